From an optimization exercise on the open Yosys and OpenROAD flow, aimed at small area; shortcuts taken in it are not production practice.
Where RTL was checked, it was by simulation tests only, not by an equivalence proof against the original.
Order is by start time. A run may have started before the one above it ended, and the first run may already hold edits.
Not every run is shown, and edits may drop behaviour that the tests do not exercise.
No functional check of the RTL was part of runs 1 to 14, 22, 27, 28, 30 and 31.
Power is estimated from default activity; no workload was simulated.

**flow/design.v**
```verilog
`timescale 1ns / 1ps
module dff_reset(
    input clk,
    input reset,
    input D,
    output reg Q
    );
always @(posedge clk or posedge reset)
begin
    if (reset)
        Q <= 1'b0;
    else
        Q <= D;
end
endmodule
`timescale 1ns / 1ps
module stage_register_n #(parameter WIDTH = 1)(
    input clk,
    input reset,
    input [WIDTH-1:0] d,
    output [WIDTH-1:0] q
    );
    genvar i;
    generate
        for (i = 0; i < WIDTH; i = i + 1) begin : dff_gen
            dff_reset dff_inst (
                .clk(clk),
                .reset(reset),
                .D(d[i]),
                .Q(q[i])
            );
        end
    endgenerate
endmodule
`timescale 1ns / 1ps
module PC(
    input clk,
    input reset,
    output [8:0] pc_out
    );
    wire [8:0] pc_current;
    wire [8:0] pc_next;
    assign pc_next = pc_current + 9'd1;
    stage_register_n #(9) pc_reg (.clk(clk), .reset(reset), .d(pc_next), .q(pc_current));
    assign pc_out = pc_current;
endmodule
`timescale 1ns / 1ps
module IF_ID(
    input clk,
    input reset,
    input [31:0] instruction_in,
    output [31:0] instruction_out
    );
    stage_register_n #(32) inst_reg (.clk(clk), .reset(reset), .d(instruction_in), .q(instruction_out));
endmodule
`timescale 1ns / 1ps
module instruction_decoder(
    input  [3:0] opcode,
    output WMemEn,
    output WRegEn,
    output MemToReg
    );
    wire op3, op2, op1, op0;
    wire not_op2, not_op0;
    wire store, nop;
    wire store_or_nop;
    assign op3 = opcode[3];
    assign op2 = opcode[2];
    assign op1 = opcode[1];
    assign op0 = opcode[0];
    not (not_op2, op2);
    not (not_op0, op0);
    and (store, op3, not_op2, op1, op0);
    and (nop, op3, op2, op1, op0);
    assign WMemEn = store;
    and (MemToReg, op3, not_op2, op1, not_op0);
    or  (store_or_nop, store, nop);
    not (WRegEn, store_or_nop);
endmodule
`timescale 1ns / 1ps
module decoder2to4(
    input [1:0] addr,
    input we,
    output [3:0] dec_out
    );
	assign dec_out[0] = we & (~addr[1]) & (~addr[0]);  
	assign dec_out[1] = we & (~addr[1]) & ( addr[0]);  
	assign dec_out[2] = we & ( addr[1]) & (~addr[0]);  
	assign dec_out[3] = we & ( addr[1]) & ( addr[0]);  
endmodule
`timescale 1ns / 1ps
module reg64_2(
    input clk,
    input we,
    input [63:0] D,
	 input reset,
    output reg [63:0] Q
    );
always @(posedge clk or posedge reset)
begin
	 if (reset)
		  Q <= 64'b0;
    else if (we)
        Q <= D;
end
endmodule
`timescale 1ns / 1ps
module mux4to1_64(
    input [63:0] in0,
    input [63:0] in1,
    input [63:0] in2,
    input [63:0] in3,
    input [1:0] sel,
    output reg [63:0] y
    );
always @(*) begin
    case(sel)
        2'b00: y = in0;
        2'b01: y = in1;
        2'b10: y = in2;
        2'b11: y = in3;
        default: y = 64'b0;
    endcase
end
endmodule
`timescale 1ns / 1ps
module regfile(
    input clk,
    input we,
	 input reset,
    input [1:0] wr_addr,
    input [63:0] wr_data,
    input [1:0] rd_addr1,
    input [1:0] rd_addr2,
    output [63:0] rd_data1,
    output [63:0] rd_data2
    );
wire [3:0] dec_out;
wire [63:0] r0_out;
wire [63:0] r1_out;
wire [63:0] r2_out;
wire [63:0] r3_out;
decoder2to4 DEC (
    .addr(wr_addr),
    .we(we),
    .dec_out(dec_out)
);
reg64_2 R0 (
    .clk(clk),
    .we(dec_out[0]),
	 .reset(reset),
    .D(wr_data),
    .Q(r0_out)
);
reg64_2 R1 (
    .clk(clk),
    .we(dec_out[1]),
	 .reset(reset),
    .D(wr_data),
    .Q(r1_out)
);
reg64_2 R2 (
    .clk(clk),
    .we(dec_out[2]),
	 .reset(reset),
    .D(wr_data),
    .Q(r2_out)
);
reg64_2 R3 (
    .clk(clk),
    .we(dec_out[3]),
	 .reset(reset),
    .D(wr_data),
    .Q(r3_out)
);
mux4to1_64 MUX1 (
    .in0(r0_out),
    .in1(r1_out),
    .in2(r2_out),
    .in3(r3_out),
    .sel(rd_addr1),
    .y(rd_data1)
);
mux4to1_64 MUX2 (
    .in0(r0_out),
    .in1(r1_out),
    .in2(r2_out),
    .in3(r3_out),
    .sel(rd_addr2),
    .y(rd_data2)
);
endmodule
`timescale 1ns / 1ps
module ID_EX(
    input clk,
    input reset,
    input  [63:0] rs_data_in,
    input  [63:0] rt_data_in,
    input  [1:0]  rd_in,
    input  [7:0]  address_in,
    input         WRegEn_in,
    input         WMemEn_in,
    input         MemToReg_in,
    input  [3:0]  ALUOp_in,
    output [63:0] rs_data_out,
    output [63:0] rt_data_out,
    output [1:0]  rd_out,
    output [7:0]  address_out,
    output        WRegEn_out,
    output        WMemEn_out,
    output        MemToReg_out,
    output [3:0]  ALUOp_out
    );
    stage_register_n #(64) rs_reg (.clk(clk), .reset(reset), .d(rs_data_in), .q(rs_data_out));
    stage_register_n #(64) rt_reg (.clk(clk), .reset(reset), .d(rt_data_in), .q(rt_data_out));
    stage_register_n #(2)  rd_reg (.clk(clk), .reset(reset), .d(rd_in), .q(rd_out));
    stage_register_n #(8)  addr_reg (.clk(clk), .reset(reset), .d(address_in), .q(address_out));
    stage_register_n #(1)  wreg_reg (.clk(clk), .reset(reset), .d(WRegEn_in), .q(WRegEn_out));
    stage_register_n #(1)  wmem_reg (.clk(clk), .reset(reset), .d(WMemEn_in), .q(WMemEn_out));
    stage_register_n #(1)  mtr_reg  (.clk(clk), .reset(reset), .d(MemToReg_in), .q(MemToReg_out));
    stage_register_n #(4)  aluop_reg(.clk(clk), .reset(reset), .d(ALUOp_in), .q(ALUOp_out));
endmodule
`timescale 1ns / 1ps
module EX_MEM(
    input clk,
    input reset,
    input  [63:0] alu_result_in,
    input  [63:0] rt_data_in,
    input  [1:0]  rd_in,
    input         WRegEn_in,
    input         WMemEn_in,
    input         MemToReg_in,
	 input  [7:0]  address_in,
	 input  [63:0] rs_data_in,
    output [63:0] rs_data_out,
    output [63:0] alu_result_out,
    output [63:0] rt_data_out,
    output [1:0]  rd_out,
    output        WRegEn_out,
    output        WMemEn_out,
    output        MemToReg_out,
	 output [7:0]  address_out
    );
    stage_register_n #(64) rs_reg  (.clk(clk), .reset(reset), .d(rs_data_in), .q(rs_data_out));
    stage_register_n #(64) alu_reg (.clk(clk), .reset(reset), .d(alu_result_in), .q(alu_result_out));
    stage_register_n #(64) rt_reg  (.clk(clk), .reset(reset), .d(rt_data_in), .q(rt_data_out));
    stage_register_n #(2)  rd_reg  (.clk(clk), .reset(reset), .d(rd_in), .q(rd_out));
    stage_register_n #(8)  addr_reg(.clk(clk), .reset(reset), .d(address_in), .q(address_out));
    stage_register_n #(1)  wreg_reg(.clk(clk), .reset(reset), .d(WRegEn_in), .q(WRegEn_out));
    stage_register_n #(1)  wmem_reg(.clk(clk), .reset(reset), .d(WMemEn_in), .q(WMemEn_out));
    stage_register_n #(1)  mtr_reg (.clk(clk), .reset(reset), .d(MemToReg_in), .q(MemToReg_out));
endmodule
`timescale 1ns / 1ps
module MEM_WB(
    input clk,
    input reset,
    input  [63:0] alu_result_in,
    input  [63:0] mem_data_in,
    input  [1:0]  rd_in,
    input         WRegEn_in,
    input         MemToReg_in,
    output [63:0] alu_result_out,
    output [63:0] mem_data_out,
    output [1:0]  rd_out,
    output        WRegEn_out,
    output        MemToReg_out
    );
    stage_register_n #(64) alu_reg (.clk(clk), .reset(reset), .d(alu_result_in), .q(alu_result_out));
    stage_register_n #(64) mem_reg (.clk(clk), .reset(reset), .d(mem_data_in), .q(mem_data_out));
    stage_register_n #(2)  rd_reg  (.clk(clk), .reset(reset), .d(rd_in), .q(rd_out));
    stage_register_n #(1)  wreg_reg(.clk(clk), .reset(reset), .d(WRegEn_in), .q(WRegEn_out));
    stage_register_n #(1)  mtr_reg (.clk(clk), .reset(reset), .d(MemToReg_in), .q(MemToReg_out));
endmodule
`timescale 1ns / 1ps
module pipeline_top(
    input clk,
    input reset,
    output [8:0]  imem_addr,
    input  [31:0] imem_rdata,
    output [7:0]  dmem_addr,
    input  [63:0] dmem_rdata,
    output [63:0] dmem_wdata,
    output        dmem_we
    );
    wire [8:0] pc_out;
    wire [31:0] instruction;
    PC pc_inst (
        .clk(clk),
        .reset(reset),
        .pc_out(pc_out)
    );
    assign imem_addr   = pc_out;
    assign instruction = imem_rdata;
    wire [31:0] instruction_ID;
    IF_ID if_id_inst (
        .clk(clk),
        .reset(reset),
        .instruction_in(instruction),
        .instruction_out(instruction_ID)
    );
    wire [3:0] opcode;
    wire [1:0] rs, rt, rd;
    wire [7:0] address;
	 assign opcode  = instruction_ID[31:28];
	 assign rs      = instruction_ID[27:26];
	 assign rt      = instruction_ID[25:24];
	 wire [1:0] rd_rtype = instruction_ID[23:22];    
	 wire [1:0] rd_load  = instruction_ID[27:26];    
	 assign rd = (opcode == 4'b1010) ? rd_load : rd_rtype;
	 assign address = instruction_ID[21:14];
    wire WMemEn_ID;
    wire WRegEn_ID;
    wire MemToReg_ID;
    instruction_decoder decoder_inst (
        .opcode(opcode),
        .WMemEn(WMemEn_ID),
        .WRegEn(WRegEn_ID),
        .MemToReg(MemToReg_ID)
    );
    wire [63:0] rs_data;
    wire [63:0] rt_data;
    wire [63:0] write_data_WB;
    wire [1:0]  rd_WB;
    wire        WRegEn_WB;
    regfile regfile_inst (
        .clk(clk),
		  .reset(reset),
		  .we(WRegEn_WB),
		  .wr_addr(rd_WB),
		  .wr_data(write_data_WB),
		  .rd_addr1(rs),
		  .rd_addr2(rt),
		  .rd_data1(rs_data),
		  .rd_data2(rt_data)
    );
    wire [63:0] rs_data_EX;
    wire [63:0] rt_data_EX;
    wire [1:0]  rd_EX;
    wire [7:0]  address_EX;
    wire        WMemEn_EX;
    wire        WRegEn_EX;
    wire        MemToReg_EX;
    ID_EX id_ex_inst (
        .clk(clk),
        .reset(reset),
        .rs_data_in(rs_data),
        .rt_data_in(rt_data),
        .rd_in(rd),
        .address_in(address),
        .WRegEn_in(WRegEn_ID),
        .WMemEn_in(WMemEn_ID),
        .MemToReg_in(MemToReg_ID),
        .ALUOp_in(4'b0),
        .rs_data_out(rs_data_EX),
        .rt_data_out(rt_data_EX),
        .rd_out(rd_EX),
        .address_out(address_EX),
        .WRegEn_out(WRegEn_EX),
        .WMemEn_out(WMemEn_EX),
        .MemToReg_out(MemToReg_EX),
        .ALUOp_out()
    );
    wire [63:0] alu_result_EX;
    assign alu_result_EX = rs_data_EX;  
    wire [63:0] alu_result_MEM;
    wire [63:0] rt_data_MEM;
    wire [1:0]  rd_MEM;
    wire        WMemEn_MEM;
    wire        WRegEn_MEM;
    wire        MemToReg_MEM;
	 wire [7:0]  address_MEM;
	 wire [63:0] rs_data_MEM;
    EX_MEM ex_mem_inst (
        .clk(clk),
        .reset(reset),
        .alu_result_in(alu_result_EX),
        .rt_data_in(rt_data_EX),
        .rd_in(rd_EX),
        .WRegEn_in(WRegEn_EX),
        .WMemEn_in(WMemEn_EX),
        .MemToReg_in(MemToReg_EX),
		  .address_in(address_EX),
		  .address_out(address_MEM),
		  .rs_data_in(rs_data_EX),
        .rs_data_out(rs_data_MEM),
        .alu_result_out(alu_result_MEM),
        .rt_data_out(rt_data_MEM),
        .rd_out(rd_MEM),
        .WRegEn_out(WRegEn_MEM),
        .WMemEn_out(WMemEn_MEM),
        .MemToReg_out(MemToReg_MEM)
    );
    wire [63:0] mem_data;
    assign dmem_addr  = address_MEM;
    assign dmem_wdata = rs_data_MEM;
    assign dmem_we    = WMemEn_MEM;
    assign mem_data   = dmem_rdata;
    wire [63:0] alu_result_WB;
    wire [63:0] mem_data_WB;
    wire        MemToReg_WB;
    MEM_WB mem_wb_inst (
        .clk(clk),
        .reset(reset),
        .alu_result_in(alu_result_MEM),
        .mem_data_in(mem_data),
        .rd_in(rd_MEM),
        .WRegEn_in(WRegEn_MEM),
        .MemToReg_in(MemToReg_MEM),
        .alu_result_out(alu_result_WB),
        .mem_data_out(mem_data_WB),
        .rd_out(rd_WB),
        .WRegEn_out(WRegEn_WB),
        .MemToReg_out(MemToReg_WB)
    );
    assign write_data_WB = (MemToReg_WB) ? mem_data_WB : alu_result_WB;
endmodule
```
**flow/run.sh**
```bash
#!/bin/bash
# synth_recipe.tcl (not shown) runs the flow's synth.tcl, then flattens the netlist and writes it again
# the make line also repeats each setting of config.mk as NAME=value (left out here)
make -C /OpenROAD-flow-scripts/flow DESIGN_CONFIG=/design/flow/config.mk WORK_HOME=/design/flow/orfs CLKGATE_MAP_FILE= SYNTH_SCRIPT=/design/flow/synth_recipe.tcl finish
```
**flow/config.mk**
```make
export PLATFORM = sky130hd
export DESIGN_NAME = pipeline_top
export DESIGN_NICKNAME = pipeline_top
export VERILOG_FILES = /design/flow/design.v
export SDC_FILE = /design/flow/constraint.sdc
export NUM_CORES = 4
export LEC_CHECK = 0
export CAP_MARGIN = 20
export CORE_MARGIN = 2
export CORE_UTILIZATION = 40
export SLEW_MARGIN = 20
```
**flow/constraint.sdc**
```tcl
create_clock -name core_clock -period 5.0 [get_ports {clk}]
set_input_delay 1.0000 -clock core_clock [delete_from_list [all_inputs] [get_ports {clk}]]
set_output_delay 1.0000 -clock core_clock [all_outputs]
set_load 0.01 [all_outputs]
```
==> results of run 1 <==
==> report_power, final <==
| group | total (mW) | switching [mW] | internal [mW] | leakage (nW) |
|---|---|---|---|---|
| Sequential | 6.45 | 0.596 | 5.86 | 6.99 |
| Combinational | 1.87 | 0.897 | 0.972 | 2.25 |
| Clock | 4.53 | 1.77 | 2.76 | 1.01 |
==> metrics by stage <==
step	instances	util (%)	hold slack [ps]
2_1_floorplan	1395	-	331.2
3_3_place_gp	2087	43.83	331.2
3_5_place_dp	2087	43.83	334.7
4_1_cts	2195	48.02	345.0
5_1_grt	2195	48.02	349.5
6_report	2195	48.02	341.6
==> kinds of logic after synthesis <==
| group | count (synthesis) |
|---|---|
| AOI/OAI and AO/OA | 256 |
| and+or+nand+nor | 274 |
| buffers and inverters | 160 |
| muxes | 130 |
| xor gates and xnor gates | 7 |
| DFF | 567 |
| adders and majority gates | 1 |
==> routing by layer <==
layer	vias to the layer above	share of wire (%)	GRT usage, %
met1	5383	46	20.96
met2	201	47	23.34
li1	4835	-	-
met5	-	0	0
met4	0	2.3	4.860
met3	64	4.3	2.656
==> state kept, by name, summed over array words and instances, names as in the netlist, 2 cells and up <==
| register | count |
|---|---|
| if_id_inst.inst_reg.dff_gen.dff_inst.Q | 16 |
| regfile_inst.R0.Q | 64 |
| id_ex_inst.rs_reg.dff_gen.dff_inst.Q | 64 |
| mem_wb_inst.rd_reg.dff_gen.dff_inst.Q | 2 |
| mem_wb_inst.alu_reg.dff_gen.dff_inst.Q | 64 |
| mem_wb_inst.mem_reg.dff_gen.dff_inst.Q | 64 |
| id_ex_inst.rd_reg.dff_gen.dff_inst.Q | 2 |
| pc_inst.pc_reg.dff_gen.dff_inst.Q | 9 |
| regfile_inst.R1.Q | 64 |
| ex_mem_inst.rs_reg.dff_gen.dff_inst.Q | 63 |
| id_ex_inst.addr_reg.dff_gen.dff_inst.Q | 8 |
| regfile_inst.R3.Q | 64 |
| ex_mem_inst.rd_reg.dff_gen.dff_inst.Q | 2 |
| regfile_inst.R2.Q | 64 |
| ex_mem_inst.addr_reg.dff_gen.dff_inst.Q | 8 |
==> layout by cell type, fill, tap and decap left out <==
cell	instances
a21oi_1	64
buf_12	6
buf_4	17
bufinv_16	7
clkbuf_1	9
clkbuf_16	61
clkbuf_8	12
clkdlybuf4s50_1	163
clkinv_2	13
clkinv_4	1
clkinvlp_4	4
dfrtp_1	564
dfrtp_4	3
ha_1	1
inv_1	1
inv_6	1
inv_8	1
mux2_2	2
mux2i_1	64
mux4_2	64
nand2_1	196
nand3_1	4
nand3_4	1
nand3b_1	2
nor2_1	67
nor3_1	3
nor3b_4	1
o21ai_0	186
o21ai_1	6
xnor2_1	2
xor2_1	5
==> layout make-up <==
type	instances	area (um^2)
fillers	4245	25440
clock inverters	26	326.6
clock buffers	82	1725
multi-input cells	668	4533
repair buffers	186	1879
flip-flops and latches	567	14200
well taps	664	830.8
inverters	2	11.26
==> final timing paths <==
kind | from | to | slack [ps] | cells past startpoint
hold / removal | ex_mem_inst.mtr_reg.dff_gen[0].dff_inst.Q$_DFF_PP0_ | mem_wb_inst.mtr_reg.dff_gen[0].dff_inst.Q$_DFF_PP0_ | 340 | 0
setup reg to reg | mem_wb_inst.mtr_reg.dff_gen[0].dff_inst.Q$_DFF_PP0_ | regfile_inst.R3.Q[22]$_DFFE_PP0P_ | 2610 | 3
min in group asynchronous | reset | ex_mem_inst.addr_reg.dff_gen[1].dff_inst.Q$_DFF_PP0_ | 830 | 2
max in group asynchronous | reset | id_ex_inst.rs_reg.dff_gen[32].dff_inst.Q$_DFF_PP0_ | 3030 | 3
hold reg to reg | ex_mem_inst.mtr_reg.dff_gen[0].dff_inst.Q$_DFF_PP0_ | mem_wb_inst.mtr_reg.dff_gen[0].dff_inst.Q$_DFF_PP0_ | 340 | 0
setup / recovery | ex_mem_inst.rs_reg.dff_gen[29].dff_inst.Q$_DFF_PP0_ | dmem_wdata[29] | 2410 | 1
==> reports/qor.txt, run 1 <==
Vias: 10,480
synth warn: 3
DRT Pass-1 Iters: 5
Clock Tree Root: clkbuf_16
minimum clock period: 2588 ps
Placed Area: 21,450 um^2
Req. time, crit path: 4000 ps
synthesized area per cell: 14.23 um^2
Port Buf Inserts: 163
clk_skew: 9.568 ps
Final TNS setup: 0 ps
cell row count: 81
ys async rst share: 100.0%
WL/cell: 16.50 um
die area: 51,410 um^2
Total Routed Length: 36,230 um
top-count cell post-synth: dfrtp_1
Core ar.: 48,950 um^2
Adder-Cell Fraction of Synth Area: 0.06305%
complex-gate fraction of the synthesized area: 6.456%
Cell variety after synth: 24
first-pass GRT wire length: 59,690 um
Ant. Diodes: 0
share of cells above drive strength 1: 12.67%
cells along the critical path: clkdlybuf4s50_1
CTS tree: done
Clock Sinks: 567
pin count of the biggest net entering global routing: 146
largest cells by area after synthesis: dfrtp_1 (71%), mux4_2 (7.3%), o21ai_0 (4.7%)
outcome: timing/DRC/antenna clean
DPL Wire Length: 20,590 um
Slew Limit Fails: 0
critical path peak fanout: 2
mapped cell area: 19,850 um^2
area share of the largest cell type after synthesis: 71.50%
fmax: 386.4 MHz
Tcrit/Tclk final: 51.75%
startpoint types: register
layout net count: 1,582
CTS clk-pin slew, worst paths: 60 ps
Finished Cell Area: 23,510 um^2
EDFF count, synth: 0
top cell family by delay on the critical path: buffers and inverters
vias in the first global route: 11,090
Starting Density: 40.54%
largest family of logic cells by synthesized area: multiplexers
initial antenna violation count: 0
Arrival @ worst endpoint: 1590 ps
post-route DRC violation count: 0
CP max stage delay: 570 ps
Num CTS Buffers: 58
Buffers & Inverters on Critical Path: 1
DP Worst Slack: 2344 ps
Die W: 226.7 um
Die Height: 226.7 um
DRT iter0 DRCs: 806
Worst-Skew Late Latency: 590 ps
post-CTS setup buffers: 0
Total Power: 12.85 mW
area grow syn2layout: 18.45%
#FFs+latches synth: 567
Worst-Margin Slew: 985.9 ps
slowest cell on the critical path: clkdlybuf4s50_1
Peak VDD IR: 0.2771 mV
Final Hold Viols: 0
Synth top cells by count: dfrtp_1 (567), nand2_1 (196), o21ai_0 (186)
cts hold-fix bufs: 0
area leader, netlist: dfrtp_1
Ports: 180
Syn Nets: 1,494
gpl congestion: 0.6709
mux contribution to synthesized area: 10.60%
max-cap viol count: 0
post-cts resize count: 0
final setup vio count: 0
Gate Count Post-Synth: 1,395
critical path class: register to primary output
grt ovf: 0
Leak Pwr: 10.25 nW
Hold WC Path Type: register to register
RSZ-0062 raised after global routing: false
vias per cell: 4.776
Final WS setup: 2412 ps
CTS H-tree depth: 2
CTS max path bufs: 3
Total GRT Usage: 14.83%
XOR/XNOR Fraction of Synth Area: 0.3089%
Post-synth top flop: dfrtp_1
simple-gate share of the synthesized area: 5.315%
Slew HR: 34.27%
power density over the cells: 546.8 nW/um^2
DRT antenna net count: 0
CP Capture Type: primary output
sequential area share after synthesis: 71.50%
==> run 2, diff against run 1 <==
==> flow/design.v (replaced) <==
`timescale 1ns / 1ps
module pipeline_top(
    input         clk,
    input         reset,
    output [8:0]  imem_addr,
    input  [31:0] imem_rdata,
    output [7:0]  dmem_addr,
    input  [63:0] dmem_rdata,
    output [63:0] dmem_wdata,
    output        dmem_we
    );
    reg [8:0] pc;
    always @(posedge clk or posedge reset)
        if (reset) pc <= 9'd0;
        else       pc <= pc + 9'd1;
    assign imem_addr = pc;
    wire [3:0] f_op    = imem_rdata[31:28];
    wire       f_load  = (f_op == 4'b1010);
    wire       f_store = (f_op == 4'b1011);
    wire       f_wreg  = ~(f_store | (f_op == 4'b1111));
    wire [1:0] f_dst   = f_load ? imem_rdata[27:26] : imem_rdata[23:22];
    reg       d_store, d_wreg;
    reg       d_load;
    reg [1:0] d_ra, d_dst;
    reg [7:0] d_addr;
    always @(posedge clk or posedge reset)
        if (reset) begin
            d_store <= 1'b0;
            d_wreg  <= 1'b0;
        end else begin
            d_store <= f_store;
            d_wreg  <= f_wreg;
        end
    always @(posedge clk) begin
        d_load <= f_load;
        d_ra   <= imem_rdata[27:26];
        d_dst  <= f_dst;
        d_addr <= imem_rdata[21:14];
    end
    reg [63:0] r0, r1, r2, r3;
    reg [3:0]  valid;
    wire [3:0] rsel;
    assign rsel[0] = valid[0] & (d_ra == 2'd0);
    assign rsel[1] = valid[1] & (d_ra == 2'd1);
    assign rsel[2] = valid[2] & (d_ra == 2'd2);
    assign rsel[3] = valid[3] & (d_ra == 2'd3);
    wire [63:0] rdata = ({64{rsel[0]}} & r0) | ({64{rsel[1]}} & r1) |
                        ({64{rsel[2]}} & r2) | ({64{rsel[3]}} & r3);
    reg        e_store, e_wreg;
    reg        e_load;
    reg [1:0]  e_dst;
    reg [7:0]  e_addr;
    reg [63:0] e_val;
    always @(posedge clk or posedge reset)
        if (reset) begin
            e_store <= 1'b0;
            e_wreg  <= 1'b0;
        end else begin
            e_store <= d_store;
            e_wreg  <= d_wreg;
        end
    always @(posedge clk) begin
        e_load <= d_load;
        e_dst  <= d_dst;
        e_addr <= d_addr;
        e_val  <= rdata;
    end
    reg        m_store, m_wreg;
    reg        m_load;
    reg [1:0]  m_dst;
    reg [7:0]  m_addr;
    reg [63:0] m_val;
    always @(posedge clk or posedge reset)
        if (reset) begin
            m_store <= 1'b0;
            m_wreg  <= 1'b0;
        end else begin
            m_store <= e_store;
            m_wreg  <= e_wreg;
        end
    always @(posedge clk) begin
        m_load <= e_load;
        m_dst  <= e_dst;
        m_addr <= e_addr;
        m_val  <= e_val;
    end
    assign dmem_we    = m_store;
    assign dmem_addr  = m_addr;
    assign dmem_wdata = m_val;
    reg        w_wreg;
    reg [1:0]  w_dst;
    reg [63:0] w_val;
    always @(posedge clk or posedge reset)
        if (reset) w_wreg <= 1'b0;
        else       w_wreg <= m_wreg;
    always @(posedge clk) begin
        w_dst <= m_dst;
        w_val <= m_load ? dmem_rdata : m_val;
    end
    wire [3:0] we;
    assign we[0] = w_wreg & (w_dst == 2'd0);
    assign we[1] = w_wreg & (w_dst == 2'd1);
    assign we[2] = w_wreg & (w_dst == 2'd2);
    assign we[3] = w_wreg & (w_dst == 2'd3);
    always @(posedge clk or posedge reset)
        if (reset) valid <= 4'b0;
        else       valid <= valid | we;
    always @(posedge clk) begin
        if (we[0]) r0 <= w_val;
        if (we[1]) r1 <= w_val;
        if (we[2]) r2 <= w_val;
        if (we[3]) r3 <= w_val;
    end
endmodule
==> reports/qor.txt, run 2 <==
outcome: timing/DRC/antenna clean
Clock Tree Root: clkbuf_16
number of placed instances, taps included: 1,476 (-29%)
DPL Wire Length: 15,610 um (-24%)
ys async rst share: 3.960% (-96 points)
mapped cell area: 15,270 um^2 (-23%)
filler instances: 3,169 (-25%)
cts hold-fix bufs: 0 (unchanged)
startpoint types: register
top-count cell post-synth: edfxtp_1
most common cell after layout, fill and taps aside: edfxtp_1
pin count of the biggest net entering global routing: 66 (-55%)
Finished Cell Area: 18,990 um^2 (-19%)
Hold Path End: m_val[55]$_DFF_P_
area leader, netlist: edfxtp_1
sequential area share after synthesis: 83.65% (+12 points)
final setup vio count: 0 (unchanged)
most frequent cells in the layout: edfxtp_1 (256), dfxtp_1 (228), clkdlybuf4s50_1 (163)
sw frac: 20.52% (-4.8 points)
Ports: 180 (unchanged)
post-cts resize count: 0 (unchanged)
GR Util met1: 20.79% (-0.16 points)
Port Buf Inserts: 163 (unchanged)
WL/cell: 18.48 um (+12%)
Slew Limit Fails: 0 (unchanged)
CTS tree: done
Vias: 7,413 (-29%)
cells along the critical path: buf_4, and3b_2, buf_4, a22oi_1, o21ai_0
Logic pwr share: 5.8% (-8.7 points)
Cell variety after synth: 31 (+29%)
minimum clock period: 2869 ps (+281.4 ps)
CP Capture Type: register
CP max stage delay: 850 ps (+280 ps)
GR met2 Demand/Resource: 22.80% (-0.54 points)
FF-to-FF path depth: 5 (+2)
fmax: 348.5 MHz (-9.8%)
grt ovf: 0 (unchanged)
CTS clk-pin slew, worst paths: 60 ps (about the same)
post-CTS setup buffers: 0 (unchanged)
clock share of power: 38.6% (+3.4 points)
share of cells above drive strength 1: 14.91% (+2.2 points)
Layout Utilization: 50.42% (+2.4 points)
RSZ-0062 raised after global routing: false
area share of the largest cell type after synthesis: 50.35% (-21 points)
RR Startpoint: d_ra[1]$_DFF_P_
Peak VDD IR: 0.2179 mV (-21%)
simple-gate share of the synthesized area: 1.180% (-4.1 points)
Leak Pwr: 6.803 nW (-34%)
Int Power: 7.037 mW (-27%)
die area: 39,750 um^2 (-23%)
gpl congestion: 0.6539 (-2.5%)
Critical Path Most Common Cell: buf_4
Placed Area: 17,480 um^2 (-19%)
Post-synth top flop: edfxtp_1
top cell family by delay on the critical path: buffers and inverters
initial antenna violation count: 0 (unchanged)
Tcrit/Tclk final: 57.38% (+5.6 points)
Finished Layout Cells: 1,564 (-29%)
synthesized area per cell: 18.37 um^2 (+29%)
DRT Pass-1 Iters: 5 (unchanged)
Worst-Margin Slew: 1091 ps (+105.2 ps)
first-pass GRT wire length: 44,110 um (-26%)
critical path class: register to register
DP Worst Slack: 2080 ps (-263.6 ps)
EDFF count, synth: 256 (+256)
Core ar.: 37,670 um^2 (-23%)
max-cap viol count: 0 (unchanged)
DRT antenna net count: 0 (unchanged)
cell row count: 71 (-12%)
largest cells by area after synthesis: edfxtp_1 (50%), dfxtp_1 (30%), mux2_2 (4.9%)
area grow syn2layout: 24.37%
Worst-Skew Late Latency: 540 ps (-50 ps)
busiest grt layer: met2
post-route DRC violation count: 0 (unchanged)
Clock Sinks: 505 (-11%)
reg-to-reg slack, setup: 2130 ps (-480 ps)
#FFs+latches synth: 505 (-11%)
Total GRT Usage: 14.66% (-0.16 points)
power density over the cells: 466.3 nW/um^2 (-15%)
met3 Use GR: 3.342% (+0.69 points)
clk_skew: 9.833 ps (+0.2651 ps)
CTS H-tree depth: 2 (unchanged)
Total Power: 8.854 mW (-31%)
Total Routed Length: 28,910 um (-20%)
XOR/XNOR Fraction of Synth Area: 0.4015% (+0.093 points)
Die Height: 199.4 um (-12%)
Starting Density: 40.54% (about the same)
HP Start: e_val[55]$_DFF_P_
mux contribution to synthesized area: 4.868% (-5.7 points)
Switching Power: 1.816 mW (-44%)
Arrival @ worst endpoint: 3310 ps (+1720 ps)
DRT iter0 DRCs: 462 (-43%)
critical path peak fanout: 38 (+36)
CTS max path bufs: 3 (unchanged)
Final TNS setup: 0 ps (unchanged)
Req. time, crit path: 5450 ps (+1450 ps)
Hold Path Cell Cnt: 0 (unchanged)
Num CTS Buffers: 49 (-16%)
Final Hold Viols: 0 (unchanged)
largest family of logic cells by synthesized area: compound AO/OA/AOI/OAI gates
Flop pwr share: 55.6% (+5.4 points)
Die W: 199.4 um (-12%)
Slew HR: 27.26% (-7.0 points)
layout net count: 1,115 (-30%)
Adder-Cell Fraction of Synth Area: 0.08195% (+0.019 points)
Buffers & Inverters on Critical Path: 2 (+1)
Synth top cells by count: edfxtp_1 (256), dfxtp_1 (229), a22oi_1 (98)
slowest cell on the critical path: and3b_2
vias per cell: 4.740 (-0.76%)
worst reg2reg endpoint: e_val[16]$_DFF_P_
complex-gate fraction of the synthesized area: 8.268% (+1.8 points)
Final WS setup: 2131 ps (-281.4 ps)
Gate Count Post-Synth: 831 (-40%)
Ant. Diodes: 0 (unchanged)
Syn Nets: 930 (-38%)
synth warn: 1 (-2)
Hold WC Path Type: register to register
final hold slack: 322.3 ps (-19.32 ps)
vias in the first global route: 7,570 (-32%)
## run 2: cell families after synthesis
| logic type | Yosys count |
|---|---|
| flip-flops | 505 |
| AO/OA/AOI/OAI | 177 |
| multiplexers | 66 |
| buffers and inverters | 44 |
| AND/OR/NAND/NOR | 31 |
| XOR/XNOR | 7 |
| adder cells (fa/ha/maj) | 1 |
## run 2: worst max path at each step
stage | to | cells past startpoint | slack [ps] | from
floorplan | r1[0]$_DFFE_PP_ | 2 | 1390 | w_dst[0]$_DFF_P_
global placement | e_val[33]$_DFF_P_ | 5 | 2110 | d_ra[1]$_DFF_P_
detailed placement | e_val[16]$_DFF_P_ | 5 | 2080 | d_ra[1]$_DFF_P_
CTS | e_val[16]$_DFF_P_ | 5 | 2060 | d_ra[1]$_DFF_P_
global route | e_val[33]$_DFF_P_ | 5 | 1890 | d_ra[1]$_DFF_P_
finish | e_val[16]$_DFF_P_ | 5 | 2130 | d_ra[1]$_DFF_P_
## run 2: final cells by class
type / count / area [um^2] / share of cell area (%)
Multi-Input combinational cell: 282 / 2308 / 12.16
Clock buffer: 75 / 1425 / 7.505
Sequential cell: 505 / 12780 / 67.28
Clock inverter: 13 / 82.58 / 0.4349
Tap cell: 511 / 639.4 / 3.367
Timing Repair Buffer: 175 / 1747 / 9.198
Inverter: 3 / 11.26 / 0.05930
## run 2: routing by layer
| metal | share of wire (%) | up-vias |
|---|---|---|
| met5 | 0 | - |
| met3 | 5.5 | 45 |
| met1 | 47 | 3645 |
| li1 | - | 3530 |
| met4 | 2.0 | 0 |
| met2 | 45 | 193 |
## run 2: power groups by stage
stage | Combinational, mW | Clock (mW) | Sequential, mW
after floorplan | 0.214 | 0 | 4.99
after global placement | 0.515 | 0 | 5.00
after detailed placement | 0.517 | 0 | 5.01
after CTS | 0.522 | 3.51 | 4.93
after global routing | 0.555 | 3.68 | 4.96
final | 0.510 | 3.42 | 4.92
## run 2: worst reg2reg max path, cell delays in order, from the launching register on
cell     delay, ps
dfxtp_1        730
buf_4          370
and3b_2        860
buf_4          520
a22oi_1        160
o21ai_0        130
==> run 3, diff against run 2 <==
--- a/flow/design.v
+++ b/flow/design.v
@@ -106,9 +106,9 @@
         if (reset) valid <= 4'b0;
         else       valid <= valid | we;
     always @(posedge clk) begin
-        if (we[0]) r0 <= w_val;
-        if (we[1]) r1 <= w_val;
-        if (we[2]) r2 <= w_val;
-        if (we[3]) r3 <= w_val;
+        r0 <= ({64{we[0]}} & w_val) | ({64{~we[0]}} & r0);
+        r1 <= ({64{we[1]}} & w_val) | ({64{~we[1]}} & r1);
+        r2 <= ({64{we[2]}} & w_val) | ({64{~we[2]}} & r2);
+        r3 <= ({64{we[3]}} & w_val) | ({64{~we[3]}} & r3);
     end
 endmodule
==> reports/qor.txt, run 3 <==
area leader, netlist: edfxtp_1
most common cell after layout, fill and taps aside: edfxtp_1
simple-gate share of the synthesized area: 1.164% (-0.016 points)
critical path peak fanout: 2 (-95%)
Starting Density: 40.61% (+0.076 points)
Req. time, crit path: 4000 ps (-1450 ps)
slowest cell on the critical path: clkdlybuf4s50_1
most frequent cells in the layout: edfxtp_1 (256), dfxtp_1 (227), clkdlybuf4s50_1 (163)
first-pass GRT wire length: 44,410 um (+0.67%)
Ant. Diodes: 0 (unchanged)
Core ar.: 37,580 um^2 (-0.24%)
Syn Nets: 930 (unchanged)
vias in the first global route: 7,700 (+1.7%)
top cell family by delay on the critical path: buffers and inverters
Final TNS setup: 0 ps (unchanged)
EDFF count, synth: 256 (unchanged)
Hold WC Path Type: register to register
Ports: 180 (unchanged)
Placed Area: 17,460 um^2 (-0.12%)
register area: 12,780 um^2 (about the same)
DPL Wire Length: 16,000 um (+2.5%)
top-count cell post-synth: edfxtp_1
cells along the critical path: clkdlybuf4s50_1
Leak Pwr: 6.861 nW (+0.86%)
post-route DRC violation count: 0 (unchanged)
area share of the largest cell type after synthesis: 50.37% (about the same)
Tcrit/Tclk final: 51.38% (-6.0 points)
Arrival @ worst endpoint: 1570 ps (-1740 ps)
Num CTS Buffers: 49 (unchanged)
outcome: timing/DRC/antenna clean
minimum clock period: 2569 ps (-300.1 ps)
cell row count: 71 (unchanged)
Post-synth top flop: edfxtp_1
Gate Count Post-Synth: 831 (unchanged)
Worst-Margin Slew: 1076 ps (-14.93 ps)
CTS max path bufs: 3 (unchanged)
share of cells above drive strength 1: 16.30% (+1.4 points)
filler instances: 3,098 (-2.2%)
complex-gate fraction of the synthesized area: 8.273% (about the same)
Vias: 7,404 (-0.12%)
fmax: 389.3 MHz (+12%)
cts hold-fix bufs: 0 (unchanged)
die area: 39,730 um^2 (about the same)
RSZ-0062 raised after global routing: false
Die W: 199.3 um (about the same)
Total GRT Usage: 15.08% (+0.41 points)
gpl congestion: 0.6566 (+0.41%)
synthesized area per cell: 18.36 um^2 (about the same)
max-cap viol count: 0 (unchanged)
number of placed instances, taps included: 1,475 (-0.068%)
mapped cell area: 15,260 um^2 (about the same)
XOR/XNOR Fraction of Synth Area: 0.4017% (about the same)
Clock Sinks: 505 (unchanged)
area grow syn2layout: 24.99%
Peak VDD IR: 0.2646 mV (+21%)
largest family of logic cells by synthesized area: compound AO/OA/AOI/OAI gates
Layout Utilization: 50.76% (+0.35 points)
synth warn: 1 (unchanged)
Synth top cells by count: edfxtp_1 (256), dfxtp_1 (229), a22oi_1 (98)
Multi-input gate area: 2306 um^2 (-0.11%)
largest cells by area after synthesis: edfxtp_1 (50%), dfxtp_1 (30%), mux2_2 (4.9%)
CP max stage delay: 570 ps (-280 ps)
Worst-Skew Late Latency: 580 ps (+40 ps)
#FFs+latches synth: 505 (unchanged)
Die Height: 199.3 um (about the same)
mux contribution to synthesized area: 4.870% (about the same)
Finished Layout Cells: 1,566 (+0.13%)
Buffers & Inverters on Critical Path: 1 (-1)
CTS tree: done
Clock Tree Root: clkbuf_16
vias per cell: 4.728 (-0.25%)
Total Routed Length: 29,450 um (+1.9%)
Adder-Cell Fraction of Synth Area: 0.08199% (about the same)
Finished Cell Area: 19,070 um^2 (+0.45%)
startpoint types: register
Port Buf Inserts: 163 (unchanged)
critical path class: register to primary output
initial antenna violation count: 0 (unchanged)
WL/cell: 18.80 um (+1.7%)
DRT Pass-1 Iters: 5 (unchanged)
Final Hold Viols: 0 (unchanged)
layout net count: 1,114 (-0.090%)
post-CTS setup buffers: 0 (unchanged)
post-cts resize count: 0 (unchanged)
DRT antenna net count: 0 (unchanged)
grt ovf: 0 (unchanged)
ys async rst share: 3.960% (unchanged)
sequential area share after synthesis: 83.69% (about the same)
clk_skew: 17.63 ps (+7.792 ps)
Slew HR: 28.25% (+1.0 points)
CTS clk-pin slew, worst paths: 60 ps (about the same)
power density over the cells: 473.6 nW/um^2 (+1.6%)
final setup vio count: 0 (unchanged)
DRT iter0 DRCs: 320 (-31%)
CP Capture Type: primary output
Cell variety after synth: 33 (+6.5%)
Slew Limit Fails: 0 (unchanged)
CTS H-tree depth: 2 (unchanged)
pin count of the biggest net entering global routing: 66 (unchanged)
[run 3: logic make-up (layout without fill, tap and decap cells)]
family | Yosys count | count (layout)
XOR/XNOR | 7 | 7
AND/OR/NAND/NOR | 31 | 31
flip-flops | 505 | 505
buffers and inverters | 44 | 268
multiplexers | 66 | 66
adder cells (fa/ha/maj) | 1 | 1
AO/OA/AOI/OAI | 177 | 177
[run 3: worst register-to-register path, stage by stage (launching register included)]
cell and delay [ps]:
dfxtp_2 860, and3b_2 770, buf_4 430, a22oi_1 160, o21ai_0 130
[run 3: worst paths after layout]
path | from | end | slack, ps | cells past startpoint
min in group asynchronous | reset | m_store$_DFF_PP0_ | 870 | 2
worst min register to register | e_load$_DFF_P_ | m_load$_DFF_P_ | 320 | 0
max in group asynchronous | reset | pc[4]$_DFF_PP0_ | 3620 | 2
worst min-delay path | e_load$_DFF_P_ | m_load$_DFF_P_ | 320 | 0
worst max register to register | d_ra[1]$_DFF_P_ | e_val[13]$_DFF_P_ | 2560 | 4
worst max-delay path | m_val[63]$_DFF_P_ | dmem_wdata[63] | 2430 | 1
[run 3: per-layer routing]
layer  GRT usage, %  part of all wire [%]  wire [um]  vias up
met3          4.135                   5.7       1672       31
li1               -                     -          -     3545
met4          3.814                   1.5        446        0
met1          20.48                    46      13460     3664
met2          24.04                    47      13870      164
met5              0                     0          0        -
[run 3: area by class of cell]
| cell class | count | area share [%] |
|---|---|---|
| Multi-Input combinational cell | 282 | 12.09 |
| Clock inverter | 24 | 1.089 |
| Inverter | 3 | 0.05904 |
| Tap cell | 511 | 3.352 |
| Clock buffer | 67 | 7.373 |
| Timing Repair Buffer | 174 | 9.052 |
| Sequential cell | 505 | 66.99 |
[run 3: metrics by stage]
step	hold WS (ps)	total power [mW]	setup WS, ps
finish	324.8	9.034	2431
global route	327.9	9.387	2346
detailed placement	312.1	5.531	2492
global placement	309.3	5.516	2481
floorplan	309.6	5.199	1383
CTS	326.0	9.156	2370
[run 3: power breakdown]
part           switching [mW]  internal (mW)  total, mW  leakage, nW
combinational           0.238          0.271      0.509         1.48
sequential              0.160           4.76       4.92         4.57
clock                    1.51           2.09       3.60        0.806
total                    1.91           7.12       9.03         6.86
==> run 4, diff against run 3 <==
--- a/flow/design.v
+++ b/flow/design.v
@@ -106,9 +106,9 @@
         if (reset) valid <= 4'b0;
         else       valid <= valid | we;
     always @(posedge clk) begin
-        r0 <= ({64{we[0]}} & w_val) | ({64{~we[0]}} & r0);
-        r1 <= ({64{we[1]}} & w_val) | ({64{~we[1]}} & r1);
-        r2 <= ({64{we[2]}} & w_val) | ({64{~we[2]}} & r2);
-        r3 <= ({64{we[3]}} & w_val) | ({64{~we[3]}} & r3);
+        if (we[0]) r0 <= w_val;
+        if (we[1]) r1 <= w_val;
+        if (we[2]) r2 <= w_val;
+        if (we[3]) r3 <= w_val;
     end
 endmodule
--- a/flow/config.mk
+++ b/flow/config.mk
@@ -5,6 +5,7 @@
 export SDC_FILE = /design/flow/constraint.sdc
 export NUM_CORES = 4
 export LEC_CHECK = 0
+export ABC_AREA = 1
 export CAP_MARGIN = 20
 export CORE_MARGIN = 2
 export CORE_UTILIZATION = 40
==> reports/qor.txt, run 4 <==
Hold Path End: m_addr[1]$_DFF_P_
die area: 43,530 um^2 (+9.6%)
Clock Sinks: 505 (unchanged)
CTS clk-pin slew, worst paths: 60 ps (about the same)
Ports: 180 (unchanged)
grt ovf: 0 (unchanged)
startpoint types: register
Total GRT Usage: 15.69% (+0.61 points)
area leader, netlist: edfxtp_1
Buffers & Inverters on Critical Path: 1 (unchanged)
CP max stage delay: 570 ps (about the same)
Finished Cell Area: 20,660 um^2 (+8.3%)
Synth top cells by count: edfxtp_1 (256), dfxtp_1 (229), inv_1 (190)
post-CTS setup buffers: 0 (unchanged)
CTS tree: done
Hold Path Cell Cnt: 0 (unchanged)
post-route DRC violation count: 0 (unchanged)
Hold WC Path Type: register to register
Req. time, crit path: 4000 ps (about the same)
Leak Pwr: 8.499 nW (+24%)
DRT Pass-1 Iters: 5 (unchanged)
reg-to-reg slack, setup: 2430 ps (-130 ps)
HP Start: e_addr[1]$_DFF_P_
clock share of power: 41.1% (+1.2 points)
Slew HR: 29.12% (+0.86 points)
top-count cell post-synth: edfxtp_1
Die W: 208.6 um (+4.7%)
Vias: 9,579 (+29%)
Flop pwr share: 52.7% (-1.8 points)
Int Power: 7.374 mW (+3.5%)
cells along the critical path: clkdlybuf4s50_1
area grow syn2layout: 23.33%
Port Buf Inserts: 163 (unchanged)
fmax: 388.1 MHz (-0.31%)
top cell family by delay on the critical path: buffers and inverters
Arrival @ worst endpoint: 1580 ps (about the same)
Gate Count Post-Synth: 1,323 (+59%)
Multi-input gate area: 3040 um^2 (+32%)
ys async rst share: 3.960% (unchanged)
Layout Utilization: 50.25% (-0.51 points)
Num CTS Buffers: 51 (+4.1%)
Tcrit/Tclk final: 51.54% (+0.16 points)
slowest cell on the critical path: clkdlybuf4s50_1
Logic pwr share: 6.2% (+0.6 points)
Total Routed Length: 33,980 um (+15%)
power density over the cells: 454.6 nW/um^2 (-4.0%)
critical path peak fanout: 5 (+3)
max-cap viol count: 0 (unchanged)
share of cells above drive strength 1: 11.69% (-4.6 points)
gpl congestion: 0.6921 (+5.4%)
cell row count: 74 (+4.2%)
sw frac: 21.48% (+0.34 points)
Peak VDD IR: 0.2718 mV (+2.7%)
EDFF count, synth: 256 (unchanged)
FF-to-FF path depth: 5 (+1)
vias in the first global route: 9,742 (+27%)
outcome: timing/DRC/antenna clean
critical path class: register to primary output
post-cts resize count: 0 (unchanged)
Clock Tree Root: clkbuf_16
Final TNS setup: 0 ps (unchanged)
register area: 12,780 um^2 (about the same)
final setup vio count: 0 (unchanged)
DRT antenna net count: 0 (unchanged)
pin count of the biggest net entering global routing: 66 (unchanged)
CTS max path bufs: 3 (unchanged)
CP Capture Type: primary output
Core ar.: 41,110 um^2 (+9.4%)
Post-synth top flop: edfxtp_1
Switching Power: 2.017 mW (+5.6%)
DRT iter0 DRCs: 610 (+91%)
Die Height: 208.6 um (+4.7%)
Slew Limit Fails: 0 (unchanged)
minimum clock period: 2577 ps (+7.890 ps)
area share of the largest cell type after synthesis: 45.90% (-4.5 points)
Starting Density: 40.74% (+0.13 points)
CTS H-tree depth: 2 (unchanged)
sequential area share after synthesis: 76.25% (-7.4 points)
Syn Nets: 1,422 (+53%)
Cell variety after synth: 21 (-36%)
Worst-Margin Slew: 1063 ps (-12.93 ps)
synth warn: 1 (unchanged)
largest cells by area after synthesis: edfxtp_1 (46%), dfxtp_1 (27%), mux2_2 (4.3%)
Final Hold Viols: 0 (unchanged)
Placed Area: 18,920 um^2 (+8.4%)
synthesized area per cell: 12.66 um^2 (-31%)
filler instances: 3,529 (+14%)
RSZ-0062 raised after global routing: false
Worst-Skew Late Latency: 580 ps (about the same)
RR Startpoint: d_ra[0]$_DFF_P_
mapped cell area: 16,750 um^2 (+9.8%)
#FFs+latches synth: 505 (unchanged)
most frequent cells in the layout: edfxtp_1 (256), dfxtp_1 (226), inv_1 (188)
most common cell after layout, fill and taps aside: edfxtp_1
initial antenna violation count: 0 (unchanged)
DPL Wire Length: 17,900 um (+12%)
vias per cell: 4.641 (-1.8%)
clk_skew: 15.43 ps (-2.193 ps)
cts hold-fix bufs: 0 (unchanged)
WL/cell: 16.46 um (-12%)
worst reg2reg endpoint: e_val[51]$_DFF_P_
first-pass GRT wire length: 53,110 um (+20%)
layout net count: 1,589 (+43%)
## run 4: power groups by stage
stage	clock network, mW	registers, mW	logic [mW]
2_1_floorplan	0	5.01	0.267
3_3_place_gp	0	5.02	0.587
3_5_place_dp	0	5.04	0.593
4_1_cts	3.96	4.95	0.598
5_1_grt	4.11	4.99	0.646
6_report	3.86	4.95	0.583
## run 4: per-layer routing
| layer | GRT usage (%) | up-vias | wire length (um) |
|---|---|---|---|
| met4 | 6.232 | 0 | 851 |
| met5 | 0 | - | 0 |
| met1 | 20.49 | 4540 | 15320 |
| met2 | 25.94 | 259 | 15990 |
| li1 | - | 4715 | - |
| met3 | 2.991 | 65 | 1809 |
## run 4: final cells by class
cell class | instances | area share, %
Sequential cell | 505 | 61.88
Multi-Input combinational cell | 567 | 14.72
Timing Repair Buffer | 175 | 8.334
Clock buffer | 62 | 6.778
Inverter | 190 | 3.452
Tap cell | 532 | 3.222
Clock inverter | 32 | 1.605
Antenna cell | 1 | 0.01211
## run 4: cell families after synthesis
kind of cell	after synthesis	synth area share, %
AO/OA/AOI/OAI	2	0.05976
XOR/XNOR	3	0.1569
adder cells (fa/ha/maj)	1	0.07469
buffers and inverters	251	5.909
flip-flops	505	76.25
multiplexers	64	4.303
AND/OR/NAND/NOR	497	13.24
## run 4: worst max-delay path by stage
stage / startpoint / to / cells past startpoint
final: pc[4]$_DFF_PP0_ / imem_addr[4] / 1
after global routing: d_ra[0]$_DFF_P_ / e_val[56]$_DFF_P_ / 5
after CTS: d_ra[0]$_DFF_P_ / e_val[45]$_DFF_P_ / 5
after detailed placement: d_ra[0]$_DFF_P_ / e_val[41]$_DFF_P_ / 5
after global placement: d_ra[0]$_DFF_P_ / e_val[35]$_DFF_P_ / 5
after floorplan: w_wreg$_DFF_PP0_ / r0[0]$_DFFE_PP_ / 2
## run 4: through the flow
stage / worst slack [ps] / instances / power, mW / hold WS, ps
5_1_grt: 2141 / 2063 / 9.749 / 327.5
6_report: 2423 / 2064 / 9.391 / 318.2
3_5_place_dp: 2368 / 1969 / 5.628 / 311.8
2_1_floorplan: 1415 / 1323 / 5.279 / 309.6
4_1_cts: 2346 / 2063 / 9.514 / 322.4
3_3_place_gp: 2390 / 1969 / 5.611 / 310.5
==> run 5, diff against run 4 <==
--- a/flow/design.v
+++ b/flow/design.v
@@ -106,9 +106,9 @@
         if (reset) valid <= 4'b0;
         else       valid <= valid | we;
     always @(posedge clk) begin
-        if (we[0]) r0 <= w_val;
-        if (we[1]) r1 <= w_val;
-        if (we[2]) r2 <= w_val;
-        if (we[3]) r3 <= w_val;
+        r0 <= ({64{we[0]}} & w_val) | ({64{~we[0]}} & r0);
+        r1 <= ({64{we[1]}} & w_val) | ({64{~we[1]}} & r1);
+        r2 <= ({64{we[2]}} & w_val) | ({64{~we[2]}} & r2);
+        r3 <= ({64{we[3]}} & w_val) | ({64{~we[3]}} & r3);
     end
 endmodule
==> reports/qor.txt, run 5 <==
outcome: timing/DRC/antenna clean
Starting Density: 40.28% (-0.46 points)
Final TNS setup: 0 ps (unchanged)
register area: 12,790 um^2 (about the same)
FF-to-FF path depth: 5 (unchanged)
CTS clk-pin slew, worst paths: 60 ps (about the same)
area share of the largest cell type after synthesis: 45.70% (-0.20 points)
CP max stage delay: 920 ps (+350 ps)
Total Power: 9.157 mW (-2.5%)
CP Capture Type: register
Vias: 9,631 (+0.54%)
Hold Path End: m_val[15]$_DFF_P_
share of cells above drive strength 1: 10.81% (-0.88 points)
synthesized area per cell: 12.72 um^2 (+0.43%)
final setup vio count: 0 (unchanged)
DPL Wire Length: 17,880 um (about the same)
area grow syn2layout: 22.14%
DRT iter0 DRCs: 544 (-11%)
Slew HR: 26.95% (-2.2 points)
Ports: 180 (unchanged)
top-count cell post-synth: edfxtp_1
Num CTS Buffers: 50 (-2.0%)
critical path peak fanout: 57 (+52)
slowest cell on the critical path: nand3_2
post-CTS setup buffers: 0 (unchanged)
Final WS setup: 2105 ps (-317.8 ps)
mux contribution to synthesized area: 4.284% (-0.019 points)
clk_skew: 9.309 ps (-6.123 ps)
EDFF count, synth: 256 (unchanged)
cells along the critical path: inv_2, nand3_2, nor2_1, nor2_1, nand2_1
critical path class: register to register
DRT Pass-1 Iters: 7 (+2)
first-pass GRT wire length: 54,490 um (+2.6%)
minimum clock period: 2895 ps (+317.8 ps)
vias in the first global route: 9,890 (+1.5%)
cell row count: 75 (+1.4%)
CTS max path bufs: 3 (unchanged)
sequential area share after synthesis: 75.92% (-0.33 points)
Finished Cell Area: 20,550 um^2 (-0.53%)
Ant. Diodes: 0 (-1)
Syn Nets: 1,422 (unchanged)
Worst-Margin Slew: 1096 ps (+32.41 ps)
Total GRT Usage: 16.11% (+0.42 points)
post-route DRC violation count: 0 (unchanged)
filler instances: 3,576 (+1.3%)
Die W: 209.1 um (+0.21%)
RR Startpoint: d_ra[1]$_DFF_P_
synth warn: 1 (unchanged)
pin count of the biggest net entering global routing: 66 (unchanged)
max-cap viol count: 0 (unchanged)
DRT antenna net count: 0 (unchanged)
Port Buf Inserts: 163 (unchanged)
Cell variety after synth: 24 (+14%)
Slew Limit Fails: 0 (unchanged)
Tcrit/Tclk final: 57.89% (+6.4 points)
Hold Path Cell Cnt: 0 (unchanged)
Gate Count Post-Synth: 1,323 (unchanged)
largest family of logic cells by synthesized area: simple AND/OR/NAND/NOR gates
Arrival @ worst endpoint: 3410 ps (+1830 ps)
Placed Area: 18,930 um^2 (about the same)
grt ovf: 0 (unchanged)
Die Height: 209.1 um (+0.21%)
CTS tree: done
vias per cell: 4.664 (+0.49%)
Multi-input gate area: 3057 um^2 (+0.53%)
Adder-Cell Fraction of Synth Area: 0.07438% (-0.00032 points)
ys async rst share: 3.960% (unchanged)
Worst-Skew Late Latency: 570 ps (about the same)
die area: 43,710 um^2 (+0.43%)
fmax: 345.5 MHz (-11%)
Leak Pwr: 8.439 nW (-0.71%)
layout net count: 1,583 (-0.38%)
Clock Tree Root: clkbuf_16
mapped cell area: 16,820 um^2 (+0.43%)
Final Hold Viols: 0 (unchanged)
worst reg2reg endpoint: e_val[60]$_DFF_P_
post-cts resize count: 0 (unchanged)
area leader, netlist: edfxtp_1
cts hold-fix bufs: 0 (unchanged)
Peak VDD IR: 0.2635 mV (-3.1%)
Synth top cells by count: edfxtp_1 (256), dfxtp_1 (229), inv_1 (189)
RSZ-0062 raised after global routing: false
gpl congestion: 0.6904 (-0.25%)
DP Worst Slack: 2024 ps (-343.8 ps)
Req. time, crit path: 5510 ps (+1510 ps)
Critical Path Most Common Cell: nor2_1
HP Start: e_val[15]$_DFF_P_
XOR/XNOR Fraction of Synth Area: 0.1562% (-0.00068 points)
initial antenna violation count: 0 (unchanged)
largest cells by area after synthesis: edfxtp_1 (46%), dfxtp_1 (27%), mux2_2 (4.3%)
Total Routed Length: 34,860 um (+2.6%)
#FFs+latches synth: 505 (unchanged)
WL/cell: 16.88 um (+2.6%)
power density over the cells: 445.7 nW/um^2 (-2.0%)
Clock Sinks: 505 (unchanged)
reg-to-reg slack, setup: 2110 ps (-320 ps)
Post-synth top flop: edfxtp_1
complex-gate fraction of the synthesized area: 0.05950% (-0.00026 points)
most frequent cells in the layout: edfxtp_1 (256), dfxtp_1 (226), inv_1 (188)
simple-gate share of the synthesized area: 13.34% (+0.099 points)
Core ar.: 41,760 um^2 (+1.6%)
most common cell after layout, fill and taps aside: edfxtp_1
Hold WC Path Type: register to register
CTS H-tree depth: 2 (unchanged)
startpoint types: register
run 5: changes by cell type in the layout (fill, tap and decap cells not counted), moves of 2 or more:
cell,delta
dfxtp_4,+2
dfxtp_2,-2
clkbuf_8,+6
clkinv_1,-5
clkinv_2,-3
buf_4,-6
inv_6,-2
clkinvlp_4,-3
clkbuf_1,+14
bufinv_16,-6
run 5: layer usage:
metal	GRT usage, %	wire (um)
met1	20.76	15570
met2	27.76	17150
met3	2.780	1539
met4	5.049	604
met5	0	0
run 5: cell families after synthesis:
| family | after synthesis |
|---|---|
| compound gates | 2 |
| xor+xnor | 3 |
| fa+ha+maj | 1 |
| buf+inv | 251 |
| flops | 505 |
| mux | 64 |
| simple gates | 497 |
run 5: worst max path at each step:
stage | startpoint | to | slack, ps | cells after the start
after floorplan | w_wreg$_DFF_PP0_ | register | 1420 | 2
after global placement | d_ra[1]$_DFF_P_ | e_val[6]$_DFF_P_ | 2110 | 5
after detailed placement | d_ra[1]$_DFF_P_ | e_val[60]$_DFF_P_ | 2020 | 5
after CTS | d_ra[1]$_DFF_P_ | e_val[60]$_DFF_P_ | 2010 | 5
after global routing | d_ra[1]$_DFF_P_ | e_val[46]$_DFF_P_ | 1870 | 5
final | d_ra[1]$_DFF_P_ | e_val[60]$_DFF_P_ | 2110 | 5
run 5: cell type report:
class	instances	area share (%)
inverter	190	3.471
sequential	505	62.23
multi-input combinational	567	14.88
clock buffer	84	7.630
timing repair buffer	170	8.257
tap	539	3.282
clock inverter	10	0.2497
run 5: stage by stage:
stage               hold slack (ps)  util, %  cells
floorplan                     309.6        -   1323
global route                  329.6    49.20   2065
finish                        324.4    49.20   2065
detailed placement            312.1    45.33   1971
CTS                           322.7    49.20   2065
global placement              310.4    45.28   1970
run 5: worst max-delay path, delay by kind of cell (launching register included):
family                 cells  cell delay, ps
buffers and inverters      1             820
flip-flops                 1             580
AND/OR/NAND/NOR            4            1400
run 5: power by group:
group	internal, mW	switching (mW)	leakage [nW]	total (mW)
sequential	4.78	0.182	4.57	4.96
clock	2.13	1.49	0.797	3.62
combinational	0.284	0.292	3.07	0.576
==> run 6, diff against run 5 <==
--- a/flow/design.v
+++ b/flow/design.v
@@ -106,9 +106,9 @@
         if (reset) valid <= 4'b0;
         else       valid <= valid | we;
     always @(posedge clk) begin
-        r0 <= ({64{we[0]}} & w_val) | ({64{~we[0]}} & r0);
-        r1 <= ({64{we[1]}} & w_val) | ({64{~we[1]}} & r1);
-        r2 <= ({64{we[2]}} & w_val) | ({64{~we[2]}} & r2);
-        r3 <= ({64{we[3]}} & w_val) | ({64{~we[3]}} & r3);
+        if (we[0]) r0 <= w_val;
+        if (we[1]) r1 <= w_val;
+        if (we[2]) r2 <= w_val;
+        if (we[3]) r3 <= w_val;
     end
 endmodule
--- a/flow/config.mk
+++ b/flow/config.mk
@@ -5,8 +5,8 @@
 export SDC_FILE = /design/flow/constraint.sdc
 export NUM_CORES = 4
 export LEC_CHECK = 0
-export ABC_AREA = 1
 export CAP_MARGIN = 20
 export CORE_MARGIN = 2
 export CORE_UTILIZATION = 40
+export CTS_BUF_LIST = sky130_fd_sc_hd__clkbuf_4
 export SLEW_MARGIN = 20
==> reports/qor.txt, run 6 <==
DPL Wire Length: 15,610 um (-13%)
vias per cell: 4.663 (about the same)
grt ovf: 0 (unchanged)
Final TNS setup: 0 ps (unchanged)
Core ar.: 37,670 um^2 (-9.8%)
Clock Sinks: 505 (unchanged)
share of cells above drive strength 1: 25.38% (+15 points)
CTS tree: done
ys async rst share: 3.960% (unchanged)
RSZ-0062 raised after global routing: false
Ports: 180 (unchanged)
slowest cell on the critical path: and3b_2
minimum clock period: 2836 ps (-59.03 ps)
Cell variety after synth: 31 (+29%)
EDFF count, synth: 256 (unchanged)
post-cts resize count: 0 (unchanged)
DRT antenna net count: 0 (unchanged)
final setup vio count: 0 (unchanged)
synthesized area per cell: 18.37 um^2 (+44%)
critical path class: register to register
first-pass GRT wire length: 45,560 um (-16%)
most frequent cells in the layout: edfxtp_1 (256), dfxtp_1 (228), clkbuf_4 (205)
area grow syn2layout: 25.17%
Total Routed Length: 29,590 um (-15%)
Starting Density: 40.54% (+0.25 points)
DRT iter0 DRCs: 417 (-23%)
startpoint types: register
synth warn: 1 (unchanged)
CP max stage delay: 850 ps (-70 ps)
Slew HR: 27.56% (+0.60 points)
Vias: 7,918 (-18%)
clk_skew: 35.07 ps (+25.76 ps)
mapped cell area: 15,270 um^2 (-9.2%)
Req. time, crit path: 5660 ps (+150 ps)
die area: 39,750 um^2 (-9.1%)
area leader, netlist: edfxtp_1
Post-synth top flop: edfxtp_1
Synth top cells by count: edfxtp_1 (256), dfxtp_1 (229), a22oi_1 (98)
Worst-Skew Late Latency: 770 ps (+200 ps)
Port Buf Inserts: 163 (unchanged)
initial antenna violation count: 1 (+1)
post-CTS setup buffers: 0 (unchanged)
Total Power: 8.803 mW (-3.9%)
Die Height: 199.4 um (-4.6%)
cells along the critical path: buf_4, and3b_2, buf_4, a22oi_1, o21ai_0
Total GRT Usage: 15.24% (-0.87 points)
cell row count: 71 (-5.3%)
Worst-Margin Slew: 1087 ps (-9.028 ps)
most common cell after layout, fill and taps aside: edfxtp_1
Finished Layout Cells: 1,698 (-18%)
Gate Count Post-Synth: 831 (-37%)
Final Hold Viols: 0 (unchanged)
Die W: 199.4 um (-4.6%)
Arrival @ worst endpoint: 3490 ps (+80 ps)
Clock Tree Root: clkbuf_4
Tcrit/Tclk final: 56.71% (-1.2 points)
Leak Pwr: 7.050 nW (-16%)
power density over the cells: 460.6 nW/um^2 (+3.3%)
WL/cell: 17.43 um (+3.2%)
filler instances: 3,247 (-9.2%)
Slew Limit Fails: 0 (unchanged)
number of placed instances, taps included: 1,476 (-25%)
CTS max path bufs: 3 (unchanged)
Peak VDD IR: 0.2034 mV (-23%)
top cell family by delay on the critical path: buffers and inverters
layout net count: 1,185 (-25%)
CTS clk-pin slew, worst paths: 70 ps (about the same)
#FFs+latches synth: 505 (unchanged)
largest cells by area after synthesis: edfxtp_1 (50%), dfxtp_1 (30%), mux2_2 (4.9%)
Hold WC Path Type: register to register
gpl congestion: 0.6539 (-5.3%)
critical path peak fanout: 38 (-33%)
max-cap viol count: 0 (unchanged)
Syn Nets: 930 (-35%)
sequential area share after synthesis: 83.65% (+7.7 points)
CP Capture Type: register
Critical Path Most Common Cell: buf_4
cts hold-fix bufs: 0 (unchanged)
post-route DRC violation count: 0 (unchanged)
fmax: 352.7 MHz (+2.1%)
Buffers & Inverters on Critical Path: 2 (+1)
area share of the largest cell type after synthesis: 50.35% (+4.7 points)
outcome: timing/DRC/antenna clean
pin count of the biggest net entering global routing: 66 (unchanged)
top-count cell post-synth: edfxtp_1
DRT Pass-1 Iters: 5 (-2)
CTS H-tree depth: 3 (+1)
vias in the first global route: 8,207 (-17%)
Num CTS Buffers: 119 (+140%)
==> run 6: worst paths after layout <==
check	from	end	slack (ps)	cells past startpoint
min reg2reg	e_val[5]$_DFF_P_	m_val[5]$_DFF_P_	320	0
max in group asynchronous	reset	pc[1]$_DFF_PP0_	3790	2
min in group asynchronous	reset	valid[3]$_DFF_PP0_	690	2
max	d_ra[1]$_DFF_P_	e_val[22]$_DFF_P_	2160	5
min	e_val[5]$_DFF_P_	m_val[5]$_DFF_P_	320	0
max reg2reg	d_ra[1]$_DFF_P_	e_val[22]$_DFF_P_	2160	5
==> run 6: report_power, final <==
group | switching [mW] | internal [mW]
clock | 1.50 | 1.88
combinational | 0.237 | 0.273
sequential | 0.162 | 4.76
total | 1.89 | 6.91
==> run 6: cell families after synthesis <==
kind of cell	Yosys count	synth area share, %
buffers and inverters	44	1.549
flip-flops	505	83.65
AND/OR/NAND/NOR	31	1.180
AO/OA/AOI/OAI	177	8.269
adder cells (fa/ha/maj)	1	0.08193
XOR/XNOR	7	0.4015
multiplexers	66	4.868
==> run 6: final cells by class <==
class	instances	area (um^2)	share of cell area (%)
Inverter	3	11.26	0.05892
Antenna cell	1	2.502	0.01309
Clock buffer	205	1539	8.052
Clock inverter	16	88.84	0.4648
Tap cell	511	639.4	3.345
Sequential cell	505	12780	66.85
Multi-Input combinational cell	282	2308	12.08
Timing Repair Buffer	175	1747	9.139
==> run 6: metrics by stage <==
stage / setup slack, ps / cell area, um^2 / util [%] / hold slack (ps)
detailed placement: 2080 / 17480 / 46.41 / 312.1
floorplan: 1392 / 15270 / - / 309.6
CTS: 2060 / 19110 / 50.73 / 304.6
finish: 2164 / 19110 / 50.74 / 318.5
global placement: 2113 / 17460 / 46.36 / 310.1
global route: 1863 / 19110 / 50.74 / 324.7
==> run 6: worst reg2reg max path: stages, from the launching register on <==
cell and delay (ps):
dfxtp_1 720, buf_4 370, and3b_2 870, buf_4 520
a22oi_1 150, o21ai_0 130
==> run 6: per-layer routing <==
layer  vias up  part of all wire (%)  global-route usage (%)
li1       3769                     -                       -
met1      3867                    46                   20.42
met2       229                    46                   23.13
met3        53                   6.1                   4.743
met4         0                   2.0                   6.200
met5         -                     0                       0
==> run 7, diff against run 6 <==
--- a/flow/config.mk
+++ b/flow/config.mk
@@ -8,5 +8,5 @@
 export CAP_MARGIN = 20
 export CORE_MARGIN = 2
 export CORE_UTILIZATION = 40
-export CTS_BUF_LIST = sky130_fd_sc_hd__clkbuf_4
+export CTS_BUF_LIST = sky130_fd_sc_hd__clkbuf_8
 export SLEW_MARGIN = 20
==> reports/qor.txt, run 7 <==
gpl congestion: 0.6539 (unchanged)
top-count cell post-synth: edfxtp_1
initial antenna violation count: 0 (-1)
DRT antenna net count: 0 (unchanged)
startpoint types: register
CTS clk-pin slew, worst paths: 60 ps (about the same)
final hold slack: 315.7 ps (-2.819 ps)
Tcrit/Tclk final: 56.81% (+0.10 points)
mapped cell area: 15,270 um^2 (unchanged)
Die Height: 199.4 um (unchanged)
first-pass GRT wire length: 44,820 um (-1.6%)
filler instances: 3,184 (-1.9%)
EDFF count, synth: 256 (unchanged)
WP depth: 5 (unchanged)
most frequent cells in the layout: edfxtp_1 (256), dfxtp_1 (228), clkdlybuf4s50_1 (163)
critical path class: register to register
power density over the cells: 467.9 nW/um^2 (+1.6%)
Total Power: 8.966 mW (+1.9%)
slowest cell on the critical path: and3b_2
CP max stage delay: 860 ps (about the same)
DRT iter0 DRCs: 470 (+13%)
Slew Limit Fails: 0 (unchanged)
register area: 12,780 um^2 (unchanged)
Buffers & Inverters on Critical Path: 2 (unchanged)
Total Routed Length: 29,450 um (-0.47%)
ys async rst share: 3.960% (unchanged)
Peak VDD IR: 0.2376 mV (+17%)
sequential area share after synthesis: 83.65% (unchanged)
DPL Wire Length: 15,610 um (unchanged)
area grow syn2layout: 25.51%
pin count of the biggest net entering global routing: 66 (unchanged)
DRT Pass-1 Iters: 5 (unchanged)
layout net count: 1,144 (-3.5%)
Vias: 7,635 (-3.6%)
Slew HR: 25.98% (-1.6 points)
Syn Nets: 930 (unchanged)
final setup vio count: 0 (unchanged)
sw frac: 21.31% (-0.21 points)
Cell variety after synth: 31 (unchanged)
vias per cell: 4.707 (+0.94%)
Finished Layout Cells: 1,622 (-4.5%)
CP Capture Type: register
post-cts resize count: 0 (unchanged)
Worst-Margin Slew: 1110 ps (+23.58 ps)
fmax: 352.0 MHz (-0.18%)
cts hold-fix bufs: 0 (unchanged)
Hold Path Cell Cnt: 0 (unchanged)
Critical Path Most Common Cell: buf_4
synthesized area per cell: 18.37 um^2 (unchanged)
max-cap viol count: 0 (unchanged)
Clock Tree Root: clkbuf_8
RSZ-0062 raised after global routing: false
Gate Count Post-Synth: 831 (unchanged)
most common cell after layout, fill and taps aside: edfxtp_1
cells along the critical path: buf_4, and3b_2, buf_4, a22oi_1, o21ai_1
clk_skew: 15.94 ps (-19.13 ps)
Worst-Skew Late Latency: 600 ps (-170 ps)
Final Hold Viols: 0 (unchanged)
CTS tree: done
CTS H-tree depth: 3 (unchanged)
share of cells above drive strength 1: 19.08% (-6.3 points)
FF-to-FF path depth: 5 (unchanged)
Total GRT Usage: 15.07% (-0.17 points)
Placed Area: 17,480 um^2 (unchanged)
area leader, netlist: edfxtp_1
WL/cell: 18.16 um (+4.2%)
Arrival @ worst endpoint: 3360 ps (-130 ps)
critical path peak fanout: 38 (unchanged)
die area: 39,750 um^2 (unchanged)
top cell family by delay on the critical path: buffers and inverters
vias in the first global route: 7,872 (-4.1%)
clock share of power: 39.4% (+1.1 points)
outcome: timing/DRC/antenna clean
Post-synth top flop: edfxtp_1
Switching Power: 1.911 mW (+0.89%)
Req. time, crit path: 5520 ps (-140 ps)
post-route DRC violation count: 0 (unchanged)
number of placed instances, taps included: 1,476 (unchanged)
Final TNS setup: 0 ps (unchanged)
area share of the largest cell type after synthesis: 50.35% (unchanged)
Logic pwr share: 5.7% (about the same)
Flop pwr share: 54.9% (-1.0 points)
grt ovf: 0 (unchanged)
Int Power: 7.056 mW (+2.1%)
largest cells by area after synthesis: edfxtp_1 (50%), dfxtp_1 (30%), mux2_2 (4.9%)
post-CTS setup buffers: 0 (unchanged)
Synth top cells by count: edfxtp_1 (256), dfxtp_1 (229), a22oi_1 (98)
cell row count: 71 (unchanged)
Port Buf Inserts: 163 (unchanged)
Clock Sinks: 505 (unchanged)
Layout Utilization: 50.88% (+0.14 points)
Multi-input gate area: 2308 um^2 (unchanged)
CTS max path bufs: 3 (unchanged)
Finished Cell Area: 19,160 um^2 (+0.27%)
Num CTS Buffers: 78 (-34%)
Leak Pwr: 7.006 nW (-0.63%)
Core ar.: 37,670 um^2 (unchanged)
Ant. Diodes: 0 (-1)
Starting Density: 40.54% (unchanged)
DP Worst Slack: 2080 ps (unchanged)
synth warn: 1 (unchanged)
Hold WC Path Type: register to register
#FFs+latches synth: 505 (unchanged)
Die W: 199.4 um (unchanged)
Final WS setup: 2159 ps (-5.050 ps)
Ports: 180 (unchanged)
minimum clock period: 2841 ps (+5.050 ps)
-- run 7: cell count changes in the layout (fill, tap and decap cells not counted), moves of 2 or more --
cell        delta
clkinv_2      +13
clkbuf_8      +97
clkbuf_4     -205
inv_1         +19
bufinv_16      +4
clkinvlp_4     +2
clkinv_1       -5
-- run 7: area by class of cell --
cell class              count  area share (%)
clock buffers              97           6.967
flip-flops and latches    505           66.67
repair buffers            175           9.115
multi-input cells         282           12.05
inverters                   3         0.05876
clock inverters            49           1.809
well taps                 511           3.336
-- run 7: routing by layer --
metal	GRT usage (%)	routed length, um	vias to the layer above
met5	0	0	-
met1	20.74	13710	3729
li1	-	-	3609
met4	5.295	688	0
met2	23.02	13220	230
met3	4.186	1825	67
-- run 7: kinds of logic (layout without fill, tap and decap cells) --
group / count (synthesis) / count (layout) / share of synthesized area, %
AND/OR/NAND/NOR: 31 / 31 / 1.180
AO/OA/AOI/OAI: 177 / 177 / 8.269
buffers and inverters: 44 / 324 / 1.549
flip-flops: 505 / 505 / 83.65
XOR/XNOR: 7 / 7 / 0.4015
multiplexers: 66 / 66 / 4.868
adder cells (fa/ha/maj): 1 / 1 / 0.08193
-- run 7: final timing paths --
check,from,endpoint,slack [ps]
max in group asynchronous,reset,w_wreg$_DFF_PP0_,3660
max reg2reg,d_ra[1]$_DFF_P_,e_val[34]$_DFF_P_,2160
min,e_val[5]$_DFF_P_,m_val[5]$_DFF_P_,320
min reg2reg,e_val[5]$_DFF_P_,m_val[5]$_DFF_P_,320
min in group asynchronous,reset,d_store$_DFF_PP0_,850
max,d_ra[1]$_DFF_P_,e_val[34]$_DFF_P_,2160
-- run 7: power groups by stage --
stage               clock, mW  sequential (mW)  combinational [mW]
detailed placement          0             5.01               0.517
global route             3.83             4.96               0.556
global placement            0             5.00               0.515
finish                   3.53             4.92               0.511
floorplan                   0             4.99               0.214
CTS                      3.65             4.93               0.522
==> run 8, diff against run 7 <==
--- a/flow/config.mk
+++ b/flow/config.mk
@@ -8,5 +8,7 @@
 export CAP_MARGIN = 20
 export CORE_MARGIN = 2
 export CORE_UTILIZATION = 40
-export CTS_BUF_LIST = sky130_fd_sc_hd__clkbuf_8
+export CTS_BUF_LIST = sky130_fd_sc_hd__clkbuf_4
+export CTS_CLUSTER_DIAMETER = 50
+export CTS_CLUSTER_SIZE = 10
 export SLEW_MARGIN = 20
==> reports/qor.txt, run 8 <==
clk_skew: 34.41 ps (+18.47 ps)
Starting Density: 40.54% (unchanged)
post-CTS setup buffers: 0 (unchanged)
Placed Area: 17,480 um^2 (unchanged)
Critical Path Most Common Cell: buf_4
clock share of power: 28.7% (-11 points)
Total Routed Length: 28,840 um (-2.1%)
pin count of the biggest net entering global routing: 66 (unchanged)
Adder-Cell Fraction of Synth Area: 0.08195% (unchanged)
cts hold-fix bufs: 0 (unchanged)
Slew HR: 33.86% (+7.9 points)
fmax: 349.8 MHz (-0.64%)
vias in the first global route: 7,610 (-3.3%)
Multi-input gate area: 2308 um^2 (unchanged)
RSZ-0062 raised after global routing: false
Clock Sinks: 505 (unchanged)
startpoint types: register
#FFs+latches synth: 505 (unchanged)
CP Capture Type: register
Final TNS setup: 0 ps (unchanged)
Hold WC Path Type: register to register
Peak VDD IR: 0.1922 mV (-19%)
power density over the cells: 416.1 nW/um^2 (-11%)
vias per cell: 4.727 (+0.42%)
top-count cell post-synth: edfxtp_1
most frequent cells in the layout: edfxtp_1 (256), dfxtp_1 (228), clkdlybuf4s50_1 (163)
CTS tree: done
Leak Pwr: 6.554 nW (-6.5%)
Slew Limit Fails: 0 (unchanged)
final setup vio count: 0 (unchanged)
Switching Power: 1.658 mW (-13%)
slowest cell on the critical path: and3b_2
Flop pwr share: 64.5% (+9.6 points)
DPL Wire Length: 15,610 um (unchanged)
register area: 12,780 um^2 (unchanged)
Req. time, crit path: 5680 ps (+160 ps)
Die Height: 199.4 um (unchanged)
share of cells above drive strength 1: 18.11% (-0.97 points)
post-route DRC violation count: 0 (unchanged)
complex-gate fraction of the synthesized area: 8.268% (unchanged)
Core ar.: 37,670 um^2 (unchanged)
Int Power: 5.956 mW (-16%)
CTS max path bufs: 3 (unchanged)
Gate Count Post-Synth: 831 (unchanged)
Total GRT Usage: 14.84% (-0.23 points)
max-cap viol count: 0 (unchanged)
CTS clk-pin slew, worst paths: 120 ps (+60 ps)
Synth top cells by count: edfxtp_1 (256), dfxtp_1 (229), a22oi_1 (98)
ys async rst share: 3.960% (unchanged)
cells along the critical path: buf_4, and3b_2, buf_4, a22oi_1, o21ai_0
Clock Tree Root: clkbuf_4
die area: 39,750 um^2 (unchanged)
sw frac: 21.77% (+0.47 points)
CP max stage delay: 860 ps (about the same)
Top Layer Used: met4
minimum clock period: 2859 ps (+18.17 ps)
DRT Pass-1 Iters: 5 (unchanged)
gpl congestion: 0.6539 (unchanged)
synthesized area per cell: 18.37 um^2 (unchanged)
Die W: 199.4 um (unchanged)
Post-synth top flop: edfxtp_1
WL/cell: 18.22 um (+0.34%)
largest cells by area after synthesis: edfxtp_1 (50%), dfxtp_1 (30%), mux2_2 (4.9%)
Cell variety after synth: 31 (unchanged)
XOR/XNOR Fraction of Synth Area: 0.4015% (unchanged)
critical path class: register to register
cell row count: 71 (unchanged)
synth warn: 1 (unchanged)
Logic pwr share: 6.7% (+1.0 points)
mux contribution to synthesized area: 4.868% (unchanged)
EDFF count, synth: 256 (unchanged)
area leader, netlist: edfxtp_1
outcome: timing/DRC/antenna clean
largest family of logic cells by synthesized area: compound AO/OA/AOI/OAI gates
critical path peak fanout: 38 (unchanged)
grt ovf: 0 (unchanged)
Worst-Margin Slew: 991.0 ps (-119.2 ps)
area share of the largest cell type after synthesis: 50.35% (unchanged)
Syn Nets: 930 (unchanged)
routed length on met3: 1911 um (+4.7%)
simple-gate share of the synthesized area: 1.180% (unchanged)
DRT antenna net count: 0 (unchanged)
first-pass GRT wire length: 44,270 um (-1.2%)
Finished Cell Area: 18,300 um^2 (-4.5%)
Worst-Skew Late Latency: 780 ps (+180 ps)
mapped cell area: 15,270 um^2 (unchanged)
Num CTS Buffers: 57 (-27%)
Total Power: 7.614 mW (-15%)
CTS H-tree depth: 2 (-1)
Tcrit/Tclk final: 57.18% (+0.36 points)
Final Hold Viols: 0 (unchanged)
initial antenna violation count: 1 (+1)
Port Buf Inserts: 163 (unchanged)
Ports: 180 (unchanged)
layout net count: 1,124 (-1.7%)
DRT iter0 DRCs: 438 (-6.8%)
met1 WL: 13,420 um (-2.1%)
area grow syn2layout: 19.86%
most common cell after layout, fill and taps aside: edfxtp_1
Routed met2 length: 13,010 um (-1.6%)
post-cts resize count: 0 (unchanged)
filler instances: 3,246 (+1.9%)
sequential area share after synthesis: 83.65% (unchanged)
Vias: 7,483 (-2.0%)
Arrival @ worst endpoint: 3540 ps (+180 ps)
[run 8: power by group through the flow]
stage | Sequential, mW | Clock [mW] | Combinational (mW)
2_1_floorplan | 4.99 | 0 | 0.214
3_3_place_gp | 5.00 | 0 | 0.515
3_5_place_dp | 5.01 | 0 | 0.517
4_1_cts | 4.92 | 2.30 | 0.521
5_1_grt | 4.96 | 2.46 | 0.558
6_report | 4.91 | 2.19 | 0.512
[run 8: cell type report]
class | instances | area share, %
Clock buffer | 98 | 4.020
Inverter | 3 | 0.06153
Clock inverter | 7 | 0.2872
Timing Repair Buffer | 176 | 9.695
Tap cell | 511 | 3.494
Multi-Input combinational cell | 282 | 12.61
Sequential cell | 505 | 69.81
Antenna cell | 1 | 0.01367
[run 8: metrics by stage]
stage	utilization [%]	worst slack, ps	instances	hold slack [ps]
detailed placement	46.41	2080	1476	312.1
global route	48.58	1879	1583	300.9
finish	48.58	2141	1583	313.4
global placement	46.36	2113	1475	310.1
CTS	48.51	2042	1581	312.2
floorplan	-	1392	831	309.6
[run 8: cell families (layout without fill, tap and decap cells)]
logic type / count (synthesis) / after routing
compound gates: 177 / 177
xor+xnor: 7 / 7
fa+ha+maj: 1 / 1
buf+inv: 44 / 284
flops: 505 / 505
mux: 66 / 66
other cells: 0 / 1
simple gates: 31 / 31
[run 8: path summary, 6_finish.rpt]
kind | startpoint | endpoint | slack, ps | cells after the start
setup / recovery | d_ra[1]$_DFF_P_ | e_val[16]$_DFF_P_ | 2140 | 5
hold reg to reg | e_val[5]$_DFF_P_ | m_val[5]$_DFF_P_ | 310 | 0
setup reg to reg | d_ra[1]$_DFF_P_ | e_val[16]$_DFF_P_ | 2140 | 5
max in group asynchronous | reset | w_wreg$_DFF_PP0_ | 3830 | 2
hold / removal | e_val[5]$_DFF_P_ | m_val[5]$_DFF_P_ | 310 | 0
min in group asynchronous | reset | valid[2]$_DFF_PP0_ | 650 | 2
[run 8: per-layer routing]
metal	global-route usage, %	vias to the layer above
met3	4.186	45
met5	0	-
li1	-	3583
met4	4.499	0
met2	22.47	207
met1	20.84	3648
[run 8: worst max-delay path: cells and delay by family, from the launching register on]
kind,cells,cell delay (ps)
AOI/OAI and AO/OA,2,280
buffers and inverters,2,850
and+or+nand+nor,1,860
DFF,1,740
==> run 9, diff against run 8 <==
--- a/flow/config.mk
+++ b/flow/config.mk
@@ -8,7 +8,6 @@
 export CAP_MARGIN = 20
 export CORE_MARGIN = 2
 export CORE_UTILIZATION = 40
-export CTS_BUF_LIST = sky130_fd_sc_hd__clkbuf_4
-export CTS_CLUSTER_DIAMETER = 50
-export CTS_CLUSTER_SIZE = 10
+export CTS_CLUSTER_DIAMETER = 60
+export CTS_CLUSTER_SIZE = 25
 export SLEW_MARGIN = 20
==> reports/qor.txt, run 9 <==
synth warn: 1 (unchanged)
Port Buf Inserts: 163 (unchanged)
minimum clock period: 2854 ps (-4.420 ps)
Ant. Diodes: 0 (-1)
startpoint types: register
DRT Pass-1 Iters: 4 (-1)
power density over the cells: 451.6 nW/um^2 (+8.5%)
Peak VDD IR: 0.3327 mV (+73%)
register area: 12,780 um^2 (unchanged)
cts hold-fix bufs: 0 (unchanged)
outcome: timing/DRC/antenna clean
ys async rst share: 3.960% (unchanged)
CP Capture Type: register
Post-synth top flop: edfxtp_1
number of placed instances, taps included: 1,476 (unchanged)
Gate Count Post-Synth: 831 (unchanged)
CTS tree: done
largest cells by area after synthesis: edfxtp_1 (50%), dfxtp_1 (30%), mux2_2 (4.9%)
cell row count: 71 (unchanged)
post-CTS setup buffers: 0 (unchanged)
area share of the largest cell type after synthesis: 50.35% (unchanged)
die area: 39,750 um^2 (unchanged)
#FFs+latches synth: 505 (unchanged)
vias in the first global route: 7,433 (-2.3%)
mapped cell area: 15,270 um^2 (unchanged)
Slew HR: 27.23% (-6.6 points)
Ports: 180 (unchanged)
gpl congestion: 0.6539 (unchanged)
synthesized area per cell: 18.37 um^2 (unchanged)
Final Hold Viols: 0 (unchanged)
critical path class: register to register
Slew Limit Fails: 0 (unchanged)
Starting Density: 40.54% (unchanged)
vias per cell: 4.791 (+1.3%)
Die W: 199.4 um (unchanged)
post-cts resize count: 0 (unchanged)
most frequent cells in the layout: edfxtp_1 (256), dfxtp_1 (228), clkdlybuf4s50_1 (163)
Clock Sinks: 505 (unchanged)
filler instances: 3,189 (-1.8%)
CTS clk-pin slew, worst paths: 90 ps (-30 ps)
Hold WC Path Type: register to register
Num CTS Buffers: 34 (-40%)
DRT antenna net count: 0 (unchanged)
Arrival @ worst endpoint: 3290 ps (-250 ps)
area leader, netlist: edfxtp_1
max-cap viol count: 0 (unchanged)
most common cell after layout, fill and taps aside: edfxtp_1
Die Height: 199.4 um (unchanged)
Total GRT Usage: 14.40% (-0.44 points)
first-pass GRT wire length: 43,460 um (-1.8%)
Syn Nets: 930 (unchanged)
critical path peak fanout: 38 (unchanged)
FF-to-FF path depth: 5 (unchanged)
layout net count: 1,100 (-2.1%)
clk_skew: 24.50 ps (-9.912 ps)
top-count cell post-synth: edfxtp_1
sequential area share after synthesis: 83.65% (unchanged)
area grow syn2layout: 22.73%
CTS H-tree depth: 2 (unchanged)
RSZ-0062 raised after global routing: false
Req. time, crit path: 5440 ps (-240 ps)
grt ovf: 0 (unchanged)
Leak Pwr: 6.675 nW (+1.8%)
post-route DRC violation count: 0 (unchanged)
initial antenna violation count: 0 (-1)
share of cells above drive strength 1: 14.62% (-3.5 points)
Worst-Skew Late Latency: 530 ps (-250 ps)
Total Power: 8.462 mW (+11%)
Clock Tree Root: clkbuf_16
reg-to-reg slack, setup: 2150 ps (about the same)
DPL Wire Length: 15,610 um (unchanged)
CTS max path bufs: 3 (unchanged)
fmax: 350.3 MHz (+0.15%)
Hold Path Cell Cnt: 0 (unchanged)
Finished Layout Cells: 1,537 (-2.9%)
Vias: 7,363 (-1.6%)
Tcrit/Tclk final: 57.09% (-0.088 points)
Cell variety after synth: 31 (unchanged)
Core ar.: 37,670 um^2 (unchanged)
WL/cell: 18.49 um (+1.5%)
Synth top cells by count: edfxtp_1 (256), dfxtp_1 (229), a22oi_1 (98)
final setup vio count: 0 (unchanged)
EDFF count, synth: 256 (unchanged)
Multi-input gate area: 2308 um^2 (unchanged)
pin count of the biggest net entering global routing: 66 (unchanged)
Final TNS setup: 0 ps (unchanged)
Worst-Margin Slew: 1092 ps (+100.5 ps)
Total Routed Length: 28,420 um (-1.5%)
DRT iter0 DRCs: 462 (+5.5%)
run 9: cell counts after synthesis:
Identical to the previous run, type by type.
run 9: routing by layer:
layer,global-route usage (%),routed length (um),up-vias,part of all wire [%]
li1,-,-,3499,-
met1,20.60,13250,3627,47
met2,22.61,13040,199,46
met3,2.700,1583,38,5.6
met4,3.978,544,0,1.9
met5,0,0,-,0
run 9: cell type report:
cell class                 count  area share, %
inverter                       3        0.06009
tap                          511          3.412
timing repair buffer         175          9.321
multi-input combinational    282          12.32
clock buffer                  44          5.415
sequential                   505          68.18
clock inverter                17          1.295
run 9: cells by family after synthesis:
logic type                 after synthesis  share of synthesized area, %
DFF                                    505                         83.65
AOI/OAI and AO/OA                      177                         8.269
muxes                                   66                         4.868
buffers and inverters                   44                         1.549
and+or+nand+nor                         31                         1.180
xor gates and xnor gates                 7                        0.4015
adders and majority gates                1                       0.08193
run 9: through the flow:
stage,util [%],area (um^2),hold WS (ps),setup WS (ps)
floorplan,-,15270,309.6,1392
global placement,46.36,17460,310.1,2113
detailed placement,46.41,17480,312.1,2080
CTS,49.75,18740,318.3,2079
global route,49.75,18740,322.0,1906
finish,49.75,18740,316.5,2146
run 9: critical path: stages, from the launching register on:
cell	delay, ps
dfxtp_1	740
buf_4	370
and3b_2	860
buf_4	510
a22oi_1	150
o21ai_0	120
run 9: where the power goes:
group | switching (mW) | internal [mW] | leakage (nW)
Sequential | 0.161 | 4.75 | 4.57
Combinational | 0.236 | 0.273 | 1.49
Clock | 1.46 | 1.58 | 0.613
run 9: final timing paths:
path	startpoint	endpoint
max	d_ra[1]$_DFF_P_	e_val[16]$_DFF_P_
min	d_addr[7]$_DFF_P_	e_addr[7]$_DFF_P_
min in group asynchronous	reset	pc[3]$_DFF_PP0_
min reg2reg	d_addr[7]$_DFF_P_	e_addr[7]$_DFF_P_
max reg2reg	d_ra[1]$_DFF_P_	e_val[16]$_DFF_P_
max in group asynchronous	reset	valid[1]$_DFF_PP0_
==> run 10, diff against run 9 <==
--- a/flow/config.mk
+++ b/flow/config.mk
@@ -8,6 +8,7 @@
 export CAP_MARGIN = 20
 export CORE_MARGIN = 2
 export CORE_UTILIZATION = 40
-export CTS_CLUSTER_DIAMETER = 60
-export CTS_CLUSTER_SIZE = 25
+export CTS_BUF_LIST = sky130_fd_sc_hd__clkbuf_8
+export CTS_CLUSTER_DIAMETER = 50
+export CTS_CLUSTER_SIZE = 18
 export SLEW_MARGIN = 20
==> reports/qor.txt, run 10 <==
outcome: timing/DRC/antenna clean
RSZ-0062 raised after global routing: false
#FFs+latches synth: 505 (unchanged)
DRT iter0 DRCs: 497 (+7.6%)
most frequent cells in the layout: edfxtp_1 (256), dfxtp_1 (228), clkdlybuf4s50_1 (163)
post-cts resize count: 0 (unchanged)
fmax: 347.0 MHz (-0.94%)
largest cells by area after synthesis: edfxtp_1 (50%), dfxtp_1 (30%), mux2_2 (4.9%)
synth warn: 1 (unchanged)
startpoint types: register
synthesized area per cell: 18.37 um^2 (unchanged)
Syn Nets: 930 (unchanged)
clk_skew: 29.50 ps (+5.003 ps)
most common cell after layout, fill and taps aside: edfxtp_1
Port Buf Inserts: 163 (unchanged)
first-pass GRT wire length: 43,630 um (+0.40%)
die area: 39,750 um^2 (unchanged)
area grow syn2layout: 20.30%
vias in the first global route: 7,511 (+1.0%)
Placed Area: 17,480 um^2 (unchanged)
final setup vio count: 0 (unchanged)
Final Hold Viols: 0 (unchanged)
Cell variety after synth: 31 (unchanged)
cells along the critical path: buf_4, and3b_2, buf_4, a22oi_1, o21ai_0
CTS clk-pin slew, worst paths: 100 ps (about the same)
Total Routed Length: 28,810 um (+1.4%)
met1 WL: 13,360 um (+0.88%)
Starting Density: 40.54% (unchanged)
Total GRT Usage: 14.51% (+0.10 points)
filler instances: 3,232 (+1.3%)
worst setup path startpoint: d_ra[1]$_DFF_P_
CTS H-tree depth: 2 (unchanged)
post-CTS setup buffers: 0 (unchanged)
initial antenna violation count: 1 (+1)
CP max stage delay: 860 ps (about the same)
Critical Path Most Common Cell: buf_4
grt ovf: 0 (unchanged)
Synth top cells by count: edfxtp_1 (256), dfxtp_1 (229), a22oi_1 (98)
Worst-Margin Slew: 1082 ps (-9.896 ps)
CTS tree: done
vias per cell: 4.791 (about the same)
Clock Tree Root: clkbuf_8
RR Startpoint: d_ra[1]$_DFF_P_
slowest cell on the critical path: and3b_2
post-route DRC violation count: 0 (unchanged)
mapped cell area: 15,270 um^2 (unchanged)
area share of the largest cell type after synthesis: 50.35% (unchanged)
worst reg2reg endpoint: e_val[16]$_DFF_P_
CTS max path bufs: 3 (unchanged)
Num CTS Buffers: 42 (+24%)
Final TNS setup: 0 ps (unchanged)
Ant. Diodes: 0 (unchanged)
Req. time, crit path: 5490 ps (+50 ps)
Worst-Skew Late Latency: 590 ps (+60 ps)
Ports: 180 (unchanged)
reg-to-reg slack, setup: 2120 ps (-30 ps)
minimum clock period: 2881 ps (+27.02 ps)
power density over the cells: 422.9 nW/um^2 (-6.3%)
Peak VDD IR: 0.2664 mV (-20%)
share of cells above drive strength 1: 15.53% (+0.91 points)
Slew Limit Fails: 0 (unchanged)
Clock Sinks: 505 (unchanged)
Die W: 199.4 um (unchanged)
Layout Utilization: 48.76% (-0.99 points)
ys async rst share: 3.960% (unchanged)
Arrival @ worst endpoint: 3370 ps (+80 ps)
WP depth: 5 (unchanged)
Top Layer Used: met4
DRT antenna net count: 0 (unchanged)
critical path peak fanout: 38 (unchanged)
layout net count: 1,108 (+0.73%)
Post-synth top flop: edfxtp_1
EDFF count, synth: 256 (unchanged)
critical path class: register to register
max-cap viol count: 0 (unchanged)
Vias: 7,445 (+1.1%)
pin count of the biggest net entering global routing: 66 (unchanged)
cell row count: 71 (unchanged)
Buffers & Inverters on Critical Path: 2 (unchanged)
routed length on met3: 1869 um (+18%)
Setup crit end: e_val[16]$_DFF_P_
Die Height: 199.4 um (unchanged)
cts hold-fix bufs: 0 (unchanged)
Hold WC Path Type: register to register
Leak Pwr: 6.531 nW (-2.2%)
Core ar.: 37,670 um^2 (unchanged)
top-count cell post-synth: edfxtp_1
Routed met2 length: 13,060 um (+0.15%)
area leader, netlist: edfxtp_1
Slew HR: 27.89% (+0.66 points)
WL/cell: 18.54 um (+0.27%)
Finished Cell Area: 18,370 um^2 (-2.0%)
FF-to-FF path depth: 5 (unchanged)
DP Worst Slack: 2080 ps (unchanged)
gpl congestion: 0.6539 (unchanged)
CP Capture Type: register
DRT Pass-1 Iters: 5 (+1)
DPL Wire Length: 15,610 um (unchanged)
Gate Count Post-Synth: 831 (unchanged)
Final WS setup: 2119 ps (-27.02 ps)
sequential area share after synthesis: 83.65% (unchanged)
top cell family by delay on the critical path: buffers and inverters
Tcrit/Tclk final: 57.63% (+0.54 points)
[run 10: worst min path at each step]
| stage | from | endpoint | slack (ps) | cells after the start |
|---|---|---|---|---|
| 2_1_floorplan | d_addr[0]$_DFF_P_ | e_addr[0]$_DFF_P_ | 310 | 0 |
| 3_3_place_gp | e_load$_DFF_P_ | m_load$_DFF_P_ | 310 | 0 |
| 3_5_place_dp | e_val[52]$_DFF_P_ | m_val[52]$_DFF_P_ | 310 | 0 |
| 4_1_cts | e_val[5]$_DFF_P_ | m_val[5]$_DFF_P_ | 320 | 0 |
| 5_1_grt | e_load$_DFF_P_ | m_load$_DFF_P_ | 330 | 0 |
| 6_report | e_load$_DFF_P_ | m_load$_DFF_P_ | 320 | 0 |
[run 10: layer usage]
layer  vias up  track usage [%]
met2       225            22.65
met1      3653            20.74
met5         -                0
li1       3520                -
met3        47            2.852
met4         0            4.088
[run 10: cell type report]
| cell class | instances | area (um^2) | share of cell area [%] |
|---|---|---|---|
| Inverter | 3 | 11.26 | 0.06131 |
| Sequential cell | 505 | 12780 | 69.56 |
| Timing Repair Buffer | 175 | 1747 | 9.510 |
| Clock buffer | 44 | 605.6 | 3.297 |
| Multi-Input combinational cell | 282 | 2308 | 12.57 |
| Clock inverter | 34 | 280.3 | 1.526 |
| Tap cell | 511 | 639.4 | 3.481 |
[run 10: through the flow]
stage	hold slack, ps	std cells	total power, mW
finish	323.3	1554	7.768
global route	330.8	1554	8.100
floorplan	309.6	831	5.199
detailed placement	312.1	1476	5.527
global placement	310.1	1475	5.517
CTS	323.5	1554	7.877
[run 10: kinds of logic (layout without fill, tap and decap cells)]
kind of cell,Yosys count,count (layout),share of synthesized area [%]
flops,505,505,83.65
xor+xnor,7,7,0.4015
fa+ha+maj,1,1,0.08193
simple gates,31,31,1.180
compound gates,177,177,8.269
buf+inv,44,256,1.549
mux,66,66,4.868
[run 10: power by group]
group	internal, mW	switching [mW]
registers	4.75	0.162
logic	0.273	0.237
clock network	0.947	1.40
==> run 11, diff against run 10 <==
==> flow/flow/run.sh (new file) <==
#!/bin/bash
# Standard ORFS layout (standard.sh), with the ports buffered by the smallest
# buffer and the clock tree built from small clock buffers.
set -euo pipefail
bash standard.sh \
  BUFFER_PORTS_ARGS="-buffer_cell sky130_fd_sc_hd__buf_1" \
  CTS_ARGS="-sink_clustering_enable -repair_clock_nets -buf_list sky130_fd_sc_hd__clkbuf_4 -sink_clustering_size 10 -sink_clustering_max_diameter 50" \
  finish > standard_flow.log 2>&1
==> flow/standard.sh (new file) <==
#!/bin/bash
# synth_recipe.tcl (not shown) runs the flow's synth.tcl, then flattens the netlist and writes it again
# the make line also repeats each setting of config.mk as NAME=value (left out here)
make -C /OpenROAD-flow-scripts/flow DESIGN_CONFIG=/design/flow/config.mk WORK_HOME=/design/flow/orfs CLKGATE_MAP_FILE= SYNTH_SCRIPT=/design/flow/synth_recipe.tcl "${@:-finish}"
--- a/flow/config.mk
+++ b/flow/config.mk
@@ -8,7 +8,4 @@
 export CAP_MARGIN = 20
 export CORE_MARGIN = 2
 export CORE_UTILIZATION = 40
-export CTS_BUF_LIST = sky130_fd_sc_hd__clkbuf_8
-export CTS_CLUSTER_DIAMETER = 50
-export CTS_CLUSTER_SIZE = 18
 export SLEW_MARGIN = 20
removed: flow/run.sh
==> reports/qor.txt, run 11 <==
ys async rst share: 3.960% (unchanged)
mapped cell area: 15,270 um^2 (unchanged)
grt ovf: 0 (unchanged)
power density over the cells: 436.7 nW/um^2 (+3.3%)
Hold WC Path Type: input pin to register
Req. time, crit path: 5700 ps (+210 ps)
cell row count: 71 (unchanged)
Arrival @ worst endpoint: 3250 ps (-120 ps)
DRT antenna net count: 0 (unchanged)
DP Worst Slack: 2445 ps (+364.5 ps)
Worst-Skew Late Latency: 810 ps (+220 ps)
Ports: 180 (unchanged)
cts hold-fix bufs: 0 (unchanged)
synth warn: 1 (unchanged)
vias per cell: 4.759 (-0.67%)
most common cell after layout, fill and taps aside: edfxtp_1
area grow syn2layout: 13.05%
Tcrit/Tclk final: 50.91% (-6.7 points)
synthesized area per cell: 18.37 um^2 (unchanged)
WL/cell: 18.29 um (-1.4%)
top-count cell post-synth: edfxtp_1
gpl congestion: 0.6636 (+1.5%)
CTS clk-pin slew, worst paths: 110 ps (about the same)
Slew HR: 26.25% (-1.6 points)
outcome: timing/DRC/antenna clean
area leader, netlist: edfxtp_1
Clock Tree Root: clkbuf_4
largest cells by area after synthesis: edfxtp_1 (50%), dfxtp_1 (30%), mux2_2 (4.9%)
Gate Count Post-Synth: 831 (unchanged)
Leak Pwr: 6.122 nW (-6.3%)
#FFs+latches synth: 505 (unchanged)
Synth top cells by count: edfxtp_1 (256), dfxtp_1 (229), a22oi_1 (98)
Slew Limit Fails: 0 (unchanged)
Peak VDD IR: 0.1905 mV (-29%)
post-route DRC violation count: 0 (unchanged)
Die Height: 199.4 um (unchanged)
Total GRT Usage: 14.78% (+0.28 points)
Die W: 199.4 um (unchanged)
initial antenna violation count: 1 (unchanged)
post-CTS setup buffers: 0 (unchanged)
vias in the first global route: 7,675 (+2.2%)
minimum clock period: 2546 ps (-335.9 ps)
Finished Cell Area: 17,260 um^2 (-6.0%)
post-cts resize count: 0 (unchanged)
Placed Area: 16,440 um^2 (-5.9%)
critical path class: register to register
Num CTS Buffers: 59 (+40%)
DRT iter0 DRCs: 363 (-27%)
layout net count: 1,126 (+1.6%)
pin count of the biggest net entering global routing: 65 (-1.5%)
Vias: 7,557 (+1.5%)
area share of the largest cell type after synthesis: 50.35% (unchanged)
DPL Wire Length: 15,650 um (+0.27%)
Final Hold Viols: 0 (unchanged)
most frequent cells in the layout: edfxtp_1 (256), dfxtp_1 (228), buf_1 (163)
EDFF count, synth: 256 (unchanged)
Layout Utilization: 45.83% (-2.9 points)
first-pass GRT wire length: 43,680 um (+0.13%)
Clock Sinks: 505 (unchanged)
critical path peak fanout: 42 (+11%)
fmax: 392.8 MHz (+13%)
Core ar.: 37,670 um^2 (unchanged)
final setup vio count: 0 (unchanged)
max-cap viol count: 0 (unchanged)
Cell variety after synth: 31 (unchanged)
Worst-Margin Slew: 1106 ps (+24.57 ps)
CTS tree: done
share of cells above drive strength 1: 18.68% (+3.1 points)
final hold slack: 295.5 ps (-27.80 ps)
Post-synth top flop: edfxtp_1
Final TNS setup: 0 ps (unchanged)
sequential area share after synthesis: 83.65% (unchanged)
Final WS setup: 2454 ps (+335.9 ps)
Syn Nets: 930 (unchanged)
CTS max path bufs: 3 (unchanged)
filler instances: 3,379 (+4.5%)
Total Power: 7.538 mW (-3.0%)
Total Routed Length: 29,040 um (+0.79%)
Finished Layout Cells: 1,588 (+2.2%)
clk_skew: 37.98 ps (+8.481 ps)
Port Buf Inserts: 163 (unchanged)
startpoint types: register
CP Capture Type: register
RSZ-0062 raised after global routing: false
number of placed instances, taps included: 1,477 (+0.068%)
die area: 39,750 um^2 (unchanged)
Starting Density: 40.54% (unchanged)
DRT Pass-1 Iters: 5 (unchanged)
CTS H-tree depth: 2 (unchanged)
[run 11: cell count changes in the layout (fill, tap and decap cells not counted), moves of 6 or more]
| cell | before | now |
|---|---|---|
| clkbuf_8 | 44 | 0 |
| clkdlybuf4s50_1 | 163 | 0 |
| clkbuf_4 | 0 | 102 |
| buf_1 | 0 | 163 |
| inv_6 | 7 | 1 |
| inv_1 | 10 | 3 |
[run 11: layer usage]
metal / vias up / routed length, um / part of all wire (%) / global-route usage [%]
li1: 3575 / - / - / -
met1: 3697 / 13550 / 47 / 20.49
met2: 221 / 13040 / 45 / 22.73
met3: 64 / 1688 / 5.8 / 3.190
met4: 0 / 761 / 2.6 / 5.981
met5: - / 0 / 0 / 0
[run 11: kinds of logic (layout without fill, tap and decap cells)]
family,Yosys count,in the layout,synth area share (%)
flip-flops,505,505,83.65
AO/OA/AOI/OAI,177,177,8.269
multiplexers,66,66,4.868
buffers and inverters,44,289,1.549
AND/OR/NAND/NOR,31,31,1.180
XOR/XNOR,7,7,0.4015
adder cells (fa/ha/maj),1,1,0.08193
other,0,1,0
[run 11: layout make-up]
cell class	count	area [um^2]	area share, %
Sequential cell	505	12780	74.01
Multi-Input combinational cell	282	2308	13.37
Clock buffer	102	765.7	4.436
Timing Repair Buffer	176	709.4	4.110
Tap cell	511	639.4	3.704
Clock inverter	8	48.80	0.2827
Inverter	3	11.26	0.06524
Antenna cell	1	2.502	0.01450
[run 11: path summary, 6_finish.rpt]
check / from / slack (ps) / depth (start not counted) / end
max in group asynchronous: reset / 4160 / 2 / valid[2]$_DFF_PP0_
worst max register to register: d_ra[1]$_DFF_P_ / 2450 / 5 / e_val[13]$_DFF_P_
worst min-delay path: imem_rdata[15] / 300 / 1 / d_addr[1]$_DFF_P_
worst max-delay path: d_ra[1]$_DFF_P_ / 2450 / 5 / e_val[13]$_DFF_P_
worst min register to register: e_val[3]$_DFF_P_ / 310 / 0 / m_val[3]$_DFF_P_
min in group asynchronous: reset / 320 / 2 / pc[0]$_DFF_PP0_
[run 11: critical path, cell delays in order (launching register included)]
cell	delay, ps
dfxtp_1	330
buf_4	370
and3b_2	1020
buf_4	460
a22oi_1	150
o21ai_0	130
[run 11: where the power goes]
| group | switching (mW) | total (mW) | internal [mW] | leakage, nW |
|---|---|---|---|---|
| clock | 1.31 | 2.23 | 0.921 | 0.497 |
| combinational | 0.240 | 0.394 | 0.154 | 1.05 |
| sequential | 0.159 | 4.91 | 4.75 | 4.57 |
| total | 1.71 | 7.54 | 5.83 | 6.12 |
==> run 12, diff against run 11 <==
==> flow/flow/run.sh (replaced) <==
#!/bin/bash
# Standard ORFS layout (standard.sh) with smaller port buffers and a tuned clock tree.
set -euo pipefail
bash standard.sh \
  BUFFER_PORTS_ARGS="-buffer_cell sky130_fd_sc_hd__buf_1" \
  CTS_ARGS="-sink_clustering_enable -repair_clock_nets -dont_use_dummy_load -buf_list sky130_fd_sc_hd__clkbuf_8 -sink_clustering_size 20 -sink_clustering_max_diameter 60"  \
  finish > standard_flow.log 2>&1
==> reports/qor.txt, run 12 <==
outcome: timing/DRC/antenna clean
Ports: 180 (unchanged)
Final TNS setup: 0 ps (unchanged)
Slew Limit Fails: 0 (unchanged)
grt ovf: 0 (unchanged)
Cell variety after synth: 31 (unchanged)
gpl congestion: 0.6636 (unchanged)
cell row count: 71 (unchanged)
FF-to-FF path depth: 5 (unchanged)
CP Capture Type: register
minimum clock period: 2549 ps (+3.660 ps)
Starting Density: 40.54% (unchanged)
Port Buf Inserts: 163 (unchanged)
Clock Tree Root: clkbuf_8
CTS H-tree depth: 2 (unchanged)
reg-to-reg slack, setup: 2450 ps (about the same)
fmax: 392.3 MHz (-0.14%)
Num CTS Buffers: 34 (-42%)
Clock Sinks: 505 (unchanged)
die area: 39,750 um^2 (unchanged)
cts hold-fix bufs: 0 (unchanged)
post-cts resize count: 0 (unchanged)
DRT antenna net count: 0 (unchanged)
Finished Cell Area: 16,910 um^2 (-2.0%)
area share of the largest cell type after synthesis: 50.35% (unchanged)
final setup vio count: 0 (unchanged)
area grow syn2layout: 10.77%
RR Startpoint: d_ra[1]$_DFF_P_
most common cell after layout, fill and taps aside: edfxtp_1
DPL Wire Length: 15,650 um (unchanged)
Leak Pwr: 5.869 nW (-4.1%)
area leader, netlist: edfxtp_1
#FFs+latches synth: 505 (unchanged)
vias per cell: 4.860 (+2.1%)
CTS tree: done
largest cells by area after synthesis: edfxtp_1 (50%), dfxtp_1 (30%), mux2_2 (4.9%)
Synth top cells by count: edfxtp_1 (256), dfxtp_1 (229), a22oi_1 (98)
sequential area share after synthesis: 83.65% (unchanged)
clk_skew: 64.32 ps (+26.34 ps)
max-cap viol count: 0 (unchanged)
Vias: 7,344 (-2.8%)
Slew HR: 27.50% (+1.3 points)
DRT iter0 DRCs: 399 (+9.9%)
first-pass GRT wire length: 42,530 um (-2.6%)
RSZ-0062 raised after global routing: false
Core ar.: 37,670 um^2 (unchanged)
Total GRT Usage: 14.30% (-0.48 points)
critical path class: register to register
synthesized area per cell: 18.37 um^2 (unchanged)
top-count cell post-synth: edfxtp_1
Placed Area: 16,440 um^2 (unchanged)
post-CTS setup buffers: 0 (unchanged)
mapped cell area: 15,270 um^2 (unchanged)
Die W: 199.4 um (unchanged)
post-route DRC violation count: 0 (unchanged)
Peak VDD IR: 0.2693 mV (+41%)
Tcrit/Tclk final: 50.98% (+0.073 points)
HP Start: e_val[17]$_DFF_P_
Hold Path Cell Cnt: 0 (-1)
filler instances: 3,373 (-0.18%)
Layout Utilization: 44.90% (-0.93 points)
Worst-Margin Slew: 1087 ps (-18.76 ps)
Worst-Skew Late Latency: 570 ps (-240 ps)
Gate Count Post-Synth: 831 (unchanged)
pin count of the biggest net entering global routing: 65 (unchanged)
Req. time, crit path: 5460 ps (-240 ps)
Hold WC Path Type: register to register
EDFF count, synth: 256 (unchanged)
Post-synth top flop: edfxtp_1
share of cells above drive strength 1: 12.70% (-6.0 points)
layout net count: 1,101 (-2.2%)
worst reg2reg endpoint: e_val[2]$_DFF_P_
ys async rst share: 3.960% (unchanged)
critical path peak fanout: 42 (unchanged)
synth warn: 1 (unchanged)
CTS max path bufs: 3 (unchanged)
Arrival @ worst endpoint: 3010 ps (-240 ps)
startpoint types: register
Final Hold Viols: 0 (unchanged)
vias in the first global route: 7,401 (-3.6%)
DRT Pass-1 Iters: 4 (-1)
CTS clk-pin slew, worst paths: 110 ps (about the same)
power density over the cells: 417.3 nW/um^2 (-4.5%)
final hold slack: 308.4 ps (+12.87 ps)
most frequent cells in the layout: edfxtp_1 (256), dfxtp_1 (228), buf_1 (163)
Syn Nets: 930 (unchanged)
Hold Path End: m_val[17]$_DFF_P_
Total Power: 7.057 mW (-6.4%)
Die Height: 199.4 um (unchanged)
initial antenna violation count: 0 (-1)
Total Routed Length: 28,160 um (-3.0%)
Ant. Diodes: 0 (-1)
WL/cell: 18.64 um (+1.9%)
[run 12: changes by cell type in the layout (fill, tap and decap cells not counted), sizes merged]
cell    delta
clkinv     -7
inv        -1
clkbuf    -68
diode      -1
[run 12: through the flow]
stage	cells	setup WS, ps
floorplan	831	1392
global placement	1477	2514
detailed placement	1477	2445
CTS	1511	2392
global route	1511	2260
finish	1511	2451
[run 12: layer usage]
| layer | wire length, um | global-route usage, % |
|---|---|---|
| met5 | 0 | 0 |
| met4 | 493 | 3.731 |
| met3 | 1461 | 2.903 |
| met2 | 12840 | 22.71 |
| met1 | 13370 | 20.16 |
[run 12: critical path, cell delays in order, from the launching register on]
cell	delay [ps]
dfxtp_1	330
buf_4	360
and3b_2	1000
buf_4	460
a22oi_1	150
o21ai_0	120
[run 12: cell families (layout without fill, tap and decap cells)]
| family | after synthesis | after routing | synth area share [%] |
|---|---|---|---|
| AOI/OAI and AO/OA | 177 | 177 | 8.269 |
| muxes | 66 | 66 | 4.868 |
| buffers and inverters | 44 | 213 | 1.549 |
| adders and majority gates | 1 | 1 | 0.08193 |
| xor gates and xnor gates | 7 | 7 | 0.4015 |
| DFF | 505 | 505 | 83.65 |
| and+or+nand+nor | 31 | 31 | 1.180 |
[run 12: worst max path at each step]
stage,endpoint,startpoint,slack [ps],cells after the start
after floorplan,r1[0]$_DFFE_PP_,w_dst[0]$_DFF_P_,1390,2
after global placement,e_val[13]$_DFF_P_,d_ra[1]$_DFF_P_,2510,5
after detailed placement,e_val[14]$_DFF_P_,d_ra[1]$_DFF_P_,2440,5
after CTS,e_val[2]$_DFF_P_,d_ra[1]$_DFF_P_,2390,5
after global routing,e_val[2]$_DFF_P_,d_ra[1]$_DFF_P_,2260,5
final,e_val[2]$_DFF_P_,d_ra[1]$_DFF_P_,2450,5
[run 12: cell type report]
class,instances,area [um^2],area share [%]
Sequential cell,505,12780,75.54
Tap cell,511,639.4,3.780
Clock buffer,34,467.9,2.767
Inverter,3,11.26,0.06658
Multi-Input combinational cell,282,2308,13.65
Timing Repair Buffer,176,709.4,4.195
[run 12: report_power, final]
group / total (mW) / internal, mW / leakage (nW) / switching [mW]
clock: 1.75 / 0.616 / 0.244 / 1.14
sequential: 4.91 / 4.75 / 4.57 / 0.159
combinational: 0.392 / 0.154 / 1.05 / 0.238
total: 7.06 / 5.52 / 5.87 / 1.53
==> run 13, diff against run 12 <==
==> flow/flow/run.sh (replaced) <==
#!/bin/bash
# Standard ORFS layout (standard.sh) with smaller port buffers and a tuned clock tree.
set -euo pipefail
bash standard.sh \
  BUFFER_PORTS_ARGS="-buffer_cell sky130_fd_sc_hd__buf_1" \
  CTS_ARGS="-sink_clustering_enable -repair_clock_nets -dont_use_dummy_load -buf_list sky130_fd_sc_hd__clkbuf_4 -sink_clustering_size 10 -sink_clustering_max_diameter 50"  \
  finish > standard_flow.log 2>&1
==> reports/qor.txt, run 13 <==
outcome: timing/DRC/antenna clean
final hold slack: 301.1 ps (-7.323 ps)
layout net count: 1,126 (+2.3%)
cell row count: 71 (unchanged)
CTS H-tree depth: 2 (unchanged)
startpoint types: register
Post-synth top flop: edfxtp_1
largest family of logic cells by synthesized area: compound AO/OA/AOI/OAI gates
critical path class: register to register
area share of the largest cell type after synthesis: 50.35% (unchanged)
Die W: 199.4 um (unchanged)
Die Height: 199.4 um (unchanged)
mapped cell area: 15,270 um^2 (unchanged)
fmax: 396.8 MHz (+1.2%)
post-CTS setup buffers: 0 (unchanged)
die area: 39,750 um^2 (unchanged)
clk_skew: 72.75 ps (+8.427 ps)
minimum clock period: 2520 ps (-29.30 ps)
Gate Count Post-Synth: 831 (unchanged)
DRT Pass-1 Iters: 5 (+1)
Hold WC Path Type: register to register
most common cell after layout, fill and taps aside: edfxtp_1
most frequent cells in the layout: edfxtp_1 (256), dfxtp_1 (228), buf_1 (163)
post-route DRC violation count: 0 (unchanged)
DRT antenna net count: 0 (unchanged)
synthesized area per cell: 18.37 um^2 (unchanged)
CTS max path bufs: 3 (unchanged)
initial antenna violation count: 1 (+1)
slowest cell on the critical path: and3b_2
WL/cell: 18.71 um (+0.38%)
Leak Pwr: 5.896 nW (+0.46%)
sequential area share after synthesis: 83.65% (unchanged)
Final WS setup: 2480 ps (+29.30 ps)
Placed Area: 16,440 um^2 (unchanged)
Final TNS setup: 0 ps (unchanged)
max-cap viol count: 0 (unchanged)
vias in the first global route: 7,638 (+3.2%)
cells along the critical path: buf_4, and3b_2, buf_4, a22oi_1, o21ai_1
XOR/XNOR Fraction of Synth Area: 0.4015% (unchanged)
Worst-Margin Slew: 1109 ps (+21.68 ps)
grt ovf: 0 (unchanged)
Final Hold Viols: 0 (unchanged)
filler instances: 3,397 (+0.71%)
critical path peak fanout: 42 (unchanged)
area grow syn2layout: 10.64%
RSZ-0062 raised after global routing: false
Num CTS Buffers: 59 (+74%)
power density over the cells: 416.5 nW/um^2 (-0.19%)
Slew HR: 26.06% (-1.4 points)
Peak VDD IR: 0.2107 mV (-22%)
mux contribution to synthesized area: 4.868% (unchanged)
DRT iter0 DRCs: 369 (-7.5%)
area leader, netlist: edfxtp_1
Adder-Cell Fraction of Synth Area: 0.08195% (unchanged)
Total Power: 7.035 mW (-0.31%)
ys async rst share: 3.960% (unchanged)
top cell family by delay on the critical path: simple AND/OR/NAND/NOR gates
simple-gate share of the synthesized area: 1.180% (unchanged)
Finished Cell Area: 16,890 um^2 (-0.12%)
Tcrit/Tclk final: 50.40% (-0.59 points)
DP Worst Slack: 2445 ps (unchanged)
largest cells by area after synthesis: edfxtp_1 (50%), dfxtp_1 (30%), mux2_2 (4.9%)
synth warn: 1 (unchanged)
CTS tree: done
Clock Tree Root: clkbuf_4
vias per cell: 4.854 (-0.12%)
top-count cell post-synth: edfxtp_1
final setup vio count: 0 (unchanged)
Req. time, crit path: 5660 ps (+200 ps)
share of cells above drive strength 1: 14.83% (+2.1 points)
Synth top cells by count: edfxtp_1 (256), dfxtp_1 (229), a22oi_1 (98)
first-pass GRT wire length: 43,490 um (+2.3%)
pin count of the biggest net entering global routing: 65 (unchanged)
gpl congestion: 0.6636 (unchanged)
Vias: 7,466 (+1.7%)
Cell variety after synth: 31 (unchanged)
#FFs+latches synth: 505 (unchanged)
Ports: 180 (unchanged)
Clock Sinks: 505 (unchanged)
Slew Limit Fails: 0 (unchanged)
Syn Nets: 930 (unchanged)
Core ar.: 37,670 um^2 (unchanged)
Port Buf Inserts: 163 (unchanged)
complex-gate fraction of the synthesized area: 8.268% (unchanged)
post-cts resize count: 0 (unchanged)
Total Routed Length: 28,770 um (+2.2%)
EDFF count, synth: 256 (unchanged)
Starting Density: 40.54% (unchanged)
Arrival @ worst endpoint: 3180 ps (+170 ps)
cts hold-fix bufs: 0 (unchanged)
Buffers & Inverters on Critical Path: 2 (unchanged)
CTS clk-pin slew, worst paths: 100 ps (about the same)
DPL Wire Length: 15,650 um (unchanged)
reg-to-reg slack, setup: 2480 ps (+30 ps)
Total GRT Usage: 14.71% (+0.41 points)
CP max stage delay: 1020 ps (+20 ps)
CP Capture Type: register
Critical Path Most Common Cell: buf_4
Worst-Skew Late Latency: 790 ps (+220 ps)
-- run 13: cell counts after synthesis --
Identical to the previous run, type by type.
-- run 13: worst register-to-register path, cell delays in order, from the launching register on --
cell and delay, ps:
dfxtp_1 320, buf_4 360, and3b_2 1020, buf_4 470, a22oi_1 150, o21ai_1 100
-- run 13: layout make-up --
cell class,count,area (um^2),area share (%)
multi-input combinational,282,2308,13.67
sequential,505,12780,75.63
antenna,2,5.005,0.02963
tap,511,639.4,3.785
clock buffer,59,442.9,2.622
timing repair buffer,176,709.4,4.200
inverter,3,11.26,0.06666
-- run 13: final timing paths --
kind	startpoint	end	depth (start not counted)
max	d_ra[1]$_DFF_P_	e_val[34]$_DFF_P_	5
min	e_val[5]$_DFF_P_	m_val[5]$_DFF_P_	0
max reg2reg	d_ra[1]$_DFF_P_	e_val[34]$_DFF_P_	5
min reg2reg	e_val[5]$_DFF_P_	m_val[5]$_DFF_P_	0
max in group asynchronous	reset	valid[2]$_DFF_PP0_	2
min in group asynchronous	reset	pc[0]$_DFF_PP0_	2
-- run 13: layer usage --
layer / vias up / track usage (%) / wire length [um]
met3: 56 / 3.291 / 1828
met1: 3650 / 20.33 / 13280
met5: - / 0 / 0
li1: 3532 / - / -
met2: 228 / 22.64 / 12980
met4: 0 / 5.844 / 680
-- run 13: through the flow --
stage	std cells	util, %
finish	1538	44.85
global route	1537	44.84
CTS	1536	44.83
detailed placement	1477	43.66
global placement	1477	43.66
floorplan	831	-
-- run 13: cells by family after synthesis --
kind of cell / count (synthesis)
flops: 505
buf+inv: 44
xor+xnor: 7
fa+ha+maj: 1
mux: 66
compound gates: 177
simple gates: 31
-- run 13: report_power, final --
| group | leakage [nW] | switching [mW] | total, mW | internal (mW) |
|---|---|---|---|---|
| Combinational | 1.05 | 0.239 | 0.393 | 0.154 |
| Sequential | 4.57 | 0.158 | 4.91 | 4.75 |
| Clock | 0.271 | 1.19 | 1.73 | 0.539 |
==> run 14, diff against run 13 <==
==> flow/flow/run.sh (replaced) <==
#!/bin/bash
# Standard ORFS layout (standard.sh) with smaller port buffers and a tuned clock tree.
set -euo pipefail
bash standard.sh \
  BUFFER_PORTS_ARGS="-buffer_cell sky130_fd_sc_hd__buf_1" \
  CTS_ARGS="-sink_clustering_enable -repair_clock_nets -dont_use_dummy_load -buf_list sky130_fd_sc_hd__clkbuf_4 -sink_clustering_size 12 -sink_clustering_max_diameter 60"  \
  finish > standard_flow.log 2>&1
==> reports/qor.txt, run 14 <==
fmax: 395.9 MHz (-0.23%)
CTS clk-pin slew, worst paths: 120 ps (+20 ps)
CP Capture Type: register
Arrival @ worst endpoint: 3120 ps (-60 ps)
outcome: timing/DRC/antenna clean
reg-to-reg slack, setup: 2470 ps (about the same)
CTS max path bufs: 3 (unchanged)
mux contribution to synthesized area: 4.868% (unchanged)
Finished Layout Cells: 1,526 (-0.78%)
vias per cell: 4.872 (+0.35%)
Slew Limit Fails: 0 (unchanged)
top-count cell post-synth: edfxtp_1
Final Hold Viols: 0 (unchanged)
#FFs+latches synth: 505 (unchanged)
Core ar.: 37,670 um^2 (unchanged)
critical path peak fanout: 42 (unchanged)
minimum clock period: 2526 ps (+5.890 ps)
Vias: 7,434 (-0.43%)
Finished Cell Area: 16,810 um^2 (-0.50%)
Num CTS Buffers: 48 (-19%)
register area: 12,780 um^2 (unchanged)
DRT iter0 DRCs: 390 (+5.7%)
DRT Pass-1 Iters: 4 (-1)
Gate Count Post-Synth: 831 (unchanged)
CTS tree: done
grt ovf: 0 (unchanged)
Final TNS setup: 0 ps (unchanged)
Hold WC Path Type: register to register
Syn Nets: 930 (unchanged)
Die Height: 199.4 um (unchanged)
post-route DRC violation count: 0 (unchanged)
final hold slack: 276.9 ps (-24.15 ps)
Total GRT Usage: 14.44% (-0.27 points)
worst reg2reg endpoint: e_val[2]$_DFF_P_
GR Util met1: 20.36% (+0.025 points)
largest cells by area after synthesis: edfxtp_1 (50%), dfxtp_1 (30%), mux2_2 (4.9%)
DRT antenna net count: 0 (unchanged)
Clock Sinks: 505 (unchanged)
synth warn: 1 (unchanged)
area grow syn2layout: 10.08%
WL/cell: 18.63 um (-0.43%)
vias in the first global route: 7,534 (-1.4%)
XOR/XNOR Fraction of Synth Area: 0.4015% (unchanged)
gpl congestion: 0.6636 (unchanged)
Starting Density: 40.54% (unchanged)
critical path class: register to register
FF-to-FF path depth: 5 (unchanged)
Total Power: 6.898 mW (-2.0%)
Clock Tree Root: clkbuf_4
post-cts resize count: 0 (unchanged)
Total Routed Length: 28,430 um (-1.2%)
Leak Pwr: 5.846 nW (-0.86%)
synthesized area per cell: 18.37 um^2 (unchanged)
ys async rst share: 3.960% (unchanged)
Slew HR: 26.99% (+0.93 points)
met3 Use GR: 2.970% (-0.32 points)
initial antenna violation count: 1 (unchanged)
GR met2 Demand/Resource: 22.69% (+0.052 points)
Port Buf Inserts: 163 (unchanged)
RR Startpoint: d_ra[1]$_DFF_P_
most common cell after layout, fill and taps aside: edfxtp_1
Ports: 180 (unchanged)
share of cells above drive strength 1: 13.91% (-0.92 points)
Tcrit/Tclk final: 50.52% (+0.12 points)
Setup crit end: e_val[2]$_DFF_P_
worst setup path startpoint: d_ra[1]$_DFF_P_
Req. time, crit path: 5590 ps (-70 ps)
startpoint types: register
Worst-Margin Slew: 1095 ps (-14.01 ps)
CTS H-tree depth: 2 (unchanged)
Multi-input gate area: 2308 um^2 (unchanged)
power density over the cells: 410.4 nW/um^2 (-1.5%)
cell row count: 71 (unchanged)
Adder-Cell Fraction of Synth Area: 0.08195% (unchanged)
Peak VDD IR: 0.1956 mV (-7.1%)
filler instances: 3,404 (+0.21%)
complex-gate fraction of the synthesized area: 8.268% (unchanged)
EDFF count, synth: 256 (unchanged)
mapped cell area: 15,270 um^2 (unchanged)
Placed Area: 16,440 um^2 (unchanged)
Post-synth top flop: edfxtp_1
layout net count: 1,115 (-0.98%)
simple-gate share of the synthesized area: 1.180% (unchanged)
Cell variety after synth: 31 (unchanged)
largest family of logic cells by synthesized area: compound AO/OA/AOI/OAI gates
post-CTS setup buffers: 0 (unchanged)
cts hold-fix bufs: 0 (unchanged)
sequential area share after synthesis: 83.65% (unchanged)
Synth top cells by count: edfxtp_1 (256), dfxtp_1 (229), a22oi_1 (98)
RSZ-0062 raised after global routing: false
die area: 39,750 um^2 (unchanged)
busiest grt layer: met2
pin count of the biggest net entering global routing: 65 (unchanged)
area leader, netlist: edfxtp_1
Die W: 199.4 um (unchanged)
Worst-Skew Late Latency: 720 ps (-70 ps)
final setup vio count: 0 (unchanged)
clk_skew: 65.49 ps (-7.262 ps)
first-pass GRT wire length: 43,120 um (-0.86%)
max-cap viol count: 0 (unchanged)
area share of the largest cell type after synthesis: 50.35% (unchanged)
DPL Wire Length: 15,650 um (unchanged)
number of placed instances, taps included: 1,477 (unchanged)
most frequent cells in the layout: edfxtp_1 (256), dfxtp_1 (228), buf_1 (163)
[run 14: report_power, final]
group / switching, mW / internal, mW
combinational: 0.239 / 0.154
clock: 1.15 / 0.444
sequential: 0.158 / 4.75
[run 14: metrics by stage]
step | setup WS (ps) | util [%]
3_3_place_gp | 2514 | 43.66
3_5_place_dp | 2445 | 43.66
2_1_floorplan | 1392 | -
6_report | 2474 | 44.62
4_1_cts | 2395 | 44.62
5_1_grt | 2274 | 44.62
[run 14: final cells by class]
type,instances,area share [%]
clock buffer,48,2.144
inverter,3,0.06700
antenna,1,0.01489
multi-input combinational,282,13.73
timing repair buffer,176,4.221
sequential,505,76.01
tap,511,3.804
[run 14: worst min-delay path by stage]
stage | depth (start not counted) | to | slack, ps | start
CTS | 0 | m_val[3]$_DFF_P_ | 260 | e_val[3]$_DFF_P_
global route | 0 | m_val[3]$_DFF_P_ | 270 | e_val[3]$_DFF_P_
detailed placement | 0 | m_addr[5]$_DFF_P_ | 310 | e_addr[5]$_DFF_P_
global placement | 0 | e_addr[0]$_DFF_P_ | 310 | d_addr[0]$_DFF_P_
floorplan | 0 | e_addr[0]$_DFF_P_ | 310 | d_addr[0]$_DFF_P_
finish | 0 | m_val[3]$_DFF_P_ | 280 | e_val[3]$_DFF_P_
[run 14: logic make-up after synthesis]
| family | Yosys count |
|---|---|
| buffers and inverters | 44 |
| adder cells (fa/ha/maj) | 1 |
| AND/OR/NAND/NOR | 31 |
| XOR/XNOR | 7 |
| flip-flops | 505 |
| AO/OA/AOI/OAI | 177 |
| multiplexers | 66 |
[run 14: critical path: stages (launching register included)]
cell and delay [ps]:
dfxtp_1 330, buf_4 360, and3b_2 1010, buf_4 460, a22oi_1 150, o21ai_0 120
[run 14: layer usage]
metal  wire length, um  share of wire (%)
met1             13590                 48
met2             12830                 45
met3              1491                5.2
met4               515                1.8
met5                 0                  0
==> run 15, diff against run 14 <==
--- a/flow/design.v
+++ b/flow/design.v
@@ -18,21 +18,20 @@
     wire       f_load  = (f_op == 4'b1010);
     wire       f_store = (f_op == 4'b1011);
     wire       f_wreg  = ~(f_store | (f_op == 4'b1111));
+    wire       f_mem   = f_load | f_store;
     wire [1:0] f_dst   = f_load ? imem_rdata[27:26] : imem_rdata[23:22];
-    reg       d_store, d_wreg;
-    reg       d_load;
+    reg       d_mem, d_wreg;
     reg [1:0] d_ra, d_dst;
     reg [7:0] d_addr;
     always @(posedge clk or posedge reset)
         if (reset) begin
-            d_store <= 1'b0;
-            d_wreg  <= 1'b0;
+            d_mem  <= 1'b0;
+            d_wreg <= 1'b0;
         end else begin
-            d_store <= f_store;
-            d_wreg  <= f_wreg;
+            d_mem  <= f_mem;
+            d_wreg <= f_wreg;
         end
     always @(posedge clk) begin
-        d_load <= f_load;
         d_ra   <= imem_rdata[27:26];
         d_dst  <= f_dst;
         d_addr <= imem_rdata[21:14];
@@ -46,45 +45,42 @@
     assign rsel[3] = valid[3] & (d_ra == 2'd3);
     wire [63:0] rdata = ({64{rsel[0]}} & r0) | ({64{rsel[1]}} & r1) |
                         ({64{rsel[2]}} & r2) | ({64{rsel[3]}} & r3);
-    reg        e_store, e_wreg;
-    reg        e_load;
+    reg        e_mem, e_wreg;
     reg [1:0]  e_dst;
     reg [7:0]  e_addr;
     reg [63:0] e_val;
     always @(posedge clk or posedge reset)
         if (reset) begin
-            e_store <= 1'b0;
-            e_wreg  <= 1'b0;
+            e_mem  <= 1'b0;
+            e_wreg <= 1'b0;
         end else begin
-            e_store <= d_store;
-            e_wreg  <= d_wreg;
+            e_mem  <= d_mem;
+            e_wreg <= d_wreg;
         end
     always @(posedge clk) begin
-        e_load <= d_load;
         e_dst  <= d_dst;
         e_addr <= d_addr;
         e_val  <= rdata;
     end
-    reg        m_store, m_wreg;
-    reg        m_load;
+    reg        m_mem, m_wreg;
     reg [1:0]  m_dst;
     reg [7:0]  m_addr;
     reg [63:0] m_val;
     always @(posedge clk or posedge reset)
         if (reset) begin
-            m_store <= 1'b0;
-            m_wreg  <= 1'b0;
+            m_mem  <= 1'b0;
+            m_wreg <= 1'b0;
         end else begin
-            m_store <= e_store;
-            m_wreg  <= e_wreg;
+            m_mem  <= e_mem;
+            m_wreg <= e_wreg;
         end
     always @(posedge clk) begin
-        m_load <= e_load;
         m_dst  <= e_dst;
         m_addr <= e_addr;
         m_val  <= e_val;
     end
-    assign dmem_we    = m_store;
+    wire   m_load     = m_mem & m_wreg;
+    assign dmem_we    = m_mem & ~m_wreg;
     assign dmem_addr  = m_addr;
     assign dmem_wdata = m_val;
     reg        w_wreg;
==> flow/run.sh (new file) <==
#!/bin/bash
# synth_recipe.tcl (not shown) runs the flow's synth.tcl, then flattens the netlist and writes it again
# the make line also repeats each setting of config.mk as NAME=value (left out here)
make -C /OpenROAD-flow-scripts/flow DESIGN_CONFIG=/design/flow/config.mk WORK_HOME=/design/flow/orfs CLKGATE_MAP_FILE= SYNTH_SCRIPT=/design/flow/synth_recipe.tcl finish
--- a/flow/config.mk
+++ b/flow/config.mk
@@ -8,4 +8,7 @@
 export CAP_MARGIN = 20
 export CORE_MARGIN = 2
 export CORE_UTILIZATION = 40
+export CTS_BUF_LIST = sky130_fd_sc_hd__clkbuf_8
+export CTS_CLUSTER_DIAMETER = 50
+export CTS_CLUSTER_SIZE = 18
 export SLEW_MARGIN = 20
removed: flow/flow/run.sh
removed: flow/standard.sh
==> reports/qor.txt, run 15 <==
CTS tree: done
Routed met2 length: 14,070 um (+9.7%)
Leak Pwr: 6.608 nW (+13%)
outcome: timing/DRC/antenna clean
Starting Density: 40.66% (+0.13 points)
largest cells by area after synthesis: edfxtp_1 (50%), dfxtp_1 (30%), a22oi_1 (5.8%)
Synth top cells by count: edfxtp_1 (256), dfxtp_1 (226), a22oi_1 (118)
clk_skew: 20.78 ps (-44.71 ps)
post-CTS setup buffers: 0 (unchanged)
#FFs+latches synth: 502 (-0.59%)
max-cap viol count: 0 (unchanged)
minimum clock period: 2787 ps (+261.6 ps)
Syn Nets: 943 (+1.4%)
EDFF count, synth: 256 (unchanged)
Peak VDD IR: 0.2121 mV (+8.4%)
Arrival @ worst endpoint: 1790 ps (-1330 ps)
CP Capture Type: primary output
Worst-Skew Late Latency: 630 ps (-90 ps)
sequential area share after synthesis: 83.00% (-0.65 points)
Clock Tree Root: clkbuf_8
filler instances: 3,211 (-5.7%)
Total Routed Length: 29,890 um (+5.2%)
Core ar.: 37,670 um^2 (unchanged)
Gate Count Post-Synth: 844 (+1.6%)
vias in the first global route: 7,765 (+3.1%)
top-count cell post-synth: edfxtp_1
DRT Pass-1 Iters: 4 (unchanged)
Post-synth top flop: edfxtp_1
CTS clk-pin slew, worst paths: 100 ps (-20 ps)
CTS max path bufs: 3 (unchanged)
Tcrit/Tclk final: 55.75% (+5.2 points)
critical path class: register to primary output
DRT iter0 DRCs: 381 (-2.3%)
ys async rst share: 3.984% (+0.024 points)
first-pass GRT wire length: 44,940 um (+4.2%)
share of cells above drive strength 1: 15.50% (+1.6 points)
Multi-input gate area: 2344 um^2 (+1.5%)
Worst-Margin Slew: 1012 ps (-83.46 ps)
WL/cell: 19.05 um (+2.3%)
Port Buf Inserts: 163 (unchanged)
cell row count: 71 (unchanged)
pin count of the biggest net entering global routing: 65 (unchanged)
Clock Sinks: 502 (-0.59%)
synth warn: 1 (unchanged)
area leader, netlist: edfxtp_1
Slew Limit Fails: 0 (unchanged)
Ports: 180 (unchanged)
fmax: 358.7 MHz (-9.4%)
die area: 39,870 um^2 (+0.30%)
Final TNS setup: 0 ps (unchanged)
final setup vio count: 0 (unchanged)
mapped cell area: 15,320 um^2 (+0.31%)
CTS H-tree depth: 2 (unchanged)
DPL Wire Length: 15,880 um (+1.5%)
Die Height: 199.7 um (+0.15%)
Hold WC Path Type: register to register
Req. time, crit path: 4000 ps (-1590 ps)
Vias: 7,550 (+1.6%)
grt ovf: 0 (unchanged)
routed length on met3: 1526 um (+2.3%)
most frequent cells in the layout: edfxtp_1 (256), dfxtp_1 (225), clkdlybuf4s50_1 (163)
gpl congestion: 0.6640 (about the same)
register area: 12,710 um^2 (-0.49%)
Ant. Diodes: 0 (-1)
Total GRT Usage: 15.26% (+0.82 points)
Final WS setup: 2213 ps (-261.6 ps)
post-cts resize count: 0 (unchanged)
post-route DRC violation count: 0 (unchanged)
area grow syn2layout: 20.55%
Slew HR: 32.56% (+5.6 points)
critical path peak fanout: 3 (-93%)
met1 WL: 13,750 um (+1.2%)
area share of the largest cell type after synthesis: 50.19% (-0.16 points)
initial antenna violation count: 0 (-1)
DP Worst Slack: 2504 ps (+59.90 ps)
synthesized area per cell: 18.15 um^2 (-1.2%)
layout net count: 1,122 (+0.63%)
most common cell after layout, fill and taps aside: edfxtp_1
power density over the cells: 434.1 nW/um^2 (+5.8%)
Cell variety after synth: 31 (unchanged)
RSZ-0062 raised after global routing: false
Top Layer Used: met4
Die W: 199.7 um (+0.15%)
cts hold-fix bufs: 0 (unchanged)
Num CTS Buffers: 43 (-10%)
vias per cell: 4.812 (-1.2%)
DRT antenna net count: 0 (unchanged)
Final Hold Viols: 0 (unchanged)
startpoint types: register
## run 15: cell types whose count changed after synthesis, moves of 3 or more
| cell | change |
|---|---|
| a221o_1 | -15 |
| a22o_1 | -15 |
| a22oi_1 | +20 |
| a32oi_1 | +8 |
| buf_2 | -9 |
| buf_6 | +11 |
| dfxtp_1 | -3 |
| nand2_1 | +13 |
| o21ai_0 | -31 |
| o21ai_1 | +31 |
## run 15: critical path, stage by stage (launching register included)
cell             delay [ps]
dfrtp_1                 430
nor2b_1                 150
clkdlybuf4s50_1         590
## run 15: layer usage
| metal | global-route usage [%] | vias up |
|---|---|---|
| met4 | 4.362 | 0 |
| met3 | 3.612 | 42 |
| met5 | 0 | - |
| li1 | - | 3555 |
| met1 | 20.47 | 3778 |
| met2 | 24.81 | 175 |
## run 15: report_power, final
part	switching, mW	leakage [nW]	total [mW]	internal, mW
registers	0.161	4.55	4.91	4.75
logic	0.255	1.54	0.537	0.282
clock network	1.41	0.526	2.57	1.16
## run 15: cells by family (layout without fill, tap and decap cells)
family | Yosys count | after routing | share of synthesized area, %
compound gates | 177 | 177 | 8.006
simple gates | 47 | 47 | 1.642
mux | 66 | 66 | 4.853
fa+ha+maj | 1 | 1 | 0.08168
flops | 502 | 502 | 83.00
xor+xnor | 7 | 7 | 0.4003
buf+inv | 44 | 258 | 2.018
## run 15: final cells by class
cell class / instances / area share [%]
timing repair buffer: 176 / 9.582
tap: 511 / 3.463
multi-input combinational: 298 / 12.69
sequential: 502 / 68.86
clock buffer: 45 / 3.354
inverter: 2 / 0.04066
clock inverter: 35 / 2.013
## run 15: metrics by stage
step	cells	util (%)	hold WS, ps	total power [mW]	instance area (um^2)
after global placement	1486	46.22	309.5	5.532	17410
after floorplan	844	-	309.6	5.217	15320
final	1569	49.02	327.3	8.016	18460
after CTS	1567	48.89	329.8	8.127	18420
after global routing	1569	49.02	329.4	8.347	18460
after detailed placement	1487	46.26	312.1	5.546	17430
## run 15: final timing paths
| check | cells past startpoint | from | slack [ps] | end |
|---|---|---|---|---|
| worst max-delay path | 2 | m_wreg$_DFF_PP0_ | 2210 | dmem_we |
| worst min-delay path | 0 | e_dst[1]$_DFF_P_ | 330 | m_dst[1]$_DFF_P_ |
| worst max register to register | 3 | d_ra[1]$_DFF_P_ | 2600 | e_val[53]$_DFF_P_ |
| worst min register to register | 0 | e_dst[1]$_DFF_P_ | 330 | m_dst[1]$_DFF_P_ |
| max in group asynchronous | 2 | reset | 3680 | pc[4]$_DFF_PP0_ |
| min in group asynchronous | 2 | reset | 820 | m_mem$_DFF_PP0_ |
==> run 16, diff against run 15 <==
==> flow/flow/run.sh (new file) <==
#!/bin/bash
# Standard ORFS layout (standard.sh) with smaller port buffers and a tuned clock tree.
set -euo pipefail
bash standard.sh \
  BUFFER_PORTS_ARGS="-buffer_cell sky130_fd_sc_hd__buf_1" \
  CTS_ARGS="-sink_clustering_enable -repair_clock_nets -dont_use_dummy_load -buf_list sky130_fd_sc_hd__clkbuf_4 -sink_clustering_size 10 -sink_clustering_max_diameter 50"  \
  finish > standard_flow.log 2>&1
==> flow/standard.sh (new file) <==
#!/bin/bash
# synth_recipe.tcl (not shown) runs the flow's synth.tcl, then flattens the netlist and writes it again
# the make line also repeats each setting of config.mk as NAME=value (left out here)
make -C /OpenROAD-flow-scripts/flow DESIGN_CONFIG=/design/flow/config.mk WORK_HOME=/design/flow/orfs CLKGATE_MAP_FILE= SYNTH_SCRIPT=/design/flow/synth_recipe.tcl "${@:-finish}"
--- a/flow/config.mk
+++ b/flow/config.mk
@@ -8,7 +8,4 @@
 export CAP_MARGIN = 20
 export CORE_MARGIN = 2
 export CORE_UTILIZATION = 40
-export CTS_BUF_LIST = sky130_fd_sc_hd__clkbuf_8
-export CTS_CLUSTER_DIAMETER = 50
-export CTS_CLUSTER_SIZE = 18
 export SLEW_MARGIN = 20
removed: flow/run.sh
==> reports/qor.txt, run 16 <==
mapped cell area: 15,320 um^2 (unchanged)
DRT Pass-1 Iters: 5 (+1)
Peak VDD IR: 0.2707 mV (+28%)
#FFs+latches synth: 502 (unchanged)
Slew HR: 33.25% (+0.70 points)
Synth top cells by count: edfxtp_1 (256), dfxtp_1 (226), a22oi_1 (118)
Hold Path End: m_val[28]$_DFF_P_
vias in the first global route: 7,593 (-2.2%)
gpl congestion: 0.6812 (+2.6%)
initial antenna violation count: 1 (+1)
FF-to-FF path depth: 5 (+2)
Starting Density: 40.66% (unchanged)
startpoint types: register
top-count cell post-synth: edfxtp_1
CTS max path bufs: 3 (unchanged)
DRT iter0 DRCs: 289 (-24%)
Logic pwr share: 5.8% (-0.9 points)
CTS clk-pin slew, worst paths: 100 ps (about the same)
first-pass GRT wire length: 43,780 um (-2.6%)
area grow syn2layout: 10.01%
die area: 39,870 um^2 (unchanged)
Slew Limit Fails: 0 (unchanged)
area leader, netlist: edfxtp_1
Clock Tree Root: clkbuf_4
share of cells above drive strength 1: 14.45% (-1.0 points)
Ports: 180 (unchanged)
critical path peak fanout: 3 (unchanged)
sw frac: 22.53% (-0.25 points)
DRT antenna net count: 0 (unchanged)
Post-synth top flop: edfxtp_1
CP Capture Type: primary output
Port Buf Inserts: 163 (unchanged)
HP Start: e_val[28]$_DFF_P_
Vias: 7,542 (-0.11%)
cts hold-fix bufs: 0 (unchanged)
pin count of the biggest net entering global routing: 65 (unchanged)
Switching Power: 1.579 mW (-14%)
most common cell after layout, fill and taps aside: edfxtp_1
Worst-Margin Slew: 1001 ps (-10.45 ps)
Num CTS Buffers: 57 (+33%)
Leak Pwr: 5.886 nW (-11%)
Int Power: 5.430 mW (-12%)
Worst-Skew Late Latency: 770 ps (+140 ps)
DP Worst Slack: 2570 ps (+65.26 ps)
Final WS setup: 2512 ps (+299.2 ps)
CTS tree: done
most frequent cells in the layout: edfxtp_1 (256), dfxtp_1 (225), buf_1 (163)
Syn Nets: 943 (unchanged)
fmax: 401.9 MHz (+12%)
WL/cell: 18.98 um (-0.37%)
Flop pwr share: 70.0% (+8.7 points)
max-cap viol count: 0 (unchanged)
CTS H-tree depth: 2 (unchanged)
power density over the cells: 416.0 nW/um^2 (-4.2%)
minimum clock period: 2488 ps (-299.2 ps)
outcome: timing/DRC/antenna clean
Arrival @ worst endpoint: 1490 ps (-300 ps)
Die W: 199.7 um (unchanged)
sequential area share after synthesis: 83.00% (unchanged)
worst reg2reg endpoint: e_val[12]$_DFF_P_
Hold WC Path Type: register to register
Final TNS setup: 0 ps (unchanged)
ys async rst share: 3.984% (unchanged)
Tcrit/Tclk final: 49.76% (-6.0 points)
clock share of power: 24.1% (-8.0 points)
Gate Count Post-Synth: 844 (unchanged)
clk_skew: 51.35 ps (+30.57 ps)
Clock Sinks: 502 (unchanged)
critical path class: register to primary output
reg-to-reg slack, setup: 2600 ps (about the same)
post-route DRC violation count: 0 (unchanged)
grt ovf: 0 (unchanged)
Die Height: 199.7 um (unchanged)
post-CTS setup buffers: 0 (unchanged)
DPL Wire Length: 14,820 um (-6.7%)
cell row count: 71 (unchanged)
Req. time, crit path: 4000 ps (about the same)
synthesized area per cell: 18.15 um^2 (unchanged)
RR Startpoint: d_ra[1]$_DFF_P_
area share of the largest cell type after synthesis: 50.19% (unchanged)
Core ar.: 37,670 um^2 (unchanged)
final setup vio count: 0 (unchanged)
vias per cell: 4.885 (+1.5%)
Final Hold Viols: 0 (unchanged)
synth warn: 1 (unchanged)
worst setup path startpoint: m_wreg$_DFF_PP0_
Hold Path Cell Cnt: 0 (unchanged)
Total GRT Usage: 14.88% (-0.38 points)
largest cells by area after synthesis: edfxtp_1 (50%), dfxtp_1 (30%), a22oi_1 (5.8%)
EDFF count, synth: 256 (unchanged)
layout net count: 1,132 (+0.89%)
Total Routed Length: 29,310 um (-2.0%)
Cell variety after synth: 31 (unchanged)
post-cts resize count: 0 (unchanged)
RSZ-0062 raised after global routing: false
[run 16: how the worst max path moves through the flow]
stage               slack, ps                 to  cells past startpoint
finish                   2510            dmem_we                      2
detailed placement       2570  e_val[12]$_DFF_P_                      5
floorplan                1400    r2[0]$_DFFE_PP_                      2
global route             2330            dmem_we                      2
global placement         2570  e_val[12]$_DFF_P_                      5
CTS                      2370            dmem_we                      2
[run 16: layout make-up]
type | instances | area [um^2]
Timing Repair Buffer | 172 | 711.9
Antenna cell | 2 | 5.005
Sequential cell | 502 | 12710
Clock buffer | 57 | 427.9
Tap cell | 511 | 639.4
Multi-Input combinational cell | 298 | 2344
Fill cell | 3357 | 20820
Inverter | 2 | 7.507
[run 16: logic make-up after synthesis]
kind of cell	synth area share, %
DFF	83.00
AOI/OAI and AO/OA	8.006
muxes	4.853
and+or+nand+nor	1.642
buffers and inverters	2.018
xor gates and xnor gates	0.4003
adders and majority gates	0.08168
[run 16: worst max-delay path: stages, from the launching register on]
cell and delay [ps]:
dfrtp_1 430, nor2b_1 120, buf_1 190
[run 16: routing by layer]
layer	global-route usage (%)	vias up	routed length, um
met3	3.359	52	1485
li1	-	3563	-
met5	0	-	0
met1	19.80	3741	13360
met2	23.79	186	13780
met4	5.761	0	675
[run 16: through the flow]
| step | power, mW | hold slack [ps] | instance area [um^2] | util [%] | cells |
|---|---|---|---|---|---|
| global placement | 5.409 | 310.1 | 16390 | 43.51 | 1484 |
| detailed placement | 5.422 | 312.1 | 16390 | 43.51 | 1484 |
| global route | 7.340 | 225.1 | 16850 | 44.73 | 1544 |
| CTS | 7.134 | 195.3 | 16820 | 44.65 | 1541 |
| finish | 7.009 | 325.7 | 16850 | 44.73 | 1544 |
| floorplan | 5.217 | 309.6 | 15320 | - | 844 |
[run 16: power by group through the flow]
stage	sequential, mW	combinational (mW)	clock (mW)
2_1_floorplan	4.98	0.232	0
3_3_place_gp	4.99	0.420	0
3_5_place_dp	5.00	0.419	0
4_1_cts	4.91	0.422	1.80
5_1_grt	4.95	0.456	1.93
6_report	4.91	0.410	1.69
==> run 17, diff against run 16 <==
==> flow/flow/run.sh (replaced) <==
#!/bin/bash
# Standard ORFS layout (standard.sh) with smaller port buffers and a tuned clock tree.
set -euo pipefail
bash standard.sh \
  BUFFER_PORTS_ARGS="-buffer_cell sky130_fd_sc_hd__buf_1" \
  CTS_ARGS="-sink_clustering_enable -repair_clock_nets -dont_use_dummy_load -buf_list sky130_fd_sc_hd__clkbuf_16 -sink_clustering_size 40 -sink_clustering_max_diameter 50"  \
  finish > standard_flow.log 2>&1
--- a/flow/config.mk
+++ b/flow/config.mk
@@ -7,5 +7,5 @@
 export LEC_CHECK = 0
 export CAP_MARGIN = 20
 export CORE_MARGIN = 2
-export CORE_UTILIZATION = 40
+export CORE_UTILIZATION = 60
 export SLEW_MARGIN = 20
==> reports/qor.txt, run 17 <==
outcome: timing/DRC/antenna clean
Post-synth top flop: edfxtp_1
Final Hold Viols: 0 (unchanged)
synthesized area per cell: 18.15 um^2 (unchanged)
FF-to-FF path depth: 4 (-1)
Arrival @ worst endpoint: 2990 ps (+1500 ps)
Req. time, crit path: 5420 ps (+1420 ps)
Num CTS Buffers: 37 (-35%)
vias in the first global route: 7,853 (+3.4%)
DPL Wire Length: 15,060 um (+1.6%)
EDFF count, synth: 256 (unchanged)
top-count cell post-synth: edfxtp_1
Starting Density: 61.00% (+20 points)
Hold Path Cell Cnt: 0 (unchanged)
Slew Limit Fails: 0 (unchanged)
clk_skew: 28.90 ps (-22.45 ps)
DP Worst Slack: 2422 ps (-147.9 ps)
Port Buf Inserts: 163 (unchanged)
#FFs+latches synth: 502 (unchanged)
CP max stage delay: 930 ps (+500 ps)
initial antenna violation count: 0 (-1)
post-route DRC violation count: 0 (unchanged)
DRT iter0 DRCs: 496 (+72%)
vias per cell: 5.622 (+15%)
startpoint types: register
CTS tree: done
Layout Utilization: 67.94% (+23 points)
slowest cell on the critical path: and3_2
critical path peak fanout: 35 (+32)
worst reg2reg endpoint: e_val[30]$_DFF_P_
share of cells above drive strength 1: 12.60% (-1.9 points)
power density over the cells: 459.7 nW/um^2 (+11%)
Hold WC Path Type: register to register
Ports: 180 (unchanged)
cells along the critical path: and3_2, buf_4, a22oi_1, o21ai_1
DRT antenna net count: 0 (unchanged)
ys async rst share: 3.984% (unchanged)
die area: 26,820 um^2 (-33%)
Vias: 7,522 (-0.27%)
first-pass GRT wire length: 42,820 um (-2.2%)
grt ovf: 0 (unchanged)
CP Capture Type: register
Cell variety after synth: 31 (unchanged)
Gate Count Post-Synth: 844 (unchanged)
area share of the largest cell type after synthesis: 50.19% (unchanged)
max-cap viol count: 0 (unchanged)
Ant. Diodes: 0 (-2)
Clock Tree Root: clkbuf_16
RSZ-0062 raised after global routing: false
most frequent cells in the layout: edfxtp_1 (256), dfxtp_1 (225), buf_1 (163)
Die Height: 163.8 um (-18%)
sequential area share after synthesis: 83.00% (unchanged)
minimum clock period: 2570 ps (+81.34 ps)
HP Start: e_val[33]$_DFF_P_
critical path class: register to register
Syn Nets: 943 (unchanged)
largest cells by area after synthesis: edfxtp_1 (50%), dfxtp_1 (30%), a22oi_1 (5.8%)
Final WS setup: 2430 ps (-81.34 ps)
RR Startpoint: d_ra[0]$_DFF_P_
Hold Path End: m_val[33]$_DFF_P_
CTS clk-pin slew, worst paths: 90 ps (about the same)
synth warn: 1 (unchanged)
Total Routed Length: 28,260 um (-3.6%)
most common cell after layout, fill and taps aside: edfxtp_1
Finished Cell Area: 17,060 um^2 (+1.2%)
DRT Pass-1 Iters: 5 (unchanged)
post-CTS setup buffers: 0 (unchanged)
final hold slack: 303.3 ps (-22.43 ps)
Worst-Margin Slew: 1091 ps (+90.07 ps)
Total GRT Usage: 21.13% (+6.3 points)
CTS max path bufs: 3 (unchanged)
layout net count: 1,109 (-2.0%)
Synth top cells by count: edfxtp_1 (256), dfxtp_1 (226), a22oi_1 (118)
Die W: 163.8 um (-18%)
WL/cell: 21.12 um (+11%)
Final TNS setup: 0 ps (unchanged)
CTS H-tree depth: 2 (unchanged)
Slew HR: 27.25% (-6.0 points)
fmax: 389.2 MHz (-3.2%)
mapped cell area: 15,320 um^2 (unchanged)
Peak VDD IR: 0.3948 mV (+46%)
Clock Sinks: 502 (unchanged)
area grow syn2layout: 11.38%
Tcrit/Tclk final: 51.39% (+1.6 points)
pin count of the biggest net entering global routing: 66 (+1.5%)
post-cts resize count: 0 (unchanged)
Leak Pwr: 6.055 nW (+2.9%)
area leader, netlist: edfxtp_1
cell row count: 58 (-18%)
cts hold-fix bufs: 0 (unchanged)
Placed Area: 16,130 um^2 (-1.6%)
final setup vio count: 0 (unchanged)
Worst-Skew Late Latency: 520 ps (-250 ps)
reg-to-reg slack, setup: 2430 ps (-170 ps)
Core ar.: 25,110 um^2 (-33%)
gpl congestion: 0.7333 (+7.6%)
-- run 17: changes by cell type in the layout (fill, tap and decap cells not counted), sizes merged --
cell and change:
buf -3, diode -2, clkbuf -20
-- run 17: cells by family (layout without fill, tap and decap cells) --
family | after synthesis | in the layout | share of synthesized area, %
fa+ha+maj | 1 | 1 | 0.08168
xor+xnor | 7 | 7 | 0.4003
flops | 502 | 502 | 83.00
mux | 66 | 66 | 4.853
simple gates | 47 | 47 | 1.642
buf+inv | 44 | 208 | 2.018
compound gates | 177 | 177 | 8.006
-- run 17: layout make-up --
| cell class | instances | area, um^2 |
|---|---|---|
| multi-input combinational | 298 | 2342 |
| clock buffer | 37 | 925.9 |
| sequential | 502 | 12710 |
| tap | 330 | 412.9 |
| fill | 1766 | 8050 |
| timing repair buffer | 169 | 656.9 |
| inverter | 2 | 7.507 |
-- run 17: worst max-delay path by stage --
stage	depth (start not counted)	to	from	slack [ps]
after floorplan	2	r2[0]$_DFFE_PP_	w_dst[1]$_DFF_P_	1400
after global placement	4	e_val[4]$_DFF_P_	d_ra[0]$_DFF_P_	2420
after detailed placement	4	e_val[17]$_DFF_P_	d_ra[0]$_DFF_P_	2420
after CTS	4	e_val[17]$_DFF_P_	d_ra[0]$_DFF_P_	2420
after global routing	4	e_val[6]$_DFF_P_	d_ra[0]$_DFF_P_	2230
final	4	e_val[30]$_DFF_P_	d_ra[0]$_DFF_P_	2430
-- run 17: metrics by stage --
step	total power [mW]	cells
2_1_floorplan	5.217	844
3_5_place_dp	5.422	1301
5_1_grt	8.123	1338
3_3_place_gp	5.386	1301
4_1_cts	7.918	1338
6_report	7.843	1338
-- run 17: per-layer routing --
layer / routed length (um) / part of all wire [%] / GRT usage (%) / up-vias
met5: 0 / 0 / 0 / -
met4: 487 / 1.7 / 5.383 / 0
met3: 1362 / 4.8 / 3.258 / 38
met2: 13940 / 49 / 35.66 / 207
met1: 12480 / 44 / 29.19 / 3777
li1: - / - / - / 3500
-- run 17: worst max-delay path: cells and delay by family (launching register included) --
family,cells,cell delay [ps]
and+or+nand+nor,1,930
DFF,1,720
AOI/OAI and AO/OA,2,280
buffers and inverters,1,530
-- run 17: power breakdown --
part | switching, mW | total (mW) | internal [mW] | leakage, nW
sequential | 0.162 | 4.92 | 4.76 | 4.55
clock | 1.20 | 2.51 | 1.31 | 0.456
combinational | 0.257 | 0.412 | 0.155 | 1.05
==> run 18, diff against run 17 <==
==> flow/flow/run.sh (replaced) <==
#!/bin/bash
# Standard ORFS layout (standard.sh) with smaller port buffers and a tuned clock tree.
set -euo pipefail
bash standard.sh \
  BUFFER_PORTS_ARGS="-buffer_cell sky130_fd_sc_hd__buf_1" \
  CTS_ARGS="-sink_clustering_enable -repair_clock_nets -dont_use_dummy_load -buf_list sky130_fd_sc_hd__clkbuf_8 -sink_clustering_size 24 -sink_clustering_max_diameter 40"  \
  finish > standard_flow.log 2>&1
--- a/flow/config.mk
+++ b/flow/config.mk
@@ -7,5 +7,5 @@
 export LEC_CHECK = 0
 export CAP_MARGIN = 20
 export CORE_MARGIN = 2
-export CORE_UTILIZATION = 60
+export CORE_UTILIZATION = 70
 export SLEW_MARGIN = 20
==> reports/qor.txt, run 18 <==
Core ar.: 21,620 um^2 (-14%)
vias per cell: 5.896 (+4.9%)
vias in the first global route: 8,041 (+2.4%)
Synth top cells by count: edfxtp_1 (256), dfxtp_1 (226), a22oi_1 (118)
die area: 23,080 um^2 (-14%)
area leader, netlist: edfxtp_1
power density over the cells: 432.1 nW/um^2 (-6.0%)
Hold WC Path Type: register to register
Cell variety after synth: 31 (unchanged)
Starting Density: 70.84% (+9.8 points)
pin count of the biggest net entering global routing: 66 (unchanged)
clk_skew: 43.00 ps (+14.10 ps)
Final TNS setup: 0 ps (unchanged)
max-cap viol count: 0 (unchanged)
Logic pwr share: 5.7% (+0.4 points)
post-CTS setup buffers: 0 (unchanged)
Total Power: 7.196 mW (-8.2%)
Flop pwr share: 68.4% (+5.7 points)
gpl congestion: 0.7238 (-1.3%)
sequential area share after synthesis: 83.00% (unchanged)
Tcrit/Tclk final: 55.54% (+4.2 points)
Gate Count Post-Synth: 844 (unchanged)
synthesized area per cell: 18.15 um^2 (unchanged)
post-route DRC violation count: 0 (unchanged)
area share of the largest cell type after synthesis: 50.19% (unchanged)
EDFF count, synth: 256 (unchanged)
CTS H-tree depth: 2 (unchanged)
startpoint types: register
most frequent cells in the layout: edfxtp_1 (256), dfxtp_1 (225), buf_1 (163)
CP max stage delay: 1030 ps (+100 ps)
first-pass GRT wire length: 42,680 um (-0.32%)
Die Height: 151.9 um (-7.2%)
ys async rst share: 3.984% (unchanged)
Num CTS Buffers: 42 (+14%)
RSZ-0062 raised after global routing: false
Ant. Diodes: 0 (unchanged)
Clock Tree Root: clkbuf_8
Final Hold Viols: 0 (unchanged)
DRT iter0 DRCs: 522 (+5.2%)
cell row count: 54 (-6.9%)
cells along the critical path: buf_4, and3_2, buf_4, a22oi_1, o21ai_1
minimum clock period: 2777 ps (+207.5 ps)
clock share of power: 26.0% (-6.0 points)
Syn Nets: 943 (unchanged)
Peak VDD IR: 0.2843 mV (-28%)
#FFs+latches synth: 502 (unchanged)
share of cells above drive strength 1: 13.12% (+0.52 points)
DPL Wire Length: 14,920 um (-0.91%)
CTS clk-pin slew, worst paths: 90 ps (about the same)
critical path class: register to register
Slew HR: 23.35% (-3.9 points)
Worst-Skew Late Latency: 570 ps (+50 ps)
Worst-Margin Slew: 1150 ps (+58.48 ps)
Routed met2 length: 13,280 um (-4.7%)
fmax: 360.1 MHz (-7.5%)
Die W: 151.9 um (-7.2%)
Post-synth top flop: edfxtp_1
Buffers & Inverters on Critical Path: 2 (+1)
Req. time, crit path: 5450 ps (+30 ps)
area grow syn2layout: 8.741%
sw frac: 21.34% (+0.64 points)
Int Power: 5.661 mW (-9.0%)
WL/cell: 21.12 um (about the same)
Switching Power: 1.535 mW (-5.4%)
DRT Pass-1 Iters: 4 (-1)
CP Capture Type: register
Total Routed Length: 27,340 um (-3.3%)
slowest cell on the critical path: and3_2
Slew Limit Fails: 0 (unchanged)
cts hold-fix bufs: 0 (unchanged)
Critical Path Most Common Cell: buf_4
filler instances: 1,273 (-28%)
grt ovf: 0 (unchanged)
Arrival @ worst endpoint: 3220 ps (+230 ps)
Ports: 180 (unchanged)
CTS max path bufs: 3 (unchanged)
routed length on met3: 1842 um (+35%)
final setup vio count: 0 (unchanged)
Top Layer Used: met4
DRT antenna net count: 0 (unchanged)
top cell family by delay on the critical path: buffers and inverters
initial antenna violation count: 0 (unchanged)
Layout Utilization: 77.03% (+9.1 points)
critical path peak fanout: 54 (+54%)
CTS tree: done
largest cells by area after synthesis: edfxtp_1 (50%), dfxtp_1 (30%), a22oi_1 (5.8%)
layout net count: 1,115 (+0.54%)
top-count cell post-synth: edfxtp_1
Total GRT Usage: 23.62% (+2.5 points)
mapped cell area: 15,320 um^2 (unchanged)
synth warn: 1 (unchanged)
outcome: timing/DRC/antenna clean
Vias: 7,630 (+1.4%)
most common cell after layout, fill and taps aside: edfxtp_1
Port Buf Inserts: 163 (unchanged)
met1 WL: 11,550 um (-7.4%)
Leak Pwr: 5.904 nW (-2.5%)
Clock Sinks: 502 (unchanged)
post-cts resize count: 0 (unchanged)
==> run 18: per-layer routing <==
layer | global-route usage, % | vias to the layer above
met5 | 0 | -
met4 | 7.833 | 0
met3 | 4.050 | 49
met2 | 38.82 | 302
met1 | 32.87 | 3778
li1 | - | 3501
==> run 18: final cells by class <==
type	count	area [um^2]	share of cell area, %
clock buffer	42	578.1	3.471
inverter	2	7.507	0.04508
multi-input combinational	298	2341	14.06
sequential	502	12710	76.34
tap	280	350.3	2.104
timing repair buffer	170	664.4	3.989
==> run 18: worst reg2reg max path, delay by kind of cell (launching register included) <==
kind            cells  cell delay, ps
compound gates      2             230
simple gates        1            1060
buf+inv             2            1060
flops               1             320
==> run 18: final timing paths <==
kind                                    from                 to  slack (ps)  cells past startpoint
hold reg to reg            e_val[22]$_DFF_P_  m_val[22]$_DFF_P_         300                      0
setup reg to reg             d_ra[1]$_DFF_P_  e_val[22]$_DFF_P_        2220                      5
setup / recovery             d_ra[1]$_DFF_P_  e_val[22]$_DFF_P_        2220                      5
min in group asynchronous              reset    pc[2]$_DFF_PP0_         550                      2
hold / removal             e_val[22]$_DFF_P_  m_val[22]$_DFF_P_         300                      0
max in group asynchronous              reset    m_mem$_DFF_PP0_        3940                      2
==> run 18: logic make-up after synthesis <==
family	share of synthesized area (%)
compound gates	8.006
xor+xnor	0.4003
fa+ha+maj	0.08168
buf+inv	2.018
flops	83.00
mux	4.853
simple gates	1.642
==> run 18: power by group through the flow <==
stage	Clock [mW]	Combinational [mW]	Sequential (mW)
finish	1.87	0.407	4.92
global route	2.06	0.445	4.95
CTS	1.91	0.414	4.92
detailed placement	0	0.410	5.01
global placement	0	0.403	4.97
floorplan	0	0.232	4.98
==> run 18: stage by stage <==
step | worst slack, ps | hold slack [ps] | cell area, um^2 | std cells
global route | 2035 | 303.1 | 16650 | 1294
CTS | 2232 | 303.4 | 16650 | 1294
global placement | 2251 | 309.7 | 16080 | 1252
finish | 2223 | 299.9 | 16650 | 1294
floorplan | 1400 | 309.6 | 15320 | 844
detailed placement | 2257 | 312.1 | 16080 | 1252
==> run 19, diff against run 18 <==
==> flow/flow/run.sh (replaced) <==
#!/bin/bash
# Standard ORFS layout (standard.sh) with smaller port buffers and a tuned clock tree.
set -euo pipefail
bash standard.sh \
  BUFFER_PORTS_ARGS="-buffer_cell sky130_fd_sc_hd__buf_1" \
  CTS_ARGS="-sink_clustering_enable -repair_clock_nets -dont_use_dummy_load -buf_list sky130_fd_sc_hd__clkbuf_4 -sink_clustering_size 12 -sink_clustering_max_diameter 40"  \
  finish > standard_flow.log 2>&1
--- a/flow/config.mk
+++ b/flow/config.mk
@@ -7,5 +7,5 @@
 export LEC_CHECK = 0
 export CAP_MARGIN = 20
 export CORE_MARGIN = 2
-export CORE_UTILIZATION = 70
+export CORE_UTILIZATION = 60
 export SLEW_MARGIN = 20
==> reports/qor.txt, run 19 <==
Arrival @ worst endpoint: 3180 ps (-40 ps)
Vias: 7,635 (+0.066%)
post-cts resize count: 0 (unchanged)
Worst-Skew Late Latency: 690 ps (+120 ps)
cell row count: 58 (+7.4%)
fmax: 387.0 MHz (+7.5%)
Finished Cell Area: 16,560 um^2 (-0.59%)
synthesized area per cell: 18.15 um^2 (unchanged)
Total GRT Usage: 21.34% (-2.3 points)
DRT antenna net count: 0 (unchanged)
pin count of the biggest net entering global routing: 66 (unchanged)
first-pass GRT wire length: 43,150 um (+1.1%)
minimum clock period: 2584 ps (-193.4 ps)
synth warn: 1 (unchanged)
Leak Pwr: 5.849 nW (-0.94%)
Core ar.: 25,110 um^2 (+16%)
Clock Tree Root: clkbuf_4
CTS tree: done
Int Power: 5.387 mW (-4.8%)
Cell variety after synth: 31 (unchanged)
Hold Path End: m_val[36]$_DFF_P_
gpl congestion: 0.7333 (+1.3%)
Tcrit/Tclk final: 51.67% (-3.9 points)
sequential area share after synthesis: 83.00% (unchanged)
Flop pwr share: 70.9% (+2.5 points)
Hold Path Cell Cnt: 0 (unchanged)
Starting Density: 61.00% (-9.8 points)
RSZ-0062 raised after global routing: false
largest cells by area after synthesis: edfxtp_1 (50%), dfxtp_1 (30%), a22oi_1 (5.8%)
Final WS setup: 2416 ps (+193.4 ps)
critical path class: register to register
reg-to-reg slack, setup: 2420 ps (+190 ps)
Slew HR: 25.30% (+1.9 points)
CTS H-tree depth: 2 (unchanged)
top-count cell post-synth: edfxtp_1
die area: 26,820 um^2 (+16%)
most frequent cells in the layout: edfxtp_1 (256), dfxtp_1 (225), buf_1 (163)
layout net count: 1,125 (+0.90%)
post-route DRC violation count: 0 (unchanged)
HP Start: e_val[36]$_DFF_P_
Die Height: 163.8 um (+7.8%)
Req. time, crit path: 5590 ps (+140 ps)
Hold WC Path Type: register to register
Switching Power: 1.538 mW (+0.18%)
max-cap viol count: 0 (unchanged)
EDFF count, synth: 256 (unchanged)
mapped cell area: 15,320 um^2 (unchanged)
FF-to-FF path depth: 4 (-1)
Clock Sinks: 502 (unchanged)
CP Capture Type: register
clk_skew: 42.71 ps (-0.2909 ps)
Gate Count Post-Synth: 844 (unchanged)
Worst-Margin Slew: 1121 ps (-29.24 ps)
grt ovf: 0 (unchanged)
Die W: 163.8 um (+7.8%)
Syn Nets: 943 (unchanged)
vias in the first global route: 7,992 (-0.61%)
DRT iter0 DRCs: 440 (-16%)
Total Power: 6.925 mW (-3.8%)
area grow syn2layout: 8.104%
area share of the largest cell type after synthesis: 50.19% (unchanged)
Port Buf Inserts: 163 (unchanged)
Logic pwr share: 6.0% (+0.3 points)
initial antenna violation count: 1 (+1)
DP Worst Slack: 2422 ps (+164.9 ps)
DPL Wire Length: 15,060 um (+0.92%)
filler instances: 1,849 (+45%)
outcome: timing/DRC/antenna clean
Total Routed Length: 28,400 um (+3.9%)
WL/cell: 20.93 um (-0.91%)
CTS max path bufs: 3 (unchanged)
vias per cell: 5.626 (-4.6%)
clock share of power: 23.1% (-2.9 points)
DRT Pass-1 Iters: 4 (unchanged)
most common cell after layout, fill and taps aside: edfxtp_1
share of cells above drive strength 1: 13.96% (+0.85 points)
RR Startpoint: d_ra[0]$_DFF_P_
Slew Limit Fails: 0 (unchanged)
Placed Area: 16,130 um^2 (+0.34%)
final setup vio count: 0 (unchanged)
cts hold-fix bufs: 0 (unchanged)
sw frac: 22.21% (+0.87 points)
Final TNS setup: 0 ps (unchanged)
Post-synth top flop: edfxtp_1
area leader, netlist: edfxtp_1
post-CTS setup buffers: 0 (unchanged)
Num CTS Buffers: 52 (+24%)
power density over the cells: 418.3 nW/um^2 (-3.2%)
Synth top cells by count: edfxtp_1 (256), dfxtp_1 (226), a22oi_1 (118)
worst reg2reg endpoint: e_val[17]$_DFF_P_
startpoint types: register
critical path peak fanout: 35 (-35%)
Peak VDD IR: 0.2451 mV (-14%)
CTS clk-pin slew, worst paths: 110 ps (+20 ps)
#FFs+latches synth: 502 (unchanged)
Final Hold Viols: 0 (unchanged)
ys async rst share: 3.984% (unchanged)
Ports: 180 (unchanged)
[run 19: cell counts after synthesis]
Identical to the previous run, type by type.
[run 19: power by group through the flow]
stage / logic [mW] / clock network, mW / registers [mW]
floorplan: 0.232 / 0 / 4.98
global placement: 0.412 / 0 / 4.97
detailed placement: 0.416 / 0 / 5.01
CTS: 0.421 / 1.66 / 4.92
global route: 0.456 / 1.82 / 4.95
finish: 0.414 / 1.60 / 4.91
[run 19: cell type report]
type	instances	area, um^2	share of cell area (%)
flip-flops and latches	502	12710	76.79
multi-input cells	298	2341	14.14
repair buffers	170	684.4	4.134
well taps	330	412.9	2.494
clock buffers	52	390.4	2.358
inverters	2	7.507	0.04534
diodes	3	7.507	0.04534
[run 19: routing by layer]
layer  wire (um)  share of wire [%]  vias to the layer above  global-route usage [%]
met5           0                  0                        -                       0
met4         557                2.0                        0                   5.821
met3        1684                5.9                       52                   4.015
met2       13800                 49                      246                   35.41
met1       12370                 44                     3787                   29.35
li1            -                  -                     3550                       -
[run 19: worst max-delay path by stage]
stage | from | endpoint | cells past startpoint
finish | d_ra[0]$_DFF_P_ | e_val[17]$_DFF_P_ | 4
global route | d_ra[0]$_DFF_P_ | e_val[17]$_DFF_P_ | 4
CTS | d_ra[0]$_DFF_P_ | e_val[17]$_DFF_P_ | 4
detailed placement | d_ra[0]$_DFF_P_ | e_val[17]$_DFF_P_ | 4
global placement | d_ra[0]$_DFF_P_ | e_val[4]$_DFF_P_ | 4
floorplan | w_dst[1]$_DFF_P_ | r2[0]$_DFFE_PP_ | 2
[run 19: cell families after synthesis]
family	after synthesis	synth area share (%)
AO/OA/AOI/OAI	177	8.006
AND/OR/NAND/NOR	47	1.642
buffers and inverters	44	2.018
adder cells (fa/ha/maj)	1	0.08168
multiplexers	66	4.853
flip-flops	502	83.00
XOR/XNOR	7	0.4003
[run 19: worst max-delay path, cell delays in order (launching register included)]
cell     delay (ps)
dfxtp_1         740
and3_2          920
buf_4           530
a22oi_1         120
o21ai_1         160
[run 19: stage by stage]
step	hold slack (ps)	util, %	cells
floorplan	309.6	-	844
global placement	309.9	64.24	1301
detailed placement	312.1	64.25	1301
CTS	307.4	65.80	1353
global route	313.2	65.94	1357
finish	315.5	65.94	1357
==> run 20, diff against run 19 <==
==> flow/flow/run.sh (replaced) <==
#!/bin/bash
# Standard ORFS layout (standard.sh) with smaller port buffers and a tuned clock tree.
set -euo pipefail
bash standard.sh \
  BUFFER_PORTS_ARGS="-buffer_cell sky130_fd_sc_hd__buf_1" \
  CTS_ARGS="-sink_clustering_enable -repair_clock_nets -dont_use_dummy_load -buf_list sky130_fd_sc_hd__clkbuf_4 -sink_clustering_size 10 -sink_clustering_max_diameter 50"  \
  finish > standard_flow.log 2>&1
==> flow/config.mk (replaced) <==
export PLATFORM = sky130hd
export DESIGN_NAME = pipeline_top
export DESIGN_NICKNAME = pipeline_top
export VERILOG_FILES = /design/flow/design.v
export SDC_FILE = /design/flow/constraint.sdc
export NUM_CORES = 4
export LEC_CHECK = 0
export CAP_MARGIN = 0
export CORE_MARGIN = 2
export CORE_UTILIZATION = 40
export SLEW_MARGIN = 0
==> reports/qor.txt, run 20 <==
minimum clock period: 2483 ps (-100.7 ps)
cells along the critical path: nor2b_1, buf_1
sw frac: 22.47% (+0.26 points)
pin count of the biggest net entering global routing: 65 (-1.5%)
slowest cell on the critical path: dfrtp_1
Total Power: 7.003 mW (+1.1%)
post-route DRC violation count: 0 (unchanged)
Clock Tree Root: clkbuf_4
Req. time, crit path: 4000 ps (-1590 ps)
mapped cell area: 15,320 um^2 (unchanged)
Core ar.: 37,670 um^2 (+50%)
Final TNS setup: 0 ps (unchanged)
Tcrit/Tclk final: 49.66% (-2.0 points)
DRT antenna net count: 0 (unchanged)
clk_skew: 53.83 ps (+11.12 ps)
worst setup path startpoint: m_wreg$_DFF_PP0_
#FFs+latches synth: 502 (unchanged)
CTS H-tree depth: 2 (unchanged)
Leak Pwr: 5.872 nW (+0.41%)
outcome: timing/DRC/antenna clean
Total GRT Usage: 14.88% (-6.5 points)
CP Capture Type: primary output
top-count cell post-synth: edfxtp_1
post-CTS setup buffers: 0 (unchanged)
HP Start: e_val[28]$_DFF_P_
post-cts resize count: 0 (unchanged)
Cell variety after synth: 31 (unchanged)
CTS tree: done
Hold WC Path Type: register to register
cts hold-fix bufs: 0 (unchanged)
Total Routed Length: 29,260 um (+3.0%)
CTS max path bufs: 3 (unchanged)
final setup vio count: 0 (unchanged)
Vias: 7,520 (-1.5%)
clock share of power: 24.1% (+1.0 points)
synthesized area per cell: 18.15 um^2 (unchanged)
Clock Sinks: 502 (unchanged)
CTS clk-pin slew, worst paths: 100 ps (about the same)
Worst-Margin Slew: 1058 ps (-62.95 ps)
Slew HR: 29.50% (+4.2 points)
critical path peak fanout: 3 (-91%)
Num CTS Buffers: 57 (+9.6%)
synth warn: 1 (unchanged)
largest cells by area after synthesis: edfxtp_1 (50%), dfxtp_1 (30%), a22oi_1 (5.8%)
vias in the first global route: 7,593 (-5.0%)
EDFF count, synth: 256 (unchanged)
gpl congestion: 0.6812 (-7.1%)
first-pass GRT wire length: 43,780 um (+1.5%)
Int Power: 5.429 mW (+0.78%)
DRT iter0 DRCs: 330 (-25%)
Final Hold Viols: 0 (unchanged)
max-cap viol count: 0 (unchanged)
most frequent cells in the layout: edfxtp_1 (256), dfxtp_1 (225), buf_1 (163)
Peak VDD IR: 0.2706 mV (+10%)
RSZ-0062 raised after global routing: false
most common cell after layout, fill and taps aside: edfxtp_1
Worst-Skew Late Latency: 770 ps (+80 ps)
vias per cell: 4.874 (-13%)
power density over the cells: 416.3 nW/um^2 (-0.47%)
Port Buf Inserts: 163 (unchanged)
Gate Count Post-Synth: 844 (unchanged)
die area: 39,870 um^2 (+49%)
area share of the largest cell type after synthesis: 50.19% (unchanged)
DRT Pass-1 Iters: 4 (unchanged)
WL/cell: 18.97 um (-9.4%)
share of cells above drive strength 1: 14.37% (+0.40 points)
Logic pwr share: 5.8% (-0.2 points)
area leader, netlist: edfxtp_1
Post-synth top flop: edfxtp_1
Buffers & Inverters on Critical Path: 1 (unchanged)
Starting Density: 40.66% (-20 points)
ys async rst share: 3.984% (unchanged)
CP max stage delay: 430 ps (-490 ps)
DPL Wire Length: 14,820 um (-1.5%)
RR Startpoint: d_ra[1]$_DFF_P_
layout net count: 1,131 (+0.53%)
area grow syn2layout: 9.827%
sequential area share after synthesis: 83.00% (unchanged)
Syn Nets: 943 (unchanged)
top cell family by delay on the critical path: flip-flops
critical path class: register to primary output
startpoint types: register
Synth top cells by count: edfxtp_1 (256), dfxtp_1 (226), a22oi_1 (118)
Arrival @ worst endpoint: 1480 ps (-1700 ps)
fmax: 402.7 MHz (+4.1%)
Switching Power: 1.574 mW (+2.3%)
Die W: 199.7 um (+22%)
Die Height: 199.7 um (+22%)
Flop pwr share: 70.1% (-0.8 points)
Slew Limit Fails: 0 (unchanged)
grt ovf: 0 (unchanged)
initial antenna violation count: 1 (unchanged)
Ports: 180 (unchanged)
cell row count: 71 (+22%)
## run 20: cell count changes in the layout (fill, tap and decap cells not counted), sizes merged
cell / before / now
buf: 170 / 171
diode: 3 / 2
clkbuf: 52 / 57
## run 20: kinds of logic (layout without fill, tap and decap cells)
group                      count (synthesis)  count (layout)  synth area share [%]
xor gates and xnor gates                   7               7                0.4003
DFF                                      502             502                 83.00
AOI/OAI and AO/OA                        177             177                 8.006
buffers and inverters                     44             230                 2.018
muxes                                     66              66                 4.853
adders and majority gates                  1               1               0.08168
and+or+nand+nor                           47              47                 1.642
other                                      0               2                     0
## run 20: worst reg2reg max path: stages (launching register included)
cell and delay, ps:
dfxtp_2 860, buf_4 530, and3b_1 310, buf_4 260
a22oi_1 160, o21ai_0 140
## run 20: final cells by class
type,count,area [um^2]
timing repair buffer,171,684.4
antenna,2,5.005
tap,511,639.4
clock buffer,57,427.9
fill,3360,20850
sequential,502,12710
inverter,2,7.507
multi-input combinational,298,2344
## run 20: metrics by stage
stage	instances	hold WS [ps]	util [%]	area, um^2	worst slack, ps
detailed placement	1484	312.1	43.51	16390	2570
global placement	1484	310.1	43.51	16390	2573
CTS	1541	195.3	44.65	16820	2372
floorplan	844	309.6	-	15320	1400
global route	1543	225.1	44.66	16820	2332
finish	1543	324.6	44.66	16820	2517
## run 20: path summary, 6_finish.rpt
kind	cells past startpoint	to	slack, ps
min reg2reg	0	m_val[28]$_DFF_P_	320
max reg2reg	5	e_val[12]$_DFF_P_	2600
max	2	dmem_we	2520
min in group asynchronous	2	e_wreg$_DFF_PP0_	350
max in group asynchronous	2	valid[0]$_DFF_PP0_	4140
min	0	m_val[28]$_DFF_P_	320
## run 20: power by group through the flow
stage          clock network, mW  logic [mW]  registers [mW]
2_1_floorplan                  0       0.232            4.98
3_3_place_gp                   0       0.420            4.99
3_5_place_dp                   0       0.419            5.00
4_1_cts                     1.80       0.422            4.91
5_1_grt                     1.93       0.455            4.95
6_report                    1.69       0.407            4.91
## run 20: metal layers
metal	GRT usage, %	vias to the layer above	wire length (um)
met5	0	-	0
met4	5.761	0	636
met3	3.359	52	1520
met2	23.79	187	13810
met1	19.80	3722	13300
li1	-	3559	-
==> run 21, diff against run 20 <==
--- a/flow/config.mk
+++ b/flow/config.mk
@@ -7,5 +7,6 @@
 export LEC_CHECK = 0
 export CAP_MARGIN = 0
 export CORE_MARGIN = 2
-export CORE_UTILIZATION = 40
+export CORE_UTILIZATION = 55
+export PLACE_DENSITY = 0.7
 export SLEW_MARGIN = 0
==> reports/qor.txt, run 21 <==
Leak Pwr: 5.869 nW (about the same)
Gate Count Post-Synth: 844 (unchanged)
Peak VDD IR: 0.2133 mV (-21%)
Clock Tree Root: clkbuf_4
Hold Path End: m_val[25]$_DFF_P_
Req. time, crit path: 5610 ps (+1610 ps)
area leader, netlist: edfxtp_1
most frequent cells in the layout: edfxtp_1 (256), dfxtp_1 (225), buf_1 (163)
cell row count: 61 (-14%)
top-count cell post-synth: edfxtp_1
Cell variety after synth: 31 (unchanged)
largest cells by area after synthesis: edfxtp_1 (50%), dfxtp_1 (30%), a22oi_1 (5.8%)
die area: 29,200 um^2 (-27%)
WL/cell: 18.52 um (-2.4%)
synthesized area per cell: 18.15 um^2 (unchanged)
Final TNS setup: 0 ps (unchanged)
Placed Area: 16,220 um^2 (-1.0%)
post-route DRC violation count: 0 (unchanged)
layout net count: 1,130 (-0.088%)
CTS clk-pin slew, worst paths: 110 ps (about the same)
Hold WC Path Type: register to register
critical path class: register to register
area share of the largest cell type after synthesis: 50.19% (unchanged)
Slew Limit Fails: 0 (unchanged)
sequential area share after synthesis: 83.00% (unchanged)
reg-to-reg slack, setup: 2480 ps (-120 ps)
vias per cell: 5.311 (+9.0%)
met1 WL: 12,080 um (-9.2%)
cts hold-fix bufs: 0 (unchanged)
critical path peak fanout: 38 (+35)
initial antenna violation count: 1 (unchanged)
CTS tree: done
#FFs+latches synth: 502 (unchanged)
Worst-Margin Slew: 1101 ps (+43.66 ps)
outcome: timing/DRC/antenna clean
share of cells above drive strength 1: 14.29% (-0.083 points)
Total GRT Usage: 17.98% (+3.1 points)
Layout Utilization: 60.24% (+16 points)
clk_skew: 51.16 ps (-2.668 ps)
synth warn: 1 (unchanged)
mapped cell area: 15,320 um^2 (unchanged)
Total Routed Length: 26,090 um (-11%)
most common cell after layout, fill and taps aside: edfxtp_1
DRT Pass-1 Iters: 5 (+1)
DPL Wire Length: 13,710 um (-7.5%)
RR Startpoint: d_ra[0]$_DFF_P_
Slew HR: 26.41% (-3.1 points)
Worst-Skew Late Latency: 680 ps (-90 ps)
grt ovf: 0 (unchanged)
Synth top cells by count: edfxtp_1 (256), dfxtp_1 (226), a22oi_1 (118)
startpoint types: register
post-cts resize count: 0 (unchanged)
Arrival @ worst endpoint: 3130 ps (+1650 ps)
Die Height: 170.9 um (-14%)
DRT antenna net count: 0 (unchanged)
Vias: 7,483 (-0.49%)
CTS max path bufs: 3 (unchanged)
RSZ-0062 raised after global routing: false
ys async rst share: 3.984% (unchanged)
Post-synth top flop: edfxtp_1
number of placed instances, taps included: 1,351 (-9.0%)
CP Capture Type: register
Top Layer Used: met4
Die W: 170.9 um (-14%)
Routed met2 length: 11,930 um (-14%)
Hold Path Cell Cnt: 0 (unchanged)
Tcrit/Tclk final: 50.42% (+0.76 points)
Num CTS Buffers: 56 (-1.8%)
CTS H-tree depth: 2 (unchanged)
Finished Cell Area: 16,640 um^2 (-1.1%)
vias in the first global route: 7,279 (-4.1%)
Starting Density: 55.43% (+15 points)
Clock Sinks: 502 (unchanged)
EDFF count, synth: 256 (unchanged)
Port Buf Inserts: 163 (unchanged)
Core ar.: 27,630 um^2 (-27%)
area grow syn2layout: 8.668%
post-CTS setup buffers: 0 (unchanged)
Ports: 180 (unchanged)
max-cap viol count: 0 (unchanged)
power density over the cells: 417.3 nW/um^2 (+0.25%)
Final Hold Viols: 0 (unchanged)
filler instances: 2,099 (-38%)
FF-to-FF path depth: 4 (-1)
DRT iter0 DRCs: 464 (+41%)
worst reg2reg endpoint: e_val[36]$_DFF_P_
HP Start: e_val[25]$_DFF_P_
pin count of the biggest net entering global routing: 66 (+1.5%)
minimum clock period: 2521 ps (+38.23 ps)
Syn Nets: 943 (unchanged)
routed length on met3: 1704 um (+12%)
Finished Layout Cells: 1,409 (-8.7%)
gpl congestion: 0.6799 (-0.19%)
fmax: 396.6 MHz (-1.5%)
final setup vio count: 0 (unchanged)
first-pass GRT wire length: 39,650 um (-9.4%)
-- run 21: cell counts after synthesis --
Identical to the previous run, type by type.
-- run 21: cell families after synthesis --
| kind of cell | synth area share (%) |
|---|---|
| flip-flops | 83.00 |
| AO/OA/AOI/OAI | 8.006 |
| multiplexers | 4.853 |
| AND/OR/NAND/NOR | 1.642 |
| buffers and inverters | 2.018 |
| XOR/XNOR | 0.4003 |
| adder cells (fa/ha/maj) | 0.08168 |
-- run 21: report_power, final --
part	switching (mW)	internal [mW]	leakage [nW]
Combinational	0.248	0.157	1.06
Clock	1.12	0.515	0.258
Sequential	0.160	4.75	4.55
Total	1.52	5.42	5.87
-- run 21: critical path, cell delays in order, from the launching register on --
cell and delay (ps):
dfxtp_1 800, and3_2 780, buf_4 570, a22oi_1 180
o21ai_1 110
-- run 21: area by class of cell --
cell class                      instances  area, um^2  share of cell area (%)
Timing Repair Buffer                  171       684.4                   4.112
Inverter                                2       7.507                 0.04511
Tap cell                              378       473.0                   2.842
Multi-Input combinational cell        298        2340                   14.06
Sequential cell                       502       12710                   76.39
Clock buffer                           56       420.4                   2.526
Antenna cell                            2       5.005                 0.03007
-- run 21: metrics by stage --
step / hold WS, ps / setup WS [ps] / total power [mW]
floorplan: 309.6 / 1400 / 5.217
global placement: 309.7 / 2522 / 5.396
detailed placement: 312.1 / 2465 / 5.412
CTS: 310.4 / 2452 / 7.019
global route: 315.8 / 2279 / 7.265
finish: 325.5 / 2479 / 6.946
-- run 21: layer usage --
metal  up-vias  global-route usage, %
li1       3556                      -
met1      3633                  26.03
met2       251                  27.92
met3        43                  4.025
met4         0                  4.679
met5         -                      0
-- run 21: worst max path at each step --
stage / from / end
detailed placement: d_ra[0]$_DFF_P_ / e_val[36]$_DFF_P_
CTS: d_ra[0]$_DFF_P_ / e_val[20]$_DFF_P_
floorplan: w_dst[1]$_DFF_P_ / r2[0]$_DFFE_PP_
global route: d_ra[0]$_DFF_P_ / e_val[33]$_DFF_P_
finish: d_ra[0]$_DFF_P_ / e_val[36]$_DFF_P_
global placement: d_ra[0]$_DFF_P_ / e_val[20]$_DFF_P_
==> run 22, diff against run 21 <==
--- a/flow/design.v
+++ b/flow/design.v
@@ -43,8 +43,8 @@
     assign rsel[1] = valid[1] & (d_ra == 2'd1);
     assign rsel[2] = valid[2] & (d_ra == 2'd2);
     assign rsel[3] = valid[3] & (d_ra == 2'd3);
-    wire [63:0] rdata = ({64{rsel[0]}} & r0) | ({64{rsel[1]}} & r1) |
-                        ({64{rsel[2]}} & r2) | ({64{rsel[3]}} & r3);
+    wire [63:0] rdata = ({64{rsel[0]}} & ~r0) | ({64{rsel[1]}} & ~r1) |
+                        ({64{rsel[2]}} & ~r2) | ({64{rsel[3]}} & ~r3);
     reg        e_mem, e_wreg;
     reg [1:0]  e_dst;
     reg [7:0]  e_addr;
@@ -85,13 +85,13 @@
     assign dmem_wdata = m_val;
     reg        w_wreg;
     reg [1:0]  w_dst;
-    reg [63:0] w_val;
+    reg [63:0] w_nval;    
     always @(posedge clk or posedge reset)
         if (reset) w_wreg <= 1'b0;
         else       w_wreg <= m_wreg;
     always @(posedge clk) begin
         w_dst <= m_dst;
-        w_val <= m_load ? dmem_rdata : m_val;
+        w_nval <= ~(m_load ? dmem_rdata : m_val);
     end
     wire [3:0] we;
     assign we[0] = w_wreg & (w_dst == 2'd0);
@@ -102,9 +102,9 @@
         if (reset) valid <= 4'b0;
         else       valid <= valid | we;
     always @(posedge clk) begin
-        if (we[0]) r0 <= w_val;
-        if (we[1]) r1 <= w_val;
-        if (we[2]) r2 <= w_val;
-        if (we[3]) r3 <= w_val;
+        if (we[0]) r0 <= w_nval;
+        if (we[1]) r1 <= w_nval;
+        if (we[2]) r2 <= w_nval;
+        if (we[3]) r3 <= w_nval;
     end
 endmodule
==> flow/config.mk (replaced) <==
export PLATFORM = sky130hd
export DESIGN_NAME = pipeline_top
export DESIGN_NICKNAME = pipeline_top
export VERILOG_FILES = /design/flow/design.v
export SDC_FILE = /design/flow/constraint.sdc
export NUM_CORES = 4
export LEC_CHECK = 0
export CAP_MARGIN = 20
export CORE_MARGIN = 2
export CORE_UTILIZATION = 40
export SLEW_MARGIN = 20
==> reports/qor.txt, run 22 <==
Total GRT Usage: 15.30% (-2.7 points)
GR met2 Demand/Resource: 23.49% (-4.4 points)
Arrival @ worst endpoint: 3460 ps (+330 ps)
Hold WC Path Type: input pin to asynchronous set/reset pin
post-route DRC violation count: 0 (unchanged)
Syn Nets: 925 (-1.9%)
Die W: 199.4 um (+17%)
clk_skew: 59.44 ps (+8.279 ps)
CTS H-tree depth: 2 (unchanged)
CTS clk-pin slew, worst paths: 100 ps (about the same)
Worst-Margin Slew: 983.7 ps (-117.5 ps)
layout net count: 1,124 (-0.53%)
Tcrit/Tclk final: 56.72% (+6.3 points)
filler instances: 3,373 (+61%)
post-cts resize count: 0 (unchanged)
DRT iter0 DRCs: 341 (-27%)
Leak Pwr: 6.067 nW (+3.4%)
RSZ-0062 raised after global routing: false
power density over the cells: 413.5 nW/um^2 (-0.92%)
gpl congestion: 0.6580 (-3.2%)
DRT Pass-1 Iters: 4 (-1)
synth warn: 1 (unchanged)
Die Height: 199.4 um (+17%)
area grow syn2layout: 10.97%
fmax: 352.6 MHz (-11%)
WL/cell: 19.28 um (+4.1%)
FF-to-FF path depth: 5 (+1)
Synth top cells by count: edfxtp_1 (256), dfxtp_1 (226), o22a_1 (108)
DP Worst Slack: 2148 ps (-317.6 ps)
area share of the largest cell type after synthesis: 50.32% (+0.12 points)
share of cells above drive strength 1: 9.971% (-4.3 points)
Slew Limit Fails: 0 (unchanged)
post-CTS setup buffers: 0 (unchanged)
EDFF count, synth: 256 (unchanged)
most common cell after layout, fill and taps aside: edfxtp_1
Final TNS setup: 0 ps (unchanged)
pin count of the biggest net entering global routing: 65 (-1.5%)
mapped cell area: 15,280 um^2 (-0.25%)
final setup vio count: 0 (unchanged)
met3 Use GR: 4.506% (+0.48 points)
vias in the first global route: 7,716 (+6.0%)
Total Power: 7.010 mW (+0.93%)
largest family of logic cells by synthesized area: compound AO/OA/AOI/OAI gates
complex-gate fraction of the synthesized area: 9.393% (+1.4 points)
critical path peak fanout: 27 (-29%)
cell row count: 71 (+16%)
Post-synth top flop: edfxtp_1
DPL Wire Length: 16,210 um (+18%)
Num CTS Buffers: 58 (+3.6%)
Clock Tree Root: clkbuf_4
DRT antenna net count: 0 (unchanged)
Slew HR: 34.22% (+7.8 points)
busiest grt layer: met2
Peak VDD IR: 0.2395 mV (+12%)
RR Startpoint: d_ra[1]$_DFF_P_
mux contribution to synthesized area: 4.340% (-0.51 points)
Req. time, crit path: 5630 ps (+20 ps)
startpoint types: register
reg-to-reg slack, setup: 2160 ps (-310 ps)
Core ar.: 37,670 um^2 (+36%)
Total Routed Length: 29,680 um (+14%)
initial antenna violation count: 2 (+1)
top-count cell post-synth: edfxtp_1
max-cap viol count: 0 (unchanged)
Gate Count Post-Synth: 826 (-2.1%)
XOR/XNOR Fraction of Synth Area: 0.4013% (+0.00098 points)
Final WS setup: 2164 ps (-314.7 ps)
most frequent cells in the layout: edfxtp_1 (256), dfxtp_1 (225), buf_1 (163)
first-pass GRT wire length: 44,940 um (+13%)
Final Hold Viols: 0 (unchanged)
Port Buf Inserts: 163 (unchanged)
CTS tree: done
minimum clock period: 2836 ps (+314.7 ps)
die area: 39,770 um^2 (+36%)
vias per cell: 4.829 (-9.1%)
Worst-Skew Late Latency: 790 ps (+110 ps)
critical path class: register to register
grt ovf: 0 (unchanged)
worst reg2reg endpoint: e_val[28]$_DFF_P_
Starting Density: 40.56% (-15 points)
CTS max path bufs: 3 (unchanged)
ys async rst share: 3.984% (unchanged)
Adder-Cell Fraction of Synth Area: 0.08189% (+0.00020 points)
Vias: 7,432 (-0.68%)
Ports: 180 (unchanged)
Clock Sinks: 502 (unchanged)
Cell variety after synth: 34 (+9.7%)
simple-gate share of the synthesized area: 1.253% (-0.39 points)
CP Capture Type: register
largest cells by area after synthesis: edfxtp_1 (50%), dfxtp_1 (30%), o22a_1 (6.2%)
area leader, netlist: edfxtp_1
outcome: timing/DRC/antenna clean
cts hold-fix bufs: 0 (unchanged)
GR Util met1: 21.13% (-4.9 points)
#FFs+latches synth: 502 (unchanged)
sequential area share after synthesis: 83.20% (+0.20 points)
synthesized area per cell: 18.50 um^2 (+1.9%)
[run 22: cell count changes in the layout (fill, tap and decap cells not counted), sizes merged, moves of 6 or more]
cell / before / now
o221ai: 0 / 15
buf: 171 / 177
a32oi: 8 / 0
mux2: 66 / 2
nand2: 19 / 6
o22a: 0 / 113
mux2i: 0 / 64
a22oi: 120 / 0
[run 22: how the worst max path moves through the flow]
| stage | startpoint | end | slack (ps) | depth (start not counted) |
|---|---|---|---|---|
| final | d_ra[1]$_DFF_P_ | e_val[28]$_DFF_P_ | 2160 | 5 |
| after global routing | d_ra[1]$_DFF_P_ | e_val[28]$_DFF_P_ | 1970 | 5 |
| after CTS | d_ra[1]$_DFF_P_ | e_val[28]$_DFF_P_ | 2080 | 5 |
| after detailed placement | d_ra[1]$_DFF_P_ | e_val[28]$_DFF_P_ | 2150 | 5 |
| after global placement | d_ra[1]$_DFF_P_ | e_val[20]$_DFF_P_ | 2210 | 5 |
| after floorplan | w_dst[0]$_DFF_P_ | r1[0]$_DFFE_PP_ | 1400 | 2 |
[run 22: cells by family (layout without fill, tap and decap cells)]
logic type      Yosys count  in the layout
mux                      66             66
buf+inv                  40            237
flops                   502            502
fa+ha+maj                 1              1
other cells               0              5
xor+xnor                  7              7
compound gates          177            177
simple gates             33             33
[run 22: cell type report]
class,count,area [um^2],share of cell area [%]
Timing Repair Buffer,177,742.0,4.376
Inverter,2,7.507,0.04428
Tap cell,511,639.4,3.771
Antenna cell,5,12.51,0.07380
Sequential cell,502,12710,74.99
Multi-Input combinational cell,284,2404,14.18
Clock buffer,58,435.4,2.568
[run 22: metrics by stage]
step	util, %	hold slack [ps]	instances	cell area (um^2)
floorplan	-	309.6	826	15280
global placement	43.77	310.1	1475	16490
detailed placement	43.77	312.1	1475	16490
CTS	44.92	173.9	1533	16920
global route	45.01	145.5	1539	16950
finish	45.01	296.5	1539	16950
[run 22: critical path: stages (launching register included)]
cell and delay (ps):
dfxtp_2 870, buf_4 420, nand3b_1 760, buf_4 390
o22a_1 170, o21ai_1 60
[run 22: layer usage]
layer	part of all wire, %	vias to the layer above
li1	-	3540
met1	47	3657
met3	6.0	55
met5	0	-
met2	45	180
met4	2.0	0
[run 22: report_power, final]
| group | switching, mW | leakage (nW) | internal (mW) | total (mW) |
|---|---|---|---|---|
| Sequential | 0.160 | 4.47 | 4.72 | 4.88 |
| Clock | 1.19 | 0.267 | 0.531 | 1.72 |
| Combinational | 0.252 | 1.33 | 0.155 | 0.407 |
| Total | 1.60 | 6.07 | 5.41 | 7.01 |
==> run 23, diff against run 22 <==
--- a/flow/design.v
+++ b/flow/design.v
@@ -43,8 +43,9 @@
     assign rsel[1] = valid[1] & (d_ra == 2'd1);
     assign rsel[2] = valid[2] & (d_ra == 2'd2);
     assign rsel[3] = valid[3] & (d_ra == 2'd3);
-    wire [63:0] rdata = ({64{rsel[0]}} & ~r0) | ({64{rsel[1]}} & ~r1) |
-                        ({64{rsel[2]}} & ~r2) | ({64{rsel[3]}} & ~r3);
+    wire [63:0] p01 = ~(({64{~rsel[0]}} | r0) & ({64{~rsel[1]}} | r1));
+    wire [63:0] p23 = ~(({64{~rsel[2]}} | r2) & ({64{~rsel[3]}} | r3));
+    wire [63:0] rdata = p01 | p23;
     reg        e_mem, e_wreg;
     reg [1:0]  e_dst;
     reg [7:0]  e_addr;
==> reports/qor.txt, run 23 <==
Hold WC Path Type: register to register
Arrival @ worst endpoint: 1620 ps (-1840 ps)
Peak VDD IR: 0.2109 mV (-12%)
Vias: 7,521 (+1.2%)
post-route DRC violation count: 0 (unchanged)
Switching Power: 1.572 mW (-1.8%)
number of placed instances, taps included: 1,483 (+0.54%)
share of cells above drive strength 1: 8.058% (-1.9 points)
DRT antenna net count: 0 (unchanged)
clock share of power: 24.4% (about the same)
CTS clk-pin slew, worst paths: 100 ps (about the same)
cell row count: 71 (unchanged)
max-cap viol count: 0 (unchanged)
Slew HR: 27.16% (-7.1 points)
Die Height: 198.4 um (-0.51%)
pin count of the biggest net entering global routing: 66 (+1.5%)
most common cell after layout, fill and taps aside: edfxtp_1
Die W: 198.4 um (-0.51%)
final setup vio count: 0 (unchanged)
Total Power: 6.971 mW (-0.55%)
Routed met2 length: 13,530 um (+1.7%)
ys async rst share: 3.984% (unchanged)
gpl congestion: 0.6983 (+6.1%)
final hold slack: 301.9 ps (+5.373 ps)
Finished Layout Cells: 1,542 (+0.19%)
Starting Density: 40.42% (-0.14 points)
Slew Limit Fails: 0 (unchanged)
critical path peak fanout: 3 (-89%)
filler instances: 3,355 (-0.53%)
top-count cell post-synth: edfxtp_1
area grow syn2layout: 10.51%
EDFF count, synth: 256 (unchanged)
mapped cell area: 15,120 um^2 (-1.0%)
#FFs+latches synth: 502 (unchanged)
Final WS setup: 2380 ps (+216.3 ps)
post-cts resize count: 0 (unchanged)
sequential area share after synthesis: 84.09% (+0.88 points)
post-CTS setup buffers: 0 (unchanged)
Finished Cell Area: 16,710 um^2 (-1.5%)
grt ovf: 0 (unchanged)
Leak Pwr: 6.398 nW (+5.5%)
Worst-Skew Late Latency: 770 ps (-20 ps)
vias per cell: 4.877 (+1.0%)
Logic pwr share: 5.8% (about the same)
Port Buf Inserts: 163 (unchanged)
area share of the largest cell type after synthesis: 50.85% (+0.53 points)
Final Hold Viols: 0 (unchanged)
Layout Utilization: 44.67% (-0.34 points)
DRT Pass-1 Iters: 5 (+1)
outcome: timing/DRC/antenna clean
CP Capture Type: primary output
area leader, netlist: edfxtp_1
Ports: 180 (unchanged)
DPL Wire Length: 14,640 um (-9.7%)
Total Routed Length: 28,530 um (-3.9%)
Top Layer Used: met4
DP Worst Slack: 2727 ps (+579.5 ps)
Tcrit/Tclk final: 52.39% (-4.3 points)
WL/cell: 18.50 um (-4.1%)
DRT iter0 DRCs: 356 (+4.4%)
Post-synth top flop: edfxtp_1
Core ar.: 37,400 um^2 (-0.71%)
fmax: 381.7 MHz (+8.3%)
register area: 12,710 um^2 (unchanged)
CTS H-tree depth: 2 (unchanged)
power density over the cells: 417.3 nW/um^2 (+0.91%)
synth warn: 1 (unchanged)
sw frac: 22.54% (-0.29 points)
Clock Tree Root: clkbuf_4
clk_skew: 77.76 ps (+18.33 ps)
cts hold-fix bufs: 0 (unchanged)
Total GRT Usage: 14.65% (-0.65 points)
met1 WL: 13,020 um (-7.1%)
Req. time, crit path: 4000 ps (-1630 ps)
synthesized area per cell: 18.02 um^2 (-2.6%)
minimum clock period: 2620 ps (-216.3 ps)
Gate Count Post-Synth: 839 (+1.6%)
Int Power: 5.400 mW (-0.18%)
critical path class: register to primary output
startpoint types: register
largest cells by area after synthesis: edfxtp_1 (51%), dfxtp_1 (30%), o22ai_1 (5.3%)
CTS max path bufs: 3 (unchanged)
Worst-Margin Slew: 1093 ps (+108.9 ps)
Syn Nets: 938 (+1.4%)
routed length on met3: 1358 um (-23%)
first-pass GRT wire length: 43,290 um (-3.7%)
Placed Area: 16,270 um^2 (-1.3%)
Multi-input gate area: 2218 um^2 (-7.7%)
Cell variety after synth: 27 (-21%)
Clock Sinks: 502 (unchanged)
die area: 39,370 um^2 (-1.0%)
Flop pwr share: 69.8% (about the same)
initial antenna violation count: 1 (-1)
RSZ-0062 raised after global routing: false
most frequent cells in the layout: edfxtp_1 (256), dfxtp_1 (225), buf_1 (163)
CTS tree: done
Final TNS setup: 0 ps (unchanged)
vias in the first global route: 7,694 (-0.29%)
layout net count: 1,131 (+0.62%)
Num CTS Buffers: 58 (unchanged)
Synth top cells by count: edfxtp_1 (256), dfxtp_1 (226), o22ai_1 (128)
==> run 23: changes by cell type after synthesis, moves of 5 or more <==
cell | previous run | this run
a21o_1 | 0 | 64
buf_6 | 1 | 7
o21ai_0 | 22 | 0
o21ai_1 | 27 | 0
o221ai_1 | 5 | 0
o221ai_2 | 10 | 0
o22a_1 | 108 | 0
o22a_2 | 5 | 0
o22ai_1 | 0 | 128
==> run 23: layout make-up <==
class | count | share of cell area [%]
Antenna cell | 1 | 0.01498
Tap cell | 511 | 3.827
Inverter | 3 | 0.06740
Sequential cell | 502 | 76.09
Clock buffer | 58 | 2.606
Multi-Input combinational cell | 294 | 13.28
Timing Repair Buffer | 173 | 4.111
==> run 23: cells by family (layout without fill, tap and decap cells) <==
| logic type | Yosys count | after routing | synth area share [%] |
|---|---|---|---|
| buffers and inverters | 43 | 234 | 1.556 |
| muxes | 66 | 66 | 4.386 |
| AOI/OAI and AO/OA | 192 | 192 | 8.475 |
| other | 0 | 1 | 0 |
| xor gates and xnor gates | 7 | 7 | 0.4055 |
| adders and majority gates | 1 | 1 | 0.08275 |
| DFF | 502 | 502 | 84.09 |
| and+or+nand+nor | 28 | 28 | 1.010 |
==> run 23: final timing paths <==
kind | from | endpoint | cells after the start | slack [ps]
worst min register to register | e_val[24]$_DFF_P_ | m_val[24]$_DFF_P_ | 0 | 300
min in group asynchronous | reset | pc[4]$_DFF_PP0_ | 2 | 320
worst max register to register | w_dst[1]$_DFF_P_ | r2[9]$_DFFE_PP_ | 3 | 2720
worst max-delay path | m_wreg$_DFF_PP0_ | dmem_we | 2 | 2380
worst min-delay path | e_val[24]$_DFF_P_ | m_val[24]$_DFF_P_ | 0 | 300
max in group asynchronous | reset | valid[1]$_DFF_PP0_ | 2 | 4160
==> run 23: per-layer routing <==
metal | global-route usage, % | up-vias
met1 | 19.48 | 3732
met4 | 5.473 | 0
li1 | - | 3570
met2 | 23.73 | 173
met3 | 3.171 | 46
met5 | 0 | -
==> run 23: critical path: stages, from the launching register on <==
cell and delay (ps):
dfrtp_1 430, nor2b_1 240, buf_1 190
==> run 23: power groups by stage <==
stage | combinational (mW) | sequential, mW | clock, mW
finish | 0.401 | 4.87 | 1.70
global route | 0.444 | 4.91 | 1.95
CTS | 0.413 | 4.87 | 1.80
detailed placement | 0.410 | 4.96 | 0
global placement | 0.409 | 4.95 | 0
floorplan | 0.220 | 4.95 | 0
==> run 24, diff against run 23 <==
==> flow/flow/run.sh (replaced) <==
#!/bin/bash
# Standard ORFS layout (standard.sh) with smaller port buffers and a tuned clock tree.
set -euo pipefail
bash standard.sh \
  BUFFER_PORTS_ARGS="-buffer_cell sky130_fd_sc_hd__buf_1" \
  CTS_ARGS="-sink_clustering_enable -repair_clock_nets -dont_use_dummy_load -buf_list sky130_fd_sc_hd__clkbuf_4 -sink_clustering_size 10 -sink_clustering_max_diameter 60"  \
  finish > standard_flow.log 2>&1
==> reports/qor.txt, run 24 <==
outcome: timing/DRC/antenna clean
post-cts resize count: 0 (unchanged)
Clock Tree Root: clkbuf_4
Peak VDD IR: 0.2109 mV (about the same)
worst reg2reg endpoint: e_val[26]$_DFF_P_
Switching Power: 1.569 mW (-0.17%)
DPL Wire Length: 14,640 um (unchanged)
largest family of logic cells by synthesized area: compound AO/OA/AOI/OAI gates
minimum clock period: 2600 ps (-19.29 ps)
area leader, netlist: edfxtp_1
Ports: 180 (unchanged)
ys async rst share: 3.984% (unchanged)
RSZ-0062 raised after global routing: false
Post-synth top flop: edfxtp_1
Die Height: 198.4 um (unchanged)
final setup vio count: 0 (unchanged)
complex-gate fraction of the synthesized area: 8.475% (unchanged)
Slew Limit Fails: 0 (unchanged)
power density over the cells: 416.8 nW/um^2 (-0.12%)
sw frac: 22.54% (about the same)
Total Routed Length: 28,460 um (-0.21%)
Num CTS Buffers: 57 (-1.7%)
Adder-Cell Fraction of Synth Area: 0.08276% (unchanged)
startpoint types: register
mux contribution to synthesized area: 4.386% (unchanged)
HP Start: e_addr[5]$_DFF_P_
DP Worst Slack: 2727 ps (unchanged)
#FFs+latches synth: 502 (unchanged)
CTS clk-pin slew, worst paths: 100 ps (about the same)
Logic pwr share: 5.7% (about the same)
Hold Path End: m_addr[5]$_DFF_P_
area share of the largest cell type after synthesis: 50.85% (unchanged)
CTS H-tree depth: 2 (unchanged)
synthesized area per cell: 18.02 um^2 (unchanged)
EDFF count, synth: 256 (unchanged)
DRT antenna net count: 0 (unchanged)
largest cells by area after synthesis: edfxtp_1 (51%), dfxtp_1 (30%), o22ai_1 (5.3%)
Syn Nets: 938 (unchanged)
Req. time, crit path: 4000 ps (about the same)
area grow syn2layout: 10.46% (about the same)
initial antenna violation count: 1 (unchanged)
clock share of power: 24.3% (about the same)
Clock Sinks: 502 (unchanged)
Starting Density: 40.42% (unchanged)
grt ovf: 0 (unchanged)
post-CTS setup buffers: 0 (unchanged)
gpl congestion: 0.6983 (unchanged)
Core ar.: 37,400 um^2 (unchanged)
Tcrit/Tclk final: 52.01% (-0.39 points)
Port Buf Inserts: 163 (unchanged)
Vias: 7,526 (+0.066%)
CTS tree: done
most common cell after layout, fill and taps aside: edfxtp_1
first-pass GRT wire length: 43,270 um (about the same)
DRT iter0 DRCs: 357 (+0.28%)
share of cells above drive strength 1: 7.969% (-0.089 points)
sequential area share after synthesis: 84.09% (unchanged)
WL/cell: 18.47 um (-0.15%)
Worst-Skew Late Latency: 770 ps (about the same)
clk_skew: 37.14 ps (-40.62 ps)
top-count cell post-synth: edfxtp_1
Total Power: 6.960 mW (-0.16%)
Final TNS setup: 0 ps (unchanged)
vias per cell: 4.884 (+0.13%)
FF-to-FF path depth: 5 (+2)
RR Startpoint: d_ra[1]$_DFF_P_
Final Hold Viols: 0 (unchanged)
Worst-Margin Slew: 1096 ps (+3.438 ps)
Int Power: 5.391 mW (-0.16%)
Gate Count Post-Synth: 839 (unchanged)
mapped cell area: 15,120 um^2 (unchanged)
layout net count: 1,130 (-0.088%)
Final WS setup: 2400 ps (+19.29 ps)
XOR/XNOR Fraction of Synth Area: 0.4055% (unchanged)
synth warn: 1 (unchanged)
cts hold-fix bufs: 0 (unchanged)
CTS max path bufs: 3 (unchanged)
Die W: 198.4 um (unchanged)
cell row count: 71 (unchanged)
Total GRT Usage: 14.64% (-0.015 points)
Arrival @ worst endpoint: 1600 ps (-20 ps)
most frequent cells in the layout: edfxtp_1 (256), dfxtp_1 (225), buf_1 (163)
simple-gate share of the synthesized area: 1.010% (unchanged)
critical path peak fanout: 3 (unchanged)
Cell variety after synth: 27 (unchanged)
critical path class: register to primary output
fmax: 384.6 MHz (+0.74%)
pin count of the biggest net entering global routing: 66 (unchanged)
Hold Path Cell Cnt: 0 (unchanged)
vias in the first global route: 7,707 (+0.17%)
Hold WC Path Type: register to register
reg-to-reg slack, setup: 2760 ps (+40 ps)
Slew HR: 26.93% (-0.23 points)
max-cap viol count: 0 (unchanged)
CP Capture Type: primary output
Leak Pwr: 6.394 nW (about the same)
Layout Utilization: 44.65% (about the same)
Synth top cells by count: edfxtp_1 (256), dfxtp_1 (226), o22ai_1 (128)
Flop pwr share: 70.0% (+0.2 points)
DRT Pass-1 Iters: 5 (unchanged)
die area: 39,370 um^2 (unchanged)
post-route DRC violation count: 0 (unchanged)
==> run 24: cell count changes in the layout (fill, tap and decap cells not counted), sizes merged <==
cell    previous run  this run
clkbuf            58        57
==> run 24: critical path, cell delays in order, from the launching register on <==
cell	delay, ps
dfrtp_1	430
nor2b_1	240
buf_1	190
==> run 24: how the worst max path moves through the flow <==
| stage | start | to | slack (ps) |
|---|---|---|---|
| 6_report | m_wreg$_DFF_PP0_ | dmem_we | 2400 |
| 2_1_floorplan | w_dst[1]$_DFF_P_ | r2[0]$_DFFE_PP_ | 1400 |
| 5_1_grt | m_mem$_DFF_PP0_ | dmem_we | 2290 |
| 3_3_place_gp | d_ra[1]$_DFF_P_ | e_val[62]$_DFF_P_ | 2760 |
| 3_5_place_dp | d_ra[1]$_DFF_P_ | e_val[5]$_DFF_P_ | 2730 |
| 4_1_cts | m_wreg$_DFF_PP0_ | dmem_we | 2250 |
==> run 24: cells by family after synthesis <==
kind of cell / Yosys count
fa+ha+maj: 1
buf+inv: 43
simple gates: 28
xor+xnor: 7
flops: 502
compound gates: 192
mux: 66
==> run 24: layout make-up <==
type / instances / area (um^2)
fillers: 3358 / 20700
flip-flops and latches: 502 / 12710
multi-input cells: 294 / 2218
repair buffers: 173 / 686.9
well taps: 511 / 639.4
clock buffers: 57 / 427.9
inverters: 3 / 11.26
diodes: 1 / 2.502
==> run 24: power by group through the flow <==
stage / Combinational (mW) / Sequential, mW / Clock, mW
final: 0.400 / 4.87 / 1.69
after global routing: 0.444 / 4.91 / 1.94
after CTS: 0.413 / 4.87 / 1.79
after detailed placement: 0.410 / 4.96 / 0
after global placement: 0.409 / 4.95 / 0
after floorplan: 0.220 / 4.95 / 0
==> run 24: metal layers <==
layer  GRT usage [%]  wire [um]  vias to the layer above
li1                -          -                     3564
met1           19.39      12920                     3739
met2           23.82      13560                      179
met3           3.154       1407                       44
met4           5.417        570                        0
met5               0          0                        -
==> run 24: through the flow <==
step / instances / hold WS, ps / instance area [um^2]
6_report: 1541 / 301.5 / 16700
5_1_grt: 1541 / 241.1 / 16700
4_1_cts: 1540 / 209.6 / 16700
3_5_place_dp: 1483 / 312.1 / 16270
3_3_place_gp: 1483 / 310.1 / 16270
2_1_floorplan: 839 / 309.6 / 15120
==> run 25, diff against run 24 <==
==> flow/flow/run.sh (replaced) <==
#!/bin/bash
# Standard ORFS layout (standard.sh) with smaller port buffers and a tuned clock tree.
set -euo pipefail
bash standard.sh \
  BUFFER_PORTS_ARGS="-buffer_cell sky130_fd_sc_hd__buf_1" \
  CTS_ARGS="-sink_clustering_enable -repair_clock_nets -dont_use_dummy_load -buf_list sky130_fd_sc_hd__clkbuf_4 -sink_clustering_size 12 -sink_clustering_max_diameter 50"  \
  finish > standard_flow.log 2>&1
==> reports/qor.txt, run 25 <==
outcome: timing/DRC/antenna clean
CTS max path bufs: 3 (unchanged)
most frequent cells in the layout: edfxtp_1 (256), dfxtp_1 (225), buf_1 (163)
Leak Pwr: 6.362 nW (-0.50%)
Die Height: 198.4 um (unchanged)
area grow syn2layout: 10.13%
post-CTS setup buffers: 0 (unchanged)
critical path peak fanout: 3 (unchanged)
final hold slack: 300.3 ps (-1.188 ps)
top cell family by delay on the critical path: flip-flops
Num CTS Buffers: 50 (-12%)
Synth top cells by count: edfxtp_1 (256), dfxtp_1 (226), o22ai_1 (128)
Port Buf Inserts: 163 (unchanged)
final setup vio count: 0 (unchanged)
GR met2 Demand/Resource: 23.87% (+0.052 points)
ys async rst share: 3.984% (unchanged)
DPL Wire Length: 14,640 um (unchanged)
EDFF count, synth: 256 (unchanged)
cts hold-fix bufs: 0 (unchanged)
WL/cell: 18.52 um (+0.26%)
Final WS setup: 2420 ps (+19.97 ps)
sequential area share after synthesis: 84.09% (unchanged)
gpl congestion: 0.6983 (unchanged)
DRT iter0 DRCs: 330 (-7.6%)
synth warn: 1 (unchanged)
pin count of the biggest net entering global routing: 66 (unchanged)
power density over the cells: 413.1 nW/um^2 (-0.87%)
layout net count: 1,123 (-0.62%)
Starting Density: 40.42% (unchanged)
synthesized area per cell: 18.02 um^2 (unchanged)
Arrival @ worst endpoint: 1580 ps (-20 ps)
fmax: 387.6 MHz (+0.77%)
busiest grt layer: met2
vias in the first global route: 7,696 (-0.14%)
Worst-Skew Late Latency: 770 ps (about the same)
Worst-Margin Slew: 1089 ps (-6.941 ps)
Post-synth top flop: edfxtp_1
area share of the largest cell type after synthesis: 50.85% (unchanged)
Hold Path Cell Cnt: 0 (unchanged)
Final TNS setup: 0 ps (unchanged)
clk_skew: 86.21 ps (+49.07 ps)
CTS clk-pin slew, worst paths: 110 ps (about the same)
vias per cell: 4.876 (-0.16%)
Vias: 7,485 (-0.54%)
Total Routed Length: 28,430 um (-0.13%)
Hold WC Path Type: register to register
grt ovf: 0 (unchanged)
CTS H-tree depth: 2 (unchanged)
Total GRT Usage: 14.58% (-0.056 points)
cells along the critical path: nor2b_1, buf_1
Cell variety after synth: 27 (unchanged)
CP max stage delay: 430 ps (about the same)
Syn Nets: 938 (unchanged)
FF-to-FF path depth: 5 (unchanged)
reg-to-reg slack, setup: 2710 ps (-50 ps)
largest cells by area after synthesis: edfxtp_1 (51%), dfxtp_1 (30%), o22ai_1 (5.3%)
Slew HR: 27.39% (+0.46 points)
mapped cell area: 15,120 um^2 (unchanged)
Peak VDD IR: 0.2249 mV (+6.6%)
Buffers & Inverters on Critical Path: 1 (unchanged)
DP Worst Slack: 2727 ps (unchanged)
Tcrit/Tclk final: 51.61% (-0.40 points)
met3 Use GR: 3.103% (-0.051 points)
minimum clock period: 2580 ps (-19.97 ps)
CTS tree: done
DRT Pass-1 Iters: 5 (unchanged)
area leader, netlist: edfxtp_1
Layout Utilization: 44.52% (-0.13 points)
Req. time, crit path: 4000 ps (about the same)
most common cell after layout, fill and taps aside: edfxtp_1
slowest cell on the critical path: dfrtp_1
post-cts resize count: 0 (unchanged)
share of cells above drive strength 1: 7.339% (-0.63 points)
top-count cell post-synth: edfxtp_1
cell row count: 71 (unchanged)
Clock Tree Root: clkbuf_4
startpoint types: register
RSZ-0062 raised after global routing: false
DRT antenna net count: 0 (unchanged)
CP Capture Type: primary output
Gate Count Post-Synth: 839 (unchanged)
max-cap viol count: 0 (unchanged)
die area: 39,370 um^2 (unchanged)
Final Hold Viols: 0 (unchanged)
Slew Limit Fails: 0 (unchanged)
#FFs+latches synth: 502 (unchanged)
Clock Sinks: 502 (unchanged)
WP depth: 2 (unchanged)
first-pass GRT wire length: 43,030 um (-0.56%)
GR Util met1: 19.28% (-0.11 points)
Die W: 198.4 um (unchanged)
critical path class: register to primary output
Ports: 180 (unchanged)
post-route DRC violation count: 0 (unchanged)
Core ar.: 37,400 um^2 (unchanged)
initial antenna violation count: 1 (unchanged)
run 25: worst paths after layout:
path / startpoint / to
min in group asynchronous: reset / pc[6]$_DFF_PP0_
max in group asynchronous: reset / valid[1]$_DFF_PP0_
max reg2reg: d_ra[1]$_DFF_P_ / e_val[9]$_DFF_P_
min: e_val[9]$_DFF_P_ / m_val[9]$_DFF_P_
min reg2reg: e_val[9]$_DFF_P_ / m_val[9]$_DFF_P_
max: m_wreg$_DFF_PP0_ / dmem_we
run 25: logic make-up (layout without fill, tap and decap cells):
logic type      Yosys count  after routing  synth area share (%)
buf+inv                  43            226                 1.556
mux                      66             66                 4.386
flops                   502            502                 84.09
xor+xnor                  7              7                0.4055
simple gates             28             28                 1.010
other cells               0              2                     0
fa+ha+maj                 1              1               0.08275
compound gates          192            192                 8.475
run 25: power by group:
group	internal [mW]	switching [mW]
clock network	0.461	1.15
registers	4.72	0.148
logic	0.147	0.253
total	5.33	1.55
run 25: area by class of cell:
cell class                 count  area, um^2
fill                        3369       20750
inverter                       3       11.26
tap                          511       639.4
sequential                   502       12710
timing repair buffer         173       686.9
antenna                        2       5.005
clock buffer                  50       375.4
multi-input combinational    294        2218
run 25: per-stage QoR:
| stage | instances | cell area [um^2] | power (mW) |
|---|---|---|---|
| after floorplan | 839 | 15120 | 5.169 |
| after global placement | 1483 | 16270 | 5.360 |
| after detailed placement | 1483 | 16270 | 5.374 |
| after CTS | 1533 | 16640 | 6.986 |
| after global routing | 1535 | 16650 | 7.199 |
| final | 1535 | 16650 | 6.878 |
run 25: routing by layer:
layer / vias up / share of wire, %
li1: 3551 / -
met5: - / 0
met4: 0 / 2.1
met2: 157 / 48
met3: 49 / 4.6
met1: 3728 / 46
==> run 26, diff against run 25 <==
==> flow/flow/run.sh (replaced) <==
#!/bin/bash
# Standard ORFS layout (standard.sh) with smaller port buffers and a tuned clock tree.
set -euo pipefail
bash standard.sh \
  BUFFER_PORTS_ARGS="-buffer_cell sky130_fd_sc_hd__buf_1" \
  CTS_ARGS="-sink_clustering_enable -repair_clock_nets -dont_use_dummy_load -buf_list sky130_fd_sc_hd__clkbuf_8 -sink_clustering_size 16 -sink_clustering_max_diameter 50"  \
  finish > standard_flow.log 2>&1
==> reports/qor.txt, run 26 <==
outcome: timing/DRC/antenna clean
ys async rst share: 3.984% (unchanged)
clk_skew: 56.16 ps (-30.05 ps)
cell row count: 71 (unchanged)
Tcrit/Tclk final: 48.64% (-3.0 points)
Ant. Diodes: 0 (-2)
complex-gate fraction of the synthesized area: 8.475% (unchanged)
DRT antenna net count: 0 (unchanged)
reg-to-reg slack, setup: 2740 ps (+30 ps)
vias in the first global route: 7,575 (-1.6%)
final setup vio count: 0 (unchanged)
Total GRT Usage: 14.59% (about the same)
Die Height: 198.4 um (unchanged)
initial antenna violation count: 0 (-1)
Hold WC Path Type: register to register
fmax: 411.2 MHz (+6.1%)
Leak Pwr: 6.448 nW (+1.4%)
Num CTS Buffers: 44 (-12%)
startpoint types: register
RSZ-0062 raised after global routing: false
Vias: 7,421 (-0.86%)
Final TNS setup: 0 ps (unchanged)
grt ovf: 0 (unchanged)
WL/cell: 18.65 um (+0.71%)
Post-synth top flop: edfxtp_1
largest cells by area after synthesis: edfxtp_1 (51%), dfxtp_1 (30%), o22ai_1 (5.3%)
DPL Wire Length: 14,640 um (unchanged)
met1 WL: 13,160 um (+1.5%)
Finished Cell Area: 16,870 um^2 (+1.4%)
CTS tree: done
minimum clock period: 2432 ps (-148.4 ps)
Req. time, crit path: 4000 ps (about the same)
DRT Pass-1 Iters: 4 (-1)
most frequent cells in the layout: edfxtp_1 (256), dfxtp_1 (225), buf_1 (163)
Die W: 198.4 um (unchanged)
critical path class: register to primary output
gpl congestion: 0.6983 (unchanged)
Total Power: 7.257 mW (+5.5%)
Slew Limit Fails: 0 (unchanged)
most common cell after layout, fill and taps aside: edfxtp_1
cts hold-fix bufs: 0 (unchanged)
mux contribution to synthesized area: 4.386% (unchanged)
Final Hold Viols: 0 (unchanged)
Arrival @ worst endpoint: 1430 ps (-150 ps)
sequential area share after synthesis: 84.09% (unchanged)
area grow syn2layout: 11.62%
critical path peak fanout: 3 (unchanged)
Top Layer Used: met4
post-cts resize count: 0 (unchanged)
Adder-Cell Fraction of Synth Area: 0.08276% (unchanged)
Clock Tree Root: clkbuf_8
largest family of logic cells by synthesized area: compound AO/OA/AOI/OAI gates
post-CTS setup buffers: 0 (unchanged)
synth warn: 1 (unchanged)
DRT iter0 DRCs: 370 (+12%)
Syn Nets: 938 (unchanged)
Placed Area: 16,270 um^2 (unchanged)
layout net count: 1,117 (-0.53%)
Clock Sinks: 502 (unchanged)
post-route DRC violation count: 0 (unchanged)
Port Buf Inserts: 163 (unchanged)
XOR/XNOR Fraction of Synth Area: 0.4055% (unchanged)
Routed met2 length: 13,340 um (-1.7%)
power density over the cells: 430.0 nW/um^2 (+4.1%)
mapped cell area: 15,120 um^2 (unchanged)
Cell variety after synth: 27 (unchanged)
share of cells above drive strength 1: 6.791% (-0.55 points)
filler instances: 3,320 (-1.5%)
area leader, netlist: edfxtp_1
area share of the largest cell type after synthesis: 50.85% (unchanged)
simple-gate share of the synthesized area: 1.010% (unchanged)
max-cap viol count: 0 (unchanged)
Total Routed Length: 28,480 um (+0.18%)
CP Capture Type: primary output
die area: 39,370 um^2 (unchanged)
pin count of the biggest net entering global routing: 66 (unchanged)
Worst-Margin Slew: 1084 ps (-4.716 ps)
top-count cell post-synth: edfxtp_1
routed length on met3: 1258 um (-2.8%)
Worst-Skew Late Latency: 600 ps (-170 ps)
Peak VDD IR: 0.2580 mV (+15%)
vias per cell: 4.860 (-0.34%)
CTS clk-pin slew, worst paths: 90 ps (-20 ps)
Starting Density: 40.42% (unchanged)
CTS H-tree depth: 2 (unchanged)
#FFs+latches synth: 502 (unchanged)
Gate Count Post-Synth: 839 (unchanged)
Synth top cells by count: edfxtp_1 (256), dfxtp_1 (226), o22ai_1 (128)
Ports: 180 (unchanged)
Slew HR: 27.71% (+0.31 points)
CTS max path bufs: 3 (unchanged)
EDFF count, synth: 256 (unchanged)
synthesized area per cell: 18.02 um^2 (unchanged)
Core ar.: 37,400 um^2 (unchanged)
first-pass GRT wire length: 43,070 um (about the same)
run 26: cell counts after synthesis:
No cell type changed its count.
run 26: per-stage QoR:
| step | worst slack (ps) | hold slack, ps | instances | util (%) |
|---|---|---|---|---|
| 2_1_floorplan | 1400 | 309.6 | 839 | - |
| 3_3_place_gp | 2759 | 310.1 | 1483 | 43.50 |
| 3_5_place_dp | 2727 | 312.1 | 1483 | 43.50 |
| 4_1_cts | 2478 | 293.3 | 1527 | 45.12 |
| 5_1_grt | 2501 | 283.0 | 1527 | 45.12 |
| 6_report | 2568 | 293.1 | 1527 | 45.12 |
run 26: report_power, final:
part           internal, mW  switching, mW
Clock                 0.787           1.20
Sequential             4.72          0.148
Combinational         0.147          0.253
Total                  5.66           1.60
run 26: area by class of cell:
class                           instances  area, um^2  share of cell area [%]
Timing Repair Buffer                  173       686.9                   4.071
Tap cell                              511       639.4                   3.789
Sequential cell                       502       12710                   75.34
Clock buffer                           44       605.6                   3.589
Multi-Input combinational cell        294        2218                   13.15
Inverter                                3       11.26                 0.06673
run 26: worst paths after layout:
path	start	end	depth (start not counted)
min in group asynchronous	reset	pc[8]$_DFF_PP0_	2
max in group asynchronous	reset	pc[0]$_DFF_PP0_	2
worst max-delay path	m_wreg$_DFF_PP0_	dmem_we	2
worst min register to register	e_val[9]$_DFF_P_	m_val[9]$_DFF_P_	0
worst max register to register	d_ra[1]$_DFF_P_	e_val[6]$_DFF_P_	5
worst min-delay path	e_val[9]$_DFF_P_	m_val[9]$_DFF_P_	0
run 26: cell families (layout without fill, tap and decap cells):
family | after synthesis | after routing
AOI/OAI and AO/OA | 192 | 192
xor gates and xnor gates | 7 | 7
adders and majority gates | 1 | 1
buffers and inverters | 43 | 220
DFF | 502 | 502
muxes | 66 | 66
and+or+nand+nor | 28 | 28
run 26: critical path: stages (launching register included):
cell     delay, ps
dfrtp_1        420
nor2b_1        230
buf_1          180
run 26: per-layer routing:
metal | up-vias | track usage (%)
met5 | - | 0
met4 | 0 | 5.583
met3 | 53 | 2.696
met2 | 153 | 23.53
met1 | 3699 | 19.73
li1 | 3516 | -
==> run 27, diff against run 26 <==
==> flow/design.v (replaced) <==
`timescale 1ns / 1ps
module pipeline_top(
    input         clk,
    input         reset,
    output [8:0]  imem_addr,
    input  [31:0] imem_rdata,
    output [7:0]  dmem_addr,
    input  [63:0] dmem_rdata,
    output [63:0] dmem_wdata,
    output        dmem_we
    );
    reg [63:0] r0, r1, r2, r3;    
    reg [3:0]  valid;             
    reg [3:0]  we;                
    reg [3:0]  hold;              
    reg [8:0] pc;
    always @(posedge clk or posedge reset)
        if (reset) pc <= 9'd0;
        else       pc <= pc + 9'd1;
    assign imem_addr = pc;
    wire [3:0] f_op    = imem_rdata[31:28];
    wire [1:0] f_ra    = imem_rdata[27:26];
    wire       f_load  = (f_op == 4'b1010);
    wire       f_store = (f_op == 4'b1011);
    wire       f_wreg  = ~(f_store | (f_op == 4'b1111));
    wire       f_mem   = f_load | f_store;
    wire [1:0] f_dst   = f_load ? f_ra : imem_rdata[23:22];
    wire [3:0] valid_next = valid | we;
    reg       d_mem, d_wreg;
    reg [3:0] d_rsel;             
    reg [1:0] d_dst;
    reg [7:0] d_addr;
    always @(posedge clk or posedge reset)
        if (reset) begin
            d_mem  <= 1'b0;
            d_wreg <= 1'b0;
        end else begin
            d_mem  <= f_mem;
            d_wreg <= f_wreg;
        end
    always @(posedge clk) begin
        d_rsel[0] <= valid_next[0] & (f_ra == 2'd0);
        d_rsel[1] <= valid_next[1] & (f_ra == 2'd1);
        d_rsel[2] <= valid_next[2] & (f_ra == 2'd2);
        d_rsel[3] <= valid_next[3] & (f_ra == 2'd3);
        d_dst  <= f_dst;
        d_addr <= imem_rdata[21:14];
    end
    wire [63:0] rdata = ({64{d_rsel[0]}} & r0) | ({64{d_rsel[1]}} & r1) |
                        ({64{d_rsel[2]}} & r2) | ({64{d_rsel[3]}} & r3);
    reg        e_mem, e_wreg;
    reg [1:0]  e_dst;
    reg [7:0]  e_addr;
    reg [63:0] e_val;
    always @(posedge clk or posedge reset)
        if (reset) begin
            e_mem  <= 1'b0;
            e_wreg <= 1'b0;
        end else begin
            e_mem  <= d_mem;
            e_wreg <= d_wreg;
        end
    always @(posedge clk) begin
        e_dst  <= d_dst;
        e_addr <= d_addr;
        e_val  <= rdata;
    end
    reg        m_mem, m_wreg;
    reg        m_load;
    reg [1:0]  m_dst;
    reg [7:0]  m_addr;
    reg [63:0] m_val;
    always @(posedge clk or posedge reset)
        if (reset) begin
            m_mem  <= 1'b0;
            m_wreg <= 1'b0;
        end else begin
            m_mem  <= e_mem;
            m_wreg <= e_wreg;
        end
    always @(posedge clk) begin
        m_load <= e_mem & e_wreg;
        m_dst  <= e_dst;
        m_addr <= e_addr;
        m_val  <= e_val;
    end
    assign dmem_we    = m_mem & ~m_wreg;
    assign dmem_addr  = m_addr;
    assign dmem_wdata = m_val;
    reg [63:0] w_val;
    wire [3:0] m_we;
    assign m_we[0] = m_wreg & (m_dst == 2'd0);
    assign m_we[1] = m_wreg & (m_dst == 2'd1);
    assign m_we[2] = m_wreg & (m_dst == 2'd2);
    assign m_we[3] = m_wreg & (m_dst == 2'd3);
    always @(posedge clk or posedge reset)
        if (reset) we <= 4'b0;
        else       we <= m_we;
    always @(posedge clk) begin
        hold  <= ~m_we;
        w_val <= m_load ? dmem_rdata : m_val;
    end
    always @(posedge clk or posedge reset)
        if (reset) valid <= 4'b0;
        else       valid <= valid_next;
    always @(posedge clk) begin
        r0 <= ({64{we[0]}} & w_val) | ({64{hold[0]}} & r0);
        r1 <= ({64{we[1]}} & w_val) | ({64{hold[1]}} & r1);
        r2 <= ({64{we[2]}} & w_val) | ({64{hold[2]}} & r2);
        r3 <= ({64{we[3]}} & w_val) | ({64{hold[3]}} & r3);
    end
endmodule
==> flow/flow/run.sh (replaced) <==
#!/bin/bash
# Standard ORFS layout (standard.sh) with smaller port buffers and a tuned clock tree.
set -euo pipefail
bash standard.sh \
  BUFFER_PORTS_ARGS="-buffer_cell sky130_fd_sc_hd__buf_1" \
  CTS_ARGS="-sink_clustering_enable -repair_clock_nets -dont_use_dummy_load -buf_list sky130_fd_sc_hd__clkbuf_4 -sink_clustering_size 10 -sink_clustering_max_diameter 50"  \
  finish > standard_flow.log 2>&1
==> reports/qor.txt, run 27 <==
synthesized area per cell: 13.44 um^2 (-25%)
ys async rst share: 4.510% (+0.53 points)
Total Routed Length: 35,380 um (+24%)
XOR/XNOR Fraction of Synth Area: 0.3940% (-0.012 points)
#FFs+latches synth: 510 (+1.6%)
cell row count: 72 (+1.4%)
startpoint types: register
DPL Wire Length: 18,740 um (+28%)
Syn Nets: 1,257 (+34%)
largest cells by area after synthesis: dfxtp_1 (63%), a22o_1 (14%), a22oi_1 (6.2%)
outcome: timing/DRC/antenna clean
Worst-Skew Late Latency: 820 ps (+220 ps)
Req. time, crit path: 4000 ps (about the same)
minimum clock period: 2541 ps (+109.2 ps)
Synth top cells by count: dfxtp_1 (487), a22o_1 (256), a22oi_1 (128)
CTS tree: done
Arrival @ worst endpoint: 1540 ps (+110 ps)
mux contribution to synthesized area: 6.224% (+1.8 points)
power density over the cells: 517.2 nW/um^2 (+20%)
simple-gate share of the synthesized area: 2.646% (+1.6 points)
top-count cell post-synth: dfxtp_1
area share of the largest cell type after synthesis: 62.66% (+12 points)
Total GRT Usage: 17.35% (+2.8 points)
Port Buf Inserts: 163 (unchanged)
critical path class: register to primary output
final setup vio count: 0 (unchanged)
Cell variety after synth: 26 (-3.7%)
Peak VDD IR: 0.2321 mV (-10%)
most frequent cells in the layout: dfxtp_1 (478), a22o_1 (256), buf_1 (163)
layout net count: 1,401 (+25%)
Tcrit/Tclk final: 50.82% (+2.2 points)
Final TNS setup: 0 ps (unchanged)
grt ovf: 0 (unchanged)
max-cap viol count: 0 (unchanged)
area leader, netlist: dfxtp_1
post-route DRC violation count: 0 (unchanged)
Clock Sinks: 510 (+1.6%)
Leak Pwr: 6.907 nW (+7.1%)
DRT Pass-1 Iters: 5 (+1)
Starting Density: 40.36% (-0.068 points)
RSZ-0062 raised after global routing: false
largest family of logic cells by synthesized area: compound AO/OA/AOI/OAI gates
Slew HR: 30.99% (+3.3 points)
fmax: 393.5 MHz (-4.3%)
DRT iter0 DRCs: 590 (+59%)
Worst-Margin Slew: 1035 ps (-49.21 ps)
register area: 10,340 um^2 (-19%)
most common cell after layout, fill and taps aside: dfxtp_1
Post-synth top flop: dfxtp_1
Num CTS Buffers: 57 (+30%)
Ports: 180 (unchanged)
post-CTS setup buffers: 0 (unchanged)
share of cells above drive strength 1: 12.00% (+5.2 points)
filler instances: 3,604 (+8.6%)
area grow syn2layout: 8.065%
synth warn: 1 (unchanged)
CTS H-tree depth: 2 (unchanged)
cts hold-fix bufs: 0 (unchanged)
die area: 40,490 um^2 (+2.9%)
Slew Limit Fails: 0 (unchanged)
initial antenna violation count: 1 (+1)
first-pass GRT wire length: 56,070 um (+30%)
gpl congestion: 0.6882 (-1.4%)
mapped cell area: 15,560 um^2 (+2.9%)
pin count of the biggest net entering global routing: 43 (-35%)
vias in the first global route: 9,884 (+30%)
Gate Count Post-Synth: 1,158 (+38%)
vias per cell: 5.349 (+10%)
Clock Tree Root: clkbuf_4
CTS max path bufs: 3 (unchanged)
Multi-input gate area: 4657 um^2 (+110%)
EDFF count, synth: 0 (-100%)
CP Capture Type: primary output
sequential area share after synthesis: 66.36% (-18 points)
Hold WC Path Type: input pin to register
Core ar.: 38,560 um^2 (+3.1%)
final hold slack: 272.6 ps (-20.44 ps)
Vias: 9,730 (+31%)
WL/cell: 19.45 um (+4.3%)
critical path peak fanout: 5 (+2)
Die Height: 201.2 um (+1.4%)
CTS clk-pin slew, worst paths: 100 ps (about the same)
complex-gate fraction of the synthesized area: 20.59% (+12 points)
Die W: 201.2 um (+1.4%)
clk_skew: 63.98 ps (+7.829 ps)
post-cts resize count: 0 (unchanged)
Final Hold Viols: 0 (unchanged)
DRT antenna net count: 0 (unchanged)
Adder-Cell Fraction of Synth Area: 0.08041% (-0.0023 points)
run 27: cell count changes after synthesis, moves of 67 or more:
cell and change:
a22o_1 +256, dfxtp_1 +261, edfxtp_1 -256, o22ai_1 -128, a22oi_1 +128, buf_2 +67
run 27: metal layers:
layer | routed length [um] | GRT usage [%] | up-vias
met5 | 0 | 0 | -
met4 | 711 | 5.042 | 0
met2 | 15090 | 25.98 | 307
met1 | 17410 | 24.91 | 4804
li1 | - | - | 4552
met3 | 2165 | 4.163 | 67
run 27: logic make-up (layout without fill, tap and decap cells):
group | Yosys count | after routing
and+or+nand+nor | 92 | 92
muxes | 66 | 66
xor gates and xnor gates | 7 | 7
AOI/OAI and AO/OA | 384 | 384
other | 0 | 1
buffers and inverters | 98 | 240
adders and majority gates | 1 | 1
DFF | 510 | 510
run 27: area by class of cell:
cell class	count	share of cell area (%)
flip-flops and latches	510	61.52
multi-input cells	550	27.70
repair buffers	176	4.219
well taps	518	3.854
clock buffers	57	2.545
inverters	7	0.1563
diodes	1	0.01488
run 27: worst max-delay path: stages, from the launching register on:
cell and delay (ps):
dfrtp_1 440, nor2b_1 150, buf_1 200
run 27: path summary, 6_finish.rpt:
| path | endpoint | depth (start not counted) | slack [ps] | startpoint |
|---|---|---|---|---|
| setup reg to reg | w_val[63]$_DFF_P_ | 2 | 2980 | m_load$_DFF_P_ |
| max in group asynchronous | we[3]$_DFF_PP0_ | 2 | 4020 | reset |
| min in group asynchronous | pc[0]$_DFF_PP0_ | 2 | 370 | reset |
| hold / removal | d_addr[4]$_DFF_P_ | 1 | 270 | imem_rdata[18] |
| hold reg to reg | m_val[8]$_DFF_P_ | 0 | 290 | e_val[8]$_DFF_P_ |
| setup / recovery | dmem_we | 2 | 2460 | m_wreg$_DFF_PP0_ |
run 27: report_power, final:
| group | internal, mW | switching (mW) | leakage (nW) | total [mW] |
|---|---|---|---|---|
| registers | 5.08 | 0.674 | 4.29 | 5.76 |
| clock network | 0.522 | 1.22 | 0.262 | 1.74 |
| logic | 0.733 | 0.463 | 2.36 | 1.20 |
run 27: stage by stage:
| step | util (%) | power (mW) | std cells | setup slack, ps | cell area (um^2) |
|---|---|---|---|---|---|
| after detailed placement | 42.49 | 7.025 | 1761 | 2926 | 16380 |
| after global routing | 43.61 | 9.201 | 1819 | 2287 | 16810 |
| final | 43.61 | 8.696 | 1819 | 2459 | 16810 |
| after floorplan | - | 6.562 | 1158 | 3343 | 15560 |
| after CTS | 43.60 | 8.806 | 1818 | 2373 | 16810 |
| after global placement | 42.49 | 6.973 | 1761 | 2931 | 16380 |
==> run 28, diff against run 27 <==
==> flow/flow/run.sh (replaced) <==
#!/bin/bash
# Standard ORFS layout (standard.sh) with smaller port buffers and a tuned clock tree.
set -euo pipefail
bash standard.sh \
  BUFFER_PORTS_ARGS="-buffer_cell sky130_fd_sc_hd__buf_1" \
  CTS_ARGS="-sink_clustering_enable -repair_clock_nets -dont_use_dummy_load -buf_list sky130_fd_sc_hd__clkbuf_4 -sink_clustering_size 10 -sink_clustering_max_diameter 50" RECOVER_POWER=100 \
  finish > standard_flow.log 2>&1
==> reports/qor.txt, run 28 <==
Adder-Cell Fraction of Synth Area: 0.08041% (unchanged)
Gate Count Post-Synth: 1,158 (unchanged)
Final WS setup: 1448 ps (-1011 ps)
largest cells by area after synthesis: dfxtp_1 (63%), a22o_1 (14%), a22oi_1 (6.2%)
power density over the cells: 519.4 nW/um^2 (+0.43%)
initial antenna violation count: 1 (unchanged)
max-cap viol count: 11 (+11)
final setup vio count: 0 (unchanged)
simple-gate share of the synthesized area: 2.646% (unchanged)
critical path class: register to register
Synth top cells by count: dfxtp_1 (487), a22o_1 (256), a22oi_1 (128)
CTS H-tree depth: 2 (unchanged)
ys async rst share: 4.510% (unchanged)
synthesized area per cell: 13.44 um^2 (unchanged)
number of placed instances, taps included: 1,761 (unchanged)
outcome: complete, but fails checks
largest family of logic cells by synthesized area: compound AO/OA/AOI/OAI gates
WL/cell: 19.36 um (-0.45%)
complex-gate fraction of the synthesized area: 20.59% (unchanged)
worst setup path startpoint: d_rsel[0]$_DFF_P_
Port Buf Inserts: 163 (unchanged)
Worst-Margin Slew: 2379 ps (+1344 ps)
die area: 40,490 um^2 (unchanged)
mux contribution to synthesized area: 6.224% (unchanged)
synth warn: 1 (unchanged)
minimum clock period: 3552 ps (+1011 ps)
Syn Nets: 1,257 (unchanged)
area grow syn2layout: 6.321%
Total Routed Length: 35,220 um (-0.45%)
#FFs+latches synth: 510 (unchanged)
Vias: 9,670 (-0.62%)
DRT iter0 DRCs: 643 (+9.0%)
share of cells above drive strength 1: 6.077% (-5.9 points)
cts hold-fix bufs: 0 (unchanged)
Ports: 180 (unchanged)
RR Startpoint: d_rsel[0]$_DFF_P_
pin count of the biggest net entering global routing: 43 (unchanged)
post-cts resize count: 0 (unchanged)
HP Start: imem_rdata[18]
cell row count: 72 (unchanged)
EDFF count, synth: 0 (unchanged)
Clock Tree Root: clkbuf_4
Req. time, crit path: 5740 ps (+1740 ps)
fmax: 281.6 MHz (-28%)
Post-synth top flop: dfxtp_1
Die Height: 201.2 um (unchanged)
top-count cell post-synth: dfxtp_1
CTS clk-pin slew, worst paths: 100 ps (about the same)
first-pass GRT wire length: 56,070 um (unchanged)
Placed Area: 16,380 um^2 (unchanged)
vias in the first global route: 9,884 (unchanged)
sequential area share after synthesis: 66.36% (unchanged)
Slew HR: -58.60% (-90 points)
Leak Pwr: 6.816 nW (-1.3%)
most frequent cells in the layout: dfxtp_1 (484), a22o_1 (256), buf_1 (163)
most common cell after layout, fill and taps aside: dfxtp_1
Cell variety after synth: 26 (unchanged)
XOR/XNOR Fraction of Synth Area: 0.3940% (unchanged)
RSZ-0062 raised after global routing: false
Finished Cell Area: 16,540 um^2 (-1.6%)
Worst-Skew Late Latency: 820 ps (about the same)
critical path peak fanout: 33 (+28)
clk_skew: 67.72 ps (+3.733 ps)
Starting Density: 40.36% (unchanged)
CTS max path bufs: 3 (unchanged)
DPL Wire Length: 18,740 um (unchanged)
Peak VDD IR: 0.2289 mV (-1.4%)
Hold WC Path Type: input pin to register
mapped cell area: 15,560 um^2 (unchanged)
DP Worst Slack: 2926 ps (unchanged)
gpl congestion: 0.6882 (unchanged)
startpoint types: register
DRT Pass-1 Iters: 7 (+2)
layout net count: 1,401 (unchanged)
Total GRT Usage: 17.35% (unchanged)
DRT antenna net count: 0 (unchanged)
post-route DRC violation count: 0 (unchanged)
Fail Reasons: max-capacitance violations, max-slew violations
Num CTS Buffers: 57 (unchanged)
vias per cell: 5.316 (-0.62%)
area share of the largest cell type after synthesis: 62.66% (unchanged)
Finished Layout Cells: 1,819 (unchanged)
Clock Sinks: 510 (unchanged)
area leader, netlist: dfxtp_1
post-CTS setup buffers: 0 (unchanged)
reg-to-reg slack, setup: 1450 ps (-1530 ps)
Arrival @ worst endpoint: 4290 ps (+2750 ps)
CP Capture Type: register
Core ar.: 38,560 um^2 (unchanged)
Tcrit/Tclk final: 71.03% (+20 points)
Slew Limit Fails: 372 (+372)
CTS tree: done
Die W: 201.2 um (unchanged)
Final TNS setup: 0 ps (unchanged)
grt ovf: 0 (unchanged)
Final Hold Viols: 0 (unchanged)
run 28: cell counts after synthesis:
No cell type changed its count.
run 28: through the flow:
step                      power (mW)  utilization [%]  hold slack (ps)
after floorplan                6.562                -            309.6
after global placement         6.973            42.49            310.1
after detailed placement       7.025            42.49            312.1
after CTS                      8.806            43.60            178.3
after global routing           9.095            42.91            185.6
final                          8.592            42.91            275.4
run 28: logic make-up after synthesis:
kind of cell | count (synthesis)
multiplexers | 66
buffers and inverters | 98
AND/OR/NAND/NOR | 92
XOR/XNOR | 7
AO/OA/AOI/OAI | 384
adder cells (fa/ha/maj) | 1
flip-flops | 510
run 28: metal layers:
layer	track usage, %	vias to the layer above	part of all wire, %
met5	0	-	0
met4	5.042	0	1.9
met3	4.163	61	6.5
met2	25.98	303	43
met1	24.91	4752	49
li1	-	4554	-
run 28: area by class of cell:
| cell class | instances | area, um^2 |
|---|---|---|
| sequential | 510 | 10330 |
| inverter | 7 | 26.28 |
| timing repair buffer | 176 | 676.9 |
| clock buffer | 57 | 427.9 |
| antenna | 1 | 2.502 |
| multi-input combinational | 550 | 4433 |
| tap | 518 | 648.1 |
| fill | 3679 | 22010 |
run 28: final timing paths:
path,cells after the start,to
worst min register to register,0,m_val[8]$_DFF_P_
worst min-delay path,1,d_addr[4]$_DFF_P_
min in group asynchronous,2,pc[0]$_DFF_PP0_
worst max register to register,3,e_val[11]$_DFF_P_
max in group asynchronous,2,pc[5]$_DFF_PP0_
worst max-delay path,3,e_val[11]$_DFF_P_
run 28: where the power goes:
part           leakage [nW]  internal (mW)  switching, mW
sequential             4.29           5.08          0.665
clock                 0.262          0.522           1.22
combinational          2.26          0.640          0.459
run 28: critical path, cell delays in order, from the launching register on:
cell and delay, ps:
dfxtp_1 1320, clkbuf_1 1650, a22oi_1 290, nand2_1 210
==> run 29, diff against run 28 <==
==> flow/design.v: back to that of run 23 <==
==> reports/qor.txt, run 29 <==
met3 Use GR: 3.171% (-0.99 points)
clk_skew: 75.16 ps (+7.439 ps)
clock share of power: 24.3% (+4.0 points)
Die W: 198.4 um (-1.4%)
Port Buf Inserts: 163 (unchanged)
most common cell after layout, fill and taps aside: edfxtp_1
busiest grt layer: met2
CP Capture Type: register
post-cts resize count: 0 (unchanged)
fmax: 282.3 MHz (+0.26%)
cts hold-fix bufs: 0 (unchanged)
Fail Reasons: max-capacitance violations, max-slew violations
CTS tree: done
Num CTS Buffers: 58 (+1.8%)
die area: 39,370 um^2 (-2.8%)
Synth top cells by count: edfxtp_1 (256), dfxtp_1 (226), o22ai_1 (128)
Arrival @ worst endpoint: 4200 ps (-90 ps)
most frequent cells in the layout: edfxtp_1 (256), dfxtp_1 (226), buf_1 (163)
area leader, netlist: edfxtp_1
Final TNS setup: 0 ps (unchanged)
Final Hold Viols: 0 (unchanged)
post-CTS setup buffers: 0 (unchanged)
Total GRT Usage: 14.65% (-2.7 points)
sequential area share after synthesis: 84.09% (+18 points)
CTS max path bufs: 3 (unchanged)
complex-gate fraction of the synthesized area: 8.475% (-12 points)
Clock Sinks: 502 (-1.6%)
share of cells above drive strength 1: 7.282% (+1.2 points)
grt ovf: 0 (unchanged)
Worst-Skew Late Latency: 770 ps (-50 ps)
Core ar.: 37,400 um^2 (-3.0%)
WL/cell: 18.53 um (-4.3%)
Clock Tree Root: clkbuf_4
startpoint types: register
Hold WC Path Type: register to register
minimum clock period: 3542 ps (-9.180 ps)
GR met2 Demand/Resource: 23.73% (-2.2 points)
post-route DRC violation count: 0 (unchanged)
Slew HR: -81.76% (-23 points)
Finished Cell Area: 16,660 um^2 (+0.70%)
Worst-Margin Slew: 2726 ps (+347.4 ps)
Ports: 180 (unchanged)
Cell variety after synth: 27 (+3.8%)
critical path class: register to register
Req. time, crit path: 5650 ps (-90 ps)
Switching Power: 1.564 mW (-33%)
Adder-Cell Fraction of Synth Area: 0.08276% (+0.0023 points)
Peak VDD IR: 0.2110 mV (-7.8%)
Syn Nets: 938 (-25%)
Main power group: registers
Logic pwr share: 5.7% (-7.1 points)
vias per cell: 4.881 (-8.2%)
Total Power: 6.967 mW (-19%)
initial antenna violation count: 1 (unchanged)
Tcrit/Tclk final: 70.85% (-0.18 points)
DPL Wire Length: 14,640 um (-22%)
outcome: complete, but fails checks
largest cells by area after synthesis: edfxtp_1 (51%), dfxtp_1 (30%), o22ai_1 (5.3%)
Total Routed Length: 28,570 um (-19%)
vias in the first global route: 7,694 (-22%)
seq pwr: 4.87 mW (-15%)
Clk power: 1.69 mW (-3%)
first-pass GRT wire length: 43,290 um (-23%)
top-count cell post-synth: edfxtp_1
largest family of logic cells by synthesized area: compound AO/OA/AOI/OAI gates
layout net count: 1,131 (-19%)
Starting Density: 40.42% (+0.068 points)
mapped cell area: 15,120 um^2 (-2.8%)
Gate Count Post-Synth: 839 (-28%)
XOR/XNOR Fraction of Synth Area: 0.4055% (+0.012 points)
Leak Pwr: 6.385 nW (-6.3%)
RSZ-0062 raised after global routing: false
gpl congestion: 0.6983 (+1.5%)
DRT iter0 DRCs: 378 (-41%)
combinational power: 0.400 mW (-64%)
pin count of the biggest net entering global routing: 66 (+53%)
Die Height: 198.4 um (-1.4%)
Post-synth top flop: edfxtp_1
final setup vio count: 0 (unchanged)
area share of the largest cell type after synthesis: 50.85% (-12 points)
CTS H-tree depth: 2 (unchanged)
ys async rst share: 3.984% (-0.53 points)
Int Power: 5.403 mW (-13%)
area grow syn2layout: 10.19%
mux contribution to synthesized area: 4.386% (-1.8 points)
simple-gate share of the synthesized area: 1.010% (-1.6 points)
synth warn: 1 (unchanged)
EDFF count, synth: 256 (+256)
DRT antenna net count: 0 (unchanged)
critical path peak fanout: 35 (+6.1%)
Flop pwr share: 69.9% (+3.0 points)
max-cap viol count: 7 (-4)
filler instances: 3,365 (-8.5%)
Placed Area: 16,270 um^2 (-0.70%)
#FFs+latches synth: 502 (-1.6%)
DRT Pass-1 Iters: 4 (-3)
synthesized area per cell: 18.02 um^2 (+34%)
power density over the cells: 418.2 nW/um^2 (-19%)
GR Util met1: 19.48% (-5.4 points)
cell row count: 71 (-1.4%)
Slew Limit Fails: 269 (-28%)
CTS clk-pin slew, worst paths: 100 ps (about the same)
Vias: 7,526 (-22%)
sw frac: 22.45% (-4.9 points)
## run 29: changes by cell type after synthesis, moves of 6 or more
cell | before | now
buf_12 | 6 | 0
a21o_1 | 0 | 64
a22o_1 | 256 | 0
nand2_1 | 67 | 5
dfxtp_1 | 487 | 226
mux2_4 | 60 | 0
clkbuf_1 | 0 | 16
o22ai_1 | 0 | 128
buf_6 | 1 | 7
edfxtp_1 | 0 | 256
a22oi_1 | 128 | 0
mux2i_1 | 0 | 64
buf_2 | 84 | 17
## run 29: path summary, 6_finish.rpt
path	from	end	slack (ps)	cells past startpoint
hold / removal	e_val[24]$_DFF_P_	m_val[24]$_DFF_P_	310	0
setup reg to reg	m_wreg$_DFF_PP0_	w_nval[42]$_DFF_P_	1460	3
min in group asynchronous	reset	pc[4]$_DFF_PP0_	320	2
max in group asynchronous	reset	valid[1]$_DFF_PP0_	4160	2
hold reg to reg	e_val[24]$_DFF_P_	m_val[24]$_DFF_P_	310	0
setup / recovery	m_wreg$_DFF_PP0_	w_nval[42]$_DFF_P_	1460	3
## run 29: metal layers
| metal | up-vias | routed length (um) |
|---|---|---|
| li1 | 3568 | - |
| met1 | 3744 | 12990 |
| met2 | 167 | 13630 |
| met3 | 47 | 1324 |
| met4 | 0 | 626 |
| met5 | - | 0 |
## run 29: final cells by class
class | count | area [um^2] | share of cell area, %
diodes | 1 | 2.502 | 0.01502
clock buffers | 58 | 435.4 | 2.614
inverters | 3 | 11.26 | 0.06760
multi-input cells | 294 | 2183 | 13.11
flip-flops and latches | 502 | 12710 | 76.31
well taps | 511 | 639.4 | 3.838
repair buffers | 173 | 674.4 | 4.048
## run 29: worst max-delay path, cell delays in order, from the launching register on
cell and delay (ps):
dfrtp_1 400, nand2_1 1610, clkbuf_2 1060, mux2i_1 340
## run 29: logic make-up (layout without fill, tap and decap cells)
| kind of cell | Yosys count | after routing |
|---|---|---|
| AND/OR/NAND/NOR | 28 | 28 |
| buffers and inverters | 43 | 234 |
| AO/OA/AOI/OAI | 192 | 192 |
| multiplexers | 66 | 66 |
| other | 0 | 1 |
| adder cells (fa/ha/maj) | 1 | 1 |
| flip-flops | 502 | 502 |
| XOR/XNOR | 7 | 7 |
## run 29: metrics by stage
stage               hold slack (ps)  std cells  util [%]  setup slack, ps
floorplan                     309.6        839         -             1400
global placement              310.1       1483     43.50             2759
detailed placement            312.1       1483     43.50             2727
CTS                           198.3       1541     44.67             2229
global route                  231.1       1542     44.54             1158
finish                        305.4       1542     44.54             1458
==> run 30, diff against run 29 <==
==> flow/design.v: back to that of run 27 <==
==> flow/flow/run.sh (replaced) <==
#!/bin/bash
# Standard ORFS layout (standard.sh) in two parts: after the floorplan, every
# cell is swapped to its smallest drive strength (flow/downsize.tcl), so that
# the later repair steps size up only where needed.  Ports are buffered by the
# smallest buffer and the clock tree is built from small clock buffers.
set -euo pipefail
ARGS=(BUFFER_PORTS_ARGS="-buffer_cell sky130_fd_sc_hd__buf_1"
      CTS_ARGS="-sink_clustering_enable -repair_clock_nets -dont_use_dummy_load -buf_list sky130_fd_sc_hd__clkbuf_4 -sink_clustering_size 10 -sink_clustering_max_diameter 50" )
bash standard.sh "${ARGS[@]}" floorplan > standard_floorplan.log 2>&1
DOWNSIZE_ODB=orfs/results/$FLOW_PLATFORM/pipeline_top/base/2_floorplan.odb \
DONT_USE_CELLS="$(make -s -C $FLOW_HOME DESIGN_CONFIG=$PWD/config.mk print-DONT_USE_CELLS 2>/dev/null | sed 's/^DONT_USE_CELLS = //')" \
  openroad -no_init -exit flow/downsize.tcl > downsize.log 2>&1
bash standard.sh "${ARGS[@]}" finish > standard_finish.log 2>&1
==> flow/flow/downsize.tcl (new file) <==
# Swap every standard cell of the synthesized netlist to the smallest drive
# strength of the same cell, before placement; the flow's own repair steps
# then size up or buffer only where slew, capacitance or timing need it.
set odb $::env(DOWNSIZE_ODB)
read_db $odb
set db [ord::get_db]
set block [ord::get_db_block]
set masters {}
foreach lib [$db getLibs] {
  foreach m [$lib getMasters] {
    dict set masters [$m getName] $m
  }
}
set dont_use [split $::env(DONT_USE_CELLS)]
set n 0
foreach inst [$block getInsts] {
  set m [$inst getMaster]
  set name [$m getName]
  if {![regexp {^(sky130_fd_sc_hd__[a-z0-9]+)_([0-9]+)$} $name -> base drv]} { continue }
  if {[string match *tap* $base] || [string match *fill* $base] || [string match *decap* $base]} { continue }
  set best $m
  set best_area [expr {[$m getWidth] * [$m getHeight]}]
  dict for {cand cm} $masters {
    if {![regexp "^${base}_\[0-9\]+\$" $cand]} { continue }
    if {[lsearch -exact $dont_use $cand] >= 0} { continue }
    set a [expr {[$cm getWidth] * [$cm getHeight]}]
    if {$a < $best_area} { set best $cm; set best_area $a }
  }
  if {$best ne $m} {
    $inst swapMaster $best
    incr n
  }
}
puts "downsize: swapped $n instances"
write_db $odb
==> reports/qor.txt, run 30 <==
filler instances: 3,687 (+9.6%)
Clock Sinks: 510 (+1.6%)
max-cap viol count: 0 (-7)
cts hold-fix bufs: 0 (unchanged)
CTS tree: done
Die W: 201.2 um (+1.4%)
outcome: timing/DRC/antenna clean
post-route DRC violation count: 0 (unchanged)
final setup vio count: 0 (unchanged)
DRT antenna net count: 0 (unchanged)
EDFF count, synth: 0 (-100%)
minimum clock period: 2496 ps (-1046 ps)
Tcrit/Tclk final: 49.93% (-21 points)
Final Hold Viols: 0 (unchanged)
power density over the cells: 518.5 nW/um^2 (+24%)
Core ar.: 38,560 um^2 (+3.1%)
Die Height: 201.2 um (+1.4%)
Hold WC Path Type: input pin to register
Arrival @ worst endpoint: 1500 ps (-2700 ps)
Total GRT Usage: 17.32% (+2.7 points)
Post-synth top flop: dfxtp_1
largest cells by area after synthesis: dfxtp_1 (63%), a22o_1 (14%), a22oi_1 (6.2%)
gpl congestion: 0.6809 (-2.5%)
ys async rst share: 4.510% (+0.53 points)
most common cell after layout, fill and taps aside: dfxtp_1
RSZ-0062 raised after global routing: false
Hold Path Cell Cnt: 1 (+1)
Leak Pwr: 6.844 nW (+7.2%)
initial antenna violation count: 1 (unchanged)
DP Worst Slack: 3102 ps (+375.0 ps)
Slew HR: 26.71% (+110 points)
share of cells above drive strength 1: 7.302% (+0.021 points)
Total Power: 8.604 mW (+23%)
vias per cell: 5.354 (+9.7%)
top-count cell post-synth: dfxtp_1
cell row count: 72 (+1.4%)
Worst-Skew Late Latency: 810 ps (+40 ps)
post-CTS setup buffers: 0 (unchanged)
first-pass GRT wire length: 56,080 um (+30%)
Req. time, crit path: 4000 ps (-1650 ps)
startpoint types: register
Finished Cell Area: 16,590 um^2 (-0.40%)
Gate Count Post-Synth: 1,158 (+38%)
FF-to-FF path depth: 3 (unchanged)
Num CTS Buffers: 58 (unchanged)
Peak VDD IR: 0.2795 mV (+32%)
Placed Area: 16,150 um^2 (-0.74%)
#FFs+latches synth: 510 (+1.6%)
Total Routed Length: 35,230 um (+23%)
DPL Wire Length: 18,830 um (+29%)
Worst-Margin Slew: 1099 ps (-1627 ps)
fmax: 400.6 MHz (+42%)
die area: 40,490 um^2 (+2.9%)
Vias: 9,745 (+29%)
sequential area share after synthesis: 66.36% (-18 points)
synthesized area per cell: 13.44 um^2 (-25%)
CTS clk-pin slew, worst paths: 100 ps (about the same)
clk_skew: 54.13 ps (-21.03 ps)
Ports: 180 (unchanged)
critical path class: register to primary output
post-cts resize count: 0 (unchanged)
Final TNS setup: 0 ps (unchanged)
pin count of the biggest net entering global routing: 44 (-33%)
Slew Limit Fails: 0 (-100%)
Synth top cells by count: dfxtp_1 (487), a22o_1 (256), a22oi_1 (128)
mapped cell area: 15,560 um^2 (+2.9%)
Starting Density: 40.36% (-0.068 points)
layout net count: 1,402 (+24%)
CP Capture Type: primary output
vias in the first global route: 9,931 (+29%)
CTS max path bufs: 3 (unchanged)
final hold slack: 311.9 ps (+6.509 ps)
WL/cell: 19.36 um (+4.5%)
DRT iter0 DRCs: 608 (+61%)
synth warn: 1 (unchanged)
most frequent cells in the layout: dfxtp_1 (478), a22o_1 (256), buf_1 (163)
Syn Nets: 1,257 (+34%)
grt ovf: 0 (unchanged)
Port Buf Inserts: 163 (unchanged)
area leader, netlist: dfxtp_1
Cell variety after synth: 26 (-3.7%)
area share of the largest cell type after synthesis: 62.66% (+12 points)
DRT Pass-1 Iters: 5 (+1)
Clock Tree Root: clkbuf_4
CTS H-tree depth: 2 (unchanged)
critical path peak fanout: 5 (-86%)
area grow syn2layout: 6.634%
Final WS setup: 2504 ps (+1046 ps)
run 30: cell types whose count changed in the layout (fill, tap and decap cells not counted), moves of 7 or more:
cell | before | now
edfxtp_1 | 256 | 0
a21o_1 | 64 | 0
dfxtp_1 | 226 | 478
a22o_1 | 0 | 256
mux2i_1 | 64 | 0
mux2_1 | 0 | 60
buf_4 | 6 | 13
nand2_1 | 4 | 67
o22ai_1 | 128 | 0
a22oi_1 | 0 | 128
run 30: worst paths after layout:
check | startpoint | to | slack (ps)
setup / recovery | m_wreg$_DFF_PP0_ | dmem_we | 2500
hold / removal | imem_rdata[16] | d_addr[2]$_DFF_P_ | 310
setup reg to reg | d_rsel[1]$_DFF_P_ | e_val[25]$_DFF_P_ | 3110
hold reg to reg | d_addr[7]$_DFF_P_ | e_addr[7]$_DFF_P_ | 320
max in group asynchronous | reset | we[1]$_DFF_PP0_ | 4040
min in group asynchronous | reset | valid[3]$_DFF_PP0_ | 330
run 30: power breakdown:
group / leakage, nW / internal [mW] / switching (mW)
sequential: 4.29 / 5.08 / 0.676
clock: 0.267 / 0.530 / 1.23
combinational: 2.29 / 0.636 / 0.447
total: 6.84 / 6.25 / 2.35
run 30: critical path, stage by stage (launching register included):
cell and delay [ps]:
dfrtp_1 430, nor2b_1 120, buf_1 190
run 30: cells by family (layout without fill, tap and decap cells):
family / count (synthesis) / after routing / synth area share, %
flops: 510 / 510 / 66.36
compound gates: 384 / 384 / 20.59
buf+inv: 98 / 241 / 3.715
simple gates: 92 / 92 / 2.646
mux: 66 / 66 / 6.224
xor+xnor: 7 / 7 / 0.3940
fa+ha+maj: 1 / 1 / 0.08040
other cells: 0 / 1 / 0
run 30: per-stage QoR:
step | utilization, % | cells
2_1_floorplan | - | 1158
3_5_place_dp | 41.88 | 1761
5_1_grt | 43.03 | 1820
3_3_place_gp | 41.88 | 1761
4_1_cts | 43.01 | 1819
6_report | 43.03 | 1820
run 30: layer usage:
layer	vias up	share of wire, %	GRT usage (%)
met5	-	0	0
met4	0	2.1	6.224
met3	58	6.5	3.531
met2	321	43	25.56
met1	4809	49	25.10
li1	4557	-	-
run 30: layout make-up:
| cell class | count | area (um^2) | share of cell area (%) |
|---|---|---|---|
| diodes | 1 | 2.502 | 0.01508 |
| repair buffers | 176 | 709.4 | 4.276 |
| flip-flops and latches | 510 | 10350 | 62.37 |
| clock buffers | 58 | 435.4 | 2.624 |
| well taps | 518 | 648.1 | 3.906 |
| multi-input cells | 550 | 4422 | 26.65 |
| inverters | 7 | 26.28 | 0.1584 |
==> run 31, diff against run 30 <==
--- a/flow/design.v
+++ b/flow/design.v
@@ -46,8 +46,9 @@
         d_dst  <= f_dst;
         d_addr <= imem_rdata[21:14];
     end
-    wire [63:0] rdata = ({64{d_rsel[0]}} & r0) | ({64{d_rsel[1]}} & r1) |
-                        ({64{d_rsel[2]}} & r2) | ({64{d_rsel[3]}} & r3);
+    wire [63:0] p01 = ~(({64{~d_rsel[0]}} | r0) & ({64{~d_rsel[1]}} | r1));
+    wire [63:0] p23 = ~(({64{~d_rsel[2]}} | r2) & ({64{~d_rsel[3]}} | r3));
+    wire [63:0] rdata = p01 | p23;
     reg        e_mem, e_wreg;
     reg [1:0]  e_dst;
     reg [7:0]  e_addr;
@@ -87,7 +88,7 @@
     assign dmem_we    = m_mem & ~m_wreg;
     assign dmem_addr  = m_addr;
     assign dmem_wdata = m_val;
-    reg [63:0] w_val;
+    reg [63:0] w_nval;    
     wire [3:0] m_we;
     assign m_we[0] = m_wreg & (m_dst == 2'd0);
     assign m_we[1] = m_wreg & (m_dst == 2'd1);
@@ -98,15 +99,15 @@
         else       we <= m_we;
     always @(posedge clk) begin
         hold  <= ~m_we;
-        w_val <= m_load ? dmem_rdata : m_val;
+        w_nval <= ~(m_load ? dmem_rdata : m_val);
     end
     always @(posedge clk or posedge reset)
         if (reset) valid <= 4'b0;
         else       valid <= valid_next;
     always @(posedge clk) begin
-        r0 <= ({64{we[0]}} & w_val) | ({64{hold[0]}} & r0);
-        r1 <= ({64{we[1]}} & w_val) | ({64{hold[1]}} & r1);
-        r2 <= ({64{we[2]}} & w_val) | ({64{hold[2]}} & r2);
-        r3 <= ({64{we[3]}} & w_val) | ({64{hold[3]}} & r3);
+        r0 <= ({64{we[0]}} & w_nval) | ({64{hold[0]}} & r0);
+        r1 <= ({64{we[1]}} & w_nval) | ({64{hold[1]}} & r1);
+        r2 <= ({64{we[2]}} & w_nval) | ({64{hold[2]}} & r2);
+        r3 <= ({64{we[3]}} & w_nval) | ({64{hold[3]}} & r3);
     end
 endmodule
==> reports/qor.txt, run 31 <==
outcome: timing/DRC/antenna clean
initial antenna violation count: 1 (unchanged)
Final Hold Viols: 0 (unchanged)
Hold WC Path Type: input pin to register
clk_skew: 100.9 ps (+46.79 ps)
gpl congestion: 0.7029 (+3.2%)
Finished Cell Area: 16,840 um^2 (+1.5%)
synthesized area per cell: 13.34 um^2 (-0.75%)
number of placed instances, taps included: 1,834 (+4.1%)
DRT Pass-1 Iters: 4 (-1)
Arrival @ worst endpoint: 1520 ps (+20 ps)
Clock Sinks: 510 (unchanged)
CP max stage delay: 430 ps (about the same)
Die W: 205.8 um (+2.3%)
post-CTS setup buffers: 0 (unchanged)
post-route DRC violation count: 0 (unchanged)
most common cell after layout, fill and taps aside: dfxtp_1
#FFs+latches synth: 510 (unchanged)
sequential area share after synthesis: 63.36% (-3.0 points)
final setup vio count: 0 (unchanged)
Slew HR: 41.26% (+15 points)
max-cap viol count: 0 (unchanged)
power density over the cells: 512.1 nW/um^2 (-1.2%)
Slew Limit Fails: 0 (unchanged)
slowest cell on the critical path: dfrtp_1
Vias: 9,839 (+0.96%)
Tcrit/Tclk final: 50.38% (+0.45 points)
Ports: 180 (unchanged)
Core ar.: 40,010 um^2 (+3.8%)
most frequent cells in the layout: dfxtp_1 (480), a22o_1 (256), buf_1 (163)
Port Buf Inserts: 163 (unchanged)
Gate Count Post-Synth: 1,222 (+5.5%)
critical path class: register to primary output
Worst-Skew Late Latency: 830 ps (+20 ps)
EDFF count, synth: 0 (unchanged)
top cell family by delay on the critical path: flip-flops
Peak VDD IR: 0.2245 mV (-20%)
top-count cell post-synth: dfxtp_1
cell row count: 73 (+1.4%)
startpoint types: register
critical path peak fanout: 5 (unchanged)
complex-gate fraction of the synthesized area: 24.25% (+3.7 points)
die area: 42,370 um^2 (+4.6%)
CTS clk-pin slew, worst paths: 100 ps (about the same)
share of cells above drive strength 1: 6.657% (-0.65 points)
minimum clock period: 2519 ps (+22.74 ps)
Num CTS Buffers: 58 (unchanged)
area leader, netlist: dfxtp_1
CTS H-tree depth: 2 (unchanged)
vias in the first global route: 10,040 (+1.1%)
largest cells by area after synthesis: dfxtp_1 (60%), a22o_1 (14%), o221ai_2 (5.4%)
ys async rst share: 4.510% (unchanged)
Placed Area: 16,400 um^2 (+1.6%)
layout net count: 1,468 (+4.7%)
Die Height: 205.8 um (+2.3%)
first-pass GRT wire length: 56,810 um (+1.3%)
area grow syn2layout: 3.340%
Buffers & Inverters on Critical Path: 1 (unchanged)
Finished Layout Cells: 1,893 (+4.0%)
Starting Density: 40.74% (+0.38 points)
Adder-Cell Fraction of Synth Area: 0.07678% (-0.0036 points)
RSZ-0062 raised after global routing: false
WL/cell: 19.15 um (-1.1%)
DRT antenna net count: 0 (unchanged)
pin count of the biggest net entering global routing: 43 (-2.3%)
mux contribution to synthesized area: 4.069% (-2.2 points)
Post-synth top flop: dfxtp_1
mapped cell area: 16,300 um^2 (+4.7%)
CTS max path bufs: 3 (unchanged)
CP Capture Type: primary output
DRT iter0 DRCs: 572 (-5.9%)
Synth top cells by count: dfxtp_1 (487), a22o_1 (256), inv_1 (135)
Leak Pwr: 7.171 nW (+4.8%)
Clock Tree Root: clkbuf_4
Syn Nets: 1,321 (+5.1%)
Total Routed Length: 36,240 um (+2.9%)
Cell variety after synth: 31 (+19%)
XOR/XNOR Fraction of Synth Area: 0.3762% (-0.018 points)
cts hold-fix bufs: 0 (unchanged)
area share of the largest cell type after synthesis: 59.82% (-2.8 points)
vias per cell: 5.198 (-2.9%)
simple-gate share of the synthesized area: 1.052% (-1.6 points)
post-cts resize count: 0 (unchanged)
Final TNS setup: 0 ps (unchanged)
synth warn: 1 (unchanged)
cells along the critical path: nor2b_1, buf_1
grt ovf: 0 (unchanged)
Worst-Margin Slew: 880.2 ps (-219.2 ps)
largest family of logic cells by synthesized area: compound AO/OA/AOI/OAI gates
Req. time, crit path: 4000 ps (about the same)
Total GRT Usage: 17.16% (-0.16 points)
DPL Wire Length: 19,670 um (+4.5%)
CTS tree: done
fmax: 397.0 MHz (-0.90%)
-- run 31: path summary, 6_finish.rpt --
check | start | to | slack (ps) | cells after the start
setup reg to reg | d_rsel[1]$_DFF_P_ | e_val[56]$_DFF_P_ | 3070 | 3
min in group asynchronous | reset | valid[3]$_DFF_PP0_ | 320 | 2
hold / removal | imem_rdata[14] | d_addr[0]$_DFF_P_ | 260 | 1
max in group asynchronous | reset | we[3]$_DFF_PP0_ | 4030 | 2
setup / recovery | m_wreg$_DFF_PP0_ | dmem_we | 2480 | 2
hold reg to reg | e_val[54]$_DFF_P_ | m_val[54]$_DFF_P_ | 330 | 0
-- run 31: logic make-up after synthesis --
group / count (synthesis)
flip-flops: 510
AND/OR/NAND/NOR: 28
AO/OA/AOI/OAI: 384
buffers and inverters: 226
multiplexers: 66
XOR/XNOR: 7
adder cells (fa/ha/maj): 1
-- run 31: metrics by stage --
stage	worst slack (ps)	hold slack [ps]	power [mW]	utilization, %
after floorplan	3343	309.6	6.683	-
after global placement	3075	309.7	6.890	41.00
after detailed placement	3084	312.1	6.938	41.00
after CTS	2359	151.5	8.721	42.09
after global routing	2336	186.3	9.128	42.10
final	2481	256.9	8.625	42.10
-- run 31: per-layer routing --
metal  vias to the layer above  track usage [%]  wire length, um
li1                       4698                -                -
met3                        59            3.627             1879
met5                         -                0                0
met2                       263            26.83            16360
met1                      4819            23.59            17180
met4                         0            5.765              827
-- run 31: power breakdown --
group / total (mW) / switching (mW) / internal, mW
Sequential: 5.69 / 0.628 / 5.06
Combinational: 1.17 / 0.524 / 0.650
Clock: 1.76 / 1.23 / 0.530
-- run 31: layout make-up --
| cell class | count | area, um^2 |
|---|---|---|
| Antenna cell | 1 | 2.502 |
| Clock buffer | 58 | 435.4 |
| Fill cell | 3753 | 23160 |
| Inverter | 137 | 514.2 |
| Multi-Input combinational cell | 486 | 4182 |
| Sequential cell | 510 | 10340 |
| Tap cell | 525 | 656.9 |
| Timing Repair Buffer | 176 | 709.4 |
==> run 32, diff against run 31 <==
==> flow/design.v: back to that of run 23 <==
==> reports/qor.txt, run 32 <==
critical path class: register to primary output
XOR/XNOR Fraction of Synth Area: 0.4055% (+0.029 points)
Port Buf Inserts: 163 (unchanged)
outcome: timing/DRC/antenna clean
#FFs+latches synth: 502 (-1.6%)
fmax: 403.7 MHz (+1.7%)
WL/cell: 18.48 um (-3.4%)
Final WS setup: 2523 ps (+41.91 ps)
die area: 39,370 um^2 (-7.1%)
Worst-Skew Late Latency: 790 ps (-40 ps)
Total Power: 6.952 mW (-19%)
Total Routed Length: 28,520 um (-21%)
RR Startpoint: d_ra[1]$_DFF_P_
Gate Count Post-Synth: 839 (-31%)
number of placed instances, taps included: 1,485 (-19%)
FF-to-FF path depth: 5 (+2)
CTS tree: done
critical path peak fanout: 3 (-2)
Die W: 198.4 um (-3.6%)
largest family of logic cells by synthesized area: compound AO/OA/AOI/OAI gates
Placed Area: 16,280 um^2 (-0.73%)
Final Hold Viols: 0 (unchanged)
Leak Pwr: 6.393 nW (-11%)
Post-synth top flop: edfxtp_1
Vias: 7,484 (-24%)
ys async rst share: 3.984% (-0.53 points)
Syn Nets: 938 (-29%)
mux contribution to synthesized area: 4.386% (+0.32 points)
synth warn: 1 (unchanged)
mapped cell area: 15,120 um^2 (-7.2%)
Synth top cells by count: edfxtp_1 (256), dfxtp_1 (226), o22ai_1 (128)
Die Height: 198.4 um (-3.6%)
DRT iter0 DRCs: 315 (-45%)
layout net count: 1,131 (-23%)
EDFF count, synth: 256 (+256)
Finished Layout Cells: 1,543 (-18%)
post-CTS setup buffers: 0 (unchanged)
Num CTS Buffers: 56 (-3.4%)
largest cells by area after synthesis: edfxtp_1 (51%), dfxtp_1 (30%), o22ai_1 (5.3%)
sequential area share after synthesis: 84.09% (+21 points)
minimum clock period: 2477 ps (-41.91 ps)
Slew HR: 30.70% (-11 points)
power density over the cells: 416.1 nW/um^2 (-19%)
DP Worst Slack: 2762 ps (-322.7 ps)
Tcrit/Tclk final: 49.54% (-0.84 points)
final setup vio count: 0 (unchanged)
area grow syn2layout: 10.52%
most frequent cells in the layout: edfxtp_1 (256), dfxtp_1 (225), buf_1 (163)
Adder-Cell Fraction of Synth Area: 0.08276% (+0.0060 points)
clk_skew: 56.05 ps (-44.87 ps)
Hold WC Path Type: input pin to register
first-pass GRT wire length: 43,090 um (-24%)
synthesized area per cell: 18.02 um^2 (+35%)
area leader, netlist: edfxtp_1
CTS clk-pin slew, worst paths: 100 ps (about the same)
cell row count: 71 (-2.7%)
post-cts resize count: 0 (unchanged)
Core ar.: 37,400 um^2 (-6.5%)
filler instances: 3,340 (-11%)
top-count cell post-synth: edfxtp_1
Starting Density: 40.42% (-0.31 points)
DPL Wire Length: 14,450 um (-27%)
final hold slack: 295.4 ps (+38.41 ps)
max-cap viol count: 0 (unchanged)
cts hold-fix bufs: 0 (unchanged)
startpoint types: register
area share of the largest cell type after synthesis: 50.85% (-9.0 points)
RSZ-0062 raised after global routing: false
gpl congestion: 0.7235 (+2.9%)
post-route DRC violation count: 0 (unchanged)
CP Capture Type: primary output
Cell variety after synth: 27 (-13%)
Total GRT Usage: 14.57% (-2.6 points)
Setup crit end: dmem_we
vias in the first global route: 7,603 (-24%)
Finished Cell Area: 16,710 um^2 (-0.79%)
Layout Utilization: 44.68% (+2.6 points)
initial antenna violation count: 1 (unchanged)
Ports: 180 (unchanged)
most common cell after layout, fill and taps aside: edfxtp_1
DRT Pass-1 Iters: 4 (unchanged)
Worst-Margin Slew: 1037 ps (+156.9 ps)
CTS max path bufs: 3 (unchanged)
grt ovf: 0 (unchanged)
Slew Limit Fails: 0 (unchanged)
DRT antenna net count: 0 (unchanged)
worst setup path startpoint: m_wreg$_DFF_PP0_
Peak VDD IR: 0.2197 mV (-2.1%)
Arrival @ worst endpoint: 1480 ps (-40 ps)
worst reg2reg endpoint: e_val[59]$_DFF_P_
share of cells above drive strength 1: 8.058% (+1.4 points)
CTS H-tree depth: 2 (unchanged)
vias per cell: 4.850 (-6.7%)
complex-gate fraction of the synthesized area: 8.475% (-16 points)
reg-to-reg slack, setup: 2810 ps (-260 ps)
Clock Tree Root: clkbuf_4
Req. time, crit path: 4000 ps (about the same)
pin count of the biggest net entering global routing: 66 (+53%)
Clock Sinks: 502 (-1.6%)
simple-gate share of the synthesized area: 1.010% (-0.042 points)
Final TNS setup: 0 ps (unchanged)
run 32: area by class of cell:
class | count | area (um^2) | area share (%)
Sequential cell | 502 | 12710 | 76.09
Multi-Input combinational cell | 294 | 2205 | 13.19
Timing Repair Buffer | 175 | 714.4 | 4.276
Tap cell | 511 | 639.4 | 3.827
Clock buffer | 56 | 420.4 | 2.516
Inverter | 3 | 11.26 | 0.06740
Antenna cell | 2 | 5.005 | 0.02995
run 32: worst max-delay path, stage by stage, from the launching register on:
cell     delay, ps
dfrtp_1        430
nor2b_1        120
buf_1          180
run 32: kinds of logic after synthesis:
group                      count (synthesis)
adders and majority gates                  1
DFF                                      502
buffers and inverters                     43
xor gates and xnor gates                   7
AOI/OAI and AO/OA                        192
muxes                                     66
and+or+nand+nor                           28
run 32: worst min path at each step:
stage	end	depth (start not counted)	start	slack, ps
floorplan	e_addr[0]$_DFF_P_	0	d_addr[0]$_DFF_P_	310
global placement	m_val[57]$_DFF_P_	0	e_val[57]$_DFF_P_	310
detailed placement	m_val[20]$_DFF_P_	0	e_val[20]$_DFF_P_	310
CTS	d_addr[7]$_DFF_P_	1	imem_rdata[21]	180
global route	d_addr[0]$_DFF_P_	1	imem_rdata[14]	200
finish	d_addr[7]$_DFF_P_	1	imem_rdata[21]	300
run 32: report_power, final:
group / internal, mW / leakage, nW / switching [mW] / total [mW]
Sequential: 4.72 / 4.47 / 0.149 / 4.87
Combinational: 0.148 / 1.67 / 0.255 / 0.403
Clock: 0.513 / 0.258 / 1.16 / 1.68
Total: 5.38 / 6.39 / 1.57 / 6.95
run 32: per-layer routing:
metal	vias to the layer above	track usage, %	share of wire (%)
li1	3566	-	-
met1	3714	18.98	46
met2	152	24.11	48
met3	52	3.001	4.0
met4	0	5.583	2.2
met5	-	0	0
==> run 33, diff against run 32 <==
==> flow/design.v (replaced) <==
`timescale 1ns / 1ps
module pipeline_top(
    input         clk,
    input         reset,
    output [8:0]  imem_addr,
    input  [31:0] imem_rdata,
    output [7:0]  dmem_addr,
    input  [63:0] dmem_rdata,
    output [63:0] dmem_wdata,
    output        dmem_we
    );
    reg [63:0] r0, r1, r2, r3;    
    reg [3:0]  valid;             
    reg [3:0]  we;                
    reg [3:0]  hold;              
    reg [8:0] pc;
    always @(posedge clk or posedge reset)
        if (reset) pc <= 9'd0;
        else       pc <= pc + 9'd1;
    assign imem_addr = pc;
    wire [3:0] f_op    = imem_rdata[31:28];
    wire [1:0] f_ra    = imem_rdata[27:26];
    wire       f_load  = (f_op == 4'b1010);
    wire       f_store = (f_op == 4'b1011);
    wire       f_wreg  = ~(f_store | (f_op == 4'b1111));
    wire       f_mem   = f_load | f_store;
    wire [1:0] f_dst   = f_load ? f_ra : imem_rdata[23:22];
    wire [3:0] valid_next = valid | we;
    reg       d_mem, d_wreg;
    reg [3:0] d_nrsel;            
    reg [1:0] d_dst;
    reg [7:0] d_addr;
    always @(posedge clk or posedge reset)
        if (reset) begin
            d_mem  <= 1'b0;
            d_wreg <= 1'b0;
        end else begin
            d_mem  <= f_mem;
            d_wreg <= f_wreg;
        end
    always @(posedge clk) begin
        d_nrsel[0] <= ~(valid_next[0] & (f_ra == 2'd0));
        d_nrsel[1] <= ~(valid_next[1] & (f_ra == 2'd1));
        d_nrsel[2] <= ~(valid_next[2] & (f_ra == 2'd2));
        d_nrsel[3] <= ~(valid_next[3] & (f_ra == 2'd3));
        d_dst  <= f_dst;
        d_addr <= imem_rdata[21:14];
    end
    wire [63:0] p01 = ~(({64{d_nrsel[0]}} | r0) & ({64{d_nrsel[1]}} | r1));
    wire [63:0] p23 = ~(({64{d_nrsel[2]}} | r2) & ({64{d_nrsel[3]}} | r3));
    wire [63:0] rdata = p01 | p23;
    reg        e_mem, e_wreg;
    reg [1:0]  e_dst;
    reg [7:0]  e_addr;
    reg [63:0] e_val;
    always @(posedge clk or posedge reset)
        if (reset) begin
            e_mem  <= 1'b0;
            e_wreg <= 1'b0;
        end else begin
            e_mem  <= d_mem;
            e_wreg <= d_wreg;
        end
    always @(posedge clk) begin
        e_dst  <= d_dst;
        e_addr <= d_addr;
        e_val  <= rdata;
    end
    reg        m_mem, m_wreg;
    reg        m_load;
    reg [1:0]  m_dst;
    reg [7:0]  m_addr;
    reg [63:0] m_val;
    always @(posedge clk or posedge reset)
        if (reset) begin
            m_mem  <= 1'b0;
            m_wreg <= 1'b0;
        end else begin
            m_mem  <= e_mem;
            m_wreg <= e_wreg;
        end
    always @(posedge clk) begin
        m_load <= e_mem & e_wreg;
        m_dst  <= e_dst;
        m_addr <= e_addr;
        m_val  <= e_val;
    end
    assign dmem_we    = m_mem & ~m_wreg;
    assign dmem_addr  = m_addr;
    assign dmem_wdata = m_val;
    reg [63:0] w_nval;    
    wire [3:0] m_we;
    assign m_we[0] = m_wreg & (m_dst == 2'd0);
    assign m_we[1] = m_wreg & (m_dst == 2'd1);
    assign m_we[2] = m_wreg & (m_dst == 2'd2);
    assign m_we[3] = m_wreg & (m_dst == 2'd3);
    always @(posedge clk or posedge reset)
        if (reset) we <= 4'b0;
        else       we <= m_we;
    always @(posedge clk) begin
        hold  <= ~m_we;
        w_nval <= ~(m_load ? dmem_rdata : m_val);
    end
    always @(posedge clk or posedge reset)
        if (reset) valid <= 4'b0;
        else       valid <= valid_next;
    always @(posedge clk) begin
        r0 <= ({64{we[0]}} & w_nval) | ({64{hold[0]}} & r0);
        r1 <= ({64{we[1]}} & w_nval) | ({64{hold[1]}} & r1);
        r2 <= ({64{we[2]}} & w_nval) | ({64{hold[2]}} & r2);
        r3 <= ({64{we[3]}} & w_nval) | ({64{hold[3]}} & r3);
    end
endmodule
==> flow/flow/run.sh (replaced) <==
#!/bin/bash
# Standard ORFS layout (standard.sh) with smaller port buffers and a tuned clock tree.
set -euo pipefail
bash standard.sh \
  BUFFER_PORTS_ARGS="-buffer_cell sky130_fd_sc_hd__buf_1" \
  CTS_ARGS="-sink_clustering_enable -repair_clock_nets -dont_use_dummy_load -buf_list sky130_fd_sc_hd__clkbuf_4 -sink_clustering_size 10 -sink_clustering_max_diameter 50"  \
  finish > standard_flow.log 2>&1
removed: flow/flow/downsize.tcl
==> reports/qor.txt, run 33 <==
outcome: timing/DRC/antenna clean
Placed Area: 15,990 um^2 (-1.8%)
CTS H-tree depth: 2 (unchanged)
ys async rst share: 4.510% (+0.53 points)
CTS tree: done
share of cells above drive strength 1: 7.103% (-0.96 points)
minimum clock period: 2523 ps (+45.37 ps)
Req. time, crit path: 4000 ps (about the same)
Tcrit/Tclk final: 50.45% (+0.91 points)
number of placed instances, taps included: 1,691 (+14%)
worst setup path startpoint: m_wreg$_DFF_PP0_
Cell variety after synth: 28 (+3.7%)
post-route DRC violation count: 0 (unchanged)
Syn Nets: 1,194 (+27%)
CP max stage delay: 420 ps (about the same)
Clock Tree Root: clkbuf_4
Arrival @ worst endpoint: 1520 ps (+40 ps)
Multi-input gate area: 4273 um^2 (+94%)
gpl congestion: 0.6842 (-5.4%)
post-cts resize count: 0 (unchanged)
Vias: 9,429 (+26%)
Worst-Margin Slew: 984.9 ps (-52.22 ps)
RR Startpoint: d_nrsel[2]$_DFF_P_
pin count of the biggest net entering global routing: 41 (-38%)
DP Worst Slack: 3030 ps (+268.5 ps)
DRT antenna net count: 0 (unchanged)
Ports: 180 (unchanged)
Port Buf Inserts: 163 (unchanged)
Total GRT Usage: 17.84% (+3.3 points)
CTS max path bufs: 3 (unchanged)
Core ar.: 37,670 um^2 (+0.71%)
slowest cell on the critical path: dfrtp_1
sw frac: 27.11% (+4.5 points)
Flop pwr share: 66.7% (-3.4 points)
fmax: 396.4 MHz (-1.8%)
CTS clk-pin slew, worst paths: 110 ps (about the same)
Synth top cells by count: dfxtp_1 (487), a22o_1 (256), mux2i_1 (64), o221ai_1 (64), o22a_1 (64)
Slew Limit Fails: 0 (unchanged)
initial antenna violation count: 1 (unchanged)
EDFF count, synth: 0 (-100%)
first-pass GRT wire length: 54,970 um (+28%)
most common cell after layout, fill and taps aside: dfxtp_1
Clock Sinks: 510 (+1.6%)
die area: 39,860 um^2 (+1.3%)
Final WS setup: 2477 ps (-45.37 ps)
#FFs+latches synth: 510 (+1.6%)
register area: 10,340 um^2 (-19%)
startpoint types: register
final setup vio count: 0 (unchanged)
Post-synth top flop: dfxtp_1
Total Routed Length: 35,410 um (+24%)
Int Power: 6.242 mW (+16%)
cts hold-fix bufs: 0 (unchanged)
critical path peak fanout: 5 (+2)
RSZ-0062 raised after global routing: false
Finished Cell Area: 16,440 um^2 (-1.6%)
max-cap viol count: 0 (unchanged)
sequential area share after synthesis: 67.42% (-17 points)
cell row count: 71 (unchanged)
Num CTS Buffers: 59 (+5.4%)
DPL Wire Length: 18,690 um (+29%)
HP Start: e_val[36]$_DFF_P_
post-CTS setup buffers: 0 (unchanged)
DRT Pass-1 Iters: 5 (+1)
Finished Layout Cells: 1,751 (+13%)
layout net count: 1,340 (+18%)
most frequent cells in the layout: dfxtp_1 (478), a22o_1 (256), buf_1 (163)
cells along the critical path: nor2b_1, buf_1
Starting Density: 40.66% (+0.23 points)
DRT iter0 DRCs: 543 (+72%)
synth warn: 1 (unchanged)
grt ovf: 0 (unchanged)
largest cells by area after synthesis: dfxtp_1 (64%), a22o_1 (15%), mux2i_1 (4.2%)
filler instances: 3,499 (+4.8%)
Slew HR: 34.34% (+3.6 points)
Die Height: 199.7 um (+0.63%)
Worst-Skew Late Latency: 800 ps (about the same)
mapped cell area: 15,310 um^2 (+1.3%)
Peak VDD IR: 0.1996 mV (-9.2%)
clock share of power: 20.7% (-3.4 points)
CP Capture Type: primary output
area leader, netlist: dfxtp_1
area grow syn2layout: 7.337%
Hold WC Path Type: register to register
Final TNS setup: 0 ps (unchanged)
Gate Count Post-Synth: 1,095 (+31%)
WL/cell: 20.22 um (+9.4%)
clk_skew: 36.17 ps (-19.88 ps)
vias per cell: 5.385 (+11%)
Logic pwr share: 12.6% (+6.8 points)
Die W: 199.7 um (+0.63%)
synthesized area per cell: 13.98 um^2 (-22%)
Final Hold Viols: 0 (unchanged)
area share of the largest cell type after synthesis: 63.67% (+13 points)
critical path class: register to primary output
top-count cell post-synth: dfxtp_1
vias in the first global route: 9,645 (+27%)
power density over the cells: 521.0 nW/um^2 (+25%)
Switching Power: 2.322 mW (+48%)
Leak Pwr: 6.622 nW (+3.6%)
==> run 33: cell types whose count changed after synthesis, moves of 128 or more <==
cell	change
a22o_1	+256
dfxtp_1	+261
edfxtp_1	-256
o22ai_1	-128
==> run 33: final cells by class <==
cell class	instances	area share (%)
inverters	7	0.1599
multi-input cells	487	26.00
clock buffers	59	2.695
diodes	1	0.01522
well taps	511	3.890
repair buffers	176	4.316
flip-flops and latches	510	62.93
==> run 33: kinds of logic (layout without fill, tap and decap cells) <==
family	after synthesis	after routing	share of synthesized area (%)
flip-flops	510	510	67.42
XOR/XNOR	7	7	0.4004
AO/OA/AOI/OAI	384	384	21.96
buffers and inverters	98	242	4.674
adder cells (fa/ha/maj)	1	1	0.08169
multiplexers	66	66	4.330
other	0	1	0
AND/OR/NAND/NOR	29	29	1.128
==> run 33: layer usage <==
metal	share of wire, %	vias up	global-route usage (%)
met5	0	-	0
li1	-	4455	-
met4	2.0	0	5.898
met3	6.3	56	4.118
met2	44	290	26.90
met1	48	4628	25.20
==> run 33: worst max-delay path: cells and delay by family (launching register included) <==
kind                   cells  cell delay [ps]
flip-flops                 1              420
AND/OR/NAND/NOR            1              120
buffers and inverters      1              210
==> run 33: power by group through the flow <==
stage	clock network (mW)	logic (mW)	registers, mW
2_1_floorplan	0	0.830	5.61
3_3_place_gp	0	1.06	5.75
3_5_place_dp	0	1.09	5.78
4_1_cts	1.87	1.10	5.70
5_1_grt	2.02	1.20	5.82
6_report	1.77	1.08	5.71
==> run 33: path summary, 6_finish.rpt <==
check	depth (start not counted)	slack (ps)	end
min in group asynchronous	2	370	pc[7]$_DFF_PP0_
max in group asynchronous	2	4000	we[2]$_DFF_PP0_
setup / recovery	2	2480	dmem_we
hold / removal	0	280	m_val[36]$_DFF_P_
hold reg to reg	0	280	m_val[36]$_DFF_P_
setup reg to reg	3	2980	e_val[8]$_DFF_P_
==> run 33: through the flow <==
stage	power [mW]	util (%)	hold slack (ps)
floorplan	6.438	-	309.6
global placement	6.816	42.46	310.1
detailed placement	6.861	42.46	312.1
CTS	8.666	43.63	189.3
global route	9.046	43.64	211.1
finish	8.564	43.64	284.2
==> run 34, diff against run 33 <==
==> flow/flow/run.sh (replaced) <==
#!/bin/bash
# Standard ORFS layout (standard.sh) in two parts: after the floorplan, every
# cell is swapped to its smallest drive strength (flow/downsize.tcl), so that
# the later repair steps size up only where needed.  Ports are buffered by the
# smallest buffer and the clock tree is built from small clock buffers.
set -euo pipefail
ARGS=(BUFFER_PORTS_ARGS="-buffer_cell sky130_fd_sc_hd__buf_1"
      CTS_ARGS="-sink_clustering_enable -repair_clock_nets -dont_use_dummy_load -buf_list sky130_fd_sc_hd__clkbuf_4 -sink_clustering_size 10 -sink_clustering_max_diameter 50" )
bash standard.sh "${ARGS[@]}" floorplan > standard_floorplan.log 2>&1
DOWNSIZE_ODB=orfs/results/$FLOW_PLATFORM/pipeline_top/base/2_floorplan.odb \
DONT_USE_CELLS="$(make -s -C $FLOW_HOME DESIGN_CONFIG=$PWD/config.mk print-DONT_USE_CELLS 2>/dev/null | sed 's/^DONT_USE_CELLS = //')" \
  openroad -no_init -exit flow/downsize.tcl > downsize.log 2>&1
bash standard.sh "${ARGS[@]}" finish > standard_finish.log 2>&1
==> flow/flow/downsize.tcl (new file) <==
# Swap every standard cell of the synthesized netlist to the smallest drive
# strength of the same cell, before placement; the flow's own repair steps
# then size up or buffer only where slew, capacitance or timing need it.
set odb $::env(DOWNSIZE_ODB)
read_db $odb
set db [ord::get_db]
set block [ord::get_db_block]
set masters {}
foreach lib [$db getLibs] {
  foreach m [$lib getMasters] {
    dict set masters [$m getName] $m
  }
}
set dont_use [split $::env(DONT_USE_CELLS)]
set n 0
foreach inst [$block getInsts] {
  set m [$inst getMaster]
  set name [$m getName]
  if {![regexp {^(sky130_fd_sc_hd__[a-z0-9]+)_([0-9]+)$} $name -> base drv]} { continue }
  if {[string match *tap* $base] || [string match *fill* $base] || [string match *decap* $base]} { continue }
  set best $m
  set best_area [expr {[$m getWidth] * [$m getHeight]}]
  dict for {cand cm} $masters {
    if {![regexp "^${base}_\[0-9\]+\$" $cand]} { continue }
    if {[lsearch -exact $dont_use $cand] >= 0} { continue }
    set a [expr {[$cm getWidth] * [$cm getHeight]}]
    if {$a < $best_area} { set best $cm; set best_area $a }
  }
  if {$best ne $m} {
    $inst swapMaster $best
    incr n
  }
}
puts "downsize: swapped $n instances"
write_db $odb
==> reports/qor.txt, run 34 <==
Syn Nets: 1,194 (unchanged)
busiest grt layer: met2
RSZ-0062 raised after global routing: false
WL/cell: 19.92 um (-1.5%)
Slew Limit Fails: 0 (unchanged)
post-cts resize count: 0 (unchanged)
Vias: 9,436 (+0.074%)
vias in the first global route: 9,821 (+1.8%)
DPL Wire Length: 18,430 um (-1.4%)
CP Capture Type: primary output
Final WS setup: 2424 ps (-52.99 ps)
layout net count: 1,339 (-0.075%)
pin count of the biggest net entering global routing: 56 (+37%)
Req. time, crit path: 4000 ps (about the same)
Worst-Skew Late Latency: 810 ps (about the same)
sequential area share after synthesis: 67.42% (unchanged)
ys async rst share: 4.510% (unchanged)
fmax: 388.3 MHz (-2.1%)
synth warn: 1 (unchanged)
Hold WC Path Type: input pin to register
Peak VDD IR: 0.2371 mV (+19%)
share of cells above drive strength 1: 6.785% (-0.32 points)
cts hold-fix bufs: 0 (unchanged)
Leak Pwr: 6.616 nW (about the same)
die area: 39,860 um^2 (unchanged)
#FFs+latches synth: 510 (unchanged)
Port Buf Inserts: 163 (unchanged)
DRT antenna net count: 0 (unchanged)
mapped cell area: 15,310 um^2 (unchanged)
Tcrit/Tclk final: 51.51% (+1.1 points)
final hold slack: 283.1 ps (-1.168 ps)
Ports: 180 (unchanged)
CTS tree: done
critical path class: register to primary output
cells along the critical path: nor2b_1, buf_1
Worst-Margin Slew: 1141 ps (+156.2 ps)
synthesized area per cell: 13.98 um^2 (unchanged)
GR Util met1: 25.20% (about the same)
met3 Use GR: 3.527% (-0.59 points)
max-cap viol count: 0 (unchanged)
final setup vio count: 0 (unchanged)
Slew HR: 23.93% (-10 points)
largest cells by area after synthesis: dfxtp_1 (64%), a22o_1 (15%), mux2i_1 (4.2%)
Adder-Cell Fraction of Synth Area: 0.08171% (unchanged)
Die W: 199.7 um (unchanged)
Gate Count Post-Synth: 1,095 (unchanged)
grt ovf: 0 (unchanged)
Finished Cell Area: 16,410 um^2 (-0.14%)
DP Worst Slack: 3027 ps (-2.690 ps)
EDFF count, synth: 0 (unchanged)
GR met2 Demand/Resource: 26.56% (-0.35 points)
simple-gate share of the synthesized area: 1.128% (unchanged)
Post-synth top flop: dfxtp_1
DRT Pass-1 Iters: 4 (-1)
CTS clk-pin slew, worst paths: 100 ps (about the same)
Buffers & Inverters on Critical Path: 1 (unchanged)
CP max stage delay: 420 ps (about the same)
minimum clock period: 2576 ps (+52.99 ps)
Num CTS Buffers: 58 (-1.7%)
CTS max path bufs: 3 (unchanged)
mux contribution to synthesized area: 4.330% (unchanged)
startpoint types: register
post-route DRC violation count: 0 (unchanged)
XOR/XNOR Fraction of Synth Area: 0.4004% (unchanged)
top-count cell post-synth: dfxtp_1
most common cell after layout, fill and taps aside: dfxtp_1
DRT iter0 DRCs: 561 (+3.3%)
Total Power: 8.546 mW (-0.22%)
Clock Tree Root: clkbuf_4
Cell variety after synth: 28 (unchanged)
slowest cell on the critical path: dfrtp_1
complex-gate fraction of the synthesized area: 21.96% (unchanged)
most frequent cells in the layout: dfxtp_1 (478), a22o_1 (256), buf_1 (163)
power density over the cells: 520.6 nW/um^2 (about the same)
initial antenna violation count: 1 (unchanged)
first-pass GRT wire length: 54,990 um (about the same)
Clock Sinks: 510 (unchanged)
vias per cell: 5.392 (+0.13%)
post-CTS setup buffers: 0 (unchanged)
Die Height: 199.7 um (unchanged)
Total GRT Usage: 17.82% (-0.027 points)
area leader, netlist: dfxtp_1
CTS H-tree depth: 2 (unchanged)
top cell family by delay on the critical path: flip-flops
Final TNS setup: 0 ps (unchanged)
Total Routed Length: 34,860 um (-1.5%)
Core ar.: 37,670 um^2 (unchanged)
critical path peak fanout: 5 (unchanged)
area grow syn2layout: 7.190%
clk_skew: 43.51 ps (+7.333 ps)
largest family of logic cells by synthesized area: compound AO/OA/AOI/OAI gates
Starting Density: 40.66% (unchanged)
Arrival @ worst endpoint: 1580 ps (+60 ps)
area share of the largest cell type after synthesis: 63.67% (unchanged)
cell row count: 71 (unchanged)
Synth top cells by count: dfxtp_1 (487), a22o_1 (256), mux2i_1 (64), o221ai_1 (64), o22a_1 (64)
outcome: timing/DRC/antenna clean
Final Hold Viols: 0 (unchanged)
gpl congestion: 0.6967 (+1.8%)
Placed Area: 15,980 um^2 (about the same)
-- run 34: where the power goes --
group	internal [mW]	switching, mW
logic	0.642	0.433
registers	5.06	0.657
clock network	0.530	1.22
total	6.23	2.31
-- run 34: logic make-up (layout without fill, tap and decap cells) --
| family | after synthesis | count (layout) |
|---|---|---|
| buf+inv | 98 | 241 |
| flops | 510 | 510 |
| xor+xnor | 7 | 7 |
| compound gates | 384 | 384 |
| mux | 66 | 66 |
| other cells | 0 | 1 |
| fa+ha+maj | 1 | 1 |
| simple gates | 29 | 29 |
-- run 34: cell type report --
type                       count  area (um^2)
antenna                        1        2.502
sequential                   510        10340
tap                          511        639.4
multi-input combinational    487         4258
clock buffer                  58        435.4
timing repair buffer         176        709.4
inverter                       7        26.28
fill                        3503        21250
-- run 34: metrics by stage --
step / utilization [%] / instances
2_1_floorplan: - / 1095
3_3_place_gp: 42.42 / 1691
3_5_place_dp: 42.42 / 1691
4_1_cts: 43.57 / 1749
5_1_grt: 43.58 / 1750
6_report: 43.58 / 1750
-- run 34: layer usage --
layer  share of wire, %  wire (um)  up-vias
met1                 48      16810     4653
met3                5.5       1926       70
met4                2.7        935        0
met2                 44      15190      270
li1                   -          -     4443
met5                  0          0        -
-- run 34: worst paths after layout --
path / startpoint / end / slack [ps] / cells past startpoint
min reg2reg: e_val[56]$_DFF_P_ / m_val[56]$_DFF_P_ / 330 / 0
min in group asynchronous: reset / e_wreg$_DFF_PP0_ / 340 / 2
min: imem_rdata[20] / d_addr[6]$_DFF_P_ / 280 / 1
max: m_wreg$_DFF_PP0_ / dmem_we / 2420 / 2
max in group asynchronous: reset / we[1]$_DFF_PP0_ / 4050 / 2
max reg2reg: d_nrsel[2]$_DFF_P_ / e_val[56]$_DFF_P_ / 2970 / 3
==> run 35, diff against run 34 <==
==> flow/flow/run.sh (replaced) <==
#!/bin/bash
# Standard ORFS layout (standard.sh) in two parts: after the floorplan, every
# cell is swapped to its smallest drive strength (flow/downsize.tcl), so that
# the later repair steps size up only where needed.  Ports are buffered by the
# smallest buffer and the clock tree is built from small clock buffers.
set -euo pipefail
ARGS=(BUFFER_PORTS_ARGS="-buffer_cell sky130_fd_sc_hd__buf_1"
      CTS_ARGS="-sink_clustering_enable -repair_clock_nets -dont_use_dummy_load -buf_list sky130_fd_sc_hd__clkbuf_8 -sink_clustering_size 20 -sink_clustering_max_diameter 50" )
bash standard.sh "${ARGS[@]}" floorplan > standard_floorplan.log 2>&1
DOWNSIZE_ODB=orfs/results/$FLOW_PLATFORM/pipeline_top/base/2_floorplan.odb \
  openroad -no_init -exit flow/downsize.tcl > downsize.log 2>&1
bash standard.sh "${ARGS[@]}" finish > standard_finish.log 2>&1
--- a/flow/flow/downsize.tcl
+++ b/flow/flow/downsize.tcl
@@ -11,7 +11,6 @@
     dict set masters [$m getName] $m
   }
 }
-set dont_use [split $::env(DONT_USE_CELLS)]
 set n 0
 foreach inst [$block getInsts] {
   set m [$inst getMaster]
@@ -22,7 +21,7 @@
   set best_area [expr {[$m getWidth] * [$m getHeight]}]
   dict for {cand cm} $masters {
     if {![regexp "^${base}_\[0-9\]+\$" $cand]} { continue }
-    if {[lsearch -exact $dont_use $cand] >= 0} { continue }
+    if {[string match *lpflow* $cand] || [string match *probe* $cand]} { continue }
     set a [expr {[$cm getWidth] * [$cm getHeight]}]
     if {$a < $best_area} { set best $cm; set best_area $a }
   }
==> reports/qor.txt, run 35 <==
final setup vio count: 0 (unchanged)
Peak VDD IR: 0.2359 mV (-0.54%)
Die Height: 199.7 um (unchanged)
Final Hold Viols: 0 (unchanged)
worst setup path startpoint: m_wreg$_DFF_PP0_
Multi-input gate area: 4258 um^2 (unchanged)
final hold slack: 271.8 ps (-11.30 ps)
filler instances: 3,489 (-0.40%)
Port Buf Inserts: 163 (unchanged)
area grow syn2layout: 8.016%
Cell variety after synth: 28 (unchanged)
minimum clock period: 2399 ps (-176.4 ps)
area leader, netlist: dfxtp_1
RSZ-0062 raised after global routing: false
RR Startpoint: d_nrsel[3]$_DFF_P_
Total Power: 8.740 mW (+2.3%)
initial antenna violation count: 0 (-1)
outcome: timing/DRC/antenna clean
Hold WC Path Type: register to register
cts hold-fix bufs: 0 (unchanged)
DRT antenna net count: 0 (unchanged)
Worst-Margin Slew: 1155 ps (+13.66 ps)
Setup crit end: dmem_we
Total GRT Usage: 17.58% (-0.23 points)
Ports: 180 (unchanged)
pin count of the biggest net entering global routing: 56 (unchanged)
number of placed instances, taps included: 1,691 (unchanged)
#FFs+latches synth: 510 (unchanged)
top-count cell post-synth: dfxtp_1
synthesized area per cell: 13.98 um^2 (unchanged)
fmax: 416.8 MHz (+7.4%)
Worst-Skew Late Latency: 610 ps (-200 ps)
post-CTS setup buffers: 0 (unchanged)
Final TNS setup: 0 ps (unchanged)
largest cells by area after synthesis: dfxtp_1 (64%), a22o_1 (15%), mux2i_1 (4.2%)
Core ar.: 37,670 um^2 (unchanged)
Syn Nets: 1,194 (unchanged)
DPL Wire Length: 18,430 um (unchanged)
Ant. Diodes: 0 (-1)
CTS H-tree depth: 2 (unchanged)
Req. time, crit path: 4000 ps (about the same)
FF-to-FF path depth: 3 (unchanged)
vias in the first global route: 9,590 (-2.4%)
mapped cell area: 15,310 um^2 (unchanged)
EDFF count, synth: 0 (unchanged)
CTS tree: done
Clock Sinks: 510 (unchanged)
Synth top cells by count: dfxtp_1 (487), a22o_1 (256), mux2i_1 (64), o221ai_1 (64), o22a_1 (64)
Vias: 9,325 (-1.2%)
post-route DRC violation count: 0 (unchanged)
area share of the largest cell type after synthesis: 63.67% (unchanged)
ys async rst share: 4.510% (unchanged)
synth warn: 1 (unchanged)
Post-synth top flop: dfxtp_1
cell row count: 71 (unchanged)
Tcrit/Tclk final: 47.98% (-3.5 points)
reg-to-reg slack, setup: 2970 ps (about the same)
Slew Limit Fails: 0 (unchanged)
DRT iter0 DRCs: 571 (+1.8%)
CP Capture Type: primary output
power density over the cells: 528.4 nW/um^2 (+1.5%)
critical path peak fanout: 5 (unchanged)
Total Routed Length: 34,600 um (-0.76%)
Leak Pwr: 6.644 nW (+0.42%)
Clock Tree Root: clkbuf_8
Num CTS Buffers: 41 (-29%)
vias per cell: 5.384 (-0.15%)
post-cts resize count: 0 (unchanged)
Slew HR: 23.01% (-0.91 points)
clk_skew: 62.50 ps (+18.99 ps)
gpl congestion: 0.6967 (unchanged)
Gate Count Post-Synth: 1,095 (unchanged)
max-cap viol count: 0 (unchanged)
Starting Density: 40.66% (unchanged)
first-pass GRT wire length: 54,420 um (-1.0%)
most frequent cells in the layout: dfxtp_1 (478), a22o_1 (256), buf_1 (163)
CTS max path bufs: 3 (unchanged)
most common cell after layout, fill and taps aside: dfxtp_1
startpoint types: register
Finished Layout Cells: 1,732 (-1.0%)
register area: 10,340 um^2 (unchanged)
Arrival @ worst endpoint: 1400 ps (-180 ps)
die area: 39,860 um^2 (unchanged)
critical path class: register to primary output
grt ovf: 0 (unchanged)
Die W: 199.7 um (unchanged)
WL/cell: 19.97 um (+0.27%)
layout net count: 1,322 (-1.3%)
CTS clk-pin slew, worst paths: 120 ps (+20 ps)
worst reg2reg endpoint: e_val[56]$_DFF_P_
Layout Utilization: 43.91% (+0.34 points)
share of cells above drive strength 1: 5.487% (-1.3 points)
DRT Pass-1 Iters: 5 (+1)
sequential area share after synthesis: 67.42% (unchanged)
## run 35: cell counts after synthesis
Identical to the previous run, type by type.
## run 35: logic make-up (layout without fill, tap and decap cells)
group	after synthesis	count (layout)	share of synthesized area, %
buffers and inverters	98	224	4.674
AO/OA/AOI/OAI	384	384	21.96
multiplexers	66	66	4.330
XOR/XNOR	7	7	0.4004
AND/OR/NAND/NOR	29	29	1.128
flip-flops	510	510	67.42
adder cells (fa/ha/maj)	1	1	0.08169
## run 35: how the worst min path moves through the flow
stage / to / start / depth (start not counted) / slack (ps)
6_report: m_val[2]$_DFF_P_ / e_val[2]$_DFF_P_ / 0 / 270
5_1_grt: m_val[2]$_DFF_P_ / e_val[2]$_DFF_P_ / 0 / 280
4_1_cts: m_val[2]$_DFF_P_ / e_val[2]$_DFF_P_ / 0 / 270
3_5_place_dp: m_val[12]$_DFF_P_ / e_val[12]$_DFF_P_ / 0 / 310
3_3_place_gp: m_addr[3]$_DFF_P_ / e_addr[3]$_DFF_P_ / 0 / 310
2_1_floorplan: e_addr[0]$_DFF_P_ / d_addr[0]$_DFF_P_ / 0 / 310
## run 35: per-stage QoR
stage	instance area (um^2)	worst slack (ps)
detailed placement	15980	3027
finish	16540	2601
CTS	16540	2523
floorplan	15310	3354
global route	16540	2498
global placement	15980	3049
## run 35: layer usage
| layer | GRT usage [%] | up-vias | share of wire (%) |
|---|---|---|---|
| met5 | 0 | - | 0 |
| met4 | 6.447 | 0 | 2.5 |
| met3 | 3.072 | 61 | 5.5 |
| met2 | 26.27 | 267 | 43 |
| met1 | 25.40 | 4618 | 49 |
| li1 | - | 4379 | - |
## run 35: area by class of cell
class | instances | share of cell area [%]
Multi-Input combinational cell | 487 | 25.74
Sequential cell | 510 | 62.53
Clock buffer | 41 | 3.411
Tap cell | 511 | 3.865
Timing Repair Buffer | 176 | 4.289
Inverter | 7 | 0.1588
## run 35: where the power goes
group / leakage, nW / total, mW / internal (mW) / switching, mW
registers: 4.36 / 5.72 / 5.06 / 0.657
logic: 1.99 / 1.07 / 0.642 / 0.432
clock network: 0.295 / 1.95 / 0.737 / 1.21
## run 35: worst max-delay path, cell delays in order (launching register included)
cell     delay [ps]
dfrtp_1         430
nor2b_1         130
buf_1           230
==> run 36, diff against run 35 <==
--- a/flow/flow/run.sh
+++ b/flow/flow/run.sh
@@ -5,7 +5,7 @@
 # smallest buffer and the clock tree is built from small clock buffers.
 set -euo pipefail
 ARGS=(BUFFER_PORTS_ARGS="-buffer_cell sky130_fd_sc_hd__buf_1"
-      CTS_ARGS="-sink_clustering_enable -repair_clock_nets -dont_use_dummy_load -buf_list sky130_fd_sc_hd__clkbuf_8 -sink_clustering_size 20 -sink_clustering_max_diameter 50" )
+      CTS_ARGS="-sink_clustering_enable -repair_clock_nets -dont_use_dummy_load -buf_list sky130_fd_sc_hd__clkbuf_4 -sink_clustering_size 11 -sink_clustering_max_diameter 45" )
 bash standard.sh "${ARGS[@]}" floorplan > standard_floorplan.log 2>&1
 DOWNSIZE_ODB=orfs/results/$FLOW_PLATFORM/pipeline_top/base/2_floorplan.odb \
   openroad -no_init -exit flow/downsize.tcl > downsize.log 2>&1
==> reports/qor.txt, run 36 <==
Layout Utilization: 43.55% (-0.37 points)
Clock Sinks: 510 (unchanged)
Final TNS setup: 0 ps (unchanged)
clock share of power: 20.1% (-2.2 points)
Req. time, crit path: 4000 ps (about the same)
Synth top cells by count: dfxtp_1 (487), a22o_1 (256), mux2i_1 (64), o221ai_1 (64), o22a_1 (64)
CP Capture Type: primary output
share of cells above drive strength 1: 6.559% (+1.1 points)
DRT antenna net count: 0 (unchanged)
sw frac: 27.02% (+0.71 points)
most frequent cells in the layout: dfxtp_1 (478), a22o_1 (256), buf_1 (163)
Final Hold Viols: 0 (unchanged)
XOR/XNOR Fraction of Synth Area: 0.4004% (unchanged)
ys async rst share: 4.510% (unchanged)
critical path class: register to primary output
Arrival @ worst endpoint: 1580 ps (+180 ps)
DRT iter0 DRCs: 513 (-10%)
largest cells by area after synthesis: dfxtp_1 (64%), a22o_1 (15%), mux2i_1 (4.2%)
CTS tree: done
RSZ-0062 raised after global routing: false
simple-gate share of the synthesized area: 1.128% (unchanged)
grt ovf: 0 (unchanged)
Slew Limit Fails: 0 (unchanged)
mapped cell area: 15,310 um^2 (unchanged)
top cell family by delay on the critical path: flip-flops
Core ar.: 37,670 um^2 (unchanged)
Starting Density: 40.66% (unchanged)
CTS clk-pin slew, worst paths: 110 ps (about the same)
Multi-input gate area: 4258 um^2 (unchanged)
Buffers & Inverters on Critical Path: 1 (unchanged)
post-route DRC violation count: 0 (unchanged)
minimum clock period: 2584 ps (+184.6 ps)
power density over the cells: 518.5 nW/um^2 (-1.9%)
cells along the critical path: nor2b_1, buf_1
register area: 10,340 um^2 (unchanged)
Slew HR: 23.90% (+0.88 points)
clk_skew: 41.63 ps (-20.87 ps)
filler instances: 3,509 (+0.57%)
Switching Power: 2.298 mW (about the same)
FF-to-FF path depth: 3 (unchanged)
layout net count: 1,336 (+1.1%)
Finished Layout Cells: 1,751 (+1.1%)
Cell variety after synth: 28 (unchanged)
Hold WC Path Type: input pin to register
synthesized area per cell: 13.98 um^2 (unchanged)
complex-gate fraction of the synthesized area: 21.96% (unchanged)
Setup crit end: dmem_we
post-CTS setup buffers: 0 (unchanged)
CP max stage delay: 430 ps (about the same)
Worst-Margin Slew: 1142 ps (-13.23 ps)
worst reg2reg endpoint: e_val[56]$_DFF_P_
Worst-Skew Late Latency: 800 ps (+190 ps)
WP depth: 2 (unchanged)
Total Power: 8.505 mW (-2.7%)
area grow syn2layout: 7.109%
final setup vio count: 0 (unchanged)
EDFF count, synth: 0 (unchanged)
WL/cell: 19.88 um (-0.49%)
outcome: timing/DRC/antenna clean
final hold slack: 282.5 ps (+10.71 ps)
post-cts resize count: 0 (unchanged)
top-count cell post-synth: dfxtp_1
Flop pwr share: 67.2% (+1.8 points)
fmax: 387.0 MHz (-7.1%)
Int Power: 6.207 mW (-3.6%)
Syn Nets: 1,194 (unchanged)
Tcrit/Tclk final: 51.68% (+3.7 points)
Logic pwr share: 12.6% (+0.3 points)
first-pass GRT wire length: 54,840 um (+0.77%)
DRT Pass-1 Iters: 4 (-1)
sequential area share after synthesis: 67.42% (unchanged)
Final WS setup: 2416 ps (-184.6 ps)
vias in the first global route: 9,738 (+1.5%)
area leader, netlist: dfxtp_1
RR Startpoint: d_nrsel[2]$_DFF_P_
startpoint types: register
critical path peak fanout: 5 (unchanged)
Vias: 9,397 (+0.77%)
Port Buf Inserts: 163 (unchanged)
max-cap viol count: 0 (unchanged)
Clock Tree Root: clkbuf_4
Ports: 180 (unchanged)
cts hold-fix bufs: 0 (unchanged)
Gate Count Post-Synth: 1,095 (unchanged)
slowest cell on the critical path: dfrtp_1
synth warn: 1 (unchanged)
reg-to-reg slack, setup: 2980 ps (about the same)
Die Height: 199.7 um (unchanged)
mux contribution to synthesized area: 4.330% (unchanged)
Adder-Cell Fraction of Synth Area: 0.08171% (unchanged)
#FFs+latches synth: 510 (unchanged)
gpl congestion: 0.6967 (unchanged)
cell row count: 71 (unchanged)
CTS max path bufs: 3 (unchanged)
most common cell after layout, fill and taps aside: dfxtp_1
Finished Cell Area: 16,400 um^2 (-0.84%)
DP Worst Slack: 3027 ps (unchanged)
CTS H-tree depth: 2 (unchanged)
Die W: 199.7 um (unchanged)
area share of the largest cell type after synthesis: 63.67% (unchanged)
pin count of the biggest net entering global routing: 56 (unchanged)
Post-synth top flop: dfxtp_1
Leak Pwr: 6.603 nW (-0.63%)
Total GRT Usage: 17.76% (+0.18 points)
die area: 39,860 um^2 (unchanged)
Total Routed Length: 34,800 um (+0.60%)
vias per cell: 5.367 (-0.32%)
Placed Area: 15,980 um^2 (unchanged)
number of placed instances, taps included: 1,691 (unchanged)
DPL Wire Length: 18,430 um (unchanged)
worst setup path startpoint: m_wreg$_DFF_PP0_
Num CTS Buffers: 55 (+34%)
largest family of logic cells by synthesized area: compound AO/OA/AOI/OAI gates
Peak VDD IR: 0.2716 mV (+15%)
initial antenna violation count: 2 (+2)
==> run 36: cell counts after synthesis <==
No cell type changed its count.
==> run 36: power by group through the flow <==
| stage | combinational (mW) | clock, mW | sequential (mW) |
|---|---|---|---|
| after floorplan | 0.830 | 0 | 5.61 |
| after global placement | 1.06 | 0 | 5.76 |
| after detailed placement | 1.08 | 0 | 5.78 |
| after CTS | 1.09 | 1.80 | 5.71 |
| after global routing | 1.20 | 1.97 | 5.84 |
| final | 1.07 | 1.71 | 5.72 |
==> run 36: worst register-to-register path, stage by stage (launching register included) <==
cell and delay [ps]:
dfxtp_2 920, buf_4 570, o22a_1 220, o221ai_1 110
==> run 36: cell type report <==
type	instances	share of cell area, %
Inverter	7	0.1602
Multi-Input combinational cell	487	25.96
Antenna cell	5	0.07628
Clock buffer	55	2.517
Timing Repair Buffer	176	4.325
Sequential cell	510	63.06
Tap cell	511	3.898
==> run 36: how the worst min path moves through the flow <==
| stage | start | to | slack (ps) | cells after the start |
|---|---|---|---|---|
| 6_report | imem_rdata[21] | d_addr[7]$_DFF_P_ | 280 | 1 |
| 5_1_grt | imem_rdata[17] | d_addr[3]$_DFF_P_ | 170 | 1 |
| 4_1_cts | imem_rdata[21] | d_addr[7]$_DFF_P_ | 180 | 1 |
| 3_3_place_gp | e_addr[3]$_DFF_P_ | m_addr[3]$_DFF_P_ | 310 | 0 |
| 3_5_place_dp | e_val[12]$_DFF_P_ | m_val[12]$_DFF_P_ | 310 | 0 |
| 2_1_floorplan | d_addr[0]$_DFF_P_ | e_addr[0]$_DFF_P_ | 310 | 0 |
==> run 36: logic make-up after synthesis <==
kind of cell / after synthesis
adders and majority gates: 1
and+or+nand+nor: 29
DFF: 510
AOI/OAI and AO/OA: 384
xor gates and xnor gates: 7
muxes: 66
buffers and inverters: 98
==> run 36: routing by layer <==
metal	global-route usage [%]	up-vias	share of wire, %	routed length, um
met3	4.051	58	5.3	1856
met5	0	-	0	0
met2	26.62	258	43	15090
met4	5.706	0	2.1	721
met1	25.30	4639	49	17130
li1	-	4442	-	-
==> run 37, diff against run 36 <==
--- a/flow/design.v
+++ b/flow/design.v
@@ -67,7 +67,6 @@
         e_val  <= rdata;
     end
     reg        m_mem, m_wreg;
-    reg        m_load;
     reg [1:0]  m_dst;
     reg [7:0]  m_addr;
     reg [63:0] m_val;
@@ -80,11 +79,11 @@
             m_wreg <= e_wreg;
         end
     always @(posedge clk) begin
-        m_load <= e_mem & e_wreg;
         m_dst  <= e_dst;
         m_addr <= e_addr;
         m_val  <= e_val;
     end
+    wire   m_load     = m_mem & m_wreg;
     assign dmem_we    = m_mem & ~m_wreg;
     assign dmem_addr  = m_addr;
     assign dmem_wdata = m_val;
--- a/flow/flow/run.sh
+++ b/flow/flow/run.sh
@@ -5,7 +5,7 @@
 # smallest buffer and the clock tree is built from small clock buffers.
 set -euo pipefail
 ARGS=(BUFFER_PORTS_ARGS="-buffer_cell sky130_fd_sc_hd__buf_1"
-      CTS_ARGS="-sink_clustering_enable -repair_clock_nets -dont_use_dummy_load -buf_list sky130_fd_sc_hd__clkbuf_4 -sink_clustering_size 11 -sink_clustering_max_diameter 45" )
+      CTS_ARGS="-sink_clustering_enable -repair_clock_nets -dont_use_dummy_load -buf_list sky130_fd_sc_hd__clkbuf_4 -sink_clustering_size 10 -sink_clustering_max_diameter 50" )
 bash standard.sh "${ARGS[@]}" floorplan > standard_floorplan.log 2>&1
 DOWNSIZE_ODB=orfs/results/$FLOW_PLATFORM/pipeline_top/base/2_floorplan.odb \
   openroad -no_init -exit flow/downsize.tcl > downsize.log 2>&1
==> reports/qor.txt, run 37 <==
critical path peak fanout: 6 (+1)
Int Power: 6.220 mW (+0.20%)
Switching Power: 2.320 mW (+0.97%)
Worst-Margin Slew: 960.0 ps (-181.6 ps)
post-cts resize count: 0 (unchanged)
Arrival @ worst endpoint: 1550 ps (-30 ps)
first-pass GRT wire length: 54,710 um (-0.24%)
critical path class: register to primary output
Synth top cells by count: dfxtp_1 (486), a22o_1 (256), buf_2 (68)
Vias: 9,405 (+0.085%)
DRT iter0 DRCs: 551 (+7.4%)
cell row count: 71 (unchanged)
Final Hold Viols: 0 (unchanged)
sw frac: 27.17% (+0.15 points)
DRT Pass-1 Iters: 4 (unchanged)
area grow syn2layout: 8.341%
worst setup path startpoint: m_wreg$_DFF_PP0_
#FFs+latches synth: 509 (-0.20%)
sequential area share after synthesis: 68.08% (+0.66 points)
pin count of the biggest net entering global routing: 56 (unchanged)
Placed Area: 15,960 um^2 (-0.12%)
Die Height: 198.5 um (-0.57%)
grt ovf: 0 (unchanged)
area share of the largest cell type after synthesis: 64.28% (+0.62 points)
filler instances: 3,455 (-1.5%)
outcome: timing/DRC/antenna clean
Final TNS setup: 0 ps (unchanged)
Logic pwr share: 12.8% (+0.2 points)
DRT antenna net count: 0 (unchanged)
register area: 10,320 um^2 (-0.23%)
post-CTS setup buffers: 0 (unchanged)
share of cells above drive strength 1: 6.796% (+0.24 points)
Gate Count Post-Synth: 1,094 (-0.091%)
Cell variety after synth: 28 (unchanged)
Final WS setup: 2448 ps (+31.85 ps)
Finished Cell Area: 16,400 um^2 (about the same)
ys async rst share: 4.519% (+0.0089 points)
Syn Nets: 1,193 (-0.084%)
Worst-Skew Late Latency: 820 ps (+20 ps)
max-cap viol count: 0 (unchanged)
RSZ-0062 raised after global routing: false
Leak Pwr: 7.030 nW (+6.5%)
final setup vio count: 0 (unchanged)
most common cell after layout, fill and taps aside: dfxtp_1
CTS tree: done
layout net count: 1,337 (+0.075%)
Num CTS Buffers: 57 (+3.6%)
mapped cell area: 15,140 um^2 (-1.2%)
most frequent cells in the layout: dfxtp_1 (478), a22o_1 (256), buf_1 (163)
CTS H-tree depth: 2 (unchanged)
Clock Sinks: 509 (-0.20%)
Total GRT Usage: 17.89% (+0.13 points)
CTS max path bufs: 3 (unchanged)
startpoint types: register
WL/cell: 20.05 um (+0.88%)
die area: 39,410 um^2 (-1.1%)
Req. time, crit path: 4000 ps (about the same)
Clock Tree Root: clkbuf_4
Slew HR: 36.00% (+12 points)
Ports: 180 (unchanged)
top-count cell post-synth: dfxtp_1
clock share of power: 20.5% (+0.4 points)
Die W: 198.5 um (-0.57%)
cts hold-fix bufs: 0 (unchanged)
RR Startpoint: d_nrsel[3]$_DFF_P_
synthesized area per cell: 13.84 um^2 (-1.1%)
initial antenna violation count: 2 (unchanged)
fmax: 391.9 MHz (+1.2%)
largest cells by area after synthesis: dfxtp_1 (64%), a22o_1 (15%), mux2i_1 (4.2%)
EDFF count, synth: 0 (unchanged)
minimum clock period: 2552 ps (-31.85 ps)
Peak VDD IR: 0.2247 mV (-17%)
Post-synth top flop: dfxtp_1
Slew Limit Fails: 0 (unchanged)
vias in the first global route: 9,518 (-2.3%)
CP Capture Type: primary output
Total Routed Length: 35,130 um (+0.94%)
gpl congestion: 0.6947 (-0.29%)
Flop pwr share: 66.7% (-0.5 points)
power density over the cells: 520.8 nW/um^2 (+0.44%)
HP Start: imem_rdata[17]
Hold WC Path Type: input pin to register
post-route DRC violation count: 0 (unchanged)
Port Buf Inserts: 163 (unchanged)
clk_skew: 60.98 ps (+19.36 ps)
DP Worst Slack: 2981 ps (-46.74 ps)
Multi-input gate area: 4263 um^2 (+0.12%)
Starting Density: 40.37% (-0.28 points)
area leader, netlist: dfxtp_1
CTS clk-pin slew, worst paths: 100 ps (about the same)
DPL Wire Length: 18,290 um (-0.79%)
Tcrit/Tclk final: 51.04% (-0.64 points)
Core ar.: 37,490 um^2 (-0.47%)
vias per cell: 5.368 (about the same)
synth warn: 1 (unchanged)
==> run 37: changes by cell type in the layout (fill, tap and decap cells not counted) <==
cell and change:
and2_1 -1, clkbuf_4 +2, inv_2 +1, inv_1 -1, dfxtp_4 -1, nand2_4 +1
==> run 37: path summary, 6_finish.rpt <==
kind | slack, ps | to | cells past startpoint
worst max register to register | 2970 | e_val[10]$_DFF_P_ | 3
worst max-delay path | 2450 | dmem_we | 2
worst min register to register | 300 | m_val[60]$_DFF_P_ | 0
max in group asynchronous | 4030 | we[0]$_DFF_PP0_ | 2
min in group asynchronous | 360 | valid[2]$_DFF_PP0_ | 2
worst min-delay path | 280 | d_addr[3]$_DFF_P_ | 1
==> run 37: cells by family (layout without fill, tap and decap cells) <==
group           count (synthesis)  after routing  synth area share [%]
flops                         509            509                 68.08
compound gates                384            384                 22.22
buf+inv                        98            240                 3.662
mux                            66             66                 4.381
simple gates                   29             29                 1.166
xor+xnor                        7              7                0.4051
fa+ha+maj                       1              1               0.08265
other cells                     0              5                     0
==> run 37: power by group through the flow <==
stage / sequential, mW / combinational, mW / clock, mW
2_1_floorplan: 5.60 / 0.814 / 0
3_3_place_gp: 5.74 / 1.07 / 0
3_5_place_dp: 5.76 / 1.10 / 0
4_1_cts: 5.69 / 1.10 / 1.83
5_1_grt: 5.82 / 1.21 / 1.98
6_report: 5.70 / 1.09 / 1.75
==> run 37: metrics by stage <==
stage          hold WS (ps)  cells  total power [mW]  utilization [%]
4_1_cts               189.3   1747             8.624            43.71
5_1_grt               170.5   1749             9.007            43.72
2_1_floorplan         309.6   1094             6.414                -
3_3_place_gp          309.8   1690             6.813            42.57
3_5_place_dp          312.1   1690             6.858            42.57
6_report              278.1   1752             8.540            43.74
==> run 37: routing by layer <==
layer / up-vias / track usage, % / share of wire [%]
li1: 4435 / - / -
met1: 4632 / 25.56 / 49
met2: 281 / 26.93 / 44
met3: 57 / 4.222 / 5.8
met4: 0 / 5.224 / 1.9
met5: - / 0 / 0
==> run 37: critical path, stage by stage, from the launching register on <==
cell	delay, ps
dfrtp_1	460
nor2b_1	140
buf_1	190
==> run 37: cell type report <==
| class | instances | share of cell area [%] |
|---|---|---|
| timing repair buffer | 176 | 4.326 |
| sequential | 509 | 62.93 |
| tap | 511 | 3.899 |
| multi-input combinational | 487 | 26.00 |
| clock buffer | 57 | 2.609 |
| antenna | 5 | 0.07630 |
| inverter | 7 | 0.1602 |
==> run 38, diff against run 37 <==
--- a/flow/flow/run.sh
+++ b/flow/flow/run.sh
@@ -5,7 +5,7 @@
 # smallest buffer and the clock tree is built from small clock buffers.
 set -euo pipefail
 ARGS=(BUFFER_PORTS_ARGS="-buffer_cell sky130_fd_sc_hd__buf_1"
-      CTS_ARGS="-sink_clustering_enable -repair_clock_nets -dont_use_dummy_load -buf_list sky130_fd_sc_hd__clkbuf_4 -sink_clustering_size 10 -sink_clustering_max_diameter 50" )
+      CTS_ARGS="-sink_clustering_enable -repair_clock_nets -dont_use_dummy_load -buf_list sky130_fd_sc_hd__clkbuf_4 -sink_clustering_size 12 -sink_clustering_max_diameter 40" )
 bash standard.sh "${ARGS[@]}" floorplan > standard_floorplan.log 2>&1
 DOWNSIZE_ODB=orfs/results/$FLOW_PLATFORM/pipeline_top/base/2_floorplan.odb \
   openroad -no_init -exit flow/downsize.tcl > downsize.log 2>&1
--- a/flow/config.mk
+++ b/flow/config.mk
@@ -7,5 +7,5 @@
 export LEC_CHECK = 0
 export CAP_MARGIN = 20
 export CORE_MARGIN = 2
-export CORE_UTILIZATION = 40
+export CORE_UTILIZATION = 60
 export SLEW_MARGIN = 20
==> reports/qor.txt, run 38 <==
pin count of the biggest net entering global routing: 54 (-3.6%)
Slew Limit Fails: 0 (unchanged)
startpoint types: register
register area: 10,320 um^2 (unchanged)
Final WS setup: 2497 ps (+48.51 ps)
Total Routed Length: 32,510 um (-7.4%)
Cell variety after synth: 28 (unchanged)
reg-to-reg slack, setup: 2940 ps (-30 ps)
Final TNS setup: 0 ps (unchanged)
met1 WL: 15,530 um (-9.4%)
clk_skew: 46.75 ps (-14.23 ps)
Port Buf Inserts: 163 (unchanged)
area grow syn2layout: 6.547%
DP Worst Slack: 2926 ps (-54.50 ps)
final setup vio count: 0 (unchanged)
Leak Pwr: 7.007 nW (-0.33%)
cts hold-fix bufs: 0 (unchanged)
area share of the largest cell type after synthesis: 64.28% (unchanged)
layout net count: 1,332 (-0.37%)
area leader, netlist: dfxtp_1
most frequent cells in the layout: dfxtp_1 (478), a22o_1 (256), buf_1 (163)
Clock Tree Root: clkbuf_4
critical path peak fanout: 6 (unchanged)
Starting Density: 60.63% (+20 points)
Placed Area: 15,730 um^2 (-1.4%)
Die W: 162.8 um (-18%)
DRT iter0 DRCs: 803 (+46%)
CTS tree: done
CTS H-tree depth: 2 (unchanged)
#FFs+latches synth: 509 (unchanged)
Num CTS Buffers: 52 (-8.8%)
CTS max path bufs: 3 (unchanged)
DRT antenna net count: 0 (unchanged)
first-pass GRT wire length: 51,750 um (-5.4%)
power density over the cells: 521.2 nW/um^2 (about the same)
Peak VDD IR: 0.3106 mV (+38%)
mapped cell area: 15,140 um^2 (unchanged)
top-count cell post-synth: dfxtp_1
sequential area share after synthesis: 68.08% (unchanged)
Die Height: 162.8 um (-18%)
CTS clk-pin slew, worst paths: 110 ps (about the same)
grt ovf: 0 (unchanged)
cell row count: 58 (-18%)
Total Power: 8.405 mW (-1.6%)
gpl congestion: 0.7025 (+1.1%)
post-cts resize count: 0 (unchanged)
vias per cell: 6.072 (+13%)
Arrival @ worst endpoint: 1500 ps (-50 ps)
Hold WC Path Type: register to register
Multi-input gate area: 4263 um^2 (unchanged)
most common cell after layout, fill and taps aside: dfxtp_1
Worst-Skew Late Latency: 700 ps (-120 ps)
final hold slack: 315.8 ps (+37.66 ps)
HP Start: e_val[38]$_DFF_P_
CP Capture Type: primary output
routed length on met3: 1931 um (-4.7%)
Tcrit/Tclk final: 50.07% (-0.97 points)
Syn Nets: 1,193 (unchanged)
post-CTS setup buffers: 0 (unchanged)
EDFF count, synth: 0 (unchanged)
largest cells by area after synthesis: dfxtp_1 (64%), a22o_1 (15%), mux2i_1 (4.2%)
outcome: timing/DRC/antenna clean
DRT Pass-1 Iters: 5 (+1)
synth warn: 1 (unchanged)
fmax: 399.4 MHz (+1.9%)
Req. time, crit path: 4000 ps (about the same)
post-route DRC violation count: 0 (unchanged)
Top Layer Used: met4
Slew HR: 42.27% (+6.3 points)
minimum clock period: 2503 ps (-48.51 ps)
max-cap viol count: 0 (unchanged)
initial antenna violation count: 2 (unchanged)
critical path class: register to primary output
Synth top cells by count: dfxtp_1 (486), a22o_1 (256), buf_2 (68)
Gate Count Post-Synth: 1,094 (unchanged)
Core ar.: 24,960 um^2 (-33%)
share of cells above drive strength 1: 6.418% (-0.38 points)
Post-synth top flop: dfxtp_1
DPL Wire Length: 17,150 um (-6.2%)
Ports: 180 (unchanged)
ys async rst share: 4.519% (unchanged)
Worst-Margin Slew: 865.0 ps (-94.98 ps)
Final Hold Viols: 0 (unchanged)
Vias: 9,490 (+0.90%)
vias in the first global route: 9,542 (+0.25%)
Total GRT Usage: 24.63% (+6.7 points)
WL/cell: 20.80 um (+3.7%)
Clock Sinks: 509 (unchanged)
die area: 26,510 um^2 (-33%)
synthesized area per cell: 13.84 um^2 (unchanged)
RSZ-0062 raised after global routing: false
RR Startpoint: m_wreg$_DFF_PP0_
Routed met2 length: 14,430 um (-5.6%)
worst setup path startpoint: m_wreg$_DFF_PP0_
Finished Cell Area: 16,130 um^2 (-1.7%)
filler instances: 1,938 (-44%)
-- run 38: cell counts after synthesis --
Identical to the previous run, type by type.
-- run 38: per-stage QoR --
step,utilization (%),instances
global route,64.60,1563
floorplan,-,1094
CTS,64.58,1561
global placement,63.02,1509
detailed placement,63.02,1509
finish,64.60,1563
-- run 38: path summary, 6_finish.rpt --
kind / cells past startpoint / to
worst max-delay path: 2 / dmem_we
worst min-delay path: 0 / m_val[38]$_DFF_P_
worst max register to register: 3 / w_nval[63]$_DFF_P_
worst min register to register: 0 / m_val[38]$_DFF_P_
max in group asynchronous: 2 / we[1]$_DFF_PP0_
min in group asynchronous: 2 / we[2]$_DFF_PP0_
-- run 38: where the power goes --
group          internal [mW]  leakage [nW]  switching, mW  total (mW)
logic                  0.645          2.41          0.448        1.09
registers               5.05          4.35          0.623        5.68
clock network          0.479         0.239           1.16        1.64
total                   6.18          7.01           2.23        8.40
-- run 38: layer usage --
metal	up-vias	global-route usage, %
met5	-	0
met3	64	4.125
li1	4426	-
met1	4689	35.79
met2	311	37.90
met4	0	7.683
-- run 38: layout make-up --
| cell class | instances | share of cell area (%) |
|---|---|---|
| diodes | 2 | 0.03103 |
| multi-input cells | 487 | 26.43 |
| flip-flops and latches | 509 | 63.99 |
| repair buffers | 176 | 4.399 |
| clock buffers | 52 | 2.421 |
| well taps | 330 | 2.560 |
| inverters | 7 | 0.1629 |
-- run 38: logic make-up after synthesis --
kind of cell / after synthesis / share of synthesized area, %
xor+xnor: 7 / 0.4051
compound gates: 384 / 22.22
mux: 66 / 4.381
flops: 509 / 68.08
fa+ha+maj: 1 / 0.08265
simple gates: 29 / 1.166
buf+inv: 98 / 3.662
-- run 38: critical path, stage by stage (launching register included) --
cell     delay, ps
dfrtp_1        480
nor2b_1        160
buf_1          180
==> run 39, diff against run 38 <==
--- a/flow/flow/run.sh
+++ b/flow/flow/run.sh
@@ -5,7 +5,7 @@
 # smallest buffer and the clock tree is built from small clock buffers.
 set -euo pipefail
 ARGS=(BUFFER_PORTS_ARGS="-buffer_cell sky130_fd_sc_hd__buf_1"
-      CTS_ARGS="-sink_clustering_enable -repair_clock_nets -dont_use_dummy_load -buf_list sky130_fd_sc_hd__clkbuf_4 -sink_clustering_size 12 -sink_clustering_max_diameter 40" )
+      CTS_ARGS="-sink_clustering_enable -repair_clock_nets -dont_use_dummy_load -buf_list sky130_fd_sc_hd__clkbuf_4 -sink_clustering_size 10 -sink_clustering_max_diameter 40" )
 bash standard.sh "${ARGS[@]}" floorplan > standard_floorplan.log 2>&1
 DOWNSIZE_ODB=orfs/results/$FLOW_PLATFORM/pipeline_top/base/2_floorplan.odb \
   openroad -no_init -exit flow/downsize.tcl > downsize.log 2>&1
==> reports/qor.txt, run 39 <==
HP Start: d_addr[4]$_DFF_P_
Slew Limit Fails: 0 (unchanged)
cts hold-fix bufs: 0 (unchanged)
pin count of the biggest net entering global routing: 54 (unchanged)
Arrival @ worst endpoint: 1510 ps (about the same)
final setup vio count: 0 (unchanged)
Finished Layout Cells: 1,569 (+0.38%)
#FFs+latches synth: 509 (unchanged)
fmax: 398.9 MHz (-0.14%)
post-route DRC violation count: 0 (unchanged)
Clock Sinks: 509 (unchanged)
Flop pwr share: 66.9% (-0.6 points)
XOR/XNOR Fraction of Synth Area: 0.4051% (unchanged)
Die Height: 162.8 um (unchanged)
Worst-Margin Slew: 863.9 ps (-1.122 ps)
CTS max path bufs: 3 (unchanged)
most common cell after layout, fill and taps aside: dfxtp_1
mapped cell area: 15,140 um^2 (unchanged)
Tcrit/Tclk final: 50.14% (+0.072 points)
ys async rst share: 4.519% (unchanged)
area share of the largest cell type after synthesis: 64.28% (unchanged)
outcome: timing/DRC/antenna clean
cell row count: 58 (unchanged)
complex-gate fraction of the synthesized area: 22.22% (unchanged)
Cell variety after synth: 28 (unchanged)
Switching Power: 2.255 mW (+1.2%)
power density over the cells: 524.7 nW/um^2 (+0.67%)
grt ovf: 0 (unchanged)
post-CTS setup buffers: 0 (unchanged)
RSZ-0062 raised after global routing: false
worst setup path startpoint: m_wreg$_DFF_PP0_
CP max stage delay: 470 ps (about the same)
vias per cell: 6.069 (about the same)
Clock Tree Root: clkbuf_4
Starting Density: 60.63% (unchanged)
DRT Pass-1 Iters: 5 (unchanged)
Leak Pwr: 7.035 nW (+0.39%)
area grow syn2layout: 6.845%
sequential area share after synthesis: 68.08% (unchanged)
Req. time, crit path: 4000 ps (about the same)
Synth top cells by count: dfxtp_1 (486), a22o_1 (256), buf_2 (68)
Syn Nets: 1,193 (unchanged)
cells along the critical path: nor2b_1, buf_1
largest family of logic cells by synthesized area: compound AO/OA/AOI/OAI gates
post-cts resize count: 0 (unchanged)
clock share of power: 20.2% (+0.7 points)
max-cap viol count: 0 (unchanged)
largest cells by area after synthesis: dfxtp_1 (64%), a22o_1 (15%), mux2i_1 (4.2%)
WL/cell: 20.74 um (-0.32%)
DRT antenna net count: 0 (unchanged)
Int Power: 6.230 mW (+0.87%)
critical path class: register to primary output
DRT iter0 DRCs: 648 (-19%)
minimum clock period: 2507 ps (+3.620 ps)
Vias: 9,523 (+0.35%)
vias in the first global route: 9,583 (+0.43%)
Die W: 162.8 um (unchanged)
CTS tree: done
area leader, netlist: dfxtp_1
Final Hold Viols: 0 (unchanged)
RR Startpoint: m_wreg$_DFF_PP0_
initial antenna violation count: 2 (unchanged)
CTS H-tree depth: 2 (unchanged)
mux contribution to synthesized area: 4.381% (unchanged)
critical path peak fanout: 6 (unchanged)
top cell family by delay on the critical path: flip-flops
clk_skew: 47.58 ps (+0.8253 ps)
slowest cell on the critical path: dfrtp_1
Total Routed Length: 32,530 um (about the same)
Logic pwr share: 12.9% (about the same)
DPL Wire Length: 17,150 um (unchanged)
Ports: 180 (unchanged)
first-pass GRT wire length: 51,920 um (+0.33%)
simple-gate share of the synthesized area: 1.166% (unchanged)
startpoint types: register
Final TNS setup: 0 ps (unchanged)
Post-synth top flop: dfxtp_1
number of placed instances, taps included: 1,509 (unchanged)
CTS clk-pin slew, worst paths: 100 ps (about the same)
Core ar.: 24,960 um^2 (unchanged)
synthesized area per cell: 13.84 um^2 (unchanged)
Port Buf Inserts: 163 (unchanged)
layout net count: 1,338 (+0.45%)
Buffers & Inverters on Critical Path: 1 (unchanged)
share of cells above drive strength 1: 6.871% (+0.45 points)
Peak VDD IR: 0.3050 mV (-1.8%)
sw frac: 26.58% (+0.059 points)
Gate Count Post-Synth: 1,094 (unchanged)
top-count cell post-synth: dfxtp_1
Adder-Cell Fraction of Synth Area: 0.08267% (unchanged)
EDFF count, synth: 0 (unchanged)
Slew HR: 42.34% (+0.075 points)
Worst-Skew Late Latency: 690 ps (about the same)
die area: 26,510 um^2 (unchanged)
Total GRT Usage: 24.69% (+0.059 points)
synth warn: 1 (unchanged)
CP Capture Type: primary output
Hold WC Path Type: register to register
Num CTS Buffers: 58 (+12%)
most frequent cells in the layout: dfxtp_1 (478), a22o_1 (256), buf_1 (163)
Layout Utilization: 64.78% (+0.18 points)
gpl congestion: 0.7025 (unchanged)
-- run 39: cell counts after synthesis --
No cell type changed its count.
-- run 39: per-stage QoR --
step	cell area (um^2)	setup WS, ps	power (mW)	hold slack (ps)
final	16170	2493	8.485	280.0
after global routing	16170	2387	8.932	285.7
after floorplan	15140	3313	6.414	309.6
after CTS	16170	2440	8.541	286.7
after detailed placement	15730	2926	6.832	312.1
after global placement	15730	2988	6.788	310.1
-- run 39: per-layer routing --
layer	part of all wire (%)	vias up	wire length [um]	track usage [%]
li1	-	4437	-	-
met1	48	4697	15470	36.02
met2	44	335	14410	37.85
met3	6.3	54	2058	4.176
met4	1.8	0	597	7.603
met5	0	-	0	0
-- run 39: worst reg2reg max path: stages, from the launching register on --
cell and delay, ps:
dfrtp_1 470, nand2_4 660, buf_4 580, mux2i_1 260
-- run 39: path summary, 6_finish.rpt --
kind | to | slack (ps) | depth (start not counted)
min | e_addr[4]$_DFF_P_ | 280 | 0
max | dmem_we | 2490 | 2
max in group asynchronous | we[1]$_DFF_PP0_ | 3970 | 2
min in group asynchronous | d_mem$_DFF_PP0_ | 440 | 2
min reg2reg | e_addr[4]$_DFF_P_ | 280 | 0
max reg2reg | w_nval[32]$_DFF_P_ | 2960 | 3
-- run 39: kinds of logic after synthesis --
family	after synthesis
mux	66
buf+inv	98
fa+ha+maj	1
simple gates	29
xor+xnor	7
compound gates	384
flops	509
-- run 39: cell type report --
type / count / area (um^2)
sequential: 509 / 10320
fill: 1953 / 8792
multi-input combinational: 487 / 4263
timing repair buffer: 176 / 709.4
clock buffer: 58 / 435.4
tap: 330 / 412.9
inverter: 7 / 26.28
antenna: 2 / 5.005
-- run 39: power by group through the flow --
stage | registers [mW] | clock network (mW) | logic [mW]
5_1_grt | 5.79 | 1.93 | 1.21
2_1_floorplan | 5.60 | 0 | 0.814
6_report | 5.68 | 1.71 | 1.09
3_3_place_gp | 5.72 | 0 | 1.07
3_5_place_dp | 5.74 | 0 | 1.09
4_1_cts | 5.66 | 1.77 | 1.10
==> run 40, diff against run 39 <==
--- a/flow/flow/run.sh
+++ b/flow/flow/run.sh
@@ -5,7 +5,7 @@
 # smallest buffer and the clock tree is built from small clock buffers.
 set -euo pipefail
 ARGS=(BUFFER_PORTS_ARGS="-buffer_cell sky130_fd_sc_hd__buf_1"
-      CTS_ARGS="-sink_clustering_enable -repair_clock_nets -dont_use_dummy_load -buf_list sky130_fd_sc_hd__clkbuf_4 -sink_clustering_size 10 -sink_clustering_max_diameter 40" )
+      CTS_ARGS="-sink_clustering_enable -repair_clock_nets -dont_use_dummy_load -buf_list sky130_fd_sc_hd__clkbuf_4 -sink_clustering_size 11 -sink_clustering_max_diameter 40" )
 bash standard.sh "${ARGS[@]}" floorplan > standard_floorplan.log 2>&1
 DOWNSIZE_ODB=orfs/results/$FLOW_PLATFORM/pipeline_top/base/2_floorplan.odb \
   openroad -no_init -exit flow/downsize.tcl > downsize.log 2>&1
--- a/flow/config.mk
+++ b/flow/config.mk
@@ -7,5 +7,6 @@
 export LEC_CHECK = 0
 export CAP_MARGIN = 20
 export CORE_MARGIN = 2
-export CORE_UTILIZATION = 60
+export CORE_UTILIZATION = 50
+export PLACE_DENSITY = 0.7
 export SLEW_MARGIN = 20
==> reports/qor.txt, run 40 <==
Clock Sinks: 509 (unchanged)
Buffers & Inverters on Critical Path: 1 (unchanged)
grt ovf: 0 (unchanged)
Ports: 180 (unchanged)
mapped cell area: 15,140 um^2 (unchanged)
vias in the first global route: 9,567 (-0.17%)
WL/cell: 20.23 um (-2.4%)
Cell variety after synth: 28 (unchanged)
Post-synth top flop: dfxtp_1
power density over the cells: 521.7 nW/um^2 (-0.56%)
CTS clk-pin slew, worst paths: 110 ps (about the same)
die area: 31,680 um^2 (+19%)
Int Power: 6.203 mW (-0.43%)
largest cells by area after synthesis: dfxtp_1 (64%), a22o_1 (15%), mux2i_1 (4.2%)
area grow syn2layout: 7.175%
layout net count: 1,335 (-0.22%)
Starting Density: 50.93% (-9.7 points)
Total Routed Length: 32,870 um (+1.0%)
Req. time, crit path: 4000 ps (about the same)
Flop pwr share: 67.4% (+0.5 points)
top cell family by delay on the critical path: flip-flops
pin count of the biggest net entering global routing: 51 (-5.6%)
Die W: 178.0 um (+9.3%)
DPL Wire Length: 17,970 um (+4.8%)
Leak Pwr: 7.021 nW (-0.20%)
Core ar.: 29,720 um^2 (+19%)
fmax: 404.9 MHz (+1.5%)
Tcrit/Tclk final: 49.40% (-0.74 points)
DRT antenna net count: 0 (unchanged)
Peak VDD IR: 0.1970 mV (-35%)
sequential area share after synthesis: 68.08% (unchanged)
CP Capture Type: primary output
Gate Count Post-Synth: 1,094 (unchanged)
slowest cell on the critical path: dfrtp_1
RSZ-0062 raised after global routing: false
DRT iter0 DRCs: 854 (+32%)
Slew Limit Fails: 0 (unchanged)
most frequent cells in the layout: dfxtp_1 (478), a22o_1 (256), buf_1 (163)
Synth top cells by count: dfxtp_1 (486), a22o_1 (256), buf_2 (68)
Worst-Margin Slew: 866.1 ps (+2.157 ps)
Num CTS Buffers: 55 (-5.2%)
CTS max path bufs: 3 (unchanged)
#FFs+latches synth: 509 (unchanged)
post-cts resize count: 0 (unchanged)
gpl congestion: 0.7059 (+0.48%)
Hold WC Path Type: register to register
clock share of power: 19.8% (-0.4 points)
EDFF count, synth: 0 (unchanged)
initial antenna violation count: 1 (-1)
synthesized area per cell: 13.84 um^2 (unchanged)
cell row count: 63 (+8.6%)
post-CTS setup buffers: 0 (unchanged)
post-route DRC violation count: 0 (unchanged)
Logic pwr share: 12.9% (about the same)
CTS H-tree depth: 2 (unchanged)
most common cell after layout, fill and taps aside: dfxtp_1
area leader, netlist: dfxtp_1
filler instances: 2,477 (+27%)
Placed Area: 15,810 um^2 (+0.48%)
cts hold-fix bufs: 0 (unchanged)
clk_skew: 77.27 ps (+29.69 ps)
CTS tree: done
sw frac: 26.71% (+0.13 points)
ys async rst share: 4.519% (unchanged)
final setup vio count: 0 (unchanged)
CP max stage delay: 460 ps (about the same)
Switching Power: 2.261 mW (+0.25%)
startpoint types: register
area share of the largest cell type after synthesis: 64.28% (unchanged)
outcome: timing/DRC/antenna clean
Final TNS setup: 0 ps (unchanged)
Final Hold Viols: 0 (unchanged)
Finished Cell Area: 16,220 um^2 (+0.31%)
Vias: 9,462 (-0.64%)
cells along the critical path: nor2b_1, buf_1
critical path class: register to primary output
Syn Nets: 1,193 (unchanged)
Clock Tree Root: clkbuf_4
max-cap viol count: 0 (unchanged)
synth warn: 1 (unchanged)
Total GRT Usage: 20.57% (-4.1 points)
minimum clock period: 2470 ps (-37.16 ps)
vias per cell: 5.823 (-4.1%)
Slew HR: 42.20% (-0.14 points)
share of cells above drive strength 1: 6.645% (-0.23 points)
Die Height: 178.0 um (+9.3%)
Worst-Skew Late Latency: 740 ps (+50 ps)
Port Buf Inserts: 163 (unchanged)
first-pass GRT wire length: 51,860 um (-0.12%)
DRT Pass-1 Iters: 5 (unchanged)
top-count cell post-synth: dfxtp_1
critical path peak fanout: 6 (unchanged)
Arrival @ worst endpoint: 1470 ps (-40 ps)
run 40: power groups by stage:
stage                     combinational, mW  sequential (mW)  clock [mW]
after global placement                 1.06             5.73           0
final                                  1.09             5.70        1.67
after CTS                              1.10             5.69        1.74
after global routing                   1.20             5.82        1.89
after floorplan                       0.814             5.60           0
after detailed placement               1.09             5.76           0
run 40: path summary, 6_finish.rpt:
check	end	slack (ps)	cells past startpoint	from
setup / recovery	dmem_we	2530	2	m_wreg$_DFF_PP0_
setup reg to reg	w_nval[54]$_DFF_P_	2980	3	m_wreg$_DFF_PP0_
min in group asynchronous	we[1]$_DFF_PP0_	410	2	reset
hold reg to reg	m_val[60]$_DFF_P_	260	0	e_val[60]$_DFF_P_
max in group asynchronous	we[0]$_DFF_PP0_	3940	2	reset
hold / removal	m_val[60]$_DFF_P_	260	0	e_val[60]$_DFF_P_
run 40: metal layers:
layer	part of all wire, %	global-route usage (%)
met1	48	29.58
met2	44	31.57
met3	5.8	3.708
met4	2.0	6.387
met5	0	0
run 40: through the flow:
stage	worst slack (ps)	hold slack (ps)	util (%)	total power [mW]	cells
3_5_place_dp	3006	312.1	53.19	6.849	1569
5_1_grt	2365	267.6	54.59	8.904	1625
6_report	2530	263.3	54.59	8.464	1625
2_1_floorplan	3313	309.6	-	6.414	1094
4_1_cts	2447	262.7	54.58	8.527	1624
3_3_place_gp	3035	309.7	53.19	6.789	1569
run 40: cell families after synthesis:
group / Yosys count / synth area share, %
DFF: 509 / 68.08
AOI/OAI and AO/OA: 384 / 22.22
buffers and inverters: 98 / 3.662
muxes: 66 / 4.381
and+or+nand+nor: 29 / 1.166
xor gates and xnor gates: 7 / 0.4051
adders and majority gates: 1 / 0.08265
run 40: cell type report:
type | count | area (um^2) | area share [%]
diodes | 1 | 2.502 | 0.01543
clock buffers | 55 | 412.9 | 2.545
repair buffers | 176 | 709.4 | 4.373
inverters | 7 | 26.28 | 0.1620
well taps | 390 | 488.0 | 3.008
multi-input cells | 487 | 4263 | 26.28
flip-flops and latches | 509 | 10320 | 63.62
==> run 41, diff against run 40 <==
--- a/flow/design.v
+++ b/flow/design.v
@@ -10,7 +10,6 @@
     output        dmem_we
     );
     reg [63:0] r0, r1, r2, r3;    
-    reg [3:0]  valid;             
     reg [3:0]  we;                
     reg [3:0]  hold;              
     reg [8:0] pc;
@@ -25,7 +24,6 @@
     wire       f_wreg  = ~(f_store | (f_op == 4'b1111));
     wire       f_mem   = f_load | f_store;
     wire [1:0] f_dst   = f_load ? f_ra : imem_rdata[23:22];
-    wire [3:0] valid_next = valid | we;
     reg       d_mem, d_wreg;
     reg [3:0] d_nrsel;            
     reg [1:0] d_dst;
@@ -39,10 +37,10 @@
             d_wreg <= f_wreg;
         end
     always @(posedge clk) begin
-        d_nrsel[0] <= ~(valid_next[0] & (f_ra == 2'd0));
-        d_nrsel[1] <= ~(valid_next[1] & (f_ra == 2'd1));
-        d_nrsel[2] <= ~(valid_next[2] & (f_ra == 2'd2));
-        d_nrsel[3] <= ~(valid_next[3] & (f_ra == 2'd3));
+        d_nrsel[0] <= (f_ra != 2'd0);
+        d_nrsel[1] <= (f_ra != 2'd1);
+        d_nrsel[2] <= (f_ra != 2'd2);
+        d_nrsel[3] <= (f_ra != 2'd3);
         d_dst  <= f_dst;
         d_addr <= imem_rdata[21:14];
     end
@@ -94,19 +92,19 @@
     assign m_we[2] = m_wreg & (m_dst == 2'd2);
     assign m_we[3] = m_wreg & (m_dst == 2'd3);
     always @(posedge clk or posedge reset)
-        if (reset) we <= 4'b0;
-        else       we <= m_we;
+        if (reset) begin
+            we   <= 4'b1111;
+            hold <= 4'b1111;
+        end else begin
+            we   <= m_we;
+            hold <= ~m_we;
+        end
+    always @(posedge clk)
+        w_nval <= ~(m_load ? dmem_rdata : m_val);
     always @(posedge clk) begin
-        hold  <= ~m_we;
-        w_nval <= ~(m_load ? dmem_rdata : m_val);
-    end
-    always @(posedge clk or posedge reset)
-        if (reset) valid <= 4'b0;
-        else       valid <= valid_next;
-    always @(posedge clk) begin
-        r0 <= ({64{we[0]}} & w_nval) | ({64{hold[0]}} & r0);
-        r1 <= ({64{we[1]}} & w_nval) | ({64{hold[1]}} & r1);
-        r2 <= ({64{we[2]}} & w_nval) | ({64{hold[2]}} & r2);
-        r3 <= ({64{we[3]}} & w_nval) | ({64{hold[3]}} & r3);
+        r0 <= ({64{we[0]}} | r0) & ({64{hold[0]}} | w_nval);
+        r1 <= ({64{we[1]}} | r1) & ({64{hold[1]}} | w_nval);
+        r2 <= ({64{we[2]}} | r2) & ({64{hold[2]}} | w_nval);
+        r3 <= ({64{we[3]}} | r3) & ({64{hold[3]}} | w_nval);
     end
 endmodule
--- a/flow/flow/run.sh
+++ b/flow/flow/run.sh
@@ -5,7 +5,7 @@
 # smallest buffer and the clock tree is built from small clock buffers.
 set -euo pipefail
 ARGS=(BUFFER_PORTS_ARGS="-buffer_cell sky130_fd_sc_hd__buf_1"
-      CTS_ARGS="-sink_clustering_enable -repair_clock_nets -dont_use_dummy_load -buf_list sky130_fd_sc_hd__clkbuf_4 -sink_clustering_size 11 -sink_clustering_max_diameter 40" )
+      CTS_ARGS="-sink_clustering_enable -repair_clock_nets -dont_use_dummy_load -buf_list sky130_fd_sc_hd__clkbuf_4 -sink_clustering_size 10 -sink_clustering_max_diameter 50" )
 bash standard.sh "${ARGS[@]}" floorplan > standard_floorplan.log 2>&1
 DOWNSIZE_ODB=orfs/results/$FLOW_PLATFORM/pipeline_top/base/2_floorplan.odb \
   openroad -no_init -exit flow/downsize.tcl > downsize.log 2>&1
--- a/flow/config.mk
+++ b/flow/config.mk
@@ -7,6 +7,5 @@
 export LEC_CHECK = 0
 export CAP_MARGIN = 20
 export CORE_MARGIN = 2
-export CORE_UTILIZATION = 50
-export PLACE_DENSITY = 0.7
+export CORE_UTILIZATION = 40
 export SLEW_MARGIN = 20
==> reports/qor.txt, run 41 <==
most frequent cells in the layout: dfxtp_1 (478), o22a_1 (320), buf_1 (163)
Syn Nets: 1,184 (-0.75%)
slowest cell on the critical path: dfrtp_1
Die Height: 197.9 um (+11%)
post-cts resize count: 0 (unchanged)
Cell variety after synth: 28 (unchanged)
Multi-input gate area: 4233 um^2 (-0.70%)
die area: 39,180 um^2 (+24%)
Num CTS Buffers: 57 (+3.6%)
layout net count: 1,328 (-0.52%)
CTS clk-pin slew, worst paths: 100 ps (about the same)
first-pass GRT wire length: 53,340 um (+2.8%)
Vias: 9,358 (-1.1%)
CTS tree: done
CP max stage delay: 460 ps (about the same)
Core ar.: 37,310 um^2 (+26%)
Peak VDD IR: 0.2169 mV (+10%)
cells along the critical path: nor2b_1, buf_1
cell row count: 71 (+13%)
CP Capture Type: primary output
Worst-Margin Slew: 839.4 ps (-26.65 ps)
power density over the cells: 524.2 nW/um^2 (+0.47%)
#FFs+latches synth: 505 (-0.79%)
top-count cell post-synth: dfxtp_1
critical path peak fanout: 6 (unchanged)
most common cell after layout, fill and taps aside: dfxtp_1
area grow syn2layout: 7.883%
Total Routed Length: 33,910 um (+3.1%)
DRT iter0 DRCs: 350 (-59%)
grt ovf: 0 (unchanged)
outcome: timing/DRC/antenna clean
post-route DRC violation count: 0 (unchanged)
Worst-Skew Late Latency: 830 ps (+90 ps)
ys async rst share: 4.554% (+0.036 points)
synth warn: 1 (unchanged)
Die W: 197.9 um (+11%)
DRT Pass-1 Iters: 4 (-1)
Final WS setup: 2373 ps (-156.9 ps)
pin count of the biggest net entering global routing: 56 (+9.8%)
max-cap viol count: 0 (unchanged)
area share of the largest cell type after synthesis: 64.13% (-0.15 points)
Clock Sinks: 505 (-0.79%)
Port Buf Inserts: 163 (unchanged)
reg-to-reg slack, setup: 2890 ps (-90 ps)
CTS max path bufs: 3 (unchanged)
vias per cell: 5.498 (-5.6%)
final setup vio count: 0 (unchanged)
DPL Wire Length: 18,490 um (+2.9%)
startpoint types: register
DP Worst Slack: 2906 ps (-100.4 ps)
Leak Pwr: 6.210 nW (-12%)
sequential area share after synthesis: 68.02% (about the same)
DRT antenna net count: 0 (unchanged)
clk_skew: 107.5 ps (+30.25 ps)
Post-synth top flop: dfxtp_1
Arrival @ worst endpoint: 1630 ps (+160 ps)
area leader, netlist: dfxtp_1
Total Power: 8.509 mW (+0.53%)
Tcrit/Tclk final: 52.54% (+3.1 points)
fmax: 380.7 MHz (-6.0%)
vias in the first global route: 9,638 (+0.74%)
Hold WC Path Type: input pin to register
Final Hold Viols: 0 (unchanged)
WL/cell: 19.92 um (-1.5%)
largest cells by area after synthesis: dfxtp_1 (64%), o22a_1 (19%), mux2i_1 (4.3%)
Total GRT Usage: 17.47% (-3.1 points)
filler instances: 3,503 (+41%)
Slew HR: 43.98% (+1.8 points)
Synth top cells by count: dfxtp_1 (482), o22a_1 (320), buf_2 (72)
EDFF count, synth: 0 (unchanged)
Gate Count Post-Synth: 1,085 (-0.82%)
critical path class: register to primary output
Slew Limit Fails: 0 (unchanged)
post-CTS setup buffers: 0 (unchanged)
Req. time, crit path: 4000 ps (about the same)
initial antenna violation count: 1 (unchanged)
final hold slack: 254.6 ps (-8.697 ps)
synthesized area per cell: 13.87 um^2 (+0.23%)
mapped cell area: 15,050 um^2 (-0.60%)
RSZ-0062 raised after global routing: false
Ports: 180 (unchanged)
cts hold-fix bufs: 0 (unchanged)
register area: 10,240 um^2 (-0.78%)
CTS H-tree depth: 2 (unchanged)
share of cells above drive strength 1: 6.846% (+0.20 points)
Clock Tree Root: clkbuf_4
Final TNS setup: 0 ps (unchanged)
Starting Density: 40.33% (-11 points)
gpl congestion: 0.6838 (-3.1%)
minimum clock period: 2627 ps (+156.9 ps)
==> run 41: cell types whose count changed after synthesis, moves of 2 or more <==
cell	previous run	this run
nand2b_1	0	2
dfstp_2	0	8
clkbuf_1	16	12
o22a_1	64	320
or2_1	5	2
dfxtp_1	486	482
a22o_1	256	0
dfrtp_1	23	15
nand3b_1	3	1
buf_2	68	72
==> run 41: kinds of logic after synthesis <==
logic type                 synth area share, %
AOI/OAI and AO/OA                        22.35
adders and majority gates              0.08315
muxes                                    4.407
buffers and inverters                    3.717
and+or+nand+nor                          1.006
xor gates and xnor gates                0.4075
DFF                                      68.02
==> run 41: stage by stage <==
stage | cell area [um^2] | std cells | utilization (%)
2_1_floorplan | 15050 | 1085 | -
3_3_place_gp | 15800 | 1644 | 42.35
3_5_place_dp | 15800 | 1644 | 42.35
4_1_cts | 16230 | 1701 | 43.50
5_1_grt | 16230 | 1702 | 43.50
6_report | 16230 | 1702 | 43.50
==> run 41: area by class of cell <==
class / instances / share of cell area (%)
Antenna cell: 1 / 0.01542
Inverter: 7 / 0.1619
Multi-Input combinational cell: 482 / 26.08
Clock buffer: 57 / 2.636
Tap cell: 474 / 3.654
Sequential cell: 505 / 63.08
Timing Repair Buffer: 176 / 4.371
==> run 41: worst paths after layout <==
kind | start | endpoint | cells after the start
min | imem_rdata[21] | d_addr[7]$_DFF_P_ | 1
min in group asynchronous | reset | d_wreg$_DFF_PP0_ | 2
max reg2reg | m_wreg$_DFF_PP0_ | w_nval[55]$_DFF_P_ | 3
max in group asynchronous | reset | e_mem$_DFF_PP0_ | 2
min reg2reg | e_val[60]$_DFF_P_ | m_val[60]$_DFF_P_ | 0
max | m_wreg$_DFF_PP0_ | dmem_we | 2
==> run 41: per-layer routing <==
layer	track usage (%)	part of all wire, %
met5	0	0
met3	3.560	5.1
met4	6.906	2.6
met1	23.66	48
met2	27.41	44
==> run 41: where the power goes <==
| group | switching (mW) | internal (mW) |
|---|---|---|
| Clock | 1.20 | 0.521 |
| Combinational | 0.449 | 0.660 |
| Sequential | 0.633 | 5.04 |
| Total | 2.28 | 6.23 |
==> run 41: critical path, delay by kind of cell, from the launching register on <==
family | cells | cell delay, ps
buffers and inverters | 1 | 200
DFF | 1 | 460
and+or+nand+nor | 1 | 140
==> run 42, diff against run 41 <==
--- a/flow/flow/run.sh
+++ b/flow/flow/run.sh
@@ -5,7 +5,7 @@
 # smallest buffer and the clock tree is built from small clock buffers.
 set -euo pipefail
 ARGS=(BUFFER_PORTS_ARGS="-buffer_cell sky130_fd_sc_hd__buf_1"
-      CTS_ARGS="-sink_clustering_enable -repair_clock_nets -dont_use_dummy_load -buf_list sky130_fd_sc_hd__clkbuf_4 -sink_clustering_size 10 -sink_clustering_max_diameter 50" )
+      CTS_ARGS="-sink_clustering_enable -repair_clock_nets -dont_use_dummy_load -buf_list {sky130_fd_sc_hd__clkbuf_4 sky130_fd_sc_hd__clkbuf_8} -sink_clustering_size 10 -sink_clustering_max_diameter 50" )
 bash standard.sh "${ARGS[@]}" floorplan > standard_floorplan.log 2>&1
 DOWNSIZE_ODB=orfs/results/$FLOW_PLATFORM/pipeline_top/base/2_floorplan.odb \
   openroad -no_init -exit flow/downsize.tcl > downsize.log 2>&1
==> reports/qor.txt, run 42 <==
Buffers & Inverters on Critical Path: 1 (unchanged)
Total Routed Length: 34,120 um (+0.63%)
area grow syn2layout: 10.24%
most common cell after layout, fill and taps aside: dfxtp_1
Die W: 197.9 um (unchanged)
Clock Sinks: 505 (unchanged)
minimum clock period: 2438 ps (-189.3 ps)
outcome: timing/DRC/antenna clean
top cell family by delay on the critical path: flip-flops
Tcrit/Tclk final: 48.75% (-3.8 points)
vias in the first global route: 9,697 (+0.61%)
power density over the cells: 547.1 nW/um^2 (+4.4%)
die area: 39,180 um^2 (unchanged)
Ant. Diodes: 0 (-1)
DRT iter0 DRCs: 302 (-14%)
DP Worst Slack: 2906 ps (unchanged)
Cell variety after synth: 28 (unchanged)
gpl congestion: 0.6838 (unchanged)
cells along the critical path: nor2b_1, buf_1
final hold slack: 322.2 ps (+67.51 ps)
Worst-Skew Late Latency: 650 ps (-180 ps)
max-cap viol count: 0 (unchanged)
Final WS setup: 2562 ps (+189.3 ps)
CP max stage delay: 450 ps (about the same)
top-count cell post-synth: dfxtp_1
ys async rst share: 4.554% (unchanged)
Syn Nets: 1,184 (unchanged)
Port Buf Inserts: 163 (unchanged)
most frequent cells in the layout: dfxtp_1 (478), o22a_1 (320), buf_1 (163)
Layout Utilization: 44.45% (+0.95 points)
Total Power: 9.075 mW (+6.7%)
CP Capture Type: primary output
CTS max path bufs: 3 (unchanged)
simple-gate share of the synthesized area: 1.006% (unchanged)
complex-gate fraction of the synthesized area: 22.35% (unchanged)
mapped cell area: 15,050 um^2 (unchanged)
WL/cell: 20.06 um (+0.68%)
XOR/XNOR Fraction of Synth Area: 0.4075% (unchanged)
filler instances: 3,457 (-1.3%)
CTS tree: done
Slew HR: 44.08% (+0.11 points)
Finished Cell Area: 16,590 um^2 (+2.2%)
Post-synth top flop: dfxtp_1
register area: 10,240 um^2 (unchanged)
critical path peak fanout: 6 (unchanged)
CTS H-tree depth: 2 (unchanged)
Ports: 180 (unchanged)
Starting Density: 40.33% (unchanged)
synthesized area per cell: 13.87 um^2 (unchanged)
startpoint types: register
final setup vio count: 0 (unchanged)
Worst-Margin Slew: 837.8 ps (-1.576 ps)
largest family of logic cells by synthesized area: compound AO/OA/AOI/OAI gates
Vias: 9,327 (-0.33%)
Final TNS setup: 0 ps (unchanged)
cts hold-fix bufs: 0 (unchanged)
number of placed instances, taps included: 1,644 (unchanged)
Arrival @ worst endpoint: 1440 ps (-190 ps)
clock share of power: 25.1% (+4.9 points)
Gate Count Post-Synth: 1,085 (unchanged)
slowest cell on the critical path: dfrtp_1
#FFs+latches synth: 505 (unchanged)
DRT Pass-1 Iters: 4 (unchanged)
post-cts resize count: 0 (unchanged)
Die Height: 197.9 um (unchanged)
Slew Limit Fails: 0 (unchanged)
Flop pwr share: 62.7% (-4.0 points)
area leader, netlist: dfxtp_1
layout net count: 1,328 (unchanged)
grt ovf: 0 (unchanged)
Hold WC Path Type: register to register
Multi-input gate area: 4233 um^2 (unchanged)
fmax: 410.3 MHz (+7.8%)
critical path class: register to primary output
Req. time, crit path: 4000 ps (about the same)
Final Hold Viols: 0 (unchanged)
Total GRT Usage: 17.48% (+0.018 points)
post-CTS setup buffers: 0 (unchanged)
share of cells above drive strength 1: 6.846% (unchanged)
Clock Tree Root: clkbuf_8
Synth top cells by count: dfxtp_1 (482), o22a_1 (320), buf_2 (72)
Int Power: 6.718 mW (+7.9%)
initial antenna violation count: 0 (-1)
Leak Pwr: 6.358 nW (+2.4%)
RSZ-0062 raised after global routing: false
Logic pwr share: 12.2% (-0.8 points)
largest cells by area after synthesis: dfxtp_1 (64%), o22a_1 (19%), mux2i_1 (4.3%)
post-route DRC violation count: 0 (unchanged)
mux contribution to synthesized area: 4.407% (unchanged)
DPL Wire Length: 18,490 um (unchanged)
Core ar.: 37,310 um^2 (unchanged)
Placed Area: 15,800 um^2 (unchanged)
DRT antenna net count: 0 (unchanged)
EDFF count, synth: 0 (unchanged)
clk_skew: 67.61 ps (-39.92 ps)
vias per cell: 5.483 (-0.27%)
cell row count: 71 (unchanged)
area share of the largest cell type after synthesis: 64.13% (unchanged)
first-pass GRT wire length: 53,410 um (+0.14%)
sequential area share after synthesis: 68.02% (unchanged)
synth warn: 1 (unchanged)
pin count of the biggest net entering global routing: 56 (unchanged)
Peak VDD IR: 0.2396 mV (+10%)
Finished Layout Cells: 1,701 (-0.059%)
sw frac: 25.97% (-0.86 points)
Adder-Cell Fraction of Synth Area: 0.08316% (unchanged)
Num CTS Buffers: 57 (unchanged)
CTS clk-pin slew, worst paths: 70 ps (-30 ps)
Switching Power: 2.357 mW (+3.2%)
run 42: cell count changes in the layout (fill, tap and decap cells not counted), sizes merged:
cell,previous run,this run
diode,1,0
run 42: final cells by class:
cell class	instances	share of cell area, %
Multi-Input combinational cell	482	25.52
Sequential cell	505	61.74
Inverter	7	0.1584
Clock buffer	57	4.730
Timing Repair Buffer	176	4.277
Tap cell	474	3.576
run 42: cells by family (layout without fill, tap and decap cells):
family / count (synthesis) / in the layout
mux: 66 / 66
buf+inv: 98 / 240
flops: 505 / 505
fa+ha+maj: 1 / 1
xor+xnor: 7 / 7
simple gates: 24 / 24
compound gates: 384 / 384
run 42: worst paths after layout:
path	slack (ps)	depth (start not counted)	start	to
min in group asynchronous	490	2	reset	d_wreg$_DFF_PP0_
max reg2reg	2920	3	m_wreg$_DFF_PP0_	w_nval[55]$_DFF_P_
min	320	0	e_addr[1]$_DFF_P_	m_addr[1]$_DFF_P_
max in group asynchronous	3950	2	reset	e_mem$_DFF_PP0_
min reg2reg	320	0	e_addr[1]$_DFF_P_	m_addr[1]$_DFF_P_
max	2560	2	m_wreg$_DFF_PP0_	dmem_we
run 42: power by group through the flow:
stage / Combinational, mW / Clock, mW / Sequential (mW)
2_1_floorplan: 0.828 / 0 / 5.60
3_5_place_dp: 1.13 / 0 / 5.76
3_3_place_gp: 1.09 / 0 / 5.71
6_report: 1.11 / 2.28 / 5.69
5_1_grt: 1.23 / 2.53 / 5.81
4_1_cts: 1.13 / 2.37 / 5.68
run 42: routing by layer:
layer | up-vias | GRT usage (%) | share of wire (%)
li1 | 4397 | - | -
met1 | 4660 | 23.56 | 48
met2 | 221 | 27.71 | 45
met3 | 49 | 3.628 | 4.8
met4 | 0 | 6.544 | 1.9
met5 | - | 0 | 0
==> run 43, diff against run 42 <==
--- a/flow/flow/run.sh
+++ b/flow/flow/run.sh
@@ -5,7 +5,7 @@
 # smallest buffer and the clock tree is built from small clock buffers.
 set -euo pipefail
 ARGS=(BUFFER_PORTS_ARGS="-buffer_cell sky130_fd_sc_hd__buf_1"
-      CTS_ARGS="-sink_clustering_enable -repair_clock_nets -dont_use_dummy_load -buf_list {sky130_fd_sc_hd__clkbuf_4 sky130_fd_sc_hd__clkbuf_8} -sink_clustering_size 10 -sink_clustering_max_diameter 50" )
+      CTS_ARGS="-sink_clustering_enable -repair_clock_nets -dont_use_dummy_load -buf_list sky130_fd_sc_hd__clkbuf_4 -sink_clustering_size 10 -sink_clustering_max_diameter 50" )
 bash standard.sh "${ARGS[@]}" floorplan > standard_floorplan.log 2>&1
 DOWNSIZE_ODB=orfs/results/$FLOW_PLATFORM/pipeline_top/base/2_floorplan.odb \
   openroad -no_init -exit flow/downsize.tcl > downsize.log 2>&1
--- a/flow/config.mk
+++ b/flow/config.mk
@@ -7,5 +7,6 @@
 export LEC_CHECK = 0
 export CAP_MARGIN = 20
 export CORE_MARGIN = 2
-export CORE_UTILIZATION = 40
+export CORE_UTILIZATION = 50
+export PLACE_DENSITY = 0.75
 export SLEW_MARGIN = 20
==> reports/qor.txt, run 43 <==
clk_skew: 38.14 ps (-29.47 ps)
#FFs+latches synth: 505 (unchanged)
DPL Wire Length: 17,150 um (-7.2%)
DP Worst Slack: 2982 ps (+76.41 ps)
post-route DRC violation count: 0 (unchanged)
layout net count: 1,328 (unchanged)
Slew HR: 38.49% (-5.6 points)
RSZ-0062 raised after global routing: false
startpoint types: register
Hold WC Path Type: register to register
gpl congestion: 0.6838 (unchanged)
grt ovf: 0 (unchanged)
filler instances: 2,545 (-26%)
first-pass GRT wire length: 50,560 um (-5.3%)
Num CTS Buffers: 57 (unchanged)
outcome: timing/DRC/antenna clean
Tcrit/Tclk final: 49.61% (+0.86 points)
Worst-Skew Late Latency: 690 ps (+40 ps)
synth warn: 1 (unchanged)
Finished Cell Area: 16,130 um^2 (-2.8%)
critical path peak fanout: 6 (unchanged)
Req. time, crit path: 4000 ps (about the same)
Final WS setup: 2519 ps (-43.07 ps)
die area: 31,500 um^2 (-20%)
Worst-Margin Slew: 922.7 ps (+84.85 ps)
vias per cell: 5.802 (+5.8%)
power density over the cells: 525.2 nW/um^2 (-4.0%)
final setup vio count: 0 (unchanged)
sequential area share after synthesis: 68.02% (unchanged)
cts hold-fix bufs: 0 (unchanged)
Peak VDD IR: 0.2118 mV (-12%)
area grow syn2layout: 7.202%
top-count cell post-synth: dfxtp_1
Arrival @ worst endpoint: 1480 ps (+40 ps)
Core ar.: 29,640 um^2 (-21%)
DRT iter0 DRCs: 638 (+110%)
CTS tree: done
DRT antenna net count: 0 (unchanged)
Leak Pwr: 6.210 nW (-2.3%)
cell row count: 63 (-11%)
vias in the first global route: 9,789 (+0.95%)
Die Height: 177.5 um (-10%)
Placed Area: 15,700 um^2 (-0.67%)
share of cells above drive strength 1: 6.846% (unchanged)
HP Start: e_val[56]$_DFF_P_
CP max stage delay: 460 ps (about the same)
CP Capture Type: primary output
WL/cell: 19.52 um (-2.7%)
ys async rst share: 4.554% (unchanged)
Port Buf Inserts: 163 (unchanged)
largest cells by area after synthesis: dfxtp_1 (64%), o22a_1 (19%), mux2i_1 (4.3%)
most frequent cells in the layout: dfxtp_1 (478), o22a_1 (320), buf_1 (163)
Total GRT Usage: 20.00% (+2.5 points)
worst reg2reg endpoint: w_nval[32]$_DFF_P_
cells along the critical path: nor2b_1, buf_1
synthesized area per cell: 13.87 um^2 (unchanged)
reg-to-reg slack, setup: 2990 ps (+70 ps)
Die W: 177.5 um (-10%)
Starting Density: 50.76% (+10 points)
post-cts resize count: 0 (unchanged)
Total Routed Length: 31,600 um (-7.4%)
CTS max path bufs: 3 (unchanged)
Post-synth top flop: dfxtp_1
CTS clk-pin slew, worst paths: 100 ps (+30 ps)
DRT Pass-1 Iters: 5 (+1)
FF-to-FF path depth: 3 (unchanged)
critical path class: register to primary output
Synth top cells by count: dfxtp_1 (482), o22a_1 (320), buf_2 (72)
area leader, netlist: dfxtp_1
Cell variety after synth: 28 (unchanged)
Ports: 180 (unchanged)
minimum clock period: 2481 ps (+43.07 ps)
initial antenna violation count: 1 (+1)
fmax: 403.1 MHz (-1.7%)
most common cell after layout, fill and taps aside: dfxtp_1
post-CTS setup buffers: 0 (unchanged)
Slew Limit Fails: 0 (unchanged)
area share of the largest cell type after synthesis: 64.13% (unchanged)
Final Hold Viols: 0 (unchanged)
Hold Path Cell Cnt: 0 (unchanged)
EDFF count, synth: 0 (unchanged)
Hold Path End: m_val[56]$_DFF_P_
Total Power: 8.472 mW (-6.6%)
Final TNS setup: 0 ps (unchanged)
Syn Nets: 1,184 (unchanged)
mapped cell area: 15,050 um^2 (unchanged)
max-cap viol count: 0 (unchanged)
pin count of the biggest net entering global routing: 65 (+16%)
Clock Tree Root: clkbuf_4
CTS H-tree depth: 2 (unchanged)
Vias: 9,393 (+0.71%)
slowest cell on the critical path: dfrtp_1
register area: 10,240 um^2 (unchanged)
Multi-input gate area: 4233 um^2 (unchanged)
RR Startpoint: m_wreg$_DFF_PP0_
Gate Count Post-Synth: 1,085 (unchanged)
Clock Sinks: 505 (unchanged)
final hold slack: 287.4 ps (-34.74 ps)
-- run 43: worst max-delay path: cells and delay by family, from the launching register on --
family / cells / cell delay (ps)
buffers and inverters: 1 / 180
DFF: 1 / 460
and+or+nand+nor: 1 / 160
-- run 43: logic make-up after synthesis --
logic type	after synthesis	synth area share (%)
DFF	505	68.02
AOI/OAI and AO/OA	384	22.35
buffers and inverters	98	3.717
muxes	66	4.407
and+or+nand+nor	24	1.006
xor gates and xnor gates	7	0.4075
adders and majority gates	1	0.08315
-- run 43: where the power goes --
part	switching, mW	internal, mW	total (mW)
Clock	1.16	0.523	1.69
Combinational	0.455	0.662	1.12
Sequential	0.625	5.04	5.67
-- run 43: per-stage QoR --
step / util [%] / instances
floorplan: - / 1085
finish: 54.42 / 1619
detailed placement: 52.96 / 1560
global route: 54.42 / 1619
global placement: 52.96 / 1560
CTS: 54.40 / 1617
-- run 43: worst max path at each step --
stage,start,to,slack [ps],depth (start not counted)
after detailed placement,m_wreg$_DFF_PP0_,w_nval[36]$_DFF_P_,2980,3
after CTS,m_wreg$_DFF_PP0_,dmem_we,2450,2
after global routing,m_wreg$_DFF_PP0_,dmem_we,2390,2
after floorplan,m_wreg$_DFF_PP0_,dmem_we,3310,2
final,m_wreg$_DFF_PP0_,dmem_we,2520,2
after global placement,m_wreg$_DFF_PP0_,w_nval[32]$_DFF_P_,3040,3
-- run 43: layer usage --
metal,wire (um),vias up,global-route usage (%)
li1,-,4411,-
met1,14690,4656,27.24
met2,14550,271,32.51
met3,1697,55,3.620
met4,661,0,6.045
met5,0,-,0
-- run 43: cell type report --
type                            instances  share of cell area (%)
Antenna cell                            2                 0.03103
Clock buffer                           57                   2.653
Inverter                                7                  0.1629
Multi-Input combinational cell        482                   26.24
Sequential cell                       505                   63.49
Tap cell                              390                   3.025
Timing Repair Buffer                  176                   4.398
==> run 44, diff against run 43 <==
--- a/flow/config.mk
+++ b/flow/config.mk
@@ -7,6 +7,7 @@
 export LEC_CHECK = 0
 export CAP_MARGIN = 20
 export CORE_MARGIN = 2
-export CORE_UTILIZATION = 50
-export PLACE_DENSITY = 0.75
+export CORE_UTILIZATION = 40
+export GPL_ROUTABILITY_DRIVEN = 0
+export GPL_TIMING_DRIVEN = 0
 export SLEW_MARGIN = 20
==> reports/qor.txt, run 44 <==
mapped cell area: 15,050 um^2 (unchanged)
slowest cell on the critical path: dfrtp_1
CP max stage delay: 370 ps (-90 ps)
Routed met2 length: 15,460 um (+6.3%)
Hold Path Cell Cnt: 1 (+1)
startpoint types: register
initial antenna violation count: 2 (+1)
Flop pwr share: 65.9% (-1.0 points)
HP Start: imem_rdata[19]
met3 Use GR: 3.901% (+0.28 points)
Syn Nets: 1,184 (unchanged)
Slew HR: 41.65% (+3.2 points)
cts hold-fix bufs: 0 (unchanged)
clock share of power: 20.1% (+0.2 points)
grt ovf: 0 (unchanged)
fmax: 383.9 MHz (-4.8%)
CP Capture Type: primary output
Total GRT Usage: 17.70% (-2.3 points)
layout net count: 1,405 (+5.8%)
Clock Sinks: 505 (unchanged)
Leak Pwr: 6.251 nW (+0.65%)
Cell variety after synth: 28 (unchanged)
cell row count: 71 (+13%)
Total Routed Length: 34,260 um (+8.4%)
RSZ-0062 raised after global routing: false
first-pass GRT wire length: 53,910 um (+6.6%)
DRT iter0 DRCs: 385 (-40%)
sw frac: 27.04% (+0.57 points)
Slew Limit Fails: 0 (unchanged)
Final TNS setup: 0 ps (unchanged)
RR Startpoint: m_wreg$_DFF_PP0_
DPL Wire Length: 22,010 um (+28%)
most common cell after layout, fill and taps aside: dfxtp_1
busiest grt layer: met2
post-cts resize count: 0 (unchanged)
post-route DRC violation count: 0 (unchanged)
reg-to-reg slack, setup: 2760 ps (-230 ps)
Worst-Margin Slew: 875.3 ps (-47.39 ps)
area leader, netlist: dfxtp_1
Die W: 197.9 um (+12%)
#FFs+latches synth: 505 (unchanged)
WL/cell: 19.25 um (-1.4%)
worst reg2reg endpoint: w_nval[62]$_DFF_P_
Starting Density: 40.33% (-10 points)
top cell family by delay on the critical path: flip-flops
power density over the cells: 518.4 nW/um^2 (-1.3%)
Port Buf Inserts: 163 (unchanged)
Gate Count Post-Synth: 1,085 (unchanged)
Req. time, crit path: 4000 ps (about the same)
Switching Power: 2.307 mW (+2.9%)
post-CTS setup buffers: 0 (unchanged)
vias per cell: 5.405 (-6.8%)
max-cap viol count: 0 (unchanged)
Top Layer Used: met4
CTS max path bufs: 3 (unchanged)
FF-to-FF path depth: 4 (+1)
area grow syn2layout: 9.389%
synthesized area per cell: 13.87 um^2 (unchanged)
Clock Tree Root: clkbuf_4
DRT antenna net count: 0 (unchanged)
CTS clk-pin slew, worst paths: 110 ps (about the same)
Hold Path End: d_addr[5]$_DFF_P_
clk_skew: 36.75 ps (-1.386 ps)
EDFF count, synth: 0 (unchanged)
critical path class: register to primary output
Logic pwr share: 14.0% (+0.8 points)
Die Height: 197.9 um (+12%)
Final Hold Viols: 0 (unchanged)
CTS tree: done
largest cells by area after synthesis: dfxtp_1 (64%), o22a_1 (19%), mux2i_1 (4.3%)
vias in the first global route: 9,669 (-1.2%)
Buffers & Inverters on Critical Path: 2 (+1)
Peak VDD IR: 0.2264 mV (+6.9%)
critical path peak fanout: 6 (unchanged)
filler instances: 3,489 (+37%)
Int Power: 6.225 mW (about the same)
Synth top cells by count: dfxtp_1 (482), o22a_1 (320), buf_2 (72)
most frequent cells in the layout: dfxtp_1 (482), o22a_1 (320), buf_1 (242)
Vias: 9,621 (+2.4%)
outcome: timing/DRC/antenna clean
sequential area share after synthesis: 68.02% (unchanged)
final setup vio count: 0 (unchanged)
CTS H-tree depth: 2 (unchanged)
die area: 39,180 um^2 (+24%)
area share of the largest cell type after synthesis: 64.13% (unchanged)
Tcrit/Tclk final: 52.10% (+2.5 points)
Post-synth top flop: dfxtp_1
top-count cell post-synth: dfxtp_1
GR Util met1: 24.13% (-3.1 points)
routed length on met3: 1721 um (+1.4%)
share of cells above drive strength 1: 4.985% (-1.9 points)
met1 WL: 16,120 um (+9.7%)
Num CTS Buffers: 56 (-1.8%)
ys async rst share: 4.554% (unchanged)
synth warn: 1 (unchanged)
Arrival @ worst endpoint: 1600 ps (+120 ps)
Core ar.: 37,310 um^2 (+26%)
DRT Pass-1 Iters: 4 (-1)
pin count of the biggest net entering global routing: 24 (-63%)
Hold WC Path Type: input pin to register
minimum clock period: 2605 ps (+124.2 ps)
Ports: 180 (unchanged)
cells along the critical path: buf_1, nor2b_1, buf_1
Worst-Skew Late Latency: 810 ps (+120 ps)
Total Power: 8.532 mW (+0.71%)
Critical Path Most Common Cell: buf_1
GR met2 Demand/Resource: 27.44% (-5.1 points)
## run 44: cell counts after synthesis
No cell type changed its count.
## run 44: final cells by class
class / instances / area, um^2 / share of cell area (%)
clock buffer: 56 / 420.4 / 2.554
timing repair buffer: 163 / 611.8 / 3.717
multi-input combinational: 482 / 4225 / 25.67
buffer: 91 / 341.6 / 2.075
antenna: 2 / 5.005 / 0.03041
tap: 474 / 593.1 / 3.603
sequential: 505 / 10230 / 62.19
inverter: 7 / 26.28 / 0.1596
## run 44: worst max path at each step
stage / start / end / slack [ps] / cells after the start
floorplan: m_wreg$_DFF_PP0_ / dmem_we / 3310 / 2
global placement: m_wreg$_DFF_PP0_ / w_nval[62]$_DFF_P_ / 2730 / 4
detailed placement: m_wreg$_DFF_PP0_ / w_nval[62]$_DFF_P_ / 2710 / 4
CTS: m_wreg$_DFF_PP0_ / dmem_we / 2300 / 3
global route: m_wreg$_DFF_PP0_ / dmem_we / 2210 / 3
finish: m_wreg$_DFF_PP0_ / dmem_we / 2400 / 3
## run 44: cell families (layout without fill, tap and decap cells)
logic type / count (synthesis) / count (layout) / synth area share, %
multiplexers: 66 / 66 / 4.407
buffers and inverters: 98 / 317 / 3.717
adder cells (fa/ha/maj): 1 / 1 / 0.08315
AND/OR/NAND/NOR: 24 / 24 / 1.006
XOR/XNOR: 7 / 7 / 0.4075
other: 0 / 2 / 0
AO/OA/AOI/OAI: 384 / 384 / 22.35
flip-flops: 505 / 505 / 68.02
## run 44: metrics by stage
stage | util, % | hold slack, ps | setup WS (ps) | area (um^2) | instances
6_report | 44.11 | 274.7 | 2395 | 16460 | 1780
5_1_grt | 44.11 | 188.9 | 2208 | 16460 | 1780
4_1_cts | 44.10 | 163.3 | 2298 | 16450 | 1778
3_5_place_dp | 42.97 | 312.1 | 2712 | 16030 | 1722
3_3_place_gp | 42.97 | 311.6 | 2726 | 16030 | 1722
2_1_floorplan | - | 309.6 | 3313 | 15050 | 1085
## run 44: power by group through the flow
stage / Combinational (mW) / Sequential, mW / Clock [mW]
6_report: 1.19 / 5.62 / 1.72
5_1_grt: 1.32 / 5.73 / 1.96
4_1_cts: 1.22 / 5.61 / 1.81
3_5_place_dp: 1.21 / 5.70 / 0
3_3_place_gp: 1.18 / 5.66 / 0
2_1_floorplan: 0.828 / 5.60 / 0
==> run 45, diff against run 44 <==
==> flow/config.mk (replaced) <==
export PLATFORM = sky130hd
export DESIGN_NAME = pipeline_top
export DESIGN_NICKNAME = pipeline_top
export VERILOG_FILES = /design/flow/design.v
export SDC_FILE = /design/flow/constraint.sdc
export NUM_CORES = 4
export LEC_CHECK = 0
export CAP_MARGIN = 0
export CORE_MARGIN = 2
export CORE_UTILIZATION = 40
export SLEW_MARGIN = 0
==> reports/qor.txt, run 45 <==
outcome: timing/DRC/antenna clean
grt ovf: 0 (unchanged)
most frequent cells in the layout: dfxtp_1 (478), o22a_1 (320), buf_1 (163)
RSZ-0062 raised after global routing: false
cell row count: 71 (unchanged)
filler instances: 3,503 (+0.40%)
die area: 39,180 um^2 (unchanged)
post-cts resize count: 0 (unchanged)
synthesized area per cell: 13.87 um^2 (unchanged)
Worst-Skew Late Latency: 830 ps (+20 ps)
max-cap viol count: 0 (unchanged)
top-count cell post-synth: dfxtp_1
first-pass GRT wire length: 53,340 um (-1.1%)
Starting Density: 40.33% (unchanged)
pin count of the biggest net entering global routing: 56 (+130%)
Final TNS setup: 0 ps (unchanged)
Cell variety after synth: 28 (unchanged)
Clock Tree Root: clkbuf_4
Multi-input gate area: 4233 um^2 (+0.18%)
DRT iter0 DRCs: 350 (-9.1%)
Slew HR: 43.98% (+2.3 points)
Total Routed Length: 33,910 um (-1.0%)
final setup vio count: 0 (unchanged)
register area: 10,240 um^2 (about the same)
final hold slack: 254.6 ps (-20.01 ps)
EDFF count, synth: 0 (unchanged)
DRT Pass-1 Iters: 4 (unchanged)
Synth top cells by count: dfxtp_1 (482), o22a_1 (320), buf_2 (72)
Clock Sinks: 505 (unchanged)
CP Capture Type: primary output
area leader, netlist: dfxtp_1
vias per cell: 5.498 (+1.7%)
startpoint types: register
critical path class: register to primary output
cts hold-fix bufs: 0 (unchanged)
DPL Wire Length: 18,490 um (-16%)
synth warn: 1 (unchanged)
initial antenna violation count: 1 (-1)
Syn Nets: 1,184 (unchanged)
Int Power: 6.225 mW (about the same)
DP Worst Slack: 2906 ps (+193.4 ps)
post-route DRC violation count: 0 (unchanged)
fmax: 380.7 MHz (-0.84%)
most common cell after layout, fill and taps aside: dfxtp_1
Leak Pwr: 6.210 nW (-0.65%)
WL/cell: 19.92 um (+3.5%)
clk_skew: 107.5 ps (+70.77 ps)
Ports: 180 (unchanged)
Req. time, crit path: 4000 ps (about the same)
Final WS setup: 2373 ps (-22.07 ps)
Worst-Margin Slew: 839.4 ps (-35.88 ps)
Slew Limit Fails: 0 (unchanged)
clock share of power: 20.2% (about the same)
power density over the cells: 524.2 nW/um^2 (+1.1%)
sequential area share after synthesis: 68.02% (unchanged)
Core ar.: 37,310 um^2 (unchanged)
CTS max path bufs: 3 (unchanged)
Hold WC Path Type: input pin to register
sw frac: 26.83% (-0.21 points)
area grow syn2layout: 7.883%
Final Hold Viols: 0 (unchanged)
Peak VDD IR: 0.2169 mV (-4.2%)
Gate Count Post-Synth: 1,085 (unchanged)
post-CTS setup buffers: 0 (unchanged)
Switching Power: 2.283 mW (-1.0%)
CTS tree: done
gpl congestion: 0.6838
Logic pwr share: 13.0% (-1.0 points)
Vias: 9,358 (-2.7%)
layout net count: 1,328 (-5.5%)
CTS clk-pin slew, worst paths: 100 ps (about the same)
Tcrit/Tclk final: 52.54% (+0.44 points)
#FFs+latches synth: 505 (unchanged)
Total Power: 8.509 mW (-0.27%)
area share of the largest cell type after synthesis: 64.13% (unchanged)
Die W: 197.9 um (unchanged)
Flop pwr share: 66.7% (+0.8 points)
Layout Utilization: 43.50% (-0.61 points)
mapped cell area: 15,050 um^2 (unchanged)
minimum clock period: 2627 ps (+22.07 ps)
vias in the first global route: 9,638 (-0.32%)
Port Buf Inserts: 163 (unchanged)
largest cells by area after synthesis: dfxtp_1 (64%), o22a_1 (19%), mux2i_1 (4.3%)
ys async rst share: 4.554% (unchanged)
share of cells above drive strength 1: 6.846% (+1.9 points)
critical path peak fanout: 6 (unchanged)
Die Height: 197.9 um (unchanged)
Arrival @ worst endpoint: 1630 ps (+30 ps)
Post-synth top flop: dfxtp_1
DRT antenna net count: 0 (unchanged)
Total GRT Usage: 17.47% (-0.23 points)
Num CTS Buffers: 57 (+1.8%)
CTS H-tree depth: 2 (unchanged)
==> run 45: cell count changes in the layout (fill, tap and decap cells not counted) <==
cell and change:
dfxtp_1 -4, buf_1 -79, buf_4 +13, nand2_4 +1, nand2_1 -1, clkbuf_4 +1, clkbuf_1 -12, diode_2 -1
dfxtp_2 +4
==> run 45: through the flow <==
stage	instance area, um^2	cells
2_1_floorplan	15050	1085
3_3_place_gp	15800	1644
3_5_place_dp	15800	1644
4_1_cts	16230	1701
5_1_grt	16230	1702
6_report	16230	1702
==> run 45: layer usage <==
layer	vias up	part of all wire [%]	wire (um)	track usage, %
met5	-	0	0	0
met4	0	2.6	886	6.906
met3	67	5.1	1743	3.560
met2	226	44	14910	27.41
met1	4641	48	16370	23.66
li1	4424	-	-	-
==> run 45: logic make-up after synthesis <==
| group | count (synthesis) | synth area share, % |
|---|---|---|
| buf+inv | 98 | 3.717 |
| compound gates | 384 | 22.35 |
| simple gates | 24 | 1.006 |
| flops | 505 | 68.02 |
| mux | 66 | 4.407 |
| fa+ha+maj | 1 | 0.08315 |
| xor+xnor | 7 | 0.4075 |
==> run 45: path summary, 6_finish.rpt <==
check                                       start                 end  slack, ps  cells past startpoint
min in group asynchronous                   reset    d_wreg$_DFF_PP0_        300                      2
worst max-delay path             m_wreg$_DFF_PP0_             dmem_we       2370                      2
worst max register to register   m_wreg$_DFF_PP0_  w_nval[55]$_DFF_P_       2890                      3
worst min register to register  e_val[60]$_DFF_P_   m_val[60]$_DFF_P_        330                      0
max in group asynchronous                   reset     e_mem$_DFF_PP0_       4110                      2
worst min-delay path               imem_rdata[21]   d_addr[7]$_DFF_P_        250                      1
==> run 45: power by group through the flow <==
stage	clock network [mW]	logic (mW)	registers, mW
finish	1.72	1.11	5.68
global placement	0	1.09	5.71
floorplan	0	0.828	5.60
global route	1.97	1.23	5.80
CTS	1.81	1.13	5.67
detailed placement	0	1.13	5.76
==> run 45: area by class of cell <==
cell class / count / area share (%)
clock buffers: 57 / 2.636
flip-flops and latches: 505 / 63.08
inverters: 7 / 0.1619
multi-input cells: 482 / 26.08
diodes: 1 / 0.01542
repair buffers: 176 / 4.371
well taps: 474 / 3.654
==> run 45: critical path: stages (launching register included) <==
cell     delay (ps)
dfrtp_1         460
nor2b_1         140
buf_1           200
==> run 46, diff against run 45 <==
--- a/flow/flow/run.sh
+++ b/flow/flow/run.sh
@@ -5,7 +5,7 @@
 # smallest buffer and the clock tree is built from small clock buffers.
 set -euo pipefail
 ARGS=(BUFFER_PORTS_ARGS="-buffer_cell sky130_fd_sc_hd__buf_1"
-      CTS_ARGS="-sink_clustering_enable -repair_clock_nets -dont_use_dummy_load -buf_list sky130_fd_sc_hd__clkbuf_4 -sink_clustering_size 10 -sink_clustering_max_diameter 50" )
+      CTS_ARGS="-sink_clustering_enable -repair_clock_nets -dont_use_dummy_load -buf_list sky130_fd_sc_hd__clkbuf_4 -sink_clustering_size 10 -sink_clustering_max_diameter 40" )
 bash standard.sh "${ARGS[@]}" floorplan > standard_floorplan.log 2>&1
 DOWNSIZE_ODB=orfs/results/$FLOW_PLATFORM/pipeline_top/base/2_floorplan.odb \
   openroad -no_init -exit flow/downsize.tcl > downsize.log 2>&1
--- a/flow/config.mk
+++ b/flow/config.mk
@@ -5,7 +5,7 @@
 export SDC_FILE = /design/flow/constraint.sdc
 export NUM_CORES = 4
 export LEC_CHECK = 0
-export CAP_MARGIN = 0
+export CAP_MARGIN = 20
 export CORE_MARGIN = 2
 export CORE_UTILIZATION = 40
-export SLEW_MARGIN = 0
+export SLEW_MARGIN = 20
==> reports/qor.txt, run 46 <==
Hold Path End: m_val[63]$_DFF_P_
Total GRT Usage: 17.52% (+0.055 points)
RR Startpoint: m_wreg$_DFF_PP0_
Leak Pwr: 6.261 nW (+0.81%)
RSZ-0062 raised after global routing: false
DRT antenna net count: 0 (unchanged)
final hold slack: 303.3 ps (+48.70 ps)
WL/cell: 19.87 um (-0.27%)
max-cap viol count: 0 (unchanged)
CP max stage delay: 460 ps (about the same)
HP Start: e_val[63]$_DFF_P_
worst reg2reg endpoint: w_nval[55]$_DFF_P_
die area: 39,180 um^2 (unchanged)
final setup vio count: 0 (unchanged)
Slew Limit Fails: 0 (unchanged)
synthesized area per cell: 13.87 um^2 (unchanged)
cells along the critical path: nor2b_1, buf_1
number of placed instances, taps included: 1,644 (unchanged)
top cell family by delay on the critical path: flip-flops
Worst-Skew Late Latency: 730 ps (-100 ps)
gpl congestion: 0.6838 (unchanged)
most common cell after layout, fill and taps aside: dfxtp_1
outcome: timing/DRC/antenna clean
sequential area share after synthesis: 68.02% (unchanged)
Post-synth top flop: dfxtp_1
Gate Count Post-Synth: 1,085 (unchanged)
Die Height: 197.9 um (unchanged)
cts hold-fix bufs: 0 (unchanged)
CTS max path bufs: 3 (unchanged)
Hold Path Cell Cnt: 0 (-1)
Ports: 180 (unchanged)
filler instances: 3,496 (-0.20%)
Die W: 197.9 um (unchanged)
critical path class: register to primary output
vias in the first global route: 9,753 (+1.2%)
Arrival @ worst endpoint: 1540 ps (-90 ps)
vias per cell: 5.501 (about the same)
post-route DRC violation count: 0 (unchanged)
Tcrit/Tclk final: 50.80% (-1.7 points)
CP Capture Type: primary output
Final TNS setup: 0 ps (unchanged)
Req. time, crit path: 4000 ps (about the same)
most frequent cells in the layout: dfxtp_1 (478), o22a_1 (320), buf_1 (163)
Clock Sinks: 505 (unchanged)
Clock Tree Root: clkbuf_4
CTS clk-pin slew, worst paths: 100 ps (about the same)
DRT Pass-1 Iters: 6 (+2)
first-pass GRT wire length: 53,480 um (+0.26%)
EDFF count, synth: 0 (unchanged)
share of cells above drive strength 1: 7.674% (+0.83 points)
FF-to-FF path depth: 3 (unchanged)
Synth top cells by count: dfxtp_1 (482), o22a_1 (320), buf_2 (72)
area leader, netlist: dfxtp_1
Peak VDD IR: 0.2025 mV (-6.6%)
fmax: 393.7 MHz (+3.4%)
DPL Wire Length: 18,490 um (unchanged)
Port Buf Inserts: 163 (unchanged)
grt ovf: 0 (unchanged)
Vias: 9,423 (+0.69%)
reg-to-reg slack, setup: 2930 ps (+40 ps)
pin count of the biggest net entering global routing: 56 (unchanged)
Cell variety after synth: 28 (unchanged)
area grow syn2layout: 8.432%
synth warn: 1 (unchanged)
Final Hold Viols: 0 (unchanged)
Slew HR: 44.29% (+0.31 points)
DRT iter0 DRCs: 384 (+9.7%)
layout net count: 1,339 (+0.83%)
Num CTS Buffers: 68 (+19%)
Worst-Margin Slew: 834.7 ps (-4.683 ps)
Starting Density: 40.33% (unchanged)
mapped cell area: 15,050 um^2 (unchanged)
CTS tree: done
Hold WC Path Type: register to register
Total Power: 8.638 mW (+1.5%)
Buffers & Inverters on Critical Path: 1 (unchanged)
minimum clock period: 2540 ps (-87.05 ps)
post-cts resize count: 0 (unchanged)
ys async rst share: 4.554% (unchanged)
Total Routed Length: 34,030 um (+0.37%)
clk_skew: 85.03 ps (-22.50 ps)
cell row count: 71 (unchanged)
critical path peak fanout: 6 (unchanged)
post-CTS setup buffers: 0 (unchanged)
Syn Nets: 1,184 (unchanged)
#FFs+latches synth: 505 (unchanged)
Core ar.: 37,310 um^2 (unchanged)
CTS H-tree depth: 3 (+1)
slowest cell on the critical path: dfrtp_1
power density over the cells: 529.5 nW/um^2 (+1.0%)
top-count cell post-synth: dfxtp_1
Finished Layout Cells: 1,713 (+0.65%)
startpoint types: register
initial antenna violation count: 1 (unchanged)
largest cells by area after synthesis: dfxtp_1 (64%), o22a_1 (19%), mux2i_1 (4.3%)
area share of the largest cell type after synthesis: 64.13% (unchanged)
[run 46: cell counts after synthesis]
No cell type changed its count.
[run 46: kinds of logic after synthesis]
family / Yosys count / share of synthesized area (%)
AOI/OAI and AO/OA: 384 / 22.35
xor gates and xnor gates: 7 / 0.4075
adders and majority gates: 1 / 0.08315
buffers and inverters: 98 / 3.717
DFF: 505 / 68.02
muxes: 66 / 4.407
and+or+nand+nor: 24 / 1.006
[run 46: worst max path at each step]
stage / startpoint / to / slack, ps / depth (start not counted)
after CTS: m_wreg$_DFF_PP0_ / dmem_we / 2350 / 2
after global placement: m_wreg$_DFF_PP0_ / w_nval[55]$_DFF_P_ / 2940 / 3
after detailed placement: m_wreg$_DFF_PP0_ / w_nval[55]$_DFF_P_ / 2910 / 3
after global routing: m_wreg$_DFF_PP0_ / dmem_we / 2310 / 2
after floorplan: m_wreg$_DFF_PP0_ / dmem_we / 3310 / 2
final: m_wreg$_DFF_PP0_ / dmem_we / 2460 / 2
[run 46: stage by stage]
step / utilization [%] / cell area (um^2) / setup WS (ps)
6_report: 43.73 / 16310 / 2460
5_1_grt: 43.73 / 16310 / 2307
4_1_cts: 43.72 / 16310 / 2355
3_5_place_dp: 42.35 / 15800 / 2906
3_3_place_gp: 42.35 / 15800 / 2936
2_1_floorplan: - / 15050 / 3313
[run 46: routing by layer]
layer	vias up	share of wire, %	GRT usage [%]
met1	4690	48	23.61
met4	0	2.2	6.739
met2	234	44	27.37
met5	-	0	0
met3	60	5.5	4.037
li1	4439	-	-
[run 46: where the power goes]
group / switching [mW] / internal [mW]
Clock: 1.22 / 0.627
Combinational: 0.450 / 0.660
Sequential: 0.633 / 5.05
Total: 2.31 / 6.33
[run 46: cell type report]
| class | instances | area (um^2) | share of cell area (%) |
|---|---|---|---|
| tap | 474 | 593.1 | 3.635 |
| sequential | 505 | 10240 | 62.77 |
| timing repair buffer | 176 | 709.4 | 4.348 |
| antenna | 1 | 2.502 | 0.01534 |
| inverter | 7 | 26.28 | 0.1611 |
| multi-input combinational | 482 | 4233 | 25.95 |
| clock buffer | 68 | 510.5 | 3.129 |
==> run 47, diff against run 46 <==
--- a/flow/flow/run.sh
+++ b/flow/flow/run.sh
@@ -5,7 +5,7 @@
 # smallest buffer and the clock tree is built from small clock buffers.
 set -euo pipefail
 ARGS=(BUFFER_PORTS_ARGS="-buffer_cell sky130_fd_sc_hd__buf_1"
-      CTS_ARGS="-sink_clustering_enable -repair_clock_nets -dont_use_dummy_load -buf_list sky130_fd_sc_hd__clkbuf_4 -sink_clustering_size 10 -sink_clustering_max_diameter 40" )
+      CTS_ARGS="-sink_clustering_enable -repair_clock_nets -dont_use_dummy_load -buf_list sky130_fd_sc_hd__clkbuf_4 -sink_clustering_size 11 -sink_clustering_max_diameter 50" )
 bash standard.sh "${ARGS[@]}" floorplan > standard_floorplan.log 2>&1
 DOWNSIZE_ODB=orfs/results/$FLOW_PLATFORM/pipeline_top/base/2_floorplan.odb \
   openroad -no_init -exit flow/downsize.tcl > downsize.log 2>&1
==> reports/qor.txt, run 47 <==
outcome: timing/DRC/antenna clean
CTS max path bufs: 3 (unchanged)
Final TNS setup: 0 ps (unchanged)
DRT iter0 DRCs: 413 (+7.6%)
Leak Pwr: 6.197 nW (-1.0%)
Synth top cells by count: dfxtp_1 (482), o22a_1 (320), buf_2 (72)
CTS clk-pin slew, worst paths: 110 ps (about the same)
Hold WC Path Type: input pin to register
DRT Pass-1 Iters: 6 (unchanged)
share of cells above drive strength 1: 6.618% (-1.1 points)
minimum clock period: 2601 ps (+61.13 ps)
Final WS setup: 2399 ps (-61.13 ps)
Ports: 180 (unchanged)
mapped cell area: 15,050 um^2 (unchanged)
CTS tree: done
Total GRT Usage: 17.41% (-0.11 points)
DRT antenna net count: 0 (unchanged)
final setup vio count: 0 (unchanged)
post-CTS setup buffers: 0 (unchanged)
Die W: 197.9 um (unchanged)
DPL Wire Length: 18,490 um (unchanged)
Adder-Cell Fraction of Synth Area: 0.08316% (unchanged)
synthesized area per cell: 13.87 um^2 (unchanged)
Vias: 9,324 (-1.1%)
most common cell after layout, fill and taps aside: dfxtp_1
Finished Layout Cells: 1,700 (-0.76%)
initial antenna violation count: 2 (+1)
CTS H-tree depth: 2 (-1)
RR Startpoint: m_wreg$_DFF_PP0_
number of placed instances, taps included: 1,644 (unchanged)
top-count cell post-synth: dfxtp_1
worst setup path startpoint: m_wreg$_DFF_PP0_
ys async rst share: 4.554% (unchanged)
RSZ-0062 raised after global routing: false
Num CTS Buffers: 54 (-21%)
Starting Density: 40.33% (unchanged)
CP Capture Type: primary output
Tcrit/Tclk final: 52.02% (+1.2 points)
Req. time, crit path: 4000 ps (about the same)
Cell variety after synth: 28 (unchanged)
Post-synth top flop: dfxtp_1
largest cells by area after synthesis: dfxtp_1 (64%), o22a_1 (19%), mux2i_1 (4.3%)
largest family of logic cells by synthesized area: compound AO/OA/AOI/OAI gates
Clock Tree Root: clkbuf_4
complex-gate fraction of the synthesized area: 22.35% (unchanged)
Total Power: 8.473 mW (-1.9%)
vias per cell: 5.485 (-0.29%)
HP Start: imem_rdata[17]
Worst-Margin Slew: 839.0 ps (+4.279 ps)
Core ar.: 37,310 um^2 (unchanged)
die area: 39,180 um^2 (unchanged)
Die Height: 197.9 um (unchanged)
cts hold-fix bufs: 0 (unchanged)
Syn Nets: 1,184 (unchanged)
XOR/XNOR Fraction of Synth Area: 0.4075% (unchanged)
area leader, netlist: dfxtp_1
post-cts resize count: 0 (unchanged)
max-cap viol count: 0 (unchanged)
Peak VDD IR: 0.2048 mV (+1.1%)
DP Worst Slack: 2906 ps (unchanged)
Clock Sinks: 505 (unchanged)
Finished Cell Area: 16,210 um^2 (-0.63%)
Arrival @ worst endpoint: 1600 ps (+60 ps)
most frequent cells in the layout: dfxtp_1 (478), o22a_1 (320), buf_1 (163)
critical path class: register to primary output
grt ovf: 0 (unchanged)
cell row count: 71 (unchanged)
Placed Area: 15,800 um^2 (unchanged)
startpoint types: register
simple-gate share of the synthesized area: 1.006% (unchanged)
Total Routed Length: 33,900 um (-0.39%)
Final Hold Viols: 0 (unchanged)
fmax: 384.5 MHz (-2.4%)
Port Buf Inserts: 163 (unchanged)
mux contribution to synthesized area: 4.407% (unchanged)
Layout Utilization: 43.45% (-0.28 points)
Worst-Skew Late Latency: 790 ps (+60 ps)
EDFF count, synth: 0 (unchanged)
Gate Count Post-Synth: 1,085 (unchanged)
area share of the largest cell type after synthesis: 64.13% (unchanged)
Slew HR: 44.01% (-0.29 points)
pin count of the biggest net entering global routing: 56 (unchanged)
first-pass GRT wire length: 53,170 um (-0.57%)
power density over the cells: 522.7 nW/um^2 (-1.3%)
final hold slack: 288.2 ps (-15.15 ps)
layout net count: 1,325 (-1.0%)
WL/cell: 19.94 um (+0.37%)
sequential area share after synthesis: 68.02% (unchanged)
area grow syn2layout: 7.751%
post-route DRC violation count: 0 (unchanged)
gpl congestion: 0.6838 (unchanged)
#FFs+latches synth: 505 (unchanged)
synth warn: 1 (unchanged)
vias in the first global route: 9,556 (-2.0%)
clk_skew: 90.94 ps (+5.917 ps)
critical path peak fanout: 6 (unchanged)
Slew Limit Fails: 0 (unchanged)
-- run 47: path summary, 6_finish.rpt --
| check | to | slack [ps] | cells after the start |
|---|---|---|---|
| hold / removal | d_addr[3]$_DFF_P_ | 290 | 1 |
| setup reg to reg | w_nval[55]$_DFF_P_ | 2930 | 3 |
| max in group asynchronous | pc[2]$_DFF_PP0_ | 4050 | 2 |
| hold reg to reg | m_val[12]$_DFF_P_ | 330 | 0 |
| setup / recovery | dmem_we | 2400 | 2 |
| min in group asynchronous | pc[5]$_DFF_PP0_ | 330 | 2 |
-- run 47: final cells by class --
cell class / instances / area [um^2]
fillers: 3495 / 21100
flip-flops and latches: 505 / 10240
multi-input cells: 482 / 4233
repair buffers: 176 / 709.4
well taps: 474 / 593.1
clock buffers: 54 / 405.4
inverters: 7 / 26.28
diodes: 2 / 5.005
-- run 47: kinds of logic after synthesis --
family	count (synthesis)
adders and majority gates	1
AOI/OAI and AO/OA	384
buffers and inverters	98
muxes	66
xor gates and xnor gates	7
DFF	505
and+or+nand+nor	24
-- run 47: routing by layer --
metal	wire [um]	up-vias	part of all wire, %	track usage [%]
met1	16350	4626	48	23.66
met3	2021	54	6.0	4.343
met5	0	-	0	0
met2	14890	233	44	27.35
met4	639	0	1.9	5.319
li1	-	4411	-	-
-- run 47: worst max-delay path, stage by stage, from the launching register on --
cell	delay, ps
dfrtp_1	470
nor2b_1	140
buf_1	200
-- run 47: power breakdown --
group          internal [mW]  switching, mW
Sequential              5.04          0.633
Combinational          0.660          0.449
Clock                  0.495           1.19
==> run 48, diff against run 47 <==
--- a/flow/flow/run.sh
+++ b/flow/flow/run.sh
@@ -5,7 +5,7 @@
 # smallest buffer and the clock tree is built from small clock buffers.
 set -euo pipefail
 ARGS=(BUFFER_PORTS_ARGS="-buffer_cell sky130_fd_sc_hd__buf_1"
-      CTS_ARGS="-sink_clustering_enable -repair_clock_nets -dont_use_dummy_load -buf_list sky130_fd_sc_hd__clkbuf_4 -sink_clustering_size 11 -sink_clustering_max_diameter 50" )
+      CTS_ARGS="-sink_clustering_enable -repair_clock_nets -dont_use_dummy_load -buf_list sky130_fd_sc_hd__clkbuf_4 -sink_clustering_size 11 -sink_clustering_max_diameter 60" )
 bash standard.sh "${ARGS[@]}" floorplan > standard_floorplan.log 2>&1
 DOWNSIZE_ODB=orfs/results/$FLOW_PLATFORM/pipeline_top/base/2_floorplan.odb \
   openroad -no_init -exit flow/downsize.tcl > downsize.log 2>&1
==> reports/qor.txt, run 48 <==
post-route DRC violation count: 0 (unchanged)
CTS tree: done
Gate Count Post-Synth: 1,085 (unchanged)
sw frac: 26.79% (-0.052 points)
largest family of logic cells by synthesized area: compound AO/OA/AOI/OAI gates
slowest cell on the critical path: dfrtp_1
register area: 10,240 um^2 (unchanged)
Die Height: 197.9 um (unchanged)
EDFF count, synth: 0 (unchanged)
Synth top cells by count: dfxtp_1 (482), o22a_1 (320), buf_2 (72)
cells along the critical path: nor2b_1, buf_1
CP Capture Type: primary output
critical path peak fanout: 6 (unchanged)
Worst-Margin Slew: 836.7 ps (-2.252 ps)
Finished Cell Area: 16,200 um^2 (about the same)
CTS clk-pin slew, worst paths: 110 ps (about the same)
Vias: 9,290 (-0.36%)
vias in the first global route: 9,563 (+0.073%)
Int Power: 6.181 mW (-0.28%)
pin count of the biggest net entering global routing: 56 (unchanged)
Req. time, crit path: 4000 ps (about the same)
startpoint types: register
max-cap viol count: 0 (unchanged)
gpl congestion: 0.6838 (unchanged)
Leak Pwr: 6.187 nW (-0.15%)
Switching Power: 2.262 mW (-0.54%)
top cell family by delay on the critical path: flip-flops
CP max stage delay: 470 ps (about the same)
minimum clock period: 2594 ps (-6.800 ps)
Clock Sinks: 505 (unchanged)
area leader, netlist: dfxtp_1
fmax: 385.5 MHz (+0.26%)
vias per cell: 5.468 (-0.31%)
Placed Area: 15,800 um^2 (unchanged)
layout net count: 1,323 (-0.15%)
Peak VDD IR: 0.2196 mV (+7.2%)
Starting Density: 40.33% (unchanged)
complex-gate fraction of the synthesized area: 22.35% (unchanged)
Worst-Skew Late Latency: 790 ps (about the same)
mapped cell area: 15,050 um^2 (unchanged)
Total GRT Usage: 17.41% (unchanged)
filler instances: 3,488 (-0.20%)
Final Hold Viols: 0 (unchanged)
Final TNS setup: 0 ps (unchanged)
Cell variety after synth: 28 (unchanged)
FF-to-FF path depth: 3 (unchanged)
XOR/XNOR Fraction of Synth Area: 0.4075% (unchanged)
Slew Limit Fails: 0 (unchanged)
grt ovf: 0 (unchanged)
RR Startpoint: m_wreg$_DFF_PP0_
WL/cell: 19.92 um (-0.13%)
DRT Pass-1 Iters: 5 (-1)
worst setup path startpoint: m_wreg$_DFF_PP0_
largest cells by area after synthesis: dfxtp_1 (64%), o22a_1 (19%), mux2i_1 (4.3%)
Arrival @ worst endpoint: 1590 ps (about the same)
Adder-Cell Fraction of Synth Area: 0.08316% (unchanged)
DP Worst Slack: 2906 ps (unchanged)
Syn Nets: 1,184 (unchanged)
DRT antenna net count: 0 (unchanged)
Ports: 180 (unchanged)
WP depth: 2 (unchanged)
ys async rst share: 4.554% (unchanged)
Die W: 197.9 um (unchanged)
clk_skew: 65.94 ps (-25.01 ps)
top-count cell post-synth: dfxtp_1
cts hold-fix bufs: 0 (unchanged)
Buffers & Inverters on Critical Path: 1 (unchanged)
post-cts resize count: 0 (unchanged)
clock share of power: 19.6% (-0.3 points)
post-CTS setup buffers: 0 (unchanged)
Core ar.: 37,310 um^2 (unchanged)
Hold WC Path Type: input pin to register
Multi-input gate area: 4233 um^2 (unchanged)
synth warn: 1 (unchanged)
CTS H-tree depth: 2 (unchanged)
synthesized area per cell: 13.87 um^2 (unchanged)
mux contribution to synthesized area: 4.407% (unchanged)
Total Routed Length: 33,840 um (-0.19%)
DPL Wire Length: 18,490 um (unchanged)
initial antenna violation count: 2 (unchanged)
Port Buf Inserts: 163 (unchanged)
critical path class: register to primary output
Clock Tree Root: clkbuf_4
outcome: timing/DRC/antenna clean
power density over the cells: 521.2 nW/um^2 (-0.27%)
Num CTS Buffers: 52 (-3.7%)
die area: 39,180 um^2 (unchanged)
first-pass GRT wire length: 53,190 um (about the same)
cell row count: 71 (unchanged)
final setup vio count: 0 (unchanged)
area share of the largest cell type after synthesis: 64.13% (unchanged)
share of cells above drive strength 1: 6.465% (-0.15 points)
most common cell after layout, fill and taps aside: dfxtp_1
Flop pwr share: 67.2% (+0.2 points)
RSZ-0062 raised after global routing: false
DRT iter0 DRCs: 367 (-11%)
Tcrit/Tclk final: 51.88% (-0.14 points)
area grow syn2layout: 7.667% (about the same)
HP Start: imem_rdata[17]
Final WS setup: 2406 ps (+6.800 ps)
sequential area share after synthesis: 68.02% (unchanged)
#FFs+latches synth: 505 (unchanged)
CTS max path bufs: 3 (unchanged)
Hold Path Cell Cnt: 1 (unchanged)
Slew HR: 44.16% (+0.15 points)
Logic pwr share: 13.2% (about the same)
simple-gate share of the synthesized area: 1.006% (unchanged)
most frequent cells in the layout: dfxtp_1 (478), o22a_1 (320), buf_1 (163)
Post-synth top flop: dfxtp_1
reg-to-reg slack, setup: 2930 ps (about the same)
run 48: cell counts after synthesis:
No cell type changed its count.
run 48: layout make-up:
class / count / share of cell area [%]
inverters: 7 / 0.1622
clock buffers: 52 / 2.410
flip-flops and latches: 505 / 63.21
well taps: 474 / 3.661
multi-input cells: 482 / 26.13
repair buffers: 176 / 4.379
diodes: 3 / 0.04634
run 48: power by group through the flow:
| stage | clock network (mW) | logic, mW | registers (mW) |
|---|---|---|---|
| detailed placement | 0 | 1.13 | 5.76 |
| floorplan | 0 | 0.828 | 5.60 |
| global placement | 0 | 1.09 | 5.71 |
| global route | 1.92 | 1.23 | 5.80 |
| CTS | 1.75 | 1.13 | 5.67 |
| finish | 1.66 | 1.11 | 5.68 |
run 48: cells by family (layout without fill, tap and decap cells):
| kind of cell | Yosys count | in the layout |
|---|---|---|
| flops | 505 | 505 |
| mux | 66 | 66 |
| buf+inv | 98 | 235 |
| other cells | 0 | 3 |
| xor+xnor | 7 | 7 |
| fa+ha+maj | 1 | 1 |
| simple gates | 24 | 24 |
| compound gates | 384 | 384 |
run 48: routing by layer:
layer	wire, um	GRT usage (%)
met1	16510	23.67
met2	15000	27.43
met3	1748	4.258
met4	576	5.263
met5	0	0
run 48: stage by stage:
stage	util (%)	total power, mW	hold WS (ps)	instances
CTS	43.40	8.556	177.5	1696
global placement	42.35	6.804	310.4	1644
floorplan	-	6.428	309.6	1085
global route	43.42	8.946	187.2	1699
detailed placement	42.35	6.884	312.1	1644
finish	43.42	8.444	292.6	1699
run 48: final timing paths:
check,end
setup / recovery,dmem_we
hold / removal,d_addr[3]$_DFF_P_
setup reg to reg,w_nval[55]$_DFF_P_
hold reg to reg,m_val[1]$_DFF_P_
max in group asynchronous,d_mem$_DFF_PP0_
min in group asynchronous,e_wreg$_DFF_PP0_
==> run 49, diff against run 48 <==
--- a/flow/flow/run.sh
+++ b/flow/flow/run.sh
@@ -5,7 +5,7 @@
 # smallest buffer and the clock tree is built from small clock buffers.
 set -euo pipefail
 ARGS=(BUFFER_PORTS_ARGS="-buffer_cell sky130_fd_sc_hd__buf_1"
-      CTS_ARGS="-sink_clustering_enable -repair_clock_nets -dont_use_dummy_load -buf_list sky130_fd_sc_hd__clkbuf_4 -sink_clustering_size 11 -sink_clustering_max_diameter 60" )
+      CTS_ARGS="-sink_clustering_enable -repair_clock_nets -dont_use_dummy_load -buf_list sky130_fd_sc_hd__clkbuf_4 -sink_clustering_size 11 -sink_clustering_max_diameter 70" )
 bash standard.sh "${ARGS[@]}" floorplan > standard_floorplan.log 2>&1
 DOWNSIZE_ODB=orfs/results/$FLOW_PLATFORM/pipeline_top/base/2_floorplan.odb \
   openroad -no_init -exit flow/downsize.tcl > downsize.log 2>&1
==> reports/qor.txt, run 49 <==
Flop pwr share: 67.3% (about the same)
initial antenna violation count: 1 (-1)
Starting Density: 40.33% (unchanged)
Peak VDD IR: 0.2137 mV (-2.7%)
outcome: timing/DRC/antenna clean
mapped cell area: 15,050 um^2 (unchanged)
most frequent cells in the layout: dfxtp_1 (478), o22a_1 (320), buf_1 (163)
minimum clock period: 2597 ps (+2.770 ps)
RSZ-0062 raised after global routing: false
slowest cell on the critical path: dfrtp_1
Gate Count Post-Synth: 1,085 (unchanged)
Worst-Margin Slew: 838.2 ps (+1.427 ps)
Switching Power: 2.265 mW (about the same)
vias per cell: 5.492 (+0.45%)
largest cells by area after synthesis: dfxtp_1 (64%), o22a_1 (19%), mux2i_1 (4.3%)
first-pass GRT wire length: 53,200 um (about the same)
Logic pwr share: 13.2% (about the same)
layout net count: 1,322 (-0.076%)
power density over the cells: 521.2 nW/um^2 (about the same)
DRT iter0 DRCs: 363 (-1.1%)
Die W: 197.9 um (unchanged)
share of cells above drive strength 1: 6.388% (-0.077 points)
Tcrit/Tclk final: 51.94% (+0.055 points)
Placed Area: 15,800 um^2 (unchanged)
cells along the critical path: nor2b_1, buf_1
Num CTS Buffers: 51 (-1.9%)
post-route DRC violation count: 0 (unchanged)
Slew HR: 44.06% (-0.095 points)
FF-to-FF path depth: 3 (unchanged)
cts hold-fix bufs: 0 (unchanged)
area leader, netlist: dfxtp_1
gpl congestion: 0.6838 (unchanged)
CP max stage delay: 470 ps (about the same)
clk_skew: 58.63 ps (-7.312 ps)
#FFs+latches synth: 505 (unchanged)
Hold WC Path Type: input pin to register
Finished Cell Area: 16,190 um^2 (about the same)
DP Worst Slack: 2906 ps (unchanged)
vias in the first global route: 9,569 (+0.063%)
most common cell after layout, fill and taps aside: dfxtp_1
Clock Tree Root: clkbuf_4
synthesized area per cell: 13.87 um^2 (unchanged)
area share of the largest cell type after synthesis: 64.13% (unchanged)
critical path peak fanout: 6 (unchanged)
Die Height: 197.9 um (unchanged)
Slew Limit Fails: 0 (unchanged)
RR Startpoint: m_wreg$_DFF_PP0_
Ports: 180 (unchanged)
Synth top cells by count: dfxtp_1 (482), o22a_1 (320), buf_2 (72)
Post-synth top flop: dfxtp_1
max-cap viol count: 0 (unchanged)
CTS H-tree depth: 2 (unchanged)
grt ovf: 0 (unchanged)
Leak Pwr: 6.183 nW (about the same)
Final TNS setup: 0 ps (unchanged)
Clock Sinks: 505 (unchanged)
final setup vio count: 0 (unchanged)
Syn Nets: 1,184 (unchanged)
Arrival @ worst endpoint: 1600 ps (about the same)
die area: 39,180 um^2 (unchanged)
Buffers & Inverters on Critical Path: 1 (unchanged)
Layout Utilization: 43.38% (about the same)
post-CTS setup buffers: 0 (unchanged)
DRT Pass-1 Iters: 7 (+2)
ys async rst share: 4.554% (unchanged)
WL/cell: 19.98 um (+0.32%)
HP Start: imem_rdata[17]
cell row count: 71 (unchanged)
CTS clk-pin slew, worst paths: 110 ps (about the same)
CTS max path bufs: 3 (unchanged)
Final Hold Viols: 0 (unchanged)
worst reg2reg endpoint: w_nval[55]$_DFF_P_
Int Power: 6.173 mW (-0.14%)
DPL Wire Length: 18,490 um (unchanged)
pin count of the biggest net entering global routing: 56 (unchanged)
area grow syn2layout: 7.584% (about the same)
fmax: 385.1 MHz (-0.11%)
top-count cell post-synth: dfxtp_1
Final WS setup: 2403 ps (-2.770 ps)
Total Power: 8.437 mW (about the same)
clock share of power: 19.6% (about the same)
Vias: 9,315 (+0.27%)
critical path class: register to primary output
reg-to-reg slack, setup: 2900 ps (-30 ps)
Req. time, crit path: 4000 ps (about the same)
top cell family by delay on the critical path: flip-flops
Port Buf Inserts: 163 (unchanged)
sw frac: 26.84% (+0.046 points)
startpoint types: register
Total GRT Usage: 17.43% (+0.026 points)
CP Capture Type: primary output
Total Routed Length: 33,890 um (+0.15%)
Cell variety after synth: 28 (unchanged)
DRT antenna net count: 0 (unchanged)
Worst-Skew Late Latency: 790 ps (about the same)
EDFF count, synth: 0 (unchanged)
Hold Path Cell Cnt: 1 (unchanged)
CTS tree: done
post-cts resize count: 0 (unchanged)
synth warn: 1 (unchanged)
Core ar.: 37,310 um^2 (unchanged)
Hold Path End: d_addr[3]$_DFF_P_
sequential area share after synthesis: 68.02% (unchanged)
==> run 49: cell counts after synthesis <==
No cell type changed its count.
==> run 49: worst reg2reg max path, stage by stage, from the launching register on <==
cell	delay (ps)
dfrtp_1	470
nand2_4	620
buf_4	570
mux2i_1	300
==> run 49: worst max path at each step <==
| stage | startpoint | end | slack [ps] | depth (start not counted) |
|---|---|---|---|---|
| 3_3_place_gp | m_wreg$_DFF_PP0_ | w_nval[55]$_DFF_P_ | 2940 | 3 |
| 2_1_floorplan | m_wreg$_DFF_PP0_ | dmem_we | 3310 | 2 |
| 4_1_cts | m_wreg$_DFF_PP0_ | dmem_we | 2290 | 2 |
| 6_report | m_wreg$_DFF_PP0_ | dmem_we | 2400 | 2 |
| 3_5_place_dp | m_wreg$_DFF_PP0_ | w_nval[55]$_DFF_P_ | 2910 | 3 |
| 5_1_grt | m_wreg$_DFF_PP0_ | dmem_we | 2260 | 2 |
==> run 49: cell families after synthesis <==
family          share of synthesized area [%]
mux                                     4.407
simple gates                            1.006
flops                                   68.02
fa+ha+maj                             0.08315
xor+xnor                               0.4075
compound gates                          22.35
buf+inv                                 3.717
==> run 49: through the flow <==
stage | std cells | hold slack (ps)
after detailed placement | 1644 | 312.1
after global placement | 1644 | 310.4
after global routing | 1696 | 227.4
after floorplan | 1085 | 309.6
final | 1696 | 289.6
after CTS | 1695 | 185.8
==> run 49: final cells by class <==
type / count / area, um^2
tap: 474 / 593.1
sequential: 505 / 10240
multi-input combinational: 482 / 4233
inverter: 7 / 26.28
fill: 3497 / 21120
antenna: 1 / 2.502
timing repair buffer: 176 / 709.4
clock buffer: 51 / 382.9
==> run 49: metal layers <==
metal	GRT usage [%]	wire length, um
met5	0	0
met1	23.75	16260
met2	27.41	15130
met3	3.781	1818
met4	6.071	686
==> run 49: power by group through the flow <==
stage               clock network, mW  logic (mW)  registers [mW]
floorplan                           0       0.828            5.60
global placement                    0        1.09            5.71
detailed placement                  0        1.13            5.76
CTS                              1.75        1.13            5.67
global route                     1.90        1.23            5.80
finish                           1.65        1.11            5.68
==> run 50, diff against run 49 <==
--- a/flow/flow/run.sh
+++ b/flow/flow/run.sh
@@ -5,7 +5,7 @@
 # smallest buffer and the clock tree is built from small clock buffers.
 set -euo pipefail
 ARGS=(BUFFER_PORTS_ARGS="-buffer_cell sky130_fd_sc_hd__buf_1"
-      CTS_ARGS="-sink_clustering_enable -repair_clock_nets -dont_use_dummy_load -buf_list sky130_fd_sc_hd__clkbuf_4 -sink_clustering_size 11 -sink_clustering_max_diameter 70" )
+      CTS_ARGS="-sink_clustering_enable -repair_clock_nets -dont_use_dummy_load -buf_list sky130_fd_sc_hd__clkbuf_4 -sink_clustering_size 12 -sink_clustering_max_diameter 60" )
 bash standard.sh "${ARGS[@]}" floorplan > standard_floorplan.log 2>&1
 DOWNSIZE_ODB=orfs/results/$FLOW_PLATFORM/pipeline_top/base/2_floorplan.odb \
   openroad -no_init -exit flow/downsize.tcl > downsize.log 2>&1
==> reports/qor.txt, run 50 <==
slowest cell on the critical path: dfrtp_1
post-cts resize count: 0 (unchanged)
EDFF count, synth: 0 (unchanged)
Total GRT Usage: 17.38% (-0.056 points)
Layout Utilization: 43.36% (about the same)
largest cells by area after synthesis: dfxtp_1 (64%), o22a_1 (19%), mux2i_1 (4.3%)
CTS clk-pin slew, worst paths: 120 ps (about the same)
fmax: 385.4 MHz (about the same)
CTS tree: done
Num CTS Buffers: 49 (-3.9%)
cells along the critical path: nor2b_1, buf_1
outcome: timing/DRC/antenna clean
top-count cell post-synth: dfxtp_1
die area: 39,180 um^2 (unchanged)
Gate Count Post-Synth: 1,085 (unchanged)
filler instances: 3,490 (-0.20%)
Core ar.: 37,310 um^2 (unchanged)
Slew Limit Fails: 0 (unchanged)
Syn Nets: 1,184 (unchanged)
first-pass GRT wire length: 53,060 um (-0.26%)
minimum clock period: 2595 ps (-2.280 ps)
startpoint types: register
WL/cell: 20.02 um (+0.22%)
RSZ-0062 raised after global routing: false
Arrival @ worst endpoint: 1590 ps (about the same)
layout net count: 1,320 (-0.15%)
Peak VDD IR: 0.2290 mV (+7.2%)
area leader, netlist: dfxtp_1
critical path peak fanout: 6 (unchanged)
Clock Tree Root: clkbuf_4
gpl congestion: 0.6838 (unchanged)
DRT antenna net count: 0 (unchanged)
Total Routed Length: 33,960 um (+0.22%)
Vias: 9,289 (-0.28%)
power density over the cells: 520.4 nW/um^2 (-0.17%)
Leak Pwr: 6.174 nW (-0.15%)
final setup vio count: 0 (unchanged)
vias in the first global route: 9,590 (+0.22%)
post-route DRC violation count: 0 (unchanged)
CP Capture Type: primary output
Tcrit/Tclk final: 51.89% (about the same)
max-cap viol count: 0 (unchanged)
ys async rst share: 4.554% (unchanged)
cell row count: 71 (unchanged)
Die Height: 197.9 um (unchanged)
CP max stage delay: 470 ps (about the same)
Ports: 180 (unchanged)
Post-synth top flop: dfxtp_1
share of cells above drive strength 1: 6.235% (-0.15 points)
synthesized area per cell: 13.87 um^2 (unchanged)
CTS H-tree depth: 2 (unchanged)
#FFs+latches synth: 505 (unchanged)
most common cell after layout, fill and taps aside: dfxtp_1
area share of the largest cell type after synthesis: 64.13% (unchanged)
clk_skew: 125.3 ps (+66.68 ps)
grt ovf: 0 (unchanged)
Starting Density: 40.33% (unchanged)
Worst-Skew Late Latency: 790 ps (about the same)
Port Buf Inserts: 163 (unchanged)
most frequent cells in the layout: dfxtp_1 (478), o22a_1 (320), buf_1 (163)
vias per cell: 5.477 (-0.28%)
area grow syn2layout: 7.518% (about the same)
Hold WC Path Type: input pin to register
Final TNS setup: 0 ps (unchanged)
Req. time, crit path: 4000 ps (about the same)
synth warn: 1 (unchanged)
sequential area share after synthesis: 68.02% (unchanged)
DRT iter0 DRCs: 400 (+10%)
post-CTS setup buffers: 0 (unchanged)
Synth top cells by count: dfxtp_1 (482), o22a_1 (320), buf_2 (72)
DRT Pass-1 Iters: 4 (-3)
cts hold-fix bufs: 0 (unchanged)
pin count of the biggest net entering global routing: 56 (unchanged)
critical path class: register to primary output
mapped cell area: 15,050 um^2 (unchanged)
DPL Wire Length: 18,490 um (unchanged)
CTS max path bufs: 3 (unchanged)
initial antenna violation count: 1 (unchanged)
Cell variety after synth: 28 (unchanged)
Die W: 197.9 um (unchanged)
Slew HR: 44.16% (+0.097 points)
Clock Sinks: 505 (unchanged)
Worst-Margin Slew: 836.7 ps (-1.453 ps)
Final Hold Viols: 0 (unchanged)
run 50: cell counts after synthesis:
No cell type changed its count.
run 50: final cells by class:
type / count / area (um^2) / share of cell area (%)
repair buffers: 176 / 709.4 / 4.385
flip-flops and latches: 505 / 10240 / 63.30
diodes: 3 / 7.507 / 0.04641
inverters: 7 / 26.28 / 0.1624
well taps: 474 / 593.1 / 3.666
clock buffers: 49 / 367.9 / 2.274
multi-input cells: 482 / 4233 / 26.17
run 50: final timing paths:
path,from,to,slack (ps),cells past startpoint
setup / recovery,m_wreg$_DFF_PP0_,dmem_we,2410,2
hold / removal,imem_rdata[17],d_addr[3]$_DFF_P_,290,1
setup reg to reg,m_wreg$_DFF_PP0_,w_nval[54]$_DFF_P_,2880,3
hold reg to reg,e_val[58]$_DFF_P_,m_val[58]$_DFF_P_,330,0
max in group asynchronous,reset,e_mem$_DFF_PP0_,4090,2
min in group asynchronous,reset,pc[5]$_DFF_PP0_,340,2
run 50: power breakdown:
part	internal [mW]	switching, mW	leakage (nW)
registers	5.04	0.633	4.30
logic	0.660	0.450	1.65
clock network	0.451	1.18	0.225
run 50: worst max-delay path, delay by kind of cell, from the launching register on:
family / cells / cell delay [ps]
buf+inv: 1 / 200
flops: 1 / 470
simple gates: 1 / 140
run 50: through the flow:
| step | cells | hold WS, ps | setup WS (ps) | instance area [um^2] | power (mW) |
|---|---|---|---|---|---|
| floorplan | 1085 | 309.6 | 3313 | 15050 | 6.428 |
| global placement | 1644 | 310.4 | 2936 | 15800 | 6.804 |
| detailed placement | 1644 | 312.1 | 2906 | 15800 | 6.884 |
| CTS | 1693 | 172.7 | 2279 | 16170 | 8.524 |
| global route | 1694 | 192.8 | 2239 | 16170 | 8.902 |
| finish | 1696 | 287.8 | 2405 | 16180 | 8.418 |
run 50: kinds of logic after synthesis:
group | share of synthesized area, %
xor+xnor | 0.4075
flops | 68.02
compound gates | 22.35
buf+inv | 3.717
mux | 4.407
simple gates | 1.006
fa+ha+maj | 0.08315
run 50: per-layer routing:
| layer | vias to the layer above | track usage, % | share of wire [%] |
|---|---|---|---|
| met5 | - | 0 | 0 |
| met4 | 0 | 5.291 | 2.0 |
| met3 | 56 | 4.207 | 5.3 |
| met2 | 218 | 27.45 | 44 |
| met1 | 4618 | 23.58 | 48 |
| li1 | 4397 | - | - |

==> separate check: timing with driven ports <==
The results above use ideal ports. As a check the final layouts listed here were re-extracted and re-timed, cells and wires unchanged.
Step 1 sets driving cells, clkbuf_16 on the clock port and buf_2 on the other inputs (assumed; they add their load-dependent delay and slew).
Step 2 moves the port delays by t, midway between the first and last clock arrival at a register: inputs arrive t later, outputs are due t later. That takes back most of the time a late clock gives input paths.
a / b / c = no drivers / after step 1 / after step 2; a / b = the first two.
run | t (ns) | slack for setup (ns) | worst setup path at the end | latest minus earliest clock arrival (ns) | slew at the worst register clock pin (ns)
run 1 | 0.641 | 2.412 / 2.361 / 2.416 | input, reset recovery | 0.012 / 0.012 | 0.06 / 0.06
run 2 | 0.589 | 2.131 / 2.131 / 2.131 | register to register | 0.012 / 0.013 | 0.06 / 0.06
run 3 | 0.624 | 2.431 / 2.381 / 2.559 | register to register | 0.022 / 0.022 | 0.06 / 0.06
run 4 | 0.625 | 2.423 / 2.370 / 2.430 | register to register | 0.016 / 0.015 | 0.06 / 0.06
run 5 | 0.617 | 2.105 / 2.105 / 2.105 | register to register | 0.013 / 0.013 | 0.06 / 0.06
run 6 | 0.805 | 2.164 / 2.164 / 2.164 | register to register | 0.036 / 0.035 | 0.07 / 0.07
run 7 | 0.639 | 2.159 / 2.159 / 2.159 | register to register | 0.020 / 0.021 | 0.07 / 0.07
run 8 | 0.814 | 2.141 / 2.141 / 2.141 | register to register | 0.038 / 0.037 | 0.12 / 0.12
run 9 | 0.570 | 2.146 / 2.146 / 2.146 | register to register | 0.025 / 0.025 | 0.09 / 0.09
run 10 | 0.622 | 2.119 / 2.119 / 2.119 | register to register | 0.030 / 0.030 | 0.11 / 0.11
run 11 | 0.834 | 2.454 / 2.454 / 2.454 | register to register | 0.057 / 0.057 | 0.12 / 0.12
run 12 | 0.593 | 2.451 / 2.451 / 2.451 | register to register | 0.074 / 0.074 | 0.12 / 0.12
run 13 | 0.807 | 2.480 / 2.480 / 2.480 | register to register | 0.081 / 0.081 | 0.11 / 0.11
run 14 | 0.736 | 2.474 / 2.474 / 2.474 | register to register | 0.071 / 0.071 | 0.12 / 0.12
run 15 | 0.661 | 2.213 / 2.165 / 2.599 | register to register | 0.026 / 0.025 | 0.11 / 0.11
run 16 | 0.793 | 2.512 / 2.464 / 2.600 | register to register | 0.059 / 0.059 | 0.11 / 0.11
run 17 | 0.551 | 2.430 / 2.430 / 2.430 | register to register | 0.034 / 0.034 | 0.09 / 0.09
run 18 | 0.590 | 2.223 / 2.223 / 2.223 | register to register | 0.056 / 0.055 | 0.11 / 0.11
run 19 | 0.714 | 2.416 / 2.416 / 2.416 | register to register | 0.053 / 0.053 | 0.12 / 0.12
run 20 | 0.788 | 2.517 / 2.471 / 2.596 | register to register | 0.062 / 0.062 | 0.11 / 0.11
run 21 | 0.701 | 2.479 / 2.479 / 2.479 | register to register | 0.056 / 0.056 | 0.11 / 0.11
run 22 | 0.805 | 2.164 / 2.164 / 2.164 | register to register | 0.061 / 0.061 | 0.11 / 0.11
run 23 | 0.779 | 2.380 / 2.337 / 2.725 | register to register | 0.086 / 0.086 | 0.11 / 0.11
run 24 | 0.793 | 2.400 / 2.357 / 2.755 | register to register | 0.048 / 0.047 | 0.11 / 0.11
run 25 | 0.768 | 2.420 / 2.376 / 2.709 | register to register | 0.088 / 0.088 | 0.12 / 0.12
run 26 | 0.621 | 2.568 / 2.523 / 2.743 | register to register | 0.061 / 0.061 | 0.10 / 0.10
run 27 | 0.828 | 2.459 / 2.411 / 2.978 | register to register | 0.073 / 0.073 | 0.11 / 0.11
run 28 | 0.826 | 1.448 / 1.448 / 1.448 | register to register | 0.076 / 0.077 | 0.11 / 0.11
run 29 | 0.777 | 1.458 / 1.458 / 1.458 | register to register | 0.080 / 0.080 | 0.11 / 0.11
run 30 | 0.815 | 2.504 / 2.456 / 3.095 | input to register | 0.092 / 0.092 | 0.11 / 0.11
run 31 | 0.826 | 2.481 / 2.433 / 3.059 | input to register | 0.104 / 0.104 | 0.11 / 0.11
run 32 | 0.797 | 2.523 / 2.478 / 2.806 | register to register | 0.077 / 0.078 | 0.11 / 0.11
run 33 | 0.807 | 2.477 / 2.432 / 2.982 | register to register | 0.075 / 0.075 | 0.11 / 0.11
run 34 | 0.829 | 2.424 / 2.379 / 2.974 | register to register | 0.053 / 0.054 | 0.11 / 0.11
run 35 | 0.632 | 2.601 / 2.557 / 2.972 | register to register | 0.076 / 0.076 | 0.12 / 0.12
run 36 | 0.823 | 2.416 / 2.371 / 2.983 | register to register | 0.055 / 0.056 | 0.12 / 0.12
run 37 | 0.831 | 2.448 / 2.404 / 2.968 | register to register | 0.061 / 0.061 | 0.11 / 0.11
run 38 | 0.726 | 2.497 / 2.453 / 2.940 | register to register | 0.057 / 0.057 | 0.12 / 0.12
run 39 | 0.717 | 2.493 / 2.451 / 2.960 | register to register | 0.061 / 0.061 | 0.11 / 0.11
run 40 | 0.723 | 2.530 / 2.485 / 2.977 | register to register | 0.116 / 0.116 | 0.12 / 0.12
run 41 | 0.822 | 2.373 / 2.326 / 2.886 | register to register | 0.111 / 0.111 | 0.11 / 0.11
run 42 | 0.665 | 2.562 / 2.515 / 2.918 | register to register | 0.071 / 0.070 | 0.07 / 0.07
run 43 | 0.722 | 2.519 / 2.477 / 2.991 | register to register | 0.050 / 0.051 | 0.11 / 0.11
run 44 | 0.835 | 2.395 / 2.348 / 2.756 | register to register | 0.041 / 0.041 | 0.11 / 0.11
run 45 | 0.822 | 2.373 / 2.326 / 2.886 | register to register | 0.111 / 0.111 | 0.11 / 0.11
run 46 | 0.751 | 2.460 / 2.413 / 2.925 | register to register | 0.117 / 0.116 | 0.11 / 0.11
run 47 | 0.800 | 2.399 / 2.354 / 2.926 | register to register | 0.102 / 0.103 | 0.12 / 0.12
run 48 | 0.807 | 2.406 / 2.359 / 2.934 | register to register | 0.067 / 0.068 | 0.12 / 0.12
run 49 | 0.811 | 2.403 / 2.354 / 2.902 | register to register | 0.062 / 0.063 | 0.12 / 0.12
run 50 | 0.777 | 2.405 / 2.359 / 2.880 | register to register | 0.135 / 0.135 | 0.13 / 0.13
The worst setup slack also covers recovery checks on asynchronous resets.
